Background: an optimization exercise with open tools, aiming at small area, a short achievable clock period and few clock cycles per item. Do not read the settings as production practice. RTL that was checked went through simulation tests only; none was proved equivalent to the original. Order is by start time. A run may have started before the one above it ended, and the first run may already hold edits. The series may have gaps, and a smaller design here may also do less where the tests do not look. For runs 1, 2, 7, 8, 28 and 29, only the layout was checked, not whether the RTL still works. In runs 21 and 23 to 33 the design's own scripts or RTL, not TritonCTS, make the clock network. No driver is modelled on the clock port, so clock power and skew are understated where the tree is cut down; a real chip needs a root buffer or a tree. Power and IR drop assume default switching activity.

[flow/config.mk]
export PLATFORM = sky130hd
export DESIGN_NAME = timing_example
export DESIGN_NICKNAME = timing_example
export VERILOG_FILES = /design/flow/design.v
export SDC_FILE = /design/flow/constraint.sdc
export NUM_CORES = 4
export LEC_CHECK = 0
export CAP_MARGIN = 20
export CORE_MARGIN = 2
export CORE_UTILIZATION = 40
export SLEW_MARGIN = 20
[flow/constraint.sdc]
create_clock -name core_clock -period 8.0 [get_ports {clk}]
set_input_delay 1.6000 -clock core_clock [delete_from_list [all_inputs] [get_ports {clk}]]
set_output_delay 1.6000 -clock core_clock [all_outputs]
set_load 0.01 [all_outputs]
[flow/design.v]
module timing_example #(
    parameter int INPUT_WIDTH   = 32,
    parameter int OUTPUT_WIDTH  = 8,
    parameter int COUNTER_WIDTH = 64,
    parameter int NUM_PIPELINES = 16
) (
    input  logic                                  clk,
    input  logic                                  rst,
    input  logic [               INPUT_WIDTH-1:0] data_in,
    input  logic                                  data_in_valid,
    input  logic [NUM_PIPELINES*OUTPUT_WIDTH-1:0] pipe_in,
    output logic                                  ready,
    output logic [              OUTPUT_WIDTH-1:0] data_out,
    output logic                                  data_out_valid,
    output logic [             COUNTER_WIDTH-1:0] count
);
  assign ready = 1'b1;
  logic [3:0] v_r;
  always_ff @(posedge clk or posedge rst) begin
    if (rst) v_r <= '0;
    else v_r <= {v_r, data_in_valid};
  end
  assign data_out_valid = v_r[3];
  always_ff @(posedge clk or posedge rst) begin
    if (rst) count <= '0;
    else if (data_in_valid) count <= count + 1'b1;
  end
  logic pas_0;
  logic pac_1;
  logic pas_2;
  logic pac_3;
  logic pas_4;
  logic pac_5;
  logic pas_6;
  logic pac_7;
  logic pas_8;
  logic pac_9;
  logic pas_10;
  logic pac_11;
  logic pas_12;
  logic pac_13;
  logic pas_14;
  logic pac_15;
  logic pas_16;
  logic pac_17;
  logic pas_18;
  logic pac_19;
  logic pas_20;
  logic pac_21;
  logic pas_22;
  logic pac_23;
  logic pas_24;
  logic pac_25;
  logic pas_26;
  logic pac_27;
  logic pas_28;
  logic pac_29;
  logic pas_30;
  logic pac_31;
  logic pas_32;
  logic pac_33;
  logic [14:0] x_r;
  logic pbs_34;
  logic pbc_35;
  logic pbs_36;
  logic pbc_37;
  logic pbs_38;
  logic pbc_39;
  logic pbs_40;
  logic pbc_41;
  logic pbs_42;
  logic pbc_43;
  logic pbs_44;
  logic pbc_45;
  logic pbs_46;
  logic pbc_47;
  logic [7:0] x2_r;
  logic pqs_48;
  logic pqc_49;
  logic pqs_50;
  logic pqc_51;
  logic [5:0] pc;
  logic [5:0] e_r;
  logic sas_52;
  logic sac_53;
  logic sas_54;
  logic sac_55;
  logic sas_56;
  logic sac_57;
  logic sas_58;
  logic sac_59;
  logic sas_60;
  logic sac_61;
  logic sas_62;
  logic sac_63;
  logic sas_64;
  logic sac_65;
  logic sas_66;
  logic sac_67;
  logic sas_68;
  logic sac_69;
  logic sas_70;
  logic sac_71;
  logic sas_72;
  logic sac_73;
  logic sas_74;
  logic sac_75;
  logic sas_76;
  logic sac_77;
  logic sas_78;
  logic sac_79;
  logic sas_80;
  logic sac_81;
  logic sas_82;
  logic sac_83;
  logic sas_84;
  logic sac_85;
  logic sas_86;
  logic sac_87;
  logic sas_88;
  logic sac_89;
  logic sas_90;
  logic sac_91;
  logic sas_92;
  logic sac_93;
  logic sas_94;
  logic sac_95;
  logic sas_96;
  logic sac_97;
  logic sas_98;
  logic sac_99;
  logic sas_100;
  logic sac_101;
  logic sas_102;
  logic sac_103;
  logic sas_104;
  logic sac_105;
  logic sas_106;
  logic sac_107;
  logic sas_108;
  logic sac_109;
  logic sas_110;
  logic sac_111;
  logic sas_112;
  logic sas_113;
  logic sas_114;
  logic sas_115;
  logic sas_116;
  logic sas_117;
  logic sac_118;
  logic sas_119;
  logic sac_120;
  logic sas_121;
  logic sac_122;
  logic sas_123;
  logic sac_124;
  logic sas_125;
  logic sac_126;
  logic sas_127;
  logic sac_128;
  logic sas_129;
  logic sac_130;
  logic sas_131;
  logic sac_132;
  logic sas_133;
  logic sac_134;
  logic sas_135;
  logic sac_136;
  logic sas_137;
  logic sac_138;
  logic sas_139;
  logic sac_140;
  logic sas_141;
  logic sac_142;
  logic sas_143;
  logic sac_144;
  logic sas_145;
  logic sac_146;
  logic sas_147;
  logic sac_148;
  logic sas_149;
  logic sac_150;
  logic sas_151;
  logic sas_152;
  logic sas_153;
  logic [48:0] s1_r;
  logic sbs_154;
  logic sbc_155;
  logic sbs_156;
  logic sbc_157;
  logic sbs_158;
  logic sbc_159;
  logic sbs_160;
  logic sbc_161;
  logic sbs_162;
  logic sbc_163;
  logic sbs_164;
  logic sbc_165;
  logic sbs_166;
  logic sbc_167;
  logic sbs_168;
  logic sbc_169;
  logic sbs_170;
  logic sbc_171;
  logic sbs_172;
  logic sbc_173;
  logic sbs_174;
  logic sbs_175;
  logic sbs_176;
  logic sbc_177;
  logic sbs_178;
  logic sbc_179;
  logic sbs_180;
  logic sbc_181;
  logic sbs_182;
  logic sbc_183;
  logic sbs_184;
  logic sbc_185;
  logic sbs_186;
  logic sbc_187;
  logic sbs_188;
  logic sbc_189;
  logic sbs_190;
  logic sbc_191;
  logic sbs_192;
  logic sbc_193;
  logic sbs_194;
  logic sbs_195;
  logic sbs_196;
  logic sbc_197;
  logic sbs_198;
  logic sbc_199;
  logic sbs_200;
  logic sbc_201;
  logic sbs_202;
  logic sbc_203;
  logic sbs_204;
  logic sbs_205;
  logic sbc_206;
  logic sbs_207;
  logic sbc_208;
  logic sbs_209;
  logic sbc_210;
  logic sbs_211;
  logic [10:0] s2_r;
  logic [6:0] s_sum;
  logic [6:0] s_r;
  logic pp_212;
  logic pp_213;
  logic pp_214;
  logic pp_215;
  logic pp_216;
  logic pp_217;
  logic pp_218;
  logic pp_219;
  logic pp_220;
  logic pp_221;
  logic pp_222;
  logic pp_223;
  logic pp_224;
  logic pp_225;
  logic pp_226;
  logic pp_227;
  logic pp_228;
  logic pp_229;
  logic pp_230;
  logic pp_231;
  logic pp_232;
  logic pp_233;
  logic pp_234;
  logic pp_235;
  logic pp_236;
  logic pp_237;
  logic pp_238;
  logic ms_239;
  logic mc_240;
  logic ms_241;
  logic mc_242;
  logic ms_243;
  logic mc_244;
  logic ms_245;
  logic mc_246;
  logic ms_247;
  logic mc_248;
  logic ms_249;
  logic ms_250;
  logic ms_251;
  logic mc_252;
  logic ms_253;
  logic mc_254;
  logic ms_255;
  logic mc_256;
  logic ms_257;
  logic ms_258;
  logic mc_259;
  logic ms_260;
  logic ms_261;
  logic mc_262;
  logic [6:0] y;
  logic [6:0] y_r;
  assign pas_0 = data_in[0] ^ data_in[1] ^ data_in[2];
  assign pac_1 = (data_in[0] & data_in[1]) | (data_in[0] & data_in[2]) | (data_in[1] & data_in[2]);
  assign pas_2 = data_in[3] ^ data_in[4] ^ data_in[5];
  assign pac_3 = (data_in[3] & data_in[4]) | (data_in[3] & data_in[5]) | (data_in[4] & data_in[5]);
  assign pas_4 = data_in[6] ^ data_in[7] ^ data_in[8];
  assign pac_5 = (data_in[6] & data_in[7]) | (data_in[6] & data_in[8]) | (data_in[7] & data_in[8]);
  assign pas_6 = data_in[9] ^ data_in[10] ^ data_in[11];
  assign pac_7 = (data_in[9] & data_in[10]) | (data_in[9] & data_in[11]) | (data_in[10] & data_in[11]);
  assign pas_8 = data_in[12] ^ data_in[13] ^ data_in[14];
  assign pac_9 = (data_in[12] & data_in[13]) | (data_in[12] & data_in[14]) | (data_in[13] & data_in[14]);
  assign pas_10 = data_in[15] ^ data_in[16] ^ data_in[17];
  assign pac_11 = (data_in[15] & data_in[16]) | (data_in[15] & data_in[17]) | (data_in[16] & data_in[17]);
  assign pas_12 = data_in[18] ^ data_in[19] ^ data_in[20];
  assign pac_13 = (data_in[18] & data_in[19]) | (data_in[18] & data_in[20]) | (data_in[19] & data_in[20]);
  assign pas_14 = data_in[21] ^ data_in[22] ^ data_in[23];
  assign pac_15 = (data_in[21] & data_in[22]) | (data_in[21] & data_in[23]) | (data_in[22] & data_in[23]);
  assign pas_16 = data_in[24] ^ data_in[25] ^ data_in[26];
  assign pac_17 = (data_in[24] & data_in[25]) | (data_in[24] & data_in[26]) | (data_in[25] & data_in[26]);
  assign pas_18 = data_in[27] ^ data_in[28] ^ data_in[29];
  assign pac_19 = (data_in[27] & data_in[28]) | (data_in[27] & data_in[29]) | (data_in[28] & data_in[29]);
  assign pas_20 = pas_0 ^ pas_2 ^ pas_4;
  assign pac_21 = (pas_0 & pas_2) | (pas_0 & pas_4) | (pas_2 & pas_4);
  assign pas_22 = pas_6 ^ pas_8 ^ pas_10;
  assign pac_23 = (pas_6 & pas_8) | (pas_6 & pas_10) | (pas_8 & pas_10);
  assign pas_24 = pas_12 ^ pas_14 ^ pas_16;
  assign pac_25 = (pas_12 & pas_14) | (pas_12 & pas_16) | (pas_14 & pas_16);
  assign pas_26 = pas_18 ^ data_in[30] ^ data_in[31];
  assign pac_27 = (pas_18 & data_in[30]) | (pas_18 & data_in[31]) | (data_in[30] & data_in[31]);
  assign pas_28 = pac_1 ^ pac_3 ^ pac_5;
  assign pac_29 = (pac_1 & pac_3) | (pac_1 & pac_5) | (pac_3 & pac_5);
  assign pas_30 = pac_7 ^ pac_9 ^ pac_11;
  assign pac_31 = (pac_7 & pac_9) | (pac_7 & pac_11) | (pac_9 & pac_11);
  assign pas_32 = pac_13 ^ pac_15 ^ pac_17;
  assign pac_33 = (pac_13 & pac_15) | (pac_13 & pac_17) | (pac_15 & pac_17);
  always_ff @(posedge clk) x_r[0] <= pas_20;
  always_ff @(posedge clk) x_r[1] <= pas_22;
  always_ff @(posedge clk) x_r[2] <= pas_24;
  always_ff @(posedge clk) x_r[3] <= pas_26;
  always_ff @(posedge clk) x_r[4] <= pac_21;
  always_ff @(posedge clk) x_r[5] <= pac_23;
  always_ff @(posedge clk) x_r[6] <= pac_25;
  always_ff @(posedge clk) x_r[7] <= pac_27;
  always_ff @(posedge clk) x_r[8] <= pas_28;
  always_ff @(posedge clk) x_r[9] <= pas_30;
  always_ff @(posedge clk) x_r[10] <= pas_32;
  always_ff @(posedge clk) x_r[11] <= pac_19;
  always_ff @(posedge clk) x_r[12] <= pac_29;
  always_ff @(posedge clk) x_r[13] <= pac_31;
  always_ff @(posedge clk) x_r[14] <= pac_33;
  assign pbs_34 = x_r[0] ^ x_r[1] ^ x_r[2];
  assign pbc_35 = (x_r[0] & x_r[1]) | (x_r[0] & x_r[2]) | (x_r[1] & x_r[2]);
  assign pbs_36 = x_r[4] ^ x_r[5] ^ x_r[6];
  assign pbc_37 = (x_r[4] & x_r[5]) | (x_r[4] & x_r[6]) | (x_r[5] & x_r[6]);
  assign pbs_38 = x_r[7] ^ x_r[8] ^ x_r[9];
  assign pbc_39 = (x_r[7] & x_r[8]) | (x_r[7] & x_r[9]) | (x_r[8] & x_r[9]);
  assign pbs_40 = x_r[12] ^ x_r[13] ^ x_r[14];
  assign pbc_41 = (x_r[12] & x_r[13]) | (x_r[12] & x_r[14]) | (x_r[13] & x_r[14]);
  assign pbs_42 = pbc_35 ^ pbs_36 ^ pbs_38;
  assign pbc_43 = (pbc_35 & pbs_36) | (pbc_35 & pbs_38) | (pbs_36 & pbs_38);
  assign pbs_44 = pbc_37 ^ pbc_39 ^ pbs_40;
  assign pbc_45 = (pbc_37 & pbc_39) | (pbc_37 & pbs_40) | (pbc_39 & pbs_40);
  assign pbs_46 = pbs_42 ^ x_r[10] ^ x_r[11];
  assign pbc_47 = (pbs_42 & x_r[10]) | (pbs_42 & x_r[11]) | (x_r[10] & x_r[11]);
  always_ff @(posedge clk) x2_r[0] <= pbs_34;
  always_ff @(posedge clk) x2_r[1] <= x_r[3];
  always_ff @(posedge clk) x2_r[2] <= pbs_46;
  always_ff @(posedge clk) x2_r[3] <= pbc_47;
  always_ff @(posedge clk) x2_r[4] <= pbc_43;
  always_ff @(posedge clk) x2_r[5] <= pbs_44;
  always_ff @(posedge clk) x2_r[6] <= pbc_45;
  always_ff @(posedge clk) x2_r[7] <= pbc_41;
  assign pqs_48 = x2_r[3] ^ x2_r[4] ^ x2_r[5];
  assign pqc_49 = (x2_r[3] & x2_r[4]) | (x2_r[3] & x2_r[5]) | (x2_r[4] & x2_r[5]);
  assign pqs_50 = pqc_49 ^ x2_r[6] ^ x2_r[7];
  assign pqc_51 = (pqc_49 & x2_r[6]) | (pqc_49 & x2_r[7]) | (x2_r[6] & x2_r[7]);
  assign pc = {1'b0, pqc_51, pqs_50, pqs_48, x2_r[2], x2_r[0]} + {1'b0, 1'b0, 1'b0, 1'b0, 1'b0, x2_r[1]};
  always_ff @(posedge clk) e_r <= {pc[5] ^ ~pc[4], ~pc[4], pc[3:0]};
  assign sas_52 = pipe_in[0] ^ pipe_in[8] ^ pipe_in[16];
  assign sac_53 = (pipe_in[0] & pipe_in[8]) | (pipe_in[0] & pipe_in[16]) | (pipe_in[8] & pipe_in[16]);
  assign sas_54 = pipe_in[24] ^ pipe_in[32] ^ pipe_in[40];
  assign sac_55 = (pipe_in[24] & pipe_in[32]) | (pipe_in[24] & pipe_in[40]) | (pipe_in[32] & pipe_in[40]);
  assign sas_56 = pipe_in[48] ^ pipe_in[56] ^ pipe_in[64];
  assign sac_57 = (pipe_in[48] & pipe_in[56]) | (pipe_in[48] & pipe_in[64]) | (pipe_in[56] & pipe_in[64]);
  assign sas_58 = pipe_in[72] ^ pipe_in[80] ^ pipe_in[88];
  assign sac_59 = (pipe_in[72] & pipe_in[80]) | (pipe_in[72] & pipe_in[88]) | (pipe_in[80] & pipe_in[88]);
  assign sas_60 = pipe_in[96] ^ pipe_in[104] ^ pipe_in[112];
  assign sac_61 = (pipe_in[96] & pipe_in[104]) | (pipe_in[96] & pipe_in[112]) | (pipe_in[104] & pipe_in[112]);
  assign sas_62 = pipe_in[1] ^ pipe_in[9] ^ pipe_in[17];
  assign sac_63 = (pipe_in[1] & pipe_in[9]) | (pipe_in[1] & pipe_in[17]) | (pipe_in[9] & pipe_in[17]);
  assign sas_64 = pipe_in[25] ^ pipe_in[33] ^ pipe_in[41];
  assign sac_65 = (pipe_in[25] & pipe_in[33]) | (pipe_in[25] & pipe_in[41]) | (pipe_in[33] & pipe_in[41]);
  assign sas_66 = pipe_in[49] ^ pipe_in[57] ^ pipe_in[65];
  assign sac_67 = (pipe_in[49] & pipe_in[57]) | (pipe_in[49] & pipe_in[65]) | (pipe_in[57] & pipe_in[65]);
  assign sas_68 = pipe_in[73] ^ pipe_in[81] ^ pipe_in[89];
  assign sac_69 = (pipe_in[73] & pipe_in[81]) | (pipe_in[73] & pipe_in[89]) | (pipe_in[81] & pipe_in[89]);
  assign sas_70 = pipe_in[97] ^ pipe_in[105] ^ pipe_in[113];
  assign sac_71 = (pipe_in[97] & pipe_in[105]) | (pipe_in[97] & pipe_in[113]) | (pipe_in[105] & pipe_in[113]);
  assign sas_72 = pipe_in[2] ^ pipe_in[10] ^ pipe_in[18];
  assign sac_73 = (pipe_in[2] & pipe_in[10]) | (pipe_in[2] & pipe_in[18]) | (pipe_in[10] & pipe_in[18]);
  assign sas_74 = pipe_in[26] ^ pipe_in[34] ^ pipe_in[42];
  assign sac_75 = (pipe_in[26] & pipe_in[34]) | (pipe_in[26] & pipe_in[42]) | (pipe_in[34] & pipe_in[42]);
  assign sas_76 = pipe_in[50] ^ pipe_in[58] ^ pipe_in[66];
  assign sac_77 = (pipe_in[50] & pipe_in[58]) | (pipe_in[50] & pipe_in[66]) | (pipe_in[58] & pipe_in[66]);
  assign sas_78 = pipe_in[74] ^ pipe_in[82] ^ pipe_in[90];
  assign sac_79 = (pipe_in[74] & pipe_in[82]) | (pipe_in[74] & pipe_in[90]) | (pipe_in[82] & pipe_in[90]);
  assign sas_80 = pipe_in[98] ^ pipe_in[106] ^ pipe_in[114];
  assign sac_81 = (pipe_in[98] & pipe_in[106]) | (pipe_in[98] & pipe_in[114]) | (pipe_in[106] & pipe_in[114]);
  assign sas_82 = pipe_in[3] ^ pipe_in[11] ^ pipe_in[19];
  assign sac_83 = (pipe_in[3] & pipe_in[11]) | (pipe_in[3] & pipe_in[19]) | (pipe_in[11] & pipe_in[19]);
  assign sas_84 = pipe_in[27] ^ pipe_in[35] ^ pipe_in[43];
  assign sac_85 = (pipe_in[27] & pipe_in[35]) | (pipe_in[27] & pipe_in[43]) | (pipe_in[35] & pipe_in[43]);
  assign sas_86 = pipe_in[51] ^ pipe_in[59] ^ pipe_in[67];
  assign sac_87 = (pipe_in[51] & pipe_in[59]) | (pipe_in[51] & pipe_in[67]) | (pipe_in[59] & pipe_in[67]);
  assign sas_88 = pipe_in[75] ^ pipe_in[83] ^ pipe_in[91];
  assign sac_89 = (pipe_in[75] & pipe_in[83]) | (pipe_in[75] & pipe_in[91]) | (pipe_in[83] & pipe_in[91]);
  assign sas_90 = pipe_in[99] ^ pipe_in[107] ^ pipe_in[115];
  assign sac_91 = (pipe_in[99] & pipe_in[107]) | (pipe_in[99] & pipe_in[115]) | (pipe_in[107] & pipe_in[115]);
  assign sas_92 = pipe_in[4] ^ pipe_in[12] ^ pipe_in[20];
  assign sac_93 = (pipe_in[4] & pipe_in[12]) | (pipe_in[4] & pipe_in[20]) | (pipe_in[12] & pipe_in[20]);
  assign sas_94 = pipe_in[28] ^ pipe_in[36] ^ pipe_in[44];
  assign sac_95 = (pipe_in[28] & pipe_in[36]) | (pipe_in[28] & pipe_in[44]) | (pipe_in[36] & pipe_in[44]);
  assign sas_96 = pipe_in[52] ^ pipe_in[60] ^ pipe_in[68];
  assign sac_97 = (pipe_in[52] & pipe_in[60]) | (pipe_in[52] & pipe_in[68]) | (pipe_in[60] & pipe_in[68]);
  assign sas_98 = pipe_in[76] ^ pipe_in[84] ^ pipe_in[92];
  assign sac_99 = (pipe_in[76] & pipe_in[84]) | (pipe_in[76] & pipe_in[92]) | (pipe_in[84] & pipe_in[92]);
  assign sas_100 = pipe_in[100] ^ pipe_in[108] ^ pipe_in[116];
  assign sac_101 = (pipe_in[100] & pipe_in[108]) | (pipe_in[100] & pipe_in[116]) | (pipe_in[108] & pipe_in[116]);
  assign sas_102 = pipe_in[5] ^ pipe_in[13] ^ pipe_in[21];
  assign sac_103 = (pipe_in[5] & pipe_in[13]) | (pipe_in[5] & pipe_in[21]) | (pipe_in[13] & pipe_in[21]);
  assign sas_104 = pipe_in[29] ^ pipe_in[37] ^ pipe_in[45];
  assign sac_105 = (pipe_in[29] & pipe_in[37]) | (pipe_in[29] & pipe_in[45]) | (pipe_in[37] & pipe_in[45]);
  assign sas_106 = pipe_in[53] ^ pipe_in[61] ^ pipe_in[69];
  assign sac_107 = (pipe_in[53] & pipe_in[61]) | (pipe_in[53] & pipe_in[69]) | (pipe_in[61] & pipe_in[69]);
  assign sas_108 = pipe_in[77] ^ pipe_in[85] ^ pipe_in[93];
  assign sac_109 = (pipe_in[77] & pipe_in[85]) | (pipe_in[77] & pipe_in[93]) | (pipe_in[85] & pipe_in[93]);
  assign sas_110 = pipe_in[101] ^ pipe_in[109] ^ pipe_in[117];
  assign sac_111 = (pipe_in[101] & pipe_in[109]) | (pipe_in[101] & pipe_in[117]) | (pipe_in[109] & pipe_in[117]);
  assign sas_112 = pipe_in[6] ^ pipe_in[14] ^ pipe_in[22];
  assign sas_113 = pipe_in[30] ^ pipe_in[38] ^ pipe_in[46];
  assign sas_114 = pipe_in[54] ^ pipe_in[62] ^ pipe_in[70];
  assign sas_115 = pipe_in[78] ^ pipe_in[86] ^ pipe_in[94];
  assign sas_116 = pipe_in[102] ^ pipe_in[110] ^ pipe_in[118];
  assign sas_117 = sas_52 ^ sas_54 ^ sas_56;
  assign sac_118 = (sas_52 & sas_54) | (sas_52 & sas_56) | (sas_54 & sas_56);
  assign sas_119 = sas_58 ^ sas_60 ^ pipe_in[120];
  assign sac_120 = (sas_58 & sas_60) | (sas_58 & pipe_in[120]) | (sas_60 & pipe_in[120]);
  assign sas_121 = sac_53 ^ sac_55 ^ sac_57;
  assign sac_122 = (sac_53 & sac_55) | (sac_53 & sac_57) | (sac_55 & sac_57);
  assign sas_123 = sac_59 ^ sac_61 ^ sas_62;
  assign sac_124 = (sac_59 & sac_61) | (sac_59 & sas_62) | (sac_61 & sas_62);
  assign sas_125 = sas_64 ^ sas_66 ^ sas_68;
  assign sac_126 = (sas_64 & sas_66) | (sas_64 & sas_68) | (sas_66 & sas_68);
  assign sas_127 = sac_63 ^ sac_65 ^ sac_67;
  assign sac_128 = (sac_63 & sac_65) | (sac_63 & sac_67) | (sac_65 & sac_67);
  assign sas_129 = sac_69 ^ sac_71 ^ sas_72;
  assign sac_130 = (sac_69 & sac_71) | (sac_69 & sas_72) | (sac_71 & sas_72);
  assign sas_131 = sas_74 ^ sas_76 ^ sas_78;
  assign sac_132 = (sas_74 & sas_76) | (sas_74 & sas_78) | (sas_76 & sas_78);
  assign sas_133 = sac_73 ^ sac_75 ^ sac_77;
  assign sac_134 = (sac_73 & sac_75) | (sac_73 & sac_77) | (sac_75 & sac_77);
  assign sas_135 = sac_79 ^ sac_81 ^ sas_82;
  assign sac_136 = (sac_79 & sac_81) | (sac_79 & sas_82) | (sac_81 & sas_82);
  assign sas_137 = sas_84 ^ sas_86 ^ sas_88;
  assign sac_138 = (sas_84 & sas_86) | (sas_84 & sas_88) | (sas_86 & sas_88);
  assign sas_139 = sac_83 ^ sac_85 ^ sac_87;
  assign sac_140 = (sac_83 & sac_85) | (sac_83 & sac_87) | (sac_85 & sac_87);
  assign sas_141 = sac_89 ^ sac_91 ^ sas_92;
  assign sac_142 = (sac_89 & sac_91) | (sac_89 & sas_92) | (sac_91 & sas_92);
  assign sas_143 = sas_94 ^ sas_96 ^ sas_98;
  assign sac_144 = (sas_94 & sas_96) | (sas_94 & sas_98) | (sas_96 & sas_98);
  assign sas_145 = sac_93 ^ sac_95 ^ sac_97;
  assign sac_146 = (sac_93 & sac_95) | (sac_93 & sac_97) | (sac_95 & sac_97);
  assign sas_147 = sac_99 ^ sac_101 ^ sas_102;
  assign sac_148 = (sac_99 & sac_101) | (sac_99 & sas_102) | (sac_101 & sas_102);
  assign sas_149 = sas_104 ^ sas_106 ^ sas_108;
  assign sac_150 = (sas_104 & sas_106) | (sas_104 & sas_108) | (sas_106 & sas_108);
  assign sas_151 = sac_103 ^ sac_105 ^ sac_107;
  assign sas_152 = sac_109 ^ sac_111 ^ sas_112;
  assign sas_153 = sas_113 ^ sas_114 ^ sas_115;
  always_ff @(posedge clk) s1_r[0] <= sas_117;
  always_ff @(posedge clk) s1_r[1] <= sas_119;
  always_ff @(posedge clk) s1_r[2] <= sac_118;
  always_ff @(posedge clk) s1_r[3] <= sac_120;
  always_ff @(posedge clk) s1_r[4] <= sas_121;
  always_ff @(posedge clk) s1_r[5] <= sas_123;
  always_ff @(posedge clk) s1_r[6] <= sas_125;
  always_ff @(posedge clk) s1_r[7] <= sas_70;
  always_ff @(posedge clk) s1_r[8] <= pipe_in[121];
  always_ff @(posedge clk) s1_r[9] <= sac_122;
  always_ff @(posedge clk) s1_r[10] <= sac_124;
  always_ff @(posedge clk) s1_r[11] <= sac_126;
  always_ff @(posedge clk) s1_r[12] <= sas_127;
  always_ff @(posedge clk) s1_r[13] <= sas_129;
  always_ff @(posedge clk) s1_r[14] <= sas_131;
  always_ff @(posedge clk) s1_r[15] <= sas_80;
  always_ff @(posedge clk) s1_r[16] <= pipe_in[122];
  always_ff @(posedge clk) s1_r[17] <= sac_128;
  always_ff @(posedge clk) s1_r[18] <= sac_130;
  always_ff @(posedge clk) s1_r[19] <= sac_132;
  always_ff @(posedge clk) s1_r[20] <= sas_133;
  always_ff @(posedge clk) s1_r[21] <= sas_135;
  always_ff @(posedge clk) s1_r[22] <= sas_137;
  always_ff @(posedge clk) s1_r[23] <= sas_90;
  always_ff @(posedge clk) s1_r[24] <= pipe_in[123];
  always_ff @(posedge clk) s1_r[25] <= sac_134;
  always_ff @(posedge clk) s1_r[26] <= sac_136;
  always_ff @(posedge clk) s1_r[27] <= sac_138;
  always_ff @(posedge clk) s1_r[28] <= sas_139;
  always_ff @(posedge clk) s1_r[29] <= sas_141;
  always_ff @(posedge clk) s1_r[30] <= sas_143;
  always_ff @(posedge clk) s1_r[31] <= sas_100;
  always_ff @(posedge clk) s1_r[32] <= pipe_in[124];
  always_ff @(posedge clk) s1_r[33] <= sac_140;
  always_ff @(posedge clk) s1_r[34] <= sac_142;
  always_ff @(posedge clk) s1_r[35] <= sac_144;
  always_ff @(posedge clk) s1_r[36] <= sas_145;
  always_ff @(posedge clk) s1_r[37] <= sas_147;
  always_ff @(posedge clk) s1_r[38] <= sas_149;
  always_ff @(posedge clk) s1_r[39] <= sas_110;
  always_ff @(posedge clk) s1_r[40] <= pipe_in[125];
  always_ff @(posedge clk) s1_r[41] <= sac_146;
  always_ff @(posedge clk) s1_r[42] <= sac_148;
  always_ff @(posedge clk) s1_r[43] <= sac_150;
  always_ff @(posedge clk) s1_r[44] <= sas_151;
  always_ff @(posedge clk) s1_r[45] <= sas_152;
  always_ff @(posedge clk) s1_r[46] <= sas_153;
  always_ff @(posedge clk) s1_r[47] <= sas_116;
  always_ff @(posedge clk) s1_r[48] <= pipe_in[126];
  assign sbs_154 = s1_r[2] ^ s1_r[3] ^ s1_r[4];
  assign sbc_155 = (s1_r[2] & s1_r[3]) | (s1_r[2] & s1_r[4]) | (s1_r[3] & s1_r[4]);
  assign sbs_156 = s1_r[5] ^ s1_r[6] ^ s1_r[7];
  assign sbc_157 = (s1_r[5] & s1_r[6]) | (s1_r[5] & s1_r[7]) | (s1_r[6] & s1_r[7]);
  assign sbs_158 = s1_r[9] ^ s1_r[10] ^ s1_r[11];
  assign sbc_159 = (s1_r[9] & s1_r[10]) | (s1_r[9] & s1_r[11]) | (s1_r[10] & s1_r[11]);
  assign sbs_160 = s1_r[12] ^ s1_r[13] ^ s1_r[14];
  assign sbc_161 = (s1_r[12] & s1_r[13]) | (s1_r[12] & s1_r[14]) | (s1_r[13] & s1_r[14]);
  assign sbs_162 = s1_r[17] ^ s1_r[18] ^ s1_r[19];
  assign sbc_163 = (s1_r[17] & s1_r[18]) | (s1_r[17] & s1_r[19]) | (s1_r[18] & s1_r[19]);
  assign sbs_164 = s1_r[20] ^ s1_r[21] ^ s1_r[22];
  assign sbc_165 = (s1_r[20] & s1_r[21]) | (s1_r[20] & s1_r[22]) | (s1_r[21] & s1_r[22]);
  assign sbs_166 = s1_r[25] ^ s1_r[26] ^ s1_r[27];
  assign sbc_167 = (s1_r[25] & s1_r[26]) | (s1_r[25] & s1_r[27]) | (s1_r[26] & s1_r[27]);
  assign sbs_168 = s1_r[28] ^ s1_r[29] ^ s1_r[30];
  assign sbc_169 = (s1_r[28] & s1_r[29]) | (s1_r[28] & s1_r[30]) | (s1_r[29] & s1_r[30]);
  assign sbs_170 = s1_r[33] ^ s1_r[34] ^ s1_r[35];
  assign sbc_171 = (s1_r[33] & s1_r[34]) | (s1_r[33] & s1_r[35]) | (s1_r[34] & s1_r[35]);
  assign sbs_172 = s1_r[36] ^ s1_r[37] ^ s1_r[38];
  assign sbc_173 = (s1_r[36] & s1_r[37]) | (s1_r[36] & s1_r[38]) | (s1_r[37] & s1_r[38]);
  assign sbs_174 = s1_r[41] ^ s1_r[42] ^ s1_r[43];
  assign sbs_175 = s1_r[44] ^ s1_r[45] ^ s1_r[46];
  assign sbs_176 = sbs_154 ^ sbs_156 ^ s1_r[8];
  assign sbc_177 = (sbs_154 & sbs_156) | (sbs_154 & s1_r[8]) | (sbs_156 & s1_r[8]);
  assign sbs_178 = sbc_155 ^ sbc_157 ^ sbs_158;
  assign sbc_179 = (sbc_155 & sbc_157) | (sbc_155 & sbs_158) | (sbc_157 & sbs_158);
  assign sbs_180 = sbs_160 ^ s1_r[15] ^ s1_r[16];
  assign sbc_181 = (sbs_160 & s1_r[15]) | (sbs_160 & s1_r[16]) | (s1_r[15] & s1_r[16]);
  assign sbs_182 = sbc_159 ^ sbc_161 ^ sbs_162;
  assign sbc_183 = (sbc_159 & sbc_161) | (sbc_159 & sbs_162) | (sbc_161 & sbs_162);
  assign sbs_184 = sbs_164 ^ s1_r[23] ^ s1_r[24];
  assign sbc_185 = (sbs_164 & s1_r[23]) | (sbs_164 & s1_r[24]) | (s1_r[23] & s1_r[24]);
  assign sbs_186 = sbc_163 ^ sbc_165 ^ sbs_166;
  assign sbc_187 = (sbc_163 & sbc_165) | (sbc_163 & sbs_166) | (sbc_165 & sbs_166);
  assign sbs_188 = sbs_168 ^ s1_r[31] ^ s1_r[32];
  assign sbc_189 = (sbs_168 & s1_r[31]) | (sbs_168 & s1_r[32]) | (s1_r[31] & s1_r[32]);
  assign sbs_190 = sbc_167 ^ sbc_169 ^ sbs_170;
  assign sbc_191 = (sbc_167 & sbc_169) | (sbc_167 & sbs_170) | (sbc_169 & sbs_170);
  assign sbs_192 = sbs_172 ^ s1_r[39] ^ s1_r[40];
  assign sbc_193 = (sbs_172 & s1_r[39]) | (sbs_172 & s1_r[40]) | (s1_r[39] & s1_r[40]);
  assign sbs_194 = sbc_171 ^ sbc_173 ^ sbs_174;
  assign sbs_195 = sbs_175 ^ s1_r[47] ^ s1_r[48];
  assign sbs_196 = sbc_177 ^ sbs_178 ^ sbs_180;
  assign sbc_197 = (sbc_177 & sbs_178) | (sbc_177 & sbs_180) | (sbs_178 & sbs_180);
  assign sbs_198 = sbc_179 ^ sbc_181 ^ sbs_182;
  assign sbc_199 = (sbc_179 & sbc_181) | (sbc_179 & sbs_182) | (sbc_181 & sbs_182);
  assign sbs_200 = sbc_183 ^ sbc_185 ^ sbs_186;
  assign sbc_201 = (sbc_183 & sbc_185) | (sbc_183 & sbs_186) | (sbc_185 & sbs_186);
  assign sbs_202 = sbc_187 ^ sbc_189 ^ sbs_190;
  assign sbc_203 = (sbc_187 & sbc_189) | (sbc_187 & sbs_190) | (sbc_189 & sbs_190);
  assign sbs_204 = sbc_191 ^ sbc_193 ^ sbs_194;
  assign sbs_205 = sbc_197 ^ sbs_198 ^ sbs_184;
  assign sbc_206 = (sbc_197 & sbs_198) | (sbc_197 & sbs_184) | (sbs_198 & sbs_184);
  assign sbs_207 = sbc_199 ^ sbs_200 ^ sbs_188;
  assign sbc_208 = (sbc_199 & sbs_200) | (sbc_199 & sbs_188) | (sbs_200 & sbs_188);
  assign sbs_209 = sbc_201 ^ sbs_202 ^ sbs_192;
  assign sbc_210 = (sbc_201 & sbs_202) | (sbc_201 & sbs_192) | (sbs_202 & sbs_192);
  assign sbs_211 = sbc_203 ^ sbs_204 ^ sbs_195;
  always_ff @(posedge clk) s2_r[0] <= s1_r[0];
  always_ff @(posedge clk) s2_r[1] <= s1_r[1];
  always_ff @(posedge clk) s2_r[2] <= sbs_176;
  always_ff @(posedge clk) s2_r[3] <= sbs_196;
  always_ff @(posedge clk) s2_r[4] <= sbs_205;
  always_ff @(posedge clk) s2_r[5] <= sbc_206;
  always_ff @(posedge clk) s2_r[6] <= sbs_207;
  always_ff @(posedge clk) s2_r[7] <= sbc_208;
  always_ff @(posedge clk) s2_r[8] <= sbs_209;
  always_ff @(posedge clk) s2_r[9] <= sbc_210;
  always_ff @(posedge clk) s2_r[10] <= sbs_211;
  assign s_sum = {s2_r[9], s2_r[7], s2_r[5], s2_r[4], s2_r[3], s2_r[2], s2_r[0]} + {s2_r[10], s2_r[8], s2_r[6], 1'b0, 1'b0, 1'b0, s2_r[1]};
  always_ff @(posedge clk) s_r <= s_sum;
  assign pp_212 = e_r[0] & s_r[0];
  assign pp_213 = e_r[0] & s_r[1];
  assign pp_214 = e_r[0] & s_r[2];
  assign pp_215 = e_r[0] & s_r[3];
  assign pp_216 = e_r[0] & s_r[4];
  assign pp_217 = e_r[0] & s_r[5];
  assign pp_218 = e_r[0] & s_r[6];
  assign pp_219 = e_r[1] & s_r[0];
  assign pp_220 = e_r[1] & s_r[1];
  assign pp_221 = e_r[1] & s_r[2];
  assign pp_222 = e_r[1] & s_r[3];
  assign pp_223 = e_r[1] & s_r[4];
  assign pp_224 = e_r[1] & s_r[5];
  assign pp_225 = e_r[2] & s_r[0];
  assign pp_226 = e_r[2] & s_r[1];
  assign pp_227 = e_r[2] & s_r[2];
  assign pp_228 = e_r[2] & s_r[3];
  assign pp_229 = e_r[2] & s_r[4];
  assign pp_230 = e_r[3] & s_r[0];
  assign pp_231 = e_r[3] & s_r[1];
  assign pp_232 = e_r[3] & s_r[2];
  assign pp_233 = e_r[3] & s_r[3];
  assign pp_234 = e_r[4] & s_r[0];
  assign pp_235 = e_r[4] & s_r[1];
  assign pp_236 = e_r[4] & s_r[2];
  assign pp_237 = e_r[5] & s_r[0];
  assign pp_238 = e_r[5] & s_r[1];
  assign ms_239 = pp_214 ^ pp_220 ^ pp_225;
  assign mc_240 = (pp_214 & pp_220) | (pp_214 & pp_225) | (pp_220 & pp_225);
  assign ms_241 = pp_215 ^ pp_221 ^ pp_226;
  assign mc_242 = (pp_215 & pp_221) | (pp_215 & pp_226) | (pp_221 & pp_226);
  assign ms_243 = pp_216 ^ pp_222 ^ pp_227;
  assign mc_244 = (pp_216 & pp_222) | (pp_216 & pp_227) | (pp_222 & pp_227);
  assign ms_245 = pp_217 ^ pp_223 ^ pp_228;
  assign mc_246 = (pp_217 & pp_223) | (pp_217 & pp_228) | (pp_223 & pp_228);
  assign ms_247 = pp_232 ^ pp_235 ^ pp_237;
  assign mc_248 = (pp_232 & pp_235) | (pp_232 & pp_237) | (pp_235 & pp_237);
  assign ms_249 = pp_218 ^ pp_224 ^ pp_229;
  assign ms_250 = pp_233 ^ pp_236 ^ pp_238;
  assign ms_251 = mc_240 ^ ms_241 ^ pp_230;
  assign mc_252 = (mc_240 & ms_241) | (mc_240 & pp_230) | (ms_241 & pp_230);
  assign ms_253 = mc_242 ^ ms_243 ^ pp_231;
  assign mc_254 = (mc_242 & ms_243) | (mc_242 & pp_231) | (ms_243 & pp_231);
  assign ms_255 = mc_244 ^ ms_245 ^ ms_247;
  assign mc_256 = (mc_244 & ms_245) | (mc_244 & ms_247) | (ms_245 & ms_247);
  assign ms_257 = mc_246 ^ mc_248 ^ ms_249;
  assign ms_258 = mc_252 ^ ms_253 ^ pp_234;
  assign mc_259 = (mc_252 & ms_253) | (mc_252 & pp_234) | (ms_253 & pp_234);
  assign ms_260 = mc_256 ^ ms_257 ^ ms_250;
  assign ms_261 = mc_259 ^ mc_254 ^ ms_255;
  assign mc_262 = (mc_259 & mc_254) | (mc_259 & ms_255) | (mc_254 & ms_255);
  assign y = {mc_262, ms_261, ms_258, ms_251, ms_239, pp_213, pp_212} + {ms_260, 1'b0, 1'b0, 1'b0, 1'b0, pp_219, 1'b0};
  always_ff @(posedge clk) y_r <= y;
  assign data_out = {y_r, 1'b0};
endmodule
[flow/flow/run.sh]
#!/bin/bash
# Standard synthesis, then the standard layout with two changes: ports are
# buffered with buf_1, and clock tree synthesis adds no dummy loads.
set -euo pipefail
bash standard.sh synth > synth.log 2>&1
export BUFFER_PORTS_ARGS="-buffer_cell sky130_fd_sc_hd__buf_1"
export CTS_ARGS="-sink_clustering_enable -repair_clock_nets -dont_use_dummy_load -buf_list {sky130_fd_sc_hd__clkbuf_4 sky130_fd_sc_hd__clkbuf_8}"
bash standard.sh > layout.log 2>&1
[flow/standard.sh]
#!/bin/bash
# synth_recipe.tcl (not shown) runs the flow's synth.tcl, then flattens the netlist and writes it again
# the make line also repeats each setting of config.mk as NAME=value (left out here)
make -C /OpenROAD-flow-scripts/flow DESIGN_CONFIG=/design/flow/config.mk WORK_HOME=/design/flow/orfs CLKGATE_MAP_FILE= SYNTH_SCRIPT=/design/flow/synth_recipe.tcl "${@:-finish}"
==> flow_metrics.env, run 1 <==
export IMPL_ios=237
export IMPL_yosys_area_top_type_share_pct=25.1
export IMPL_cp_cell_sequence="nand2_1 -> fa_1 -> fa_1 -> inv_1 -> fa_1 -> inv_1 -> fa_1 -> nor4b_1 -> xnor2_1 -> xnor2_1 -> xnor2_1"
export IMPL_drv_cap=0
export IMPL_post_cts_setup_buffers=0
export IMPL_routabilityCongestion=0.781
export IMPL_worstReg2RegEnd="y_r[6]"
export IMPL_grt_max_degree=69
export IMPL_syn_cell_area_sq_um=8710
export IMPL_cp_end_kind="flip-flop"
export IMPL_r2r_cells=11
export IMPL_grt_pass1_wl_um=24400
export IMPL_clockRootBuffer="clkbuf_8"
export IMPL_skew_ps=28.0
export IMPL_firstDrtPassIters=4
export IMPL_crit_path_end="y_r[6]"
export IMPL_max_slew_margin_pct=41.0
export IMPL_yosysMostFrequentCell="inv_1"
export IMPL_setup_violations=0
export IMPL_critPathBufInv=2
export IMPL_synth_seq_cells=171
export IMPL_area_delta_synth_final_pct=15.9
export IMPL_slowest_delay_ps=520
export IMPL_finalCriticalPeriod_ps=3490
export IMPL_rsz0062_at_grt="no"
export IMPL_async_flop_share_pct=39.8
export IMPL_hpwl_um=11700
export IMPL_cpMostUsedCell="fa_1"
export IMPL_hold_viol=0
export IMPL_crit_arrival_ps=3820
export IMPL_die_y_um=152
export IMPL_synth_edf_count=0
export IMPL_drive_above_1_share_pct=3.78
export IMPL_vias=5425
export IMPL_antenna_cells=0
export IMPL_required_ps=8330
export IMPL_synth_top_area_cell="fa_1"
export IMPL_die_area_sq_um=23000
export IMPL_synth_cell_types=36
export IMPL_drtIter0Drc=173
export IMPL_path_depth=11
export IMPL_die_width_um=152
export IMPL_status="finished clean"
export IMPL_antenna_found_initial=0
export IMPL_numCtsBuffers=17
export IMPL_synth_ff_type="dfxtp_1"
export IMPL_tritoncts="done"
export IMPL_path_max_fanout=7
export IMPL_syn_nets=1027
export IMPL_cts_hold_buf=0
export IMPL_clk_insertion_delay_late_ps=450
export IMPL_cts_sinks=171
export IMPL_final_util_pct=47.6
export IMPL_drv_slew=0
export IMPL_synthTopCellsByCount="inv_1 (178), fa_1 (109), dfxtp_1 (103)"
export IMPL_critical_path_top_delay_family="adder cells"
export IMPL_syn_inst=746
export IMPL_portBuffers=218
export IMPL_grt_pass1_vias=5450
export IMPL_worst_setup_path_type="reg -> reg"
export IMPL_grtUsageTotal_pct=13.6
export IMPL_critPathLaunchType="flip-flop"
export IMPL_postRouteAntennaNets=0
export IMPL_path_clk_slew_ps=70
export IMPL_fmax_mhz=286
export IMPL_synthTopCellsByArea="fa_1 (25%), dfxtp_1 (24%), dfrtp_1 (20%)"
export IMPL_critical_path_startpoint="e_r[0]"
export IMPL_start_util_pct=41.0
export IMPL_synth_seq_area_share_pct=43.2
export IMPL_finalNetCount=1262
export IMPL_drc=0
export IMPL_worstMarginPinSlew_ps=884
export IMPL_grt_ovfl_total=0
export IMPL_avgSynthCellArea_sq_um=11.7
export IMPL_hold_class="reg -> reg"
export IMPL_r2r_start="e_r[0]"
export IMPL_rrSetupSlack_ps=4510
export IMPL_cts_resized=0
export IMPL_yosysWarnings=1
export IMPL_htree_levels=4
export IMPL_peakVddDrop_v=0.000205
export IMPL_clockBufferDepth=2
export IMPL_fp_row_count=53
export IMPL_viasPerCell=4.33
export IMPL_wl_um=14300
export IMPL_period_share_pct=43.7
export IMPL_coreArea_sq_um=21200
export IMPL_holdPathStages=0
export IMPL_slowest_stage="fa_1"
export IMPL_setup_tns_ps=0
export IMPL_routedWlPerCell_um=11.4
export IMPL_power_density_nw_per_um2=296
export IMPL_total_leakage_power_uw=0.00466
## per-stage QoR
| stage | setup slack [ps] | hold slack, ps | cell area [sq um] | power, uW | instances |
|---|---|---|---|---|---|
| floorplan | 4690 | 310 | 8710 | 2290 | 746 |
| global placement | 4260 | 314 | 9860 | 2580 | 1237 |
| detailed placement | 4250 | 314 | 9860 | 2620 | 1237 |
| CTS | 4480 | 338 | 10100 | 3080 | 1254 |
| global route | 4270 | 350 | 10100 | 3340 | 1254 |
| finish | 4510 | 332 | 10100 | 2990 | 1254 |
## worst min-delay path by stage
stage	startpoint	end	slack, ps
floorplan	s1_r[0]	s2_r[0]	310
global placement	s1_r[0]	s2_r[0]	310
detailed placement	s1_r[0]	s2_r[0]	310
CTS	s1_r[0]	s2_r[0]	340
global route	s1_r[1]	s2_r[1]	350
finish	s1_r[0]	s2_r[0]	330
## flip-flops by register name, indices dropped and copies added, names as in the netlist
signal  cells
count      64
s1_r       49
x_r        15
s2_r       11
x2_r        8
s_r         7
y_r         7
e_r         6
v_r         4
## power by group
| part | switching (uW) | total [uW] | internal (uW) |
|---|---|---|---|
| sequential | 123 | 1210 | 1090 |
| clock | 260 | 448 | 188 |
| combinational | 675 | 1330 | 654 |
| total | 1060 | 2990 | 1930 |
## final cells by class
type | count | area (sq um)
timing repair buffer | 219 | 826
inverter | 178 | 668
clock buffer | 17 | 234
tap | 275 | 344
multi-input combinational | 394 | 4260
fill | 2044 | 11100
sequential | 171 | 3760
## placed cells by master, fill, tap and decap left out, types with 2 or more instances in the layout
cell type / instances
inv_1: 177
nor3_1: 6
clkbuf_8: 17
and2_2: 2
nor2_1: 16
dfxtp_1: 103
and3_2: 4
buf_1: 218
a21oi_1: 3
xnor2_1: 83
ha_1: 9
nand4_1: 19
nor4_1: 2
conb_1: 2
nand2_1: 34
nor4_4: 2
dfrtp_1: 68
and4_1: 6
and2_1: 15
xor2_1: 30
nand3b_1: 2
nand3_1: 29
and3_1: 6
nand4_2: 2
and4_2: 3
fa_1: 109
## layer usage
layer  global-route usage [%]  routed length [um]
met2                     21.9                6780
met5                        0                   0
met3                     4.55                 997
met4                     4.07                 161
met1                     17.4                6370
## worst reg2reg max path: stages (launching register included)
cell	delay (ps)
dfxtp_1	450
nand2_1	120
fa_1	520
fa_1	510
inv_1	50
fa_1	370
inv_1	80
fa_1	430
nor4b_1	420
xnor2_1	190
xnor2_1	150
xnor2_1	90
## kinds of logic after synthesis
kind of cell | share of synthesized area (%)
fa+ha+maj | 26.4
other cells | 0.0863
simple gates | 10.5
compound gates | 0.460
mux | 0.129
buf+inv | 7.89
xor+xnor | 11.4
flops | 43.2
==> run 2: changes to the inputs <==
==> flow/design.v (replaced) <==
module timing_example #(
    parameter int INPUT_WIDTH   = 32,
    parameter int OUTPUT_WIDTH  = 8,
    parameter int COUNTER_WIDTH = 64,
    parameter int NUM_PIPELINES = 16
) (
    input  logic                                  clk,
    input  logic                                  rst,
    input  logic [               INPUT_WIDTH-1:0] data_in,
    input  logic                                  data_in_valid,
    input  logic [NUM_PIPELINES*OUTPUT_WIDTH-1:0] pipe_in,
    output logic                                  ready,
    output logic [              OUTPUT_WIDTH-1:0] data_out,
    output logic                                  data_out_valid,
    output logic [             COUNTER_WIDTH-1:0] count
);
  assign ready = 1'b1;
  logic [3:0] v_r;
  always_ff @(posedge clk or posedge rst) begin
    if (rst) v_r <= '0;
    else v_r <= {v_r[2:0], data_in_valid};
  end
  assign data_out_valid = v_r[3];
  logic [7:0] seg_all1, seg_cin;
  logic [64:0] cc;
  logic [63:0] count_nxt;
  always_comb begin
    for (int k = 0; k < 8; k++) seg_all1[k] = &count[8*k+:8];
    seg_cin[0] = v_r[0];
    for (int k = 1; k < 8; k++) seg_cin[k] = seg_cin[k-1] & seg_all1[k-1];
    for (int k = 0; k < 8; k++) begin
      cc[8*k] = seg_cin[k];
      for (int i = 8*k; i < 8*k+8; i++) begin
        count_nxt[i] = count[i] ^ cc[i];
        cc[i+1] = count[i] & cc[i];
      end
    end
  end
  always_ff @(posedge clk or posedge rst) begin
    if (rst) count <= '0;
    else count <= count_nxt;
  end
  logic pas_0;
  logic pac_1;
  logic pas_2;
  logic pac_3;
  logic pas_4;
  logic pac_5;
  logic pas_6;
  logic pac_7;
  logic pas_8;
  logic pac_9;
  logic pas_10;
  logic pac_11;
  logic pas_12;
  logic pac_13;
  logic pas_14;
  logic pac_15;
  logic pas_16;
  logic pac_17;
  logic pas_18;
  logic pac_19;
  logic pas_20;
  logic pac_21;
  logic pas_22;
  logic pac_23;
  logic pas_24;
  logic pac_25;
  logic pas_26;
  logic pac_27;
  logic pas_28;
  logic pac_29;
  logic pas_30;
  logic pac_31;
  logic pas_32;
  logic pac_33;
  logic [14:0] x_r;
  logic pbs_34;
  logic pbc_35;
  logic pbs_36;
  logic pbc_37;
  logic pbs_38;
  logic pbc_39;
  logic pbs_40;
  logic pbc_41;
  logic pbs_42;
  logic pbc_43;
  logic pbs_44;
  logic pbc_45;
  logic pbs_46;
  logic pbc_47;
  logic [7:0] x2_r;
  logic pqs_48;
  logic pqc_49;
  logic pqs_50;
  logic pqc_51;
  logic [5:0] pc;
  logic [5:0] e;
  logic [2:0] b_one_r, b_two_r, b_neg_r;
  logic e5_r;
  logic sas_52;
  logic sac_53;
  logic sas_54;
  logic sac_55;
  logic sas_56;
  logic sac_57;
  logic sas_58;
  logic sac_59;
  logic sas_60;
  logic sac_61;
  logic sas_62;
  logic sac_63;
  logic sas_64;
  logic sac_65;
  logic sas_66;
  logic sac_67;
  logic sas_68;
  logic sac_69;
  logic sas_70;
  logic sac_71;
  logic sas_72;
  logic sac_73;
  logic sas_74;
  logic sac_75;
  logic sas_76;
  logic sac_77;
  logic sas_78;
  logic sac_79;
  logic sas_80;
  logic sac_81;
  logic sas_82;
  logic sac_83;
  logic sas_84;
  logic sac_85;
  logic sas_86;
  logic sac_87;
  logic sas_88;
  logic sac_89;
  logic sas_90;
  logic sac_91;
  logic sas_92;
  logic sac_93;
  logic sas_94;
  logic sac_95;
  logic sas_96;
  logic sac_97;
  logic sas_98;
  logic sac_99;
  logic sas_100;
  logic sac_101;
  logic sas_102;
  logic sac_103;
  logic sas_104;
  logic sac_105;
  logic sas_106;
  logic sac_107;
  logic sas_108;
  logic sac_109;
  logic sas_110;
  logic sac_111;
  logic sas_112;
  logic sas_113;
  logic sas_114;
  logic sas_115;
  logic sas_116;
  logic sas_117;
  logic sac_118;
  logic sas_119;
  logic sac_120;
  logic sas_121;
  logic sac_122;
  logic sas_123;
  logic sac_124;
  logic sas_125;
  logic sac_126;
  logic sas_127;
  logic sac_128;
  logic sas_129;
  logic sac_130;
  logic sas_131;
  logic sac_132;
  logic sas_133;
  logic sac_134;
  logic sas_135;
  logic sac_136;
  logic sas_137;
  logic sac_138;
  logic sas_139;
  logic sac_140;
  logic sas_141;
  logic sac_142;
  logic sas_143;
  logic sac_144;
  logic sas_145;
  logic sac_146;
  logic sas_147;
  logic sac_148;
  logic sas_149;
  logic sac_150;
  logic sas_151;
  logic sas_152;
  logic sas_153;
  logic [48:0] s1_r;
  logic sbs_154;
  logic sbc_155;
  logic sbs_156;
  logic sbc_157;
  logic sbs_158;
  logic sbc_159;
  logic sbs_160;
  logic sbc_161;
  logic sbs_162;
  logic sbc_163;
  logic sbs_164;
  logic sbc_165;
  logic sbs_166;
  logic sbc_167;
  logic sbs_168;
  logic sbc_169;
  logic sbs_170;
  logic sbc_171;
  logic sbs_172;
  logic sbc_173;
  logic sbs_174;
  logic sbs_175;
  logic sbs_176;
  logic sbc_177;
  logic sbs_178;
  logic sbc_179;
  logic sbs_180;
  logic sbc_181;
  logic sbs_182;
  logic sbc_183;
  logic sbs_184;
  logic sbc_185;
  logic sbs_186;
  logic sbc_187;
  logic sbs_188;
  logic sbc_189;
  logic sbs_190;
  logic sbc_191;
  logic sbs_192;
  logic sbc_193;
  logic sbs_194;
  logic sbs_195;
  logic sbs_196;
  logic sbc_197;
  logic sbs_198;
  logic sbc_199;
  logic sbs_200;
  logic sbc_201;
  logic sbs_202;
  logic sbc_203;
  logic sbs_204;
  logic sbs_205;
  logic sbc_206;
  logic sbs_207;
  logic sbc_208;
  logic sbs_209;
  logic sbc_210;
  logic sbs_211;
  logic [10:0] s2_r;
  logic [6:0] s_sum;
  logic [6:0] s_r;
  logic pp_212;
  logic pp_213;
  logic pp_214;
  logic pp_215;
  logic pp_216;
  logic pp_217;
  logic pp_218;
  logic pp_219;
  logic pp_220;
  logic pp_221;
  logic pp_222;
  logic pp_223;
  logic pp_224;
  logic pp_225;
  logic pp_226;
  logic pp_227;
  logic ms_228;
  logic mc_229;
  logic ms_230;
  logic mc_231;
  logic ms_232;
  logic ms_233;
  logic mc_234;
  logic ms_235;
  logic mc_236;
  logic ms_237;
  logic mc_238;
  logic ms_239;
  logic mc_240;
  logic ms_241;
  logic [6:0] y;
  logic [6:0] y_r;
  fa_cell u_pa0 (.a(data_in[0]), .b(data_in[1]), .c(data_in[2]), .s(pas_0), .co(pac_1));
  fa_cell u_pa1 (.a(data_in[3]), .b(data_in[4]), .c(data_in[5]), .s(pas_2), .co(pac_3));
  fa_cell u_pa2 (.a(data_in[6]), .b(data_in[7]), .c(data_in[8]), .s(pas_4), .co(pac_5));
  fa_cell u_pa3 (.a(data_in[9]), .b(data_in[10]), .c(data_in[11]), .s(pas_6), .co(pac_7));
  fa_cell u_pa4 (.a(data_in[12]), .b(data_in[13]), .c(data_in[14]), .s(pas_8), .co(pac_9));
  fa_cell u_pa5 (.a(data_in[15]), .b(data_in[16]), .c(data_in[17]), .s(pas_10), .co(pac_11));
  fa_cell u_pa6 (.a(data_in[18]), .b(data_in[19]), .c(data_in[20]), .s(pas_12), .co(pac_13));
  fa_cell u_pa7 (.a(data_in[21]), .b(data_in[22]), .c(data_in[23]), .s(pas_14), .co(pac_15));
  fa_cell u_pa8 (.a(data_in[24]), .b(data_in[25]), .c(data_in[26]), .s(pas_16), .co(pac_17));
  fa_cell u_pa9 (.a(data_in[27]), .b(data_in[28]), .c(data_in[29]), .s(pas_18), .co(pac_19));
  fa_cell u_pa10 (.a(pas_0), .b(pas_2), .c(pas_4), .s(pas_20), .co(pac_21));
  fa_cell u_pa11 (.a(pas_6), .b(pas_8), .c(pas_10), .s(pas_22), .co(pac_23));
  fa_cell u_pa12 (.a(pas_12), .b(pas_14), .c(pas_16), .s(pas_24), .co(pac_25));
  fa_cell u_pa13 (.a(pas_18), .b(data_in[30]), .c(data_in[31]), .s(pas_26), .co(pac_27));
  fa_cell u_pa14 (.a(pac_1), .b(pac_3), .c(pac_5), .s(pas_28), .co(pac_29));
  fa_cell u_pa15 (.a(pac_7), .b(pac_9), .c(pac_11), .s(pas_30), .co(pac_31));
  fa_cell u_pa16 (.a(pac_13), .b(pac_15), .c(pac_17), .s(pas_32), .co(pac_33));
  always_ff @(posedge clk) x_r[0] <= pas_20;
  always_ff @(posedge clk) x_r[1] <= pas_22;
  always_ff @(posedge clk) x_r[2] <= pas_24;
  always_ff @(posedge clk) x_r[3] <= pas_26;
  always_ff @(posedge clk) x_r[4] <= pac_21;
  always_ff @(posedge clk) x_r[5] <= pac_23;
  always_ff @(posedge clk) x_r[6] <= pac_25;
  always_ff @(posedge clk) x_r[7] <= pac_27;
  always_ff @(posedge clk) x_r[8] <= pas_28;
  always_ff @(posedge clk) x_r[9] <= pas_30;
  always_ff @(posedge clk) x_r[10] <= pas_32;
  always_ff @(posedge clk) x_r[11] <= pac_19;
  always_ff @(posedge clk) x_r[12] <= pac_29;
  always_ff @(posedge clk) x_r[13] <= pac_31;
  always_ff @(posedge clk) x_r[14] <= pac_33;
  fa_cell u_pb17 (.a(x_r[0]), .b(x_r[1]), .c(x_r[2]), .s(pbs_34), .co(pbc_35));
  fa_cell u_pb18 (.a(x_r[4]), .b(x_r[5]), .c(x_r[6]), .s(pbs_36), .co(pbc_37));
  fa_cell u_pb19 (.a(x_r[7]), .b(x_r[8]), .c(x_r[9]), .s(pbs_38), .co(pbc_39));
  fa_cell u_pb20 (.a(x_r[12]), .b(x_r[13]), .c(x_r[14]), .s(pbs_40), .co(pbc_41));
  fa_cell u_pb21 (.a(pbc_35), .b(pbs_36), .c(pbs_38), .s(pbs_42), .co(pbc_43));
  fa_cell u_pb22 (.a(pbc_37), .b(pbc_39), .c(pbs_40), .s(pbs_44), .co(pbc_45));
  fa_cell u_pb23 (.a(pbs_42), .b(x_r[10]), .c(x_r[11]), .s(pbs_46), .co(pbc_47));
  always_ff @(posedge clk) x2_r[0] <= pbs_34;
  always_ff @(posedge clk) x2_r[1] <= x_r[3];
  always_ff @(posedge clk) x2_r[2] <= pbs_46;
  always_ff @(posedge clk) x2_r[3] <= pbc_47;
  always_ff @(posedge clk) x2_r[4] <= pbc_43;
  always_ff @(posedge clk) x2_r[5] <= pbs_44;
  always_ff @(posedge clk) x2_r[6] <= pbc_45;
  always_ff @(posedge clk) x2_r[7] <= pbc_41;
  assign pqs_48 = x2_r[3] ^ x2_r[4];
  assign pqc_49 = x2_r[3] & x2_r[4];
  assign pqs_50 = x2_r[6] ^ x2_r[7];
  assign pqc_51 = x2_r[6] & x2_r[7];
  assign pc = {1'b0, pqc_51, pqs_50, x2_r[5], x2_r[2], x2_r[0]} + {1'b0, 1'b0, pqc_49, pqs_48, 1'b0, x2_r[1]};
  assign e = {pc[5] ^ ~pc[4], ~pc[4], pc[3:0]};
  always_ff @(posedge clk) e5_r <= e[5];
  always_ff @(posedge clk) begin
    for (int k = 0; k < 3; k++) begin
      logic lo, mid, hi;
      lo  = (k == 0) ? 1'b0 : e[2*k-1];
      mid = e[2*k];
      hi  = e[2*k+1];
      b_one_r[k] <= mid ^ lo;
      b_two_r[k] <= (hi & ~mid & ~lo) | (~hi & mid & lo);
      b_neg_r[k] <= hi & ~(mid & lo);
    end
  end
  fa_cell u_sa24 (.a(pipe_in[0]), .b(pipe_in[8]), .c(pipe_in[16]), .s(sas_52), .co(sac_53));
  fa_cell u_sa25 (.a(pipe_in[24]), .b(pipe_in[32]), .c(pipe_in[40]), .s(sas_54), .co(sac_55));
  fa_cell u_sa26 (.a(pipe_in[48]), .b(pipe_in[56]), .c(pipe_in[64]), .s(sas_56), .co(sac_57));
  fa_cell u_sa27 (.a(pipe_in[72]), .b(pipe_in[80]), .c(pipe_in[88]), .s(sas_58), .co(sac_59));
  fa_cell u_sa28 (.a(pipe_in[96]), .b(pipe_in[104]), .c(pipe_in[112]), .s(sas_60), .co(sac_61));
  fa_cell u_sa29 (.a(pipe_in[1]), .b(pipe_in[9]), .c(pipe_in[17]), .s(sas_62), .co(sac_63));
  fa_cell u_sa30 (.a(pipe_in[25]), .b(pipe_in[33]), .c(pipe_in[41]), .s(sas_64), .co(sac_65));
  fa_cell u_sa31 (.a(pipe_in[49]), .b(pipe_in[57]), .c(pipe_in[65]), .s(sas_66), .co(sac_67));
  fa_cell u_sa32 (.a(pipe_in[73]), .b(pipe_in[81]), .c(pipe_in[89]), .s(sas_68), .co(sac_69));
  fa_cell u_sa33 (.a(pipe_in[97]), .b(pipe_in[105]), .c(pipe_in[113]), .s(sas_70), .co(sac_71));
  fa_cell u_sa34 (.a(pipe_in[2]), .b(pipe_in[10]), .c(pipe_in[18]), .s(sas_72), .co(sac_73));
  fa_cell u_sa35 (.a(pipe_in[26]), .b(pipe_in[34]), .c(pipe_in[42]), .s(sas_74), .co(sac_75));
  fa_cell u_sa36 (.a(pipe_in[50]), .b(pipe_in[58]), .c(pipe_in[66]), .s(sas_76), .co(sac_77));
  fa_cell u_sa37 (.a(pipe_in[74]), .b(pipe_in[82]), .c(pipe_in[90]), .s(sas_78), .co(sac_79));
  fa_cell u_sa38 (.a(pipe_in[98]), .b(pipe_in[106]), .c(pipe_in[114]), .s(sas_80), .co(sac_81));
  fa_cell u_sa39 (.a(pipe_in[3]), .b(pipe_in[11]), .c(pipe_in[19]), .s(sas_82), .co(sac_83));
  fa_cell u_sa40 (.a(pipe_in[27]), .b(pipe_in[35]), .c(pipe_in[43]), .s(sas_84), .co(sac_85));
  fa_cell u_sa41 (.a(pipe_in[51]), .b(pipe_in[59]), .c(pipe_in[67]), .s(sas_86), .co(sac_87));
  fa_cell u_sa42 (.a(pipe_in[75]), .b(pipe_in[83]), .c(pipe_in[91]), .s(sas_88), .co(sac_89));
  fa_cell u_sa43 (.a(pipe_in[99]), .b(pipe_in[107]), .c(pipe_in[115]), .s(sas_90), .co(sac_91));
  fa_cell u_sa44 (.a(pipe_in[4]), .b(pipe_in[12]), .c(pipe_in[20]), .s(sas_92), .co(sac_93));
  fa_cell u_sa45 (.a(pipe_in[28]), .b(pipe_in[36]), .c(pipe_in[44]), .s(sas_94), .co(sac_95));
  fa_cell u_sa46 (.a(pipe_in[52]), .b(pipe_in[60]), .c(pipe_in[68]), .s(sas_96), .co(sac_97));
  fa_cell u_sa47 (.a(pipe_in[76]), .b(pipe_in[84]), .c(pipe_in[92]), .s(sas_98), .co(sac_99));
  fa_cell u_sa48 (.a(pipe_in[100]), .b(pipe_in[108]), .c(pipe_in[116]), .s(sas_100), .co(sac_101));
  fa_cell u_sa49 (.a(pipe_in[5]), .b(pipe_in[13]), .c(pipe_in[21]), .s(sas_102), .co(sac_103));
  fa_cell u_sa50 (.a(pipe_in[29]), .b(pipe_in[37]), .c(pipe_in[45]), .s(sas_104), .co(sac_105));
  fa_cell u_sa51 (.a(pipe_in[53]), .b(pipe_in[61]), .c(pipe_in[69]), .s(sas_106), .co(sac_107));
  fa_cell u_sa52 (.a(pipe_in[77]), .b(pipe_in[85]), .c(pipe_in[93]), .s(sas_108), .co(sac_109));
  fa_cell u_sa53 (.a(pipe_in[101]), .b(pipe_in[109]), .c(pipe_in[117]), .s(sas_110), .co(sac_111));
  assign sas_112 = pipe_in[6] ^ pipe_in[14] ^ pipe_in[22];
  assign sas_113 = pipe_in[30] ^ pipe_in[38] ^ pipe_in[46];
  assign sas_114 = pipe_in[54] ^ pipe_in[62] ^ pipe_in[70];
  assign sas_115 = pipe_in[78] ^ pipe_in[86] ^ pipe_in[94];
  assign sas_116 = pipe_in[102] ^ pipe_in[110] ^ pipe_in[118];
  fa_cell u_sa54 (.a(sas_52), .b(sas_54), .c(sas_56), .s(sas_117), .co(sac_118));
  fa_cell u_sa55 (.a(sas_58), .b(sas_60), .c(pipe_in[120]), .s(sas_119), .co(sac_120));
  fa_cell u_sa56 (.a(sac_53), .b(sac_55), .c(sac_57), .s(sas_121), .co(sac_122));
  fa_cell u_sa57 (.a(sac_59), .b(sac_61), .c(sas_62), .s(sas_123), .co(sac_124));
  fa_cell u_sa58 (.a(sas_64), .b(sas_66), .c(sas_68), .s(sas_125), .co(sac_126));
  fa_cell u_sa59 (.a(sac_63), .b(sac_65), .c(sac_67), .s(sas_127), .co(sac_128));
  fa_cell u_sa60 (.a(sac_69), .b(sac_71), .c(sas_72), .s(sas_129), .co(sac_130));
  fa_cell u_sa61 (.a(sas_74), .b(sas_76), .c(sas_78), .s(sas_131), .co(sac_132));
  fa_cell u_sa62 (.a(sac_73), .b(sac_75), .c(sac_77), .s(sas_133), .co(sac_134));
  fa_cell u_sa63 (.a(sac_79), .b(sac_81), .c(sas_82), .s(sas_135), .co(sac_136));
  fa_cell u_sa64 (.a(sas_84), .b(sas_86), .c(sas_88), .s(sas_137), .co(sac_138));
  fa_cell u_sa65 (.a(sac_83), .b(sac_85), .c(sac_87), .s(sas_139), .co(sac_140));
  fa_cell u_sa66 (.a(sac_89), .b(sac_91), .c(sas_92), .s(sas_141), .co(sac_142));
  fa_cell u_sa67 (.a(sas_94), .b(sas_96), .c(sas_98), .s(sas_143), .co(sac_144));
  fa_cell u_sa68 (.a(sac_93), .b(sac_95), .c(sac_97), .s(sas_145), .co(sac_146));
  fa_cell u_sa69 (.a(sac_99), .b(sac_101), .c(sas_102), .s(sas_147), .co(sac_148));
  fa_cell u_sa70 (.a(sas_104), .b(sas_106), .c(sas_108), .s(sas_149), .co(sac_150));
  assign sas_151 = sac_103 ^ sac_105 ^ sac_107;
  assign sas_152 = sac_109 ^ sac_111 ^ sas_112;
  assign sas_153 = sas_113 ^ sas_114 ^ sas_115;
  always_ff @(posedge clk) s1_r[0] <= sas_117;
  always_ff @(posedge clk) s1_r[1] <= sas_119;
  always_ff @(posedge clk) s1_r[2] <= sac_118;
  always_ff @(posedge clk) s1_r[3] <= sac_120;
  always_ff @(posedge clk) s1_r[4] <= sas_121;
  always_ff @(posedge clk) s1_r[5] <= sas_123;
  always_ff @(posedge clk) s1_r[6] <= sas_125;
  always_ff @(posedge clk) s1_r[7] <= sas_70;
  always_ff @(posedge clk) s1_r[8] <= pipe_in[121];
  always_ff @(posedge clk) s1_r[9] <= sac_122;
  always_ff @(posedge clk) s1_r[10] <= sac_124;
  always_ff @(posedge clk) s1_r[11] <= sac_126;
  always_ff @(posedge clk) s1_r[12] <= sas_127;
  always_ff @(posedge clk) s1_r[13] <= sas_129;
  always_ff @(posedge clk) s1_r[14] <= sas_131;
  always_ff @(posedge clk) s1_r[15] <= sas_80;
  always_ff @(posedge clk) s1_r[16] <= pipe_in[122];
  always_ff @(posedge clk) s1_r[17] <= sac_128;
  always_ff @(posedge clk) s1_r[18] <= sac_130;
  always_ff @(posedge clk) s1_r[19] <= sac_132;
  always_ff @(posedge clk) s1_r[20] <= sas_133;
  always_ff @(posedge clk) s1_r[21] <= sas_135;
  always_ff @(posedge clk) s1_r[22] <= sas_137;
  always_ff @(posedge clk) s1_r[23] <= sas_90;
  always_ff @(posedge clk) s1_r[24] <= pipe_in[123];
  always_ff @(posedge clk) s1_r[25] <= sac_134;
  always_ff @(posedge clk) s1_r[26] <= sac_136;
  always_ff @(posedge clk) s1_r[27] <= sac_138;
  always_ff @(posedge clk) s1_r[28] <= sas_139;
  always_ff @(posedge clk) s1_r[29] <= sas_141;
  always_ff @(posedge clk) s1_r[30] <= sas_143;
  always_ff @(posedge clk) s1_r[31] <= sas_100;
  always_ff @(posedge clk) s1_r[32] <= pipe_in[124];
  always_ff @(posedge clk) s1_r[33] <= sac_140;
  always_ff @(posedge clk) s1_r[34] <= sac_142;
  always_ff @(posedge clk) s1_r[35] <= sac_144;
  always_ff @(posedge clk) s1_r[36] <= sas_145;
  always_ff @(posedge clk) s1_r[37] <= sas_147;
  always_ff @(posedge clk) s1_r[38] <= sas_149;
  always_ff @(posedge clk) s1_r[39] <= sas_110;
  always_ff @(posedge clk) s1_r[40] <= pipe_in[125];
  always_ff @(posedge clk) s1_r[41] <= sac_146;
  always_ff @(posedge clk) s1_r[42] <= sac_148;
  always_ff @(posedge clk) s1_r[43] <= sac_150;
  always_ff @(posedge clk) s1_r[44] <= sas_151;
  always_ff @(posedge clk) s1_r[45] <= sas_152;
  always_ff @(posedge clk) s1_r[46] <= sas_153;
  always_ff @(posedge clk) s1_r[47] <= sas_116;
  always_ff @(posedge clk) s1_r[48] <= pipe_in[126];
  fa_cell u_sb71 (.a(s1_r[2]), .b(s1_r[3]), .c(s1_r[4]), .s(sbs_154), .co(sbc_155));
  fa_cell u_sb72 (.a(s1_r[5]), .b(s1_r[6]), .c(s1_r[7]), .s(sbs_156), .co(sbc_157));
  fa_cell u_sb73 (.a(s1_r[9]), .b(s1_r[10]), .c(s1_r[11]), .s(sbs_158), .co(sbc_159));
  fa_cell u_sb74 (.a(s1_r[12]), .b(s1_r[13]), .c(s1_r[14]), .s(sbs_160), .co(sbc_161));
  fa_cell u_sb75 (.a(s1_r[17]), .b(s1_r[18]), .c(s1_r[19]), .s(sbs_162), .co(sbc_163));
  fa_cell u_sb76 (.a(s1_r[20]), .b(s1_r[21]), .c(s1_r[22]), .s(sbs_164), .co(sbc_165));
  fa_cell u_sb77 (.a(s1_r[25]), .b(s1_r[26]), .c(s1_r[27]), .s(sbs_166), .co(sbc_167));
  fa_cell u_sb78 (.a(s1_r[28]), .b(s1_r[29]), .c(s1_r[30]), .s(sbs_168), .co(sbc_169));
  fa_cell u_sb79 (.a(s1_r[33]), .b(s1_r[34]), .c(s1_r[35]), .s(sbs_170), .co(sbc_171));
  fa_cell u_sb80 (.a(s1_r[36]), .b(s1_r[37]), .c(s1_r[38]), .s(sbs_172), .co(sbc_173));
  assign sbs_174 = s1_r[41] ^ s1_r[42] ^ s1_r[43];
  assign sbs_175 = s1_r[44] ^ s1_r[45] ^ s1_r[46];
  fa_cell u_sb81 (.a(sbs_154), .b(sbs_156), .c(s1_r[8]), .s(sbs_176), .co(sbc_177));
  fa_cell u_sb82 (.a(sbc_155), .b(sbc_157), .c(sbs_158), .s(sbs_178), .co(sbc_179));
  fa_cell u_sb83 (.a(sbs_160), .b(s1_r[15]), .c(s1_r[16]), .s(sbs_180), .co(sbc_181));
  fa_cell u_sb84 (.a(sbc_159), .b(sbc_161), .c(sbs_162), .s(sbs_182), .co(sbc_183));
  fa_cell u_sb85 (.a(sbs_164), .b(s1_r[23]), .c(s1_r[24]), .s(sbs_184), .co(sbc_185));
  fa_cell u_sb86 (.a(sbc_163), .b(sbc_165), .c(sbs_166), .s(sbs_186), .co(sbc_187));
  fa_cell u_sb87 (.a(sbs_168), .b(s1_r[31]), .c(s1_r[32]), .s(sbs_188), .co(sbc_189));
  fa_cell u_sb88 (.a(sbc_167), .b(sbc_169), .c(sbs_170), .s(sbs_190), .co(sbc_191));
  fa_cell u_sb89 (.a(sbs_172), .b(s1_r[39]), .c(s1_r[40]), .s(sbs_192), .co(sbc_193));
  assign sbs_194 = sbc_171 ^ sbc_173 ^ sbs_174;
  assign sbs_195 = sbs_175 ^ s1_r[47] ^ s1_r[48];
  fa_cell u_sb90 (.a(sbc_177), .b(sbs_178), .c(sbs_180), .s(sbs_196), .co(sbc_197));
  fa_cell u_sb91 (.a(sbc_179), .b(sbc_181), .c(sbs_182), .s(sbs_198), .co(sbc_199));
  fa_cell u_sb92 (.a(sbc_183), .b(sbc_185), .c(sbs_186), .s(sbs_200), .co(sbc_201));
  fa_cell u_sb93 (.a(sbc_187), .b(sbc_189), .c(sbs_190), .s(sbs_202), .co(sbc_203));
  assign sbs_204 = sbc_191 ^ sbc_193 ^ sbs_194;
  fa_cell u_sb94 (.a(sbc_197), .b(sbs_198), .c(sbs_184), .s(sbs_205), .co(sbc_206));
  fa_cell u_sb95 (.a(sbc_199), .b(sbs_200), .c(sbs_188), .s(sbs_207), .co(sbc_208));
  fa_cell u_sb96 (.a(sbc_201), .b(sbs_202), .c(sbs_192), .s(sbs_209), .co(sbc_210));
  assign sbs_211 = sbc_203 ^ sbs_204 ^ sbs_195;
  always_ff @(posedge clk) s2_r[0] <= s1_r[0];
  always_ff @(posedge clk) s2_r[1] <= s1_r[1];
  always_ff @(posedge clk) s2_r[2] <= sbs_176;
  always_ff @(posedge clk) s2_r[3] <= sbs_196;
  always_ff @(posedge clk) s2_r[4] <= sbs_205;
  always_ff @(posedge clk) s2_r[5] <= sbc_206;
  always_ff @(posedge clk) s2_r[6] <= sbs_207;
  always_ff @(posedge clk) s2_r[7] <= sbc_208;
  always_ff @(posedge clk) s2_r[8] <= sbs_209;
  always_ff @(posedge clk) s2_r[9] <= sbc_210;
  always_ff @(posedge clk) s2_r[10] <= sbs_211;
  assign s_sum = {s2_r[9], s2_r[7], s2_r[5], s2_r[4], s2_r[3], s2_r[2], s2_r[0]} + {s2_r[10], s2_r[8], s2_r[6], 1'b0, 1'b0, 1'b0, s2_r[1]};
  always_ff @(posedge clk) s_r <= s_sum;
  assign pp_212 = ((b_one_r[0] & s_r[0]) | (b_two_r[0] & 1'b0)) ^ b_neg_r[0];
  assign pp_213 = ((b_one_r[0] & s_r[1]) | (b_two_r[0] & s_r[0])) ^ b_neg_r[0];
  assign pp_214 = ((b_one_r[0] & s_r[2]) | (b_two_r[0] & s_r[1])) ^ b_neg_r[0];
  assign pp_215 = ((b_one_r[0] & s_r[3]) | (b_two_r[0] & s_r[2])) ^ b_neg_r[0];
  assign pp_216 = ((b_one_r[0] & s_r[4]) | (b_two_r[0] & s_r[3])) ^ b_neg_r[0];
  assign pp_217 = ((b_one_r[0] & s_r[5]) | (b_two_r[0] & s_r[4])) ^ b_neg_r[0];
  assign pp_218 = ((b_one_r[0] & s_r[6]) | (b_two_r[0] & s_r[5])) ^ b_neg_r[0];
  assign pp_219 = ((b_one_r[1] & s_r[0]) | (b_two_r[1] & 1'b0)) ^ b_neg_r[1];
  assign pp_220 = ((b_one_r[1] & s_r[1]) | (b_two_r[1] & s_r[0])) ^ b_neg_r[1];
  assign pp_221 = ((b_one_r[1] & s_r[2]) | (b_two_r[1] & s_r[1])) ^ b_neg_r[1];
  assign pp_222 = ((b_one_r[1] & s_r[3]) | (b_two_r[1] & s_r[2])) ^ b_neg_r[1];
  assign pp_223 = ((b_one_r[1] & s_r[4]) | (b_two_r[1] & s_r[3])) ^ b_neg_r[1];
  assign pp_224 = ((b_one_r[2] & s_r[0]) | (b_two_r[2] & 1'b0)) ^ b_neg_r[2];
  assign pp_225 = ((b_one_r[2] & s_r[1]) | (b_two_r[2] & s_r[0])) ^ b_neg_r[2];
  assign pp_226 = ((b_one_r[2] & s_r[2]) | (b_two_r[2] & s_r[1])) ^ b_neg_r[2];
  assign pp_227 = e5_r & s_r[0];
  assign ms_228 = pp_216 ^ pp_221;
  assign mc_229 = pp_216 & pp_221;
  assign ms_230 = pp_217 ^ pp_222;
  assign mc_231 = pp_217 & pp_222;
  assign ms_232 = pp_218 ^ pp_223 ^ pp_226;
  assign ms_233 = pp_214 ^ pp_219;
  assign mc_234 = pp_214 & pp_219;
  assign ms_235 = pp_215 ^ pp_220;
  assign mc_236 = pp_215 & pp_220;
  fa_cell u_m97 (.a(pp_224), .b(b_neg_r[2]), .c(ms_228), .s(ms_237), .co(mc_238));
  fa_cell u_m98 (.a(pp_225), .b(ms_230), .c(mc_229), .s(ms_239), .co(mc_240));
  assign ms_241 = pp_227 ^ ms_232 ^ mc_231;
  assign y = {ms_241, ms_239, ms_237, ms_235, b_neg_r[1], pp_213, pp_212} + {mc_240, mc_238, mc_236, mc_234, ms_233, 1'b0, b_neg_r[0]};
  always_ff @(posedge clk) y_r <= y;
  assign data_out = {y_r, 1'b0};
endmodule
module fa_cell (
    input  logic a,
    input  logic b,
    input  logic c,
    output logic s,
    output logic co
);
  assign s  = a ^ b ^ c;
  assign co = (a & b) | (a & c) | (b & c);
endmodule
--- a/flow/config.mk
+++ b/flow/config.mk
@@ -9,3 +9,5 @@
 export CORE_MARGIN = 2
 export CORE_UTILIZATION = 40
 export SLEW_MARGIN = 20
+export SYNTH_HIERARCHICAL = 1
+export SYNTH_MINIMUM_KEEP_SIZE = 0
==> run 2 against run 1 <==
  * Flip-flop and latch count grew 4
  * Combinational power increased by 26%
  * Die area decreased by 8.7%
  * First-iteration DRC count decreased by 29%
  * Utilization up 0.18 points
  * Clock-buffer cell count unchanged
  * Critical path type unchanged
==> flow_metrics.env, run 2 <==
export IMPL_slowest_delay_ps=380
export IMPL_clockBufferDepth=2
export IMPL_ios=237
export IMPL_topRoutingLayerUsed="met4"
export IMPL_vias=4479
export IMPL_synth_cell_types=31
export IMPL_max_slew_margin_pct=43.6
export IMPL_fill_cells=1783
export IMPL_path_max_fanout=3
export IMPL_syn_inst=507
export IMPL_setup_violations=0
export IMPL_grt_ovfl_total=0
export IMPL_setup_tns_ps=0
export IMPL_final_area_sq_um=9290
export IMPL_skew_ps=28.1
export IMPL_routedWlPerCell_um=13.2
export IMPL_crit_arrival_ps=3160
export IMPL_drtIter0Drc=122
export IMPL_synth_xor_xnor_area_share_pct=7.73
export IMPL_wl_um=13200
export IMPL_viasPerCell=4.46
export IMPL_rsz0062_at_grt="no"
export IMPL_cp_end_kind="flip-flop"
export IMPL_cts_resized=0
export IMPL_async_flop_share_pct=38.9
export IMPL_wl_met2_um=6990
export IMPL_synth_seq_area_share_pct=48.5
export IMPL_cts_sinks=175
export IMPL_yosysMostFrequentCell="dfxtp_1"
export IMPL_firstDrtPassIters=4
export IMPL_portBuffers=218
export IMPL_path_depth=13
export IMPL_hold_class="reg -> reg"
export IMPL_synthTopCellsByArea="dfxtp_1 (27%), fa_1 (25%), dfrtp_1 (21%)"
export IMPL_total_leakage_power_uw=0.00417
export IMPL_hold_viol=0
export IMPL_fp_row_count=51
export IMPL_area_delta_synth_final_pct=17.2
export IMPL_placed_area_sq_um=9060
export IMPL_yosys_area_top_type_share_pct=27.0
export IMPL_cpMostUsedCell="ha_1"
export IMPL_largest_reg_flops=64
export IMPL_numCtsBuffers=17
export IMPL_hpwl_um=11200
export IMPL_path_clk_slew_ps=90
export IMPL_power_density_nw_per_um2=364
export IMPL_drive_above_1_share_pct=2.98
export IMPL_holdPathStages=0
export IMPL_grt_max_degree=69
export IMPL_wl_met1_um=5120
export IMPL_period_share_pct=35.1
export IMPL_htree_levels=4
export IMPL_r2r_cells=13
export IMPL_fmax_mhz=356
export IMPL_finalNetCount=1083
export IMPL_post_cts_setup_buffers=0
export IMPL_die_y_um=145
export IMPL_die_area_sq_um=21000
export IMPL_grt_pass1_vias=5177
export IMPL_cts_hold_buf=0
export IMPL_final_common_cell="buf_1"
export IMPL_routabilityCongestion=0.783
export IMPL_status="finished clean"
export IMPL_drv_cap=0
export IMPL_slowest_stage="dfrtp_1"
export IMPL_drv_slew=0
export IMPL_synth_top_area_cell="dfxtp_1"
export IMPL_critical_path_top_delay_family="simple AND/OR/NAND/NOR gates"
export IMPL_grtUsageTotal_pct=13.9
export IMPL_peakVddDrop_v=0.000261
export IMPL_synth_ff_type="dfxtp_1"
export IMPL_coreArea_sq_um=19500
export IMPL_dr_wl_met3_um=841
export IMPL_critPathLaunchType="flip-flop"
export IMPL_worst_setup_path_type="reg -> reg"
export IMPL_clockRootBuffer="clkbuf_8"
export IMPL_worstMarginPinSlew_ps=846
export IMPL_antenna_cells=0
export IMPL_postRouteAntennaNets=0
export IMPL_synth_top_family_by_area="adder cells"
export IMPL_yosysWarnings=7
export IMPL_grt_pass1_wl_um=22400
export IMPL_regMostFlops="count"
export IMPL_syn_cell_area_sq_um=7930
export IMPL_required_ps=8350
export IMPL_tritoncts="done"
export IMPL_critPathBufInv=0
export IMPL_die_width_um=145
export IMPL_start_util_pct=40.7
export IMPL_synth_edf_count=0
export IMPL_muxShareOfSynthArea_pct=0.142
export IMPL_synth_seq_cells=175
export IMPL_antenna_found_initial=0
export IMPL_clk_insertion_delay_late_ps=440
export IMPL_synth_compound_area_share_pct=2.32
export IMPL_cp_cell_sequence="nand4_1 -> nor4_1 -> nand4_1 -> nor3_2 -> and2_1 -> ha_1 -> ha_1 -> ha_1 -> ha_1 -> ha_1 -> ha_1 -> ha_1 -> xor2_1"
export IMPL_syn_nets=849
export IMPL_mostFrequentLayoutCells="buf_1 (218), dfxtp_1 (107), fa_1 (99)"
export IMPL_avgSynthCellArea_sq_um=15.6
export IMPL_largestRegisters="count (64), s1_r (49), x_r (15)"
export IMPL_synthAdderAreaFrac_pct=37.6
export IMPL_synthTopCellsByCount="dfxtp_1 (107), fa_1 (99), ha_1 (80)"
export IMPL_finalCriticalPeriod_ps=2810
export IMPL_synthSimpleGateAreaFrac_pct=2.90
export IMPL_drc=0
-- run 2: worst paths after layout --
path / start / to / slack (ps)
worst min-delay path: s1_r[0] / s2_r[0] / 330
worst max-delay path: count[30] / count[63] / 5190
max in group asynchronous: rst / count[40] / 6030
worst min register to register: s1_r[0] / s2_r[0] / 330
min in group asynchronous: rst / count[57] / 1390
worst max register to register: count[30] / count[63] / 5190
-- run 2: cell families (layout without fill, tap and decap cells) --
| kind of cell | Yosys count | count (layout) |
|---|---|---|
| AO/OA/AOI/OAI | 27 | 27 |
| adder cells (fa/ha/maj) | 179 | 179 |
| flip-flops | 175 | 175 |
| XOR/XNOR | 70 | 70 |
| buffers and inverters | 11 | 243 |
| AND/OR/NAND/NOR | 42 | 42 |
| other | 2 | 2 |
| multiplexers | 1 | 1 |
-- run 2: report_power, final --
group	internal (uW)	switching, uW
combinational	854	812
sequential	1130	139
clock	188	254
total	2170	1210
-- run 2: final cells by class --
class | count | area, sq um | share of cell area [%]
clock buffer | 17 | 234 | 2.52
inverter | 7 | 26.3 | 0.283
multi-input combinational | 321 | 4030 | 43.4
sequential | 175 | 3840 | 41.4
tap | 265 | 332 | 3.57
timing repair buffer | 219 | 826 | 8.89
-- run 2: per-layer routing --
layer	vias up	track usage [%]
li1	2145	-
met1	2167	15.3
met2	145	24.5
met3	22	4.34
met4	0	6.29
met5	-	0
-- run 2: through the flow --
step / cells / util (%) / worst slack [ps] / hold WS, ps / power, uW
final: 1004 / 47.7 / 5190 / 332 / 3380
after floorplan: 507 / - / 4690 / 310 / 2610
after CTS: 1004 / 47.7 / 5150 / 335 / 3460
after global routing: 1004 / 47.7 / 4950 / 341 / 3760
after global placement: 987 / 46.5 / 5160 / 316 / 2960
after detailed placement: 987 / 46.5 / 5140 / 315 / 3000
-- run 2: modules after synthesis (local to each module, per instance) --
module	cell area, sq um	copies in the design
timing_example	5950	1
fa_cell	20.0	99
==> run 3: changes to the inputs <==
--- a/flow/design.v
+++ b/flow/design.v
@@ -21,21 +21,30 @@
     else v_r <= {v_r[2:0], data_in_valid};
   end
   assign data_out_valid = v_r[3];
-  logic [7:0] seg_all1, seg_cin;
-  logic [64:0] cc;
+  logic [10:0] seg_all1, seg_cin;
   logic [63:0] count_nxt;
-  always_comb begin
-    for (int k = 0; k < 8; k++) seg_all1[k] = &count[8*k+:8];
-    seg_cin[0] = v_r[0];
-    for (int k = 1; k < 8; k++) seg_cin[k] = seg_cin[k-1] & seg_all1[k-1];
-    for (int k = 0; k < 8; k++) begin
-      cc[8*k] = seg_cin[k];
-      for (int i = 8*k; i < 8*k+8; i++) begin
-        count_nxt[i] = count[i] ^ cc[i];
-        cc[i+1] = count[i] & cc[i];
-      end
-    end
-  end
+  cnt_seg #(.W(6)) u_cnt0 (.q(count[5:0]), .cin(seg_cin[0]), .d(count_nxt[5:0]), .all1(seg_all1[0]));
+  cnt_seg #(.W(6)) u_cnt1 (.q(count[11:6]), .cin(seg_cin[1]), .d(count_nxt[11:6]), .all1(seg_all1[1]));
+  cnt_seg #(.W(6)) u_cnt2 (.q(count[17:12]), .cin(seg_cin[2]), .d(count_nxt[17:12]), .all1(seg_all1[2]));
+  cnt_seg #(.W(6)) u_cnt3 (.q(count[23:18]), .cin(seg_cin[3]), .d(count_nxt[23:18]), .all1(seg_all1[3]));
+  cnt_seg #(.W(6)) u_cnt4 (.q(count[29:24]), .cin(seg_cin[4]), .d(count_nxt[29:24]), .all1(seg_all1[4]));
+  cnt_seg #(.W(6)) u_cnt5 (.q(count[35:30]), .cin(seg_cin[5]), .d(count_nxt[35:30]), .all1(seg_all1[5]));
+  cnt_seg #(.W(6)) u_cnt6 (.q(count[41:36]), .cin(seg_cin[6]), .d(count_nxt[41:36]), .all1(seg_all1[6]));
+  cnt_seg #(.W(6)) u_cnt7 (.q(count[47:42]), .cin(seg_cin[7]), .d(count_nxt[47:42]), .all1(seg_all1[7]));
+  cnt_seg #(.W(6)) u_cnt8 (.q(count[53:48]), .cin(seg_cin[8]), .d(count_nxt[53:48]), .all1(seg_all1[8]));
+  cnt_seg #(.W(6)) u_cnt9 (.q(count[59:54]), .cin(seg_cin[9]), .d(count_nxt[59:54]), .all1(seg_all1[9]));
+  cnt_seg #(.W(4)) u_cnt10 (.q(count[63:60]), .cin(seg_cin[10]), .d(count_nxt[63:60]), .all1(seg_all1[10]));
+  assign seg_cin[0] = v_r[0];
+  assign seg_cin[1] = v_r[0] & (&seg_all1[0:0]);
+  assign seg_cin[2] = v_r[0] & (&seg_all1[1:0]);
+  assign seg_cin[3] = v_r[0] & (&seg_all1[2:0]);
+  assign seg_cin[4] = v_r[0] & (&seg_all1[3:0]);
+  assign seg_cin[5] = v_r[0] & (&seg_all1[4:0]);
+  assign seg_cin[6] = v_r[0] & (&seg_all1[5:0]);
+  assign seg_cin[7] = v_r[0] & (&seg_all1[6:0]);
+  assign seg_cin[8] = v_r[0] & (&seg_all1[7:0]);
+  assign seg_cin[9] = v_r[0] & (&seg_all1[8:0]);
+  assign seg_cin[10] = v_r[0] & (&seg_all1[9:0]);
   always_ff @(posedge clk or posedge rst) begin
     if (rst) count <= '0;
     else count <= count_nxt;
@@ -550,3 +559,21 @@
   assign s  = a ^ b ^ c;
   assign co = (a & b) | (a & c) | (b & c);
 endmodule
+module cnt_seg #(
+    parameter int W = 8
+) (
+    input  logic [W-1:0] q,
+    input  logic         cin,
+    output logic [W-1:0] d,
+    output logic         all1
+);
+  logic [W:0] c;
+  always_comb begin
+    c[0] = cin;
+    for (int i = 0; i < W; i++) begin
+      d[i]   = q[i] ^ c[i];
+      c[i+1] = q[i] & c[i];
+    end
+  end
+  assign all1 = &q;
+endmodule
==> run 3 against run 2 <==
  * Critical path type is now reg -> out
  * Flip-flop and latch count is the same
  * Clock-buffer cell count unchanged
  * Critical endpoint is now count[41]
  * Worst setup slack improved by 190 ps
  * Largest cell class unchanged
  * Synthesized cell count up 2.6%
  * Synthesized area grew 0.41%
  * Routed wire length is 0.11% lower
  * Design area is 0.35% higher
  * Maximum frequency up 7.1%
  * Largest power group unchanged
==> flow_metrics.env, run 3 <==
export IMPL_grt_pass1_vias=5110
export IMPL_clockRootBuffer="clkbuf_8"
export IMPL_drtIter0Drc=160
export IMPL_fp_row_count=51
export IMPL_status="finished clean"
export IMPL_critPathBufInv=1
export IMPL_cp_end_kind="output port"
export IMPL_clockBufferDepth=2
export IMPL_required_ps=6400
export IMPL_grt_pass1_wl_um=23300
export IMPL_coreArea_sq_um=19500
export IMPL_numCtsBuffers=17
export IMPL_vias=4521
export IMPL_wl_um=13200
export IMPL_die_width_um=145
export IMPL_final_common_cell="buf_1"
export IMPL_worstReg2RegEnd="y_r[5]"
export IMPL_skew_ps=27.2
export IMPL_yosysWarnings=9
export IMPL_portBuffers=218
export IMPL_firstDrtPassIters=4
export IMPL_worst_setup_path_type="reg -> out"
export IMPL_r2r_start="b_two_r[0]"
export IMPL_slowest_delay_ps=400
export IMPL_swShare_pct=35.6
export IMPL_worstMarginPinSlew_ps=836
export IMPL_fill_cells=1804
export IMPL_tritoncts="done"
export IMPL_hold_viol=0
export IMPL_rsz0062_at_grt="no"
export IMPL_post_cts_setup_buffers=0
export IMPL_htree_levels=4
export IMPL_critical_path_startpoint="count[41]"
export IMPL_mostFrequentLayoutCells="buf_1 (218), dfxtp_1 (107), fa_1 (99)"
export IMPL_die_area_sq_um=21100
export IMPL_area_delta_synth_final_pct=17.1
export IMPL_power_density_nw_per_um2=363
export IMPL_p_int_uw=2180
export IMPL_avgSynthCellArea_sq_um=15.3
export IMPL_fmax_mhz=381
export IMPL_hpwl_um=11200
export IMPL_combPwrFrac_pct=49.2
export IMPL_cts_resized=0
export IMPL_total_leakage_power_uw=0.00418
export IMPL_cts_hold_buf=0
export IMPL_die_y_um=145
export IMPL_rrSetupSlack_ps=5460
export IMPL_drc=0
export IMPL_path_max_fanout=3
export IMPL_p_switching_uw=1200
export IMPL_path_depth=1
export IMPL_period_share_pct=32.8
export IMPL_grtUsageTotal_pct=13.8
export IMPL_routabilityCongestion=0.805
export IMPL_crit_arrival_ps=1030
export IMPL_start_util_pct=40.8
export IMPL_largest_reg_flops=64
export IMPL_max_slew_margin_pct=44.3
export IMPL_routedWlPerCell_um=13.0
export IMPL_slowest_stage="dfrtp_1"
export IMPL_antenna_cells=0
export IMPL_peakVddDrop_v=0.000193
export IMPL_crit_path_end="count[41]"
export IMPL_hold_class="reg -> reg"
export IMPL_finalCriticalPeriod_ps=2630
export IMPL_largestRegisters="count (64), s1_r (49), x_r (15)"
export IMPL_sequentialPowerShare_pct=37.6
export IMPL_regMostFlops="count"
export IMPL_syn_cell_area_sq_um=7960
export IMPL_drive_above_1_share_pct=2.79
export IMPL_finalPower_uw=3380
export IMPL_path_clk_slew_ps=90
export IMPL_drv_slew=0
export IMPL_setup_tns_ps=0
export IMPL_cts_sinks=175
export IMPL_grt_max_degree=69
export IMPL_finalNetCount=1093
export IMPL_r2r_cells=9
export IMPL_critical_path_top_delay_family="flip-flops"
export IMPL_power_share_clock_pct=13.1
export IMPL_critPathLaunchType="flip-flop"
export IMPL_viasPerCell=4.45
export IMPL_drv_cap=0
export IMPL_timing_final_ws_setup_ps=5370
export IMPL_grt_ovfl_total=0
export IMPL_setup_violations=0
export IMPL_syn_inst=520
export IMPL_antenna_found_initial=0
export IMPL_clk_insertion_delay_late_ps=450
export IMPL_postRouteAntennaNets=0
export IMPL_cp_cell_sequence="buf_1"
export IMPL_ios=237
export IMPL_pre_cts_slack_ps=5140
export IMPL_syn_nets=859
run 3: changes by cell type in the layout (fill, tap and decap cells not counted), sizes merged:
| cell | delta |
|---|---|
| and2 | +3 |
| and3 | +4 |
| ha | -3 |
| inv | -2 |
| nand2 | +9 |
| nand3 | -1 |
| nand4 | -4 |
| nor2 | +8 |
| nor3 | -3 |
| nor4 | -1 |
| xor2 | +3 |
run 3: worst min-delay path by stage:
stage / from / end / slack (ps) / cells past startpoint
3_3_place_gp: s1_r[1] / s2_r[1] / 320 / 0
5_1_grt: s1_r[0] / s2_r[0] / 340 / 0
4_1_cts: s1_r[1] / s2_r[1] / 330 / 0
3_5_place_dp: s1_r[1] / s2_r[1] / 320 / 0
6_report: s1_r[1] / s2_r[1] / 330 / 0
2_1_floorplan: s1_r[0] / s2_r[0] / 310 / 0
run 3: through the flow:
step | hold WS, ps | util, % | cells | area, sq um
floorplan | 310 | - | 520 | 7960
global placement | 317 | 46.5 | 1000 | 9090
detailed placement | 319 | 46.5 | 1000 | 9090
CTS | 335 | 47.7 | 1017 | 9320
global route | 338 | 47.7 | 1017 | 9320
finish | 330 | 47.7 | 1017 | 9320
run 3: worst reg2reg max path, cell delays in order, from the launching register on:
cell	delay [ps]
dfxtp_1	460
a22oi_1	150
xnor2_1	140
ha_1	320
fa_1	460
ha_1	240
or3_1	360
o21ai_0	70
a21oi_1	70
xor2_1	140
run 3: per-layer routing:
| layer | up-vias | wire [um] | global-route usage [%] |
|---|---|---|---|
| met5 | - | 0 | 0 |
| met4 | 0 | 176 | 4.71 |
| met3 | 15 | 700 | 3.77 |
| met2 | 146 | 7000 | 24.9 |
| met1 | 2190 | 5350 | 15.7 |
| li1 | 2170 | - | - |
run 3: power groups by stage:
| stage | clock (uW) | combinational, uW | sequential, uW |
|---|---|---|---|
| 2_1_floorplan | 0 | 1350 | 1270 |
| 3_3_place_gp | 0 | 1660 | 1290 |
| 3_5_place_dp | 0 | 1710 | 1290 |
| 4_1_cts | 469 | 1720 | 1280 |
| 5_1_grt | 505 | 1990 | 1300 |
| 6_report | 444 | 1670 | 1270 |
run 3: area by class of cell:
class	instances	area, sq um	share of cell area [%]
Clock buffer	17	234	2.51
Inverter	5	18.8	0.201
Multi-Input combinational cell	336	4070	43.6
Sequential cell	175	3840	41.2
Tap cell	265	332	3.56
Timing Repair Buffer	219	826	8.86
Testbench counts for the RTL of run 3, summed over its fixed seeds: cycles 1,632, items 1,600.
==> run 4: changes to the inputs <==
==> flow/flow/run.sh (replaced) <==
#!/bin/bash
# Standard synthesis, then the standard layout with three changes: ports are
# buffered with buf_1, clock tree synthesis adds no dummy loads, and timing
# repair aims at a tighter setup margin than the 8 ns clock asks for.
set -euo pipefail
bash standard.sh synth > synth.log 2>&1
export BUFFER_PORTS_ARGS="-buffer_cell sky130_fd_sc_hd__buf_1"
export CTS_ARGS="-sink_clustering_enable -repair_clock_nets -dont_use_dummy_load -buf_list {sky130_fd_sc_hd__clkbuf_4 sky130_fd_sc_hd__clkbuf_8}"
export SETUP_SLACK_MARGIN=${MARGIN:-5.7}
bash standard.sh > layout.log 2>&1
==> run 4 against run 3 <==
  * Die area is the same
  * Clock skew increased by 11 ps
  * Sequential share of layout area shrank 6.3 points
  * Cell count increased by 8.2%
  * Non-clock buffer count up 83
  * Worst hold slack got worse by 2.5 ps
  * Clock-buffer cell count did not move
  * Clock power about the same
  * Critical endpoint is now count[59]
==> flow_metrics.env, run 4 <==
export IMPL_die_width_um=145
export IMPL_cp_end_kind="flip-flop"
export IMPL_peakVddDrop_v=0.000319
export IMPL_slowest_delay_ps=390
export IMPL_postRouteAntennaNets=0
export IMPL_grtUsageTotal_pct=14.8
export IMPL_drive_above_1_share_pct=40.8
export IMPL_grt_pass1_wl_um=24800
export IMPL_area_delta_synth_final_pct=39.1
export IMPL_grt_max_degree=69
export IMPL_critPathLaunchType="flip-flop"
export IMPL_fill_cells=1577
export IMPL_vias=4953
export IMPL_period_share_pct=32.7
export IMPL_power_density_nw_per_um2=346
export IMPL_grt_pass1_vias=5543
export IMPL_crit_arrival_ps=3000
export IMPL_viasPerCell=4.50
export IMPL_routabilityCongestion=0.816
export IMPL_path_clk_slew_ps=90
export IMPL_avgSynthCellArea_sq_um=15.3
export IMPL_required_ps=8380
export IMPL_cpMostUsedCell="ha_1"
export IMPL_numCtsBuffers=17
export IMPL_yosysWarnings=9
export IMPL_hold_class="reg -> reg"
export IMPL_grt_use_met3_pct=4.06
export IMPL_pre_cts_slack_ps=5140
export IMPL_rrSetupSlack_ps=5380
export IMPL_tritoncts="done"
export IMPL_finalPower_uw=3830
export IMPL_timing_final_ws_setup_ps=5380
export IMPL_start_util_pct=40.8
export IMPL_clk_insertion_delay_late_ps=450
export IMPL_hpwl_um=11300
export IMPL_slowest_stage="dfrtp_1"
export IMPL_status="finished clean"
export IMPL_final_util_pct=56.7
export IMPL_hold_viol=0
export IMPL_final_common_cell="buf_1"
export IMPL_worst_setup_path_type="reg -> reg"
export IMPL_wl_um=15500
export IMPL_critical_path_top_delay_family="simple AND/OR/NAND/NOR gates"
export IMPL_drc=0
export IMPL_holdWs_ps=327
export IMPL_regMostFlops="count"
export IMPL_worstMarginPinSlew_ps=856
export IMPL_cp_cell_sequence="buf_6 -> buf_6 -> nand4_1 -> nor2_1 -> and3_4 -> and3_4 -> nand3_4 -> nor2_4 -> and2_1 -> ha_1 -> ha_1 -> ha_1 -> ha_1 -> ha_2 -> xor2_1"
export IMPL_syn_cell_area_sq_um=7960
export IMPL_antenna_found_initial=0
export IMPL_grt_ovfl_total=0
export IMPL_skew_ps=38.6
export IMPL_drtIter0Drc=107
export IMPL_ios=237
export IMPL_cts_sinks=175
export IMPL_setup_tns_ps=0
export IMPL_gr_usage_met2_pct=27.3
export IMPL_rsz0062_at_grt="yes"
export IMPL_portBuffers=218
export IMPL_finalCriticalPeriod_ps=2620
export IMPL_drv_slew=0
export IMPL_mostFrequentLayoutCells="buf_1 (111), dfxtp_1 (93), buf_4 (75)"
export IMPL_grtUsageMet1_pct=15.7
export IMPL_routedWlPerCell_um=14.1
export IMPL_largest_reg_flops=64
export IMPL_fp_row_count=51
export IMPL_largestRegisters="count (64), s1_r (49), x_r (15)"
export IMPL_drv_cap=0
export IMPL_syn_inst=520
export IMPL_critPathBufInv=2
export IMPL_htree_levels=4
export IMPL_die_area_sq_um=21100
export IMPL_antenna_cells=0
export IMPL_max_slew_margin_pct=42.9
export IMPL_syn_nets=859
export IMPL_clockBufferDepth=2
export IMPL_die_y_um=145
export IMPL_fmax_mhz=382
export IMPL_path_max_fanout=3
export IMPL_clockRootBuffer="clkbuf_8"
export IMPL_firstDrtPassIters=4
export IMPL_grt_busiest_layer="met2"
export IMPL_coreArea_sq_um=19500
export IMPL_total_leakage_power_uw=0.00497
export IMPL_setup_violations=0
export IMPL_finalNetCount=1176
[run 4: area by class of cell]
cell class,instances,area (sq um),area share [%]
sequential,175,3860,34.9
timing repair buffer,302,1900,17.2
tap,265,332,2.99
multi-input combinational,336,4720,42.6
clock buffer,17,234,2.11
inverter,5,22.5,0.203
[run 4: what timing repair did]
action / 4_1_cts / 5_1_grt
resized for setup: 163 / 113
hold buffers: 0 / 0
cloned: 0 / 0
pin swaps: 49 / 67
setup endpoints to repair: 103 / 114
setup buffers: 65 / 18
[run 4: final timing paths]
kind / from / end / cells past startpoint
worst max-delay path: count[11] / count[59] / 15
worst min-delay path: s1_r[1] / s2_r[1] / 0
max in group asynchronous: rst / count[14] / 3
min in group asynchronous: rst / count[50] / 3
worst max register to register: count[11] / count[59] / 15
worst min register to register: s1_r[1] / s2_r[1] / 0
[run 4: layer usage]
layer / vias up / wire length [um]
met3: 38 / 836
met2: 161 / 8490
li1: 2334 / -
met5: - / 0
met1: 2420 / 5740
met4: 0 / 444
[run 4: metrics by stage]
step                area [sq um]  std cells
floorplan                   8110        520
global route               11100       1100
finish                     11100       1100
detailed placement          9240       1000
global placement            9240       1000
CTS                        10500       1082
[run 4: power by group]
part,internal (uW),switching [uW],leakage [uW]
Clock,188,257,0.000122
Sequential,1140,146,0.00183
Combinational,1120,979,0.00301
Total,2450,1380,0.00497
==> run 5: changes to the inputs <==
==> flow/flow/run.sh (replaced) <==
#!/bin/bash
# Standard synthesis, then the standard layout with two changes: ports are
# buffered with buf_1, and clock tree synthesis adds no dummy loads.
set -euo pipefail
bash standard.sh synth > synth.log 2>&1
export BUFFER_PORTS_ARGS="-buffer_cell sky130_fd_sc_hd__buf_1"
export CTS_ARGS="-sink_clustering_enable -repair_clock_nets -dont_use_dummy_load -sink_clustering_size ${CLS:-30} -sink_clustering_max_diameter ${CLD:-120} -buf_list {sky130_fd_sc_hd__clkbuf_4 sky130_fd_sc_hd__clkbuf_8}"
bash standard.sh > layout.log 2>&1
==> run 5 against run 4 <==
  * Cell count decreased by 7.5%
  * Total power is 12% lower
  * Combinational power shrank about 20%
  * Global-route usage shrank 1.0 points
  * Die area is the same
  * Via count is 8.7% lower
  * Maximum frequency shrank 0.33%
  * Non-clock buffer count shrank 83
==> flow_metrics.env, run 5 <==
export IMPL_drv_cap=0
export IMPL_routedWlPerCell_um=13.0
export IMPL_avgSynthCellArea_sq_um=15.3
export IMPL_holdWs_ps=330
export IMPL_cts_hold_buf=0
export IMPL_period_share_pct=32.8
export IMPL_portBuffers=218
export IMPL_r2r_cells=9
export IMPL_worstReg2RegEnd="y_r[5]"
export IMPL_finalCriticalPeriod_ps=2630
export IMPL_mostFrequentLayoutCells="buf_1 (218), dfxtp_1 (107), fa_1 (99)"
export IMPL_multi_input_area_sq_um=4070
export IMPL_final_area_sq_um=9320
export IMPL_rrSetupSlack_ps=5460
export IMPL_drv_slew=0
export IMPL_die_width_um=145
export IMPL_cts_sinks=175
export IMPL_yosysWarnings=9
export IMPL_firstDrtPassIters=4
export IMPL_largestRegisters="count (64), s1_r (49), x_r (15)"
export IMPL_path_clk_slew_ps=90
export IMPL_peakVddDrop_v=0.000193
export IMPL_finalNetCount=1093
export IMPL_r2r_start="b_two_r[0]"
export IMPL_hold_class="reg -> reg"
export IMPL_finalPower_uw=3380
export IMPL_path_max_fanout=3
export IMPL_drc=0
export IMPL_grtUsageTotal_pct=13.8
export IMPL_fmax_mhz=381
export IMPL_drive_above_1_share_pct=2.79
export IMPL_die_area_sq_um=21100
export IMPL_setup_violations=0
export IMPL_slowest_stage="dfrtp_1"
export IMPL_total_leakage_power_uw=0.00418
export IMPL_grt_max_degree=69
export IMPL_viasPerCell=4.45
export IMPL_critical_path_top_delay_family="flip-flops"
export IMPL_holdCritStartpoint="s1_r[1]"
export IMPL_start_util_pct=40.8
export IMPL_fill_cells=1804
export IMPL_antenna_cells=0
export IMPL_grt_ovfl_total=0
export IMPL_regMostFlops="count"
export IMPL_clockRootBuffer="clkbuf_8"
export IMPL_final_common_cell="buf_1"
export IMPL_largest_reg_flops=64
export IMPL_regArea_sq_um=3840
export IMPL_rsz0062_at_grt="no"
export IMPL_cts_resized=0
export IMPL_routabilityCongestion=0.805
export IMPL_numCtsBuffers=17
export IMPL_max_slew_margin_pct=44.3
export IMPL_ios=237
export IMPL_required_ps=6400
export IMPL_postRouteAntennaNets=0
export IMPL_worstMarginPinSlew_ps=836
export IMPL_slowest_delay_ps=400
export IMPL_grt_pass1_vias=5110
export IMPL_clockBufferDepth=2
export IMPL_hpwl_um=11200
export IMPL_post_cts_setup_buffers=0
export IMPL_skew_ps=27.2
export IMPL_placed_area_sq_um=9090
export IMPL_fp_row_count=51
export IMPL_status="finished clean"
export IMPL_coreArea_sq_um=19500
export IMPL_min_to="s2_r[1]"
export IMPL_power_density_nw_per_um2=363
export IMPL_wl_um=13200
export IMPL_cp_end_kind="output port"
export IMPL_tritoncts="done"
export IMPL_syn_nets=859
export IMPL_critPathLaunchType="flip-flop"
export IMPL_worst_setup_path_type="reg -> out"
export IMPL_critPathBufInv=1
export IMPL_grt_pass1_wl_um=23300
export IMPL_vias=4521
export IMPL_clk_insertion_delay_late_ps=450
export IMPL_antenna_found_initial=0
export IMPL_hold_viol=0
export IMPL_die_y_um=145
export IMPL_crit_arrival_ps=1030
export IMPL_cp_cell_sequence="buf_1"
export IMPL_area_delta_synth_final_pct=17.1
export IMPL_syn_inst=520
export IMPL_htree_levels=4
export IMPL_syn_cell_area_sq_um=7960
export IMPL_holdPathStages=0
export IMPL_drtIter0Drc=160
export IMPL_setup_tns_ps=0
run 5: metrics by stage:
step,worst slack (ps),utilization (%),cells
final,5370,47.7,1017
after global routing,5210,47.7,1017
after detailed placement,5140,46.5,1000
after floorplan,4690,-,520
after global placement,5150,46.5,1000
after CTS,5320,47.7,1017
run 5: power breakdown:
group	switching [uW]	leakage [uW]	internal (uW)	total, uW
Sequential	141	0.00183	1130	1270
Clock	256	0.000122	188	444
Combinational	806	0.00223	860	1670
run 5: layout make-up:
cell class / count / share of cell area, %
flip-flops and latches: 175 / 41.2
repair buffers: 219 / 8.86
clock buffers: 17 / 2.51
multi-input cells: 336 / 43.6
well taps: 265 / 3.56
inverters: 5 / 0.201
run 5: worst max path at each step:
| stage | from | end | slack [ps] | cells after the start |
|---|---|---|---|---|
| 2_1_floorplan | rst | count[0] | 4690 | 1 |
| 3_3_place_gp | pipe_in[28] | s1_r[30] | 5150 | 3 |
| 3_5_place_dp | pipe_in[29] | s1_r[38] | 5140 | 3 |
| 4_1_cts | count[41] | count[41] | 5320 | 1 |
| 5_1_grt | count[2] | count[59] | 5210 | 13 |
| 6_report | count[41] | count[41] | 5370 | 1 |
run 5: worst register-to-register path, stage by stage, from the launching register on:
cell,delay (ps)
dfxtp_1,460
a22oi_1,150
xnor2_1,140
ha_1,320
fa_1,460
ha_1,240
or3_1,360
o21ai_0,70
a21oi_1,70
xor2_1,140
run 5: per-layer routing:
metal  GRT usage (%)  wire (um)  vias up
li1                -          -     2170
met1            15.7       5350     2190
met2            24.9       7000      146
met3            3.77        700       15
met4            4.71        176        0
met5               0          0        -
==> run 6: changes to the inputs <==
==> flow/design.v (replaced) <==
module timing_example #(
    parameter int INPUT_WIDTH   = 32,
    parameter int OUTPUT_WIDTH  = 8,
    parameter int COUNTER_WIDTH = 64,
    parameter int NUM_PIPELINES = 16
) (
    input  logic                                  clk,
    input  logic                                  rst,
    input  logic [               INPUT_WIDTH-1:0] data_in,
    input  logic                                  data_in_valid,
    input  logic [NUM_PIPELINES*OUTPUT_WIDTH-1:0] pipe_in,
    output logic                                  ready,
    output logic [              OUTPUT_WIDTH-1:0] data_out,
    output logic                                  data_out_valid,
    output logic [             COUNTER_WIDTH-1:0] count
);
  assign ready = 1'b1;
  logic [3:0] v_r;
  always_ff @(posedge clk or posedge rst) begin
    if (rst) v_r <= '0;
    else v_r <= {v_r[2:0], data_in_valid};
  end
  assign data_out_valid = v_r[3];
  logic [10:0] seg_all1, seg_cin;
  logic [63:0] count_nxt;
  cnt_seg #(.W(6)) u_cnt0 (.q(count[5:0]), .cin(seg_cin[0]), .d(count_nxt[5:0]), .all1(seg_all1[0]));
  cnt_seg #(.W(6)) u_cnt1 (.q(count[11:6]), .cin(seg_cin[1]), .d(count_nxt[11:6]), .all1(seg_all1[1]));
  cnt_seg #(.W(6)) u_cnt2 (.q(count[17:12]), .cin(seg_cin[2]), .d(count_nxt[17:12]), .all1(seg_all1[2]));
  cnt_seg #(.W(6)) u_cnt3 (.q(count[23:18]), .cin(seg_cin[3]), .d(count_nxt[23:18]), .all1(seg_all1[3]));
  cnt_seg #(.W(6)) u_cnt4 (.q(count[29:24]), .cin(seg_cin[4]), .d(count_nxt[29:24]), .all1(seg_all1[4]));
  cnt_seg #(.W(6)) u_cnt5 (.q(count[35:30]), .cin(seg_cin[5]), .d(count_nxt[35:30]), .all1(seg_all1[5]));
  cnt_seg #(.W(6)) u_cnt6 (.q(count[41:36]), .cin(seg_cin[6]), .d(count_nxt[41:36]), .all1(seg_all1[6]));
  cnt_seg #(.W(6)) u_cnt7 (.q(count[47:42]), .cin(seg_cin[7]), .d(count_nxt[47:42]), .all1(seg_all1[7]));
  cnt_seg #(.W(6)) u_cnt8 (.q(count[53:48]), .cin(seg_cin[8]), .d(count_nxt[53:48]), .all1(seg_all1[8]));
  cnt_seg #(.W(6)) u_cnt9 (.q(count[59:54]), .cin(seg_cin[9]), .d(count_nxt[59:54]), .all1(seg_all1[9]));
  cnt_seg #(.W(4)) u_cnt10 (.q(count[63:60]), .cin(seg_cin[10]), .d(count_nxt[63:60]), .all1(seg_all1[10]));
  assign seg_cin[0] = v_r[0];
  assign seg_cin[1] = v_r[0] & (&seg_all1[0:0]);
  assign seg_cin[2] = v_r[0] & (&seg_all1[1:0]);
  assign seg_cin[3] = v_r[0] & (&seg_all1[2:0]);
  assign seg_cin[4] = v_r[0] & (&seg_all1[3:0]);
  assign seg_cin[5] = v_r[0] & (&seg_all1[4:0]);
  assign seg_cin[6] = v_r[0] & (&seg_all1[5:0]);
  assign seg_cin[7] = v_r[0] & (&seg_all1[6:0]);
  assign seg_cin[8] = v_r[0] & (&seg_all1[7:0]);
  assign seg_cin[9] = v_r[0] & (&seg_all1[8:0]);
  assign seg_cin[10] = v_r[0] & (&seg_all1[9:0]);
  always_ff @(posedge clk or posedge rst) begin
    if (rst) count <= '0;
    else count <= count_nxt;
  end
  logic pas_0;
  logic pac_1;
  logic pas_2;
  logic pac_3;
  logic pas_4;
  logic pac_5;
  logic pas_6;
  logic pac_7;
  logic pas_8;
  logic pac_9;
  logic pas_10;
  logic pac_11;
  logic pas_12;
  logic pac_13;
  logic pas_14;
  logic pac_15;
  logic pas_16;
  logic pac_17;
  logic pas_18;
  logic pac_19;
  logic pas_20;
  logic pac_21;
  logic pas_22;
  logic pac_23;
  logic pas_24;
  logic pac_25;
  logic pas_26;
  logic pac_27;
  logic pas_28;
  logic pac_29;
  logic pas_30;
  logic pac_31;
  logic pas_32;
  logic pac_33;
  logic [14:0] x_r;
  logic pbs_34;
  logic pbc_35;
  logic pbs_36;
  logic pbc_37;
  logic pbs_38;
  logic pbc_39;
  logic pbs_40;
  logic pbc_41;
  logic pbs_42;
  logic pbc_43;
  logic pbs_44;
  logic pbc_45;
  logic pbs_46;
  logic pbc_47;
  logic [7:0] x2_r;
  logic pqs_48;
  logic pqc_49;
  logic pqs_50;
  logic pqc_51;
  logic [5:0] pc;
  logic [5:0] e;
  logic [2:0] b_one_r, b_two_r, b_neg_r;
  logic e5_r;
  logic sas_52;
  logic sac_53;
  logic sas_54;
  logic sac_55;
  logic sas_56;
  logic sac_57;
  logic sas_58;
  logic sac_59;
  logic sas_60;
  logic sac_61;
  logic sas_62;
  logic sac_63;
  logic sas_64;
  logic sac_65;
  logic sas_66;
  logic sac_67;
  logic sas_68;
  logic sac_69;
  logic sas_70;
  logic sac_71;
  logic sas_72;
  logic sac_73;
  logic sas_74;
  logic sac_75;
  logic sas_76;
  logic sac_77;
  logic sas_78;
  logic sac_79;
  logic sas_80;
  logic sac_81;
  logic sas_82;
  logic sac_83;
  logic sas_84;
  logic sac_85;
  logic sas_86;
  logic sac_87;
  logic sas_88;
  logic sac_89;
  logic sas_90;
  logic sac_91;
  logic sas_92;
  logic sac_93;
  logic sas_94;
  logic sac_95;
  logic sas_96;
  logic sac_97;
  logic sas_98;
  logic sac_99;
  logic sas_100;
  logic sac_101;
  logic sas_102;
  logic sac_103;
  logic sas_104;
  logic sac_105;
  logic sas_106;
  logic sac_107;
  logic sas_108;
  logic sac_109;
  logic sas_110;
  logic sac_111;
  logic sas_112;
  logic sac_113;
  logic sas_114;
  logic sac_115;
  logic sas_116;
  logic sac_117;
  logic sas_118;
  logic sac_119;
  logic sas_120;
  logic sac_121;
  logic sas_122;
  logic sac_123;
  logic sas_124;
  logic sac_125;
  logic sas_126;
  logic sac_127;
  logic sas_128;
  logic sac_129;
  logic sas_130;
  logic sac_131;
  logic sas_132;
  logic sac_133;
  logic sas_134;
  logic sac_135;
  logic sas_136;
  logic sac_137;
  logic sas_138;
  logic sac_139;
  logic sas_140;
  logic sac_141;
  logic sas_142;
  logic sac_143;
  logic sas_144;
  logic sac_145;
  logic sas_146;
  logic sas_147;
  logic sas_148;
  logic sas_149;
  logic sas_150;
  logic sas_151;
  logic sas_152;
  logic sas_153;
  logic sas_154;
  logic sas_155;
  logic sas_156;
  logic sas_157;
  logic sas_158;
  logic sas_159;
  logic sas_160;
  logic sas_161;
  logic sas_162;
  logic sas_163;
  logic sas_164;
  logic sas_165;
  logic [44:0] s1_r;
  logic sbs_166;
  logic sbc_167;
  logic sbs_168;
  logic sbc_169;
  logic sbs_170;
  logic sbc_171;
  logic sbs_172;
  logic sbc_173;
  logic sbs_174;
  logic sbc_175;
  logic sbs_176;
  logic sbc_177;
  logic sbs_178;
  logic sbc_179;
  logic sbs_180;
  logic sbc_181;
  logic sbs_182;
  logic sbc_183;
  logic sbs_184;
  logic sbc_185;
  logic sbs_186;
  logic sbs_187;
  logic sbc_188;
  logic sbs_189;
  logic sbc_190;
  logic sbs_191;
  logic sbc_192;
  logic sbs_193;
  logic sbc_194;
  logic sbs_195;
  logic sbc_196;
  logic sbs_197;
  logic sbc_198;
  logic sbs_199;
  logic sbc_200;
  logic sbs_201;
  logic sbc_202;
  logic sbs_203;
  logic sbc_204;
  logic sbs_205;
  logic sbs_206;
  logic sbc_207;
  logic sbs_208;
  logic sbc_209;
  logic sbs_210;
  logic sbc_211;
  logic sbs_212;
  logic sbc_213;
  logic sbs_214;
  logic sbs_215;
  logic sbc_216;
  logic sbs_217;
  logic sbc_218;
  logic sbs_219;
  logic sbc_220;
  logic sbs_221;
  logic [10:0] s2_r;
  logic [6:0] s_sum;
  logic [6:0] s_r;
  logic pp_222;
  logic pp_223;
  logic pp_224;
  logic pp_225;
  logic pp_226;
  logic pp_227;
  logic pp_228;
  logic pp_229;
  logic pp_230;
  logic pp_231;
  logic pp_232;
  logic pp_233;
  logic pp_234;
  logic pp_235;
  logic pp_236;
  logic pp_237;
  logic ms_238;
  logic mc_239;
  logic ms_240;
  logic mc_241;
  logic ms_242;
  logic ms_243;
  logic mc_244;
  logic ms_245;
  logic mc_246;
  logic ms_247;
  logic mc_248;
  logic ms_249;
  logic mc_250;
  logic ms_251;
  logic [6:0] y;
  logic [6:0] y_r;
  fa_cell u_pa0 (.a(data_in[0]), .b(data_in[1]), .c(data_in[2]), .s(pas_0), .co(pac_1));
  fa_cell u_pa1 (.a(data_in[3]), .b(data_in[4]), .c(data_in[5]), .s(pas_2), .co(pac_3));
  fa_cell u_pa2 (.a(data_in[6]), .b(data_in[7]), .c(data_in[8]), .s(pas_4), .co(pac_5));
  fa_cell u_pa3 (.a(data_in[9]), .b(data_in[10]), .c(data_in[11]), .s(pas_6), .co(pac_7));
  fa_cell u_pa4 (.a(data_in[12]), .b(data_in[13]), .c(data_in[14]), .s(pas_8), .co(pac_9));
  fa_cell u_pa5 (.a(data_in[15]), .b(data_in[16]), .c(data_in[17]), .s(pas_10), .co(pac_11));
  fa_cell u_pa6 (.a(data_in[18]), .b(data_in[19]), .c(data_in[20]), .s(pas_12), .co(pac_13));
  fa_cell u_pa7 (.a(data_in[21]), .b(data_in[22]), .c(data_in[23]), .s(pas_14), .co(pac_15));
  fa_cell u_pa8 (.a(data_in[24]), .b(data_in[25]), .c(data_in[26]), .s(pas_16), .co(pac_17));
  fa_cell u_pa9 (.a(data_in[27]), .b(data_in[28]), .c(data_in[29]), .s(pas_18), .co(pac_19));
  fa_cell u_pa10 (.a(data_in[30]), .b(data_in[31]), .c(pas_0), .s(pas_20), .co(pac_21));
  fa_cell u_pa11 (.a(pas_2), .b(pas_4), .c(pas_6), .s(pas_22), .co(pac_23));
  fa_cell u_pa12 (.a(pas_8), .b(pas_10), .c(pas_12), .s(pas_24), .co(pac_25));
  fa_cell u_pa13 (.a(pas_14), .b(pas_16), .c(pas_18), .s(pas_26), .co(pac_27));
  fa_cell u_pa14 (.a(pac_1), .b(pac_3), .c(pac_5), .s(pas_28), .co(pac_29));
  fa_cell u_pa15 (.a(pac_7), .b(pac_9), .c(pac_11), .s(pas_30), .co(pac_31));
  fa_cell u_pa16 (.a(pac_13), .b(pac_15), .c(pac_17), .s(pas_32), .co(pac_33));
  always_ff @(posedge clk) x_r[0] <= pas_20;
  always_ff @(posedge clk) x_r[1] <= pas_22;
  always_ff @(posedge clk) x_r[2] <= pas_24;
  always_ff @(posedge clk) x_r[3] <= pas_26;
  always_ff @(posedge clk) x_r[4] <= pac_19;
  always_ff @(posedge clk) x_r[5] <= pac_21;
  always_ff @(posedge clk) x_r[6] <= pac_23;
  always_ff @(posedge clk) x_r[7] <= pac_25;
  always_ff @(posedge clk) x_r[8] <= pac_27;
  always_ff @(posedge clk) x_r[9] <= pas_28;
  always_ff @(posedge clk) x_r[10] <= pas_30;
  always_ff @(posedge clk) x_r[11] <= pas_32;
  always_ff @(posedge clk) x_r[12] <= pac_29;
  always_ff @(posedge clk) x_r[13] <= pac_31;
  always_ff @(posedge clk) x_r[14] <= pac_33;
  fa_cell u_pb17 (.a(x_r[0]), .b(x_r[1]), .c(x_r[2]), .s(pbs_34), .co(pbc_35));
  fa_cell u_pb18 (.a(x_r[4]), .b(x_r[5]), .c(x_r[6]), .s(pbs_36), .co(pbc_37));
  fa_cell u_pb19 (.a(x_r[7]), .b(x_r[8]), .c(x_r[9]), .s(pbs_38), .co(pbc_39));
  fa_cell u_pb20 (.a(x_r[12]), .b(x_r[13]), .c(x_r[14]), .s(pbs_40), .co(pbc_41));
  fa_cell u_pb21 (.a(pbc_35), .b(pbs_36), .c(pbs_38), .s(pbs_42), .co(pbc_43));
  fa_cell u_pb22 (.a(pbc_37), .b(pbc_39), .c(pbs_40), .s(pbs_44), .co(pbc_45));
  fa_cell u_pb23 (.a(pbs_42), .b(x_r[10]), .c(x_r[11]), .s(pbs_46), .co(pbc_47));
  always_ff @(posedge clk) x2_r[0] <= pbs_34;
  always_ff @(posedge clk) x2_r[1] <= x_r[3];
  always_ff @(posedge clk) x2_r[2] <= pbs_46;
  always_ff @(posedge clk) x2_r[3] <= pbc_47;
  always_ff @(posedge clk) x2_r[4] <= pbc_43;
  always_ff @(posedge clk) x2_r[5] <= pbs_44;
  always_ff @(posedge clk) x2_r[6] <= pbc_45;
  always_ff @(posedge clk) x2_r[7] <= pbc_41;
  assign pqs_48 = x2_r[3] ^ x2_r[4];
  assign pqc_49 = x2_r[3] & x2_r[4];
  assign pqs_50 = x2_r[6] ^ x2_r[7];
  assign pqc_51 = x2_r[6] & x2_r[7];
  assign pc = {1'b0, pqc_51, pqs_50, x2_r[5], x2_r[2], x2_r[0]} + {1'b0, 1'b0, pqc_49, pqs_48, 1'b0, x2_r[1]};
  assign e = {pc[5] ^ ~pc[4], ~pc[4], pc[3:0]};
  always_ff @(posedge clk) e5_r <= e[5];
  always_ff @(posedge clk) begin
    for (int k = 0; k < 3; k++) begin
      logic lo, mid, hi;
      lo  = (k == 0) ? 1'b0 : e[2*k-1];
      mid = e[2*k];
      hi  = e[2*k+1];
      b_one_r[k] <= mid ^ lo;
      b_two_r[k] <= (hi & ~mid & ~lo) | (~hi & mid & lo);
      b_neg_r[k] <= hi & ~(mid & lo);
    end
  end
  fa_cell u_sa24 (.a(pipe_in[0]), .b(pipe_in[8]), .c(pipe_in[16]), .s(sas_52), .co(sac_53));
  fa_cell u_sa25 (.a(pipe_in[24]), .b(pipe_in[32]), .c(pipe_in[40]), .s(sas_54), .co(sac_55));
  fa_cell u_sa26 (.a(pipe_in[48]), .b(pipe_in[56]), .c(pipe_in[64]), .s(sas_56), .co(sac_57));
  fa_cell u_sa27 (.a(pipe_in[72]), .b(pipe_in[80]), .c(pipe_in[88]), .s(sas_58), .co(sac_59));
  fa_cell u_sa28 (.a(pipe_in[96]), .b(pipe_in[104]), .c(pipe_in[112]), .s(sas_60), .co(sac_61));
  fa_cell u_sa29 (.a(pipe_in[120]), .b(sas_52), .c(sas_54), .s(sas_62), .co(sac_63));
  fa_cell u_sa30 (.a(sas_56), .b(sas_58), .c(sas_60), .s(sas_64), .co(sac_65));
  fa_cell u_sa31 (.a(pipe_in[1]), .b(pipe_in[9]), .c(pipe_in[17]), .s(sas_66), .co(sac_67));
  fa_cell u_sa32 (.a(pipe_in[25]), .b(pipe_in[33]), .c(pipe_in[41]), .s(sas_68), .co(sac_69));
  fa_cell u_sa33 (.a(pipe_in[49]), .b(pipe_in[57]), .c(pipe_in[65]), .s(sas_70), .co(sac_71));
  fa_cell u_sa34 (.a(pipe_in[73]), .b(pipe_in[81]), .c(pipe_in[89]), .s(sas_72), .co(sac_73));
  fa_cell u_sa35 (.a(pipe_in[97]), .b(pipe_in[105]), .c(pipe_in[113]), .s(sas_74), .co(sac_75));
  fa_cell u_sa36 (.a(pipe_in[121]), .b(sac_53), .c(sac_55), .s(sas_76), .co(sac_77));
  fa_cell u_sa37 (.a(sac_57), .b(sac_59), .c(sac_61), .s(sas_78), .co(sac_79));
  fa_cell u_sa38 (.a(sas_66), .b(sas_68), .c(sas_70), .s(sas_80), .co(sac_81));
  fa_cell u_sa39 (.a(pipe_in[2]), .b(pipe_in[10]), .c(pipe_in[18]), .s(sas_82), .co(sac_83));
  fa_cell u_sa40 (.a(pipe_in[26]), .b(pipe_in[34]), .c(pipe_in[42]), .s(sas_84), .co(sac_85));
  fa_cell u_sa41 (.a(pipe_in[50]), .b(pipe_in[58]), .c(pipe_in[66]), .s(sas_86), .co(sac_87));
  fa_cell u_sa42 (.a(pipe_in[74]), .b(pipe_in[82]), .c(pipe_in[90]), .s(sas_88), .co(sac_89));
  fa_cell u_sa43 (.a(pipe_in[98]), .b(pipe_in[106]), .c(pipe_in[114]), .s(sas_90), .co(sac_91));
  fa_cell u_sa44 (.a(pipe_in[122]), .b(sac_67), .c(sac_69), .s(sas_92), .co(sac_93));
  fa_cell u_sa45 (.a(sac_71), .b(sac_73), .c(sac_75), .s(sas_94), .co(sac_95));
  fa_cell u_sa46 (.a(sas_82), .b(sas_84), .c(sas_86), .s(sas_96), .co(sac_97));
  fa_cell u_sa47 (.a(pipe_in[3]), .b(pipe_in[11]), .c(pipe_in[19]), .s(sas_98), .co(sac_99));
  fa_cell u_sa48 (.a(pipe_in[27]), .b(pipe_in[35]), .c(pipe_in[43]), .s(sas_100), .co(sac_101));
  fa_cell u_sa49 (.a(pipe_in[51]), .b(pipe_in[59]), .c(pipe_in[67]), .s(sas_102), .co(sac_103));
  fa_cell u_sa50 (.a(pipe_in[75]), .b(pipe_in[83]), .c(pipe_in[91]), .s(sas_104), .co(sac_105));
  fa_cell u_sa51 (.a(pipe_in[99]), .b(pipe_in[107]), .c(pipe_in[115]), .s(sas_106), .co(sac_107));
  fa_cell u_sa52 (.a(pipe_in[123]), .b(sac_83), .c(sac_85), .s(sas_108), .co(sac_109));
  fa_cell u_sa53 (.a(sac_87), .b(sac_89), .c(sac_91), .s(sas_110), .co(sac_111));
  fa_cell u_sa54 (.a(sas_98), .b(sas_100), .c(sas_102), .s(sas_112), .co(sac_113));
  fa_cell u_sa55 (.a(pipe_in[4]), .b(pipe_in[12]), .c(pipe_in[20]), .s(sas_114), .co(sac_115));
  fa_cell u_sa56 (.a(pipe_in[28]), .b(pipe_in[36]), .c(pipe_in[44]), .s(sas_116), .co(sac_117));
  fa_cell u_sa57 (.a(pipe_in[52]), .b(pipe_in[60]), .c(pipe_in[68]), .s(sas_118), .co(sac_119));
  fa_cell u_sa58 (.a(pipe_in[76]), .b(pipe_in[84]), .c(pipe_in[92]), .s(sas_120), .co(sac_121));
  fa_cell u_sa59 (.a(pipe_in[100]), .b(pipe_in[108]), .c(pipe_in[116]), .s(sas_122), .co(sac_123));
  fa_cell u_sa60 (.a(pipe_in[124]), .b(sac_99), .c(sac_101), .s(sas_124), .co(sac_125));
  fa_cell u_sa61 (.a(sac_103), .b(sac_105), .c(sac_107), .s(sas_126), .co(sac_127));
  fa_cell u_sa62 (.a(sas_114), .b(sas_116), .c(sas_118), .s(sas_128), .co(sac_129));
  fa_cell u_sa63 (.a(pipe_in[5]), .b(pipe_in[13]), .c(pipe_in[21]), .s(sas_130), .co(sac_131));
  fa_cell u_sa64 (.a(pipe_in[29]), .b(pipe_in[37]), .c(pipe_in[45]), .s(sas_132), .co(sac_133));
  fa_cell u_sa65 (.a(pipe_in[53]), .b(pipe_in[61]), .c(pipe_in[69]), .s(sas_134), .co(sac_135));
  fa_cell u_sa66 (.a(pipe_in[77]), .b(pipe_in[85]), .c(pipe_in[93]), .s(sas_136), .co(sac_137));
  fa_cell u_sa67 (.a(pipe_in[101]), .b(pipe_in[109]), .c(pipe_in[117]), .s(sas_138), .co(sac_139));
  fa_cell u_sa68 (.a(pipe_in[125]), .b(sac_115), .c(sac_117), .s(sas_140), .co(sac_141));
  fa_cell u_sa69 (.a(sac_119), .b(sac_121), .c(sac_123), .s(sas_142), .co(sac_143));
  fa_cell u_sa70 (.a(sas_130), .b(sas_132), .c(sas_134), .s(sas_144), .co(sac_145));
  assign sas_146 = pipe_in[6] ^ pipe_in[14];
  assign sas_147 = pipe_in[22] ^ pipe_in[30];
  assign sas_148 = pipe_in[38] ^ pipe_in[46];
  assign sas_149 = pipe_in[54] ^ pipe_in[62];
  assign sas_150 = pipe_in[70] ^ pipe_in[78];
  assign sas_151 = pipe_in[86] ^ pipe_in[94];
  assign sas_152 = pipe_in[102] ^ pipe_in[110];
  assign sas_153 = pipe_in[118] ^ pipe_in[126];
  assign sas_154 = sas_146 ^ sas_147;
  assign sas_155 = sas_148 ^ sas_149;
  assign sas_156 = sas_150 ^ sas_151;
  assign sas_157 = sas_152 ^ sas_153;
  assign sas_158 = sas_154 ^ sas_155;
  assign sas_159 = sas_156 ^ sas_157;
  assign sas_160 = sac_131 ^ sac_133;
  assign sas_161 = sac_135 ^ sac_137;
  assign sas_162 = sac_139 ^ sas_158;
  assign sas_163 = sas_159 ^ sas_160;
  assign sas_164 = sas_161 ^ sac_141;
  assign sas_165 = sas_162 ^ sas_163;
  always_ff @(posedge clk) s1_r[0] <= sas_62;
  always_ff @(posedge clk) s1_r[1] <= sas_64;
  always_ff @(posedge clk) s1_r[2] <= sas_72;
  always_ff @(posedge clk) s1_r[3] <= sas_74;
  always_ff @(posedge clk) s1_r[4] <= sas_76;
  always_ff @(posedge clk) s1_r[5] <= sac_63;
  always_ff @(posedge clk) s1_r[6] <= sac_65;
  always_ff @(posedge clk) s1_r[7] <= sas_78;
  always_ff @(posedge clk) s1_r[8] <= sas_80;
  always_ff @(posedge clk) s1_r[9] <= sas_88;
  always_ff @(posedge clk) s1_r[10] <= sas_90;
  always_ff @(posedge clk) s1_r[11] <= sac_77;
  always_ff @(posedge clk) s1_r[12] <= sac_79;
  always_ff @(posedge clk) s1_r[13] <= sas_92;
  always_ff @(posedge clk) s1_r[14] <= sac_81;
  always_ff @(posedge clk) s1_r[15] <= sas_94;
  always_ff @(posedge clk) s1_r[16] <= sas_96;
  always_ff @(posedge clk) s1_r[17] <= sas_104;
  always_ff @(posedge clk) s1_r[18] <= sas_106;
  always_ff @(posedge clk) s1_r[19] <= sac_93;
  always_ff @(posedge clk) s1_r[20] <= sac_95;
  always_ff @(posedge clk) s1_r[21] <= sas_108;
  always_ff @(posedge clk) s1_r[22] <= sac_97;
  always_ff @(posedge clk) s1_r[23] <= sas_110;
  always_ff @(posedge clk) s1_r[24] <= sas_112;
  always_ff @(posedge clk) s1_r[25] <= sas_120;
  always_ff @(posedge clk) s1_r[26] <= sas_122;
  always_ff @(posedge clk) s1_r[27] <= sac_109;
  always_ff @(posedge clk) s1_r[28] <= sac_111;
  always_ff @(posedge clk) s1_r[29] <= sas_124;
  always_ff @(posedge clk) s1_r[30] <= sac_113;
  always_ff @(posedge clk) s1_r[31] <= sas_126;
  always_ff @(posedge clk) s1_r[32] <= sas_128;
  always_ff @(posedge clk) s1_r[33] <= sas_136;
  always_ff @(posedge clk) s1_r[34] <= sas_138;
  always_ff @(posedge clk) s1_r[35] <= sac_125;
  always_ff @(posedge clk) s1_r[36] <= sac_127;
  always_ff @(posedge clk) s1_r[37] <= sas_140;
  always_ff @(posedge clk) s1_r[38] <= sac_129;
  always_ff @(posedge clk) s1_r[39] <= sas_142;
  always_ff @(posedge clk) s1_r[40] <= sas_144;
  always_ff @(posedge clk) s1_r[41] <= sac_143;
  always_ff @(posedge clk) s1_r[42] <= sac_145;
  always_ff @(posedge clk) s1_r[43] <= sas_164;
  always_ff @(posedge clk) s1_r[44] <= sas_165;
  fa_cell u_sb71 (.a(s1_r[2]), .b(s1_r[3]), .c(s1_r[4]), .s(sbs_166), .co(sbc_167));
  fa_cell u_sb72 (.a(s1_r[5]), .b(s1_r[6]), .c(s1_r[7]), .s(sbs_168), .co(sbc_169));
  fa_cell u_sb73 (.a(s1_r[9]), .b(s1_r[10]), .c(s1_r[11]), .s(sbs_170), .co(sbc_171));
  fa_cell u_sb74 (.a(s1_r[12]), .b(s1_r[13]), .c(s1_r[14]), .s(sbs_172), .co(sbc_173));
  fa_cell u_sb75 (.a(s1_r[17]), .b(s1_r[18]), .c(s1_r[19]), .s(sbs_174), .co(sbc_175));
  fa_cell u_sb76 (.a(s1_r[20]), .b(s1_r[21]), .c(s1_r[22]), .s(sbs_176), .co(sbc_177));
  fa_cell u_sb77 (.a(s1_r[25]), .b(s1_r[26]), .c(s1_r[27]), .s(sbs_178), .co(sbc_179));
  fa_cell u_sb78 (.a(s1_r[28]), .b(s1_r[29]), .c(s1_r[30]), .s(sbs_180), .co(sbc_181));
  fa_cell u_sb79 (.a(s1_r[33]), .b(s1_r[34]), .c(s1_r[35]), .s(sbs_182), .co(sbc_183));
  fa_cell u_sb80 (.a(s1_r[36]), .b(s1_r[37]), .c(s1_r[38]), .s(sbs_184), .co(sbc_185));
  assign sbs_186 = s1_r[41] ^ s1_r[42] ^ s1_r[43];
  fa_cell u_sb81 (.a(sbs_166), .b(sbs_168), .c(s1_r[8]), .s(sbs_187), .co(sbc_188));
  fa_cell u_sb82 (.a(sbc_167), .b(sbc_169), .c(sbs_170), .s(sbs_189), .co(sbc_190));
  fa_cell u_sb83 (.a(sbs_172), .b(s1_r[15]), .c(s1_r[16]), .s(sbs_191), .co(sbc_192));
  fa_cell u_sb84 (.a(sbc_171), .b(sbc_173), .c(sbs_174), .s(sbs_193), .co(sbc_194));
  fa_cell u_sb85 (.a(sbs_176), .b(s1_r[23]), .c(s1_r[24]), .s(sbs_195), .co(sbc_196));
  fa_cell u_sb86 (.a(sbc_175), .b(sbc_177), .c(sbs_178), .s(sbs_197), .co(sbc_198));
  fa_cell u_sb87 (.a(sbs_180), .b(s1_r[31]), .c(s1_r[32]), .s(sbs_199), .co(sbc_200));
  fa_cell u_sb88 (.a(sbc_179), .b(sbc_181), .c(sbs_182), .s(sbs_201), .co(sbc_202));
  fa_cell u_sb89 (.a(sbs_184), .b(s1_r[39]), .c(s1_r[40]), .s(sbs_203), .co(sbc_204));
  assign sbs_205 = sbc_183 ^ sbc_185 ^ sbs_186;
  fa_cell u_sb90 (.a(sbc_188), .b(sbs_189), .c(sbs_191), .s(sbs_206), .co(sbc_207));
  fa_cell u_sb91 (.a(sbc_190), .b(sbc_192), .c(sbs_193), .s(sbs_208), .co(sbc_209));
  fa_cell u_sb92 (.a(sbc_194), .b(sbc_196), .c(sbs_197), .s(sbs_210), .co(sbc_211));
  fa_cell u_sb93 (.a(sbc_198), .b(sbc_200), .c(sbs_201), .s(sbs_212), .co(sbc_213));
  assign sbs_214 = sbc_202 ^ sbc_204 ^ sbs_205;
  fa_cell u_sb94 (.a(sbc_207), .b(sbs_208), .c(sbs_195), .s(sbs_215), .co(sbc_216));
  fa_cell u_sb95 (.a(sbc_209), .b(sbs_210), .c(sbs_199), .s(sbs_217), .co(sbc_218));
  fa_cell u_sb96 (.a(sbc_211), .b(sbs_212), .c(sbs_203), .s(sbs_219), .co(sbc_220));
  assign sbs_221 = sbc_213 ^ sbs_214 ^ s1_r[44];
  always_ff @(posedge clk) s2_r[0] <= s1_r[0];
  always_ff @(posedge clk) s2_r[1] <= s1_r[1];
  always_ff @(posedge clk) s2_r[2] <= sbs_187;
  always_ff @(posedge clk) s2_r[3] <= sbs_206;
  always_ff @(posedge clk) s2_r[4] <= sbs_215;
  always_ff @(posedge clk) s2_r[5] <= sbc_216;
  always_ff @(posedge clk) s2_r[6] <= sbs_217;
  always_ff @(posedge clk) s2_r[7] <= sbc_218;
  always_ff @(posedge clk) s2_r[8] <= sbs_219;
  always_ff @(posedge clk) s2_r[9] <= sbc_220;
  always_ff @(posedge clk) s2_r[10] <= sbs_221;
  assign s_sum = {s2_r[9], s2_r[7], s2_r[5], s2_r[4], s2_r[3], s2_r[2], s2_r[0]} + {s2_r[10], s2_r[8], s2_r[6], 1'b0, 1'b0, 1'b0, s2_r[1]};
  always_ff @(posedge clk) s_r <= s_sum;
  assign pp_222 = ((b_one_r[0] & s_r[0]) | (b_two_r[0] & 1'b0)) ^ b_neg_r[0];
  assign pp_223 = ((b_one_r[0] & s_r[1]) | (b_two_r[0] & s_r[0])) ^ b_neg_r[0];
  assign pp_224 = ((b_one_r[0] & s_r[2]) | (b_two_r[0] & s_r[1])) ^ b_neg_r[0];
  assign pp_225 = ((b_one_r[0] & s_r[3]) | (b_two_r[0] & s_r[2])) ^ b_neg_r[0];
  assign pp_226 = ((b_one_r[0] & s_r[4]) | (b_two_r[0] & s_r[3])) ^ b_neg_r[0];
  assign pp_227 = ((b_one_r[0] & s_r[5]) | (b_two_r[0] & s_r[4])) ^ b_neg_r[0];
  assign pp_228 = ((b_one_r[0] & s_r[6]) | (b_two_r[0] & s_r[5])) ^ b_neg_r[0];
  assign pp_229 = ((b_one_r[1] & s_r[0]) | (b_two_r[1] & 1'b0)) ^ b_neg_r[1];
  assign pp_230 = ((b_one_r[1] & s_r[1]) | (b_two_r[1] & s_r[0])) ^ b_neg_r[1];
  assign pp_231 = ((b_one_r[1] & s_r[2]) | (b_two_r[1] & s_r[1])) ^ b_neg_r[1];
  assign pp_232 = ((b_one_r[1] & s_r[3]) | (b_two_r[1] & s_r[2])) ^ b_neg_r[1];
  assign pp_233 = ((b_one_r[1] & s_r[4]) | (b_two_r[1] & s_r[3])) ^ b_neg_r[1];
  assign pp_234 = ((b_one_r[2] & s_r[0]) | (b_two_r[2] & 1'b0)) ^ b_neg_r[2];
  assign pp_235 = ((b_one_r[2] & s_r[1]) | (b_two_r[2] & s_r[0])) ^ b_neg_r[2];
  assign pp_236 = ((b_one_r[2] & s_r[2]) | (b_two_r[2] & s_r[1])) ^ b_neg_r[2];
  assign pp_237 = e5_r & s_r[0];
  assign ms_238 = pp_226 ^ pp_231;
  assign mc_239 = pp_226 & pp_231;
  assign ms_240 = pp_227 ^ pp_232;
  assign mc_241 = pp_227 & pp_232;
  assign ms_242 = pp_228 ^ pp_233 ^ pp_236;
  assign ms_243 = pp_224 ^ pp_229;
  assign mc_244 = pp_224 & pp_229;
  assign ms_245 = pp_225 ^ pp_230;
  assign mc_246 = pp_225 & pp_230;
  fa_cell u_m97 (.a(pp_234), .b(b_neg_r[2]), .c(ms_238), .s(ms_247), .co(mc_248));
  fa_cell u_m98 (.a(pp_235), .b(ms_240), .c(mc_239), .s(ms_249), .co(mc_250));
  assign ms_251 = pp_237 ^ ms_242 ^ mc_241;
  assign y = {ms_251, ms_249, ms_247, ms_245, b_neg_r[1], pp_223, pp_222} + {mc_250, mc_248, mc_246, mc_244, ms_243, 1'b0, b_neg_r[0]};
  always_ff @(posedge clk) y_r <= y;
  assign data_out = {y_r, 1'b0};
endmodule
module fa_cell (
    input  logic a,
    input  logic b,
    input  logic c,
    output logic s,
    output logic co
);
  assign s  = a ^ b ^ c;
  assign co = (a & b) | (a & c) | (b & c);
endmodule
module cnt_seg #(
    parameter int W = 8
) (
    input  logic [W-1:0] q,
    input  logic         cin,
    output logic [W-1:0] d,
    output logic         all1
);
  logic [W:0] c;
  always_comb begin
    c[0] = cin;
    for (int i = 0; i < W; i++) begin
      d[i]   = q[i] ^ c[i];
      c[i+1] = q[i] & c[i];
    end
  end
  assign all1 = &q;
endmodule
==> flow/flow/run.sh (replaced) <==
#!/bin/bash
# Standard synthesis, then the standard layout with these changes: ports are
# buffered with buf_1, clock tree synthesis adds no dummy loads, and the timing
# repair after global routing aims at a tighter setup margin than the 8 ns clock
# asks for, fixing only the worst paths by resizing and pin swaps.
set -euo pipefail
bash standard.sh synth > synth.log 2>&1
export BUFFER_PORTS_ARGS="-buffer_cell sky130_fd_sc_hd__buf_1"
export CTS_ARGS="-sink_clustering_enable -repair_clock_nets -dont_use_dummy_load -buf_list {sky130_fd_sc_hd__clkbuf_4 sky130_fd_sc_hd__clkbuf_8}"
bash standard.sh cts > layout_to_cts.log 2>&1
export SETUP_SLACK_MARGIN=5.5
export TNS_END_PERCENT=0
export SETUP_MOVE_SEQUENCE="sizeup,swap"
bash standard.sh > layout.log 2>&1
==> run 6 against run 5 <==
  * Still clean on timing, DRC and antenna
  * Maximum frequency grew 0.18%
  * Cell count shrank 0.59%
  * Routed wire length grew 6.7%
  * Design area shrank 0.64%
  * Clock skew grew 3.2 ps
  * Critical path type is now in -> reg
  * Critical endpoint is now s1_r[44]
==> flow_metrics.env, run 6 <==
export IMPL_cp_end_kind="flip-flop"
export IMPL_cts_hold_buf=0
export IMPL_setup_tns_ps=0
export IMPL_period_share_pct=32.8
export IMPL_routabilityCongestion=0.829
export IMPL_vias=4438
export IMPL_final_common_cell="buf_1"
export IMPL_status="finished clean"
export IMPL_viasPerCell=4.39
export IMPL_hold_viol=0
export IMPL_rsz0062_at_grt="yes"
export IMPL_setup_violations=0
export IMPL_routedWlPerCell_um=14.0
export IMPL_die_width_um=144
export IMPL_wl_met2_um=7260
export IMPL_fmax_mhz=382
export IMPL_crit_arrival_ps=2970
export IMPL_antenna_found_initial=0
export IMPL_finalCriticalPeriod_ps=2620
export IMPL_numCtsBuffers=17
export IMPL_portBuffers=218
export IMPL_required_ps=8350
export IMPL_path_max_fanout=1
export IMPL_regMostFlops="count"
export IMPL_grt_pass1_wl_um=22800
export IMPL_avgSynthCellArea_sq_um=15.3
export IMPL_path_clk_slew_ps=70
export IMPL_grtUsageTotal_pct=14.4
export IMPL_start_util_pct=40.6
export IMPL_grt_ovfl_total=0
export IMPL_clockBufferDepth=2
export IMPL_firstDrtPassIters=6
export IMPL_topRoutingLayerUsed="met4"
export IMPL_die_area_sq_um=20800
export IMPL_hold_class="reg -> reg"
export IMPL_wl_um=14100
export IMPL_drtIter0Drc=88
export IMPL_antenna_cells=0
export IMPL_cts_sinks=171
export IMPL_largest_reg_flops=64
export IMPL_coreArea_sq_um=19400
export IMPL_fp_row_count=51
export IMPL_clk_insertion_delay_late_ps=440
export IMPL_syn_cell_area_sq_um=7870
export IMPL_skew_ps=30.4
export IMPL_syn_nets=853
export IMPL_hpwl_um=12000
export IMPL_mostFrequentLayoutCells="buf_1 (205), dfxtp_1 (103), fa_1 (99)"
export IMPL_postRouteAntennaNets=0
export IMPL_total_leakage_power_uw=0.00419
export IMPL_htree_levels=4
export IMPL_tritoncts="done"
export IMPL_worstMarginPinSlew_ps=823
export IMPL_drv_slew=0
export IMPL_largestRegisters="count (64), s1_r (45), x_r (15)"
export IMPL_die_y_um=144
export IMPL_drc=0
export IMPL_clockRootBuffer="clkbuf_8"
export IMPL_grt_max_degree=69
export IMPL_grt_pass1_vias=4817
export IMPL_drive_above_1_share_pct=4.83
export IMPL_finalNetCount=1087
export IMPL_drv_cap=0
export IMPL_ios=237
export IMPL_worst_setup_path_type="in -> reg"
export IMPL_syn_inst=514
export IMPL_yosysWarnings=9
export IMPL_power_density_nw_per_um2=354
export IMPL_instances_no_fill=1011
export IMPL_wl_met1_um=5940
export IMPL_dr_wl_met3_um=691
export IMPL_peakVddDrop_v=0.000236
export IMPL_max_slew_margin_pct=45.1
export IMPL_dp_cells=994
export IMPL_post_cts_setup_buffers=0
export IMPL_area_delta_synth_final_pct=17.7
export IMPL_critPathLaunchType="primary input"
## run 6: cell type report
type / count / area (sq um)
clock buffer: 17 / 234
timing repair buffer: 219 / 848
fill: 1784 / 10100
tap: 265 / 332
multi-input combinational: 334 / 4070
sequential: 171 / 3760
inverter: 5 / 18.8
## run 6: what timing repair did
item,4_1_cts,5_1_grt
endpoints found under the hold margin,0,0
setup endpoints to repair,0,86
gates resized for setup,0,18
## run 6: per-layer routing
metal / GRT usage (%) / vias to the layer above
met5: 0 / -
met4: 4.70 / 0
met3: 3.77 / 12
met2: 24.7 / 150
met1: 17.8 / 2130
li1: - / 2146
## run 6: through the flow
| step | utilization [%] | cell area [sq um] | worst slack, ps | hold slack (ps) | power, uW |
|---|---|---|---|---|---|
| floorplan | - | 7870 | 4690 | 310 | 2520 |
| global placement | 46.4 | 9000 | 4900 | 316 | 2850 |
| detailed placement | 46.4 | 9000 | 4880 | 313 | 2900 |
| CTS | 47.6 | 9230 | 5320 | 330 | 3360 |
| global route | 47.7 | 9260 | 5310 | 352 | 3640 |
| finish | 47.7 | 9260 | 5380 | 329 | 3280 |
## run 6: worst max-delay path, stage by stage
cell	delay, ps
buf_1	90
fa_1	450
xor2_1	160
xnor2_1	140
xnor2_1	240
xnor2_1	160
xnor2_1	130
## run 6: power by group
part	internal [uW]	leakage (uW)	switching [uW]
clock network	188	0.000122	253
registers	1110	0.00180	140
logic	826	0.00227	765
## run 6: path summary, 6_finish.rpt
kind	cells after the start	slack, ps	from	to
setup / recovery	7	5380	pipe_in[101]	s1_r[44]
hold / removal	0	330	x_r[3]	x2_r[1]
setup reg to reg	12	5470	count[8]	count[47]
hold reg to reg	0	330	x_r[3]	x2_r[1]
max in group asynchronous	3	6070	rst	count[34]
min in group asynchronous	3	1380	rst	v_r[2]
Testbench counts for the RTL of run 6, summed over its fixed seeds: cycles 1,632, items 1,600.
==> run 7: changes to the inputs <==
--- a/flow/design.v
+++ b/flow/design.v
@@ -16,7 +16,7 @@
 );
   assign ready = 1'b1;
   logic [3:0] v_r;
-  always_ff @(posedge clk or posedge rst) begin
+  always_ff @(posedge clk) begin
     if (rst) v_r <= '0;
     else v_r <= {v_r[2:0], data_in_valid};
   end
@@ -34,18 +34,52 @@
   cnt_seg #(.W(6)) u_cnt8 (.q(count[53:48]), .cin(seg_cin[8]), .d(count_nxt[53:48]), .all1(seg_all1[8]));
   cnt_seg #(.W(6)) u_cnt9 (.q(count[59:54]), .cin(seg_cin[9]), .d(count_nxt[59:54]), .all1(seg_all1[9]));
   cnt_seg #(.W(4)) u_cnt10 (.q(count[63:60]), .cin(seg_cin[10]), .d(count_nxt[63:60]), .all1(seg_all1[10]));
+  logic pf_1_1;
+  and2_cell u_pf0 (.a(v_r[0]), .b(seg_all1[0]), .y(pf_1_1));
+  logic pf_1_3;
+  and2_cell u_pf1 (.a(seg_all1[1]), .b(seg_all1[2]), .y(pf_1_3));
+  logic pf_1_5;
+  and2_cell u_pf2 (.a(seg_all1[3]), .b(seg_all1[4]), .y(pf_1_5));
+  logic pf_1_7;
+  and2_cell u_pf3 (.a(seg_all1[5]), .b(seg_all1[6]), .y(pf_1_7));
+  logic pf_1_9;
+  and2_cell u_pf4 (.a(seg_all1[7]), .b(seg_all1[8]), .y(pf_1_9));
+  logic pf_2_2;
+  and2_cell u_pf5 (.a(pf_1_1), .b(seg_all1[1]), .y(pf_2_2));
+  logic pf_2_3;
+  and2_cell u_pf6 (.a(pf_1_1), .b(pf_1_3), .y(pf_2_3));
+  logic pf_2_6;
+  and2_cell u_pf7 (.a(pf_1_5), .b(seg_all1[5]), .y(pf_2_6));
+  logic pf_2_7;
+  and2_cell u_pf8 (.a(pf_1_5), .b(pf_1_7), .y(pf_2_7));
+  logic pf_2_10;
+  and2_cell u_pf9 (.a(pf_1_9), .b(seg_all1[9]), .y(pf_2_10));
+  logic pf_4_4;
+  and2_cell u_pf10 (.a(pf_2_3), .b(seg_all1[3]), .y(pf_4_4));
+  logic pf_4_5;
+  and2_cell u_pf11 (.a(pf_2_3), .b(pf_1_5), .y(pf_4_5));
+  logic pf_4_6;
+  and2_cell u_pf12 (.a(pf_2_3), .b(pf_2_6), .y(pf_4_6));
+  logic pf_4_7;
+  and2_cell u_pf13 (.a(pf_2_3), .b(pf_2_7), .y(pf_4_7));
+  logic pf_8_8;
+  and2_cell u_pf14 (.a(pf_4_7), .b(seg_all1[7]), .y(pf_8_8));
+  logic pf_8_9;
+  and2_cell u_pf15 (.a(pf_4_7), .b(pf_1_9), .y(pf_8_9));
+  logic pf_8_10;
+  and2_cell u_pf16 (.a(pf_4_7), .b(pf_2_10), .y(pf_8_10));
   assign seg_cin[0] = v_r[0];
-  assign seg_cin[1] = v_r[0] & (&seg_all1[0:0]);
-  assign seg_cin[2] = v_r[0] & (&seg_all1[1:0]);
-  assign seg_cin[3] = v_r[0] & (&seg_all1[2:0]);
-  assign seg_cin[4] = v_r[0] & (&seg_all1[3:0]);
-  assign seg_cin[5] = v_r[0] & (&seg_all1[4:0]);
-  assign seg_cin[6] = v_r[0] & (&seg_all1[5:0]);
-  assign seg_cin[7] = v_r[0] & (&seg_all1[6:0]);
-  assign seg_cin[8] = v_r[0] & (&seg_all1[7:0]);
-  assign seg_cin[9] = v_r[0] & (&seg_all1[8:0]);
-  assign seg_cin[10] = v_r[0] & (&seg_all1[9:0]);
-  always_ff @(posedge clk or posedge rst) begin
+  assign seg_cin[1] = pf_1_1;
+  assign seg_cin[2] = pf_2_2;
+  assign seg_cin[3] = pf_2_3;
+  assign seg_cin[4] = pf_4_4;
+  assign seg_cin[5] = pf_4_5;
+  assign seg_cin[6] = pf_4_6;
+  assign seg_cin[7] = pf_4_7;
+  assign seg_cin[8] = pf_8_8;
+  assign seg_cin[9] = pf_8_9;
+  assign seg_cin[10] = pf_8_10;
+  always_ff @(posedge clk) begin
     if (rst) count <= '0;
     else count <= count_nxt;
   end
@@ -425,26 +459,26 @@
   fa_cell u_sa68 (.a(pipe_in[125]), .b(sac_115), .c(sac_117), .s(sas_140), .co(sac_141));
   fa_cell u_sa69 (.a(sac_119), .b(sac_121), .c(sac_123), .s(sas_142), .co(sac_143));
   fa_cell u_sa70 (.a(sas_130), .b(sas_132), .c(sas_134), .s(sas_144), .co(sac_145));
-  assign sas_146 = pipe_in[6] ^ pipe_in[14];
-  assign sas_147 = pipe_in[22] ^ pipe_in[30];
-  assign sas_148 = pipe_in[38] ^ pipe_in[46];
-  assign sas_149 = pipe_in[54] ^ pipe_in[62];
-  assign sas_150 = pipe_in[70] ^ pipe_in[78];
-  assign sas_151 = pipe_in[86] ^ pipe_in[94];
-  assign sas_152 = pipe_in[102] ^ pipe_in[110];
-  assign sas_153 = pipe_in[118] ^ pipe_in[126];
-  assign sas_154 = sas_146 ^ sas_147;
-  assign sas_155 = sas_148 ^ sas_149;
-  assign sas_156 = sas_150 ^ sas_151;
-  assign sas_157 = sas_152 ^ sas_153;
-  assign sas_158 = sas_154 ^ sas_155;
-  assign sas_159 = sas_156 ^ sas_157;
-  assign sas_160 = sac_131 ^ sac_133;
-  assign sas_161 = sac_135 ^ sac_137;
-  assign sas_162 = sac_139 ^ sas_158;
-  assign sas_163 = sas_159 ^ sas_160;
-  assign sas_164 = sas_161 ^ sac_141;
-  assign sas_165 = sas_162 ^ sas_163;
+  xor_cell u_sax0 (.a(pipe_in[6]), .b(pipe_in[14]), .y(sas_146));
+  xor_cell u_sax1 (.a(pipe_in[22]), .b(pipe_in[30]), .y(sas_147));
+  xor_cell u_sax2 (.a(pipe_in[38]), .b(pipe_in[46]), .y(sas_148));
+  xor_cell u_sax3 (.a(pipe_in[54]), .b(pipe_in[62]), .y(sas_149));
+  xor_cell u_sax4 (.a(pipe_in[70]), .b(pipe_in[78]), .y(sas_150));
+  xor_cell u_sax5 (.a(pipe_in[86]), .b(pipe_in[94]), .y(sas_151));
+  xor_cell u_sax6 (.a(pipe_in[102]), .b(pipe_in[110]), .y(sas_152));
+  xor_cell u_sax7 (.a(pipe_in[118]), .b(pipe_in[126]), .y(sas_153));
+  xor_cell u_sax8 (.a(sas_146), .b(sas_147), .y(sas_154));
+  xor_cell u_sax9 (.a(sas_148), .b(sas_149), .y(sas_155));
+  xor_cell u_sax10 (.a(sas_150), .b(sas_151), .y(sas_156));
+  xor_cell u_sax11 (.a(sas_152), .b(sas_153), .y(sas_157));
+  xor_cell u_sax12 (.a(sas_154), .b(sas_155), .y(sas_158));
+  xor_cell u_sax13 (.a(sas_156), .b(sas_157), .y(sas_159));
+  xor_cell u_sax14 (.a(sac_131), .b(sac_133), .y(sas_160));
+  xor_cell u_sax15 (.a(sac_135), .b(sac_137), .y(sas_161));
+  xor_cell u_sax16 (.a(sac_139), .b(sas_158), .y(sas_162));
+  xor_cell u_sax17 (.a(sas_159), .b(sas_160), .y(sas_163));
+  xor_cell u_sax18 (.a(sas_161), .b(sac_141), .y(sas_164));
+  xor_cell u_sax19 (.a(sas_162), .b(sas_163), .y(sas_165));
   always_ff @(posedge clk) s1_r[0] <= sas_62;
   always_ff @(posedge clk) s1_r[1] <= sas_64;
   always_ff @(posedge clk) s1_r[2] <= sas_72;
@@ -575,6 +609,20 @@
   assign s  = a ^ b ^ c;
   assign co = (a & b) | (a & c) | (b & c);
 endmodule
+module xor_cell (
+    input  logic a,
+    input  logic b,
+    output logic y
+);
+  assign y = a ^ b;
+endmodule
+module and2_cell (
+    input  logic a,
+    input  logic b,
+    output logic y
+);
+  assign y = a & b;
+endmodule
 module cnt_seg #(
     parameter int W = 8
 ) (
==> flow/flow/run.sh (replaced) <==
#!/bin/bash
# Standard synthesis, then the standard layout with two changes: ports are
# buffered with buf_1, and clock tree synthesis adds no dummy loads.
set -euo pipefail
bash standard.sh synth > synth.log 2>&1
export BUFFER_PORTS_ARGS="-buffer_cell sky130_fd_sc_hd__buf_1"
export CTS_ARGS="-sink_clustering_enable -repair_clock_nets -dont_use_dummy_load -buf_list {sky130_fd_sc_hd__clkbuf_4 sky130_fd_sc_hd__clkbuf_8}"
bash standard.sh > layout.log 2>&1
==> run 7 against run 6 <==
  * Critical path type is now reg -> reg
  * Register-to-register slack lost 90 ps
  * Clock power up 2%
  * Routed wire length grew 0.45%
  * Sequential share of layout area decreased by 4.1 points
  * Still clean on timing, DRC and antenna
==> flow_metrics.env, run 7 <==
export IMPL_vias=4736
export IMPL_hold_viol=0
export IMPL_ios=237
export IMPL_power_density_nw_per_um2=343
export IMPL_mostFrequentLayoutCells="buf_1 (217), dfxtp_1 (171), fa_1 (99)"
export IMPL_critPathLaunchType="flip-flop"
export IMPL_r2r_cells=13
export IMPL_die_y_um=146
export IMPL_rsz0062_at_grt="no"
export IMPL_postRouteAntennaNets=0
export IMPL_min_to="s2_r[1]"
export IMPL_holdPathStages=0
export IMPL_cpMostUsedCell="ha_1"
export IMPL_grtUsageTotal_pct=14.5
export IMPL_cp_cell_sequence="nand4_1 -> nor2_1 -> and2_1 -> and2_1 -> and2_1 -> and2_1 -> ha_1 -> ha_1 -> ha_1 -> ha_1 -> ha_1 -> xor2_1 -> nor2b_1"
export IMPL_max_slew_margin_pct=54.3
export IMPL_post_cts_setup_buffers=0
export IMPL_fp_row_count=51
export IMPL_firstDrtPassIters=4
export IMPL_cts_sinks=171
export IMPL_htree_levels=4
export IMPL_status="finished clean"
export IMPL_coreArea_sq_um=19600
export IMPL_grt_ovfl_total=0
export IMPL_grtUsageMet1_pct=18.1
export IMPL_instances_no_fill=1084
export IMPL_holdWs_ps=321
export IMPL_die_width_um=146
export IMPL_avgSynthCellArea_sq_um=13.5
export IMPL_fill_cells=1845
export IMPL_regMostFlops="count"
export IMPL_area_delta_synth_final_pct=16.7
export IMPL_peakVddDrop_v=0.000257
export IMPL_numCtsBuffers=17
export IMPL_path_clk_slew_ps=90
export IMPL_path_max_fanout=5
export IMPL_finalCriticalPeriod_ps=2620
export IMPL_largestRegisters="count (64), s1_r (45), x_r (15)"
export IMPL_grt_use_met3_pct=3.54
export IMPL_hpwl_um=11600
export IMPL_worstMarginPinSlew_ps=686
export IMPL_drtIter0Drc=87
export IMPL_worst_setup_path_type="reg -> reg"
export IMPL_die_area_sq_um=21200
export IMPL_dp_cells=1067
export IMPL_drive_above_1_share_pct=2.81
export IMPL_antenna_found_initial=0
export IMPL_portBuffers=218
export IMPL_finalNetCount=1160
export IMPL_worstReg2RegEnd="count[53]"
export IMPL_final_area_sq_um=9380
export IMPL_routabilityCongestion=0.753
export IMPL_placed_area_sq_um=9140
export IMPL_hold_class="reg -> reg"
export IMPL_grt_pass1_wl_um=24300
export IMPL_cts_hold_buf=0
export IMPL_r2r_start="count[3]"
export IMPL_slowest_delay_ps=340
export IMPL_syn_cell_area_sq_um=8040
export IMPL_tritoncts="done"
export IMPL_cp_end_kind="flip-flop"
export IMPL_syn_inst=594
export IMPL_drv_slew=0
export IMPL_setup_tns_ps=0
export IMPL_skew_ps=30.8
export IMPL_drv_cap=0
export IMPL_yosysWarnings=9
export IMPL_setup_violations=0
export IMPL_cts_resized=0
export IMPL_grt_busiest_layer="met2"
export IMPL_grt_max_degree=69
export IMPL_start_util_pct=41.0
export IMPL_total_leakage_power_uw=0.00397
export IMPL_clockRootBuffer="clkbuf_8"
export IMPL_clk_insertion_delay_late_ps=450
export IMPL_clockBufferDepth=2
export IMPL_grt_pass1_vias=5126
export IMPL_routedWlPerCell_um=13.1
export IMPL_slowest_stage="dfxtp_1"
export IMPL_gr_usage_met2_pct=24.4
export IMPL_final_common_cell="buf_1"
export IMPL_period_share_pct=32.8
export IMPL_crit_arrival_ps=2910
export IMPL_required_ps=8280
export IMPL_syn_nets=933
export IMPL_holdCritStartpoint="s1_r[1]"
export IMPL_largest_reg_flops=64
export IMPL_rrSetupSlack_ps=5380
export IMPL_final_util_pct=47.9
export IMPL_fmax_mhz=381
export IMPL_viasPerCell=4.37
export IMPL_wl_um=14200
export IMPL_drc=0
export IMPL_antenna_cells=0
==> run 7: cell types whose count changed in the layout (fill, tap and decap cells not counted), sizes merged, moves of 3 or more <==
cell and delta:
dfrtp -68, dfxtp +68, xor2 +17, and3 -3
xnor2 -17, and2 +13, nor2b +68, clkbuf -11
buf +11
==> run 7: final cells by class <==
type / count / area [sq um] / share of cell area (%)
multi-input cells: 409 / 4550 / 48.5
flip-flops and latches: 171 / 3420 / 36.5
repair buffers: 219 / 827 / 8.82
well taps: 265 / 332 / 3.54
clock buffers: 17 / 234 / 2.50
inverters: 3 / 11.3 / 0.120
==> run 7: worst max-delay path, delay by kind of cell (launching register included) <==
kind,cells,cell delay [ps]
AND/OR/NAND/NOR,7,1090
adder cells (fa/ha/maj),5,910
flip-flops,1,340
XOR/XNOR,1,130
==> run 7: how the worst max path moves through the flow <==
stage,start,endpoint,slack [ps],cells after the start
3_3_place_gp,pipe_in[1],s1_r[8],5120,3
6_report,count[3],count[53],5380,13
2_1_floorplan,pipe_in[4],s1_r[43],5280,3
3_5_place_dp,pipe_in[25],s1_r[8],5120,3
4_1_cts,count[23],count[23],5330,1
5_1_grt,count[2],count[53],5210,13
==> run 7: per-layer routing <==
| metal | part of all wire (%) | vias to the layer above | wire (um) |
|---|---|---|---|
| met3 | 5.3 | 19 | 754 |
| met1 | 44 | 2204 | 6180 |
| met4 | 1.7 | 0 | 244 |
| met2 | 49 | 147 | 6990 |
| li1 | - | 2366 | - |
| met5 | 0 | - | 0 |
==> run 7: power breakdown <==
part           total [uW]  leakage [uW]  switching, uW  internal, uW
Sequential           1210       0.00142            124          1080
Combinational        1550       0.00244            737           816
Clock                 450      0.000122            262           188
Total                3210       0.00397           1120          2090
==> run 7: through the flow <==
stage / power [uW] / worst slack, ps
finish: 3210 / 5380
detailed placement: 2820 / 5120
floorplan: 2490 / 5280
CTS: 3290 / 5330
global route: 3580 / 5210
global placement: 2790 / 5120
==> run 8: changes to the inputs <==
--- a/flow/design.v
+++ b/flow/design.v
@@ -16,7 +16,7 @@
 );
   assign ready = 1'b1;
   logic [3:0] v_r;
-  always_ff @(posedge clk) begin
+  always_ff @(posedge clk or posedge rst) begin
     if (rst) v_r <= '0;
     else v_r <= {v_r[2:0], data_in_valid};
   end
@@ -79,7 +79,7 @@
   assign seg_cin[8] = pf_8_8;
   assign seg_cin[9] = pf_8_9;
   assign seg_cin[10] = pf_8_10;
-  always_ff @(posedge clk) begin
+  always_ff @(posedge clk or posedge rst) begin
     if (rst) count <= '0;
     else count <= count_nxt;
   end
==> run 8 against run 7 <==
  * Total power rose by 2.4%
  * Via count fell by 3.6%
  * Critical path type is now reg -> out
  * Utilization fell by 0.11 points
==> flow_metrics.env, run 8 <==
export IMPL_status="finished clean"
export IMPL_instances_no_fill=1017
export IMPL_antenna_found_initial=0
export IMPL_grt_pass1_wl_um=22600
export IMPL_rsz0062_at_grt="no"
export IMPL_die_area_sq_um=21000
export IMPL_dp_cells=1000
export IMPL_placed_area_sq_um=9060
export IMPL_worstMarginPinSlew_ps=849
export IMPL_hold_viol=0
export IMPL_path_max_fanout=3
export IMPL_fmax_mhz=378
export IMPL_die_y_um=145
export IMPL_grtUsageTotal_pct=14.2
export IMPL_portBuffers=218
export IMPL_setup_violations=0
export IMPL_slowest_stage="dfrtp_1"
export IMPL_drv_cap=0
export IMPL_worst_setup_path_type="reg -> out"
export IMPL_grt_pass1_vias=5049
export IMPL_die_width_um=145
export IMPL_avgSynthCellArea_sq_um=15.2
export IMPL_path_clk_slew_ps=70
export IMPL_largestRegisters="count (64), s1_r (45), x_r (15)"
export IMPL_tritoncts="done"
export IMPL_syn_cell_area_sq_um=7930
export IMPL_r2r_start="count[4]"
export IMPL_yosysWarnings=9
export IMPL_finalPower_uw=3290
export IMPL_swShare_pct=35.3
export IMPL_p_int_uw=2130
export IMPL_firstDrtPassIters=4
export IMPL_regMostFlops="count"
export IMPL_routedWlPerCell_um=13.8
export IMPL_postRouteAntennaNets=0
export IMPL_cts_resized=0
export IMPL_fp_row_count=51
export IMPL_coreArea_sq_um=19500
export IMPL_largest_reg_flops=64
export IMPL_critPathLaunchType="flip-flop"
export IMPL_crit_arrival_ps=1050
export IMPL_numCtsBuffers=17
export IMPL_cp_cell_sequence="buf_1"
export IMPL_final_area_sq_um=9290
export IMPL_period_share_pct=33.1
export IMPL_required_ps=6400
export IMPL_ios=237
export IMPL_setup_tns_ps=0
export IMPL_drv_slew=0
export IMPL_grt_max_degree=69
export IMPL_power_density_nw_per_um2=354
export IMPL_combPwrFrac_pct=48.8
export IMPL_syn_nets=859
export IMPL_clockBufferDepth=2
export IMPL_hold_class="reg -> reg"
export IMPL_start_util_pct=40.7
export IMPL_viasPerCell=4.49
export IMPL_sequentialPowerShare_pct=37.9
export IMPL_wl_um=14100
export IMPL_post_cts_setup_buffers=0
export IMPL_total_leakage_power_uw=0.00419
export IMPL_drtIter0Drc=124
export IMPL_holdWs_ps=333
export IMPL_routabilityCongestion=0.825
export IMPL_hpwl_um=11900
export IMPL_vias=4564
export IMPL_drc=0
export IMPL_holdCritStartpoint="s1_r[1]"
export IMPL_cts_hold_buf=0
export IMPL_drive_above_1_share_pct=3.06
export IMPL_finalNetCount=1093
export IMPL_final_common_cell="buf_1"
export IMPL_mostFrequentLayoutCells="buf_1 (218), dfxtp_1 (103), fa_1 (99)"
export IMPL_clk_insertion_delay_late_ps=440
export IMPL_critPathBufInv=1
export IMPL_power_share_clock_pct=13.3
export IMPL_r2r_cells=12
export IMPL_critical_path_startpoint="count[35]"
export IMPL_peakVddDrop_v=0.000198
export IMPL_cp_end_kind="output port"
export IMPL_holdPathStages=0
export IMPL_antenna_cells=0
export IMPL_cts_sinks=171
export IMPL_slowest_delay_ps=380
export IMPL_path_depth=1
export IMPL_clockRootBuffer="clkbuf_8"
export IMPL_fill_cells=1765
export IMPL_area_delta_synth_final_pct=17.2
export IMPL_skew_ps=28.1
export IMPL_max_slew_margin_pct=43.4
export IMPL_critical_path_top_delay_family="flip-flops"
export IMPL_finalCriticalPeriod_ps=2650
export IMPL_syn_inst=520
export IMPL_htree_levels=4
export IMPL_p_switching_uw=1160
export IMPL_grt_ovfl_total=0
==> run 8: per-layer routing <==
metal / global-route usage (%) / share of wire (%) / up-vias
li1: - / - / 2168
met4: 7.10 / 2.8 / 0
met3: 3.39 / 5.6 / 28
met2: 25.0 / 52 / 156
met5: 0 / 0 / -
met1: 16.0 / 39 / 2212
==> run 8: per-stage QoR <==
| stage | setup slack (ps) | util (%) |
|---|---|---|
| 3_3_place_gp | 5130 | 46.5 |
| 2_1_floorplan | 4690 | - |
| 5_1_grt | 5280 | 47.7 |
| 4_1_cts | 5310 | 47.7 |
| 3_5_place_dp | 5100 | 46.5 |
| 6_report | 5350 | 47.7 |
==> run 8: power by group through the flow <==
| stage | clock [uW] | combinational, uW | sequential, uW |
|---|---|---|---|
| 2_1_floorplan | 0 | 1300 | 1240 |
| 3_3_place_gp | 0 | 1600 | 1260 |
| 3_5_place_dp | 0 | 1630 | 1260 |
| 4_1_cts | 466 | 1650 | 1250 |
| 5_1_grt | 497 | 1860 | 1270 |
| 6_report | 439 | 1600 | 1250 |
==> run 8: final cells by class <==
| cell class | count | area (sq um) | share of cell area (%) |
|---|---|---|---|
| multi-input cells | 341 | 4120 | 44.4 |
| clock buffers | 17 | 234 | 2.52 |
| well taps | 265 | 332 | 3.57 |
| flip-flops and latches | 171 | 3760 | 40.5 |
| repair buffers | 219 | 826 | 8.89 |
| inverters | 4 | 15.0 | 0.162 |
==> run 8: path summary, 6_finish.rpt <==
path | to | slack (ps)
setup / recovery | count[35] | 5350
hold / removal | s2_r[1] | 330
min in group asynchronous | count[62] | 1370
hold reg to reg | s2_r[1] | 330
max in group asynchronous | count[3] | 6060
setup reg to reg | count[59] | 5490
==> run 9: changes to the inputs <==
--- a/flow/design.v
+++ b/flow/design.v
@@ -21,19 +21,21 @@
     else v_r <= {v_r[2:0], data_in_valid};
   end
   assign data_out_valid = v_r[3];
-  logic [10:0] seg_all1, seg_cin;
+  logic [12:0] seg_all1, seg_cin;
   logic [63:0] count_nxt;
-  cnt_seg #(.W(6)) u_cnt0 (.q(count[5:0]), .cin(seg_cin[0]), .d(count_nxt[5:0]), .all1(seg_all1[0]));
-  cnt_seg #(.W(6)) u_cnt1 (.q(count[11:6]), .cin(seg_cin[1]), .d(count_nxt[11:6]), .all1(seg_all1[1]));
-  cnt_seg #(.W(6)) u_cnt2 (.q(count[17:12]), .cin(seg_cin[2]), .d(count_nxt[17:12]), .all1(seg_all1[2]));
-  cnt_seg #(.W(6)) u_cnt3 (.q(count[23:18]), .cin(seg_cin[3]), .d(count_nxt[23:18]), .all1(seg_all1[3]));
-  cnt_seg #(.W(6)) u_cnt4 (.q(count[29:24]), .cin(seg_cin[4]), .d(count_nxt[29:24]), .all1(seg_all1[4]));
-  cnt_seg #(.W(6)) u_cnt5 (.q(count[35:30]), .cin(seg_cin[5]), .d(count_nxt[35:30]), .all1(seg_all1[5]));
-  cnt_seg #(.W(6)) u_cnt6 (.q(count[41:36]), .cin(seg_cin[6]), .d(count_nxt[41:36]), .all1(seg_all1[6]));
-  cnt_seg #(.W(6)) u_cnt7 (.q(count[47:42]), .cin(seg_cin[7]), .d(count_nxt[47:42]), .all1(seg_all1[7]));
-  cnt_seg #(.W(6)) u_cnt8 (.q(count[53:48]), .cin(seg_cin[8]), .d(count_nxt[53:48]), .all1(seg_all1[8]));
-  cnt_seg #(.W(6)) u_cnt9 (.q(count[59:54]), .cin(seg_cin[9]), .d(count_nxt[59:54]), .all1(seg_all1[9]));
-  cnt_seg #(.W(4)) u_cnt10 (.q(count[63:60]), .cin(seg_cin[10]), .d(count_nxt[63:60]), .all1(seg_all1[10]));
+  cnt_seg #(.W(5)) u_cnt0 (.q(count[4:0]), .cin(seg_cin[0]), .d(count_nxt[4:0]), .all1(seg_all1[0]));
+  cnt_seg #(.W(5)) u_cnt1 (.q(count[9:5]), .cin(seg_cin[1]), .d(count_nxt[9:5]), .all1(seg_all1[1]));
+  cnt_seg #(.W(5)) u_cnt2 (.q(count[14:10]), .cin(seg_cin[2]), .d(count_nxt[14:10]), .all1(seg_all1[2]));
+  cnt_seg #(.W(5)) u_cnt3 (.q(count[19:15]), .cin(seg_cin[3]), .d(count_nxt[19:15]), .all1(seg_all1[3]));
+  cnt_seg #(.W(5)) u_cnt4 (.q(count[24:20]), .cin(seg_cin[4]), .d(count_nxt[24:20]), .all1(seg_all1[4]));
+  cnt_seg #(.W(5)) u_cnt5 (.q(count[29:25]), .cin(seg_cin[5]), .d(count_nxt[29:25]), .all1(seg_all1[5]));
+  cnt_seg #(.W(5)) u_cnt6 (.q(count[34:30]), .cin(seg_cin[6]), .d(count_nxt[34:30]), .all1(seg_all1[6]));
+  cnt_seg #(.W(5)) u_cnt7 (.q(count[39:35]), .cin(seg_cin[7]), .d(count_nxt[39:35]), .all1(seg_all1[7]));
+  cnt_seg #(.W(5)) u_cnt8 (.q(count[44:40]), .cin(seg_cin[8]), .d(count_nxt[44:40]), .all1(seg_all1[8]));
+  cnt_seg #(.W(5)) u_cnt9 (.q(count[49:45]), .cin(seg_cin[9]), .d(count_nxt[49:45]), .all1(seg_all1[9]));
+  cnt_seg #(.W(5)) u_cnt10 (.q(count[54:50]), .cin(seg_cin[10]), .d(count_nxt[54:50]), .all1(seg_all1[10]));
+  cnt_seg #(.W(5)) u_cnt11 (.q(count[59:55]), .cin(seg_cin[11]), .d(count_nxt[59:55]), .all1(seg_all1[11]));
+  cnt_seg #(.W(4)) u_cnt12 (.q(count[63:60]), .cin(seg_cin[12]), .d(count_nxt[63:60]), .all1(seg_all1[12]));
   logic pf_1_1;
   and2_cell u_pf0 (.a(v_r[0]), .b(seg_all1[0]), .y(pf_1_1));
   logic pf_1_3;
@@ -44,30 +46,40 @@
   and2_cell u_pf3 (.a(seg_all1[5]), .b(seg_all1[6]), .y(pf_1_7));
   logic pf_1_9;
   and2_cell u_pf4 (.a(seg_all1[7]), .b(seg_all1[8]), .y(pf_1_9));
+  logic pf_1_11;
+  and2_cell u_pf5 (.a(seg_all1[9]), .b(seg_all1[10]), .y(pf_1_11));
   logic pf_2_2;
-  and2_cell u_pf5 (.a(pf_1_1), .b(seg_all1[1]), .y(pf_2_2));
+  and2_cell u_pf6 (.a(pf_1_1), .b(seg_all1[1]), .y(pf_2_2));
   logic pf_2_3;
-  and2_cell u_pf6 (.a(pf_1_1), .b(pf_1_3), .y(pf_2_3));
+  and2_cell u_pf7 (.a(pf_1_1), .b(pf_1_3), .y(pf_2_3));
   logic pf_2_6;
-  and2_cell u_pf7 (.a(pf_1_5), .b(seg_all1[5]), .y(pf_2_6));
+  and2_cell u_pf8 (.a(pf_1_5), .b(seg_all1[5]), .y(pf_2_6));
   logic pf_2_7;
-  and2_cell u_pf8 (.a(pf_1_5), .b(pf_1_7), .y(pf_2_7));
+  and2_cell u_pf9 (.a(pf_1_5), .b(pf_1_7), .y(pf_2_7));
   logic pf_2_10;
-  and2_cell u_pf9 (.a(pf_1_9), .b(seg_all1[9]), .y(pf_2_10));
+  and2_cell u_pf10 (.a(pf_1_9), .b(seg_all1[9]), .y(pf_2_10));
+  logic pf_2_11;
+  and2_cell u_pf11 (.a(pf_1_9), .b(pf_1_11), .y(pf_2_11));
   logic pf_4_4;
-  and2_cell u_pf10 (.a(pf_2_3), .b(seg_all1[3]), .y(pf_4_4));
+  and2_cell u_pf12 (.a(pf_2_3), .b(seg_all1[3]), .y(pf_4_4));
   logic pf_4_5;
-  and2_cell u_pf11 (.a(pf_2_3), .b(pf_1_5), .y(pf_4_5));
+  and2_cell u_pf13 (.a(pf_2_3), .b(pf_1_5), .y(pf_4_5));
   logic pf_4_6;
-  and2_cell u_pf12 (.a(pf_2_3), .b(pf_2_6), .y(pf_4_6));
+  and2_cell u_pf14 (.a(pf_2_3), .b(pf_2_6), .y(pf_4_6));
   logic pf_4_7;
-  and2_cell u_pf13 (.a(pf_2_3), .b(pf_2_7), .y(pf_4_7));
+  and2_cell u_pf15 (.a(pf_2_3), .b(pf_2_7), .y(pf_4_7));
+  logic pf_4_12;
+  and2_cell u_pf16 (.a(pf_2_11), .b(seg_all1[11]), .y(pf_4_12));
   logic pf_8_8;
-  and2_cell u_pf14 (.a(pf_4_7), .b(seg_all1[7]), .y(pf_8_8));
+  and2_cell u_pf17 (.a(pf_4_7), .b(seg_all1[7]), .y(pf_8_8));
   logic pf_8_9;
-  and2_cell u_pf15 (.a(pf_4_7), .b(pf_1_9), .y(pf_8_9));
+  and2_cell u_pf18 (.a(pf_4_7), .b(pf_1_9), .y(pf_8_9));
   logic pf_8_10;
-  and2_cell u_pf16 (.a(pf_4_7), .b(pf_2_10), .y(pf_8_10));
+  and2_cell u_pf19 (.a(pf_4_7), .b(pf_2_10), .y(pf_8_10));
+  logic pf_8_11;
+  and2_cell u_pf20 (.a(pf_4_7), .b(pf_2_11), .y(pf_8_11));
+  logic pf_8_12;
+  and2_cell u_pf21 (.a(pf_4_7), .b(pf_4_12), .y(pf_8_12));
   assign seg_cin[0] = v_r[0];
   assign seg_cin[1] = pf_1_1;
   assign seg_cin[2] = pf_2_2;
@@ -79,6 +91,8 @@
   assign seg_cin[8] = pf_8_8;
   assign seg_cin[9] = pf_8_9;
   assign seg_cin[10] = pf_8_10;
+  assign seg_cin[11] = pf_8_11;
+  assign seg_cin[12] = pf_8_12;
   always_ff @(posedge clk or posedge rst) begin
     if (rst) count <= '0;
     else count <= count_nxt;
==> flow/flow/run.sh (replaced) <==
#!/bin/bash
# Standard synthesis, then the standard layout with these changes: ports are
# buffered with buf_1, clock tree synthesis adds no dummy loads, and the timing
# repair after global routing aims at a tighter setup margin than the 8 ns clock
# asks for, fixing only the worst paths by resizing and pin swaps.
set -euo pipefail
bash standard.sh synth > synth.log 2>&1
export BUFFER_PORTS_ARGS="-buffer_cell sky130_fd_sc_hd__buf_1"
export CTS_ARGS="-sink_clustering_enable -repair_clock_nets -dont_use_dummy_load -buf_list {sky130_fd_sc_hd__clkbuf_4 sky130_fd_sc_hd__clkbuf_8}"
bash standard.sh cts > layout_to_cts.log 2>&1
export SETUP_SLACK_MARGIN=5.53
export TNS_END_PERCENT=100
export SETUP_MOVE_SEQUENCE="sizeup,swap"
bash standard.sh > layout.log 2>&1
==> run 9 against run 8 <==
  * Clock power barely moved
  * Clock skew rose by 4.8 ps
  * First-iteration DRC count fell by 14%
  * Cell count rose by 1.2%
  * Synthesized area rose by 0.46%
  * Still clean
  * Critical endpoint is now count[14]
  * Design area rose by 2.3%
  * Register-to-register slack improved by 110 ps
  * Critical path depth did not move
  * Worst setup slack improved by 25 ps
  * Largest power group unchanged
  * Critical path type unchanged
==> flow_metrics.env, run 9 <==
export IMPL_routedWlPerCell_um=14.5
export IMPL_crit_arrival_ps=1020
export IMPL_setup_tns_ps=0
export IMPL_syn_nets=868
export IMPL_timing_final_ws_setup_ps=5380
export IMPL_rsz0062_at_grt="yes"
export IMPL_antenna_found_initial=1
export IMPL_p_int_uw=2160
export IMPL_critPathLaunchType="flip-flop"
export IMPL_wl_um=14900
export IMPL_die_width_um=145
export IMPL_fp_row_count=51
export IMPL_p_switching_uw=1170
export IMPL_avgSynthCellArea_sq_um=15.0
export IMPL_firstDrtPassIters=4
export IMPL_finalCriticalPeriod_ps=2620
export IMPL_viasPerCell=4.48
export IMPL_clockRootBuffer="clkbuf_8"
export IMPL_finalNetCount=1102
export IMPL_start_util_pct=40.8
export IMPL_hpwl_um=12600
export IMPL_min_to="x2_r[1]"
export IMPL_largest_reg_flops=64
export IMPL_period_share_pct=32.8
export IMPL_hold_viol=0
export IMPL_critical_path_top_delay_family="flip-flops"
export IMPL_setup_violations=0
export IMPL_hold_class="reg -> reg"
export IMPL_largestRegisters="count (64), s1_r (45), x_r (15)"
export IMPL_holdPathStages=0
export IMPL_path_clk_slew_ps=100
export IMPL_syn_cell_area_sq_um=7970
export IMPL_numCtsBuffers=17
export IMPL_area_delta_synth_final_pct=19.4
export IMPL_total_leakage_power_uw=0.00446
export IMPL_grt_pass1_vias=5330
export IMPL_path_max_fanout=3
export IMPL_power_density_nw_per_um2=350
export IMPL_grt_ovfl_total=0
export IMPL_htree_levels=4
export IMPL_die_area_sq_um=21100
export IMPL_cp_cell_sequence="clkbuf_2"
export IMPL_status="finished clean"
export IMPL_skew_ps=32.9
export IMPL_drtIter0Drc=107
export IMPL_max_slew_margin_pct=43.8
export IMPL_yosysWarnings=9
export IMPL_final_common_cell="buf_1"
export IMPL_slowest_stage="dfrtp_1"
export IMPL_cp_end_kind="output port"
export IMPL_ios=237
export IMPL_power_share_clock_pct=13.2
export IMPL_sequentialPowerShare_pct=37.8
export IMPL_syn_inst=531
export IMPL_clk_insertion_delay_late_ps=450
export IMPL_worstMarginPinSlew_ps=842
export IMPL_r2r_start="s1_r[33]"
export IMPL_worst_setup_path_type="reg -> out"
export IMPL_combPwrFrac_pct=49.0
export IMPL_clockBufferDepth=2
export IMPL_vias=4611
export IMPL_holdCritStartpoint="x_r[3]"
export IMPL_drv_slew=0
export IMPL_peakVddDrop_v=0.000220
export IMPL_r2r_cells=4
export IMPL_grtUsageTotal_pct=14.9
export IMPL_die_y_um=145
export IMPL_drv_cap=0
export IMPL_post_cts_setup_buffers=0
export IMPL_mostFrequentLayoutCells="buf_1 (146), dfxtp_1 (98), fa_1 (97)"
export IMPL_rrSetupSlack_ps=5600
export IMPL_coreArea_sq_um=19500
export IMPL_drive_above_1_share_pct=14.0
export IMPL_critPathBufInv=1
export IMPL_worstReg2RegEnd="s2_r[8]"
export IMPL_portBuffers=218
export IMPL_swShare_pct=35.3
export IMPL_postRouteAntennaNets=0
export IMPL_grt_max_degree=69
export IMPL_slowest_delay_ps=430
export IMPL_required_ps=6400
export IMPL_drc=0
export IMPL_fmax_mhz=381
export IMPL_holdWs_ps=337
export IMPL_regMostFlops="count"
export IMPL_routabilityCongestion=0.850
export IMPL_tritoncts="done"
export IMPL_grt_pass1_wl_um=25000
export IMPL_pre_cts_slack_ps=5110
export IMPL_cts_sinks=171
export IMPL_critical_path_startpoint="count[14]"
-- run 9: power by group through the flow --
stage                     sequential (uW)  clock (uW)  combinational (uW)
after floorplan                      1240           0                1300
after global placement               1260           0                1600
after detailed placement             1270           0                1640
after CTS                            1250         469                1650
after global routing                 1280         500                1900
final                                1260         441                1630
-- run 9: layout make-up --
type	count	area, sq um
fillers	1826	10000
multi-input cells	352	4190
flip-flops and latches	171	3770
repair buffers	219	966
well taps	265	332
clock buffers	17	234
inverters	4	15.0
diodes	1	2.50
-- run 9: worst max-delay path by stage --
stage                 to  slack, ps  depth (start not counted)
3_5_place_dp    s1_r[43]       5110                          4
5_1_grt        count[14]       5300                          1
6_report       count[14]       5380                          1
4_1_cts        count[19]       5320                          1
3_3_place_gp    s1_r[43]       5120                          4
2_1_floorplan   count[0]       4690                          1
-- run 9: timing repair --
| action | 4_1_cts | 5_1_grt |
|---|---|---|
| resized for setup | 0 | 107 |
| hold buffers | 0 | 0 |
| endpoints found under the setup margin | 0 | 80 |
-- run 9: routing by layer --
metal / routed length (um) / GRT usage [%] / vias to the layer above
met2: 8140 / 27.7 / 151
met3: 806 / 4.37 / 17
met4: 232 / 4.85 / 0
li1: - / - / 2191
met5: 0 / 0 / -
met1: 5710 / 16.3 / 2252
-- run 9: through the flow --
step / cells / util, % / area [sq um] / total power, uW
2_1_floorplan: 531 / - / 7970 / 2540
3_3_place_gp: 1011 / 46.6 / 9090 / 2860
3_5_place_dp: 1011 / 46.6 / 9090 / 2910
4_1_cts: 1028 / 47.8 / 9330 / 3370
5_1_grt: 1028 / 48.7 / 9510 / 3680
6_report: 1029 / 48.7 / 9510 / 3330
Testbench counts for the RTL of run 9, summed over its fixed seeds: cycles 1,632, items 1,600.
==> run 10: changes to the inputs <==
==> flow/flow/run.sh (replaced) <==
#!/bin/bash
# Standard synthesis, then the standard layout with two changes: ports are
# buffered with buf_1, and clock tree synthesis adds no dummy loads.
set -euo pipefail
bash standard.sh synth > synth.log 2>&1
export BUFFER_PORTS_ARGS="-buffer_cell sky130_fd_sc_hd__buf_1"
export CTS_ARGS="-sink_clustering_enable -repair_clock_nets -dont_use_dummy_load -buf_list {sky130_fd_sc_hd__clkbuf_4 sky130_fd_sc_hd__clkbuf_8}"
bash standard.sh > layout.log 2>&1
==> run 10 against run 9 <==
  * Synthesized cell count unchanged
  * Synthesized area stayed put
  * Total power shrank 1.2%
  * Register-to-register slack got worse by 40 ps
  * Combinational power barely moved
  * Cell count is the same
  * Flip-flop and latch count did not move
  * Still clean on timing, DRC and antenna
  * Utilization is 0.90 points lower
  * Sequential power hardly changed
  * Critical path depth unchanged
  * Design area is 1.9% lower
  * Clock skew about the same
==> flow_metrics.env, run 10 <==
export IMPL_postRouteAntennaNets=0
export IMPL_finalPower_uw=3290
export IMPL_fp_row_count=51
export IMPL_path_max_fanout=3
export IMPL_clk_insertion_delay_late_ps=450
export IMPL_p_int_uw=2130
export IMPL_r2r_start="s1_r[28]"
export IMPL_die_y_um=145
export IMPL_avgSynthCellArea_sq_um=15.0
export IMPL_post_cts_setup_buffers=0
export IMPL_syn_cell_area_sq_um=7970
export IMPL_worstReg2RegEnd="s2_r[10]"
export IMPL_timing_final_ws_setup_ps=5360
export IMPL_sequentialPowerShare_pct=38.0
export IMPL_setup_tns_ps=0
export IMPL_cts_resized=0
export IMPL_grt_pass1_vias=5330
export IMPL_r2r_cells=7
export IMPL_final_common_cell="buf_1"
export IMPL_peakVddDrop_v=0.000219
export IMPL_power_share_clock_pct=13.5
export IMPL_max_slew_margin_pct=43.5
export IMPL_finalNetCount=1102
export IMPL_critPathLaunchType="flip-flop"
export IMPL_slowest_stage="dfrtp_1"
export IMPL_tritoncts="done"
export IMPL_clockBufferDepth=2
export IMPL_antenna_found_initial=1
export IMPL_drc=0
export IMPL_cts_hold_buf=0
export IMPL_fmax_mhz=379
export IMPL_slowest_delay_ps=410
export IMPL_required_ps=6400
export IMPL_path_clk_slew_ps=100
export IMPL_rsz0062_at_grt="no"
export IMPL_drtIter0Drc=99
export IMPL_hpwl_um=12600
export IMPL_firstDrtPassIters=4
export IMPL_status="finished clean"
export IMPL_path_depth=1
export IMPL_die_area_sq_um=21100
export IMPL_swShare_pct=35.4
export IMPL_finalCriticalPeriod_ps=2640
export IMPL_power_density_nw_per_um2=353
export IMPL_clockRootBuffer="clkbuf_8"
export IMPL_start_util_pct=40.8
export IMPL_p_switching_uw=1160
export IMPL_cts_sinks=171
export IMPL_crit_path_end="count[14]"
export IMPL_routabilityCongestion=0.850
export IMPL_worst_setup_path_type="reg -> out"
export IMPL_skew_ps=33.0
export IMPL_htree_levels=4
export IMPL_coreArea_sq_um=19500
export IMPL_ios=237
export IMPL_syn_inst=531
export IMPL_grtUsageTotal_pct=14.9
export IMPL_largest_reg_flops=64
export IMPL_drv_cap=0
export IMPL_drv_slew=0
export IMPL_rrSetupSlack_ps=5560
export IMPL_mostFrequentLayoutCells="buf_1 (218), dfxtp_1 (103), fa_1 (99)"
export IMPL_largestRegisters="count (64), s1_r (45), x_r (15)"
export IMPL_total_leakage_power_uw=0.00420
export IMPL_drive_above_1_share_pct=3.01
export IMPL_vias=4619
export IMPL_cp_cell_sequence="buf_1"
export IMPL_numCtsBuffers=17
export IMPL_pre_cts_slack_ps=5110
export IMPL_routedWlPerCell_um=14.4
export IMPL_crit_arrival_ps=1040
export IMPL_regMostFlops="count"
export IMPL_die_width_um=145
export IMPL_worstMarginPinSlew_ps=848
export IMPL_grt_ovfl_total=0
export IMPL_viasPerCell=4.49
export IMPL_critical_path_startpoint="count[14]"
export IMPL_grt_max_degree=69
export IMPL_setup_violations=0
export IMPL_period_share_pct=33.0
export IMPL_wl_um=14800
export IMPL_grt_pass1_wl_um=25000
export IMPL_syn_nets=868
export IMPL_hold_viol=0
export IMPL_hold_class="reg -> reg"
export IMPL_cp_end_kind="output port"
export IMPL_portBuffers=218
export IMPL_combPwrFrac_pct=48.6
export IMPL_area_delta_synth_final_pct=17.2
export IMPL_critPathBufInv=1
export IMPL_yosysWarnings=9
export IMPL_critical_path_top_delay_family="flip-flops"
-- run 10: area by class of cell --
type	instances	area, sq um
tap	265	332
inverter	4	15.0
fill	1847	10200
clock buffer	17	234
sequential	171	3760
antenna	1	2.50
timing repair buffer	219	826
multi-input combinational	352	4160
-- run 10: metrics by stage --
stage	util (%)	instances	cell area, sq um	hold WS (ps)
final	47.8	1029	9330	337
after global routing	47.8	1028	9330	347
after global placement	46.6	1011	9090	316
after floorplan	-	531	7970	310
after detailed placement	46.6	1011	9090	319
after CTS	47.8	1028	9330	340
-- run 10: power groups by stage --
| stage | logic (uW) | clock network (uW) | registers (uW) |
|---|---|---|---|
| after floorplan | 1300 | 0 | 1240 |
| after detailed placement | 1640 | 0 | 1270 |
| after global placement | 1600 | 0 | 1260 |
| final | 1600 | 443 | 1250 |
| after global routing | 1860 | 500 | 1270 |
| after CTS | 1650 | 469 | 1250 |
-- run 10: layer usage --
layer | routed length (um) | GRT usage [%]
met3 | 817 | 4.37
met2 | 8060 | 27.7
met4 | 226 | 4.85
met5 | 0 | 0
met1 | 5700 | 16.3
-- run 10: worst min-delay path by stage --
stage	cells after the start	to	startpoint	slack (ps)
floorplan	0	s2_r[0]	s1_r[0]	310
global placement	0	x2_r[1]	x_r[3]	320
detailed placement	0	x2_r[1]	x_r[3]	320
CTS	0	x2_r[1]	x_r[3]	340
global route	0	x2_r[1]	x_r[3]	350
finish	0	x2_r[1]	x_r[3]	340
==> run 11: changes to the inputs <==
--- a/flow/config.mk
+++ b/flow/config.mk
@@ -7,7 +7,7 @@
 export LEC_CHECK = 0
 export CAP_MARGIN = 20
 export CORE_MARGIN = 2
-export CORE_UTILIZATION = 40
+export CORE_UTILIZATION = 60
 export SLEW_MARGIN = 20
 export SYNTH_HIERARCHICAL = 1
 export SYNTH_MINIMUM_KEEP_SIZE = 0
==> run 11 against run 10 <==
  * Still clean on timing, DRC and antenna
  * Design area decreased by 1.2%
  * Maximum frequency shrank 0.23%
  * First-iteration DRC count rose by 43%
  * Utilization increased by 23 points
==> flow_metrics.env, run 11 <==
export IMPL_status="finished clean"
export IMPL_wl_um=14000
export IMPL_coreArea_sq_um=13100
export IMPL_sequentialPowerShare_pct=37.9
export IMPL_viasPerCell=4.90
export IMPL_setup_tns_ps=0
export IMPL_final_area_sq_um=9220
export IMPL_skew_ps=15.5
export IMPL_drv_cap=0
export IMPL_avgSynthCellArea_sq_um=15.0
export IMPL_mostFrequentLayoutCells="buf_1 (218), dfxtp_1 (103), fa_1 (99)"
export IMPL_drtIter0Drc=142
export IMPL_ios=237
export IMPL_postRouteAntennaNets=0
export IMPL_final_common_cell="buf_1"
export IMPL_worstMarginPinSlew_ps=835
export IMPL_holdCritStartpoint="s1_r[0]"
export IMPL_min_to="s2_r[0]"
export IMPL_worstReg2RegEnd="s2_r[10]"
export IMPL_grtUsageTotal_pct=21.4
export IMPL_crit_arrival_ps=1040
export IMPL_worst_setup_path_type="reg -> out"
export IMPL_fp_row_count=42
export IMPL_slowest_delay_ps=400
export IMPL_r2r_cells=7
export IMPL_placed_area_sq_um=8980
export IMPL_syn_nets=868
export IMPL_syn_inst=531
export IMPL_tritoncts="done"
export IMPL_rsz0062_at_grt="no"
export IMPL_path_max_fanout=3
export IMPL_holdPathStages=0
export IMPL_critPathBufInv=1
export IMPL_regArea_sq_um=3760
export IMPL_firstDrtPassIters=4
export IMPL_max_slew_margin_pct=44.3
export IMPL_rrSetupSlack_ps=5560
export IMPL_grt_pass1_vias=4885
export IMPL_finalCriticalPeriod_ps=2640
export IMPL_fill_cells=947
export IMPL_slowest_stage="dfrtp_1"
export IMPL_portBuffers=218
export IMPL_numCtsBuffers=17
export IMPL_required_ps=6400
export IMPL_clk_insertion_delay_late_ps=440
export IMPL_regMostFlops="count"
export IMPL_largestRegisters="count (64), s1_r (45), x_r (15)"
export IMPL_clockRootBuffer="clkbuf_8"
export IMPL_period_share_pct=33.0
export IMPL_cp_cell_sequence="buf_1"
export IMPL_critPathLaunchType="flip-flop"
export IMPL_routabilityCongestion=0.834
export IMPL_start_util_pct=60.9
export IMPL_drc=0
export IMPL_grt_max_degree=69
export IMPL_critical_path_top_delay_family="flip-flops"
export IMPL_die_width_um=119
export IMPL_path_clk_slew_ps=80
export IMPL_htree_levels=4
export IMPL_grt_ovfl_total=0
export IMPL_antenna_cells=0
export IMPL_swShare_pct=35.2
export IMPL_clockBufferDepth=2
export IMPL_finalNetCount=1102
export IMPL_r2r_start="s1_r[33]"
export IMPL_holdWs_ps=328
export IMPL_routedWlPerCell_um=14.9
export IMPL_area_delta_synth_final_pct=15.7
export IMPL_antenna_found_initial=0
export IMPL_peakVddDrop_v=0.000261
export IMPL_hpwl_um=11800
export IMPL_largest_reg_flops=64
export IMPL_die_area_sq_um=14200
export IMPL_grt_pass1_wl_um=23000
export IMPL_total_leakage_power_uw=0.00420
export IMPL_vias=4602
export IMPL_die_y_um=119
export IMPL_p_switching_uw=1160
export IMPL_drive_above_1_share_pct=3.01
export IMPL_power_density_nw_per_um2=357
export IMPL_power_share_clock_pct=13.3
export IMPL_syn_cell_area_sq_um=7970
export IMPL_fmax_mhz=378
export IMPL_setup_violations=0
export IMPL_cts_sinks=171
export IMPL_multi_input_area_sq_um=4160
export IMPL_final_util_pct=70.4
export IMPL_p_int_uw=2130
export IMPL_cts_hold_buf=0
export IMPL_drv_slew=0
export IMPL_yosysWarnings=9
export IMPL_hold_class="reg -> reg"
export IMPL_combPwrFrac_pct=48.8
export IMPL_cts_resized=0
export IMPL_hold_viol=0
export IMPL_cp_end_kind="output port"
export IMPL_post_cts_setup_buffers=0
==> run 11: cell count changes in the layout (fill, tap and decap cells not counted), sizes merged <==
cell	delta
diode	-1
==> run 11: worst max path at each step <==
stage                    start        end  slack (ps)  cells after the start
floorplan                  rst   count[0]        4690                      1
global placement    pipe_in[2]   s1_r[16]        5120                      3
detailed placement  pipe_in[2]   s1_r[16]        5110                      3
CTS                  count[29]  count[29]        5320                      1
global route         count[35]  count[35]        5290                      1
finish               count[29]  count[29]        5360                      1
==> run 11: stage by stage <==
stage | std cells | power [uW] | setup slack [ps]
3_5_place_dp | 922 | 2890 | 5110
3_3_place_gp | 922 | 2830 | 5120
4_1_cts | 939 | 3350 | 5320
2_1_floorplan | 531 | 2540 | 4690
5_1_grt | 939 | 3610 | 5290
6_report | 939 | 3290 | 5360
==> run 11: cell type report <==
type	instances	share of cell area (%)
clock buffer	17	2.54
inverter	4	0.163
multi-input combinational	352	45.1
sequential	171	40.8
tap	176	2.39
timing repair buffer	219	8.96
==> run 11: layer usage <==
metal  up-vias  global-route usage, %  routed length, um
met5         -                      0                  0
met1      2235                   25.7               5450
met2       161                   37.1               7410
met3        16                   5.99                920
li1       2190                      -                  -
met4         0                   7.59                192
==> run 11: power groups by stage <==
stage	Clock (uW)	Sequential [uW]	Combinational (uW)
finish	436	1250	1610
global route	488	1270	1850
CTS	456	1250	1640
detailed placement	0	1260	1630
global placement	0	1260	1580
floorplan	0	1240	1300
==> run 12: changes to the inputs <==
--- a/flow/config.mk
+++ b/flow/config.mk
@@ -7,7 +7,7 @@
 export LEC_CHECK = 0
 export CAP_MARGIN = 20
 export CORE_MARGIN = 2
-export CORE_UTILIZATION = 60
+export CORE_UTILIZATION = 75
 export SLEW_MARGIN = 20
 export SYNTH_HIERARCHICAL = 1
 export SYNTH_MINIMUM_KEEP_SIZE = 0
==> run 12 against run 11 <==
  * Worst setup slack got worse by 77 ps
  * Global-route usage increased by 11 points
  * Via count up 6.5%
  * Routed wire length up 20%
  * Clock-buffer cell count unchanged
  * Maximum frequency shrank 2.8%
  * Register-to-register slack lost 120 ps
  * Die area is 19% lower
  * Design area down 0.54%
  * Synthesized cell count is the same
  * Critical path type unchanged
==> flow_metrics.env, run 12 <==
export IMPL_status="finished clean"
export IMPL_r2r_start="s1_r[28]"
export IMPL_fmax_mhz=368
export IMPL_drive_above_1_share_pct=3.01
export IMPL_vias=4899
export IMPL_firstDrtPassIters=4
export IMPL_syn_cell_area_sq_um=7970
export IMPL_antenna_cells=0
export IMPL_path_clk_slew_ps=80
export IMPL_p_int_uw=2150
export IMPL_largestRegisters="count (64), s1_r (45), x_r (15)"
export IMPL_holdPathStages=0
export IMPL_worstMarginPinSlew_ps=820
export IMPL_cts_resized=0
export IMPL_p_switching_uw=1270
export IMPL_grt_pass1_wl_um=27200
export IMPL_routabilityCongestion=0.797
export IMPL_ios=237
export IMPL_viasPerCell=5.45
export IMPL_rsz0062_at_grt="no"
export IMPL_clockBufferDepth=2
export IMPL_critPathBufInv=1
export IMPL_fill_cells=465
export IMPL_min_to="s2_r[0]"
export IMPL_cp_cell_sequence="buf_1"
export IMPL_holdCritStartpoint="s1_r[0]"
export IMPL_worstReg2RegEnd="s2_r[10]"
export IMPL_slowest_delay_ps=430
export IMPL_finalNetCount=1102
export IMPL_required_ps=6400
export IMPL_drc=0
export IMPL_tritoncts="done"
export IMPL_crit_arrival_ps=1120
export IMPL_yosysWarnings=9
export IMPL_critPathLaunchType="flip-flop"
export IMPL_clk_insertion_delay_late_ps=440
export IMPL_largest_reg_flops=64
export IMPL_area_delta_synth_final_pct=15.1
export IMPL_start_util_pct=77.2
export IMPL_drtIter0Drc=187
export IMPL_critical_path_top_delay_family="flip-flops"
export IMPL_postRouteAntennaNets=0
export IMPL_combPwrFrac_pct=50.4
export IMPL_hold_class="reg -> reg"
export IMPL_cts_sinks=171
export IMPL_syn_nets=868
export IMPL_syn_inst=531
export IMPL_grtUsageTotal_pct=32.5
export IMPL_max_slew_margin_pct=45.4
export IMPL_die_width_um=107
export IMPL_path_max_fanout=3
export IMPL_cts_hold_buf=0
export IMPL_portBuffers=218
export IMPL_avgSynthCellArea_sq_um=15.0
export IMPL_skew_ps=12.8
export IMPL_power_density_nw_per_um2=373
export IMPL_period_share_pct=34.0
export IMPL_clockRootBuffer="clkbuf_8"
export IMPL_final_common_cell="buf_1"
export IMPL_wl_um=16700
export IMPL_post_cts_setup_buffers=0
export IMPL_die_y_um=107
export IMPL_drv_slew=0
export IMPL_slowest_stage="dfrtp_1"
export IMPL_r2r_cells=7
export IMPL_final_util_pct=88.8
export IMPL_total_leakage_power_uw=0.00420
export IMPL_peakVddDrop_v=0.000514
export IMPL_numCtsBuffers=17
export IMPL_power_share_clock_pct=13.0
export IMPL_setup_tns_ps=0
export IMPL_sequentialPowerShare_pct=36.6
export IMPL_finalCriticalPeriod_ps=2720
export IMPL_cp_end_kind="output port"
export IMPL_worst_setup_path_type="reg -> out"
export IMPL_regMostFlops="count"
export IMPL_hpwl_um=13100
export IMPL_coreArea_sq_um=10300
export IMPL_die_area_sq_um=11500
export IMPL_htree_levels=4
export IMPL_routedWlPerCell_um=18.6
export IMPL_antenna_found_initial=0
export IMPL_rrSetupSlack_ps=5440
export IMPL_mostFrequentLayoutCells="buf_1 (218), dfxtp_1 (103), fa_1 (99)"
export IMPL_hold_viol=0
export IMPL_drv_cap=0
export IMPL_grt_ovfl_total=0
export IMPL_setup_violations=0
export IMPL_grt_max_degree=69
export IMPL_swShare_pct=37.1
export IMPL_fp_row_count=37
export IMPL_grt_pass1_vias=5707
run 12: cell counts in the layout (fill, tap and decap cells not counted):
No cell type changed its count.
run 12: cell type report:
class,count,area [sq um],share of cell area [%]
clock buffers,17,234,2.55
inverters,4,15.0,0.164
multi-input cells,352,4160,45.4
flip-flops and latches,171,3760,41.1
well taps,136,170,1.86
repair buffers,219,826,9.01
run 12: metal layers:
metal	vias up	global-route usage (%)	share of wire, %
li1	2189	-	-
met5	-	0	0
met4	0	17.4	4.8
met2	228	58.8	55
met1	2415	34.5	35
met3	67	8.15	5.6
run 12: how the worst max path moves through the flow:
| stage | endpoint | cells after the start | start |
|---|---|---|---|
| global placement | s1_r[16] | 3 | pipe_in[2] |
| finish | count[44] | 1 | count[44] |
| floorplan | count[0] | 1 | rst |
| CTS | count[44] | 1 | count[44] |
| detailed placement | s1_r[16] | 3 | pipe_in[2] |
| global route | count[44] | 1 | count[44] |
run 12: metrics by stage:
stage | std cells | instance area (sq um) | hold slack [ps] | setup WS [ps] | total power [uW]
6_report | 899 | 9170 | 337 | 5280 | 3420
3_3_place_gp | 882 | 8930 | 311 | 5130 | 2800
5_1_grt | 899 | 9170 | 349 | 5270 | 3700
4_1_cts | 899 | 9170 | 344 | 5290 | 3450
3_5_place_dp | 882 | 8930 | 325 | 5110 | 2960
2_1_floorplan | 531 | 7970 | 310 | 4690 | 2540
run 12: power groups by stage:
stage | sequential, uW | clock (uW) | combinational, uW
after detailed placement | 1270 | 0 | 1690
after CTS | 1250 | 448 | 1750
final | 1250 | 443 | 1720
after global routing | 1270 | 476 | 1950
after floorplan | 1240 | 0 | 1300
after global placement | 1260 | 0 | 1550
==> run 13: changes to the inputs <==
==> flow/flow/run.sh (replaced) <==
#!/bin/bash
# Standard synthesis, then the standard layout with these changes: input ports
# are buffered with buf_1 and output ports with a buf_2, and clock tree
# synthesis adds no dummy loads.
set -euo pipefail
bash standard.sh synth > synth.log 2>&1
export BUFFER_PORTS_ARGS="-buffer_cell sky130_fd_sc_hd__buf_1"
export OUT_BUF=buf_2
export PRE_RESIZE_TCL=$PWD/flow/outbuf.tcl
export CTS_ARGS="-sink_clustering_enable -repair_clock_nets -dont_use_dummy_load -buf_list {sky130_fd_sc_hd__clkbuf_4 sky130_fd_sc_hd__clkbuf_8}"
bash standard.sh > layout.log 2>&1
==> flow/flow/outbuf.tcl (new file) <==
# Give the buffers that drive output ports a stronger cell than the buf_1
# used for the input ports.
set n 0
foreach port [get_ports -filter "direction == output"] {
  foreach pin [get_pins -of_objects [get_nets -of_objects $port] -filter "direction == output"] {
    set inst [get_cells -of_objects $pin]
    if {[get_property [get_lib_cells -of_objects $inst] name] eq "sky130_fd_sc_hd__buf_1"} {
      replace_cell $inst sky130_fd_sc_hd__$::env(OUT_BUF)
      incr n
    }
  }
}
puts "outbuf.tcl: $n output buffers set to $::env(OUT_BUF)"
--- a/flow/config.mk
+++ b/flow/config.mk
@@ -7,7 +7,7 @@
 export LEC_CHECK = 0
 export CAP_MARGIN = 20
 export CORE_MARGIN = 2
-export CORE_UTILIZATION = 75
+export CORE_UTILIZATION = 40
 export SLEW_MARGIN = 20
 export SYNTH_HIERARCHICAL = 1
 export SYNTH_MINIMUM_KEEP_SIZE = 0
==> run 13 against run 12 <==
  * The flow now stops in 3_4_place_resized
  * Synthesized area is the same
  * Synthesized cell count unchanged
==> flow_metrics.env, run 13 <==
export IMPL_status="did not finish"
export IMPL_lastStage="3_4_place_resized"
export IMPL_error_line="[ERROR STA-0100] unsupported object type Port."
export IMPL_portBuffers=218
export IMPL_ios=237
export IMPL_fp_row_count=51
export IMPL_syn_nets=868
export IMPL_start_util_pct=40.8
export IMPL_syn_inst=531
export IMPL_yosysWarnings=9
export IMPL_avgSynthCellArea_sq_um=15.0
export IMPL_die_y_um=145
export IMPL_syn_cell_area_sq_um=7970
export IMPL_routabilityCongestion=0.850
export IMPL_die_width_um=145
==> run 13: worst max-delay path by stage <==
| stage | startpoint | endpoint | slack [ps] |
|---|---|---|---|
| 2_1_floorplan | rst | count[0] | 4690 |
| 3_3_place_gp | pipe_in[4] | s1_r[43] | 5120 |
==> run 13: power by group through the flow <==
stage / Sequential, uW / Clock, uW / Combinational, uW
after floorplan: 1240 / 0 / 1300
after global placement: 1260 / 0 / 1600
==> run 13: per-stage QoR <==
| step | cell area, sq um | hold WS [ps] | setup slack [ps] | cells | total power [uW] |
|---|---|---|---|---|---|
| floorplan | 7970 | 310 | 4690 | 531 | 2540 |
| global placement | 9090 | 316 | 5120 | 1011 | 2860 |
==> run 14: changes to the inputs <==
==> flow/flow/run.sh (replaced) <==
#!/bin/bash
# Standard synthesis, then the standard layout with these changes: input ports
# are buffered with buf_1 and output ports with a buf_4, and clock tree
# synthesis adds no dummy loads.
set -euo pipefail
bash standard.sh synth > synth.log 2>&1
export BUFFER_PORTS_ARGS="-buffer_cell sky130_fd_sc_hd__buf_1"
export OUT_BUF=buf_4
export PRE_RESIZE_TCL=$PWD/flow/outbuf.tcl
export CTS_ARGS="-sink_clustering_enable -repair_clock_nets -dont_use_dummy_load -buf_list {sky130_fd_sc_hd__clkbuf_4 sky130_fd_sc_hd__clkbuf_8}"
bash standard.sh > layout.log 2>&1
==> run 14 against run 13 <==
  * The run again fails in 3_4_place_resized
  * Synthesized area is the same
  * Synthesized cell count is the same
==> flow_metrics.env, run 14 <==
export IMPL_error_line="[ERROR STA-0100] unsupported object type Port."
export IMPL_avgSynthCellArea_sq_um=15.0
export IMPL_fp_row_count=51
export IMPL_syn_cell_area_sq_um=7970
export IMPL_portBuffers=218
export IMPL_syn_nets=868
export IMPL_syn_inst=531
export IMPL_die_y_um=145
export IMPL_ios=237
export IMPL_routabilityCongestion=0.850
export IMPL_status="did not finish"
export IMPL_start_util_pct=40.8
export IMPL_lastStage="3_4_place_resized"
export IMPL_yosysWarnings=9
export IMPL_die_width_um=145
==> run 14: power by group through the flow <==
stage | Combinational (uW) | Sequential, uW | Clock [uW]
floorplan | 1300 | 1240 | 0
global placement | 1600 | 1260 | 0
==> run 14: worst max path at each step <==
stage                        start       end  slack [ps]  cells past startpoint
after floorplan                rst  count[0]        4690                      1
after global placement  pipe_in[4]  s1_r[43]        5120                      4
==> run 14: through the flow <==
stage	hold slack [ps]	total power [uW]
after floorplan	310	2540
after global placement	316	2860
==> run 15: changes to the inputs <==
==> flow/flow/outbuf.tcl (replaced) <==
# Give the buffers that buffer_ports put on the output ports (named outputN)
# a stronger cell than the buf_1 used for the input ports.
set n 0
foreach inst [get_cells output*] {
  if {[get_property [get_lib_cells -of_objects $inst] name] eq "sky130_fd_sc_hd__buf_1"} {
    replace_cell $inst sky130_fd_sc_hd__$::env(OUT_BUF)
    incr n
  }
}
puts "outbuf.tcl: $n output buffers set to $::env(OUT_BUF)"
==> run 15 against run 14 <==
  * The run now finishes clean
  * Synthesized area stayed put
  * Synthesized cell count stayed put
==> flow_metrics.env, run 15 <==
export IMPL_htree_levels=4
export IMPL_yosysWarnings=9
export IMPL_cp_cell_sequence="buf_4"
export IMPL_worst_setup_path_type="reg -> out"
export IMPL_worstReg2RegEnd="y_r[5]"
export IMPL_critPathLaunchType="flip-flop"
export IMPL_max_slew_margin_pct=44.4
export IMPL_cp_end_kind="output port"
export IMPL_fmax_mhz=378
export IMPL_clockRootBuffer="clkbuf_8"
export IMPL_numCtsBuffers=17
export IMPL_hold_viol=0
export IMPL_critical_path_top_delay_family="flip-flops"
export IMPL_fp_row_count=51
export IMPL_slowest_delay_ps=430
export IMPL_regMostFlops="count"
export IMPL_tritoncts="done"
export IMPL_status="finished clean"
export IMPL_routabilityCongestion=0.850
export IMPL_syn_cell_area_sq_um=7970
export IMPL_path_clk_slew_ps=100
export IMPL_vias=4607
export IMPL_holdCritStartpoint="v_r[2]"
export IMPL_worstMarginPinSlew_ps=834
export IMPL_die_width_um=145
export IMPL_antenna_found_initial=1
export IMPL_r2r_cells=9
export IMPL_period_share_pct=33.0
export IMPL_skew_ps=31.3
export IMPL_rsz0062_at_grt="no"
export IMPL_die_y_um=145
export IMPL_required_ps=6400
export IMPL_crit_arrival_ps=1040
export IMPL_r2r_start="b_two_r[0]"
export IMPL_portBuffers=218
export IMPL_cts_hold_buf=0
export IMPL_min_to="v_r[3]"
export IMPL_ios=237
export IMPL_syn_inst=531
export IMPL_path_max_fanout=3
export IMPL_setup_violations=0
export IMPL_finalNetCount=1102
export IMPL_post_cts_setup_buffers=0
export IMPL_drv_cap=0
export IMPL_grt_ovfl_total=0
export IMPL_largest_reg_flops=64
export IMPL_routedWlPerCell_um=14.5
export IMPL_wl_um=14900
export IMPL_die_area_sq_um=21100
export IMPL_start_util_pct=40.8
export IMPL_fill_cells=1767
export IMPL_peakVddDrop_v=0.000220
export IMPL_syn_nets=868
export IMPL_multi_input_area_sq_um=4160
export IMPL_hpwl_um=12800
export IMPL_rrSetupSlack_ps=5560
export IMPL_setup_tns_ps=0
export IMPL_drtIter0Drc=119
export IMPL_grtUsageTotal_pct=15.2
export IMPL_area_delta_synth_final_pct=20.5
export IMPL_holdWs_ps=328
export IMPL_critPathBufInv=1
export IMPL_finalCriticalPeriod_ps=2640
export IMPL_drive_above_1_share_pct=12.5
export IMPL_final_common_cell="buf_1"
export IMPL_drv_slew=0
export IMPL_grt_max_degree=69
export IMPL_cts_resized=0
export IMPL_clk_insertion_delay_late_ps=450
export IMPL_grt_pass1_vias=5400
export IMPL_clockBufferDepth=2
export IMPL_coreArea_sq_um=19500
export IMPL_hold_class="reg -> reg"
export IMPL_viasPerCell=4.48
export IMPL_regArea_sq_um=3760
export IMPL_grt_pass1_wl_um=25300
export IMPL_drc=0
export IMPL_holdPathStages=0
export IMPL_firstDrtPassIters=4
export IMPL_mostFrequentLayoutCells="buf_1 (146), dfxtp_1 (103), fa_1 (99)"
export IMPL_postRouteAntennaNets=0
export IMPL_slowest_stage="dfrtp_1"
export IMPL_avgSynthCellArea_sq_um=15.0
export IMPL_cts_sinks=171
export IMPL_largestRegisters="count (64), s1_r (45), x_r (15)"
export IMPL_power_density_nw_per_um2=346
export IMPL_total_leakage_power_uw=0.00450
==> run 15: power by group <==
| part | leakage (uW) | total, uW | internal (uW) | switching [uW] |
|---|---|---|---|---|
| sequential | 0.00180 | 1250 | 1110 | 142 |
| combinational | 0.00258 | 1630 | 861 | 771 |
| clock | 0.000122 | 441 | 188 | 253 |
| total | 0.00450 | 3320 | 2160 | 1170 |
==> run 15: final cells by class <==
cell class              count  area share [%]
multi-input cells         352            43.3
diodes                      1          0.0261
well taps                 265            3.45
clock buffers              17            2.44
repair buffers            219            11.4
flip-flops and latches    171            39.2
inverters                   4           0.156
==> run 15: stage by stage <==
step                      cell area (sq um)  cells  total power (uW)  utilization (%)  setup WS, ps
after floorplan                        7970    531              2540                -          4690
after global placement                 9090   1011              2860             46.6          5120
after detailed placement               9370   1011              2930             48.0          5100
after CTS                              9600   1028              3390             49.2          5320
after global routing                   9600   1028              3670             49.2          5290
final                                  9600   1029              3320             49.2          5360
==> run 15: worst max-delay path by stage <==
stage                from   endpoint  slack (ps)  depth (start not counted)
3_3_place_gp   pipe_in[4]   s1_r[43]        5120                          4
2_1_floorplan         rst   count[0]        4690                          1
4_1_cts          count[9]   count[9]        5320                          1
3_5_place_dp   pipe_in[4]   s1_r[43]        5100                          4
5_1_grt         count[14]  count[14]        5290                          1
6_report         count[9]   count[9]        5360                          1
==> run 15: layer usage <==
layer	global-route usage [%]	share of wire (%)	up-vias
li1	-	-	2192
met1	16.9	39	2227
met2	27.3	53	160
met3	4.50	5.6	28
met4	6.57	2.9	0
met5	0	0	-
==> run 16: changes to the inputs <==
==> flow/flow/run.sh (replaced) <==
#!/bin/bash
# Standard synthesis, then the standard layout with these changes: input ports
# are buffered with buf_1 and output ports with a buf_2, and clock tree
# synthesis adds no dummy loads.
set -euo pipefail
bash standard.sh synth > synth.log 2>&1
export BUFFER_PORTS_ARGS="-buffer_cell sky130_fd_sc_hd__buf_1"
export OUT_BUF=buf_2
export PRE_RESIZE_TCL=$PWD/flow/outbuf.tcl
export CTS_ARGS="-sink_clustering_enable -repair_clock_nets -dont_use_dummy_load -buf_list {sky130_fd_sc_hd__clkbuf_4 sky130_fd_sc_hd__clkbuf_8}"
bash standard.sh > layout.log 2>&1
==> run 16 against run 15 <==
  * Still clean
  * Die area unchanged
  * Synthesized cell count unchanged
  * Sequential power hardly changed
  * Critical path depth did not move
  * Cell count unchanged
  * First-iteration DRC count fell by 15%
  * Design area fell by 1.9%
  * Utilization decreased by 0.92 points
  * Combinational power is essentially flat
  * Synthesized area unchanged
  * Maximum frequency up 0.74%
  * Clock power is essentially flat
  * Highest routed layer unchanged
==> flow_metrics.env, run 16 <==
export IMPL_status="finished clean"
export IMPL_firstDrtPassIters=4
export IMPL_total_leakage_power_uw=0.00450
export IMPL_syn_nets=868
export IMPL_critical_path_startpoint="count[8]"
export IMPL_fill_cells=1805
export IMPL_antenna_found_initial=1
export IMPL_grt_pass1_vias=5278
export IMPL_cts_hold_buf=0
export IMPL_numCtsBuffers=17
export IMPL_hold_viol=0
export IMPL_mostFrequentLayoutCells="buf_1 (146), dfxtp_1 (103), fa_1 (99)"
export IMPL_grt_pass1_wl_um=24800
export IMPL_finalCriticalPeriod_ps=2620
export IMPL_portBuffers=218
export IMPL_slowest_stage="dfrtp_1"
export IMPL_period_share_pct=32.8
export IMPL_tritoncts="done"
export IMPL_max_slew_margin_pct=44.1
export IMPL_r2r_cells=9
export IMPL_clockBufferDepth=2
export IMPL_rrSetupSlack_ps=5570
export IMPL_setup_violations=0
export IMPL_cp_end_kind="output port"
export IMPL_crit_arrival_ps=1020
export IMPL_power_share_clock_pct=13.4
export IMPL_postRouteAntennaNets=0
export IMPL_drv_slew=0
export IMPL_fmax_mhz=381
export IMPL_path_depth=1
export IMPL_crit_path_end="count[8]"
export IMPL_ios=237
export IMPL_syn_inst=531
export IMPL_routabilityCongestion=0.850
export IMPL_cp_cell_sequence="buf_2"
export IMPL_hold_class="reg -> reg"
export IMPL_critical_path_top_delay_family="flip-flops"
export IMPL_viasPerCell=4.42
export IMPL_grt_ovfl_total=0
export IMPL_wl_um=14700
export IMPL_worstMarginPinSlew_ps=839
export IMPL_setup_tns_ps=0
export IMPL_pre_cts_slack_ps=5110
export IMPL_critPathBufInv=1
export IMPL_cts_resized=0
export IMPL_critPathLaunchType="flip-flop"
export IMPL_die_area_sq_um=21100
export IMPL_drv_cap=0
export IMPL_syn_cell_area_sq_um=7970
export IMPL_required_ps=6400
export IMPL_drive_above_1_share_pct=12.5
export IMPL_power_density_nw_per_um2=349
export IMPL_cts_sinks=171
export IMPL_path_clk_slew_ps=100
export IMPL_regMostFlops="count"
export IMPL_rsz0062_at_grt="no"
export IMPL_die_width_um=145
export IMPL_skew_ps=30.0
export IMPL_post_cts_setup_buffers=0
export IMPL_final_common_cell="buf_1"
export IMPL_drtIter0Drc=101
export IMPL_path_max_fanout=3
export IMPL_grtUsageTotal_pct=14.9
export IMPL_sequentialPowerShare_pct=37.9
export IMPL_finalNetCount=1102
export IMPL_vias=4553
export IMPL_worstReg2RegEnd="y_r[5]"
export IMPL_drc=0
export IMPL_r2r_start="b_two_r[0]"
export IMPL_yosysWarnings=9
export IMPL_largestRegisters="count (64), s1_r (45), x_r (15)"
export IMPL_area_delta_synth_final_pct=18.3
export IMPL_holdCritStartpoint="x_r[3]"
export IMPL_swShare_pct=35.1
export IMPL_worst_setup_path_type="reg -> out"
export IMPL_p_int_uw=2130
export IMPL_clk_insertion_delay_late_ps=450
export IMPL_slowest_delay_ps=420
export IMPL_start_util_pct=40.8
export IMPL_largest_reg_flops=64
export IMPL_peakVddDrop_v=0.000211
export IMPL_die_y_um=145
export IMPL_routedWlPerCell_um=14.3
export IMPL_timing_final_ws_setup_ps=5380
export IMPL_hpwl_um=12600
export IMPL_grt_max_degree=69
export IMPL_htree_levels=4
export IMPL_p_switching_uw=1150
export IMPL_coreArea_sq_um=19500
export IMPL_clockRootBuffer="clkbuf_8"
export IMPL_combPwrFrac_pct=48.7
export IMPL_avgSynthCellArea_sq_um=15.0
export IMPL_fp_row_count=51
export IMPL_holdWs_ps=337
run 16: worst min path at each step:
stage	endpoint	slack [ps]	cells after the start
floorplan	s2_r[0]	310	0
global placement	x2_r[1]	320	0
detailed placement	x2_r[1]	320	0
CTS	x2_r[1]	340	0
global route	x2_r[1]	350	0
finish	x2_r[1]	340	0
run 16: stage by stage:
| step | power [uW] | cell area, sq um | std cells | utilization, % |
|---|---|---|---|---|
| after detailed placement | 2910 | 9190 | 1011 | 47.0 |
| final | 3290 | 9420 | 1029 | 48.3 |
| after floorplan | 2540 | 7970 | 531 | - |
| after global placement | 2860 | 9090 | 1011 | 46.6 |
| after global routing | 3640 | 9420 | 1028 | 48.2 |
| after CTS | 3370 | 9420 | 1028 | 48.2 |
run 16: per-layer routing:
layer	wire length [um]	up-vias	track usage, %
li1	-	2190	-
met1	5720	2206	16.3
met2	7920	141	27.3
met3	837	16	4.53
met4	263	0	5.10
met5	0	-	0
run 16: worst reg2reg max path, delay by kind of cell, from the launching register on:
family,cells,cell delay (ps)
AOI/OAI and AO/OA,3,410
DFF,1,460
buffers and inverters,1,60
adders and majority gates,3,1090
xor gates and xnor gates,2,280
run 16: layout make-up:
class | instances | area [sq um] | area share [%]
antenna | 1 | 2.50 | 0.0266
clock buffer | 17 | 234 | 2.48
inverter | 4 | 15.0 | 0.159
multi-input combinational | 352 | 4160 | 44.1
sequential | 171 | 3760 | 39.9
tap | 265 | 332 | 3.52
timing repair buffer | 219 | 916 | 9.72
run 16: power by group through the flow:
stage | sequential (uW) | clock (uW) | combinational (uW)
6_report | 1250 | 442 | 1600
4_1_cts | 1250 | 468 | 1650
3_5_place_dp | 1270 | 0 | 1640
3_3_place_gp | 1260 | 0 | 1600
2_1_floorplan | 1240 | 0 | 1300
5_1_grt | 1270 | 501 | 1870
==> run 17: changes to the inputs <==
==> flow/flow/run.sh (replaced) <==
#!/bin/bash
# Standard synthesis, then the standard layout with two changes: ports are
# buffered with buf_1, and clock tree synthesis adds no dummy loads.
set -euo pipefail
bash standard.sh synth > synth.log 2>&1
export BUFFER_PORTS_ARGS="-buffer_cell sky130_fd_sc_hd__buf_1"
export CTS_ARGS="-sink_clustering_enable -repair_clock_nets -dont_use_dummy_load -root_buf sky130_fd_sc_hd__clkbuf_16 -buf_list {sky130_fd_sc_hd__clkbuf_8 sky130_fd_sc_hd__clkbuf_16}"
bash standard.sh > layout.log 2>&1
removed: flow/flow/outbuf.tcl
==> run 17 against run 16 <==
  * Still clean
  * Critical path depth unchanged
  * Non-clock buffer count is the same
  * Total power is 6.5% higher
  * Cell count is the same
  * Routed wire length rose by 1.1%
  * First-iteration DRC count up 30%
  * Critical path type unchanged
  * Largest cell class unchanged
  * Largest power group unchanged
==> flow_metrics.env, run 17 <==
export IMPL_postRouteAntennaNets=0
export IMPL_cp_end_kind="output port"
export IMPL_crit_path_end="count[19]"
export IMPL_htree_levels=4
export IMPL_final_common_cell="buf_1"
export IMPL_path_clk_slew_ps=70
export IMPL_firstDrtPassIters=4
export IMPL_critical_path_startpoint="count[19]"
export IMPL_grt_pass1_vias=5346
export IMPL_hpwl_um=12600
export IMPL_status="finished clean"
export IMPL_yosysWarnings=9
export IMPL_fill_cells=1824
export IMPL_pre_cts_slack_ps=5110
export IMPL_critPathLaunchType="flip-flop"
export IMPL_period_share_pct=32.5
export IMPL_timing_final_ws_setup_ps=5400
export IMPL_drtIter0Drc=131
export IMPL_clockRootBuffer="clkbuf_16"
export IMPL_r2r_start="b_two_r[0]"
export IMPL_drc=0
export IMPL_worst_setup_path_type="reg -> out"
export IMPL_area_delta_synth_final_pct=19.6
export IMPL_grt_use_met3_pct=3.99
export IMPL_mostFrequentLayoutCells="buf_1 (218), dfxtp_1 (103), fa_1 (99)"
export IMPL_finalNetCount=1102
export IMPL_largest_reg_flops=64
export IMPL_hold_class="reg -> reg"
export IMPL_regArea_sq_um=3760
export IMPL_hold_viol=0
export IMPL_setup_violations=0
export IMPL_post_cts_setup_buffers=0
export IMPL_clockBufferDepth=2
export IMPL_finalCriticalPeriod_ps=2600
export IMPL_drive_above_1_share_pct=3.01
export IMPL_grt_max_degree=69
export IMPL_regMostFlops="count"
export IMPL_cts_sinks=171
export IMPL_instances_no_fill=1029
export IMPL_path_max_fanout=3
export IMPL_rrSetupSlack_ps=5570
export IMPL_numCtsBuffers=17
export IMPL_clk_insertion_delay_late_ps=430
export IMPL_critPathBufInv=1
export IMPL_routabilityCongestion=0.850
export IMPL_total_leakage_power_uw=0.00429
export IMPL_syn_nets=868
export IMPL_peakVddDrop_v=0.000222
export IMPL_placed_area_sq_um=9090
export IMPL_die_area_sq_um=21100
export IMPL_path_depth=1
export IMPL_fmax_mhz=385
export IMPL_power_density_nw_per_um2=368
export IMPL_tritoncts="done"
export IMPL_worstMarginPinSlew_ps=846
export IMPL_slowest_stage="dfrtp_1"
export IMPL_r2r_cells=9
export IMPL_rsz0062_at_grt="no"
export IMPL_holdPathStages=0
export IMPL_die_width_um=145
export IMPL_ios=237
export IMPL_multi_input_area_sq_um=4160
export IMPL_grt_ovfl_total=0
export IMPL_setup_tns_ps=0
export IMPL_cp_cell_sequence="buf_1"
export IMPL_routedWlPerCell_um=14.5
export IMPL_vias=4595
export IMPL_grtUsageMet1_pct=16.4
export IMPL_final_util_pct=48.8
export IMPL_die_y_um=145
export IMPL_required_ps=6400
export IMPL_coreArea_sq_um=19500
export IMPL_cts_hold_buf=0
export IMPL_fp_row_count=51
export IMPL_start_util_pct=40.8
export IMPL_worstReg2RegEnd="y_r[5]"
export IMPL_avgSynthCellArea_sq_um=15.0
export IMPL_grtUsageTotal_pct=15.1
export IMPL_largestRegisters="count (64), s1_r (45), x_r (15)"
export IMPL_grt_busiest_layer="met2"
export IMPL_antenna_found_initial=1
export IMPL_grt_pass1_wl_um=25100
export IMPL_skew_ps=22.0
export IMPL_max_slew_margin_pct=43.6
export IMPL_crit_arrival_ps=1000
export IMPL_slowest_delay_ps=400
export IMPL_dp_cells=1011
export IMPL_final_area_sq_um=9520
export IMPL_critical_path_top_delay_family="flip-flops"
export IMPL_gr_usage_met2_pct=27.8
export IMPL_drv_cap=0
export IMPL_viasPerCell=4.47
export IMPL_syn_cell_area_sq_um=7970
export IMPL_syn_inst=531
export IMPL_cts_resized=0
export IMPL_portBuffers=218
export IMPL_drv_slew=0
export IMPL_wl_um=14900
[run 17: how the worst min path moves through the flow]
stage / from / end / slack (ps)
floorplan: s1_r[0] / s2_r[0] / 310
global placement: x_r[3] / x2_r[1] / 320
detailed placement: x_r[3] / x2_r[1] / 320
CTS: x_r[3] / x2_r[1] / 330
global route: x_r[3] / x2_r[1] / 340
finish: x_r[3] / x2_r[1] / 330
[run 17: cell type report]
class / instances / area share [%]
multi-input combinational: 352 / 43.7
tap: 265 / 3.48
inverter: 4 / 0.158
clock buffer: 17 / 4.47
timing repair buffer: 219 / 8.67
antenna: 1 / 0.0263
sequential: 171 / 39.5
[run 17: per-layer routing]
layer  vias to the layer above  wire [um]
li1                       2191          -
met1                      2233       5720
met2                       151       8090
met3                        20        799
met4                         0        282
met5                         -          0
[run 17: power by group]
group | leakage [uW] | total (uW) | switching (uW) | internal (uW)
registers | 0.00180 | 1250 | 142 | 1110
clock network | 0.000209 | 653 | 284 | 369
logic | 0.00228 | 1600 | 768 | 832
[run 17: stage by stage]
step / power [uW] / hold slack [ps]
floorplan: 2540 / 310
detailed placement: 2910 / 319
CTS: 3580 / 334
finish: 3500 / 330
global placement: 2860 / 316
global route: 3850 / 340
==> run 18: changes to the inputs <==
==> flow/flow/run.sh (replaced) <==
#!/bin/bash
# Standard synthesis, then the standard layout with two changes: ports are
# buffered with buf_1, and clock tree synthesis adds no dummy loads.
set -euo pipefail
bash standard.sh synth > synth.log 2>&1
export BUFFER_PORTS_ARGS="-buffer_cell sky130_fd_sc_hd__buf_1"
export CTS_ARGS="-sink_clustering_enable -repair_clock_nets -dont_use_dummy_load -root_buf sky130_fd_sc_hd__clkbuf_16 -buf_list {sky130_fd_sc_hd__clkbuf_16}"
bash standard.sh > layout.log 2>&1
==> run 18 against run 17 <==
  * Largest cell class unchanged
  * Synthesized cell count unchanged
  * Sequential power barely moved
  * Utilization did not move
  * Worst hold slack stayed put
  * Flip-flop and latch count is the same
  * Total power unchanged
==> flow_metrics.env, run 18 <==
export IMPL_peakVddDrop_v=0.000222
export IMPL_pre_cts_slack_ps=5110
export IMPL_r2r_cells=9
export IMPL_critical_path_top_delay_family="flip-flops"
export IMPL_yosysWarnings=9
export IMPL_coreArea_sq_um=19500
export IMPL_cts_hold_buf=0
export IMPL_hpwl_um=12600
export IMPL_numCtsBuffers=17
export IMPL_drv_cap=0
export IMPL_hold_viol=0
export IMPL_power_share_clock_pct=18.6
export IMPL_grt_max_degree=69
export IMPL_setup_violations=0
export IMPL_critPathBufInv=1
export IMPL_r2r_start="b_two_r[0]"
export IMPL_antenna_found_initial=1
export IMPL_slowest_delay_ps=400
export IMPL_drv_slew=0
export IMPL_cts_sinks=171
export IMPL_timing_final_ws_setup_ps=5400
export IMPL_drtIter0Drc=131
export IMPL_clk_insertion_delay_late_ps=430
export IMPL_drc=0
export IMPL_routabilityCongestion=0.850
export IMPL_p_switching_uw=1190
export IMPL_largestRegisters="count (64), s1_r (45), x_r (15)"
export IMPL_critPathLaunchType="flip-flop"
export IMPL_holdPathStages=0
export IMPL_power_density_nw_per_um2=368
export IMPL_fp_row_count=51
export IMPL_tritoncts="done"
export IMPL_htree_levels=4
export IMPL_required_ps=6400
export IMPL_mostFrequentLayoutCells="buf_1 (218), dfxtp_1 (103), fa_1 (99)"
export IMPL_critical_path_startpoint="count[19]"
export IMPL_drive_above_1_share_pct=3.01
export IMPL_path_depth=1
export IMPL_max_slew_margin_pct=43.6
export IMPL_area_delta_synth_final_pct=19.6
export IMPL_fmax_mhz=385
export IMPL_die_width_um=145
export IMPL_rsz0062_at_grt="no"
export IMPL_finalNetCount=1102
export IMPL_grt_ovfl_total=0
export IMPL_grtUsageTotal_pct=15.1
export IMPL_postRouteAntennaNets=0
export IMPL_cp_end_kind="output port"
export IMPL_path_max_fanout=3
export IMPL_firstDrtPassIters=4
export IMPL_finalCriticalPeriod_ps=2600
export IMPL_clockRootBuffer="clkbuf_16"
export IMPL_cts_resized=0
export IMPL_syn_cell_area_sq_um=7970
export IMPL_crit_arrival_ps=1000
export IMPL_vias=4595
export IMPL_die_area_sq_um=21100
export IMPL_regMostFlops="count"
export IMPL_swShare_pct=34.1
export IMPL_combPwrFrac_pct=45.7
export IMPL_grt_pass1_vias=5346
export IMPL_avgSynthCellArea_sq_um=15.0
export IMPL_period_share_pct=32.5
export IMPL_start_util_pct=40.8
export IMPL_holdCritStartpoint="x_r[3]"
export IMPL_worst_setup_path_type="reg -> out"
export IMPL_slowest_stage="dfrtp_1"
export IMPL_path_clk_slew_ps=70
export IMPL_cp_cell_sequence="buf_1"
export IMPL_grt_pass1_wl_um=25100
export IMPL_die_y_um=145
export IMPL_status="finished clean"
export IMPL_worstMarginPinSlew_ps=846
export IMPL_syn_nets=868
export IMPL_syn_inst=531
export IMPL_hold_class="reg -> reg"
export IMPL_wl_um=14900
export IMPL_ios=237
export IMPL_skew_ps=22.0
export IMPL_post_cts_setup_buffers=0
export IMPL_setup_tns_ps=0
export IMPL_total_leakage_power_uw=0.00429
export IMPL_routedWlPerCell_um=14.5
export IMPL_sequentialPowerShare_pct=35.7
export IMPL_largest_reg_flops=64
export IMPL_portBuffers=218
export IMPL_final_common_cell="buf_1"
export IMPL_viasPerCell=4.47
export IMPL_clockBufferDepth=2
export IMPL_p_int_uw=2310
[run 18: cell type report]
type | count | area, sq um
timing repair buffer | 219 | 826
sequential | 171 | 3760
antenna | 1 | 2.50
fill | 1824 | 10000
clock buffer | 17 | 425
inverter | 4 | 15.0
tap | 265 | 332
multi-input combinational | 352 | 4160
[run 18: final timing paths]
path                                  end  slack, ps
worst min register to register    x2_r[1]        330
worst max-delay path            count[19]       5400
max in group asynchronous       count[27]       6030
worst min-delay path              x2_r[1]        330
worst max register to register     y_r[5]       5570
min in group asynchronous       count[36]       1430
[run 18: layer usage]
layer  part of all wire, %  up-vias  GRT usage (%)
met3                   5.4       20           3.99
met1                    38     2233           16.4
met2                    54      151           27.8
met5                     0        -              0
met4                   1.9        0           6.18
li1                      -     2191              -
[run 18: per-stage QoR]
| stage | power (uW) | hold WS (ps) | cells | utilization (%) | area [sq um] |
|---|---|---|---|---|---|
| global placement | 2860 | 316 | 1011 | 46.6 | 9090 |
| detailed placement | 2910 | 319 | 1011 | 46.6 | 9090 |
| finish | 3500 | 330 | 1029 | 48.8 | 9520 |
| CTS | 3580 | 334 | 1028 | 48.8 | 9520 |
| floorplan | 2540 | 310 | 531 | - | 7970 |
| global route | 3850 | 340 | 1028 | 48.8 | 9520 |
[run 18: power by group through the flow]
stage / clock [uW] / combinational [uW] / sequential, uW
after floorplan: 0 / 1300 / 1240
after global placement: 0 / 1600 / 1260
after detailed placement: 0 / 1640 / 1270
after CTS: 678 / 1650 / 1250
after global routing: 710 / 1860 / 1280
final: 653 / 1600 / 1250
==> run 19: changes to the inputs <==
==> flow/flow/run.sh (replaced) <==
#!/bin/bash
# Standard synthesis, then the standard layout with two changes: ports are
# buffered with buf_1, and clock tree synthesis adds no dummy loads.
set -euo pipefail
bash standard.sh synth > synth.log 2>&1
export BUFFER_PORTS_ARGS="-buffer_cell sky130_fd_sc_hd__buf_1"
export CTS_ARGS="-sink_clustering_enable -repair_clock_nets -dont_use_dummy_load -sink_clustering_size 40 -sink_clustering_max_diameter 300 -sink_clustering_levels 1 -buf_list {sky130_fd_sc_hd__clkbuf_4 sky130_fd_sc_hd__clkbuf_8}"
bash standard.sh > layout.log 2>&1
==> run 19 against run 18 <==
  * Non-clock buffer count unchanged
  * Sequential power about the same
  * Clock power down 32%
  * Clock skew up 11 ps
  * Synthesized area unchanged
  * Routed wire length down 0.60%
  * Total power down 6.1%
  * Sequential share of layout area up 0.81 points
  * Combinational power about the same
  * Worst hold slack better by 6.9 ps
  * Largest cell class unchanged
  * Largest power group unchanged
==> flow_metrics.env, run 19 <==
export IMPL_status="finished clean"
export IMPL_skew_ps=33.0
export IMPL_avgSynthCellArea_sq_um=15.0
export IMPL_combPwrFrac_pct=48.6
export IMPL_fmax_mhz=379
export IMPL_grt_pass1_vias=5330
export IMPL_p_switching_uw=1160
export IMPL_coreArea_sq_um=19500
export IMPL_grtUsageTotal_pct=14.9
export IMPL_rsz0062_at_grt="no"
export IMPL_cts_hold_buf=0
export IMPL_setup_tns_ps=0
export IMPL_worst_setup_path_type="reg -> out"
export IMPL_clockRootBuffer="clkbuf_8"
export IMPL_postRouteAntennaNets=0
export IMPL_path_clk_slew_ps=100
export IMPL_required_ps=6400
export IMPL_grt_pass1_wl_um=25000
export IMPL_finalNetCount=1102
export IMPL_yosysWarnings=9
export IMPL_antenna_found_initial=1
export IMPL_crit_arrival_ps=1040
export IMPL_p_int_uw=2130
export IMPL_holdWs_ps=337
export IMPL_final_common_cell="buf_1"
export IMPL_regMostFlops="count"
export IMPL_start_util_pct=40.8
export IMPL_cp_cell_sequence="buf_1"
export IMPL_final_area_sq_um=9330
export IMPL_htree_levels=4
export IMPL_largestRegisters="count (64), s1_r (45), x_r (15)"
export IMPL_placed_area_sq_um=9090
export IMPL_clk_insertion_delay_late_ps=450
export IMPL_cts_resized=0
export IMPL_finalCriticalPeriod_ps=2640
export IMPL_cts_sinks=171
export IMPL_critical_path_top_delay_family="flip-flops"
export IMPL_grt_max_degree=69
export IMPL_power_density_nw_per_um2=353
export IMPL_numCtsBuffers=17
export IMPL_cp_end_kind="output port"
export IMPL_largest_reg_flops=64
export IMPL_ios=237
export IMPL_syn_nets=868
export IMPL_syn_inst=531
export IMPL_total_leakage_power_uw=0.00420
export IMPL_wl_um=14800
export IMPL_clockBufferDepth=2
export IMPL_die_area_sq_um=21100
export IMPL_path_max_fanout=3
export IMPL_firstDrtPassIters=4
export IMPL_final_util_pct=47.8
export IMPL_slowest_stage="dfrtp_1"
export IMPL_grt_ovfl_total=0
export IMPL_tritoncts="done"
export IMPL_max_slew_margin_pct=43.5
export IMPL_setup_violations=0
export IMPL_period_share_pct=33.0
export IMPL_drive_above_1_share_pct=3.01
export IMPL_drtIter0Drc=99
export IMPL_mostFrequentLayoutCells="buf_1 (218), dfxtp_1 (103), fa_1 (99)"
export IMPL_critPathBufInv=1
export IMPL_fp_row_count=51
export IMPL_die_width_um=145
export IMPL_routabilityCongestion=0.850
export IMPL_portBuffers=218
export IMPL_finalPower_uw=3290
export IMPL_worstMarginPinSlew_ps=848
export IMPL_hold_class="reg -> reg"
export IMPL_routedWlPerCell_um=14.4
export IMPL_vias=4619
export IMPL_die_y_um=145
export IMPL_drc=0
export IMPL_slowest_delay_ps=410
export IMPL_swShare_pct=35.4
export IMPL_drv_slew=0
export IMPL_area_delta_synth_final_pct=17.2
export IMPL_critPathLaunchType="flip-flop"
export IMPL_peakVddDrop_v=0.000219
export IMPL_drv_cap=0
export IMPL_syn_cell_area_sq_um=7970
export IMPL_sequentialPowerShare_pct=38.0
export IMPL_power_share_clock_pct=13.5
export IMPL_hold_viol=0
export IMPL_viasPerCell=4.49
export IMPL_hpwl_um=12600
export IMPL_post_cts_setup_buffers=0
## run 19: changes by cell type in the layout (fill, tap and decap cells not counted)
cell and change:
clkbuf_16 -17, clkbuf_8 +17
## run 19: layout make-up
type	count	area, sq um
Clock buffer	17	234
Antenna cell	1	2.50
Timing Repair Buffer	219	826
Inverter	4	15.0
Tap cell	265	332
Sequential cell	171	3760
Fill cell	1847	10200
Multi-Input combinational cell	352	4160
## run 19: per-stage QoR
stage / setup slack (ps) / cells
after CTS: 5320 / 1028
after floorplan: 4690 / 531
after global placement: 5120 / 1011
after global routing: 5280 / 1028
after detailed placement: 5110 / 1011
final: 5360 / 1029
## run 19: final timing paths
path | start | end | slack [ps] | depth (start not counted)
setup / recovery | count[14] | count[14] | 5360 | 1
hold / removal | x_r[3] | x2_r[1] | 340 | 0
max in group asynchronous | rst | count[27] | 6050 | 3
min in group asynchronous | rst | count[17] | 1390 | 3
setup reg to reg | s1_r[28] | s2_r[10] | 5560 | 7
hold reg to reg | x_r[3] | x2_r[1] | 340 | 0
## run 19: per-layer routing
layer	vias to the layer above	share of wire, %	GRT usage [%]
li1	2189	-	-
met4	0	1.5	4.85
met1	2252	39	16.3
met3	20	5.5	4.37
met5	-	0	0
met2	158	54	27.7
## run 19: power by group through the flow
stage | clock [uW] | combinational [uW] | sequential (uW)
2_1_floorplan | 0 | 1300 | 1240
3_3_place_gp | 0 | 1600 | 1260
3_5_place_dp | 0 | 1640 | 1270
4_1_cts | 469 | 1650 | 1250
5_1_grt | 500 | 1860 | 1270
6_report | 443 | 1600 | 1250
==> run 20: changes to the inputs <==
==> flow/flow/run.sh (replaced) <==
#!/bin/bash
# Standard synthesis, then the standard layout with two changes: ports are
# buffered with buf_1, and clock tree synthesis adds no dummy loads.
set -euo pipefail
bash standard.sh synth > synth.log 2>&1
export BUFFER_PORTS_ARGS="-buffer_cell sky130_fd_sc_hd__buf_1"
export CTS_ARGS="-repair_clock_nets -dont_use_dummy_load -buf_list {sky130_fd_sc_hd__clkbuf_4 sky130_fd_sc_hd__clkbuf_8}"
bash standard.sh > layout.log 2>&1
==> run 20 against run 19 <==
  * Design area unchanged
  * Worst setup slack stayed put
  * Sequential power hardly changed
  * Register-to-register slack is essentially flat
  * Die area unchanged
  * Critical path depth unchanged
  * Non-clock buffer count stayed put
  * Total power unchanged
  * Largest power group unchanged
==> flow_metrics.env, run 20 <==
export IMPL_drv_cap=0
export IMPL_ios=237
export IMPL_syn_inst=531
export IMPL_die_area_sq_um=21100
export IMPL_routabilityCongestion=0.850
export IMPL_cp_cell_sequence="buf_1"
export IMPL_area_delta_synth_final_pct=17.2
export IMPL_grt_max_degree=69
export IMPL_slowest_delay_ps=410
export IMPL_setup_tns_ps=0
export IMPL_largestRegisters="count (64), s1_r (45), x_r (15)"
export IMPL_clockRootBuffer="clkbuf_8"
export IMPL_hold_class="reg -> reg"
export IMPL_clockBufferDepth=2
export IMPL_max_slew_margin_pct=43.5
export IMPL_instances_no_fill=1029
export IMPL_die_y_um=145
export IMPL_finalCriticalPeriod_ps=2640
export IMPL_wl_um=14800
export IMPL_cts_resized=0
export IMPL_tritoncts="done"
export IMPL_routedWlPerCell_um=14.4
export IMPL_drtIter0Drc=99
export IMPL_pre_cts_slack_ps=5110
export IMPL_finalNetCount=1102
export IMPL_slowest_stage="dfrtp_1"
export IMPL_critPathBufInv=1
export IMPL_status="finished clean"
export IMPL_htree_levels=4
export IMPL_syn_nets=868
export IMPL_gr_usage_met2_pct=27.7
export IMPL_total_leakage_power_uw=0.00420
export IMPL_setup_violations=0
export IMPL_path_clk_slew_ps=100
export IMPL_crit_arrival_ps=1040
export IMPL_rsz0062_at_grt="no"
export IMPL_hpwl_um=12600
export IMPL_power_density_nw_per_um2=353
export IMPL_avgSynthCellArea_sq_um=15.0
export IMPL_skew_ps=33.0
export IMPL_yosysWarnings=9
export IMPL_holdWs_ps=337
export IMPL_required_ps=6400
export IMPL_post_cts_setup_buffers=0
export IMPL_coreArea_sq_um=19500
export IMPL_cp_end_kind="output port"
export IMPL_vias=4619
export IMPL_grt_pass1_wl_um=25000
export IMPL_grtUsageMet1_pct=16.3
export IMPL_viasPerCell=4.49
export IMPL_grt_use_met3_pct=4.37
export IMPL_start_util_pct=40.8
export IMPL_numCtsBuffers=17
export IMPL_drv_slew=0
export IMPL_fmax_mhz=379
export IMPL_drive_above_1_share_pct=3.01
export IMPL_portBuffers=218
export IMPL_cts_sinks=171
export IMPL_worstMarginPinSlew_ps=848
export IMPL_clk_insertion_delay_late_ps=450
export IMPL_critPathLaunchType="flip-flop"
export IMPL_hold_viol=0
export IMPL_postRouteAntennaNets=0
export IMPL_firstDrtPassIters=4
export IMPL_mostFrequentLayoutCells="buf_1 (218), dfxtp_1 (103), fa_1 (99)"
export IMPL_fp_row_count=51
export IMPL_peakVddDrop_v=0.000219
export IMPL_largest_reg_flops=64
export IMPL_regMostFlops="count"
export IMPL_grt_pass1_vias=5330
export IMPL_final_common_cell="buf_1"
export IMPL_grt_busiest_layer="met2"
export IMPL_grt_ovfl_total=0
export IMPL_cts_hold_buf=0
export IMPL_critical_path_top_delay_family="flip-flops"
export IMPL_fill_cells=1847
export IMPL_grtUsageTotal_pct=14.9
export IMPL_worst_setup_path_type="reg -> out"
export IMPL_period_share_pct=33.0
export IMPL_antenna_found_initial=1
export IMPL_syn_cell_area_sq_um=7970
export IMPL_drc=0
export IMPL_timing_final_ws_setup_ps=5360
export IMPL_path_max_fanout=3
export IMPL_dp_cells=1011
export IMPL_die_width_um=145
run 20: path summary, 6_finish.rpt:
path / from / end / slack [ps] / depth (start not counted)
max reg2reg: s1_r[28] / s2_r[10] / 5560 / 7
max in group asynchronous: rst / count[27] / 6050 / 3
min: x_r[3] / x2_r[1] / 340 / 0
min in group asynchronous: rst / count[17] / 1390 / 3
min reg2reg: x_r[3] / x2_r[1] / 340 / 0
max: count[14] / count[14] / 5360 / 1
run 20: metrics by stage:
stage / instance area, sq um / power (uW) / utilization [%]
2_1_floorplan: 7970 / 2540 / -
3_5_place_dp: 9090 / 2910 / 46.6
3_3_place_gp: 9090 / 2860 / 46.6
5_1_grt: 9330 / 3640 / 47.8
4_1_cts: 9330 / 3370 / 47.8
6_report: 9330 / 3290 / 47.8
run 20: cell type report:
class / instances / area [sq um] / area share, %
flip-flops and latches: 171 / 3760 / 40.3
clock buffers: 17 / 234 / 2.51
inverters: 4 / 15.0 / 0.161
multi-input cells: 352 / 4160 / 44.6
well taps: 265 / 332 / 3.55
diodes: 1 / 2.50 / 0.0268
repair buffers: 219 / 826 / 8.85
run 20: where the power goes:
group          total (uW)  leakage, uW  internal, uW  switching [uW]
Combinational        1600      0.00228           832             766
Sequential           1250      0.00180          1110             142
Clock                 443     0.000122           188             255
Total                3290      0.00420          2130            1160
run 20: routing by layer:
metal	up-vias	wire, um
li1	2189	-
met1	2252	5700
met2	158	8060
met3	20	817
met4	0	226
met5	-	0
==> run 21: changes to the inputs <==
==> flow/design.v: back to that of run 6 <==
==> flow/flow/run.sh (replaced) <==
#!/bin/bash
# Standard synthesis, then the standard layout with these changes: ports are
# buffered with buf_1, and after clock tree synthesis its tree is replaced by a
# balanced two-level tree of clkbuf_16 cells (flow/clktree.tcl).
set -euo pipefail
bash standard.sh synth > synth.log 2>&1
export BUFFER_PORTS_ARGS="-buffer_cell sky130_fd_sc_hd__buf_1"
export CTS_ARGS="-sink_clustering_enable -repair_clock_nets -dont_use_dummy_load -buf_list {sky130_fd_sc_hd__clkbuf_4 sky130_fd_sc_hd__clkbuf_8}"
export CLK_LEAVES=8
export CLK_LEAF_CELL=clkbuf_16
export POST_CTS_TCL=$PWD/flow/clktree.tcl
bash standard.sh > layout.log 2>&1
==> flow/flow/clktree.tcl (new file) <==
# Replace the clock tree that clock_tree_synthesis built with a two-level one:
# the clock port drives one root clkbuf_16, which drives CLK_LEAVES leaf buffers,
# each feeding the flip-flops of one region (split at the median x, then at the
# median y within each half). Every flip-flop sees the same two buffers.
set nleaf [expr {[info exists ::env(CLK_LEAVES)] ? $::env(CLK_LEAVES) : 4}]
set block [ord::get_db_block]
set db [ord::get_db]
set master [$db findMaster sky130_fd_sc_hd__clkbuf_16]
set lmaster [$db findMaster sky130_fd_sc_hd__[expr {[info exists ::env(CLK_LEAF_CELL)] ? $::env(CLK_LEAF_CELL) : "clkbuf_16"}]]
set clk [$block findNet clk]

set flops {}
foreach inst [$block getInsts] {
  if {[[$inst getMaster] isSequential]} {
    set it [$inst findITerm CLK]
    lassign [$inst getLocation] x y
    lappend flops [list $inst $it $x $y]
  }
}
# the old tree: every buffer on the clock network
set old_insts {}
set old_nets {}
foreach net [$block getNets] {
  if {[$net getSigType] eq "CLOCK" && [$net getName] ne "clk"} { lappend old_nets $net }
}
foreach inst [$block getInsts] {
  set n [$inst getName]
  if {[string match clkbuf_* $n] || [string match clkload* $n]} { lappend old_insts $inst }
}
foreach f $flops { [lindex $f 1] disconnect }
foreach inst $old_insts { odb::dbInst_destroy $inst }
foreach net $old_nets { if {[$net getName] ne "clk"} { odb::dbNet_destroy $net } }

proc split_groups {items idx} {
  set s [lsort -integer -index $idx $items]
  set h [expr {[llength $s] / 2}]
  return [list [lrange $s 0 [expr {$h - 1}]] [lrange $s $h end]]
}
set groups [list $flops]
set axis 2
while {[llength $groups] < $nleaf} {
  set ng {}
  foreach g $groups { lappend ng {*}[split_groups $g $axis] }
  set groups $ng
  set axis [expr {$axis == 2 ? 3 : 2}]
}

proc centroid {items} {
  set sx 0; set sy 0
  foreach f $items { set sx [expr {$sx + [lindex $f 2]}]; set sy [expr {$sy + [lindex $f 3]}] }
  set n [llength $items]
  return [list [expr {int($sx / $n)}] [expr {int($sy / $n)}]]
}
lassign [centroid $flops] rx ry
set root [odb::dbInst_create $block $master clkroot]
$root setLocation $rx $ry
$root setPlacementStatus PLACED
[$root findITerm A] connect $clk
set rnet [odb::dbNet_create $block clknet_root]
$rnet setSigType CLOCK
[$root findITerm X] connect $rnet
set k 0
foreach g $groups {
  lassign [centroid $g] cx cy
  set leaf [odb::dbInst_create $block $lmaster clkleaf_$k]
  $leaf setLocation $cx $cy
  $leaf setPlacementStatus PLACED
  [$leaf findITerm A] connect $rnet
  set lnet [odb::dbNet_create $block clknet_leaf_$k]
  $lnet setSigType CLOCK
  [$leaf findITerm X] connect $lnet
  foreach f $g { [lindex $f 1] connect $lnet }
  incr k
}
puts "clktree.tcl: [llength $flops] flip-flops on $k leaves; removed [llength $old_insts] buffers"
detailed_placement
check_placement -verbose
estimate_parasitics -placement
report_clock_skew
report_checks -path_delay min -format end
==> run 21 against run 20 <==
  * Still clean
  * Via count down 4.5%
  * Flip-flop and latch count unchanged
  * Critical path depth up 6
  * Synthesized cell count is 3.2% lower
  * Synthesized area is 1.2% lower
  * Sequential share of layout area up 0.47 points
  * Design area decreased by 1.2%
  * Die area fell by 1.1%
  * Sequential power hardly changed
  * Worst setup slack got worse by 47 ps
  * Global-route usage decreased by 1.2 points
  * Combinational power about the same
==> flow_metrics.env, run 21 <==
export IMPL_status="finished clean"
export IMPL_setup_tns_ps=0
export IMPL_holdPathStages=0
export IMPL_required_ps=8290
export IMPL_skew_ps=8.48
export IMPL_drive_above_1_share_pct=1.76
export IMPL_regMostFlops="count"
export IMPL_firstDrtPassIters=4
export IMPL_hold_class="reg -> reg"
export IMPL_die_area_sq_um=20800
export IMPL_start_util_pct=40.6
export IMPL_total_leakage_power_uw=0.00414
export IMPL_final_common_cell="buf_1"
export IMPL_drc=0
export IMPL_finalNetCount=1079
export IMPL_avgSynthCellArea_sq_um=15.3
export IMPL_holdWs_ps=333
export IMPL_largest_reg_flops=64
export IMPL_slowest_stage="fa_1"
export IMPL_path_clk_slew_ps=80
export IMPL_r2r_start="count[9]"
export IMPL_cp_cell_sequence="buf_1 -> fa_1 -> xor2_1 -> xnor2_1 -> xnor2_1 -> xnor2_1 -> xnor2_1"
export IMPL_drtIter0Drc=55
export IMPL_r2r_cells=12
export IMPL_grtUsageTotal_pct=13.7
export IMPL_fill_cells=1780
export IMPL_drv_slew=0
export IMPL_setup_violations=0
export IMPL_die_y_um=144
export IMPL_syn_cell_area_sq_um=7870
export IMPL_cp_end_kind="flip-flop"
export IMPL_vias=4409
export IMPL_ios=237
export IMPL_holdCritStartpoint="x_r[3]"
export IMPL_crit_path_end="s1_r[44]"
export IMPL_peakVddDrop_v=0.000233
export IMPL_period_share_pct=33.5
export IMPL_coreArea_sq_um=19400
export IMPL_critPathLaunchType="primary input"
export IMPL_cpMostUsedCell="xnor2_1"
export IMPL_viasPerCell=4.40
export IMPL_fmax_mhz=373
export IMPL_hpwl_um=12000
export IMPL_grt_ovfl_total=0
export IMPL_multi_input_area_sq_um=4060
export IMPL_syn_inst=514
export IMPL_rsz0062_at_grt="no"
export IMPL_syn_nets=853
export IMPL_die_width_um=144
export IMPL_path_max_fanout=1
export IMPL_grt_pass1_vias=4774
export IMPL_routabilityCongestion=0.829
export IMPL_mostFrequentLayoutCells="buf_1 (218), dfxtp_1 (103), fa_1 (99)"
export IMPL_area_delta_synth_final_pct=17.2
export IMPL_portBuffers=218
export IMPL_fp_row_count=51
export IMPL_drv_cap=0
export IMPL_worstReg2RegEnd="count[47]"
export IMPL_slowest_delay_ps=450
export IMPL_antenna_found_initial=0
export IMPL_power_density_nw_per_um2=356
export IMPL_wl_um=14100
export IMPL_grt_pass1_wl_um=22600
export IMPL_worst_setup_path_type="in -> reg"
export IMPL_crit_arrival_ps=2980
export IMPL_rrSetupSlack_ps=5410
export IMPL_worstMarginPinSlew_ps=820
export IMPL_yosysWarnings=9
export IMPL_critical_path_startpoint="pipe_in[101]"
export IMPL_postRouteAntennaNets=0
export IMPL_clk_insertion_delay_late_ps=370
export IMPL_grt_max_degree=69
export IMPL_regArea_sq_um=3760
export IMPL_largestRegisters="count (64), s1_r (45), x_r (15)"
export IMPL_finalCriticalPeriod_ps=2680
export IMPL_hold_viol=0
export IMPL_max_slew_margin_pct=45.3
export IMPL_antenna_cells=0
export IMPL_cts_sinks=171
export IMPL_routedWlPerCell_um=14.0
[run 21: changes by cell type in the layout (fill, tap and decap cells not counted), moves of 2 or more]
| cell | before | now |
|---|---|---|
| and2_1 | 22 | 4 |
| nand4_1 | 0 | 10 |
| xor2_1 | 40 | 21 |
| xnor2_1 | 35 | 51 |
| ha_1 | 75 | 77 |
| nor2_1 | 16 | 13 |
| clkbuf_16 | 0 | 9 |
| nand3_1 | 13 | 2 |
| clkbuf_8 | 17 | 0 |
| and3_1 | 1 | 5 |
[run 21: routing by layer]
layer	track usage [%]	wire, um	up-vias
met5	0	0	-
met4	2.45	199	0
met3	2.25	736	10
met2	24.6	7270	148
met1	17.6	5850	2117
li1	-	-	2134
[run 21: worst min-delay path by stage]
stage | endpoint | slack [ps]
floorplan | s2_r[0] | 310
global placement | x2_r[1] | 320
detailed placement | x2_r[1] | 310
global route | x2_r[1] | 360
finish | x2_r[1] | 330
[run 21: power breakdown]
part	internal [uW]	switching, uW	total [uW]
Sequential	1110	140	1250
Combinational	823	763	1590
Clock	202	246	448
Total	2130	1150	3280
[run 21: critical path: cells and delay by family]
family                   cells  cell delay [ps]
XOR/XNOR                     5              840
adder cells (fa/ha/maj)      1              450
buffers and inverters        1               90
[run 21: cell type report]
| class | count | share of cell area (%) |
|---|---|---|
| repair buffers | 219 | 8.95 |
| well taps | 265 | 3.59 |
| multi-input cells | 334 | 44.0 |
| inverters | 5 | 0.203 |
| plain buffers | 9 | 2.44 |
| flip-flops and latches | 171 | 40.8 |
[run 21: per-stage QoR]
step | area [sq um] | util [%] | instances | setup WS [ps] | power (uW)
6_report | 9220 | 47.5 | 1003 | 5320 | 3280
2_1_floorplan | 7870 | - | 514 | 4690 | 2520
3_3_place_gp | 9000 | 46.4 | 994 | 4900 | 2850
3_5_place_dp | 9000 | 46.4 | 994 | 4880 | 2900
5_1_grt | 9220 | 47.5 | 1003 | 5200 | 3640
Testbench counts for the RTL of run 21, summed over its fixed seeds: cycles 1,632, items 1,600.
==> run 22: changes to the inputs <==
==> flow/flow/run.sh (replaced) <==
#!/bin/bash
# Standard synthesis, then the standard layout with two changes: ports are
# buffered with buf_1, and clock tree synthesis adds no dummy loads.
set -euo pipefail
bash standard.sh synth > synth.log 2>&1
export BUFFER_PORTS_ARGS="-buffer_cell sky130_fd_sc_hd__buf_1"
export CTS_ARGS="-sink_clustering_enable -repair_clock_nets -dont_use_dummy_load -buf_list {sky130_fd_sc_hd__clkbuf_4 sky130_fd_sc_hd__clkbuf_8}"
bash standard.sh > layout.log 2>&1
removed: flow/flow/clktree.tcl
==> run 22 against run 21 <==
  * Still clean on timing, DRC and antenna
  * Sequential share of layout area hardly changed
  * Register-to-register slack about the same
  * Die area is the same
==> flow_metrics.env, run 22 <==
export IMPL_status="finished clean"
export IMPL_worstMarginPinSlew_ps=823
export IMPL_area_delta_synth_final_pct=17.3
export IMPL_clk_insertion_delay_late_ps=440
export IMPL_slowest_stage="fa_1"
export IMPL_portBuffers=218
export IMPL_gr_usage_met2_pct=24.7
export IMPL_antenna_cells=0
export IMPL_cp_end_kind="flip-flop"
export IMPL_syn_nets=853
export IMPL_max_slew_margin_pct=45.2
export IMPL_yosysWarnings=9
export IMPL_grt_use_met3_pct=3.77
export IMPL_clockRootBuffer="clkbuf_8"
export IMPL_combPwrFrac_pct=48.5
export IMPL_coreArea_sq_um=19400
export IMPL_clockBufferDepth=2
export IMPL_fmax_mhz=382
export IMPL_postRouteAntennaNets=0
export IMPL_setup_violations=0
export IMPL_grt_pass1_wl_um=22800
export IMPL_power_density_nw_per_um2=355
export IMPL_cpMostUsedCell="xnor2_1"
export IMPL_p_int_uw=2120
export IMPL_swShare_pct=35.3
export IMPL_largestRegisters="count (64), s1_r (45), x_r (15)"
export IMPL_firstDrtPassIters=6
export IMPL_grt_ovfl_total=0
export IMPL_drive_above_1_share_pct=2.82
export IMPL_die_width_um=144
export IMPL_worst_setup_path_type="in -> reg"
export IMPL_fp_row_count=51
export IMPL_cp_cell_sequence="buf_1 -> fa_1 -> xor2_1 -> xnor2_1 -> xnor2_1 -> xnor2_1 -> xnor2_1"
export IMPL_slowest_delay_ps=450
export IMPL_largest_reg_flops=64
export IMPL_grt_max_degree=69
export IMPL_cts_hold_buf=0
export IMPL_hold_class="reg -> reg"
export IMPL_grt_busiest_layer="met2"
export IMPL_skew_ps=30.4
export IMPL_drtIter0Drc=70
export IMPL_critPathBufInv=1
export IMPL_total_leakage_power_uw=0.00415
export IMPL_rsz0062_at_grt="no"
export IMPL_mostFrequentLayoutCells="buf_1 (218), dfxtp_1 (103), fa_1 (99)"
export IMPL_syn_cell_area_sq_um=7870
export IMPL_grtUsageTotal_pct=14.4
export IMPL_start_util_pct=40.6
export IMPL_setup_tns_ps=0
export IMPL_period_share_pct=32.7
export IMPL_regMostFlops="count"
export IMPL_die_area_sq_um=20800
export IMPL_crit_arrival_ps=2970
export IMPL_drv_cap=0
export IMPL_path_max_fanout=1
export IMPL_drv_slew=0
export IMPL_hpwl_um=12000
export IMPL_wl_um=14100
export IMPL_numCtsBuffers=17
export IMPL_critical_path_top_delay_family="XOR/XNOR gates"
export IMPL_drc=0
export IMPL_routedWlPerCell_um=14.0
export IMPL_grtUsageMet1_pct=17.8
export IMPL_hold_viol=0
export IMPL_final_common_cell="buf_1"
export IMPL_finalCriticalPeriod_ps=2620
export IMPL_grt_pass1_vias=4817
export IMPL_vias=4413
export IMPL_antenna_found_initial=0
export IMPL_tritoncts="done"
export IMPL_p_switching_uw=1160
export IMPL_ios=237
export IMPL_syn_inst=514
export IMPL_routabilityCongestion=0.829
export IMPL_critPathLaunchType="primary input"
export IMPL_viasPerCell=4.36
export IMPL_required_ps=8350
export IMPL_cts_sinks=171
export IMPL_cts_resized=0
export IMPL_final_util_pct=47.6
export IMPL_peakVddDrop_v=0.000236
export IMPL_post_cts_setup_buffers=0
export IMPL_htree_levels=4
export IMPL_finalNetCount=1087
export IMPL_sequentialPowerShare_pct=38.1
export IMPL_path_clk_slew_ps=70
export IMPL_rrSetupSlack_ps=5410
export IMPL_power_share_clock_pct=13.5
export IMPL_avgSynthCellArea_sq_um=15.3
export IMPL_die_y_um=144
[run 22: per-stage QoR]
stage                     instances  hold slack, ps  power [uW]  area, sq um  worst slack (ps)
after detailed placement        994             313        2900         9000              4880
after global placement          994             316        2850         9000              4900
final                          1011             329        3280         9230              5380
after global routing           1011             352        3640         9230              5190
after floorplan                 514             310        2520         7870              4690
after CTS                      1011             330        3360         9230              5320
[run 22: path summary, 6_finish.rpt]
kind	from	end	cells past startpoint
worst max-delay path	pipe_in[101]	s1_r[44]	7
worst min-delay path	x_r[3]	x2_r[1]	0
worst max register to register	count[3]	count[53]	12
worst min register to register	x_r[3]	x2_r[1]	0
max in group asynchronous	rst	count[34]	3
min in group asynchronous	rst	v_r[2]	3
[run 22: worst register-to-register path, stage by stage, from the launching register on]
cell and delay [ps]:
dfrtp_1 400, nand4_1 110, nor2_1 130, and3_1 210
and3_1 260, nand3_1 130, nor2_1 230, ha_1 200
ha_1 150, ha_1 170, ha_1 150, ha_1 150
xor2_1 180
[run 22: layout make-up]
type / count / area (sq um)
Sequential cell: 171 / 3760
Clock buffer: 17 / 234
Tap cell: 265 / 332
Multi-Input combinational cell: 334 / 4060
Fill cell: 1786 / 10200
Timing Repair Buffer: 219 / 826
Inverter: 5 / 18.8
[run 22: routing by layer]
metal,routed length [um],up-vias
li1,-,2148
met1,5960,2109
met2,7260,144
met3,675,12
met4,218,0
met5,0,-
[run 22: power by group through the flow]
stage / combinational, uW / sequential (uW) / clock (uW)
after floorplan: 1280 / 1240 / 0
after global placement: 1590 / 1260 / 0
after detailed placement: 1630 / 1270 / 0
after CTS: 1640 / 1250 / 468
after global routing: 1860 / 1270 / 501
final: 1590 / 1250 / 442
==> run 23: changes to the inputs <==
==> flow/design.v: back to that of run 9 <==
==> flow/flow/run.sh (replaced) <==
#!/bin/bash
# Standard synthesis, then the standard layout with these changes: ports are
# buffered with buf_1, and after clock tree synthesis its tree is replaced by a
# balanced two-level tree of clkbuf_16 cells (flow/clktree.tcl).
set -euo pipefail
bash standard.sh synth > synth.log 2>&1
export BUFFER_PORTS_ARGS="-buffer_cell sky130_fd_sc_hd__buf_1"
export CTS_ARGS="-sink_clustering_enable -repair_clock_nets -dont_use_dummy_load -buf_list {sky130_fd_sc_hd__clkbuf_4 sky130_fd_sc_hd__clkbuf_8}"
export CLK_LEAVES=8
export CLK_LEAF_CELL=clkbuf_16
export POST_CTS_TCL=$PWD/flow/clktree.tcl
bash standard.sh > layout.log 2>&1
==> flow/flow/clktree.tcl: back to that of run 21 <==
==> run 23 against run 22 <==
  * Still clean on timing, DRC and antenna
  * Global-route usage down 0.074 points
  * Design area up 0.98%
  * Cell count up 0.99%
  * Flip-flop and latch count unchanged
==> flow_metrics.env, run 23 <==
export IMPL_status="finished clean"
export IMPL_slowest_stage="dfrtp_1"
export IMPL_slowest_delay_ps=400
export IMPL_cp_cell_sequence="buf_1"
export IMPL_vias=4564
export IMPL_syn_nets=868
export IMPL_start_util_pct=40.8
export IMPL_fmax_mhz=390
export IMPL_hpwl_um=12600
export IMPL_drv_slew=0
export IMPL_peakVddDrop_v=0.000220
export IMPL_postRouteAntennaNets=0
export IMPL_area_delta_synth_final_pct=17.0
export IMPL_rsz0062_at_grt="no"
export IMPL_mostFrequentLayoutCells="buf_1 (218), dfxtp_1 (103), fa_1 (99)"
export IMPL_syn_inst=531
export IMPL_skew_ps=10.7
export IMPL_crit_arrival_ps=960
export IMPL_grtUsageTotal_pct=14.3
export IMPL_critical_path_top_delay_family="flip-flops"
export IMPL_path_max_fanout=3
export IMPL_worst_setup_path_type="reg -> out"
export IMPL_clk_insertion_delay_late_ps=370
export IMPL_portBuffers=218
export IMPL_holdWs_ps=336
export IMPL_drtIter0Drc=81
export IMPL_pre_cts_slack_ps=5110
export IMPL_coreArea_sq_um=19500
export IMPL_largest_reg_flops=64
export IMPL_antenna_found_initial=1
export IMPL_finalNetCount=1094
export IMPL_timing_final_ws_setup_ps=5440
export IMPL_regMostFlops="count"
export IMPL_grt_ovfl_total=0
export IMPL_final_util_pct=47.7
export IMPL_power_density_nw_per_um2=354
export IMPL_worstMarginPinSlew_ps=852
export IMPL_firstDrtPassIters=4
export IMPL_largestRegisters="count (64), s1_r (45), x_r (15)"
export IMPL_viasPerCell=4.47
export IMPL_grt_pass1_wl_um=24900
export IMPL_max_slew_margin_pct=43.2
export IMPL_grt_max_degree=69
export IMPL_required_ps=6400
export IMPL_die_area_sq_um=21100
export IMPL_final_common_cell="buf_1"
export IMPL_avgSynthCellArea_sq_um=15.0
export IMPL_critPathLaunchType="flip-flop"
export IMPL_drc=0
export IMPL_setup_tns_ps=0
export IMPL_drv_cap=0
export IMPL_wl_um=14700
export IMPL_cp_end_kind="output port"
export IMPL_yosysWarnings=9
export IMPL_setup_violations=0
export IMPL_syn_cell_area_sq_um=7970
export IMPL_hold_class="reg -> reg"
export IMPL_die_y_um=145
export IMPL_routabilityCongestion=0.850
export IMPL_grt_pass1_vias=5269
export IMPL_finalPower_uw=3300
export IMPL_finalCriticalPeriod_ps=2560
export IMPL_critPathBufInv=1
export IMPL_die_width_um=145
export IMPL_period_share_pct=32.0
export IMPL_total_leakage_power_uw=0.00419
export IMPL_fp_row_count=51
export IMPL_cts_sinks=171
export IMPL_hold_viol=0
export IMPL_path_clk_slew_ps=80
export IMPL_routedWlPerCell_um=14.4
export IMPL_ios=237
export IMPL_drive_above_1_share_pct=1.99
run 23: report_power, final:
part	internal, uW	switching, uW	total, uW
logic	832	766	1600
registers	1110	142	1250
clock network	202	250	452
total	2140	1160	3300
run 23: worst paths after layout:
path                            start   endpoint  slack, ps  depth (start not counted)
setup reg to reg           b_two_r[0]     y_r[5]       5580                          9
setup / recovery            count[29]  count[29]       5440                          1
hold reg to reg                x_r[3]    x2_r[1]        340                          0
min in group asynchronous         rst  count[38]       1460                          3
max in group asynchronous         rst   count[1]       5980                          3
hold / removal                 x_r[3]    x2_r[1]        340                          0
run 23: metal layers:
metal	share of wire, %	GRT usage, %	vias up
met5	0	0	-
met4	1.8	3.38	0
met2	54	27.8	143
li1	-	-	2175
met1	38	16.0	2227
met3	5.7	2.89	19
run 23: final cells by class:
type,instances,area [sq um]
Sequential cell,171,3760
Tap cell,265,332
Inverter,4,15.0
Antenna cell,1,2.50
Timing Repair Buffer,219,826
Buffer,9,225
Fill cell,1833,10200
Multi-Input combinational cell,352,4160
run 23: per-stage QoR:
stage	instances	instance area, sq um
after floorplan	531	7970
final	1021	9320
after global placement	1011	9090
after detailed placement	1011	9090
after global routing	1020	9320
Testbench counts for the RTL of run 23, summed over its fixed seeds: cycles 1,632, items 1,600.
==> run 24: changes to the inputs <==
--- a/flow/flow/run.sh
+++ b/flow/flow/run.sh
@@ -6,7 +6,7 @@
 bash standard.sh synth > synth.log 2>&1
 export BUFFER_PORTS_ARGS="-buffer_cell sky130_fd_sc_hd__buf_1"
 export CTS_ARGS="-sink_clustering_enable -repair_clock_nets -dont_use_dummy_load -buf_list {sky130_fd_sc_hd__clkbuf_4 sky130_fd_sc_hd__clkbuf_8}"
-export CLK_LEAVES=8
-export CLK_LEAF_CELL=clkbuf_16
+export CLK_LEAVES=12
+export CLK_LEAF_CELL=clkbuf_8
 export POST_CTS_TCL=$PWD/flow/clktree.tcl
 bash standard.sh > layout.log 2>&1
--- a/flow/flow/clktree.tcl
+++ b/flow/flow/clktree.tcl
@@ -1,7 +1,7 @@
 # Replace the clock tree that clock_tree_synthesis built with a two-level one:
 # the clock port drives one root clkbuf_16, which drives CLK_LEAVES leaf buffers,
-# each feeding the flip-flops of one region (split at the median x, then at the
-# median y within each half). Every flip-flop sees the same two buffers.
+# each feeding the flip-flops of one region (regions of nearly equal size, cut
+# across the longer side). Every flip-flop sees the same two buffers.
 set nleaf [expr {[info exists ::env(CLK_LEAVES)] ? $::env(CLK_LEAVES) : 4}]
 set block [ord::get_db_block]
 set db [ord::get_db]
@@ -31,19 +31,21 @@
 foreach inst $old_insts { odb::dbInst_destroy $inst }
 foreach net $old_nets { if {[$net getName] ne "clk"} { odb::dbNet_destroy $net } }
 
-proc split_groups {items idx} {
+# split a group into n regions of nearly equal size, cutting across its longer side
+proc split_n {items n} {
+  if {$n <= 1} { return [list $items] }
+  set xs [lmap f $items {lindex $f 2}]
+  set ys [lmap f $items {lindex $f 3}]
+  set dx [expr {[tcl::mathfunc::max {*}$xs] - [tcl::mathfunc::min {*}$xs]}]
+  set dy [expr {[tcl::mathfunc::max {*}$ys] - [tcl::mathfunc::min {*}$ys]}]
+  set idx [expr {$dx >= $dy ? 2 : 3}]
   set s [lsort -integer -index $idx $items]
-  set h [expr {[llength $s] / 2}]
-  return [list [lrange $s 0 [expr {$h - 1}]] [lrange $s $h end]]
+  set n1 [expr {$n / 2}]
+  set cut [expr {[llength $s] * $n1 / $n}]
+  return [concat [split_n [lrange $s 0 [expr {$cut - 1}]] $n1] \
+                 [split_n [lrange $s $cut end] [expr {$n - $n1}]]]
 }
-set groups [list $flops]
-set axis 2
-while {[llength $groups] < $nleaf} {
-  set ng {}
-  foreach g $groups { lappend ng {*}[split_groups $g $axis] }
-  set groups $ng
-  set axis [expr {$axis == 2 ? 3 : 2}]
-}
+set groups [split_n $flops $nleaf]
 
 proc centroid {items} {
   set sx 0; set sy 0
==> run 24 against run 23 <==
  * Synthesized cell count unchanged
  * Maximum frequency down 0.11%
  * Sequential share of layout area up 0.15 points
  * Flip-flop and latch count unchanged
  * Critical endpoint is now count[34]
  * Design area down 0.38%
  * Routed wire length up 1.1%
  * Utilization down 0.18 points
  * Largest cell class unchanged
  * Worst hold slack about the same
  * Via count up 0.59%
  * Still clean
==> flow_metrics.env, run 24 <==
export IMPL_status="finished clean"
export IMPL_fill_cells=1843
export IMPL_power_density_nw_per_um2=351
export IMPL_drv_slew=0
export IMPL_routedWlPerCell_um=14.5
export IMPL_grt_max_degree=69
export IMPL_antenna_found_initial=1
export IMPL_hpwl_um=12600
export IMPL_worstReg2RegEnd="y_r[5]"
export IMPL_critPathBufInv=1
export IMPL_rsz0062_at_grt="no"
export IMPL_total_leakage_power_uw=0.00418
export IMPL_skew_ps=13.2
export IMPL_regMostFlops="count"
export IMPL_die_area_sq_um=21100
export IMPL_holdCritStartpoint="x_r[3]"
export IMPL_critical_path_startpoint="count[34]"
export IMPL_postRouteAntennaNets=0
export IMPL_yosysWarnings=9
export IMPL_area_delta_synth_final_pct=16.6
export IMPL_worstMarginPinSlew_ps=848
export IMPL_grt_pass1_wl_um=25100
export IMPL_critical_path_top_delay_family="flip-flops"
export IMPL_drive_above_1_share_pct=2.50
export IMPL_fmax_mhz=390
export IMPL_path_max_fanout=3
export IMPL_slowest_stage="dfrtp_1"
export IMPL_finalCriticalPeriod_ps=2560
export IMPL_finalNetCount=1098
export IMPL_coreArea_sq_um=19500
export IMPL_grt_ovfl_total=0
export IMPL_clk_insertion_delay_late_ps=380
export IMPL_wl_um=14900
export IMPL_mostFrequentLayoutCells="buf_1 (218), dfxtp_1 (103), fa_1 (99)"
export IMPL_portBuffers=218
export IMPL_vias=4591
export IMPL_slowest_delay_ps=400
export IMPL_largestRegisters="count (64), s1_r (45), x_r (15)"
export IMPL_hold_class="reg -> reg"
export IMPL_grt_pass1_vias=5316
export IMPL_rrSetupSlack_ps=5590
export IMPL_r2r_cells=9
export IMPL_path_clk_slew_ps=80
export IMPL_instances_no_fill=1025
export IMPL_critPathLaunchType="flip-flop"
export IMPL_min_to="x2_r[1]"
export IMPL_cts_sinks=171
export IMPL_hold_viol=0
export IMPL_grtUsageTotal_pct=14.5
export IMPL_viasPerCell=4.48
export IMPL_cp_end_kind="output port"
export IMPL_worst_setup_path_type="reg -> out"
export IMPL_drv_cap=0
export IMPL_final_common_cell="buf_1"
export IMPL_start_util_pct=40.8
export IMPL_ios=237
export IMPL_largest_reg_flops=64
export IMPL_required_ps=6400
export IMPL_dp_cells=1011
export IMPL_setup_violations=0
export IMPL_setup_tns_ps=0
export IMPL_max_slew_margin_pct=43.4
export IMPL_die_y_um=145
export IMPL_avgSynthCellArea_sq_um=15.0
export IMPL_drc=0
export IMPL_cp_cell_sequence="buf_1"
export IMPL_syn_cell_area_sq_um=7970
export IMPL_holdPathStages=0
export IMPL_r2r_start="b_two_r[0]"
export IMPL_syn_inst=531
export IMPL_holdWs_ps=336
export IMPL_period_share_pct=32.1
export IMPL_path_depth=1
export IMPL_syn_nets=868
export IMPL_finalPower_uw=3260
export IMPL_firstDrtPassIters=4
export IMPL_peakVddDrop_v=0.000219
export IMPL_fp_row_count=51
export IMPL_crit_arrival_ps=960
export IMPL_drtIter0Drc=91
export IMPL_routabilityCongestion=0.850
export IMPL_die_width_um=145
export IMPL_final_util_pct=47.6
[run 24: worst max path at each step]
stage,endpoint,slack (ps)
after floorplan,count[0],4690
after global placement,s1_r[43],5120
after detailed placement,s1_r[43],5110
after global routing,count[34],5370
final,count[34],5440
[run 24: worst register-to-register path, cell delays in order (launching register included)]
cell,delay [ps]
dfxtp_1,460
a22oi_1,150
xnor2_1,150
ha_1,330
fa_1,440
ha_1,320
inv_1,60
o21bai_1,170
o41ai_2,110
xnor2_1,130
[run 24: cell type report]
| type | count | area (sq um) | share of cell area, % |
|---|---|---|---|
| diodes | 1 | 2.50 | 0.0269 |
| plain buffers | 13 | 190 | 2.05 |
| multi-input cells | 352 | 4160 | 44.8 |
| repair buffers | 219 | 826 | 8.89 |
| inverters | 4 | 15.0 | 0.162 |
| well taps | 265 | 332 | 3.57 |
| flip-flops and latches | 171 | 3760 | 40.5 |
[run 24: metrics by stage]
step	cell area, sq um	setup slack [ps]
2_1_floorplan	7970	4690
3_3_place_gp	9090	5120
3_5_place_dp	9090	5110
5_1_grt	9290	5370
6_report	9290	5440
[run 24: where the power goes]
part	switching, uW	internal, uW
clock	253	158
combinational	768	833
sequential	141	1110
total	1160	2100
[run 24: per-layer routing]
metal,wire (um),vias up,GRT usage (%)
met5,0,-,0
met3,777,28,2.52
met4,456,0,4.85
met2,7970,157,27.7
li1,-,2181,-
met1,5700,2225,16.2
==> run 25: changes to the inputs <==
--- a/flow/flow/run.sh
+++ b/flow/flow/run.sh
@@ -6,7 +6,7 @@
 bash standard.sh synth > synth.log 2>&1
 export BUFFER_PORTS_ARGS="-buffer_cell sky130_fd_sc_hd__buf_1"
 export CTS_ARGS="-sink_clustering_enable -repair_clock_nets -dont_use_dummy_load -buf_list {sky130_fd_sc_hd__clkbuf_4 sky130_fd_sc_hd__clkbuf_8}"
-export CLK_LEAVES=12
+export CLK_LEAVES=10
 export CLK_LEAF_CELL=clkbuf_8
 export POST_CTS_TCL=$PWD/flow/clktree.tcl
 bash standard.sh > layout.log 2>&1
==> run 25 against run 24 <==
  * Design area shrank 0.30%
  * Critical path depth is the same
  * Total power shrank 0.82%
  * Clock power shrank 6.3%
  * Synthesized area is the same
  * Critical path type unchanged
  * Highest routed layer unchanged
==> flow_metrics.env, run 25 <==
export IMPL_die_area_sq_um=21100
export IMPL_firstDrtPassIters=4
export IMPL_holdPathStages=0
export IMPL_finalNetCount=1096
export IMPL_worst_setup_path_type="reg -> out"
export IMPL_hold_viol=0
export IMPL_path_depth=1
export IMPL_hold_class="reg -> reg"
export IMPL_area_delta_synth_final_pct=16.3
export IMPL_status="finished clean"
export IMPL_regMostFlops="count"
export IMPL_rsz0062_at_grt="no"
export IMPL_antenna_found_initial=1
export IMPL_period_share_pct=32.0
export IMPL_slowest_delay_ps=410
export IMPL_critPathBufInv=1
export IMPL_finalCriticalPeriod_ps=2560
export IMPL_grt_ovfl_total=0
export IMPL_avgSynthCellArea_sq_um=15.0
export IMPL_postRouteAntennaNets=0
export IMPL_worstMarginPinSlew_ps=847
export IMPL_drv_slew=0
export IMPL_syn_inst=531
export IMPL_syn_cell_area_sq_um=7970
export IMPL_wl_um=14800
export IMPL_largest_reg_flops=64
export IMPL_start_util_pct=40.8
export IMPL_ios=237
export IMPL_skew_ps=8.56
export IMPL_drive_above_1_share_pct=2.25
export IMPL_max_slew_margin_pct=43.5
export IMPL_fmax_mhz=390
export IMPL_cts_sinks=171
export IMPL_yosysWarnings=9
export IMPL_crit_arrival_ps=960
export IMPL_routabilityCongestion=0.850
export IMPL_clk_insertion_delay_late_ps=370
export IMPL_setup_violations=0
export IMPL_final_common_cell="buf_1"
export IMPL_drc=0
export IMPL_required_ps=6400
export IMPL_mostFrequentLayoutCells="buf_1 (218), dfxtp_1 (103), fa_1 (99)"
export IMPL_r2r_cells=9
export IMPL_syn_nets=868
export IMPL_routedWlPerCell_um=14.5
export IMPL_die_width_um=145
export IMPL_peakVddDrop_v=0.000220
export IMPL_total_leakage_power_uw=0.00417
export IMPL_setup_tns_ps=0
export IMPL_path_max_fanout=3
export IMPL_critical_path_top_delay_family="flip-flops"
export IMPL_grt_max_degree=69
export IMPL_vias=4582
export IMPL_drtIter0Drc=77
export IMPL_grt_pass1_vias=5292
export IMPL_die_y_um=145
export IMPL_hpwl_um=12600
export IMPL_cp_cell_sequence="buf_1"
export IMPL_grt_pass1_wl_um=25100
export IMPL_grtUsageTotal_pct=14.4
export IMPL_cp_end_kind="output port"
export IMPL_power_density_nw_per_um2=349
export IMPL_critPathLaunchType="flip-flop"
export IMPL_portBuffers=218
export IMPL_fill_cells=1840
export IMPL_fp_row_count=51
export IMPL_holdWs_ps=341
export IMPL_coreArea_sq_um=19500
export IMPL_drv_cap=0
export IMPL_viasPerCell=4.48
export IMPL_path_clk_slew_ps=100
export IMPL_largestRegisters="count (64), s1_r (45), x_r (15)"
export IMPL_slowest_stage="dfrtp_1"
==> run 25: changes by cell type in the layout (fill, tap and decap cells not counted) <==
cell / delta
clkbuf_8: -2
==> run 25: worst paths after layout <==
check	endpoint	slack [ps]	from
setup / recovery	count[29]	5440	count[29]
hold / removal	x2_r[1]	340	x_r[3]
setup reg to reg	y_r[5]	5570	b_two_r[0]
hold reg to reg	x2_r[1]	340	x_r[3]
max in group asynchronous	count[2]	5990	rst
min in group asynchronous	count[44]	1450	rst
==> run 25: cell type report <==
cell class / count / area [sq um] / share of cell area [%]
multi-input cells: 352 / 4160 / 44.9
flip-flops and latches: 171 / 3760 / 40.6
repair buffers: 219 / 826 / 8.92
well taps: 265 / 332 / 3.58
plain buffers: 11 / 163 / 1.76
inverters: 4 / 15.0 / 0.162
diodes: 1 / 2.50 / 0.0270
==> run 25: where the power goes <==
group	internal (uW)	switching [uW]	leakage, uW
clock	137	248	0.0000842
sequential	1110	142	0.00180
combinational	832	768	0.00228
total	2070	1160	0.00417
==> run 25: routing by layer <==
metal / up-vias / track usage [%] / share of wire [%]
met2: 153 / 27.6 / 53
met1: 2225 / 16.4 / 39
met3: 24 / 2.83 / 5.6
met4: 0 / 3.87 / 2.2
met5: - / 0 / 0
li1: 2180 / - / -
==> run 25: per-stage QoR <==
stage | instances | util, % | worst slack (ps) | cell area (sq um) | total power [uW]
after floorplan | 531 | - | 4690 | 7970 | 2540
after global placement | 1011 | 46.6 | 5120 | 9090 | 2860
after detailed placement | 1011 | 46.6 | 5110 | 9090 | 2910
after global routing | 1022 | 47.4 | 5360 | 9260 | 3580
final | 1023 | 47.4 | 5440 | 9260 | 3230
==> run 26: changes to the inputs <==
--- a/flow/flow/run.sh
+++ b/flow/flow/run.sh
@@ -6,7 +6,7 @@
 bash standard.sh synth > synth.log 2>&1
 export BUFFER_PORTS_ARGS="-buffer_cell sky130_fd_sc_hd__buf_1"
 export CTS_ARGS="-sink_clustering_enable -repair_clock_nets -dont_use_dummy_load -buf_list {sky130_fd_sc_hd__clkbuf_4 sky130_fd_sc_hd__clkbuf_8}"
-export CLK_LEAVES=10
+export CLK_LEAVES=9
 export CLK_LEAF_CELL=clkbuf_8
 export POST_CTS_TCL=$PWD/flow/clktree.tcl
 bash standard.sh > layout.log 2>&1
==> run 26 against run 25 <==
  * Die area is the same
  * Worst setup slack lost 5.6 ps
  * Cell count is essentially flat
  * Global-route usage shrank 0.095 points
  * Largest power group unchanged
  * Clock power shrank 4%
  * Maximum frequency shrank 0.22%
  * Synthesized cell count is the same
  * Critical path depth is the same
  * Highest routed layer unchanged
  * First-iteration DRC count grew 64%
  * Utilization shrank 0.071 points
  * Critical endpoint unchanged
  * Design area shrank 0.15%
  * Via count shrank 0.26%
==> flow_metrics.env, run 26 <==
export IMPL_status="finished clean"
export IMPL_skew_ps=8.66
export IMPL_portBuffers=218
export IMPL_postRouteAntennaNets=0
export IMPL_grt_ovfl_total=0
export IMPL_rsz0062_at_grt="no"
export IMPL_min_to="x2_r[1]"
export IMPL_vias=4570
export IMPL_start_util_pct=40.8
export IMPL_max_slew_margin_pct=43.6
export IMPL_rrSetupSlack_ps=5570
export IMPL_coreArea_sq_um=19500
export IMPL_area_delta_synth_final_pct=16.1
export IMPL_finalCriticalPeriod_ps=2570
export IMPL_syn_nets=868
export IMPL_syn_cell_area_sq_um=7970
export IMPL_sequentialPowerShare_pct=38.8
export IMPL_dr_wl_met3_um=821
export IMPL_slowest_delay_ps=410
export IMPL_worst_setup_path_type="reg -> out"
export IMPL_holdCritStartpoint="x_r[3]"
export IMPL_slowest_stage="dfrtp_1"
export IMPL_die_y_um=145
export IMPL_fill_cells=1839
export IMPL_final_common_cell="buf_1"
export IMPL_r2r_start="b_two_r[0]"
export IMPL_total_leakage_power_uw=0.00416
export IMPL_required_ps=6400
export IMPL_finalNetCount=1095
export IMPL_drv_cap=0
export IMPL_largest_reg_flops=64
export IMPL_drv_slew=0
export IMPL_grtUsageTotal_pct=14.3
export IMPL_grt_max_degree=69
export IMPL_hold_class="reg -> reg"
export IMPL_peakVddDrop_v=0.000220
export IMPL_period_share_pct=32.1
export IMPL_setup_tns_ps=0
export IMPL_largestRegisters="count (64), s1_r (45), x_r (15)"
export IMPL_ios=237
export IMPL_drtIter0Drc=126
export IMPL_viasPerCell=4.47
export IMPL_critPathLaunchType="flip-flop"
export IMPL_wl_met1_um=5650
export IMPL_power_share_clock_pct=11.5
export IMPL_dp_cells=1011
export IMPL_topRoutingLayerUsed="met4"
export IMPL_crit_arrival_ps=970
export IMPL_wl_um=14800
export IMPL_clk_insertion_delay_late_ps=360
export IMPL_drive_above_1_share_pct=2.12
export IMPL_holdPathStages=0
export IMPL_wl_met2_um=8000
export IMPL_antenna_found_initial=1
export IMPL_worstMarginPinSlew_ps=845
export IMPL_die_width_um=145
export IMPL_hold_viol=0
export IMPL_power_density_nw_per_um2=348
export IMPL_syn_inst=531
export IMPL_avgSynthCellArea_sq_um=15.0
export IMPL_finalPower_uw=3220
export IMPL_cp_cell_sequence="buf_1"
export IMPL_grt_pass1_vias=5287
export IMPL_mostFrequentLayoutCells="buf_1 (218), dfxtp_1 (103), fa_1 (99)"
export IMPL_firstDrtPassIters=4
export IMPL_combPwrFrac_pct=49.7
export IMPL_setup_violations=0
export IMPL_path_clk_slew_ps=110
export IMPL_grt_pass1_wl_um=24900
export IMPL_path_max_fanout=3
export IMPL_fp_row_count=51
export IMPL_regMostFlops="count"
export IMPL_instances_no_fill=1022
export IMPL_routabilityCongestion=0.850
export IMPL_yosysWarnings=9
export IMPL_worstReg2RegEnd="y_r[5]"
export IMPL_die_area_sq_um=21100
export IMPL_critPathBufInv=1
export IMPL_critical_path_top_delay_family="flip-flops"
export IMPL_routedWlPerCell_um=14.4
export IMPL_p_int_uw=2060
export IMPL_p_switching_uw=1150
export IMPL_r2r_cells=9
export IMPL_fmax_mhz=389
export IMPL_cp_end_kind="output port"
export IMPL_hpwl_um=12600
export IMPL_cts_sinks=171
export IMPL_swShare_pct=35.8
export IMPL_drc=0
==> run 26: routing by layer <==
metal / vias up / GRT usage (%)
met5: - / 0
met4: 0 / 3.53
met3: 21 / 2.86
met2: 151 / 27.7
met1: 2224 / 16.1
li1: 2174 / -
==> run 26: area by class of cell <==
class                      instances  area, sq um  share of cell area [%]
timing repair buffer             219          826                    8.93
tap                              265          332                    3.59
sequential                       171         3760                    40.7
inverter                           4         15.0                   0.162
multi-input combinational        352         4160                    45.0
buffer                            10          149                    1.61
antenna                            1         2.50                  0.0271
==> run 26: metrics by stage <==
stage | hold slack [ps] | util (%) | setup slack (ps) | cell area [sq um]
after floorplan | 310 | - | 4690 | 7970
after global placement | 316 | 46.6 | 5120 | 9090
after detailed placement | 319 | 46.6 | 5110 | 9090
after global routing | 352 | 47.3 | 5360 | 9240
final | 341 | 47.4 | 5430 | 9250
==> run 26: power groups by stage <==
stage	logic, uW	registers (uW)	clock network [uW]
finish	1600	1250	369
detailed placement	1640	1270	0
global route	1860	1270	421
global placement	1600	1260	0
floorplan	1300	1240	0
==> run 26: worst max-delay path by stage <==
stage | start | endpoint | slack, ps | cells past startpoint
after floorplan | rst | count[0] | 4690 | 1
after global placement | pipe_in[4] | s1_r[43] | 5120 | 4
after detailed placement | pipe_in[4] | s1_r[43] | 5110 | 4
after global routing | count[34] | count[34] | 5360 | 1
final | count[29] | count[29] | 5430 | 1
==> run 27: changes to the inputs <==
==> flow/flow/run.sh (replaced) <==
#!/bin/bash
# Standard synthesis, then the standard layout with these changes: ports are
# buffered with buf_1 (buf_2 on the count outputs, flow/outbuf.tcl), and after clock tree synthesis its tree is replaced by a
# balanced two-level tree of clkbuf_16 cells (flow/clktree.tcl).
set -euo pipefail
bash standard.sh synth > synth.log 2>&1
export BUFFER_PORTS_ARGS="-buffer_cell sky130_fd_sc_hd__buf_1"
export CTS_ARGS="-sink_clustering_enable -repair_clock_nets -dont_use_dummy_load -buf_list {sky130_fd_sc_hd__clkbuf_4 sky130_fd_sc_hd__clkbuf_8}"
export CLK_LEAVES=10
export CLK_LEAF_CELL=clkbuf_8
export PRE_RESIZE_TCL=$PWD/flow/outbuf.tcl
export POST_CTS_TCL=$PWD/flow/clktree.tcl
bash standard.sh > layout.log 2>&1
==> flow/flow/outbuf.tcl (new file) <==
# Give the buffers that buffer_ports put on the count output ports a buf_2
# instead of the buf_1 used on the other ports.
set n 0
set block [ord::get_db_block]
foreach inst [$block getInsts] {
  if {![string match output* [$inst getName]]} { continue }
  if {[[$inst getMaster] getName] ne "sky130_fd_sc_hd__buf_1"} { continue }
  set net [[$inst findITerm X] getNet]
  if {[string match "count*" [$net getName]]} {
    replace_cell [get_cells [$inst getName]] sky130_fd_sc_hd__buf_2
    incr n
  }
}
puts "outbuf.tcl: $n count output buffers set to buf_2"
==> run 27 against run 26 <==
  * Still clean
  * Utilization increased by 0.48 points
  * Synthesized area unchanged
  * Clock skew increased by 0.64 ps
  * Flip-flop and latch count unchanged
  * Maximum frequency increased by 0.34%
  * Critical path type unchanged
  * Highest routed layer unchanged
==> flow_metrics.env, run 27 <==
export IMPL_status="finished clean"
export IMPL_peakVddDrop_v=0.000215
export IMPL_crit_arrival_ps=960
export IMPL_power_density_nw_per_um2=345
export IMPL_grt_ovfl_total=0
export IMPL_grt_pass1_wl_um=24900
export IMPL_avgSynthCellArea_sq_um=15.0
export IMPL_rsz0062_at_grt="no"
export IMPL_die_width_um=145
export IMPL_die_y_um=145
export IMPL_path_clk_slew_ps=100
export IMPL_yosysWarnings=9
export IMPL_ios=237
export IMPL_viasPerCell=4.44
export IMPL_placed_area_sq_um=9180
export IMPL_fp_row_count=51
export IMPL_drive_above_1_share_pct=10.7
export IMPL_hold_viol=0
export IMPL_hold_class="reg -> reg"
export IMPL_setup_tns_ps=0
export IMPL_die_area_sq_um=21100
export IMPL_pre_cts_slack_ps=5100
export IMPL_antenna_found_initial=1
export IMPL_final_util_pct=47.8
export IMPL_wl_um=14800
export IMPL_dp_cells=1011
export IMPL_critPathBufInv=1
export IMPL_drc=0
export IMPL_portBuffers=218
export IMPL_swShare_pct=35.5
export IMPL_critical_path_startpoint="count[4]"
export IMPL_firstDrtPassIters=4
export IMPL_clk_insertion_delay_late_ps=370
export IMPL_cp_end_kind="output port"
export IMPL_total_leakage_power_uw=0.00444
export IMPL_vias=4544
export IMPL_slowest_stage="dfrtp_1"
export IMPL_start_util_pct=40.8
export IMPL_postRouteAntennaNets=0
export IMPL_skew_ps=9.29
export IMPL_syn_nets=868
export IMPL_path_max_fanout=3
export IMPL_finalNetCount=1096
export IMPL_finalCriticalPeriod_ps=2560
export IMPL_setup_violations=0
export IMPL_syn_inst=531
export IMPL_grtUsageTotal_pct=14.4
export IMPL_cp_cell_sequence="buf_2"
export IMPL_mostFrequentLayoutCells="buf_1 (154), dfxtp_1 (103), fa_1 (99)"
export IMPL_p_int_uw=2080
export IMPL_r2r_start="b_two_r[0]"
export IMPL_drtIter0Drc=98
export IMPL_timing_final_ws_setup_ps=5440
export IMPL_routabilityCongestion=0.850
export IMPL_required_ps=6400
export IMPL_period_share_pct=32.0
export IMPL_p_switching_uw=1140
export IMPL_holdCritStartpoint="x_r[3]"
export IMPL_sequentialPowerShare_pct=38.7
export IMPL_grt_pass1_vias=5278
export IMPL_max_slew_margin_pct=44.0
export IMPL_power_share_clock_pct=11.8
export IMPL_final_area_sq_um=9340
export IMPL_largest_reg_flops=64
export IMPL_regMostFlops="count"
export IMPL_worstMarginPinSlew_ps=840
export IMPL_syn_cell_area_sq_um=7970
export IMPL_drv_cap=0
export IMPL_grt_max_degree=69
export IMPL_area_delta_synth_final_pct=17.3
export IMPL_largestRegisters="count (64), s1_r (45), x_r (15)"
export IMPL_critical_path_top_delay_family="flip-flops"
export IMPL_drv_slew=0
export IMPL_coreArea_sq_um=19500
export IMPL_fmax_mhz=391
export IMPL_hpwl_um=12600
export IMPL_routedWlPerCell_um=14.4
export IMPL_critPathLaunchType="flip-flop"
export IMPL_slowest_delay_ps=430
export IMPL_combPwrFrac_pct=49.5
export IMPL_final_common_cell="buf_1"
export IMPL_instances_no_fill=1023
export IMPL_worst_setup_path_type="reg -> out"
export IMPL_cts_sinks=171
run 27: through the flow:
step | hold slack (ps) | power [uW]
after floorplan | 310 | 2540
after global placement | 316 | 2860
after detailed placement | 319 | 2900
after global routing | 349 | 3570
final | 342 | 3220
run 27: final cells by class:
class / count / area [sq um]
buffer: 11 / 163
timing repair buffer: 219 / 906
antenna: 1 / 2.50
sequential: 171 / 3760
inverter: 4 / 15.0
multi-input combinational: 352 / 4160
tap: 265 / 332
fill: 1831 / 10200
run 27: worst paths after layout:
| check | endpoint | slack [ps] | cells after the start |
|---|---|---|---|
| worst max-delay path | count[4] | 5440 | 1 |
| worst min-delay path | x2_r[1] | 340 | 0 |
| worst max register to register | y_r[5] | 5580 | 9 |
| worst min register to register | x2_r[1] | 340 | 0 |
| max in group asynchronous | count[19] | 6010 | 3 |
| min in group asynchronous | count[43] | 1450 | 3 |
run 27: routing by layer:
layer  global-route usage (%)  share of wire [%]  vias to the layer above  wire (um)
li1                         -                  -                     2179          -
met5                        0                  0                        -          0
met2                     27.3                 53                      145       7870
met3                     2.92                5.6                       29        823
met4                     3.82                2.2                        0        330
met1                     16.5                 39                     2191       5730
run 27: power by group through the flow:
| stage | clock, uW | sequential [uW] | combinational (uW) |
|---|---|---|---|
| detailed placement | 0 | 1270 | 1640 |
| finish | 379 | 1250 | 1590 |
| floorplan | 0 | 1240 | 1300 |
| global route | 432 | 1270 | 1870 |
| global placement | 0 | 1260 | 1600 |
==> run 28: changes to the inputs <==
==> flow/design.v: back to that of run 8 <==
==> flow/flow/run.sh (replaced) <==
#!/bin/bash
# Standard synthesis, then the standard layout with these changes: ports are
# buffered with buf_1, and after clock tree synthesis its tree is replaced by a
# balanced two-level tree of clkbuf_16 cells (flow/clktree.tcl).
set -euo pipefail
bash standard.sh synth > synth.log 2>&1
export BUFFER_PORTS_ARGS="-buffer_cell sky130_fd_sc_hd__buf_1"
export CTS_ARGS="-sink_clustering_enable -repair_clock_nets -dont_use_dummy_load -buf_list {sky130_fd_sc_hd__clkbuf_4 sky130_fd_sc_hd__clkbuf_8}"
export CLK_LEAVES=10
export CLK_LEAF_CELL=clkbuf_8
export POST_CTS_TCL=$PWD/flow/clktree.tcl
bash standard.sh > layout.log 2>&1
removed: flow/flow/outbuf.tcl
==> run 28 against run 27 <==
  * Still clean
  * Cell count is 1.2% lower
  * Design area is 1.3% lower
  * Maximum frequency is 0.88% lower
  * Clock power hardly changed
  * Synthesized area is 0.46% lower
  * Register-to-register slack worse by 70 ps
==> flow_metrics.env, run 28 <==
export IMPL_status="finished clean"
export IMPL_peakVddDrop_v=0.000199
export IMPL_holdWs_ps=340
export IMPL_drive_above_1_share_pct=2.28
export IMPL_hold_viol=0
export IMPL_drv_cap=0
export IMPL_die_y_um=145
export IMPL_holdCritStartpoint="x_r[3]"
export IMPL_cp_cell_sequence="buf_1"
export IMPL_fmax_mhz=387
export IMPL_wl_um=14000
export IMPL_clk_insertion_delay_late_ps=370
export IMPL_crit_arrival_ps=980
export IMPL_mostFrequentLayoutCells="buf_1 (218), dfxtp_1 (103), fa_1 (99)"
export IMPL_finalNetCount=1087
export IMPL_postRouteAntennaNets=0
export IMPL_hpwl_um=11900
export IMPL_antenna_cells=0
export IMPL_critical_path_top_delay_family="flip-flops"
export IMPL_r2r_start="count[5]"
export IMPL_period_share_pct=32.3
export IMPL_worstMarginPinSlew_ps=837
export IMPL_power_density_nw_per_um2=351
export IMPL_setup_violations=0
export IMPL_cts_sinks=171
export IMPL_pre_cts_slack_ps=5100
export IMPL_slowest_delay_ps=390
export IMPL_vias=4516
export IMPL_syn_inst=520
export IMPL_grt_pass1_wl_um=22600
export IMPL_cp_end_kind="output port"
export IMPL_path_max_fanout=3
export IMPL_start_util_pct=40.7
export IMPL_slowest_stage="dfrtp_1"
export IMPL_grt_ovfl_total=0
export IMPL_grt_max_degree=69
export IMPL_area_delta_synth_final_pct=16.3
export IMPL_grt_pass1_vias=5003
export IMPL_drv_slew=0
export IMPL_fp_row_count=51
export IMPL_yosysWarnings=9
export IMPL_avgSynthCellArea_sq_um=15.2
export IMPL_rsz0062_at_grt="no"
export IMPL_ios=237
export IMPL_largest_reg_flops=64
export IMPL_timing_final_ws_setup_ps=5420
export IMPL_antenna_found_initial=0
export IMPL_max_slew_margin_pct=44.2
export IMPL_drtIter0Drc=125
export IMPL_syn_nets=859
export IMPL_firstDrtPassIters=4
export IMPL_instances_no_fill=1011
export IMPL_critical_path_startpoint="count[35]"
export IMPL_critPathLaunchType="flip-flop"
export IMPL_grtUsageTotal_pct=13.5
export IMPL_skew_ps=11.8
export IMPL_fill_cells=1769
export IMPL_coreArea_sq_um=19500
export IMPL_hold_class="reg -> reg"
export IMPL_die_area_sq_um=21000
export IMPL_regMostFlops="count"
export IMPL_die_width_um=145
export IMPL_final_common_cell="buf_1"
export IMPL_viasPerCell=4.47
export IMPL_portBuffers=218
export IMPL_worst_setup_path_type="reg -> out"
export IMPL_largestRegisters="count (64), s1_r (45), x_r (15)"
export IMPL_drc=0
export IMPL_routedWlPerCell_um=13.9
export IMPL_total_leakage_power_uw=0.00415
export IMPL_setup_tns_ps=0
export IMPL_finalCriticalPeriod_ps=2580
export IMPL_critPathBufInv=1
export IMPL_syn_cell_area_sq_um=7930
export IMPL_path_clk_slew_ps=100
export IMPL_routabilityCongestion=0.825
export IMPL_dp_cells=1000
export IMPL_required_ps=6400
run 28: layout make-up:
type	count	area [sq um]	share of cell area, %
Buffer	11	163	1.76
Inverter	4	15.0	0.163
Multi-Input combinational cell	341	4120	44.7
Sequential cell	171	3760	40.8
Tap cell	265	332	3.60
Timing Repair Buffer	219	826	8.96
run 28: per-stage QoR:
| stage | instance area [sq um] | util [%] | power [uW] |
|---|---|---|---|
| floorplan | 7930 | - | 2540 |
| global placement | 9060 | 46.5 | 2860 |
| detailed placement | 9060 | 46.5 | 2900 |
| global route | 9220 | 47.4 | 3570 |
| finish | 9220 | 47.4 | 3240 |
run 28: report_power, final:
group / total, uW / switching [uW] / internal, uW / leakage (uW)
clock network: 381 / 244 / 137 / 0.0000842
registers: 1240 / 138 / 1110 / 0.00180
logic: 1610 / 774 / 837 / 0.00227
run 28: worst paths after layout:
kind                       cells after the start  slack, ps        end
setup / recovery                               1       5420  count[35]
hold / removal                                 0        340    x2_r[1]
setup reg to reg                              12       5510  count[59]
hold reg to reg                                0        340    x2_r[1]
max in group asynchronous                      3       6000  count[11]
min in group asynchronous                      3       1450  count[63]
run 28: per-layer routing:
layer | track usage (%) | vias to the layer above | routed length, um
li1 | - | 2157 | -
met1 | 16.1 | 2187 | 5550
met2 | 24.8 | 148 | 7300
met3 | 2.20 | 24 | 809
met4 | 4.24 | 0 | 390
met5 | 0 | - | 0
==> run 29: changes to the inputs <==
--- a/flow/design.v
+++ b/flow/design.v
@@ -21,19 +21,18 @@
     else v_r <= {v_r[2:0], data_in_valid};
   end
   assign data_out_valid = v_r[3];
-  logic [10:0] seg_all1, seg_cin;
+  logic [9:0] seg_all1, seg_cin;
   logic [63:0] count_nxt;
-  cnt_seg #(.W(6)) u_cnt0 (.q(count[5:0]), .cin(seg_cin[0]), .d(count_nxt[5:0]), .all1(seg_all1[0]));
-  cnt_seg #(.W(6)) u_cnt1 (.q(count[11:6]), .cin(seg_cin[1]), .d(count_nxt[11:6]), .all1(seg_all1[1]));
-  cnt_seg #(.W(6)) u_cnt2 (.q(count[17:12]), .cin(seg_cin[2]), .d(count_nxt[17:12]), .all1(seg_all1[2]));
-  cnt_seg #(.W(6)) u_cnt3 (.q(count[23:18]), .cin(seg_cin[3]), .d(count_nxt[23:18]), .all1(seg_all1[3]));
-  cnt_seg #(.W(6)) u_cnt4 (.q(count[29:24]), .cin(seg_cin[4]), .d(count_nxt[29:24]), .all1(seg_all1[4]));
-  cnt_seg #(.W(6)) u_cnt5 (.q(count[35:30]), .cin(seg_cin[5]), .d(count_nxt[35:30]), .all1(seg_all1[5]));
-  cnt_seg #(.W(6)) u_cnt6 (.q(count[41:36]), .cin(seg_cin[6]), .d(count_nxt[41:36]), .all1(seg_all1[6]));
-  cnt_seg #(.W(6)) u_cnt7 (.q(count[47:42]), .cin(seg_cin[7]), .d(count_nxt[47:42]), .all1(seg_all1[7]));
-  cnt_seg #(.W(6)) u_cnt8 (.q(count[53:48]), .cin(seg_cin[8]), .d(count_nxt[53:48]), .all1(seg_all1[8]));
-  cnt_seg #(.W(6)) u_cnt9 (.q(count[59:54]), .cin(seg_cin[9]), .d(count_nxt[59:54]), .all1(seg_all1[9]));
-  cnt_seg #(.W(4)) u_cnt10 (.q(count[63:60]), .cin(seg_cin[10]), .d(count_nxt[63:60]), .all1(seg_all1[10]));
+  cnt_seg #(.W(7)) u_cnt0 (.q(count[6:0]), .cin(seg_cin[0]), .d(count_nxt[6:0]), .all1(seg_all1[0]));
+  cnt_seg #(.W(7)) u_cnt1 (.q(count[13:7]), .cin(seg_cin[1]), .d(count_nxt[13:7]), .all1(seg_all1[1]));
+  cnt_seg #(.W(7)) u_cnt2 (.q(count[20:14]), .cin(seg_cin[2]), .d(count_nxt[20:14]), .all1(seg_all1[2]));
+  cnt_seg #(.W(7)) u_cnt3 (.q(count[27:21]), .cin(seg_cin[3]), .d(count_nxt[27:21]), .all1(seg_all1[3]));
+  cnt_seg #(.W(7)) u_cnt4 (.q(count[34:28]), .cin(seg_cin[4]), .d(count_nxt[34:28]), .all1(seg_all1[4]));
+  cnt_seg #(.W(7)) u_cnt5 (.q(count[41:35]), .cin(seg_cin[5]), .d(count_nxt[41:35]), .all1(seg_all1[5]));
+  cnt_seg #(.W(7)) u_cnt6 (.q(count[48:42]), .cin(seg_cin[6]), .d(count_nxt[48:42]), .all1(seg_all1[6]));
+  cnt_seg #(.W(7)) u_cnt7 (.q(count[55:49]), .cin(seg_cin[7]), .d(count_nxt[55:49]), .all1(seg_all1[7]));
+  cnt_seg #(.W(7)) u_cnt8 (.q(count[62:56]), .cin(seg_cin[8]), .d(count_nxt[62:56]), .all1(seg_all1[8]));
+  cnt_seg #(.W(1)) u_cnt9 (.q(count[63:63]), .cin(seg_cin[9]), .d(count_nxt[63:63]), .all1(seg_all1[9]));
   logic pf_1_1;
   and2_cell u_pf0 (.a(v_r[0]), .b(seg_all1[0]), .y(pf_1_1));
   logic pf_1_3;
@@ -52,22 +51,18 @@
   and2_cell u_pf7 (.a(pf_1_5), .b(seg_all1[5]), .y(pf_2_6));
   logic pf_2_7;
   and2_cell u_pf8 (.a(pf_1_5), .b(pf_1_7), .y(pf_2_7));
-  logic pf_2_10;
-  and2_cell u_pf9 (.a(pf_1_9), .b(seg_all1[9]), .y(pf_2_10));
   logic pf_4_4;
-  and2_cell u_pf10 (.a(pf_2_3), .b(seg_all1[3]), .y(pf_4_4));
+  and2_cell u_pf9 (.a(pf_2_3), .b(seg_all1[3]), .y(pf_4_4));
   logic pf_4_5;
-  and2_cell u_pf11 (.a(pf_2_3), .b(pf_1_5), .y(pf_4_5));
+  and2_cell u_pf10 (.a(pf_2_3), .b(pf_1_5), .y(pf_4_5));
   logic pf_4_6;
-  and2_cell u_pf12 (.a(pf_2_3), .b(pf_2_6), .y(pf_4_6));
+  and2_cell u_pf11 (.a(pf_2_3), .b(pf_2_6), .y(pf_4_6));
   logic pf_4_7;
-  and2_cell u_pf13 (.a(pf_2_3), .b(pf_2_7), .y(pf_4_7));
+  and2_cell u_pf12 (.a(pf_2_3), .b(pf_2_7), .y(pf_4_7));
   logic pf_8_8;
-  and2_cell u_pf14 (.a(pf_4_7), .b(seg_all1[7]), .y(pf_8_8));
+  and2_cell u_pf13 (.a(pf_4_7), .b(seg_all1[7]), .y(pf_8_8));
   logic pf_8_9;
-  and2_cell u_pf15 (.a(pf_4_7), .b(pf_1_9), .y(pf_8_9));
-  logic pf_8_10;
-  and2_cell u_pf16 (.a(pf_4_7), .b(pf_2_10), .y(pf_8_10));
+  and2_cell u_pf14 (.a(pf_4_7), .b(pf_1_9), .y(pf_8_9));
   assign seg_cin[0] = v_r[0];
   assign seg_cin[1] = pf_1_1;
   assign seg_cin[2] = pf_2_2;
@@ -78,7 +73,6 @@
   assign seg_cin[7] = pf_4_7;
   assign seg_cin[8] = pf_8_8;
   assign seg_cin[9] = pf_8_9;
-  assign seg_cin[10] = pf_8_10;
   always_ff @(posedge clk or posedge rst) begin
     if (rst) count <= '0;
     else count <= count_nxt;
==> run 29 against run 28 <==
  * Total power is essentially flat
  * Worst setup slack got worse by 94 ps
  * Register-to-register slack got worse by 190 ps
  * Critical endpoint is now count[62]
==> flow_metrics.env, run 29 <==
export IMPL_status="finished clean"
export IMPL_r2r_start="count[6]"
export IMPL_r2r_cells=13
export IMPL_largest_reg_flops=64
export IMPL_cts_sinks=171
export IMPL_grtUsageTotal_pct=13.5
export IMPL_viasPerCell=4.42
export IMPL_skew_ps=8.03
export IMPL_final_area_sq_um=9210
export IMPL_clk_insertion_delay_late_ps=360
export IMPL_power_density_nw_per_um2=351
export IMPL_regMostFlops="count"
export IMPL_wl_um=14200
export IMPL_coreArea_sq_um=19500
export IMPL_worstMarginPinSlew_ps=844
export IMPL_routabilityCongestion=0.844
export IMPL_cp_end_kind="flip-flop"
export IMPL_rrSetupSlack_ps=5320
export IMPL_largestRegisters="count (64), s1_r (45), x_r (15)"
export IMPL_portBuffers=218
export IMPL_drtIter0Drc=78
export IMPL_crit_path_end="count[62]"
export IMPL_path_clk_slew_ps=100
export IMPL_final_common_cell="buf_1"
export IMPL_drc=0
export IMPL_grt_max_degree=69
export IMPL_antenna_found_initial=0
export IMPL_worst_setup_path_type="reg -> reg"
export IMPL_finalCriticalPeriod_ps=2680
export IMPL_die_width_um=145
export IMPL_worstReg2RegEnd="count[62]"
export IMPL_rsz0062_at_grt="no"
export IMPL_total_leakage_power_uw=0.00415
export IMPL_finalNetCount=1083
export IMPL_hold_class="reg -> reg"
export IMPL_vias=4444
export IMPL_fill_cells=1778
export IMPL_grt_pass1_vias=4786
export IMPL_avgSynthCellArea_sq_um=15.4
export IMPL_final_util_pct=47.3
export IMPL_antenna_cells=0
export IMPL_placed_area_sq_um=9050
export IMPL_die_y_um=145
export IMPL_yosysWarnings=9
export IMPL_crit_arrival_ps=2930
export IMPL_setup_violations=0
export IMPL_postRouteAntennaNets=0
export IMPL_syn_nets=855
export IMPL_fmax_mhz=374
export IMPL_mostFrequentLayoutCells="buf_1 (218), dfxtp_1 (103), fa_1 (99)"
export IMPL_fp_row_count=51
export IMPL_start_util_pct=40.7
export IMPL_syn_cell_area_sq_um=7920
export IMPL_path_max_fanout=5
export IMPL_max_slew_margin_pct=43.8
export IMPL_ios=237
export IMPL_grt_ovfl_total=0
export IMPL_critPathLaunchType="flip-flop"
export IMPL_grt_pass1_wl_um=22400
export IMPL_hold_viol=0
export IMPL_firstDrtPassIters=4
export IMPL_critical_path_startpoint="count[6]"
export IMPL_syn_inst=515
export IMPL_drv_slew=0
export IMPL_required_ps=8250
export IMPL_peakVddDrop_v=0.000267
export IMPL_setup_tns_ps=0
export IMPL_die_area_sq_um=20900
export IMPL_hpwl_um=12000
export IMPL_drv_cap=0
export IMPL_period_share_pct=33.5
export IMPL_routedWlPerCell_um=14.1
export IMPL_drive_above_1_share_pct=2.29
export IMPL_area_delta_synth_final_pct=16.3
==> run 29: through the flow <==
| step | hold WS, ps | std cells | worst slack [ps] | total power (uW) |
|---|---|---|---|---|
| finish | 337 | 1006 | 5320 | 3230 |
| detailed placement | 314 | 995 | 5120 | 2900 |
| floorplan | 310 | 515 | 4690 | 2540 |
| global placement | 316 | 995 | 5130 | 2860 |
| global route | 349 | 1006 | 5190 | 3570 |
==> run 29: cell type report <==
| cell class | instances | area, sq um | share of cell area [%] |
|---|---|---|---|
| well taps | 265 | 332 | 3.60 |
| multi-input cells | 336 | 4110 | 44.6 |
| repair buffers | 219 | 826 | 8.97 |
| plain buffers | 11 | 163 | 1.77 |
| inverters | 4 | 15.0 | 0.163 |
| flip-flops and latches | 171 | 3760 | 40.9 |
==> run 29: worst max-delay path, stage by stage, from the launching register on <==
cell and delay, ps:
dfrtp_1 430, nand4_1 100, nor2_1 40, and2_1 150, and2_1 240, and2_1 210
and2_1 160, ha_1 180, ha_1 180, ha_1 180, ha_1 190, ha_1 180
ha_1 180, xor2_1 140
==> run 29: layer usage <==
metal	part of all wire (%)	track usage (%)	wire length [um]
met1	41	16.6	5790
met2	52	25.0	7430
met3	5.4	2.47	771
met4	1.6	2.55	234
met5	0	0	0
==> run 29: how the worst min path moves through the flow <==
stage | end | cells after the start | slack, ps | from
floorplan | s2_r[0] | 0 | 310 | s1_r[0]
global placement | x2_r[1] | 0 | 320 | x_r[3]
detailed placement | x2_r[1] | 0 | 310 | x_r[3]
global route | x2_r[1] | 0 | 350 | x_r[3]
finish | x2_r[1] | 0 | 340 | x_r[3]
==> run 29: where the power goes <==
part	total [uW]	internal [uW]	switching, uW
Clock	382	137	245
Combinational	1610	833	775
Sequential	1240	1110	139
==> run 30: changes to the inputs <==
==> flow/design.v: back to that of run 9 <==
--- a/flow/flow/run.sh
+++ b/flow/flow/run.sh
@@ -8,5 +8,6 @@
 export CTS_ARGS="-sink_clustering_enable -repair_clock_nets -dont_use_dummy_load -buf_list {sky130_fd_sc_hd__clkbuf_4 sky130_fd_sc_hd__clkbuf_8}"
 export CLK_LEAVES=10
 export CLK_LEAF_CELL=clkbuf_8
+export PRE_RESIZE_TCL=$PWD/flow/cntflop.tcl
 export POST_CTS_TCL=$PWD/flow/clktree.tcl
 bash standard.sh > layout.log 2>&1
==> flow/flow/cntflop.tcl (new file) <==
# Use the stronger drive (dfrtp_2) for the count register bits, which drive the
# count output ports.
set n 0
foreach inst [get_cells count*] {
  if {[get_property [get_lib_cells -of_objects $inst] name] eq "sky130_fd_sc_hd__dfrtp_1"} {
    replace_cell $inst sky130_fd_sc_hd__dfrtp_2
    incr n
  }
}
puts "cntflop.tcl: $n count flip-flops set to dfrtp_2"
==> run 30 against run 29 <==
  * Worst setup slack improved by 120 ps
  * Flip-flop and latch count unchanged
  * Clock skew increased by 2.7 ps
  * Synthesized area increased by 0.60%
  * Critical path depth decreased by 12
  * Cell count increased by 1.7%
  * Utilization increased by 0.51 points
  * Clock power about the same
  * Highest routed layer unchanged
==> flow_metrics.env, run 30 <==
export IMPL_regMostFlops="count"
export IMPL_hold_class="reg -> reg"
export IMPL_syn_inst=531
export IMPL_cts_sinks=171
export IMPL_holdPathStages=0
export IMPL_placed_area_sq_um=9180
export IMPL_wl_met2_um=7820
export IMPL_status="finished clean"
export IMPL_rrSetupSlack_ps=5580
export IMPL_critical_path_top_delay_family="flip-flops"
export IMPL_start_util_pct=40.8
export IMPL_fmax_mhz=392
export IMPL_holdCritStartpoint="x_r[3]"
export IMPL_peakVddDrop_v=0.000215
export IMPL_setup_violations=0
export IMPL_period_share_pct=31.9
export IMPL_avgSynthCellArea_sq_um=15.0
export IMPL_grt_pass1_vias=5285
export IMPL_worstMarginPinSlew_ps=823
export IMPL_grt_pass1_wl_um=25000
export IMPL_hpwl_um=12700
export IMPL_die_y_um=145
export IMPL_holdWs_ps=338
export IMPL_die_width_um=145
export IMPL_syn_cell_area_sq_um=7970
export IMPL_coreArea_sq_um=19500
export IMPL_slowest_delay_ps=400
export IMPL_power_density_nw_per_um2=346
export IMPL_min_to="x2_r[1]"
export IMPL_final_common_cell="buf_1"
export IMPL_worstReg2RegEnd="s2_r[4]"
export IMPL_path_clk_slew_ps=100
export IMPL_viasPerCell=4.50
export IMPL_largest_reg_flops=64
export IMPL_fp_row_count=51
export IMPL_yosysWarnings=9
export IMPL_topRoutingLayerUsed="met4"
export IMPL_clk_insertion_delay_late_ps=370
export IMPL_syn_nets=868
export IMPL_crit_arrival_ps=950
export IMPL_rsz0062_at_grt="no"
export IMPL_drv_slew=0
export IMPL_wl_um=14700
export IMPL_wl_met1_um=5680
export IMPL_total_leakage_power_uw=0.00406
export IMPL_mostFrequentLayoutCells="buf_1 (218), dfxtp_1 (103), fa_1 (99)"
export IMPL_die_area_sq_um=21100
export IMPL_path_max_fanout=3
export IMPL_largestRegisters="count (64), s1_r (45), x_r (15)"
export IMPL_grt_ovfl_total=0
export IMPL_dr_wl_met3_um=819
export IMPL_cp_cell_sequence="buf_1"
export IMPL_required_ps=6400
export IMPL_skew_ps=10.7
export IMPL_drive_above_1_share_pct=10.7
export IMPL_drc=0
export IMPL_r2r_cells=4
export IMPL_routedWlPerCell_um=14.4
export IMPL_critPathBufInv=1
export IMPL_final_area_sq_um=9340
export IMPL_worst_setup_path_type="reg -> out"
export IMPL_finalNetCount=1096
export IMPL_finalCriticalPeriod_ps=2550
export IMPL_firstDrtPassIters=4
export IMPL_antenna_found_initial=1
export IMPL_r2r_start="s1_r[12]"
export IMPL_critPathLaunchType="flip-flop"
export IMPL_portBuffers=218
export IMPL_instances_no_fill=1023
export IMPL_area_delta_synth_final_pct=17.3
export IMPL_max_slew_margin_pct=45.1
export IMPL_dp_cells=1011
export IMPL_routabilityCongestion=0.850
export IMPL_setup_tns_ps=0
export IMPL_grtUsageTotal_pct=14.4
export IMPL_hold_viol=0
export IMPL_drv_cap=0
export IMPL_vias=4602
export IMPL_slowest_stage="dfrtp_2"
export IMPL_cp_end_kind="output port"
export IMPL_postRouteAntennaNets=0
export IMPL_grt_max_degree=69
export IMPL_ios=237
export IMPL_drtIter0Drc=100
run 30: layout make-up:
cell class                 instances  area (sq um)
buffer                            11           163
inverter                           4          15.0
sequential                       171          3840
timing repair buffer             219           826
antenna                            1          2.50
multi-input combinational        352          4160
fill                            1810         10200
tap                              265           332
run 30: worst max-delay path by stage:
stage	from	end	slack (ps)	cells after the start
2_1_floorplan	rst	count[0]	4690	1
3_3_place_gp	pipe_in[4]	s1_r[43]	5120	4
3_5_place_dp	pipe_in[4]	s1_r[43]	5110	4
5_1_grt	count[34]	count[34]	5390	1
6_report	count[34]	count[34]	5450	1
run 30: layer usage:
layer,GRT usage [%],vias up
met5,0,-
met4,4.51,0
met3,2.77,28
met2,27.0,151
met1,16.5,2242
li1,-,2181
run 30: where the power goes:
group          switching [uW]  internal, uW  total, uW
registers                 141          1110       1250
logic                     769           834       1600
clock network             245           137        382
total                    1150          2080       3230
run 30: stage by stage:
stage	setup slack [ps]	power [uW]	util [%]
floorplan	4690	2540	-
global placement	5120	2860	46.6
global route	5390	3570	47.8
finish	5450	3230	47.8
detailed placement	5110	2910	47.0
Testbench counts for the RTL of run 30, summed over its fixed seeds: cycles 1,632, items 1,600.
==> run 31: changes to the inputs <==
--- a/flow/design.v
+++ b/flow/design.v
@@ -21,21 +21,19 @@
     else v_r <= {v_r[2:0], data_in_valid};
   end
   assign data_out_valid = v_r[3];
-  logic [12:0] seg_all1, seg_cin;
+  logic [10:0] seg_all1, seg_cin;
   logic [63:0] count_nxt;
-  cnt_seg #(.W(5)) u_cnt0 (.q(count[4:0]), .cin(seg_cin[0]), .d(count_nxt[4:0]), .all1(seg_all1[0]));
-  cnt_seg #(.W(5)) u_cnt1 (.q(count[9:5]), .cin(seg_cin[1]), .d(count_nxt[9:5]), .all1(seg_all1[1]));
-  cnt_seg #(.W(5)) u_cnt2 (.q(count[14:10]), .cin(seg_cin[2]), .d(count_nxt[14:10]), .all1(seg_all1[2]));
-  cnt_seg #(.W(5)) u_cnt3 (.q(count[19:15]), .cin(seg_cin[3]), .d(count_nxt[19:15]), .all1(seg_all1[3]));
-  cnt_seg #(.W(5)) u_cnt4 (.q(count[24:20]), .cin(seg_cin[4]), .d(count_nxt[24:20]), .all1(seg_all1[4]));
-  cnt_seg #(.W(5)) u_cnt5 (.q(count[29:25]), .cin(seg_cin[5]), .d(count_nxt[29:25]), .all1(seg_all1[5]));
-  cnt_seg #(.W(5)) u_cnt6 (.q(count[34:30]), .cin(seg_cin[6]), .d(count_nxt[34:30]), .all1(seg_all1[6]));
-  cnt_seg #(.W(5)) u_cnt7 (.q(count[39:35]), .cin(seg_cin[7]), .d(count_nxt[39:35]), .all1(seg_all1[7]));
-  cnt_seg #(.W(5)) u_cnt8 (.q(count[44:40]), .cin(seg_cin[8]), .d(count_nxt[44:40]), .all1(seg_all1[8]));
-  cnt_seg #(.W(5)) u_cnt9 (.q(count[49:45]), .cin(seg_cin[9]), .d(count_nxt[49:45]), .all1(seg_all1[9]));
-  cnt_seg #(.W(5)) u_cnt10 (.q(count[54:50]), .cin(seg_cin[10]), .d(count_nxt[54:50]), .all1(seg_all1[10]));
-  cnt_seg #(.W(5)) u_cnt11 (.q(count[59:55]), .cin(seg_cin[11]), .d(count_nxt[59:55]), .all1(seg_all1[11]));
-  cnt_seg #(.W(4)) u_cnt12 (.q(count[63:60]), .cin(seg_cin[12]), .d(count_nxt[63:60]), .all1(seg_all1[12]));
+  cnt_seg #(.W(6)) u_cnt0 (.q(count[5:0]), .cin(seg_cin[0]), .d(count_nxt[5:0]), .all1(seg_all1[0]));
+  cnt_seg #(.W(6)) u_cnt1 (.q(count[11:6]), .cin(seg_cin[1]), .d(count_nxt[11:6]), .all1(seg_all1[1]));
+  cnt_seg #(.W(6)) u_cnt2 (.q(count[17:12]), .cin(seg_cin[2]), .d(count_nxt[17:12]), .all1(seg_all1[2]));
+  cnt_seg #(.W(6)) u_cnt3 (.q(count[23:18]), .cin(seg_cin[3]), .d(count_nxt[23:18]), .all1(seg_all1[3]));
+  cnt_seg #(.W(6)) u_cnt4 (.q(count[29:24]), .cin(seg_cin[4]), .d(count_nxt[29:24]), .all1(seg_all1[4]));
+  cnt_seg #(.W(6)) u_cnt5 (.q(count[35:30]), .cin(seg_cin[5]), .d(count_nxt[35:30]), .all1(seg_all1[5]));
+  cnt_seg #(.W(6)) u_cnt6 (.q(count[41:36]), .cin(seg_cin[6]), .d(count_nxt[41:36]), .all1(seg_all1[6]));
+  cnt_seg #(.W(6)) u_cnt7 (.q(count[47:42]), .cin(seg_cin[7]), .d(count_nxt[47:42]), .all1(seg_all1[7]));
+  cnt_seg #(.W(6)) u_cnt8 (.q(count[53:48]), .cin(seg_cin[8]), .d(count_nxt[53:48]), .all1(seg_all1[8]));
+  cnt_seg #(.W(6)) u_cnt9 (.q(count[59:54]), .cin(seg_cin[9]), .d(count_nxt[59:54]), .all1(seg_all1[9]));
+  cnt_seg #(.W(4)) u_cnt10 (.q(count[63:60]), .cin(seg_cin[10]), .d(count_nxt[63:60]), .all1(seg_all1[10]));
   logic pf_1_1;
   and2_cell u_pf0 (.a(v_r[0]), .b(seg_all1[0]), .y(pf_1_1));
   logic pf_1_3;
@@ -46,40 +44,30 @@
   and2_cell u_pf3 (.a(seg_all1[5]), .b(seg_all1[6]), .y(pf_1_7));
   logic pf_1_9;
   and2_cell u_pf4 (.a(seg_all1[7]), .b(seg_all1[8]), .y(pf_1_9));
-  logic pf_1_11;
-  and2_cell u_pf5 (.a(seg_all1[9]), .b(seg_all1[10]), .y(pf_1_11));
   logic pf_2_2;
-  and2_cell u_pf6 (.a(pf_1_1), .b(seg_all1[1]), .y(pf_2_2));
+  and2_cell u_pf5 (.a(pf_1_1), .b(seg_all1[1]), .y(pf_2_2));
   logic pf_2_3;
-  and2_cell u_pf7 (.a(pf_1_1), .b(pf_1_3), .y(pf_2_3));
+  and2_cell u_pf6 (.a(pf_1_1), .b(pf_1_3), .y(pf_2_3));
   logic pf_2_6;
-  and2_cell u_pf8 (.a(pf_1_5), .b(seg_all1[5]), .y(pf_2_6));
+  and2_cell u_pf7 (.a(pf_1_5), .b(seg_all1[5]), .y(pf_2_6));
   logic pf_2_7;
-  and2_cell u_pf9 (.a(pf_1_5), .b(pf_1_7), .y(pf_2_7));
+  and2_cell u_pf8 (.a(pf_1_5), .b(pf_1_7), .y(pf_2_7));
   logic pf_2_10;
-  and2_cell u_pf10 (.a(pf_1_9), .b(seg_all1[9]), .y(pf_2_10));
-  logic pf_2_11;
-  and2_cell u_pf11 (.a(pf_1_9), .b(pf_1_11), .y(pf_2_11));
+  and2_cell u_pf9 (.a(pf_1_9), .b(seg_all1[9]), .y(pf_2_10));
   logic pf_4_4;
-  and2_cell u_pf12 (.a(pf_2_3), .b(seg_all1[3]), .y(pf_4_4));
+  and2_cell u_pf10 (.a(pf_2_3), .b(seg_all1[3]), .y(pf_4_4));
   logic pf_4_5;
-  and2_cell u_pf13 (.a(pf_2_3), .b(pf_1_5), .y(pf_4_5));
+  and2_cell u_pf11 (.a(pf_2_3), .b(pf_1_5), .y(pf_4_5));
   logic pf_4_6;
-  and2_cell u_pf14 (.a(pf_2_3), .b(pf_2_6), .y(pf_4_6));
+  and2_cell u_pf12 (.a(pf_2_3), .b(pf_2_6), .y(pf_4_6));
   logic pf_4_7;
-  and2_cell u_pf15 (.a(pf_2_3), .b(pf_2_7), .y(pf_4_7));
-  logic pf_4_12;
-  and2_cell u_pf16 (.a(pf_2_11), .b(seg_all1[11]), .y(pf_4_12));
+  and2_cell u_pf13 (.a(pf_2_3), .b(pf_2_7), .y(pf_4_7));
   logic pf_8_8;
-  and2_cell u_pf17 (.a(pf_4_7), .b(seg_all1[7]), .y(pf_8_8));
+  and2_cell u_pf14 (.a(pf_4_7), .b(seg_all1[7]), .y(pf_8_8));
   logic pf_8_9;
-  and2_cell u_pf18 (.a(pf_4_7), .b(pf_1_9), .y(pf_8_9));
+  and2_cell u_pf15 (.a(pf_4_7), .b(pf_1_9), .y(pf_8_9));
   logic pf_8_10;
-  and2_cell u_pf19 (.a(pf_4_7), .b(pf_2_10), .y(pf_8_10));
-  logic pf_8_11;
-  and2_cell u_pf20 (.a(pf_4_7), .b(pf_2_11), .y(pf_8_11));
-  logic pf_8_12;
-  and2_cell u_pf21 (.a(pf_4_7), .b(pf_4_12), .y(pf_8_12));
+  and2_cell u_pf16 (.a(pf_4_7), .b(pf_2_10), .y(pf_8_10));
   assign seg_cin[0] = v_r[0];
   assign seg_cin[1] = pf_1_1;
   assign seg_cin[2] = pf_2_2;
@@ -91,8 +79,6 @@
   assign seg_cin[8] = pf_8_8;
   assign seg_cin[9] = pf_8_9;
   assign seg_cin[10] = pf_8_10;
-  assign seg_cin[11] = pf_8_11;
-  assign seg_cin[12] = pf_8_12;
   always_ff @(posedge clk or posedge rst) begin
     if (rst) count <= '0;
     else count <= count_nxt;
@@ -146,9 +132,9 @@
   logic pbc_45;
   logic pbs_46;
   logic pbc_47;
-  logic [7:0] x2_r;
-  logic pqs_48;
-  logic pqc_49;
+  logic pbs_48;
+  logic pbc_49;
+  logic [6:0] x2_r;
   logic pqs_50;
   logic pqc_51;
   logic [5:0] pc;
@@ -400,19 +386,17 @@
   fa_cell u_pb21 (.a(pbc_35), .b(pbs_36), .c(pbs_38), .s(pbs_42), .co(pbc_43));
   fa_cell u_pb22 (.a(pbc_37), .b(pbc_39), .c(pbs_40), .s(pbs_44), .co(pbc_45));
   fa_cell u_pb23 (.a(pbs_42), .b(x_r[10]), .c(x_r[11]), .s(pbs_46), .co(pbc_47));
+  fa_cell u_pb24 (.a(pbc_47), .b(pbc_43), .c(pbs_44), .s(pbs_48), .co(pbc_49));
   always_ff @(posedge clk) x2_r[0] <= pbs_34;
   always_ff @(posedge clk) x2_r[1] <= x_r[3];
   always_ff @(posedge clk) x2_r[2] <= pbs_46;
-  always_ff @(posedge clk) x2_r[3] <= pbc_47;
-  always_ff @(posedge clk) x2_r[4] <= pbc_43;
-  always_ff @(posedge clk) x2_r[5] <= pbs_44;
-  always_ff @(posedge clk) x2_r[6] <= pbc_45;
-  always_ff @(posedge clk) x2_r[7] <= pbc_41;
-  assign pqs_48 = x2_r[3] ^ x2_r[4];
-  assign pqc_49 = x2_r[3] & x2_r[4];
-  assign pqs_50 = x2_r[6] ^ x2_r[7];
-  assign pqc_51 = x2_r[6] & x2_r[7];
-  assign pc = {1'b0, pqc_51, pqs_50, x2_r[5], x2_r[2], x2_r[0]} + {1'b0, 1'b0, pqc_49, pqs_48, 1'b0, x2_r[1]};
+  always_ff @(posedge clk) x2_r[3] <= pbs_48;
+  always_ff @(posedge clk) x2_r[4] <= pbc_49;
+  always_ff @(posedge clk) x2_r[5] <= pbc_45;
+  always_ff @(posedge clk) x2_r[6] <= pbc_41;
+  assign pqs_50 = x2_r[4] ^ x2_r[5];
+  assign pqc_51 = x2_r[4] & x2_r[5];
+  assign pc = {1'b0, pqc_51, x2_r[6], x2_r[3], x2_r[2], x2_r[0]} + {1'b0, 1'b0, pqs_50, 1'b0, 1'b0, x2_r[1]};
   assign e = {pc[5] ^ ~pc[4], ~pc[4], pc[3:0]};
   always_ff @(posedge clk) e5_r <= e[5];
   always_ff @(posedge clk) begin
@@ -426,53 +410,53 @@
       b_neg_r[k] <= hi & ~(mid & lo);
     end
   end
-  fa_cell u_sa24 (.a(pipe_in[0]), .b(pipe_in[8]), .c(pipe_in[16]), .s(sas_52), .co(sac_53));
-  fa_cell u_sa25 (.a(pipe_in[24]), .b(pipe_in[32]), .c(pipe_in[40]), .s(sas_54), .co(sac_55));
-  fa_cell u_sa26 (.a(pipe_in[48]), .b(pipe_in[56]), .c(pipe_in[64]), .s(sas_56), .co(sac_57));
-  fa_cell u_sa27 (.a(pipe_in[72]), .b(pipe_in[80]), .c(pipe_in[88]), .s(sas_58), .co(sac_59));
-  fa_cell u_sa28 (.a(pipe_in[96]), .b(pipe_in[104]), .c(pipe_in[112]), .s(sas_60), .co(sac_61));
-  fa_cell u_sa29 (.a(pipe_in[120]), .b(sas_52), .c(sas_54), .s(sas_62), .co(sac_63));
-  fa_cell u_sa30 (.a(sas_56), .b(sas_58), .c(sas_60), .s(sas_64), .co(sac_65));
-  fa_cell u_sa31 (.a(pipe_in[1]), .b(pipe_in[9]), .c(pipe_in[17]), .s(sas_66), .co(sac_67));
-  fa_cell u_sa32 (.a(pipe_in[25]), .b(pipe_in[33]), .c(pipe_in[41]), .s(sas_68), .co(sac_69));
-  fa_cell u_sa33 (.a(pipe_in[49]), .b(pipe_in[57]), .c(pipe_in[65]), .s(sas_70), .co(sac_71));
-  fa_cell u_sa34 (.a(pipe_in[73]), .b(pipe_in[81]), .c(pipe_in[89]), .s(sas_72), .co(sac_73));
-  fa_cell u_sa35 (.a(pipe_in[97]), .b(pipe_in[105]), .c(pipe_in[113]), .s(sas_74), .co(sac_75));
-  fa_cell u_sa36 (.a(pipe_in[121]), .b(sac_53), .c(sac_55), .s(sas_76), .co(sac_77));
-  fa_cell u_sa37 (.a(sac_57), .b(sac_59), .c(sac_61), .s(sas_78), .co(sac_79));
-  fa_cell u_sa38 (.a(sas_66), .b(sas_68), .c(sas_70), .s(sas_80), .co(sac_81));
-  fa_cell u_sa39 (.a(pipe_in[2]), .b(pipe_in[10]), .c(pipe_in[18]), .s(sas_82), .co(sac_83));
-  fa_cell u_sa40 (.a(pipe_in[26]), .b(pipe_in[34]), .c(pipe_in[42]), .s(sas_84), .co(sac_85));
-  fa_cell u_sa41 (.a(pipe_in[50]), .b(pipe_in[58]), .c(pipe_in[66]), .s(sas_86), .co(sac_87));
-  fa_cell u_sa42 (.a(pipe_in[74]), .b(pipe_in[82]), .c(pipe_in[90]), .s(sas_88), .co(sac_89));
-  fa_cell u_sa43 (.a(pipe_in[98]), .b(pipe_in[106]), .c(pipe_in[114]), .s(sas_90), .co(sac_91));
-  fa_cell u_sa44 (.a(pipe_in[122]), .b(sac_67), .c(sac_69), .s(sas_92), .co(sac_93));
-  fa_cell u_sa45 (.a(sac_71), .b(sac_73), .c(sac_75), .s(sas_94), .co(sac_95));
-  fa_cell u_sa46 (.a(sas_82), .b(sas_84), .c(sas_86), .s(sas_96), .co(sac_97));
-  fa_cell u_sa47 (.a(pipe_in[3]), .b(pipe_in[11]), .c(pipe_in[19]), .s(sas_98), .co(sac_99));
-  fa_cell u_sa48 (.a(pipe_in[27]), .b(pipe_in[35]), .c(pipe_in[43]), .s(sas_100), .co(sac_101));
-  fa_cell u_sa49 (.a(pipe_in[51]), .b(pipe_in[59]), .c(pipe_in[67]), .s(sas_102), .co(sac_103));
-  fa_cell u_sa50 (.a(pipe_in[75]), .b(pipe_in[83]), .c(pipe_in[91]), .s(sas_104), .co(sac_105));
-  fa_cell u_sa51 (.a(pipe_in[99]), .b(pipe_in[107]), .c(pipe_in[115]), .s(sas_106), .co(sac_107));
-  fa_cell u_sa52 (.a(pipe_in[123]), .b(sac_83), .c(sac_85), .s(sas_108), .co(sac_109));
-  fa_cell u_sa53 (.a(sac_87), .b(sac_89), .c(sac_91), .s(sas_110), .co(sac_111));
-  fa_cell u_sa54 (.a(sas_98), .b(sas_100), .c(sas_102), .s(sas_112), .co(sac_113));
-  fa_cell u_sa55 (.a(pipe_in[4]), .b(pipe_in[12]), .c(pipe_in[20]), .s(sas_114), .co(sac_115));
-  fa_cell u_sa56 (.a(pipe_in[28]), .b(pipe_in[36]), .c(pipe_in[44]), .s(sas_116), .co(sac_117));
-  fa_cell u_sa57 (.a(pipe_in[52]), .b(pipe_in[60]), .c(pipe_in[68]), .s(sas_118), .co(sac_119));
-  fa_cell u_sa58 (.a(pipe_in[76]), .b(pipe_in[84]), .c(pipe_in[92]), .s(sas_120), .co(sac_121));
-  fa_cell u_sa59 (.a(pipe_in[100]), .b(pipe_in[108]), .c(pipe_in[116]), .s(sas_122), .co(sac_123));
-  fa_cell u_sa60 (.a(pipe_in[124]), .b(sac_99), .c(sac_101), .s(sas_124), .co(sac_125));
-  fa_cell u_sa61 (.a(sac_103), .b(sac_105), .c(sac_107), .s(sas_126), .co(sac_127));
-  fa_cell u_sa62 (.a(sas_114), .b(sas_116), .c(sas_118), .s(sas_128), .co(sac_129));
-  fa_cell u_sa63 (.a(pipe_in[5]), .b(pipe_in[13]), .c(pipe_in[21]), .s(sas_130), .co(sac_131));
-  fa_cell u_sa64 (.a(pipe_in[29]), .b(pipe_in[37]), .c(pipe_in[45]), .s(sas_132), .co(sac_133));
-  fa_cell u_sa65 (.a(pipe_in[53]), .b(pipe_in[61]), .c(pipe_in[69]), .s(sas_134), .co(sac_135));
-  fa_cell u_sa66 (.a(pipe_in[77]), .b(pipe_in[85]), .c(pipe_in[93]), .s(sas_136), .co(sac_137));
-  fa_cell u_sa67 (.a(pipe_in[101]), .b(pipe_in[109]), .c(pipe_in[117]), .s(sas_138), .co(sac_139));
-  fa_cell u_sa68 (.a(pipe_in[125]), .b(sac_115), .c(sac_117), .s(sas_140), .co(sac_141));
-  fa_cell u_sa69 (.a(sac_119), .b(sac_121), .c(sac_123), .s(sas_142), .co(sac_143));
-  fa_cell u_sa70 (.a(sas_130), .b(sas_132), .c(sas_134), .s(sas_144), .co(sac_145));
+  fa_cell u_sa25 (.a(pipe_in[0]), .b(pipe_in[8]), .c(pipe_in[16]), .s(sas_52), .co(sac_53));
+  fa_cell u_sa26 (.a(pipe_in[24]), .b(pipe_in[32]), .c(pipe_in[40]), .s(sas_54), .co(sac_55));
+  fa_cell u_sa27 (.a(pipe_in[48]), .b(pipe_in[56]), .c(pipe_in[64]), .s(sas_56), .co(sac_57));
+  fa_cell u_sa28 (.a(pipe_in[72]), .b(pipe_in[80]), .c(pipe_in[88]), .s(sas_58), .co(sac_59));
+  fa_cell u_sa29 (.a(pipe_in[96]), .b(pipe_in[104]), .c(pipe_in[112]), .s(sas_60), .co(sac_61));
+  fa_cell u_sa30 (.a(pipe_in[120]), .b(sas_52), .c(sas_54), .s(sas_62), .co(sac_63));
+  fa_cell u_sa31 (.a(sas_56), .b(sas_58), .c(sas_60), .s(sas_64), .co(sac_65));
+  fa_cell u_sa32 (.a(pipe_in[1]), .b(pipe_in[9]), .c(pipe_in[17]), .s(sas_66), .co(sac_67));
+  fa_cell u_sa33 (.a(pipe_in[25]), .b(pipe_in[33]), .c(pipe_in[41]), .s(sas_68), .co(sac_69));
+  fa_cell u_sa34 (.a(pipe_in[49]), .b(pipe_in[57]), .c(pipe_in[65]), .s(sas_70), .co(sac_71));
+  fa_cell u_sa35 (.a(pipe_in[73]), .b(pipe_in[81]), .c(pipe_in[89]), .s(sas_72), .co(sac_73));
+  fa_cell u_sa36 (.a(pipe_in[97]), .b(pipe_in[105]), .c(pipe_in[113]), .s(sas_74), .co(sac_75));
+  fa_cell u_sa37 (.a(pipe_in[121]), .b(sac_53), .c(sac_55), .s(sas_76), .co(sac_77));
+  fa_cell u_sa38 (.a(sac_57), .b(sac_59), .c(sac_61), .s(sas_78), .co(sac_79));
+  fa_cell u_sa39 (.a(sas_66), .b(sas_68), .c(sas_70), .s(sas_80), .co(sac_81));
+  fa_cell u_sa40 (.a(pipe_in[2]), .b(pipe_in[10]), .c(pipe_in[18]), .s(sas_82), .co(sac_83));
+  fa_cell u_sa41 (.a(pipe_in[26]), .b(pipe_in[34]), .c(pipe_in[42]), .s(sas_84), .co(sac_85));
+  fa_cell u_sa42 (.a(pipe_in[50]), .b(pipe_in[58]), .c(pipe_in[66]), .s(sas_86), .co(sac_87));
+  fa_cell u_sa43 (.a(pipe_in[74]), .b(pipe_in[82]), .c(pipe_in[90]), .s(sas_88), .co(sac_89));
+  fa_cell u_sa44 (.a(pipe_in[98]), .b(pipe_in[106]), .c(pipe_in[114]), .s(sas_90), .co(sac_91));
+  fa_cell u_sa45 (.a(pipe_in[122]), .b(sac_67), .c(sac_69), .s(sas_92), .co(sac_93));
+  fa_cell u_sa46 (.a(sac_71), .b(sac_73), .c(sac_75), .s(sas_94), .co(sac_95));
+  fa_cell u_sa47 (.a(sas_82), .b(sas_84), .c(sas_86), .s(sas_96), .co(sac_97));
+  fa_cell u_sa48 (.a(pipe_in[3]), .b(pipe_in[11]), .c(pipe_in[19]), .s(sas_98), .co(sac_99));
+  fa_cell u_sa49 (.a(pipe_in[27]), .b(pipe_in[35]), .c(pipe_in[43]), .s(sas_100), .co(sac_101));
+  fa_cell u_sa50 (.a(pipe_in[51]), .b(pipe_in[59]), .c(pipe_in[67]), .s(sas_102), .co(sac_103));
+  fa_cell u_sa51 (.a(pipe_in[75]), .b(pipe_in[83]), .c(pipe_in[91]), .s(sas_104), .co(sac_105));
+  fa_cell u_sa52 (.a(pipe_in[99]), .b(pipe_in[107]), .c(pipe_in[115]), .s(sas_106), .co(sac_107));
+  fa_cell u_sa53 (.a(pipe_in[123]), .b(sac_83), .c(sac_85), .s(sas_108), .co(sac_109));
+  fa_cell u_sa54 (.a(sac_87), .b(sac_89), .c(sac_91), .s(sas_110), .co(sac_111));
+  fa_cell u_sa55 (.a(sas_98), .b(sas_100), .c(sas_102), .s(sas_112), .co(sac_113));
+  fa_cell u_sa56 (.a(pipe_in[4]), .b(pipe_in[12]), .c(pipe_in[20]), .s(sas_114), .co(sac_115));
+  fa_cell u_sa57 (.a(pipe_in[28]), .b(pipe_in[36]), .c(pipe_in[44]), .s(sas_116), .co(sac_117));
+  fa_cell u_sa58 (.a(pipe_in[52]), .b(pipe_in[60]), .c(pipe_in[68]), .s(sas_118), .co(sac_119));
+  fa_cell u_sa59 (.a(pipe_in[76]), .b(pipe_in[84]), .c(pipe_in[92]), .s(sas_120), .co(sac_121));
+  fa_cell u_sa60 (.a(pipe_in[100]), .b(pipe_in[108]), .c(pipe_in[116]), .s(sas_122), .co(sac_123));
+  fa_cell u_sa61 (.a(pipe_in[124]), .b(sac_99), .c(sac_101), .s(sas_124), .co(sac_125));
+  fa_cell u_sa62 (.a(sac_103), .b(sac_105), .c(sac_107), .s(sas_126), .co(sac_127));
+  fa_cell u_sa63 (.a(sas_114), .b(sas_116), .c(sas_118), .s(sas_128), .co(sac_129));
+  fa_cell u_sa64 (.a(pipe_in[5]), .b(pipe_in[13]), .c(pipe_in[21]), .s(sas_130), .co(sac_131));
+  fa_cell u_sa65 (.a(pipe_in[29]), .b(pipe_in[37]), .c(pipe_in[45]), .s(sas_132), .co(sac_133));
+  fa_cell u_sa66 (.a(pipe_in[53]), .b(pipe_in[61]), .c(pipe_in[69]), .s(sas_134), .co(sac_135));
+  fa_cell u_sa67 (.a(pipe_in[77]), .b(pipe_in[85]), .c(pipe_in[93]), .s(sas_136), .co(sac_137));
+  fa_cell u_sa68 (.a(pipe_in[101]), .b(pipe_in[109]), .c(pipe_in[117]), .s(sas_138), .co(sac_139));
+  fa_cell u_sa69 (.a(pipe_in[125]), .b(sac_115), .c(sac_117), .s(sas_140), .co(sac_141));
+  fa_cell u_sa70 (.a(sac_119), .b(sac_121), .c(sac_123), .s(sas_142), .co(sac_143));
+  fa_cell u_sa71 (.a(sas_130), .b(sas_132), .c(sas_134), .s(sas_144), .co(sac_145));
   xor_cell u_sax0 (.a(pipe_in[6]), .b(pipe_in[14]), .y(sas_146));
   xor_cell u_sax1 (.a(pipe_in[22]), .b(pipe_in[30]), .y(sas_147));
   xor_cell u_sax2 (.a(pipe_in[38]), .b(pipe_in[46]), .y(sas_148));
@@ -538,35 +522,35 @@
   always_ff @(posedge clk) s1_r[42] <= sac_145;
   always_ff @(posedge clk) s1_r[43] <= sas_164;
   always_ff @(posedge clk) s1_r[44] <= sas_165;
-  fa_cell u_sb71 (.a(s1_r[2]), .b(s1_r[3]), .c(s1_r[4]), .s(sbs_166), .co(sbc_167));
-  fa_cell u_sb72 (.a(s1_r[5]), .b(s1_r[6]), .c(s1_r[7]), .s(sbs_168), .co(sbc_169));
-  fa_cell u_sb73 (.a(s1_r[9]), .b(s1_r[10]), .c(s1_r[11]), .s(sbs_170), .co(sbc_171));
-  fa_cell u_sb74 (.a(s1_r[12]), .b(s1_r[13]), .c(s1_r[14]), .s(sbs_172), .co(sbc_173));
-  fa_cell u_sb75 (.a(s1_r[17]), .b(s1_r[18]), .c(s1_r[19]), .s(sbs_174), .co(sbc_175));
-  fa_cell u_sb76 (.a(s1_r[20]), .b(s1_r[21]), .c(s1_r[22]), .s(sbs_176), .co(sbc_177));
-  fa_cell u_sb77 (.a(s1_r[25]), .b(s1_r[26]), .c(s1_r[27]), .s(sbs_178), .co(sbc_179));
-  fa_cell u_sb78 (.a(s1_r[28]), .b(s1_r[29]), .c(s1_r[30]), .s(sbs_180), .co(sbc_181));
-  fa_cell u_sb79 (.a(s1_r[33]), .b(s1_r[34]), .c(s1_r[35]), .s(sbs_182), .co(sbc_183));
-  fa_cell u_sb80 (.a(s1_r[36]), .b(s1_r[37]), .c(s1_r[38]), .s(sbs_184), .co(sbc_185));
+  fa_cell u_sb72 (.a(s1_r[2]), .b(s1_r[3]), .c(s1_r[4]), .s(sbs_166), .co(sbc_167));
+  fa_cell u_sb73 (.a(s1_r[5]), .b(s1_r[6]), .c(s1_r[7]), .s(sbs_168), .co(sbc_169));
+  fa_cell u_sb74 (.a(s1_r[9]), .b(s1_r[10]), .c(s1_r[11]), .s(sbs_170), .co(sbc_171));
+  fa_cell u_sb75 (.a(s1_r[12]), .b(s1_r[13]), .c(s1_r[14]), .s(sbs_172), .co(sbc_173));
+  fa_cell u_sb76 (.a(s1_r[17]), .b(s1_r[18]), .c(s1_r[19]), .s(sbs_174), .co(sbc_175));
+  fa_cell u_sb77 (.a(s1_r[20]), .b(s1_r[21]), .c(s1_r[22]), .s(sbs_176), .co(sbc_177));
+  fa_cell u_sb78 (.a(s1_r[25]), .b(s1_r[26]), .c(s1_r[27]), .s(sbs_178), .co(sbc_179));
+  fa_cell u_sb79 (.a(s1_r[28]), .b(s1_r[29]), .c(s1_r[30]), .s(sbs_180), .co(sbc_181));
+  fa_cell u_sb80 (.a(s1_r[33]), .b(s1_r[34]), .c(s1_r[35]), .s(sbs_182), .co(sbc_183));
+  fa_cell u_sb81 (.a(s1_r[36]), .b(s1_r[37]), .c(s1_r[38]), .s(sbs_184), .co(sbc_185));
   assign sbs_186 = s1_r[41] ^ s1_r[42] ^ s1_r[43];
-  fa_cell u_sb81 (.a(sbs_166), .b(sbs_168), .c(s1_r[8]), .s(sbs_187), .co(sbc_188));
-  fa_cell u_sb82 (.a(sbc_167), .b(sbc_169), .c(sbs_170), .s(sbs_189), .co(sbc_190));
-  fa_cell u_sb83 (.a(sbs_172), .b(s1_r[15]), .c(s1_r[16]), .s(sbs_191), .co(sbc_192));
-  fa_cell u_sb84 (.a(sbc_171), .b(sbc_173), .c(sbs_174), .s(sbs_193), .co(sbc_194));
-  fa_cell u_sb85 (.a(sbs_176), .b(s1_r[23]), .c(s1_r[24]), .s(sbs_195), .co(sbc_196));
-  fa_cell u_sb86 (.a(sbc_175), .b(sbc_177), .c(sbs_178), .s(sbs_197), .co(sbc_198));
-  fa_cell u_sb87 (.a(sbs_180), .b(s1_r[31]), .c(s1_r[32]), .s(sbs_199), .co(sbc_200));
-  fa_cell u_sb88 (.a(sbc_179), .b(sbc_181), .c(sbs_182), .s(sbs_201), .co(sbc_202));
-  fa_cell u_sb89 (.a(sbs_184), .b(s1_r[39]), .c(s1_r[40]), .s(sbs_203), .co(sbc_204));
+  fa_cell u_sb82 (.a(sbs_166), .b(sbs_168), .c(s1_r[8]), .s(sbs_187), .co(sbc_188));
+  fa_cell u_sb83 (.a(sbc_167), .b(sbc_169), .c(sbs_170), .s(sbs_189), .co(sbc_190));
+  fa_cell u_sb84 (.a(sbs_172), .b(s1_r[15]), .c(s1_r[16]), .s(sbs_191), .co(sbc_192));
+  fa_cell u_sb85 (.a(sbc_171), .b(sbc_173), .c(sbs_174), .s(sbs_193), .co(sbc_194));
+  fa_cell u_sb86 (.a(sbs_176), .b(s1_r[23]), .c(s1_r[24]), .s(sbs_195), .co(sbc_196));
+  fa_cell u_sb87 (.a(sbc_175), .b(sbc_177), .c(sbs_178), .s(sbs_197), .co(sbc_198));
+  fa_cell u_sb88 (.a(sbs_180), .b(s1_r[31]), .c(s1_r[32]), .s(sbs_199), .co(sbc_200));
+  fa_cell u_sb89 (.a(sbc_179), .b(sbc_181), .c(sbs_182), .s(sbs_201), .co(sbc_202));
+  fa_cell u_sb90 (.a(sbs_184), .b(s1_r[39]), .c(s1_r[40]), .s(sbs_203), .co(sbc_204));
   assign sbs_205 = sbc_183 ^ sbc_185 ^ sbs_186;
-  fa_cell u_sb90 (.a(sbc_188), .b(sbs_189), .c(sbs_191), .s(sbs_206), .co(sbc_207));
-  fa_cell u_sb91 (.a(sbc_190), .b(sbc_192), .c(sbs_193), .s(sbs_208), .co(sbc_209));
-  fa_cell u_sb92 (.a(sbc_194), .b(sbc_196), .c(sbs_197), .s(sbs_210), .co(sbc_211));
-  fa_cell u_sb93 (.a(sbc_198), .b(sbc_200), .c(sbs_201), .s(sbs_212), .co(sbc_213));
+  fa_cell u_sb91 (.a(sbc_188), .b(sbs_189), .c(sbs_191), .s(sbs_206), .co(sbc_207));
+  fa_cell u_sb92 (.a(sbc_190), .b(sbc_192), .c(sbs_193), .s(sbs_208), .co(sbc_209));
+  fa_cell u_sb93 (.a(sbc_194), .b(sbc_196), .c(sbs_197), .s(sbs_210), .co(sbc_211));
+  fa_cell u_sb94 (.a(sbc_198), .b(sbc_200), .c(sbs_201), .s(sbs_212), .co(sbc_213));
   assign sbs_214 = sbc_202 ^ sbc_204 ^ sbs_205;
-  fa_cell u_sb94 (.a(sbc_207), .b(sbs_208), .c(sbs_195), .s(sbs_215), .co(sbc_216));
-  fa_cell u_sb95 (.a(sbc_209), .b(sbs_210), .c(sbs_199), .s(sbs_217), .co(sbc_218));
-  fa_cell u_sb96 (.a(sbc_211), .b(sbs_212), .c(sbs_203), .s(sbs_219), .co(sbc_220));
+  fa_cell u_sb95 (.a(sbc_207), .b(sbs_208), .c(sbs_195), .s(sbs_215), .co(sbc_216));
+  fa_cell u_sb96 (.a(sbc_209), .b(sbs_210), .c(sbs_199), .s(sbs_217), .co(sbc_218));
+  fa_cell u_sb97 (.a(sbc_211), .b(sbs_212), .c(sbs_203), .s(sbs_219), .co(sbc_220));
   assign sbs_221 = sbc_213 ^ sbs_214 ^ s1_r[44];
   always_ff @(posedge clk) s2_r[0] <= s1_r[0];
   always_ff @(posedge clk) s2_r[1] <= s1_r[1];
@@ -606,8 +590,8 @@
   assign mc_244 = pp_224 & pp_229;
   assign ms_245 = pp_225 ^ pp_230;
   assign mc_246 = pp_225 & pp_230;
-  fa_cell u_m97 (.a(pp_234), .b(b_neg_r[2]), .c(ms_238), .s(ms_247), .co(mc_248));
-  fa_cell u_m98 (.a(pp_235), .b(ms_240), .c(mc_239), .s(ms_249), .co(mc_250));
+  fa_cell u_m98 (.a(pp_234), .b(b_neg_r[2]), .c(ms_238), .s(ms_247), .co(mc_248));
+  fa_cell u_m99 (.a(pp_235), .b(ms_240), .c(mc_239), .s(ms_249), .co(mc_250));
   assign ms_251 = pp_237 ^ ms_242 ^ mc_241;
   assign y = {ms_251, ms_249, ms_247, ms_245, b_neg_r[1], pp_223, pp_222} + {mc_250, mc_248, mc_246, mc_244, ms_243, 1'b0, b_neg_r[0]};
   always_ff @(posedge clk) y_r <= y;
--- a/flow/flow/run.sh
+++ b/flow/flow/run.sh
@@ -8,6 +8,5 @@
 export CTS_ARGS="-sink_clustering_enable -repair_clock_nets -dont_use_dummy_load -buf_list {sky130_fd_sc_hd__clkbuf_4 sky130_fd_sc_hd__clkbuf_8}"
 export CLK_LEAVES=10
 export CLK_LEAF_CELL=clkbuf_8
-export PRE_RESIZE_TCL=$PWD/flow/cntflop.tcl
 export POST_CTS_TCL=$PWD/flow/clktree.tcl
 bash standard.sh > layout.log 2>&1
removed: flow/flow/cntflop.tcl
==> run 31 against run 30 <==
  * Largest cell class unchanged
  * Worst hold slack improved by 0.71 ps
  * Flip-flop and latch count decreased by 1
  * Synthesized area decreased by 0.85%
  * Sequential power about the same
  * Sequential share of layout area decreased by 0.42 points
  * Cell count decreased by 1.5%
  * Worst setup slack got worse by 9.1 ps
  * Critical path type unchanged
  * Critical path depth unchanged
  * Register-to-register slack got worse by 90 ps
  * Utilization decreased by 0.46 points
==> flow_metrics.env, run 31 <==
export IMPL_status="finished clean"
export IMPL_sequentialPowerShare_pct=39.0
export IMPL_drv_cap=0
export IMPL_crit_arrival_ps=960
export IMPL_hpwl_um=12000
export IMPL_antenna_cells=0
export IMPL_finalCriticalPeriod_ps=2560
export IMPL_max_slew_margin_pct=42.9
export IMPL_fmax_mhz=390
export IMPL_coreArea_sq_um=19400
export IMPL_r2r_cells=12
export IMPL_final_area_sq_um=9190
export IMPL_largest_reg_flops=64
export IMPL_drive_above_1_share_pct=2.29
export IMPL_routedWlPerCell_um=14.2
export IMPL_combPwrFrac_pct=48.9
export IMPL_finalNetCount=1083
export IMPL_ios=237
export IMPL_peakVddDrop_v=0.000239
export IMPL_swShare_pct=35.6
export IMPL_syn_cell_area_sq_um=7900
export IMPL_antenna_found_initial=0
export IMPL_p_switching_uw=1130
export IMPL_setup_tns_ps=0
export IMPL_clk_insertion_delay_late_ps=360
export IMPL_regArea_sq_um=3740
export IMPL_drv_slew=0
export IMPL_path_max_fanout=3
export IMPL_regMostFlops="count"
export IMPL_worstMarginPinSlew_ps=856
export IMPL_mostFrequentLayoutCells="buf_1 (218), dfxtp_1 (102), fa_1 (100)"
export IMPL_total_leakage_power_uw=0.00413
export IMPL_avgSynthCellArea_sq_um=15.3
export IMPL_placed_area_sq_um=9030
export IMPL_worst_setup_path_type="reg -> out"
export IMPL_syn_nets=855
export IMPL_portBuffers=218
export IMPL_period_share_pct=32.0
export IMPL_setup_violations=0
export IMPL_start_util_pct=40.7
export IMPL_yosysWarnings=9
export IMPL_cts_sinks=170
export IMPL_drc=0
export IMPL_hold_viol=0
export IMPL_grt_pass1_wl_um=22400
export IMPL_grt_max_degree=69
export IMPL_die_y_um=145
export IMPL_hold_class="reg -> reg"
export IMPL_grtUsageTotal_pct=13.5
export IMPL_power_share_clock_pct=12.1
export IMPL_critPathLaunchType="flip-flop"
export IMPL_final_common_cell="buf_1"
export IMPL_grt_ovfl_total=0
export IMPL_largestRegisters="count (64), s1_r (45), x_r (15)"
export IMPL_critPathBufInv=1
export IMPL_p_int_uw=2040
export IMPL_slowest_stage="dfrtp_1"
export IMPL_multi_input_area_sq_um=4110
export IMPL_postRouteAntennaNets=0
export IMPL_power_density_nw_per_um2=345
export IMPL_slowest_delay_ps=400
export IMPL_critical_path_top_delay_family="flip-flops"
export IMPL_path_clk_slew_ps=100
export IMPL_firstDrtPassIters=6
export IMPL_die_area_sq_um=20900
export IMPL_routabilityCongestion=0.860
export IMPL_path_depth=1
export IMPL_area_delta_synth_final_pct=16.4
export IMPL_viasPerCell=4.49
export IMPL_required_ps=6400
export IMPL_grt_pass1_vias=4925
export IMPL_holdPathStages=0
export IMPL_syn_inst=517
export IMPL_wl_um=14300
export IMPL_cp_end_kind="output port"
export IMPL_fill_cells=1796
export IMPL_die_width_um=145
export IMPL_drtIter0Drc=115
export IMPL_vias=4525
export IMPL_rsz0062_at_grt="no"
export IMPL_skew_ps=10.7
export IMPL_cp_cell_sequence="buf_1"
export IMPL_fp_row_count=51
## run 31: stage by stage
step	utilization [%]	total power [uW]	std cells	worst slack, ps	hold WS, ps
floorplan	-	2490	517	4690	310
global placement	46.5	2810	997	5120	315
detailed placement	46.5	2850	997	5110	314
finish	47.4	3170	1008	5440	338
global route	47.4	3500	1008	5320	347
## run 31: metal layers
| metal | global-route usage [%] | vias to the layer above | share of wire (%) |
|---|---|---|---|
| li1 | - | 2144 | - |
| met1 | 16.2 | 2213 | 40 |
| met2 | 24.6 | 142 | 53 |
| met3 | 2.12 | 26 | 5.1 |
| met4 | 4.55 | 0 | 2.7 |
| met5 | 0 | - | 0 |
## run 31: power groups by stage
stage | Sequential, uW | Combinational, uW | Clock (uW)
2_1_floorplan | 1230 | 1260 | 0
3_3_place_gp | 1250 | 1550 | 0
3_5_place_dp | 1260 | 1590 | 0
5_1_grt | 1260 | 1810 | 436
6_report | 1240 | 1550 | 385
## run 31: cell type report
| type | instances | share of cell area [%] |
|---|---|---|
| buffer | 11 | 1.77 |
| timing repair buffer | 219 | 8.99 |
| inverter | 4 | 0.163 |
| tap | 265 | 3.61 |
| sequential | 170 | 40.7 |
| multi-input combinational | 339 | 44.7 |
## run 31: worst reg2reg max path, delay by kind of cell (launching register included)
| family | cells | cell delay [ps] |
|---|---|---|
| xor+xnor | 1 | 140 |
| fa+ha+maj | 5 | 910 |
| flops | 1 | 420 |
| simple gates | 6 | 930 |
## run 31: final timing paths
kind	start	to	slack, ps
max in group asynchronous	rst	count[9]	5990
max reg2reg	count[3]	count[59]	5490
min in group asynchronous	rst	count[63]	1440
min	x_r[3]	x2_r[1]	340
min reg2reg	x_r[3]	x2_r[1]	340
max	count[35]	count[35]	5440
Testbench counts for the RTL of run 31, summed over its fixed seeds: cycles 1,632, items 1,600.
==> run 32: changes to the inputs <==
--- a/flow/flow/run.sh
+++ b/flow/flow/run.sh
@@ -8,5 +8,6 @@
 export CTS_ARGS="-sink_clustering_enable -repair_clock_nets -dont_use_dummy_load -buf_list {sky130_fd_sc_hd__clkbuf_4 sky130_fd_sc_hd__clkbuf_8}"
 export CLK_LEAVES=10
 export CLK_LEAF_CELL=clkbuf_8
+export CLK_ROOT_AT_PORT=1
 export POST_CTS_TCL=$PWD/flow/clktree.tcl
 bash standard.sh > layout.log 2>&1
--- a/flow/flow/clktree.tcl
+++ b/flow/flow/clktree.tcl
@@ -54,6 +54,15 @@
   return [list [expr {int($sx / $n)}] [expr {int($sy / $n)}]]
 }
 lassign [centroid $flops] rx ry
+if {[info exists ::env(CLK_ROOT_AT_PORT)]} {
+  # root halfway between the clock port and the flip-flops' centroid
+  set bt [lindex [[$block findBTerm clk] getBPins] 0]
+  set bb [$bt getBBox]
+  set px [expr {([$bb xMin] + [$bb xMax]) / 2}]
+  set py [expr {([$bb yMin] + [$bb yMax]) / 2}]
+  set rx [expr {($rx + $px) / 2}]
+  set ry [expr {($ry + $py) / 2}]
+}
 set root [odb::dbInst_create $block $master clkroot]
 $root setLocation $rx $ry
 $root setPlacementStatus PLACED
==> run 32 against run 31 <==
  * Clock power barely moved
  * Flip-flop and latch count is the same
  * Synthesized area is the same
  * Register-to-register slack about the same
  * Design area unchanged
  * Cell count unchanged
  * Total power barely moved
  * Routed wire length down 0.69%
  * Largest cell class unchanged
==> flow_metrics.env, run 32 <==
export IMPL_total_leakage_power_uw=0.00413
export IMPL_die_area_sq_um=20900
export IMPL_grtUsageMet1_pct=16.2
export IMPL_final_util_pct=47.4
export IMPL_hpwl_um=12000
export IMPL_yosysWarnings=9
export IMPL_syn_cell_area_sq_um=7900
export IMPL_grt_pass1_wl_um=22300
export IMPL_fmax_mhz=391
export IMPL_hold_viol=0
export IMPL_viasPerCell=4.49
export IMPL_grt_max_degree=69
export IMPL_routedWlPerCell_um=14.1
export IMPL_largest_reg_flops=64
export IMPL_grt_pass1_vias=4934
export IMPL_syn_nets=855
export IMPL_coreArea_sq_um=19400
export IMPL_clk_insertion_delay_late_ps=360
export IMPL_setup_violations=0
export IMPL_drive_above_1_share_pct=2.29
export IMPL_portBuffers=218
export IMPL_area_delta_synth_final_pct=16.4
export IMPL_fill_cells=1797
export IMPL_worst_setup_path_type="reg -> out"
export IMPL_power_density_nw_per_um2=345
export IMPL_grtUsageTotal_pct=13.2
export IMPL_syn_inst=517
export IMPL_path_clk_slew_ps=100
export IMPL_worstMarginPinSlew_ps=858
export IMPL_antenna_cells=0
export IMPL_finalCriticalPeriod_ps=2560
export IMPL_mostFrequentLayoutCells="buf_1 (218), dfxtp_1 (102), fa_1 (100)"
export IMPL_finalPower_uw=3170
export IMPL_drv_slew=0
export IMPL_peakVddDrop_v=0.000239
export IMPL_final_common_cell="buf_1"
export IMPL_status="finished clean"
export IMPL_drc=0
export IMPL_rrSetupSlack_ps=5490
export IMPL_multi_input_area_sq_um=4110
export IMPL_vias=4523
export IMPL_routabilityCongestion=0.860
export IMPL_grt_use_met3_pct=1.82
export IMPL_required_ps=6400
export IMPL_hold_class="reg -> reg"
export IMPL_rsz0062_at_grt="no"
export IMPL_avgSynthCellArea_sq_um=15.3
export IMPL_start_util_pct=40.7
export IMPL_crit_arrival_ps=960
export IMPL_final_area_sq_um=9190
export IMPL_gr_usage_met2_pct=24.6
export IMPL_drv_cap=0
export IMPL_postRouteAntennaNets=0
export IMPL_slowest_delay_ps=400
export IMPL_regArea_sq_um=3740
export IMPL_antenna_found_initial=0
export IMPL_setup_tns_ps=0
export IMPL_placed_area_sq_um=9030
export IMPL_path_max_fanout=3
export IMPL_regMostFlops="count"
export IMPL_max_slew_margin_pct=42.8
export IMPL_wl_um=14200
export IMPL_period_share_pct=32.0
export IMPL_drtIter0Drc=112
export IMPL_largestRegisters="count (64), s1_r (45), x_r (15)"
export IMPL_die_width_um=145
export IMPL_slowest_stage="dfrtp_1"
export IMPL_grt_busiest_layer="met2"
export IMPL_skew_ps=9.77
export IMPL_grt_ovfl_total=0
export IMPL_cp_end_kind="output port"
export IMPL_cp_cell_sequence="buf_1"
export IMPL_critPathBufInv=1
export IMPL_cts_sinks=170
export IMPL_fp_row_count=51
export IMPL_firstDrtPassIters=6
export IMPL_critPathLaunchType="flip-flop"
export IMPL_ios=237
export IMPL_critical_path_top_delay_family="flip-flops"
export IMPL_die_y_um=145
export IMPL_finalNetCount=1083
run 32: final cells by class:
class | instances | share of cell area (%)
Tap cell | 265 | 3.61
Inverter | 4 | 0.163
Multi-Input combinational cell | 339 | 44.7
Timing Repair Buffer | 219 | 8.99
Sequential cell | 170 | 40.7
Buffer | 11 | 1.77
run 32: power by group:
part	internal, uW	switching, uW	total, uW
logic	811	741	1550
registers	1100	140	1240
clock network	137	248	385
total	2040	1130	3170
run 32: worst paths after layout:
kind                                   to  depth (start not counted)  startpoint
min in group asynchronous       count[63]                          3         rst
worst min-delay path              x2_r[1]                          0      x_r[3]
worst max-delay path            count[35]                          1   count[35]
worst max register to register  count[59]                         12    count[3]
max in group asynchronous        count[9]                          3         rst
worst min register to register    x2_r[1]                          0      x_r[3]
run 32: metrics by stage:
stage          setup WS, ps  instances  hold slack [ps]
6_report               5440       1008              338
3_5_place_dp           5110        997              314
2_1_floorplan          4690        517              310
5_1_grt                5320       1008              347
3_3_place_gp           5120        997              315
run 32: layer usage:
metal / part of all wire, % / vias up
met3: 5.1 / 24
met5: 0 / -
met1: 40 / 2214
li1: - / 2144
met4: 2.1 / 0
met2: 53 / 141
run 32: worst reg2reg max path, delay by kind of cell, from the launching register on:
family                   cells  cell delay (ps)
adder cells (fa/ha/maj)      5              910
XOR/XNOR                     1              140
flip-flops                   1              420
AND/OR/NAND/NOR              6              930
==> run 33: changes to the inputs <==
--- a/flow/flow/run.sh
+++ b/flow/flow/run.sh
@@ -6,8 +6,7 @@
 bash standard.sh synth > synth.log 2>&1
 export BUFFER_PORTS_ARGS="-buffer_cell sky130_fd_sc_hd__buf_1"
 export CTS_ARGS="-sink_clustering_enable -repair_clock_nets -dont_use_dummy_load -buf_list {sky130_fd_sc_hd__clkbuf_4 sky130_fd_sc_hd__clkbuf_8}"
-export CLK_LEAVES=10
+export CLK_LEAVES=12
 export CLK_LEAF_CELL=clkbuf_8
-export CLK_ROOT_AT_PORT=1
 export POST_CTS_TCL=$PWD/flow/clktree.tcl
 bash standard.sh > layout.log 2>&1
--- a/flow/flow/clktree.tcl
+++ b/flow/flow/clktree.tcl
@@ -54,15 +54,6 @@
   return [list [expr {int($sx / $n)}] [expr {int($sy / $n)}]]
 }
 lassign [centroid $flops] rx ry
-if {[info exists ::env(CLK_ROOT_AT_PORT)]} {
-  # root halfway between the clock port and the flip-flops' centroid
-  set bt [lindex [[$block findBTerm clk] getBPins] 0]
-  set bb [$bt getBBox]
-  set px [expr {([$bb xMin] + [$bb xMax]) / 2}]
-  set py [expr {([$bb yMin] + [$bb yMax]) / 2}]
-  set rx [expr {($rx + $px) / 2}]
-  set ry [expr {($ry + $py) / 2}]
-}
 set root [odb::dbInst_create $block $master clkroot]
 $root setLocation $rx $ry
 $root setPlacementStatus PLACED
==> run 33 against run 32 <==
  * Still clean
  * Worst setup slack improved by 12 ps
  * Synthesized area did not move
  * Sequential power hardly changed
  * Cell count increased by 0.20%
  * Critical path depth is the same
  * Synthesized cell count is the same
  * Register-to-register slack improved by 20 ps
  * Worst hold slack got worse by 6.6 ps
  * Critical endpoint unchanged
  * Largest cell class unchanged
  * Largest power group unchanged
  * Highest routed layer unchanged
==> flow_metrics.env, run 33 <==
export IMPL_critical_path_top_delay_family="flip-flops"
export IMPL_grt_busiest_layer="met2"
export IMPL_grtUsageMet1_pct=16.1
export IMPL_cp_end_kind="output port"
export IMPL_status="finished clean"
export IMPL_antenna_cells=0
export IMPL_power_share_clock_pct=12.7
export IMPL_cts_sinks=170
export IMPL_fmax_mhz=392
export IMPL_combPwrFrac_pct=48.5
export IMPL_slowest_stage="dfrtp_1"
export IMPL_hold_viol=0
export IMPL_drv_cap=0
export IMPL_syn_cell_area_sq_um=7900
export IMPL_peakVddDrop_v=0.000238
export IMPL_path_clk_slew_ps=80
export IMPL_path_max_fanout=3
export IMPL_drv_slew=0
export IMPL_area_delta_synth_final_pct=16.7
export IMPL_syn_inst=517
export IMPL_drive_above_1_share_pct=2.55
export IMPL_grt_max_degree=69
export IMPL_grt_ovfl_total=0
export IMPL_grt_pass1_vias=4915
export IMPL_swShare_pct=35.3
export IMPL_grt_use_met3_pct=2.05
export IMPL_period_share_pct=31.9
export IMPL_regMostFlops="count"
export IMPL_routedWlPerCell_um=14.1
export IMPL_worst_setup_path_type="reg -> out"
export IMPL_total_leakage_power_uw=0.00414
export IMPL_rrSetupSlack_ps=5510
export IMPL_critPathLaunchType="flip-flop"
export IMPL_crit_arrival_ps=950
export IMPL_sequentialPowerShare_pct=38.7
export IMPL_postRouteAntennaNets=0
export IMPL_drtIter0Drc=107
export IMPL_clk_insertion_delay_late_ps=370
export IMPL_largestRegisters="count (64), s1_r (45), x_r (15)"
export IMPL_die_width_um=145
export IMPL_max_slew_margin_pct=42.9
export IMPL_drc=0
export IMPL_finalPower_uw=3190
export IMPL_final_common_cell="buf_1"
export IMPL_critPathBufInv=1
export IMPL_power_density_nw_per_um2=347
export IMPL_finalCriticalPeriod_ps=2550
export IMPL_hpwl_um=12000
export IMPL_slowest_delay_ps=390
export IMPL_skew_ps=15.5
export IMPL_gr_usage_met2_pct=24.5
export IMPL_p_int_uw=2070
export IMPL_wl_um=14300
export IMPL_avgSynthCellArea_sq_um=15.3
export IMPL_die_area_sq_um=20900
export IMPL_finalNetCount=1085
export IMPL_hold_class="reg -> reg"
export IMPL_yosysWarnings=9
export IMPL_grt_pass1_wl_um=22400
export IMPL_worstMarginPinSlew_ps=856
export IMPL_largest_reg_flops=64
export IMPL_cp_cell_sequence="buf_1"
export IMPL_viasPerCell=4.48
export IMPL_mostFrequentLayoutCells="buf_1 (218), dfxtp_1 (102), fa_1 (100)"
export IMPL_firstDrtPassIters=4
export IMPL_ios=237
export IMPL_vias=4525
export IMPL_grtUsageTotal_pct=13.5
export IMPL_setup_tns_ps=0
export IMPL_final_util_pct=47.5
export IMPL_required_ps=6400
export IMPL_start_util_pct=40.7
export IMPL_rsz0062_at_grt="no"
export IMPL_fp_row_count=51
export IMPL_p_switching_uw=1130
export IMPL_portBuffers=218
export IMPL_routabilityCongestion=0.860
export IMPL_coreArea_sq_um=19400
export IMPL_antenna_found_initial=0
export IMPL_die_y_um=145
export IMPL_setup_violations=0
export IMPL_syn_nets=855
-- run 33: routing by layer --
layer	wire [um]	vias up
met5	0	-
met4	428	0
met3	743	25
met2	7470	147
met1	5640	2202
li1	-	2151
-- run 33: metrics by stage --
stage	hold WS, ps	worst slack [ps]	cells	cell area (sq um)
2_1_floorplan	310	4690	517	7900
3_5_place_dp	314	5110	997	9030
3_3_place_gp	315	5120	997	9030
5_1_grt	342	5350	1010	9220
6_report	332	5450	1010	9220
-- run 33: final cells by class --
type | instances | area (sq um)
Sequential cell | 170 | 3740
Tap cell | 265 | 332
Fill cell | 1802 | 10200
Timing Repair Buffer | 219 | 826
Inverter | 4 | 15.0
Buffer | 13 | 190
Multi-Input combinational cell | 339 | 4110
-- run 33: worst paths after layout --
path	depth (start not counted)	start	end
worst max-delay path	1	count[35]	count[35]
worst max register to register	12	count[3]	count[59]
min in group asynchronous	3	rst	count[63]
max in group asynchronous	3	rst	count[7]
worst min register to register	0	x_r[3]	x2_r[1]
worst min-delay path	0	x_r[3]	x2_r[1]
-- run 33: power by group through the flow --
stage	clock, uW	sequential, uW	combinational (uW)
detailed placement	0	1260	1590
global route	463	1260	1810
global placement	0	1250	1550
finish	407	1240	1550
floorplan	0	1230	1260

-- re-timing with driven ports --
How much do the figures lean on ideal ports? The routed layouts below were timed once more, with nothing changed but the port constraints. Step 1 assumes that a clkbuf_16 drives the clock port and a buf_2 every other input. Step 2 moves the port delays by t, midway between the first and last clock arrival at a register: inputs arrive t later, outputs are due t later. That takes back most of the time a late clock gives input paths. Slacks: ideal ports / drivers / drivers and shift; pairs: ideal ports / drivers.
run	t (ns)	slack for setup (ns)	worst hold slack (ns)	worst setup path after step 2	pins driven straight from the clock port
run 1	0.469	4.506 / 4.506 / 4.232	0.332 / 0.332 / 0.332	input to register	1
run 2	0.462	5.188 / 5.188 / 5.159	0.332 / 0.332 / 0.332	input to register	1
run 3	0.470	5.375 / 5.339 / 5.146	0.330 / 0.330 / 0.330	input to register	1
run 4	0.467	5.384 / 5.365 / 5.139	0.327 / 0.327 / 0.327	input to register	1
run 5	0.470	5.375 / 5.339 / 5.146	0.330 / 0.330 / 0.330	input to register	1
run 6	0.463	5.380 / 5.344 / 4.936	0.329 / 0.329 / 0.329	input to register	1
run 7	0.472	5.375 / 5.337 / 5.128	0.321 / 0.321 / 0.321	input to register	1
run 8	0.473	5.353 / 5.315 / 5.114	0.333 / 0.333 / 0.333	input to register	1
run 9	0.468	5.379 / 5.339 / 5.108	0.337 / 0.337 / 0.337	input to register	1
run 10	0.471	5.364 / 5.324 / 5.104	0.337 / 0.337 / 0.337	input to register	1
run 11	0.469	5.357 / 5.321 / 5.115	0.328 / 0.328 / 0.328	input to register	1
run 12	0.479	5.280 / 5.242 / 5.080	0.337 / 0.337 / 0.337	input to register	1
run 15	0.471	5.357 / 5.316 / 5.096	0.328 / 0.328 / 0.328	input to register	1
run 16	0.470	5.376 / 5.334 / 5.115	0.337 / 0.337 / 0.337	input to register	1
run 17	0.459	5.401 / 5.357 / 5.106	0.330 / 0.330 / 0.330	input to register	1
run 18	0.459	5.401 / 5.357 / 5.106	0.330 / 0.330 / 0.330	input to register	1
run 19	0.471	5.364 / 5.324 / 5.104	0.337 / 0.337 / 0.337	input to register	1
run 20	0.471	5.364 / 5.324 / 5.104	0.337 / 0.337 / 0.337	input to register	1
run 21	0.405	5.316 / 5.341 / 4.936	0.333 / 0.333 / 0.333	input to register	1
run 22	0.463	5.380 / 5.342 / 4.937	0.329 / 0.329 / 0.329	input to register	1
run 23	0.411	5.439 / 5.393 / 5.121	0.336 / 0.336 / 0.336	input to register	1
run 24	0.414	5.436 / 5.390 / 5.118	0.336 / 0.336 / 0.336	input to register	1
run 25	0.408	5.437 / 5.392 / 5.122	0.341 / 0.341 / 0.341	input to register	1
run 26	0.403	5.432 / 5.387 / 5.125	0.341 / 0.341 / 0.341	input to register	1
run 27	0.407	5.441 / 5.394 / 5.100	0.342 / 0.342 / 0.342	input to register	1
run 28	0.402	5.418 / 5.376 / 5.123	0.340 / 0.340 / 0.340	input to register	1
run 29	0.403	5.324 / 5.324 / 5.128	0.337 / 0.337 / 0.337	input to register	1
run 30	0.408	5.447 / 5.403 / 5.126	0.338 / 0.338 / 0.338	input to register	1
run 31	0.406	5.438 / 5.392 / 5.122	0.338 / 0.338 / 0.338	input to register	1
run 32	0.391	5.440 / 5.408 / 5.122	0.338 / 0.338 / 0.338	input to register	1
run 33	0.410	5.451 / 5.406 / 5.116	0.332 / 0.332 / 0.332	input to register	1
After both steps setup and hold are still met in every run listed. The setup slack of run 6, which loses most, moves by -0.036 ns with the drivers and by -0.444 ns with both steps.
